This is an optimization exercise on Yosys and OpenROAD, whose aim is small area and a short achievable clock period, not a production implementation.
Where RTL was checked, it was by simulation tests only, not by an equivalence proof against the original.
Runs are listed by start time; runs that overlapped did not see each other's results, and the first one shown may already differ from the original design.
The series may have gaps, and a smaller design here may also do less where the tests do not look.
Function not checked in runs 3 to 14, 21, 22 and 27: the RTL went through the layout flow alone.
No activity file was given, so power comes from the tool's default toggle rates.

[run.sh]
#!/bin/bash
# synth_recipe.tcl (not shown) runs the flow's synth.tcl, then flattens the netlist and writes it again
# the make line also repeats each setting of config.mk as NAME=value (left out here)
make -C /OpenROAD-flow-scripts/flow DESIGN_CONFIG=/design/flow/config.mk WORK_HOME=/design/flow/orfs CLKGATE_MAP_FILE= SYNTH_SCRIPT=/design/flow/synth_recipe.tcl finish
[config.mk]
export PLATFORM = sky130hd
export DESIGN_NAME = LCD_CTRL
export DESIGN_NICKNAME = LCD_CTRL
export VERILOG_FILES = /design/flow/design.v
export SDC_FILE = /design/flow/constraint.sdc
export NUM_CORES = 4
export LEC_CHECK = 0
export CAP_MARGIN = 20
export CORE_MARGIN = 2
export CORE_UTILIZATION = 40
export SETUP_SLACK_MARGIN = 3.0
export SLEW_MARGIN = 20
[constraint.sdc]
create_clock -name core_clock -period 5.5 [get_ports {clk}]
set_input_delay 1.1000 -clock core_clock [delete_from_list [all_inputs] [get_ports {clk}]]
set_output_delay 1.1000 -clock core_clock [all_outputs]
set_load 0.01 [all_outputs]
[design.v]
module LCD_CTRL(clk,reset,datain,cmd,cmd_valid,dataout,output_valid,busy);
input clk;
input reset;
input [7:0] datain;
input [2:0] cmd;
input cmd_valid;
output  [7:0] dataout;
output  output_valid;
output  busy;
reg [2:0]origin_x, origin_y;
reg	magnification;
reg [7:0]img_buffer[0:7][0:7];
reg [5:0]counter;
reg [1:0] state;
wire [2:0]zoomouty[0:15];
wire [2:0]zoomoutx[0:15];
wire [2:0]zoominy[0:15];
wire [2:0]zoominx[0:15];
wire [2:0]addressy,addressx;
integer i;
assign zoomouty[0]=3'd0;
assign zoomouty[1]=3'd0;
assign zoomouty[2]=3'd0;
assign zoomouty[3]=3'd0;
assign zoomouty[4]=3'd2;
assign zoomouty[5]=3'd2;
assign zoomouty[6]=3'd2;
assign zoomouty[7]=3'd2;
assign zoomouty[8]=3'd4;
assign zoomouty[9]=3'd4;
assign zoomouty[10]=3'd4;
assign zoomouty[11]=3'd4;
assign zoomouty[12]=3'd6;
assign zoomouty[13]=3'd6;
assign zoomouty[14]=3'd6;
assign zoomouty[15]=3'd6;
assign zoomoutx[0]=3'd0;
assign zoomoutx[1]=3'd2;
assign zoomoutx[2]=3'd4;
assign zoomoutx[3]=3'd6;
assign zoomoutx[4]=3'd0;
assign zoomoutx[5]=3'd2;
assign zoomoutx[6]=3'd4;
assign zoomoutx[7]=3'd6;
assign zoomoutx[8]=3'd0;
assign zoomoutx[9]=3'd2;
assign zoomoutx[10]=3'd4;
assign zoomoutx[11]=3'd6;
assign zoomoutx[12]=3'd0;
assign zoomoutx[13]=3'd2;
assign zoomoutx[14]=3'd4;
assign zoomoutx[15]=3'd6;
assign zoominy[0] =origin_y;
assign zoominy[1] =origin_y;
assign zoominy[2] =origin_y;
assign zoominy[3] =origin_y;
assign zoominy[4] =origin_y+3'd1;
assign zoominy[5] =origin_y+3'd1;
assign zoominy[6] =origin_y+3'd1;
assign zoominy[7] =origin_y+3'd1;
assign zoominy[8] =origin_y+3'd2;
assign zoominy[9] =origin_y+3'd2;
assign zoominy[10]=origin_y+3'd2;
assign zoominy[11]=origin_y+3'd2;
assign zoominy[12]=origin_y+3'd3;
assign zoominy[13]=origin_y+3'd3;
assign zoominy[14]=origin_y+3'd3;
assign zoominy[15]=origin_y+3'd3;
assign zoominx[0] =origin_x;
assign zoominx[1] =origin_x+3'd1;
assign zoominx[2] =origin_x+3'd2;
assign zoominx[3] =origin_x+3'd3;
assign zoominx[4] =origin_x;
assign zoominx[5] =origin_x+3'd1;
assign zoominx[6] =origin_x+3'd2;
assign zoominx[7] =origin_x+3'd3;
assign zoominx[8] =origin_x;
assign zoominx[9] =origin_x+3'd1;
assign zoominx[10]=origin_x+3'd2;
assign zoominx[11]=origin_x+3'd3;
assign zoominx[12]=origin_x;
assign zoominx[13]=origin_x+3'd1;
assign zoominx[14]=origin_x+3'd2;
assign zoominx[15]=origin_x+3'd3;
always@(posedge clk)begin
if(reset)begin
state<=2'd0;
counter<=6'd0;
end
else begin
		case(state)
		2'd0:  	if(cmd_valid)	begin
									case(cmd)
									3'd1:	state<=2'd1;
									default:state<=2'd3;
									endcase
								end
		2'd1:					 
								if(counter<6'd63)
									counter<=counter+6'd1;
								else begin
									counter<=0;
									state<=2'd3; end 
		2'd3:	begin 
					if(counter<6'd15)begin
						counter<=counter+6'd1;
						end
					else begin
						counter<=0;
						state<=2'd0;end
				end
		endcase			
end end
always@(posedge clk)begin
		case(state)
		2'd0:			if(cmd_valid)begin 
							case(cmd)
							3'd0:;	  
							3'd1:;	 
							3'd2:	begin 
									magnification<=1;
									{origin_y,origin_x}<={3'b010,3'b010};
									end
							3'd3:	begin 
									magnification<=0;
									end
							3'd4:	begin 
										if(origin_x==3'b100)
											origin_x<=origin_x;
										else 
											origin_x<=origin_x+3'd1;
									end
							3'd5:	begin 
										if(origin_x==3'b000)
											origin_x<=origin_x;
										else 
											origin_x<=origin_x-3'd1;
									end
							3'd6:	begin 
										if(origin_y==3'b000)
											origin_y<=origin_y;
										else 
											origin_y<=origin_y-3'd1;
									end
							3'd7:	begin 
										if(origin_y==3'b100)
											origin_y<=origin_y;
										else 
											origin_y<=origin_y+3'd1;
									end
							endcase
						end
		2'd1:			begin 	if(counter<6'd63)		
									img_buffer[counter[5:3]][counter[2:0]]<=datain;
								else begin
									img_buffer[counter[5:3]][counter[2:0]]<=datain;
									origin_x<=0;
									origin_y<=0;
									magnification<=0;
								end			
						end
		2'd3: 		;	
		endcase
end
assign	busy=(state==0)?0:1;
assign	output_valid=(state==2'd3 )? 1 :0;
assign	dataout=img_buffer[addressy][addressx];
assign	addressy=(magnification)? zoominy[counter]: zoomouty[counter];
assign	addressx=(magnification)? zoominx[counter]: zoomoutx[counter];
endmodule
==> summary.txt, run 1 <==
- The core region is 65600 sq um.
- The cell with the largest stage delay on the worst path is sky130_fd_sc_hd__mux4_2.
- Measured along the y axis, the die boundary spans 261 um.
- After synthesis, the share of flip-flops with an asynchronous set or reset is 0.
- The area added between synthesis and finish is 26.5%.
- Sorting the synthesized cells by how often they occur yields 519 x sky130_fd_sc_hd__edfxtp_1, 215 x sky130_fd_sc_hd__o21ai_0, 214 x sky130_fd_sc_hd__o22ai_1, 202 x sky130_fd_sc_hd__nor2_1, 118 x sky130_fd_sc_hd__clkbuf_1.
- Pin placement for this block handled 24 I/O pins.
- The number of cells in the design after placement is 3118.
- Across all setup checks in the final design, the least slack found is 0.309 ns.
- The leftover overflow at the end of global routing is 0.
- The cell area power density is 686 nW/um^2.
- The count of flip-flops with a built-in enable after synthesis is 519.
- The post-synthesis instance area is 26400 sq um.
- At the worst endpoint, the arrival time is 4.09 ns.
- The average instance in the mapped netlist occupies 11.3 sq um.
- The largest net degree at the start of global routing is 94.
- The worst setup path is of the register to output pin kind.
- The final-report hold violation count is 0.
- The number of synthesized register bits is 527.
- The flow ran to the end and the layout has no timing, DRC or antenna violations.
- The congestion estimate from routability-driven global placement came to 0.922.
- The final-report max-slew violation count is 0.
- The worst-case headroom to the max-slew limit is 0.200.
- The share of final-layout standard cells stronger than drive strength 1 is 0.251.
- The final period utilization is 0.944.
- Dividing the detail-routed via count by the number of cells gives 6.87.
- The overall power of the completed layout is 23.0 mW.
- The post-route minimum period is 5.19 ns.
- The detailed router's first-iteration violation count is 3497.
- Measured on the finished design, the core utilization comes to 0.510.
- The sequential element share of the synthesized area is 0.595.
- The net count of the finished layout is 2497.
- The H-tree depth is 2.
- Data on the critical path is required at its endpoint by 4.40 ns.
- The count of distinct cell types in the synthesized netlist is 74.
- The clock root buffer is sky130_fd_sc_hd__clkbuf_16.
- The number of placement rows is 94.
- sky130_fd_sc_hd__edfxtp_1 is the most common cell in the netlist.
- The HPWL after detailed placement is 54.3 mm.
- The final standard cell count with taps included and fillers excluded is 3379.
- Counting the fill cells in the layout gives 5512.
- The initial cell density of the core is 0.403.
- In this design, the largest share of critical-path delay is due to buffers and inverters.
- The count of clock tree sinks is 527.
- The number of max-capacitance violations reported is 0.
- For this run, the detailed router's first-pass iteration total came to 8.
- The number of antenna violations at the first check in global routing was 0.
- The die is 261 um wide.
- Counting stages on the worst path, the most repeated cell is sky130_fd_sc_hd__buf_4.
- The number of vias in the routed layout is 23205.
- For this run, the number of Yosys warnings is 1.
- The most used flip-flop cell after synthesis is sky130_fd_sc_hd__edfxtp_1.
- Sorting the synthesized cells by area gives the leading types as sky130_fd_sc_hd__edfxtp_1 59%, sky130_fd_sc_hd__o22ai_1 5.1%, sky130_fd_sc_hd__o21ai_0 4.1%.
- Synthesis produced a netlist whose cell count is 2344.
- The antenna cell count is 0.
- The sort of element at the end of the critical path is an output pin.
- For this run, design rule violations remaining after detail routing come to 0.
- The clock buffer count from CTS is 56.
- The critical path startpoint category is a register.
- The clock skew is 0.0421 ns.
- The signal on the critical path passes through buf_4 -> ha_4 -> a211oi_4 -> buf_4 -> nor3_4 -> buf_12 -> a21oi_4 -> buf_12 -> nand2_1 -> buf_4 -> mux4_2 -> mux2i_2 -> o31a_1 -> nand4_1 -> buf_2.
- The latest clock arrival within the worst-skew pair is 0.67 ns.
- The number of flip-flops in the largest register is 512.
- The count of nets left with antenna violations once routing finished came out at 0.
- No sink is reached through more buffers than the 3 on the longest clock path.
- The top cell type by total area after synthesis is sky130_fd_sc_hd__edfxtp_1.
- Setup violations remaining at the end of the flow were counted as 0.
- At the placement stage, the worst setup path has a slack of -0.131 ns.
- The number of buffers added on ports is 23.
- The first global-routing pass estimated 147 mm of wire.
- The highest attainable clock frequency is 193 MHz.
- The min-delay analysis places its worst path in the category register to register.
- The wire length per cell is 30.1 um.
- The share of synthesized area in the top cell type comes to 0.589.
- VDD sags by at most 0.386 mV.
- The clock tree from TritonCTS is yes.
- The maximum fanout along the worst path is 7.
- Hold repair after CTS inserted 0 buffers.
- The CTS clock-pin slew for the worst setup and hold paths is 0.06 ns.
- The via count of the first global-routing pass is 22021.
- The total die area is 68200 sq um.
- Summed over all layers, the routed wires come to 102 mm.
- The longest individual stage delay on the worst path is 0.44 ns.
- Summed over all cells, the static leakage comes to 10.7 nW.
- The number of buffers and inverters on the critical path is 6.
- Setup repair after global routing could not meet its margin everywhere.
- For this run, the total global-route usage over all layers was measured as 0.291.
- For the pin with the worst max-slew slack, the measured transition is 1.20 ns.
-- cells by family after synthesis --
group / count (synthesis) / synth area share
buf+inv: 253 / 0.0427
simple gates: 553 / 0.0978
flops: 527 / 0.595
compound gates: 954 / 0.241
mux: 27 / 0.0112
xor+xnor: 16 / 0.00530
fa+ha+maj: 14 / 0.00662
-- stage by stage --
step	instance area (sq um)	hold WS, ns	setup TNS, ns
after global routing	33500	0.611	0
after global placement	28000	0.497	-0.116
after CTS	32600	0.608	0
final	33500	0.569	0
after detailed placement	28000	0.528	-0.150
after floorplan	26600	0.480	0
-- cell usage in the layout (no fill, tap or decap), types with 23 or more instances in the layout --
cell                        Yosys  final
sky130_fd_sc_hd__a21oi_1      113     93
sky130_fd_sc_hd__nor2_4         0     50
sky130_fd_sc_hd__edfxtp_1     519    519
sky130_fd_sc_hd__or3_1         69     64
sky130_fd_sc_hd__o221ai_1      70     66
sky130_fd_sc_hd__clkbuf_16      0     61
sky130_fd_sc_hd__nor2_1       202    141
sky130_fd_sc_hd__buf_12         0     40
sky130_fd_sc_hd__nand2_1      104     91
sky130_fd_sc_hd__mux2i_1       25     23
sky130_fd_sc_hd__o22ai_1      214    195
sky130_fd_sc_hd__buf_6          3     32
sky130_fd_sc_hd__o211ai_1      67     67
sky130_fd_sc_hd__a211oi_2       1     29
sky130_fd_sc_hd__nor3_1        59     55
sky130_fd_sc_hd__nand3_1       61     55
sky130_fd_sc_hd__o22a_1        74     74
sky130_fd_sc_hd__o21ai_0      215    193
sky130_fd_sc_hd__buf_4         13    163
sky130_fd_sc_hd__a211oi_1      76     42
-- tightest hold or removal path, delay by kind of cell, from the launching register on --
family,cells,cell delay [ns]
buffers and inverters,1,0.09
AOI/OAI and AO/OA,1,0.08
DFF,1,0.35
-- layer usage --
metal  wire length, um  track usage
met3             12500       0.0531
met4              6380        0.159
met1             37400        0.391
met5                 0            0
met2             45300        0.448
-- report_power, final --
group / total [mW] / switching, mW / internal [mW] / leakage (nW)
clock network: 3.95 / 1.70 / 2.26 / 0.913
registers: 4.58 / 0.0822 / 4.50 / 4.74
logic: 14.4 / 8.50 / 5.93 / 5.04
total: 23.0 / 10.3 / 12.7 / 10.7
-- what timing repair did --
item	CTS	global route
gates cloned	21	5
pin swaps	85	58
gates resized for setup	355	82
setup endpoints to repair	482	329
hold endpoints to repair	0	0
buffers inserted	98	33
-- path summary, 6_finish.rpt --
path,startpoint,cells after the start,slack (ns),end
worst min register to register,state[1]$_SDFFE_PP0P_,2,0.57,state[1]$_SDFFE_PP0P_
worst min-delay path,state[1]$_SDFFE_PP0P_,2,0.57,state[1]$_SDFFE_PP0P_
worst max-delay path,counter[1]$_SDFFE_PP0P_,15,0.31,dataout[6]
worst max register to register,counter[0]$_SDFFE_PP0P_,5,2.85,img_buffer[21][1]$_DFFE_PP_
-- area by class of cell --
cell class                 instances  area [sq um]  area share
multi-input combinational       1566         11100       0.332
clock inverter                    41           462      0.0138
tap                              864          1080      0.0323
timing repair buffer             292          3520       0.105
inverter                          26           113     0.00337
clock buffer                      63          1430      0.0427
sequential                       527         15800       0.471
==> run 2, diff against run 1 <==
==> design.v (replaced) <==
module LCD_CTRL(clk,reset,datain,cmd,cmd_valid,dataout,output_valid,busy);
input clk;
input reset;
input [7:0] datain;
input [2:0] cmd;
input cmd_valid;
output [7:0] dataout;
output output_valid;
output busy;
reg [7:0] ring [0:63];
reg [5:0] phase;
reg       busy_r, ov_r;       
reg [3:0] cnt;                
reg [5:0] ra_reg;             
reg [2:0] ox, oy;
reg       mag;
reg [7:0] out_r;
integer i;
wire idle   = ~busy_r;
wire accept = idle & cmd_valid;
wire is_load = busy_r & ~ov_r;
wire [2:0] ox_r = (ox == 3'd4) ? ox : ox + 3'd1;
wire [2:0] ox_l = (ox == 3'd0) ? ox : ox - 3'd1;
wire [2:0] oy_u = (oy == 3'd0) ? oy : oy - 3'd1;
wire [2:0] oy_d = (oy == 3'd4) ? oy : oy + 3'd1;
wire [5:0] p_o  = phase - {oy, ox};
wire [5:0] p_r  = phase - {oy, ox_r};
wire [5:0] p_l  = phase - {oy, ox_l};
wire [5:0] p_u  = phase - {oy_u, ox};
wire [5:0] p_d  = phase - {oy_d, ox};
wire [5:0] p_zi = phase - 6'd18;
reg [5:0] ra0;
reg       mag_n;
always @* begin
  mag_n = mag;
  case (cmd)
    3'd2: mag_n = 1'b1;
    3'd1, 3'd3: mag_n = 1'b0;
    default: ;
  endcase
  case (cmd)
    3'd0: ra0 = mag ? p_o : phase;
    3'd2: ra0 = p_zi;
    3'd4: ra0 = mag ? p_r : phase;
    3'd5: ra0 = mag ? p_l : phase;
    3'd6: ra0 = mag ? p_u : phase;
    3'd7: ra0 = mag ? p_d : phase;
    default: ra0 = phase;
  endcase
end
wire [5:0] ra = ov_r ? ra_reg : is_load ? phase : ra0;
wire [7:0] rd = ring[ra];
wire       row_next = (cnt[1:0] == 2'd2);
wire [5:0] step     = mag ? (row_next ? 6'd60 : 6'd0) : (row_next ? 6'd55 : 6'd63);
always @(posedge clk) begin
  for (i = 63; i > 0; i = i - 1) ring[i] <= ring[i-1];
  ring[0] <= is_load ? datain : ring[63];
  out_r <= rd;
  phase <= (accept & (cmd == 3'd1)) ? 6'd63 : phase + 6'd1;
end
always @(posedge clk) begin
  if (reset) begin
    busy_r <= 1'b0;
    ov_r   <= 1'b0;
  end else if (idle) begin
    if (cmd_valid) begin
      busy_r <= 1'b1;
      ov_r   <= (cmd != 3'd1);
    end
  end else if (is_load) begin
    if (phase == 6'd62) ov_r <= 1'b1;
  end else if (cnt == 4'd15) begin
    busy_r <= 1'b0;
    ov_r   <= 1'b0;
  end
end
always @(posedge clk) begin
  if (ov_r) begin
    cnt    <= cnt + 4'd1;
    ra_reg <= ra_reg + step;
  end else begin
    cnt    <= 4'd0;
    ra_reg <= ra + (mag_n & ~is_load ? 6'd0 : 6'd63);
  end
end
always @(posedge clk) begin
  if (accept) begin
    mag <= mag_n;
    case (cmd)
      3'd1: begin ox <= 3'd0; oy <= 3'd0; end
      3'd2: begin ox <= 3'd2; oy <= 3'd2; end
      3'd4: ox <= ox_r;
      3'd5: ox <= ox_l;
      3'd6: oy <= oy_u;
      3'd7: oy <= oy_d;
      default: ;
    endcase
  end
end
assign dataout      = out_r;
assign busy         = busy_r;
assign output_valid = ov_r;
endmodule
==> run 2 against run 1 <==
Compared with the run above: non-clock buffer count fell by 31; cell count is 26% lower; total power shrank 40%; worst setup slack gained 0.81 ns; sequential share of layout area fell by 1.4 points; via count decreased by 35%; clock skew shrank 0.016 ns.
==> summary.txt, run 2 <==
- The worst flop-to-flop path startpoint is ox[1]$_DFFE_PP_.
- The final layout contains routed wiring with a total length of 66.0 mm.
- The wire-length estimate of the detail-placed layout is 42.2 mm.
- After floorplanning, the core was divided into 77 placement rows.
- The post-synthesis instance area is 18100 sq um.
- The clock skew is 0.0263 ns.
- The initial cell density of the core is 0.408.
- The via count of the first global-routing pass came to 14536.
- TritonCTS built the clock tree.
- After clock tree synthesis, the clock-pin slew on the worst setup and hold paths is 0.07 ns.
- After detailed routing, the number of vias per cell comes to 6.03.
- The clock share of power is 0.277.
- Across all register-to-register paths, the minimum setup slack is 1.12 ns.
- The number of antenna violations at the first check in global routing is 2.
- The share of synthesized area in the top cell type comes to 0.595.
- The endpoint of the worst register-to-register path is out_r[3]$_DFF_P_.
- For this design, the sink count on the clock tree is 545.
- The run finished with no timing, DRC or antenna violations.
- The most used flip-flop cell after synthesis is sky130_fd_sc_hd__dfxtp_1.
- The clock reaches the later pin of the worst-skew pair after 0.61 ns.
- The final-report hold violation count is 0.
- STA classifies the critical path endpoint as a register.
- The critical path class is register to register.
- CTS built an H-tree with a depth of 2.
- The arrival time reported for the critical path endpoint is 4.85 ns.
- The share of total power dissipated in sequential elements is 0.324.
- In the finished design, the share of the clock period the worst path needs comes to 0.796.
- The path type of the worst min-delay path is register to register.
- The library cell used most frequently in the layout, excluding fill and tap cells, is sky130_fd_sc_hd__dfxtp_1.
- Of all cell types, the one taking the most synthesized area is sky130_fd_sc_hd__dfxtp_1.
- The synthesized design contains 7 enable-type register cells.
- Summing all non-filler instances in the final layout gives an area of 24100 sq um.
- The first global-routing pass estimated 93.6 mm of wire.
- STA classifies the critical path startpoint as a register.
- The worst slack at placement is 0.100 ns.
- The worst path setup slack after routing is 1.12 ns.
- The required time of the critical path is 5.97 ns.
- Summing over every cut layer, the via total after detailed routing is 15082.
- The floorplan step defined a die boundary enclosing 47000 sq um.
- The cell depth of the worst min-delay path is 0.
- The vertical extent of the die is 217 um.
- Once layout is complete, the utilization of the core stands at 0.542.
- The number of synthesized register bits is 545.
- The filler cell count is 3717.
- The summed negative setup slack over all endpoints is 0 ns.
- Routability-driven placement finished with a final weighted congestion of 0.953.
- A synthesized cell averages 11.0 sq um.
- The most frequently used cell type in the post-synthesis netlist is sky130_fd_sc_hd__dfxtp_1.
- After global routing the overflow that remains totals 0.
- The clock buffer count from CTS is 51.
- The cell area power density is 569 nW/um^2.
- The maximum resistive drop on vdd is 0.274 mV.
- The number of flip-flops in the largest register is 512.
- In this run the tool buffered the top-level ports with 23 buffer cells.
- The detailed-router iteration count before antenna repair is 6.
- The number of max-capacitance violations reported is 0.
- The total global-route track usage is 0.268.
- In the layout the commonest cells are 534 x sky130_fd_sc_hd__dfxtp_1, 162 x sky130_fd_sc_hd__buf_4, 127 x sky130_fd_sc_hd__nand2_1.
- The final-report max-slew violation count is 0.
- The floorplan core area is 44400 sq um.
- Compared with the post-synthesis result, the final layout area differs by 32.9%.
- The final standard cell count with taps included and fillers excluded is 2502.
- The slew at the pin with the worst max-slew slack is 0.915 ns.
- For this run, the number of Yosys warnings is 2.
- From left edge to right edge, the die measures 217 um.
- The cell area reported after detailed placement is 19700 sq um.
- The launch point of the critical path is ox[1]$_DFFE_PP_.
- The netlist uses 87 different library cells.
- For this design the total switching power over the nets is 4.95 mW.
- The post-route minimum period is 4.38 ns.
- The number of setup violations in the final report is 0.
- Setup repair after global routing could not meet its margin everywhere.
- The largest net degree at the start of global routing is 44.
- For this design the static power due to leakage is 9.43 nW.
- The maximum count of clock buffers along a single path is 3.
- Of the total power, the share spent switching nets is 0.362.
- The post-detailed-route count of antenna-violating nets is 0.
- By area the synthesized netlist is led by sky130_fd_sc_hd__dfxtp_1 60%, sky130_fd_sc_hd__nand2_1 2.8%, sky130_fd_sc_hd__ha_1 2.6%.
- At the end of the flow, the number of nets in the layout was 1925.
- The critical path capture point is out_r[3]$_DFF_P_.
- The number of cells on the worst reg-to-reg path is 18.
- The internal power of the cells totals 8.74 mW.
- The residual DRC count is 0.
- The gate count of the mapped netlist is 1647.
- The highest attainable clock frequency is 228 MHz.
- After the first detailed-routing iteration, the DRC count stood at 1906.
- The wire length per cell is 26.4 um.
- The sequential element share of the synthesized area is 0.607.
- The commonest cells after synthesis are 538 x sky130_fd_sc_hd__dfxtp_1, 135 x sky130_fd_sc_hd__nand2_1, 80 x sky130_fd_sc_hd__nand3_1, 72 x sky130_fd_sc_hd__a21oi_1, 58 x sky130_fd_sc_hd__nor2_1.
- The fraction of registers with async set/reset is 0.
- The clock root buffer is sky130_fd_sc_hd__clkbuf_16.
- In the final layout, the share of cells above drive strength 1 is 0.275.
- The post-cts hold buffer count is 0.
- The worst pin sits at a relative slew slack of 0.390.
- The count of pins on the block boundary is 24.
- Of the total power, combinational logic draws 0.398.
- Along the worst path, the maximum fanout reaches 7.
- The number of cells in the design after placement is 2266.
-- run 2: cell types whose count changed after synthesis, moves of 67 or more --
cell	previous run	this run
sky130_fd_sc_hd__dfxtp_1	8	538
sky130_fd_sc_hd__o21ai_0	215	36
sky130_fd_sc_hd__o221ai_1	70	2
sky130_fd_sc_hd__edfxtp_1	519	7
sky130_fd_sc_hd__nor2_1	202	58
sky130_fd_sc_hd__o22a_1	74	2
sky130_fd_sc_hd__or3_1	69	2
sky130_fd_sc_hd__o22ai_1	214	15
-- run 2: per-layer routing --
layer	wire [um]	share of wire	track usage
met4	3190	0.048	0.124
met5	12	0.00018	0
met1	27800	0.42	0.366
met2	28000	0.42	0.401
met3	7100	0.11	0.0655
-- run 2: worst min-delay path by stage --
stage                        startpoint                  end  slack [ns]
floorplan            ring[3][0]$_DFF_P_   ring[4][0]$_DFF_P_        0.32
global placement     ring[3][0]$_DFF_P_   ring[4][0]$_DFF_P_        0.33
detailed placement  ring[23][5]$_DFF_P_  ring[24][5]$_DFF_P_        0.34
CTS                 ring[43][2]$_DFF_P_  ring[44][2]$_DFF_P_        0.34
global route        ring[43][2]$_DFF_P_  ring[44][2]$_DFF_P_        0.34
finish              ring[61][4]$_DFF_P_  ring[62][4]$_DFF_P_        0.34
-- run 2: stage by stage --
step | hold slack (ns) | power (mW)
after detailed placement | 0.336 | 8.27
after global placement | 0.329 | 8.24
after CTS | 0.341 | 13.1
after global routing | 0.341 | 14.1
after floorplan | 0.323 | 6.71
final | 0.335 | 13.7
-- run 2: critical path, stage by stage, from the launching register on --
cell and delay, ns:
sky130_fd_sc_hd__edfxtp_1 0.43, sky130_fd_sc_hd__inv_2 0.13, sky130_fd_sc_hd__ha_4 0.19, sky130_fd_sc_hd__nand2_4 0.09, sky130_fd_sc_hd__mux2i_4 0.20, sky130_fd_sc_hd__ha_1 0.27, sky130_fd_sc_hd__nand2b_1 0.07, sky130_fd_sc_hd__a21oi_2 0.24
sky130_fd_sc_hd__mux2_4 0.34, sky130_fd_sc_hd__o31a_1 0.34, sky130_fd_sc_hd__a211oi_4 0.30, sky130_fd_sc_hd__bufinv_8 0.27, sky130_fd_sc_hd__buf_6 0.12, sky130_fd_sc_hd__nand3_4 0.18, sky130_fd_sc_hd__o2bb2ai_4 0.07, sky130_fd_sc_hd__a221oi_2 0.17
sky130_fd_sc_hd__nand4_1 0.21, sky130_fd_sc_hd__a222oi_1 0.41, sky130_fd_sc_hd__a41oi_1 0.18
-- run 2: layout make-up --
type                    count  area [sq um]  area share
repair buffers            261          2680       0.111
repair inverters            1          6.26    0.000260
clock inverters            22           314      0.0131
clock buffers              72          1530      0.0635
multi-input cells         976          7650       0.318
inverters                  32           151     0.00629
diodes                      1          2.50    0.000104
flip-flops and latches    545         11000       0.457
well taps                 592           741      0.0308
-- run 2: power by group through the flow --
stage | logic (mW) | clock network, mW | registers, mW
2_1_floorplan | 2.30 | 0 | 4.42
3_3_place_gp | 3.73 | 0 | 4.51
3_5_place_dp | 3.76 | 0 | 4.51
4_1_cts | 4.83 | 3.81 | 4.43
5_1_grt | 5.61 | 3.99 | 4.46
6_report | 5.45 | 3.80 | 4.44
-- run 2: what timing repair did --
| action | 4_1_cts | 5_1_grt |
|---|---|---|
| gates cloned | 11 | 3 |
| setup endpoints to repair | 24 | 14 |
| pin swaps | 62 | 68 |
| buffers inserted | 79 | 48 |
| resized for setup | 210 | 82 |
-- run 2: kinds of logic (layout without fill, tap and decap cells) --
family          after synthesis  count (layout)  synth area share
compound gates              443             443             0.184
xor+xnor                     31              31            0.0150
fa+ha+maj                    43              43            0.0318
buf+inv                     127             388            0.0289
flops                       545             545             0.607
mux                          25              25            0.0142
other cells                   0               1                 0
simple gates                433             434             0.119
==> run 3, diff against run 2 <==
==> design.v (replaced) <==
module LCD_CTRL(clk,reset,datain,cmd,cmd_valid,dataout,output_valid,busy);
input clk;
input reset;
input [7:0] datain;
input [2:0] cmd;
input cmd_valid;
output [7:0] dataout;
output output_valid;
output busy;
reg [7:0] ring [0:63];
reg [5:0] phase;              
reg [5:0] base;               
reg       busy_r, ov_r;       
reg [3:0] cnt;                
reg [5:0] ra_reg;             
reg [2:0] ox, oy;
reg       mag;
reg [7:0] out_r;
integer i;
wire is_load = busy_r & ~ov_r;
wire accept  = ~busy_r & cmd_valid;
wire ox0 = (ox == 3'd0), ox4 = (ox == 3'd4);
wire oy0 = (oy == 3'd0), oy4 = (oy == 3'd4);
reg [5:0] bn;
always @* begin
  case (cmd)
    3'd1: bn = 6'd62;
    3'd2: bn = phase - 6'd18;
    3'd4: bn = ox4 ? base : base - 6'd1;
    3'd5: bn = ox0 ? base : base + 6'd1;
    3'd6: bn = oy0 ? base : base + 6'd8;
    3'd7: bn = oy4 ? base : base - 6'd8;
    default: bn = base;
  endcase
end
wire out_view = (cmd == 3'd1) | (cmd == 3'd3) | (~mag & (cmd != 3'd2));
wire [5:0] ra = busy_r ? ra_reg : out_view ? phase : bn;
wire [7:0]  lo = 8'd1 << ra[2:0];
wire [7:0]  hi = 8'd1 << ra[5:3];
wire [63:0] sel;
wire [7:0]  rd;
genvar g, b;
generate
  for (g = 0; g < 64; g = g + 1) begin : s
    assign sel[g] = lo[g%8] & hi[g/8];
  end
  for (b = 0; b < 8; b = b + 1) begin : rbit
    wire [20:0] t;
    wire        t21;
    wire [5:0]  u;
    wire        v0, v1;
    for (g = 0; g < 21; g = g + 1) begin : a3
      lcd_aoi222 ua (.a(sel[3*g]), .b(ring[3*g][b]), .c(sel[3*g+1]), .d(ring[3*g+1][b]),
                     .e(sel[3*g+2]), .f(ring[3*g+2][b]), .y(t[g]));
    end
    lcd_nand2 ub (.a(sel[63]), .b(ring[63][b]), .y(t21));
    lcd_nand4 n0 (.a(t[0]),  .b(t[1]),  .c(t[2]),  .d(t[3]),  .y(u[0]));
    lcd_nand4 n1 (.a(t[4]),  .b(t[5]),  .c(t[6]),  .d(t[7]),  .y(u[1]));
    lcd_nand4 n2 (.a(t[8]),  .b(t[9]),  .c(t[10]), .d(t[11]), .y(u[2]));
    lcd_nand4 n3 (.a(t[12]), .b(t[13]), .c(t[14]), .d(t[15]), .y(u[3]));
    lcd_nand4 n4 (.a(t[16]), .b(t[17]), .c(t[18]), .d(t[19]), .y(u[4]));
    lcd_nand2 n5 (.a(t[20]), .b(t21), .y(u[5]));
    lcd_nor3  m0 (.a(u[0]), .b(u[1]), .c(u[2]), .y(v0));
    lcd_nor3  m1 (.a(u[3]), .b(u[4]), .c(u[5]), .y(v1));
    lcd_nand2 m2 (.a(v0), .b(v1), .y(rd[b]));
  end
endgenerate
wire       row_next = (cnt[1:0] == 2'd2);
wire       mag_n    = (cmd == 3'd2) | (mag & ~out_view);
reg  [5:0] step;
always @* begin
  if (ov_r)         step = mag ? (row_next ? 6'd60 : 6'd0) : (row_next ? 6'd55 : 6'd63);
  else if (busy_r)  step = (ra_reg == 6'd62) ? 6'd63 : 6'd1;
  else if (cmd == 3'd1) step = 6'd1;
  else              step = mag_n ? 6'd0 : 6'd63;
end
always @(posedge clk) begin
  for (i = 63; i > 0; i = i - 1) ring[i] <= ring[i-1];
  ring[0] <= is_load ? datain : ring[63];
  out_r  <= rd;
  ra_reg <= ((accept & (cmd == 3'd1)) ? 6'd62 : ra) + step;
  phase  <= (accept & (cmd == 3'd1)) ? 6'd63 : phase + 6'd1;
  base   <= (accept ? bn : base) + 6'd1;
  cnt    <= ov_r ? cnt + 4'd1 : 4'd0;
end
always @(posedge clk) begin
  if (reset) begin
    busy_r <= 1'b0;
    ov_r   <= 1'b0;
  end else if (~busy_r) begin
    if (cmd_valid) begin
      busy_r <= 1'b1;
      ov_r   <= (cmd != 3'd1);
    end
  end else if (is_load) begin
    if (ra_reg == 6'd62) ov_r <= 1'b1;
  end else if (cnt == 4'd15) begin
    busy_r <= 1'b0;
    ov_r   <= 1'b0;
  end
end
always @(posedge clk) begin
  if (accept) begin
    mag <= mag_n;
    case (cmd)
      3'd1: begin ox <= 3'd0; oy <= 3'd0; end
      3'd2: begin ox <= 3'd2; oy <= 3'd2; end
      3'd4: if (!ox4) ox <= ox + 3'd1;
      3'd5: if (!ox0) ox <= ox - 3'd1;
      3'd6: if (!oy0) oy <= oy - 3'd1;
      3'd7: if (!oy4) oy <= oy + 3'd1;
      default: ;
    endcase
  end
end
assign dataout      = out_r;
assign busy         = busy_r;
assign output_valid = ov_r;
endmodule
module lcd_aoi222(input a, b, c, d, e, f, output y);
  assign y = ~((a & b) | (c & d) | (e & f));
endmodule
module lcd_nand4(input a, b, c, d, output y);
  assign y = ~(a & b & c & d);
endmodule
module lcd_nand2(input a, b, output y);
  assign y = ~(a & b);
endmodule
module lcd_nor3(input a, b, c, output y);
  assign y = ~(a | b | c);
endmodule
--- a/config.mk
+++ b/config.mk
@@ -10,3 +10,4 @@
 export CORE_UTILIZATION = 40
 export SETUP_SLACK_MARGIN = 3.0
 export SLEW_MARGIN = 20
+export SYNTH_HIERARCHICAL = 1
==> run 3 against run 2 <==
Compared with the run above: non-clock buffer count decreased by 130; synthesized cell count decreased by 28%; worst hold slack improved by 0.0033 ns; total power fell by 27%; maximum frequency is 16% higher; critical endpoint is now out_r[4]$_DFF_P_; highest routed layer is now met4.
==> summary.txt, run 3 <==
- The run finished with no timing, DRC or antenna violations.
- The count of clock tree sinks is 551.
- The count of distinct cell types in the synthesized netlist is 71.
- VDD sags by at most 0.278 mV.
- In this run the cell area of the synthesized design comes to 15800 sq um.
- The maximum count of clock buffers along a single path is 3.
- The post-route minimum period is 3.79 ns.
- The share of final-layout standard cells stronger than drive strength 1 is 0.263.
- The critical path goes through buf_8 -> buf_12 -> buf_12 -> xor2_2 -> o21ai_2 -> o32ai_2 -> o211ai_1 -> buf_4 -> buf_4 -> o32a_4 -> nand3_4 -> buf_4 -> nor2_2 -> a222oi_1 -> nand4_1 -> nor3_2 -> nand2_1.
- TritonCTS built the clock tree.
- By count the netlist is led by 544 x sky130_fd_sc_hd__dfxtp_1, 168 x sky130_fd_sc_hd__a222oi_1, 79 x sky130_fd_sc_hd__nor2_1, 50 x sky130_fd_sc_hd__nand2_1, 45 x sky130_fd_sc_hd__nand4_1.
- The number of synthesized register bits is 551.
- The final-report hold violation count is 0.
- The final period utilization is 0.689.
- The via density per instance is 5.72.
- The top cell types in the final layout, fill and taps aside, are 537 x sky130_fd_sc_hd__dfxtp_1, 168 x sky130_fd_sc_hd__a222oi_1, 80 x sky130_fd_sc_hd__buf_4.
- Detailed placement finished with a half-perimeter wire length of 26.1 mm.
- After synthesis, the cell types taking the most area are sky130_fd_sc_hd__dfxtp_1 69%, sky130_fd_sc_hd__a222oi_1 11%, sky130_fd_sc_hd__nor2_1 1.9%.
- The total buffers and inverters traversed by the critical path is 6.
- The die span in x is 203 um.
- The routed design has 40.6 mm of wire.
- The number of vias in the routed layout is 10941.
- The via count of the first global-routing pass is 10889.
- For this run, the total global-route usage over all layers was measured as 0.194.
- The maximum fanout along the worst path is 8.
- The initial cell density of the core is 0.406.
- The sequential element share of the synthesized area is 0.704.
- The tool flagged a number of max-cap violations equal to 0.
- The antenna cell count is 0.
- The final-report max-slew violation count is 0.
- The post-detailed-route count of antenna-violating nets is 0.
- The required time of the critical path is 5.95 ns.
- The most common cell after layout, fill and taps aside is sky130_fd_sc_hd__dfxtp_1.
- The fraction of registers with async set/reset is 0.
- The vertical extent of the die is 203 um.
- The initialized floorplan defines 72 standard-cell rows.
- At the pin with the least slew margin, the transition time is 0.670 ns.
- Entering global routing, the biggest net connects 16 pins.
- Hold is met by 0.338 ns.
- Setup violations remaining at the end of the flow were counted as 0.
- The final non-filler cell area is 20300 sq um.
- The count of flip-flops with a built-in enable after synthesis is 7.
- After the last flow step, the layout net total stands at 1390.
- After global routing the overflow that remains totals 0.
- The sort of element at the end of the critical path is a register.
- The path type of the worst min-delay path is register to register.
- The clock reaches the later pin of the worst-skew pair after 0.57 ns.
- The gate count of the mapped netlist is 1194.
- The H-tree depth is 2.
- The cell area reported after detailed placement is 16800 sq um.
- The count of buffers added on input and output ports is 23.
- The cell area power density is 492 nW/um^2.
- Averaged over all synthesized cells, the footprint is 13.2 sq um.
- For this run, the leading register cell type out of synthesis is sky130_fd_sc_hd__dfxtp_1.
- The tree is rooted in a sky130_fd_sc_hd__clkbuf_16.
- The highest attainable clock frequency is 264 MHz.
- The floorplan core area is 38800 sq um.
- During synthesis, Yosys emitted a total of 9 warnings.
- The worst-case headroom to the max-slew limit is 0.552.
- The most frequently used cell type in the post-synthesis netlist is sky130_fd_sc_hd__dfxtp_1.
- The clock skew is 0.0217 ns.
- The area added between synthesis and finish is 28.6%.
- The longest individual stage delay on the worst path is 0.52 ns.
- The dominant delay contributor by cell family on the critical path is compound AO/OA/AOI/OAI gates.
- The post-cts hold buffer count is 0.
- Routability-driven placement finished with a final weighted congestion of 0.870.
- After detailed routing, the number of remaining DRC violations is 0.
- The portion of synthesized cell area occupied by the leading cell type is 0.691.
- The total die area is 41000 sq um.
- STA puts the critical path data arrival time at 4.24 ns.
- The cell with the largest stage delay on the worst path is sky130_fd_sc_hd__a222oi_1.
- The number of antenna violations at the first check in global routing is 1.
- The critical path startpoint category is a primary input.
- Setup repair after global routing could not meet its margin everywhere.
- The clock buffer count from CTS is 51.
- The cell seen most often among critical-path stages is sky130_fd_sc_hd__buf_4.
- 24 I/O pins were placed.
- Clock-pin slew was measured on the worst setup and hold paths at 0.06 ns.
- Summed over all cells, the static leakage comes to 7.76 nW.
- The register with the most flip-flops in the layout has 512 of them.
- The critical path class is primary input to register.
- The first TritonRoute pass finished after 6 iterations.
- After detailed routing, the average wire length per cell comes to 21.2 um.
- The biggest area contributor in the post-synthesis netlist is sky130_fd_sc_hd__dfxtp_1.
- Setup total negative slack on the finished layout was measured at 0 ns.
- The first global-routing pass estimated 63.0 mm of wire.
- The first routing iteration left 1427 violations.
==> run 3: cell types whose count changed after synthesis, sizes merged, moves of 30 or more <==
cell    delta
a221oi    -35
clkbuf    -42
nand3     -57
nand2     -85
a22o      -36
a21oi     -48
a222oi   +153
a22oi     -54
buf       -30
==> run 3: power by group <==
group	internal (mW)	total, mW	switching, mW
Combinational	0.822	1.87	1.05
Clock	2.14	3.61	1.48
Sequential	4.28	4.49	0.212
Total	7.23	9.97	2.74
==> run 3: what timing repair did <==
item,in CTS,in global routing
gates resized for setup,224,30
endpoints found under the setup margin,35,16
endpoints found under the hold margin,0,0
pin swaps,117,61
cloned,4,0
setup buffers,57,26
==> run 3: stage by stage <==
stage | setup slack [ns] | cells | util | power [mW]
after floorplan | 1.78 | 1194 | - | 5.25
after global placement | 0.266 | 1734 | 0.433 | 5.70
after detailed placement | 0.231 | 1734 | 0.433 | 5.70
after CTS | 1.82 | 1888 | 0.513 | 9.83
after global routing | 1.60 | 1914 | 0.522 | 10.4
final | 1.71 | 1914 | 0.522 | 9.97
==> run 3: cell type report <==
cell class / count / area [sq um]
Clock buffer: 73 / 1500
Tap cell: 518 / 648
Fill cell: 3203 / 18500
Sequential cell: 551 / 11100
Timing Repair Buffer: 131 / 1280
Multi-Input combinational cell: 601 / 5390
Inverter: 20 / 82.6
Clock inverter: 20 / 254
==> run 3: final timing paths <==
kind                          to  slack (ns)                 from  cells past startpoint
max             out_r[4]$_DFF_P_        1.71               cmd[1]                     17
min          ring[62][1]$_DFF_P_        0.34  ring[61][1]$_DFF_P_                      0
max reg2reg     out_r[4]$_DFF_P_        1.76      base[1]$_DFF_P_                     15
min reg2reg  ring[62][1]$_DFF_P_        0.34  ring[61][1]$_DFF_P_                      0
==> run 3: cell families (layout without fill, tap and decap cells) <==
group | Yosys count | count (layout) | synth area share
multiplexers | 12 | 12 | 0.00833
flip-flops | 551 | 551 | 0.704
XOR/XNOR | 21 | 21 | 0.0121
buffers and inverters | 43 | 244 | 0.0125
AND/OR/NAND/NOR | 283 | 283 | 0.0956
adder cells (fa/ha/maj) | 20 | 20 | 0.0173
AO/OA/AOI/OAI | 264 | 265 | 0.150
==> run 3: worst reg2reg max path: cells and delay by family (launching register included) <==
family | cells | cell delay [ns]
buf+inv | 4 | 0.58
compound gates | 6 | 1.92
flops | 1 | 0.36
simple gates | 5 | 0.76
==> run 3: per-layer routing <==
| layer | track usage | vias to the layer above | routed length, um |
|---|---|---|---|
| met5 | 0 | - | 0 |
| met4 | 0.0576 | 0 | 920 |
| met3 | 0.0324 | 69 | 2750 |
| met2 | 0.314 | 418 | 18800 |
| met1 | 0.268 | 5441 | 18100 |
| li1 | - | 5013 | - |
==> run 3: per-module statistics from Yosys (local to each module, per instance) <==
module / area [sq um] / flip-flops and latches / cells inside
lcd_nand2: 3.75 / 0 / 1
lcd_nor3: 10.0 / 0 / 1
lcd_nand4: 6.26 / 0 / 1
lcd_aoi222: 10.0 / 0 / 1
LCD_CTRL: 13600 / 551 / 946
==> run 4, diff against run 3 <==
--- a/config.mk
+++ b/config.mk
@@ -8,6 +8,6 @@
 export CAP_MARGIN = 20
 export CORE_MARGIN = 2
 export CORE_UTILIZATION = 40
-export SETUP_SLACK_MARGIN = 3.0
+export SETUP_SLACK_MARGIN = 0
 export SLEW_MARGIN = 20
 export SYNTH_HIERARCHICAL = 1
==> run 4 against run 3 <==
Compared with the run above: global-route usage is 1.2 points lower; worst setup slack worse by 0.99 ns; sequential power hardly changed; via count is 5.5% lower; synthesized area stayed put; critical path depth is 2 lower; combinational power is 39% lower; non-clock buffer count is 66 lower; sequential cell count stayed put; largest cell class unchanged; highest routed layer unchanged.
==> summary.txt, run 4 <==
- The clock reaches the later pin of the worst-skew pair after 0.56 ns.
- The via count of the first global-routing pass was 10307.
- By area the synthesized netlist is led by sky130_fd_sc_hd__dfxtp_1 69%, sky130_fd_sc_hd__a222oi_1 11%, sky130_fd_sc_hd__nor2_1 1.9%.
- The maximum fanout along the worst path is 15.
- For this run, the share of the core covered by cells in the final layout is 0.478.
- In the synthesized netlist the dominant register cell turns out to be sky130_fd_sc_hd__dfxtp_1.
- From synthesis to final layout, the design area changed by 17.6%.
- The share of final-layout standard cells stronger than drive strength 1 is 0.124.
- After clock tree synthesis, the repair step resized 0 gates.
- The largest net degree at the start of global routing is 35.
- In this run, placement finished with an instance count of 1754.
- The highest attainable clock frequency is 209 MHz.
- The total die area is 41000 sq um.
- The required time of the critical path is 6.01 ns.
- The maximum count of clock buffers along a single path is 3.
- The number of antenna violations at the first check in global routing was 0.
- The number of buffers inserted to repair setup after CTS is 0.
- The commonest cells after synthesis are 544 x sky130_fd_sc_hd__dfxtp_1, 168 x sky130_fd_sc_hd__a222oi_1, 79 x sky130_fd_sc_hd__nor2_1, 50 x sky130_fd_sc_hd__nand2_1, 45 x sky130_fd_sc_hd__nand4_1.
- Counting I/O delays and the setup requirement, the final critical path takes 4.78 ns.
- The clock skew is 0.0138 ns.
- For the final routed database, the setup TNS stands at 0 ns.
- The die span in x is 203 um.
- The critical path startpoint category is a primary input.
- The gate count of the mapped netlist is 1194.
- The top cell type by total area after synthesis is sky130_fd_sc_hd__dfxtp_1.
- The final period utilization is 0.869.
- In this run the number of H-tree levels came out at 2.
- In this run the cell area of the synthesized design comes to 15800 sq um.
- The post-detailed-route count of antenna-violating nets is 0.
- After global routing the overflow that remains totals 0.
- In this run, synthesis produced a sequential element count of 551.
- The root buffer cell chosen for the clock tree is sky130_fd_sc_hd__clkbuf_16.
- The cell area power density is 493 nW/um^2.
- The final standard cell count with taps included and fillers excluded is 1844.
- Of the synthesized area, sequential elements account for 0.704.
- The clock buffer count from CTS is 50.
- The final weighted congestion of routability-driven global placement is 0.859.
- The final-report max-slew violation count was 0.
- For this run, the number of Yosys warnings is 9.
- The initial cell density of the core is 0.406.
- In the routed design, unresolved DRC markers number 0.
- The floorplan core area is 38800 sq um.
- The flow ran to the end and the layout has no timing, DRC or antenna violations.
- For this design, the sink count on the clock tree is 551.
- The arrival time reported for the critical path endpoint is 5.29 ns.
- At the pin with the least slew margin, the transition time is 1.22 ns.
- By startpoint and endpoint, the worst setup path is classified as primary input to register.
- The portion of synthesized cell area occupied by the leading cell type is 0.691.
- After detailed routing, the average wire length per cell comes to 20.5 um.
- After the first detailed-routing iteration, the DRC count stood at 1377.
- The maximum resistive drop on vdd is 0.310 mV.
- The half-perimeter wire length after placement is 25.9 mm.
- The placed instances occupy a cell area of 16900 sq um.
- The number of vias in the routed layout is 10334.
- The first detailed-routing pass ran for 6 iterations.
- The fraction of registers with async set/reset is 0.
- Setup repair after global routing left no endpoint under its margin.
- The die is 203 um tall.
- For this run, the total global-route usage over all layers was measured as 0.182.
- Using the TritonRoute via totals, the vias-per-cell ratio works out to 5.60.
- The path type of the worst min-delay path is register to register.
- The register with the most flip-flops in the layout has 512 of them.
- Leaving out fill and tap cells, the most frequent cells in the layout are 544 x sky130_fd_sc_hd__dfxtp_1, 168 x sky130_fd_sc_hd__a222oi_1, 79 x sky130_fd_sc_hd__nor2_1.
- The CTS clock-pin slew for the worst setup and hold paths is 0.06 ns.
- The final-report hold violation count came to 0.
- The count of flip-flops with a built-in enable after synthesis is 7.
- The wire length of the first global-routing pass is 59.0 mm.
- The routed wire length is 37.7 mm.
- The leakage power of the design is 7.09 nW.
- The worst setup path is captured at a register.
- The most common cell after layout, fill and taps aside is sky130_fd_sc_hd__dfxtp_1.
- The antenna cell count is 0.
- The worst pin sits at a relative slew slack of 0.180.
- The count of distinct cell types in the synthesized netlist is 71.
- By instance count, the leading cell after synthesis is sky130_fd_sc_hd__dfxtp_1.
- The finished cells cover 18500 sq um.
- Setup violations remaining at the end of the flow were counted as 0.
- Input and output buffers added on the ports amount to 23.
- The count of pins on the block boundary is 24.
- Across the run, the number of max-cap violations was 0.
- The average size of a mapped cell is 13.2 sq um.
- The net count of the finished layout is 1322.
- TritonCTS built the clock tree.
- The post-cts hold buffer count is 0.
- Row generation in the floorplan step produced 72 rows.
==> run 4: cell count changes in the layout (fill, tap and decap cells not counted), moves of 11 or more <==
| cell | before | now |
|---|---|---|
| sky130_fd_sc_hd__buf_4 | 80 | 41 |
| sky130_fd_sc_hd__buf_6 | 15 | 0 |
| sky130_fd_sc_hd__clkdlybuf4s50_1 | 10 | 23 |
| sky130_fd_sc_hd__nand3_1 | 12 | 23 |
| sky130_fd_sc_hd__nor2_1 | 30 | 79 |
| sky130_fd_sc_hd__nor2_2 | 27 | 0 |
| sky130_fd_sc_hd__nor2_4 | 22 | 0 |
| sky130_fd_sc_hd__nor3_4 | 11 | 0 |
==> run 4: final cells by class <==
| type | count | area (sq um) |
|---|---|---|
| fill | 3425 | 20300 |
| sequential | 551 | 11100 |
| multi-input combinational | 600 | 4480 |
| clock buffer | 71 | 1470 |
| tap | 518 | 648 |
| timing repair buffer | 65 | 558 |
| clock inverter | 19 | 210 |
| inverter | 20 | 75.1 |
==> run 4: kinds of logic after synthesis <==
kind of cell	synth area share
muxes	0.00833
AOI/OAI and AO/OA	0.150
xor gates and xnor gates	0.0121
adders and majority gates	0.0173
DFF	0.704
buffers and inverters	0.0125
and+or+nand+nor	0.0956
==> run 4: routing by layer <==
| layer | vias to the layer above | global-route usage | share of wire |
|---|---|---|---|
| met5 | - | 0 | 0 |
| met4 | 0 | 0.0571 | 0.023 |
| met3 | 65 | 0.0321 | 0.067 |
| met2 | 377 | 0.289 | 0.45 |
| met1 | 5032 | 0.253 | 0.46 |
| li1 | 4860 | - | - |
==> run 4: final timing paths <==
check / start / end / slack, ns / cells after the start
max reg2reg: base[4]$_DFF_P_ / out_r[1]$_DFF_P_ / 1.26 / 14
max: cmd[2] / out_r[3]$_DFF_P_ / 0.72 / 15
min reg2reg: ring[31][1]$_DFF_P_ / ring[32][1]$_DFF_P_ / 0.34 / 0
min: ring[31][1]$_DFF_P_ / ring[32][1]$_DFF_P_ / 0.34 / 0
==> run 4: power breakdown <==
part           internal [mW]  leakage, nW  switching [mW]
Combinational          0.474         1.74           0.680
Sequential              4.27         4.52           0.228
Clock                   2.05        0.837            1.44
Total                   6.79         7.09            2.35
==> run 4: through the flow <==
step / power (mW) / hold slack, ns / worst slack [ns]
global route: 9.53 / 0.350 / 0.471
global placement: 5.70 / 0.332 / 0.144
floorplan: 5.22 / 0.330 / 1.49
detailed placement: 5.71 / 0.335 / 0.0905
finish: 9.15 / 0.342 / 0.718
CTS: 9.20 / 0.345 / 0.643
==> run 4: per-module statistics from Yosys (local to each module, per instance) <==
module / cell area [sq um] / cells inside
lcd_nand4: 6.26 / 1
lcd_nor3: 10.0 / 1
lcd_nand2: 3.75 / 1
lcd_aoi222: 10.0 / 1
LCD_CTRL: 13600 / 946
==> run 4: critical path: stages <==
cell	delay, ns
sky130_fd_sc_hd__clkdlybuf4s50_1	0.63
sky130_fd_sc_hd__buf_4	0.30
sky130_fd_sc_hd__or3b_2	0.49
sky130_fd_sc_hd__o31ai_1	0.11
sky130_fd_sc_hd__o21bai_1	0.26
sky130_fd_sc_hd__o21ai_0	0.20
sky130_fd_sc_hd__a211oi_1	0.37
sky130_fd_sc_hd__buf_4	0.19
sky130_fd_sc_hd__nand3_1	0.11
sky130_fd_sc_hd__buf_4	0.19
sky130_fd_sc_hd__nor2_1	0.67
sky130_fd_sc_hd__a222oi_1	0.27
sky130_fd_sc_hd__nand4_1	0.22
sky130_fd_sc_hd__nor3_2	0.10
sky130_fd_sc_hd__nand2_1	0.08
==> run 5, diff against run 4 <==
--- a/design.v
+++ b/design.v
@@ -16,27 +16,14 @@
 reg [2:0] ox, oy;
 reg       mag;
 reg [7:0] out_r;
+reg [7:0] c00, c22, c_o, c_r, c_d, c_u;
 integer i;
 wire is_load = busy_r & ~ov_r;
 wire accept  = ~busy_r & cmd_valid;
 wire ox0 = (ox == 3'd0), ox4 = (ox == 3'd4);
 wire oy0 = (oy == 3'd0), oy4 = (oy == 3'd4);
-reg [5:0] bn;
-always @* begin
-  case (cmd)
-    3'd1: bn = 6'd62;
-    3'd2: bn = phase - 6'd18;
-    3'd4: bn = ox4 ? base : base - 6'd1;
-    3'd5: bn = ox0 ? base : base + 6'd1;
-    3'd6: bn = oy0 ? base : base + 6'd8;
-    3'd7: bn = oy4 ? base : base - 6'd8;
-    default: bn = base;
-  endcase
-end
-wire out_view = (cmd == 3'd1) | (cmd == 3'd3) | (~mag & (cmd != 3'd2));
-wire [5:0] ra = busy_r ? ra_reg : out_view ? phase : bn;
-wire [7:0]  lo = 8'd1 << ra[2:0];
-wire [7:0]  hi = 8'd1 << ra[5:3];
+wire [7:0]  lo = 8'd1 << ra_reg[2:0];
+wire [7:0]  hi = 8'd1 << ra_reg[5:3];
 wire [63:0] sel;
 wire [7:0]  rd;
 genvar g, b;
@@ -65,23 +52,68 @@
     lcd_nand2 m2 (.a(v0), .b(v1), .y(rd[b]));
   end
 endgenerate
+reg [5:0] bn;
+always @* begin
+  case (cmd)
+    3'd1: bn = 6'd62;
+    3'd2: bn = phase - 6'd18;
+    3'd4: bn = ox4 ? base : base - 6'd1;
+    3'd5: bn = ox0 ? base : base + 6'd1;
+    3'd6: bn = oy0 ? base : base + 6'd8;
+    3'd7: bn = oy4 ? base : base - 6'd8;
+    default: bn = base;
+  endcase
+end
+wire mag_n = (cmd == 3'd2) | (mag & (cmd != 3'd1) & (cmd != 3'd3));
+reg [7:0] first;
+always @* begin
+  case (cmd)
+    3'd2: first = c22;
+    3'd0: first = mag ? c_o : c00;
+    3'd4: first = mag ? (ox4 ? c_o : c_r) : c00;
+    3'd5: first = mag ? (ox0 ? c_o : rd) : c00;
+    3'd6: first = mag ? (oy0 ? c_o : c_u) : c00;
+    3'd7: first = mag ? (oy4 ? c_o : c_d) : c00;
+    default: first = c00;
+  endcase
+end
 wire       row_next = (cnt[1:0] == 2'd2);
-wire       mag_n    = (cmd == 3'd2) | (mag & ~out_view);
-reg  [5:0] step;
+wire [5:0] step     = mag ? (row_next ? 6'd60 : 6'd0) : (row_next ? 6'd55 : 6'd63);
+reg [5:0] ra_n;
 always @* begin
-  if (ov_r)         step = mag ? (row_next ? 6'd60 : 6'd0) : (row_next ? 6'd55 : 6'd63);
-  else if (busy_r)  step = (ra_reg == 6'd62) ? 6'd63 : 6'd1;
-  else if (cmd == 3'd1) step = 6'd1;
-  else              step = mag_n ? 6'd0 : 6'd63;
+  if (~busy_r) begin
+    if (~cmd_valid)        ra_n = base + 6'd2;           
+    else if (cmd == 3'd1)  ra_n = 6'd63;
+    else if (mag_n)        ra_n = bn;                    
+    else                   ra_n = phase - 6'd1;          
+  end else if (~ov_r) begin
+    ra_n = (ra_reg == 6'd62) ? 6'd61 : ra_reg + 6'd1;
+  end else if (cnt == 4'd14) begin
+    ra_n = base + 6'd9;                                  
+  end else if (cnt == 4'd15) begin
+    ra_n = base + 6'd2;                                  
+  end else begin
+    ra_n = ra_reg + step;
+  end
 end
 always @(posedge clk) begin
   for (i = 63; i > 0; i = i - 1) ring[i] <= ring[i-1];
   ring[0] <= is_load ? datain : ring[63];
-  out_r  <= rd;
-  ra_reg <= ((accept & (cmd == 3'd1)) ? 6'd62 : ra) + step;
+  out_r  <= busy_r ? rd : first;
+  ra_reg <= ra_n;
   phase  <= (accept & (cmd == 3'd1)) ? 6'd63 : phase + 6'd1;
   base   <= (accept ? bn : base) + 6'd1;
   cnt    <= ov_r ? cnt + 4'd1 : 4'd0;
+end
+always @(posedge clk) begin
+  if (is_load & (ra_reg == 6'd63)) c00 <= datain;
+  if (is_load & (ra_reg == 6'd17)) c22 <= datain;
+  if (ov_r & (cnt == 4'd0)) begin
+    c_o <= out_r;
+    c_r <= rd;
+  end
+  if (ov_r & (cnt == 4'd3))  c_d <= rd;
+  if (ov_r & (cnt == 4'd15)) c_u <= rd;
 end
 always @(posedge clk) begin
   if (reset) begin
--- a/config.mk
+++ b/config.mk
@@ -8,6 +8,6 @@
 export CAP_MARGIN = 20
 export CORE_MARGIN = 2
 export CORE_UTILIZATION = 40
-export SETUP_SLACK_MARGIN = 0
+export SETUP_SLACK_MARGIN = 3.4
 export SLEW_MARGIN = 20
 export SYNTH_HIERARCHICAL = 1
==> run 5 against run 4 <==
Compared with the run above: clock skew grew 0.017 ns; via count is 21% higher; worst setup slack better by 1.7 ns; design area grew 25%; global-route usage up 1.9 points; combinational power rose by 96%; routed wire length rose by 27%; synthesized cell count grew 20%; critical path depth shrank 2; critical endpoint is now out_r[7]$_DFF_P_; largest cell class unchanged; largest power group unchanged.
==> summary.txt, run 5 <==
- The run finished with no timing, DRC or antenna violations.
- The wire length per cell is 21.7 um.
- Data on the critical path is required at its endpoint by 6.01 ns.
- The final-report max-slew violation count is 0.
- Yosys printed 9 warnings.
- The number of synthesized register bits is 599.
- Prior to clock tree synthesis, the placed netlist has a worst setup slack of 1.35 ns.
- The half-perimeter wire length after placement is 31.6 mm.
- The via count of the first global-routing pass is 12804.
- The initial cell density of the core is 0.406.
- The worst hold path passes through 0 cells.
- The analysis attributes to cell leakage a power of 8.59 nW.
- The routed wire length is 48.0 mm.
- The most common cell after layout, fill and taps aside is sky130_fd_sc_hd__dfxtp_1.
- Once layout is complete, the utilization of the core stands at 0.510.
- After synthesis, the mean cell area works out to 12.9 sq um.
- Of all nets on the critical path, the largest fanout is 8.
- The via density per instance is 5.66.
- The number of flip-flops in the largest register is 512.
- The routing usage on met3 is 0.0431.
- TritonCTS built the clock tree.
- The post-route minimum period is 3.07 ns.
- For this run, the total global-route usage over all layers was measured as 0.201.
- In the synthesized netlist, the cells that appear most often are 544 x sky130_fd_sc_hd__dfxtp_1, 170 x sky130_fd_sc_hd__a222oi_1, 115 x sky130_fd_sc_hd__nor2_1, 69 x sky130_fd_sc_hd__nand2_1, 55 x sky130_fd_sc_hd__edfxtp_1.
- The sequential element share of the synthesized area is 0.681.
- The summed negative setup slack over all endpoints is 0 ns.
- The signal on the critical path passes through inv_2 -> ha_4 -> nand2_8 -> buf_12 -> nor2_2 -> a222oi_1 -> nand4_1 -> nor3_4 -> nand2_2 -> a32o_1 -> a2111oi_4 -> o22ai_1 -> a22o_1.
- The total die area is 47800 sq um.
- The residual DRC count is 0.
- On the final layout, the worst clock skew is 0.0305 ns.
- The longest individual stage delay on the worst path is 0.41 ns.
- The post-synthesis instance area is 18400 sq um.
- The die span in x is 219 um.
- The share of synthesized area in the top cell type comes to 0.591.
- The clock root buffer is sky130_fd_sc_hd__clkbuf_16.
- The layer flagged by global routing as most heavily used is met2.
- The number of antenna diodes in the final layout is 0.
- In this run the remaining antenna-violating nets after routing total 0.
- The cell count after synthesis came out at 1430.
- For the worst flop-to-flop path, the logic depth is 13.
- The worst setup path is launched from a register.
- Setup violations remaining at the end of the flow were counted as 0.
- The source of the worst hold timing path is ring[61][5]$_DFF_P_.
- The launch point of the critical path is ra_reg[0]$_DFF_P_.
- The largest net degree at the start of global routing is 30.
- The number of vias in the routed layout is 12522.
- The net count of the finished layout is 1608.
- The storage element area is 12600 sq um.
- The area growth from synthesis to layout is 25.5%.
- The filler cell count is 3841.
- The maximum count of clock buffers along a single path is 3.
- For this run, global-route usage on met2 was measured as 0.323.
- The slowest stage of the critical path is the sky130_fd_sc_hd__dfxtp_4 cell.
- The sort of element at the end of the critical path is a register.
- The number of antenna violations at the first check in global routing came to 0.
- Based on the critical path, the design can be clocked at up to 326 MHz.
- The worst pin sits at a relative slew slack of 0.481.
- The count of pins on the block boundary is 24.
- The clock reaches the later pin of the worst-skew pair after 0.62 ns.
- The final weighted congestion of routability-driven global placement is 0.892.
- The leftover overflow at the end of global routing is 0.
- In the layout the commonest cells are 522 x sky130_fd_sc_hd__dfxtp_1, 170 x sky130_fd_sc_hd__a222oi_1, 64 x sky130_fd_sc_hd__nor2_1.
- The synthesized design contains 55 enable-type register cells.
- The global routing usage on met1 is 0.264.
- On the final layout, the worst hold slack is 0.324 ns.
- The wire length of the first global-routing pass is 74.4 mm.
- The final-report hold violation count is 0.
- The count of distinct cell types in the synthesized netlist is 87.
- The number of placement rows is 78.
- The number of buffers added on ports is 23.
- By area the synthesized netlist is led by sky130_fd_sc_hd__dfxtp_1 59%, sky130_fd_sc_hd__a222oi_1 9.2%, sky130_fd_sc_hd__edfxtp_1 9.0%.
- Hold repair after CTS inserted 0 buffers.
- The count of clock tree sinks is 599.
- The maximum resistive drop on vdd is 0.314 mV.
- Of all cell types, the one taking the most synthesized area is sky130_fd_sc_hd__dfxtp_1.
- The slew at the pin with the worst max-slew slack is 0.776 ns.
- The critical path class is register to register.
- The arrival time reported for the critical path endpoint is 3.58 ns.
- After layout, the worst setup slack is 2.43 ns.
- The final period utilization is 0.558.
- Counting flops with an async set or reset pin after synthesis yields a share of 0.
- The finished cells cover 23100 sq um.
- The most frequently used cell type in the post-synthesis netlist is sky130_fd_sc_hd__dfxtp_1.
- The cell area power density is 487 nW/um^2.
- In this run, CTS created clock tree buffers numbering 57.
- The vertical extent of the die is 219 um.
- The CTS clock-pin slew for the worst setup and hold paths is 0.06 ns.
- Once placement finished, the instance area stood at 19500 sq um.
- The detailed router's first-iteration violation count is 1410.
- The worst register-to-register path begins at ra_reg[0]$_DFF_P_.
- Summing all multi-input logic gate instances after layout gives 6520 sq um.
- Across the run, the number of max-cap violations was 0.
- The H-tree depth is 2.
- Setup repair after global routing could not meet its margin everywhere.
- The detailed-router iteration count before antenna repair is 9.
- In the final layout, the share of cells above drive strength 1 is 0.265.
- The floorplan core area is 45400 sq um.
- In the synthesized netlist the dominant register cell turns out to be sky130_fd_sc_hd__dfxtp_1.
- The worst hold path belongs to the class register to register.
-- run 5: cells by family (layout without fill, tap and decap cells) --
logic type / count (synthesis) / in the layout / share of synthesized area
DFF: 599 / 599 / 0.681
buffers and inverters: 77 / 258 / 0.0181
AOI/OAI and AO/OA: 336 / 336 / 0.156
adders and majority gates: 32 / 32 / 0.0229
muxes: 17 / 17 / 0.00991
and+or+nand+nor: 332 / 332 / 0.0942
xor gates and xnor gates: 37 / 37 / 0.0180
-- run 5: critical path, delay by kind of cell (launching register included) --
family,cells,cell delay [ns]
AOI/OAI and AO/OA,5,1.19
adders and majority gates,1,0.21
buffers and inverters,2,0.20
DFF,1,0.41
and+or+nand+nor,5,0.94
-- run 5: worst paths after layout --
path / end / slack (ns)
setup / recovery: out_r[7]$_DFF_P_ / 2.43
hold / removal: ring[62][5]$_DFF_P_ / 0.32
setup reg to reg: out_r[7]$_DFF_P_ / 2.43
hold reg to reg: ring[62][5]$_DFF_P_ / 0.32
-- run 5: stage by stage --
step | instances | power [mW]
final | 2211 | 11.3
after global routing | 2211 | 11.7
after CTS | 2193 | 11.1
after detailed placement | 2019 | 6.63
after global placement | 2019 | 6.63
after floorplan | 1430 | 6.08
-- run 5: cell type report --
| class | instances | share of cell area |
|---|---|---|
| clock inverter | 26 | 0.0103 |
| tap | 600 | 0.0324 |
| timing repair buffer | 114 | 0.0492 |
| multi-input combinational | 754 | 0.282 |
| inverter | 36 | 0.00784 |
| clock buffer | 82 | 0.0736 |
| sequential | 599 | 0.545 |
-- run 5: layer usage --
metal	routed length (um)	vias up
met3	3080	108
met1	21000	6159
met4	1540	0
met2	22400	425
met5	0	-
li1	-	5830
-- run 5: per-module statistics from Yosys, one instance, submodules excluded --
module	area [sq um]	flops+latches	cells	copies in the design
lcd_nor3	10.0	0	1	16
lcd_nand4	6.26	0	1	40
LCD_CTRL	16200	599	1182	1
lcd_aoi222	10.0	0	1	168
lcd_nand2	3.75	0	1	24
-- run 5: where the power goes --
group / switching (mW) / internal (mW)
Sequential: 0.309 / 4.73
Combinational: 1.29 / 0.951
Clock: 1.67 / 2.30
-- run 5: what timing repair did --
action | 4_1_cts | 5_1_grt
gates cloned | 1 | 0
pin swaps | 108 | 85
endpoints found under the setup margin | 99 | 69
setup buffers | 65 | 18
resized for setup | 252 | 56
==> run 6, diff against run 5 <==
--- a/config.mk
+++ b/config.mk
@@ -8,6 +8,6 @@
 export CAP_MARGIN = 20
 export CORE_MARGIN = 2
 export CORE_UTILIZATION = 40
-export SETUP_SLACK_MARGIN = 3.4
+export SETUP_SLACK_MARGIN = 3.0
 export SLEW_MARGIN = 20
 export SYNTH_HIERARCHICAL = 1
==> run 6 against run 5 <==
Compared with the run above: worst setup slack got worse by 0.034 ns; synthesized area unchanged; worst hold slack better by 0.014 ns; cell count shrank 1.1%; sequential share of layout area is 1.3 points higher; critical path depth fell by 1; non-clock buffer count fell by 19; largest power group unchanged; highest routed layer unchanged; clock-buffer cell count decreased by 4; total power is 2.3% lower; utilization fell by 1.3 points; critical path type unchanged; combinational power fell by 8%.
==> summary.txt, run 6 <==
- The library cells used most frequently in the layout, excluding fill and tap cells, are 532 x sky130_fd_sc_hd__dfxtp_1, 170 x sky130_fd_sc_hd__a222oi_1, 67 x sky130_fd_sc_hd__nor2_1.
- The summed negative setup slack over all endpoints is 0 ns.
- The CTS clock-pin slew for the worst setup and hold paths is 0.07 ns.
- The most used flip-flop cell after synthesis is sky130_fd_sc_hd__dfxtp_1.
- After synthesis, the cell types taking the most area are sky130_fd_sc_hd__dfxtp_1 59%, sky130_fd_sc_hd__a222oi_1 9.2%, sky130_fd_sc_hd__edfxtp_1 9.0%.
- The critical path class is register to register.
- Setup repair after global routing could not meet its margin everywhere.
- The floorplan has 78 rows.
- The region available for standard cell placement spans 45400 sq um.
- Buffers placed on the I/O ports in this run total 23.
- The most frequently used cell type in the post-synthesis netlist is sky130_fd_sc_hd__dfxtp_1.
- 0 antenna diodes ended up in the layout.
- Including well taps, the total number of placed cells is 2021.
- Between clock sinks in the finished design, the worst skew comes to 0.0311 ns.
- Of all flip-flops after synthesis, the portion carrying an async set or reset was 0.
- The post-route minimum period is 3.10 ns.
- The maximum fanout along the worst path is 8.
- The leakage power of the design is 8.44 nW.
- The half-perimeter wire length after placement is 31.9 mm.
- The path class of the tightest hold or removal check is register to register.
- The clock buffer count from CTS is 55.
- Data on the critical path arrives at its endpoint at 3.59 ns.
- The post-synthesis instance area is 18400 sq um.
- The post-detailed-route count of antenna-violating nets is 0.
- The number of synthesized register bits is 599.
- The clock tree from TritonCTS is yes.
- The count of distinct cell types in the synthesized netlist is 87.
- Entering global routing, the biggest net connects 18 pins.
- The final route contains 12537 vias.
- The count of clock tree sinks is 599.
- After the first detailed-routing iteration, the DRC count stood at 1543.
- Setup violations remaining at the end of the flow were counted as 0.
- The run finished with no timing, DRC or antenna violations.
- The number of antenna violations at the first check in global routing was 0.
- Measured against its own limit, the worst slew margin works out to 0.409.
- After synthesis, the mean cell area works out to 12.9 sq um.
- The wire length per cell is 21.9 um.
- Max-cap violations in this run came to 0.
- The clock reaches the later pin of the worst-skew pair after 0.62 ns.
- For the worst setup path, the data required time is 5.99 ns.
- The routed wire length is 47.8 mm.
- The sort of element at the end of the critical path is a register.
- The worst hold path passes through 0 cells.
- Derived from the worst setup path, the maximum achievable clock frequency is 322 MHz.
- The final-report max-slew violation count is 0.
- Ranked by instance count, the synthesized netlist is headed by 544 x sky130_fd_sc_hd__dfxtp_1, 170 x sky130_fd_sc_hd__a222oi_1, 115 x sky130_fd_sc_hd__nor2_1, 69 x sky130_fd_sc_hd__nand2_1, 55 x sky130_fd_sc_hd__edfxtp_1.
- The via count of the first global-routing pass is 12701.
- In the final layout, the share of cells above drive strength 1 is 0.216.
- The startpoint identified for the worst hold timing path is ring[4][5]$_DFF_P_.
- The clock root buffer is sky130_fd_sc_hd__clkbuf_16.
- The wire length of the first global-routing pass is 73.9 mm.
- The most critical setup path has its startpoint at ra_reg[1]$_DFF_P_.
- The via density per instance is 5.74.
- The floorplan step defined a die boundary enclosing 47800 sq um.
- The endpoint identified for the worst register-to-register timing path is out_r[6]$_DFF_P_.
- The maximum resistive drop on vdd is 0.310 mV.
- At the pin with the least slew margin, the transition time is 0.884 ns.
- The portion of synthesized cell area occupied by the leading cell type is 0.591.
- The worst flop-to-flop path startpoint is ra_reg[1]$_DFF_P_.
- The cell area power density is 488 nW/um^2.
- The area added between synthesis and finish is 22.3%.
- The first detailed-routing pass ran for 7 iterations.
- For this configuration, the core starts out at a cell density of 0.406.
- Across all register-to-register paths, the minimum setup slack is 2.40 ns.
- The final weighted congestion of routability-driven global placement is 0.895.
- The maximum count of clock buffers along a single path is 3.
- STA classifies the critical path startpoint as a register.
- From bottom edge to top edge, the die measures 219 um.
- Counting every instance in the synthesized netlist gives 1430.
- Dividing the final minimum period by the clock period gives 0.564.
- In this run, synthesis inferred 55 flip-flops with an integrated enable.
- The final standard cell utilization of the core is 0.497.
- The final layout contains 1587 nets.
- The count of pins on the block boundary is 24.
- Across every metal layer, demand over resource in global routing totals 0.200.
- For this run, the register share of the synthesized area comes to 0.681.
- The most common cell after layout, fill and taps aside is sky130_fd_sc_hd__dfxtp_1.
- The H-tree depth is 2.
- The largest total area in the synthesized netlist belongs to sky130_fd_sc_hd__dfxtp_1.
- In the routed design, unresolved DRC markers number 0.
- The leftover overflow at the end of global routing is 0.
- The register with the most flip-flops in the layout has 512 of them.
- The final-report hold violation count is 0.
- The post-cts hold buffer count is 0.
- Measured in cells, the most critical reg-to-reg path has a length of 12.
- After filler insertion, the fill cell instance count of the layout stands at 3939.
- For hold timing, the worst endpoint is ring[5][5]$_DFF_P_.
- The finished layout holds 2186 standard cells, fillers aside.
- The die span in x is 219 um.
- The overall power of the completed layout is 11.0 mW.
- The Yosys step of the flow raised 9 warnings.
## run 6: timing repair
item,CTS,global route
pin swaps,101,39
gates resized for setup,171,37
endpoints found under the setup margin,72,41
setup buffers,48,14
gates cloned,1,0
## run 6: per-module statistics from Yosys, one instance, submodules excluded
module,cells,flip-flops and latches,times used,area [sq um]
lcd_nor3,1,0,16,10.0
lcd_nand2,1,0,24,3.75
lcd_nand4,1,0,40,6.26
LCD_CTRL,1182,599,1,16200
lcd_aoi222,1,0,168,10.0
## run 6: through the flow
step / hold slack [ns] / area [sq um] / setup WS [ns]
floorplan: 0.330 / 18600 / 2.96
global placement: 0.332 / 19400 / 1.40
detailed placement: 0.335 / 19400 / 1.39
CTS: 0.334 / 22300 / 2.45
global route: 0.342 / 22500 / 2.32
finish: 0.337 / 22500 / 2.40
## run 6: power by group
group / total (mW) / switching [mW] / internal, mW
sequential: 5.03 / 0.313 / 4.72
clock: 3.89 / 1.66 / 2.23
combinational: 2.08 / 1.22 / 0.863
## run 6: layer usage
metal / GRT usage / share of wire / vias up
li1: - / - / 5798
met1: 0.264 / 0.44 / 6174
met2: 0.323 / 0.47 / 469
met3: 0.0351 / 0.061 / 96
met4: 0.0822 / 0.032 / 0
met5: 0 / 0 / -
## run 6: worst max-delay path, cell delays in order, from the launching register on
cell and delay, ns:
sky130_fd_sc_hd__dfxtp_4 0.38, sky130_fd_sc_hd__buf_4 0.14, sky130_fd_sc_hd__ha_4 0.20, sky130_fd_sc_hd__nand2_8 0.11
sky130_fd_sc_hd__nor2_2 0.10, sky130_fd_sc_hd__a222oi_1 0.47, sky130_fd_sc_hd__nand4_1 0.32, sky130_fd_sc_hd__nor3_2 0.31
sky130_fd_sc_hd__nand2_2 0.11, sky130_fd_sc_hd__a221o_1 0.32, sky130_fd_sc_hd__a221o_1 0.28, sky130_fd_sc_hd__a21oi_2 0.12
sky130_fd_sc_hd__o31ai_1 0.08
## run 6: worst max-delay path by stage
stage / end / cells past startpoint
final: out_r[6]$_DFF_P_ / 12
after global routing: out_r[6]$_DFF_P_ / 13
after CTS: out_r[6]$_DFF_P_ / 12
after detailed placement: base[5]$_DFF_P_ / 8
after global placement: base[5]$_DFF_P_ / 8
after floorplan: out_r[6]$_DFF_P_ / 11
## run 6: cells by family after synthesis
group | synth area share
flops | 0.681
compound gates | 0.156
simple gates | 0.0942
buf+inv | 0.0181
xor+xnor | 0.0180
fa+ha+maj | 0.0229
mux | 0.00991
## run 6: area by class of cell
class | instances | area (sq um) | area share
clock buffer | 78 | 1590 | 0.0706
timing repair buffer | 95 | 946 | 0.0420
multi-input combinational | 754 | 6200 | 0.275
tap | 600 | 751 | 0.0333
sequential | 599 | 12600 | 0.558
clock inverter | 24 | 309 | 0.0137
inverter | 36 | 168 | 0.00744
==> run 7, diff against run 6 <==
--- a/design.v
+++ b/design.v
@@ -12,7 +12,7 @@
 reg [5:0] base;               
 reg       busy_r, ov_r;       
 reg [3:0] cnt;                
-reg [5:0] ra_reg;             
+reg [7:0] lo_r, hi_r;         
 reg [2:0] ox, oy;
 reg       mag;
 reg [7:0] out_r;
@@ -22,14 +22,16 @@
 wire accept  = ~busy_r & cmd_valid;
 wire ox0 = (ox == 3'd0), ox4 = (ox == 3'd4);
 wire oy0 = (oy == 3'd0), oy4 = (oy == 3'd4);
-wire [7:0]  lo = 8'd1 << ra_reg[2:0];
-wire [7:0]  hi = 8'd1 << ra_reg[5:3];
+wire [5:0] ra_reg = {|hi_r[7:4] , |{hi_r[7:6], hi_r[3:2]}, |{hi_r[7], hi_r[5], hi_r[3], hi_r[1]},
+                     |lo_r[7:4] , |{lo_r[7:6], lo_r[3:2]}, |{lo_r[7], lo_r[5], lo_r[3], lo_r[1]}};
+wire use_rd = busy_r | (mag & ~ox0 & (cmd == 3'd5));
 wire [63:0] sel;
-wire [7:0]  rd;
+wire [7:0]  rd, out_d, first_n;
+wire        nuse_rd = ~use_rd;
 genvar g, b;
 generate
   for (g = 0; g < 64; g = g + 1) begin : s
-    assign sel[g] = lo[g%8] & hi[g/8];
+    assign sel[g] = lo_r[g%8] & hi_r[g/8];
   end
   for (b = 0; b < 8; b = b + 1) begin : rbit
     wire [20:0] t;
@@ -50,6 +52,7 @@
     lcd_nor3  m0 (.a(u[0]), .b(u[1]), .c(u[2]), .y(v0));
     lcd_nor3  m1 (.a(u[3]), .b(u[4]), .c(u[5]), .y(v1));
     lcd_nand2 m2 (.a(v0), .b(v1), .y(rd[b]));
+    lcd_a32oi m3 (.a1(v0), .a2(v1), .a3(use_rd), .b1(nuse_rd), .b2(first_n[b]), .y(out_d[b]));
   end
 endgenerate
 reg [5:0] bn;
@@ -64,6 +67,18 @@
     default: bn = base;
   endcase
 end
+reg [5:0] bnp;
+always @* begin
+  case (cmd)
+    3'd1: bnp = 6'd63;
+    3'd2: bnp = phase - 6'd17;
+    3'd4: bnp = ox4 ? base + 6'd1 : base;
+    3'd5: bnp = ox0 ? base + 6'd1 : base + 6'd2;
+    3'd6: bnp = oy0 ? base + 6'd1 : base + 6'd9;
+    3'd7: bnp = oy4 ? base + 6'd1 : base - 6'd7;
+    default: bnp = base + 6'd1;
+  endcase
+end
 wire mag_n = (cmd == 3'd2) | (mag & (cmd != 3'd1) & (cmd != 3'd3));
 reg [7:0] first;
 always @* begin
@@ -71,12 +86,13 @@
     3'd2: first = c22;
     3'd0: first = mag ? c_o : c00;
     3'd4: first = mag ? (ox4 ? c_o : c_r) : c00;
-    3'd5: first = mag ? (ox0 ? c_o : rd) : c00;
+    3'd5: first = mag ? c_o : c00;
     3'd6: first = mag ? (oy0 ? c_o : c_u) : c00;
     3'd7: first = mag ? (oy4 ? c_o : c_d) : c00;
     default: first = c00;
   endcase
 end
+assign first_n = ~first;
 wire       row_next = (cnt[1:0] == 2'd2);
 wire [5:0] step     = mag ? (row_next ? 6'd60 : 6'd0) : (row_next ? 6'd55 : 6'd63);
 reg [5:0] ra_n;
@@ -99,10 +115,11 @@
 always @(posedge clk) begin
   for (i = 63; i > 0; i = i - 1) ring[i] <= ring[i-1];
   ring[0] <= is_load ? datain : ring[63];
-  out_r  <= busy_r ? rd : first;
-  ra_reg <= ra_n;
+  out_r  <= out_d;
+  lo_r   <= 8'd1 << ra_n[2:0];
+  hi_r   <= 8'd1 << ra_n[5:3];
   phase  <= (accept & (cmd == 3'd1)) ? 6'd63 : phase + 6'd1;
-  base   <= (accept ? bn : base) + 6'd1;
+  base   <= accept ? bnp : base + 6'd1;
   cnt    <= ov_r ? cnt + 4'd1 : 4'd0;
 end
 always @(posedge clk) begin
@@ -161,3 +178,6 @@
 module lcd_nor3(input a, b, c, output y);
   assign y = ~(a | b | c);
 endmodule
+module lcd_a32oi(input a1, a2, a3, b1, b2, output y);
+  assign y = ~((a1 & a2 & a3) | (b1 & b2));
+endmodule
--- a/config.mk
+++ b/config.mk
@@ -8,6 +8,6 @@
 export CAP_MARGIN = 20
 export CORE_MARGIN = 2
 export CORE_UTILIZATION = 40
-export SETUP_SLACK_MARGIN = 3.0
+export SETUP_SLACK_MARGIN = 3.3
 export SLEW_MARGIN = 20
 export SYNTH_HIERARCHICAL = 1
==> run 7 against run 6 <==
Compared with the run above: register-to-register slack improved by 0.64 ns; worst hold slack got worse by 0.0043 ns; largest cell class unchanged; maximum frequency rose by 26%; synthesized area rose by 2.0%; still clean on timing, DRC and antenna; design area rose by 2.4%.
==> summary.txt, run 7 <==
- The run finished with no timing, DRC or antenna violations.
- The routing usage on met3 is 0.0381.
- Counting every sink on the clock net gives 609.
- The number of vias in the routed layout is 12907.
- The synthesized design contains 61 enable-type register cells.
- Yosys attributes the largest share of cell area to sky130_fd_sc_hd__dfxtp_1 58%, sky130_fd_sc_hd__edfxtp_1 9.7%, sky130_fd_sc_hd__a222oi_1 9.3%.
- At the end of routability-driven placement, the weighted congestion stood at 0.905.
- The fraction of registers with async set/reset is 0.
- Measured against its own limit, the worst slew margin works out to 0.608.
- The via count of the first global-routing pass is 12866.
- The count of buffers added on input and output ports is 23.
- The most used flip-flop cell after synthesis is sky130_fd_sc_hd__dfxtp_1.
- Across every metal layer, demand over resource in global routing totals 0.199.
- Clock skew on the completed layout was measured at 0.0292 ns.
- The met2 capacity usage during global routing is 0.314.
- Dividing the detail-routed via count by the number of cells gives 5.81.
- The number of synthesized register bits is 609.
- The final-report hold violation count came to 0.
- After clock tree synthesis, the flow added hold-fix buffers numbering 0.
- The most congested layer reported by global routing is met2.
- The largest net degree at the start of global routing is 18.
- The sort of element at the end of the critical path is a register.
- The post-synthesis instance area is 18800 sq um.
- The floorplan step defined a die boundary enclosing 48800 sq um.
- In this run the horizontal extent of the chip is 221 um.
- Clock tree synthesis selected as its root buffer the cell sky130_fd_sc_hd__clkbuf_16.
- The number of cells in the design after placement is 2038.
- The global routing usage on met1 is 0.275.
- For this design the static power due to leakage is 8.82 nW.
- The count of pins on the block boundary is 24.
- The vertical extent of the die is 221 um.
- The floorplan core area is 46500 sq um.
- The share of final-layout standard cells stronger than drive strength 1 is 0.237.
- The share of synthesized area in the top cell type comes to 0.583.
- Summed over all instances, the cell type with the most area after synthesis is sky130_fd_sc_hd__dfxtp_1.
- The share of the Yosys chip area taken by registers is 0.681.
- Overall power consumption after layout is estimated at 11.5 mW.
- Clock-pin slew was measured on the worst setup and hold paths at 0.06 ns.
- The clock tree from TritonCTS is yes.
- After detailed routing, the number of remaining DRC violations is 0.
- The number of antenna violations at the first check in global routing is 0.
- The initial utilization of the core area, before any placement, comes to 0.405.
- The routed wire length is 49.7 mm.
- For the final routed database, the setup TNS stands at 0 ns.
- The cell area reported after detailed placement is 19900 sq um.
- The H-tree depth is 2.
- The gate count of the mapped netlist is 1443.
- Yosys printed 9 warnings.
- The worst path needs 2.46 ns of the cycle, external delays included.
- The average size of a mapped cell is 13.0 sq um.
- The number of placement rows is 79.
- By count the netlist is led by 548 x sky130_fd_sc_hd__dfxtp_1, 175 x sky130_fd_sc_hd__a222oi_1, 95 x sky130_fd_sc_hd__nand2_1, 71 x sky130_fd_sc_hd__and2_1, 61 x sky130_fd_sc_hd__edfxtp_1.
- The detailed router's first-iteration violation count is 1799.
- The layout has 4057 filler cells.
- The register with the most flip-flops in the layout has 512 of them.
- The HPWL after detailed placement is 32.9 mm.
- Of the available clock period, the critical path in the final layout requires 0.448.
- The count of nets left with antenna violations once routing finished came out at 0.
- The highest attainable clock frequency is 406 MHz.
- By instance count, the leading cell after synthesis is sky130_fd_sc_hd__dfxtp_1.
- At the pin with the least slew margin, the transition time is 0.589 ns.
- Counting distinct cell types in the post-synthesis netlist gives 74.
- After the last flow step, the layout net total stands at 1617.
- The path type of the worst min-delay path is register to register.
- The detailed-router iteration count before antenna repair is 5.
- The maximum fanout along the worst path is 4.
- The finished cells cover 23100 sq um.
- The final-report max-slew violation count is 0.
- Excluding fillers, the count of instances in the completed layout stands at 2220.
- The most common cell after layout, fill and taps aside is sky130_fd_sc_hd__dfxtp_1.
- The leftover overflow at the end of global routing is 0.
- The worst setup path is of the register to register kind.
- The first global-routing pass estimated 76.0 mm of wire.
- The latest clock arrival within the worst-skew pair is 0.61 ns.
- The cell area power density is 498 nW/um^2.
- The required time of the critical path is 6.00 ns.
- The tool flagged a number of max-cap violations equal to 0.
- The clock buffer count from CTS is 57.
- The area added between synthesis and finish is 22.8%.
- Data arrives at the worst endpoint at 2.97 ns.
- In the layout the commonest cells are 521 x sky130_fd_sc_hd__dfxtp_1, 175 x sky130_fd_sc_hd__a222oi_1, 86 x sky130_fd_sc_hd__nand2_1.
- Setup repair after global routing could not meet its margin everywhere.
- The maximum resistive drop on vdd is 0.316 mV.
- Setup violations remaining at the end of the flow were counted as 0.
- The clock passes through at most 3 buffers.
- In the final routed layout, each cell accounts on average for 22.4 um.
- STA classifies the critical path startpoint as a register.
- The worst register-to-register path has a setup slack of 3.04 ns.
==> run 7: cell types whose count changed in the layout (fill, tap and decap cells not counted), sizes merged, moves of 8 or more <==
cell	before	now
buf	73	104
and2	5	71
a21oi	45	30
a32oi	1	9
a211oi	5	14
nor2	116	36
dlygate4sd2	9	0
nor3	34	26
nand2	70	95
==> run 7: final timing paths <==
kind	startpoint	to	cells past startpoint
max reg2reg	mag$_DFFE_PP_	lo_r[4]$_SDFF_PN0_	9
min	ring[2][3]$_DFF_P_	ring[3][3]$_DFF_P_	0
min reg2reg	ring[2][3]$_DFF_P_	ring[3][3]$_DFF_P_	0
max	mag$_DFFE_PP_	lo_r[4]$_SDFF_PN0_	9
==> run 7: kinds of logic after synthesis <==
family / synth area share
DFF: 0.681
AOI/OAI and AO/OA: 0.159
and+or+nand+nor: 0.105
buffers and inverters: 0.0164
xor gates and xnor gates: 0.0149
adders and majority gates: 0.0198
muxes: 0.00393
==> run 7: critical path, stage by stage, from the launching register on <==
cell                         delay (ns)
sky130_fd_sc_hd__edfxtp_1          0.49
sky130_fd_sc_hd__clkinvlp_4        0.18
sky130_fd_sc_hd__ha_4              0.18
sky130_fd_sc_hd__inv_2             0.06
sky130_fd_sc_hd__fa_2              0.42
sky130_fd_sc_hd__mux2_4            0.29
sky130_fd_sc_hd__a21oi_4           0.17
sky130_fd_sc_hd__a221oi_4          0.10
sky130_fd_sc_hd__a211o_1           0.31
sky130_fd_sc_hd__and3_1            0.16
==> run 7: power by group <==
part / leakage (nW) / switching [mW] / internal, mW
Sequential: 5.08 / 0.353 / 4.85
Clock: 0.882 / 1.61 / 2.15
Combinational: 2.85 / 1.46 / 1.06
==> run 7: per-module statistics from Yosys, one instance, submodules excluded <==
module	cells	area (sq um)	times used	flops+latches
LCD_CTRL	1187	16600	1	609
lcd_a32oi	1	8.76	8	0
lcd_aoi222	1	10.0	168	0
lcd_nand2	1	3.75	24	0
lcd_nand4	1	6.26	40	0
lcd_nor3	1	10.0	16	0
==> run 7: cell type report <==
cell class	instances	area (sq um)	share of cell area
sequential	609	12900	0.557
multi-input combinational	758	6450	0.279
clock buffer	79	1630	0.0706
timing repair buffer	116	1090	0.0471
tap	607	759	0.0329
clock inverter	17	156	0.00677
inverter	33	131	0.00569
antenna	1	2.50	0.000108
==> run 7: stage by stage <==
stage	hold slack, ns	setup WS [ns]	utilization
floorplan	0.330	2.85	-
global placement	0.332	1.46	0.428
detailed placement	0.335	1.40	0.428
CTS	0.337	3.07	0.492
global route	0.349	2.97	0.497
finish	0.333	3.04	0.497
==> run 7: per-layer routing <==
layer	wire [um]	vias to the layer above
li1	-	5921
met1	22300	6393
met2	22600	499
met3	3530	94
met4	1370	0
met5	0	-
==> run 7: timing repair <==
| action | 4_1_cts | 5_1_grt |
|---|---|---|
| buffers inserted | 73 | 8 |
| pin swaps | 81 | 73 |
| resized for setup | 228 | 68 |
| endpoints found under the setup margin | 104 | 65 |
| hold endpoints to repair | 0 | 0 |
| cloned | 4 | 0 |
==> run 8, diff against run 7 <==
--- a/config.mk
+++ b/config.mk
@@ -8,6 +8,6 @@
 export CAP_MARGIN = 20
 export CORE_MARGIN = 2
 export CORE_UTILIZATION = 40
-export SETUP_SLACK_MARGIN = 3.3
+export SETUP_SLACK_MARGIN = 3.0
 export SLEW_MARGIN = 20
 export SYNTH_HIERARCHICAL = 1
==> run 8 against run 7 <==
Compared with the run above: maximum frequency is 3.5% lower; worst setup slack worse by 0.089 ns; global-route usage is 0.36 points lower; non-clock buffer count is 21 lower; largest cell class unchanged.
==> summary.txt, run 8 <==
- The floorplan core area is 46500 sq um.
- The initial cell density of the core is 0.405.
- In this run the worst path has a maximum fanout of 13.
- The worst setup path is captured at a register.
- The count of clock tree sinks is 609.
- The antenna cell count is 0.
- The number of cells in the design after placement is 2039.
- The final non-filler cell area is 22900 sq um.
- The cell area power density is 519 nW/um^2.
- The total number of cells along the worst setup path is 9.
- The completed layout was analyzed and its total power is 11.9 mW.
- The count of pins on the block boundary is 24.
- The most used flip-flop cell after synthesis is sky130_fd_sc_hd__dfxtp_1.
- The maximum count of clock buffers along a single path is 3.
- The latest clock arrival within the worst-skew pair is 0.63 ns.
- The largest net degree at the start of global routing is 18.
- The library cell used most frequently in the layout, excluding fill and tap cells, is sky130_fd_sc_hd__dfxtp_1.
- The number of placement rows is 79.
- Leaving out fill and tap cells, the most frequent cells in the layout are 532 x sky130_fd_sc_hd__dfxtp_1, 175 x sky130_fd_sc_hd__a222oi_1, 91 x sky130_fd_sc_hd__nand2_1.
- The number of max-capacitance violations reported is 0.
- The clock skew is 0.0397 ns.
- The cell area reported after detailed placement is 19700 sq um.
- The flow ran to the end and the layout has no timing, DRC or antenna violations.
- The post-detailed-route count of antenna-violating nets is 0.
- The internal portion of the total power is 8.43 mW.
- The highest attainable clock frequency is 392 MHz.
- The most frequently used cell type in the post-synthesis netlist is sky130_fd_sc_hd__dfxtp_1.
- The total die area is 48800 sq um.
- The worst setup path is launched from a primary input.
- By area the synthesized netlist is led by sky130_fd_sc_hd__dfxtp_1 58%, sky130_fd_sc_hd__edfxtp_1 9.7%, sky130_fd_sc_hd__a222oi_1 9.3%.
- The share of final-layout standard cells stronger than drive strength 1 is 0.186.
- The final period utilization is 0.464.
- The maximum resistive drop on vdd is 0.374 mV.
- The signal on the critical path passes through clkdlybuf4s15_2 -> buf_12 -> or3b_4 -> nor4b_4 -> o31a_1 -> o22a_1 -> o211ai_1 -> buf_4 -> nor4_2.
- For this block, the initial DRC count from the detailed router was 1776.
- The final-report hold violation count is 0.
- The H-tree was split into 2 levels.
- For this block, the routed nets add up to 49.6 mm of wire.
- On the worst path, the slowest cell contributes a delay of 0.42 ns.
- Data on the critical path arrives at its endpoint at 3.08 ns.
- The cell family contributing the most delay on the critical path is simple AND/OR/NAND/NOR gates.
- The fraction of registers with async set/reset is 0.
- The first detailed-routing pass ran for 9 iterations.
- The clock share of power is 0.360.
- In this run the static leakage power is 8.71 nW.
- For this run, design rule violations remaining after detail routing come to 0.
- Setup repair after global routing could not meet its margin everywhere.
- The final weighted congestion of routability-driven global placement is 0.898.
- The startpoint identified for the worst hold timing path is ring[41][1]$_DFF_P_.
- sky130_fd_sc_hd__dfxtp_1 takes more of the synthesized area than any other cell.
- In this run the clock root is driven by a sky130_fd_sc_hd__clkbuf_16.
- The critical path class is primary input to register.
- The total global-route track usage is 0.195.
- The path depth of the worst reg2reg path is 5.
- The wire length per cell is 22.4 um.
- The summed negative setup slack over all endpoints is 0 ns.
- The worst flop-to-flop path startpoint is lo_r[0]$_SDFF_PP0_.
- For the worst setup path, the data required time is 6.03 ns.
- Once detailed placement completed, the half-perimeter wirelength came to 33.0 mm.
- The post-route minimum period is 2.55 ns.
- The post-synthesis instance area is 18800 sq um.
- The share of total power dissipated in sequential elements is 0.437.
- In the synthesized netlist, the number of instances is 1443.
- The sequential element share of the synthesized area is 0.681.
- After clock tree synthesis, the clock-pin slew on the worst setup and hold paths is 0.06 ns.
- The first global-routing pass estimated 74.9 mm of wire.
- The number of antenna violations at the first check in global routing was 0.
- The commonest cells after synthesis are 548 x sky130_fd_sc_hd__dfxtp_1, 175 x sky130_fd_sc_hd__a222oi_1, 95 x sky130_fd_sc_hd__nand2_1, 71 x sky130_fd_sc_hd__and2_1, 61 x sky130_fd_sc_hd__edfxtp_1.
- The launch point of the critical path is cmd[0].
- The final-report max-slew violation count is 0.
- The routed layout has 12831 vias.
- The via count of the first global-routing pass is 12574.
- The final worst hold slack is 0.334 ns.
- Global routing finished with a remaining overflow of 0.
- After the flow finishes, the layout carries non-filler instances totaling 2212.
- The cell with the largest stage delay on the worst path is sky130_fd_sc_hd__or3b_4.
- During synthesis, Yosys emitted a total of 9 warnings.
- At the pin with the least slew margin, the transition time is 0.654 ns.
- The clock tree from TritonCTS is yes.
- Counting distinct cell types in the post-synthesis netlist gives 74.
- Of the total power, the share spent switching nets is 0.291.
- The vertical extent of the die is 221 um.
- The worst hold path passes through 0 cells.
- Setup violations remaining at the end of the flow were counted as 0.
- The register with the most flip-flops in the layout has 512 of them.
- The clock buffer count from CTS is 58.
- The count of flip-flops with a built-in enable after synthesis is 61.
- The tightest min-delay check is of the register to register type.
- The total buffers and inverters traversed by the critical path is 3.
- Synthesis inferred 609 register bits.
- The via density per instance is 5.80.
- The net switching power is 3.45 mW.
- The final layout contains 1598 nets.
- The die span in x is 221 um.
- Relative to the synthesized area, the layout overhead comes to 21.7%.
- The share of synthesized area in the top cell type comes to 0.583.
- The share of total power dissipated in combinational logic is 0.202.
- The worst-case headroom to the max-slew limit is 0.563.
- In this run the mean area of a mapped cell was 13.0 sq um.
- The number of buffers added on ports is 23.
## run 8: cell counts after synthesis
Identical to the previous run, type by type.
## run 8: metal layers
metal,global-route usage,vias up,routed length (um)
met5,0,-,0
met4,0.0598,0,1040
met3,0.0315,75,3100
met2,0.304,438,22500
met1,0.279,6434,23000
li1,-,5884,-
## run 8: cell families (layout without fill, tap and decap cells)
| logic type | Yosys count | count (layout) | synth area share |
|---|---|---|---|
| AOI/OAI and AO/OA | 346 | 347 | 0.159 |
| adders and majority gates | 28 | 28 | 0.0198 |
| muxes | 7 | 7 | 0.00393 |
| and+or+nand+nor | 345 | 345 | 0.105 |
| DFF | 609 | 609 | 0.681 |
| xor gates and xnor gates | 32 | 32 | 0.0149 |
| buffers and inverters | 76 | 237 | 0.0164 |
## run 8: final timing paths
kind | slack, ns | end
min reg2reg | 0.33 | ring[42][1]$_DFF_P_
max | 2.95 | hi_r[3]$_SDFF_PP0_
max reg2reg | 3.00 | c_d[1]$_DFFE_PP_
min | 0.33 | ring[42][1]$_DFF_P_
## run 8: Yosys stat by module, one instance, submodules excluded
| module | cells | flops+latches | times used | cell area (sq um) |
|---|---|---|---|---|
| lcd_nor3 | 1 | 0 | 16 | 10.0 |
| LCD_CTRL | 1187 | 609 | 1 | 16600 |
| lcd_aoi222 | 1 | 0 | 168 | 10.0 |
| lcd_a32oi | 1 | 0 | 8 | 8.76 |
| lcd_nand4 | 1 | 0 | 40 | 6.26 |
| lcd_nand2 | 1 | 0 | 24 | 3.75 |
## run 8: area by class of cell
type / instances / area, sq um
clock inverters: 29 / 442
fillers: 4034 / 23600
inverters: 33 / 135
flip-flops and latches: 609 / 12800
multi-input cells: 759 / 6140
well taps: 607 / 759
repair buffers: 95 / 912
clock buffers: 80 / 1660
## run 8: what timing repair did
| action | 4_1_cts | 5_1_grt |
|---|---|---|
| hold buffers | 0 | 0 |
| pin swaps | 14 | 34 |
| endpoints found under the setup margin | 76 | 32 |
| gates resized for setup | 94 | 54 |
| buffers inserted | 29 | 29 |
| cloned | 3 | 3 |
## run 8: power by group through the flow
stage	clock network [mW]	logic (mW)	registers [mW]
CTS	4.35	2.05	5.21
finish	4.28	2.40	5.19
detailed placement	0	1.77	5.34
global placement	0	1.76	5.34
floorplan	0	1.31	5.08
global route	4.54	2.56	5.23
## run 8: per-stage QoR
stage / setup slack (ns) / utilization
2_1_floorplan: 2.86 / -
3_3_place_gp: 1.60 / 0.425
3_5_place_dp: 1.53 / 0.425
4_1_cts: 3.00 / 0.481
5_1_grt: 2.90 / 0.493
6_report: 2.95 / 0.493
==> run 9, diff against run 8 <==
--- a/design.v
+++ b/design.v
@@ -12,7 +12,8 @@
 reg [5:0] base;               
 reg       busy_r, ov_r;       
 reg [3:0] cnt;                
-reg [7:0] lo_r, hi_r;         
+reg [7:0] lo_n, hi_n;         
+wire [7:0] lo_r = ~lo_n, hi_r = ~hi_n;
 reg [2:0] ox, oy;
 reg       mag;
 reg [7:0] out_r;
@@ -22,8 +23,6 @@
 wire accept  = ~busy_r & cmd_valid;
 wire ox0 = (ox == 3'd0), ox4 = (ox == 3'd4);
 wire oy0 = (oy == 3'd0), oy4 = (oy == 3'd4);
-wire [5:0] ra_reg = {|hi_r[7:4] , |{hi_r[7:6], hi_r[3:2]}, |{hi_r[7], hi_r[5], hi_r[3], hi_r[1]},
-                     |lo_r[7:4] , |{lo_r[7:6], lo_r[3:2]}, |{lo_r[7], lo_r[5], lo_r[3], lo_r[1]}};
 wire use_rd = busy_r | (mag & ~ox0 & (cmd == 3'd5));
 wire [63:0] sel;
 wire [7:0]  rd, out_d, first_n;
@@ -31,7 +30,7 @@
 genvar g, b;
 generate
   for (g = 0; g < 64; g = g + 1) begin : s
-    assign sel[g] = lo_r[g%8] & hi_r[g/8];
+    assign sel[g] = ~(lo_n[g%8] | hi_n[g/8]);
   end
   for (b = 0; b < 8; b = b + 1) begin : rbit
     wire [20:0] t;
@@ -55,10 +54,40 @@
     lcd_a32oi m3 (.a1(v0), .a2(v1), .a3(use_rd), .b1(nuse_rd), .b2(first_n[b]), .y(out_d[b]));
   end
 endgenerate
+function [15:0] oh;
+  input [5:0] v;
+  oh = {8'd1 << v[5:3], 8'd1 << v[2:0]};
+endfunction
+function [7:0] rotl;
+  input [7:0] v;
+  input [2:0] k;
+  rotl = (v << k) | (v >> (4'd8 - k));
+endfunction
+function [15:0] oh_add;
+  input [15:0] v;
+  input [5:0]  k;
+  reg          c;
+  begin
+    c = |(v[7:0] & ~(8'hff >> k[2:0]));
+    oh_add = {c ? rotl(v[15:8], k[5:3] + 3'd1) : rotl(v[15:8], k[5:3]),
+              rotl(v[7:0], k[2:0])};
+  end
+endfunction
+wire mag_n = (cmd == 3'd2) | (mag & (cmd != 3'd1) & (cmd != 3'd3));
+wire [15:0] rr = {hi_r, lo_r};
+wire        row_next = (cnt[1:0] == 2'd2);
+wire        at62     = lo_r[6] & hi_r[7];
+reg  [15:0] busy_n;
+always @* begin
+  if (~ov_r)              busy_n = at62 ? oh(6'd61) : oh_add(rr, 6'd1);
+  else if (cnt == 4'd14)  busy_n = oh(base + 6'd9);    
+  else if (cnt == 4'd15)  busy_n = oh(base + 6'd2);    
+  else if (mag)           busy_n = row_next ? oh_add(rr, 6'd60) : rr;
+  else                    busy_n = row_next ? oh_add(rr, 6'd55) : oh_add(rr, 6'd63);
+end
 reg [5:0] bn;
 always @* begin
   case (cmd)
-    3'd1: bn = 6'd62;
     3'd2: bn = phase - 6'd18;
     3'd4: bn = ox4 ? base : base - 6'd1;
     3'd5: bn = ox0 ? base : base + 6'd1;
@@ -67,6 +96,14 @@
     default: bn = base;
   endcase
 end
+reg [5:0] idle_n;
+always @* begin
+  if (~cmd_valid)        idle_n = base + 6'd2;
+  else if (cmd == 3'd1)  idle_n = 6'd63;
+  else if (mag_n)        idle_n = bn;
+  else                   idle_n = phase - 6'd1;
+end
+wire [15:0] ra_n = busy_r ? busy_n : oh(idle_n);
 reg [5:0] bnp;
 always @* begin
   case (cmd)
@@ -79,7 +116,6 @@
     default: bnp = base + 6'd1;
   endcase
 end
-wire mag_n = (cmd == 3'd2) | (mag & (cmd != 3'd1) & (cmd != 3'd3));
 reg [7:0] first;
 always @* begin
   case (cmd)
@@ -93,38 +129,18 @@
   endcase
 end
 assign first_n = ~first;
-wire       row_next = (cnt[1:0] == 2'd2);
-wire [5:0] step     = mag ? (row_next ? 6'd60 : 6'd0) : (row_next ? 6'd55 : 6'd63);
-reg [5:0] ra_n;
-always @* begin
-  if (~busy_r) begin
-    if (~cmd_valid)        ra_n = base + 6'd2;           
-    else if (cmd == 3'd1)  ra_n = 6'd63;
-    else if (mag_n)        ra_n = bn;                    
-    else                   ra_n = phase - 6'd1;          
-  end else if (~ov_r) begin
-    ra_n = (ra_reg == 6'd62) ? 6'd61 : ra_reg + 6'd1;
-  end else if (cnt == 4'd14) begin
-    ra_n = base + 6'd9;                                  
-  end else if (cnt == 4'd15) begin
-    ra_n = base + 6'd2;                                  
-  end else begin
-    ra_n = ra_reg + step;
-  end
-end
 always @(posedge clk) begin
   for (i = 63; i > 0; i = i - 1) ring[i] <= ring[i-1];
   ring[0] <= is_load ? datain : ring[63];
   out_r  <= out_d;
-  lo_r   <= 8'd1 << ra_n[2:0];
-  hi_r   <= 8'd1 << ra_n[5:3];
+  {hi_n, lo_n} <= ~ra_n;
   phase  <= (accept & (cmd == 3'd1)) ? 6'd63 : phase + 6'd1;
   base   <= accept ? bnp : base + 6'd1;
   cnt    <= ov_r ? cnt + 4'd1 : 4'd0;
 end
 always @(posedge clk) begin
-  if (is_load & (ra_reg == 6'd63)) c00 <= datain;
-  if (is_load & (ra_reg == 6'd17)) c22 <= datain;
+  if (is_load & lo_r[7] & hi_r[7]) c00 <= datain;
+  if (is_load & lo_r[1] & hi_r[2]) c22 <= datain;
   if (ov_r & (cnt == 4'd0)) begin
     c_o <= out_r;
     c_r <= rd;
@@ -142,7 +158,7 @@
       ov_r   <= (cmd != 3'd1);
     end
   end else if (is_load) begin
-    if (ra_reg == 6'd62) ov_r <= 1'b1;
+    if (at62) ov_r <= 1'b1;
   end else if (cnt == 4'd15) begin
     busy_r <= 1'b0;
     ov_r   <= 1'b0;
--- a/config.mk
+++ b/config.mk
@@ -8,6 +8,8 @@
 export CAP_MARGIN = 20
 export CORE_MARGIN = 2
 export CORE_UTILIZATION = 40
-export SETUP_SLACK_MARGIN = 3.0
+export CTS_CLUSTER_DIAMETER = 100
+export CTS_CLUSTER_SIZE = 30
+export SETUP_SLACK_MARGIN = 3.3
 export SLEW_MARGIN = 20
 export SYNTH_HIERARCHICAL = 1
==> run 9 against run 8 <==
Compared with the run above: clock skew fell by 0.024 ns; cell count rose by 3.8%; synthesized cell count rose by 4.4%; total power fell by 11%; worst hold slack improved by 0.0098 ns; non-clock buffer count rose by 116; still clean on timing, DRC and antenna; routed wire length rose by 7.5%; clock-buffer cell count fell by 49.
==> summary.txt, run 9 <==
- Synthesis produced 1507 cells.
- Setup repair after global routing could not meet its margin everywhere.
- The critical path startpoint category is a register.
- The number of placement rows is 79.
- Yosys instantiated no cell more often than sky130_fd_sc_hd__dfxtp_1.
- The most numerous cell type found on the critical path is sky130_fd_sc_hd__buf_12.
- The congestion estimate from routability-driven global placement came to 0.915.
- After legalization and detailed placement, the total HPWL measured 34.6 mm.
- The clock buffer count from CTS is 24.
- The longest individual stage delay on the worst path is 0.60 ns.
- Sorting the synthesized cells by area gives the leading types as sky130_fd_sc_hd__dfxtp_1 56%, sky130_fd_sc_hd__edfxtp_1 12%, sky130_fd_sc_hd__a222oi_1 9.5%.
- The clock tree from TritonCTS is yes.
- The floorplan core area is 46800 sq um.
- The via density per instance is 5.92.
- The final-report max-slew violation count is 0.
- The total global-route track usage is 0.206.
- The number of setup violations in the final report is 0.
- The number of antenna violations at the first check in global routing is 0.
- The antenna cell count is 0.
- Setup slack on the critical path of the routed design comes to 3.11 ns.
- The final-report hold violation count is 0.
- The post-route minimum period is 2.39 ns.
- Timing would allow up to 419 MHz.
- The leakage power of the design is 8.82 nW.
- The worst setup path is captured at a register.
- The number of cells in the design after placement is 2087.
- The sequential element share of the synthesized area is 0.681.
- In the final layout, the share of cells above drive strength 1 is 0.257.
- Counting flops with a built-in enable in the synthesized netlist gives 77.
- The worst-case IR drop observed on VDD is 0.276 mV.
- The count of distinct cell types in the synthesized netlist is 74.
- Dividing the detail-routed wire length by the instance count gives 23.2 um.
- For the worst setup path, the data required time is 5.84 ns.
- The clock passes through at most 3 buffers.
- The register-to-register setup slack is 3.11 ns.
- CTS placed an instance of sky130_fd_sc_hd__clkbuf_16 at the clock tree root.
- At the worst endpoint, the arrival time is 2.73 ns.
- The first TritonRoute pass finished after 8 iterations.
- The H-tree depth is 1.
- The via count of the first global-routing pass is 13268.
- In the finished design, the share of the clock period the worst path needs comes to 0.434.
- The critical path capture point is c_u[6]$_DFFE_PP_.
- Entering global routing, the biggest net connects 32 pins.
- The latest clock arrival within the worst-skew pair is 0.59 ns.
- For this configuration, the core starts out at a cell density of 0.407.
- The total of warnings raised by yosys is 9.
- The residual DRC count is 0.
- After synthesis, the mean cell area works out to 12.6 sq um.
- Dividing total power by cell area gives a power density of 453 nW/um^2.
- The leftover overflow at the end of global routing is 0.
- Of all nets on the critical path, the largest fanout is 8.
- The detailed router's first-iteration violation count is 1936.
- The routed wire length is 53.3 mm.
- The wire length of the first global-routing pass is 79.1 mm.
- The total number of cells along the worst setup path is 8.
- The commonest cells after synthesis are 532 x sky130_fd_sc_hd__dfxtp_1, 180 x sky130_fd_sc_hd__a222oi_1, 110 x sky130_fd_sc_hd__nor2_1, 108 x sky130_fd_sc_hd__nand2_1, 77 x sky130_fd_sc_hd__edfxtp_1.
- The count of clock tree sinks is 609.
- The total die area is 49300 sq um.
- By startpoint and endpoint, the worst setup path is classified as register to register.
- The number of vias in the routed layout is 13607.
- The run finished with no timing, DRC or antenna violations.
- In the layout the commonest cells are 521 x sky130_fd_sc_hd__dfxtp_1, 180 x sky130_fd_sc_hd__a222oi_1, 141 x sky130_fd_sc_hd__buf_4.
- OpenSTA, run right after detailed placement, puts the worst setup slack at 1.32 ns.
- The largest individual stage delay along the critical path comes from the cell sky130_fd_sc_hd__edfxtp_1.
- The net count of the finished layout is 1719.
- Compared with the post-synthesis result, the final layout area differs by 22.9%.
- For this run, the number of standard cells in the final layout without fillers is 2297.
- Setup total negative slack on the finished layout was measured at 0 ns.
- The most used flip-flop cell after synthesis is sky130_fd_sc_hd__dfxtp_1.
- The number of synthesized register bits is 609.
- The count of pins on the block boundary is 24.
- The worst pin sits at a relative slew slack of 0.457.
- The library cell used most frequently in the layout, excluding fill and tap cells, is sky130_fd_sc_hd__dfxtp_1.
- For the worst flop-to-flop path, the logic depth is 8.
- In the synthesized netlist the async set-or-reset flop fraction comes to 0.
- The tightest min-delay check is of the register to register type.
- The post-detailed-route count of antenna-violating nets is 0.
- The overall power of the completed layout is 10.6 mW.
- Across the run, the number of max-cap violations was 0.
- The endpoint of the worst register-to-register path is c_u[6]$_DFFE_PP_.
- The post-synthesis instance area is 19000 sq um.
- In this run the horizontal extent of the chip is 222 um.
- For the pin with the worst max-slew slack, the measured transition is 0.811 ns.
- The critical path goes through buf_12 -> buf_12 -> nor2_4 -> buf_4 -> a222oi_1 -> nand4_1 -> nor3_4 -> nand2_2.
- The die is 222 um tall.
- The cell family contributing the most delay on the critical path is simple AND/OR/NAND/NOR gates.
- After clock tree synthesis, the clock-pin slew on the worst setup and hold paths is 0.12 ns.
- The portion of synthesized cell area occupied by the leading cell type is 0.560.
- The top cell type by total area after synthesis is sky130_fd_sc_hd__dfxtp_1.
- The number of buffers added on ports is 23.
- The register with the most flip-flops in the layout has 512 of them.
- The total buffers and inverters traversed by the critical path is 3.
- The clock skew is 0.0158 ns.
[run 9: changes by cell type after synthesis, moves of 14 or more]
cell,change
sky130_fd_sc_hd__and2_1,-62
sky130_fd_sc_hd__nor2_1,+74
sky130_fd_sc_hd__edfxtp_1,+16
sky130_fd_sc_hd__dfxtp_1,-16
sky130_fd_sc_hd__mux2i_1,+14
sky130_fd_sc_hd__a21oi_1,+17
[run 9: area by class of cell]
type                            instances  area, sq um
Clock buffer                           31          647
Clock inverter                          3         36.3
Fill cell                            3950        23400
Inverter                               30          128
Multi-Input combinational cell        806         6720
Sequential cell                       609        13000
Tap cell                              607          759
Timing Repair Buffer                  211         2090
[run 9: per-module statistics from Yosys, one instance, submodules excluded]
| module | cells | cell area (sq um) | copies in the design |
|---|---|---|---|
| LCD_CTRL | 1251 | 16800 | 1 |
| lcd_aoi222 | 1 | 10.0 | 168 |
| lcd_nor3 | 1 | 10.0 | 16 |
| lcd_a32oi | 1 | 8.76 | 8 |
| lcd_nand4 | 1 | 6.26 | 40 |
| lcd_nand2 | 1 | 3.75 | 24 |
[run 9: cell families (layout without fill, tap and decap cells)]
family	after synthesis	after routing	share of synthesized area
flip-flops	609	609	0.681
adder cells (fa/ha/maj)	23	23	0.0159
AO/OA/AOI/OAI	364	364	0.163
AND/OR/NAND/NOR	365	366	0.0944
multiplexers	21	21	0.0112
buffers and inverters	93	275	0.0195
XOR/XNOR	32	32	0.0147
[run 9: power breakdown]
part	total (mW)	switching [mW]	internal, mW	leakage, nW
combinational	3.25	1.89	1.36	3.40
clock	2.16	1.31	0.847	0.334
sequential	5.18	0.277	4.90	5.09
total	10.6	3.48	7.11	8.82
[run 9: timing repair]
item,CTS,global route
endpoints found under the setup margin,118,65
gates cloned,5,3
pin swaps,119,102
resized for setup,253,88
hold buffers,0,0
hold endpoints to repair,0,0
setup buffers,124,44
[run 9: worst reg2reg max path, stage by stage (launching register included)]
cell and delay (ns):
sky130_fd_sc_hd__edfxtp_1 0.60, sky130_fd_sc_hd__buf_12 0.20, sky130_fd_sc_hd__buf_12 0.12, sky130_fd_sc_hd__nor2_4 0.07, sky130_fd_sc_hd__buf_4 0.14, sky130_fd_sc_hd__a222oi_1 0.33, sky130_fd_sc_hd__nand4_1 0.22, sky130_fd_sc_hd__nor3_4 0.34
sky130_fd_sc_hd__nand2_2 0.12
[run 9: per-stage QoR]
| step | area, sq um | util | hold slack, ns |
|---|---|---|---|
| floorplan | 19200 | - | 0.330 |
| global placement | 20000 | 0.427 | 0.331 |
| detailed placement | 20000 | 0.427 | 0.335 |
| CTS | 22600 | 0.483 | 0.347 |
| global route | 23400 | 0.500 | 0.356 |
| finish | 23400 | 0.500 | 0.344 |
[run 9: metal layers]
metal	global-route usage	share of wire	vias to the layer above
met5	0	0	-
met4	0.0721	0.037	0
met3	0.0419	0.072	108
met2	0.328	0.45	566
met1	0.280	0.44	6762
li1	-	-	6171
[run 9: worst min-delay path by stage]
stage                         from                  end  slack, ns  cells past startpoint
5_1_grt        ring[25][5]$_DFF_P_  ring[26][5]$_DFF_P_       0.36                      0
6_report       ring[41][7]$_DFF_P_  ring[42][7]$_DFF_P_       0.34                      0
2_1_floorplan   ring[9][0]$_DFF_P_  ring[10][0]$_DFF_P_       0.33                      0
4_1_cts        ring[41][7]$_DFF_P_  ring[42][7]$_DFF_P_       0.35                      0
3_3_place_gp   ring[49][1]$_DFF_P_  ring[50][1]$_DFF_P_       0.33                      0
3_5_place_dp   ring[49][4]$_DFF_P_  ring[50][4]$_DFF_P_       0.34                      0
==> run 10, diff against run 9 <==
--- a/config.mk
+++ b/config.mk
@@ -8,8 +8,6 @@
 export CAP_MARGIN = 20
 export CORE_MARGIN = 2
 export CORE_UTILIZATION = 40
-export CTS_CLUSTER_DIAMETER = 100
-export CTS_CLUSTER_SIZE = 30
 export SETUP_SLACK_MARGIN = 3.3
 export SLEW_MARGIN = 20
 export SYNTH_HIERARCHICAL = 1
==> run 10 against run 9 <==
Compared with the run above: combinational power fell by 2%; total power rose by 16%; sequential share of layout area fell by 2.6 points; sequential power barely moved; routed wire length rose by 3.4%; first-iteration DRC count rose by 5.1%; critical path type unchanged; largest cell class unchanged; highest routed layer unchanged.
==> summary.txt, run 10 <==
- Input and output buffers added on the ports amount to 23.
- The die is 222 um wide.
- For this block, the via count after detailed routing is 13944.
- The area of combinational cells with multiple inputs is 6660 sq um.
- The critical path startpoint category is a register.
- The final period utilization is 0.454.
- The required time of the critical path is 5.85 ns.
- The final-report hold violation count is 0.
- The core region is 46800 sq um.
- The most common cell after layout, fill and taps aside is sky130_fd_sc_hd__dfxtp_1.
- Dividing the synthesized area by the synthesized cell count gives 12.6 sq um.
- For this configuration, the core starts out at a cell density of 0.407.
- The portion of synthesized cell area occupied by the leading cell type is 0.560.
- Along the worst hold path, the cell count comes to 0.
- Entering global routing, the biggest net connects 24 pins.
- Between clock sinks in the finished design, the worst skew comes to 0.0149 ns.
- TritonCTS built the clock tree.
- The detailed-router iteration count before antenna repair is 7.
- The worst pin sits at a relative slew slack of 0.249.
- Max-cap violations in this run came to 0.
- Detailed routing placed a total of 25.0 mm of wire on met2.
- The arrival time reported for the critical path endpoint is 2.85 ns.
- The number of antenna violations at the first check in global routing is 0.
- For flop-to-flop paths, the worst setup slack is 3.00 ns.
- Measured in cells, the most critical reg-to-reg path has a length of 9.
- Synthesis produced a netlist whose cell count is 1507.
- Summed over all layers, the routed wires come to 55.1 mm.
- The cell area power density is 500 nW/um^2.
- The min-delay analysis places its worst path in the category register to register.
- Compared with the post-synthesis result, the final layout area differs by 28.8%.
- The leftover overflow at the end of global routing is 0.
- TritonCTS created 57 clock buffers.
- The detailed router's first-iteration violation count is 2034.
- The net count of the finished layout is 1750.
- In this run the worst path has a maximum fanout of 5.
- The cell area reported after detailed placement is 20000 sq um.
- The most used flip-flop cell after synthesis is sky130_fd_sc_hd__dfxtp_1.
- The die covers 49300 sq um.
- The count of distinct cell types in the synthesized netlist is 74.
- The summed negative setup slack over all endpoints is 0 ns.
- The total of warnings raised by yosys is 9.
- Sorting the synthesized cells by area gives the leading types as sky130_fd_sc_hd__dfxtp_1 56%, sky130_fd_sc_hd__edfxtp_1 12%, sky130_fd_sc_hd__a222oi_1 9.5%.
- The CTS clock-pin slew for the worst setup and hold paths is 0.07 ns.
- Of all flip-flops after synthesis, the portion carrying an async set or reset was 0.
- The share of the Yosys chip area taken by registers is 0.681.
- The highest attainable clock frequency is 401 MHz.
- The count of nets left with antenna violations once routing finished came out at 0.
- Row generation in the floorplan step produced 79 rows.
- The via density per instance is 5.90.
- The number of synthesized register bits is 609.
- The wire length on met1 is 23.3 mm.
- The root buffer cell chosen for the clock tree is sky130_fd_sc_hd__clkbuf_16.
- Yosys mapped a number of flops with a built-in enable equal to 77.
- The worst flop-to-flop path startpoint is ox[1]$_DFFE_PP_.
- Setup repair after global routing could not meet its margin everywhere.
- The final weighted congestion of routability-driven global placement is 0.915.
- The share of final-layout standard cells stronger than drive strength 1 is 0.276.
- The latest clock arrival within the worst-skew pair is 0.62 ns.
- The number of flip-flops in the largest register is 512.
- The flow ran to the end and the layout has no timing, DRC or antenna violations.
- Summed over all cells, the static leakage comes to 9.40 nW.
- The length of routed met3 wiring is 4.58 mm.
- The count of pins on the block boundary is 24.
- The startpoint identified for the worst hold timing path is ring[10][2]$_DFF_P_.
- The vertical extent of the die is 222 um.
- The routed design could run at a clock period as short as 2.50 ns.
- For hold timing, the worst endpoint is ring[11][2]$_DFF_P_.
- For this run, the share of the core covered by cells in the final layout is 0.524.
- For this run, design rule violations remaining after detail routing come to 0.
- The mapped netlist covers 19000 sq um.
- The H-tree depth is 2.
- The number of antenna diodes in the final layout is 0.
- Once layout is done, the placed cells without fillers occupy 24500 sq um.
- The biggest area contributor in the post-synthesis netlist is sky130_fd_sc_hd__dfxtp_1.
- The number of setup violations in the final report is 0.
- The via count of the first global-routing pass is 13788.
- The slew at the pin with the worst max-slew slack is 1.12 ns.
- In the layout the commonest cells are 521 x sky130_fd_sc_hd__dfxtp_1, 180 x sky130_fd_sc_hd__a222oi_1, 140 x sky130_fd_sc_hd__buf_4.
- The maximum resistive drop on vdd is 0.288 mV.
- The topmost layer with routed signal wires is met4.
- The half-perimeter wire length after placement is 34.6 mm.
- The most frequently used cell type in the post-synthesis netlist is sky130_fd_sc_hd__dfxtp_1.
- The wire length per cell is 23.3 um.
- In the final layout, flip-flops and latches occupy 13000 sq um.
- The sort of element at the end of the critical path is a register.
- The wire length of the first global-routing pass is 81.2 mm.
- Ranked by instance count, the synthesized netlist is headed by 532 x sky130_fd_sc_hd__dfxtp_1, 180 x sky130_fd_sc_hd__a222oi_1, 110 x sky130_fd_sc_hd__nor2_1, 108 x sky130_fd_sc_hd__nand2_1, 77 x sky130_fd_sc_hd__edfxtp_1.
- The final-report max-slew violation count is 0.
- Across every metal layer, demand over resource in global routing totals 0.214.
- The maximum count of clock buffers along a single path is 3.
- The overall power of the completed layout is 12.3 mW.
- After filler insertion, the fill cell instance count of the layout stands at 3861.
- The count of clock tree sinks is 609.
- The worst setup path is of the register to register kind.
run 10: report_power, final:
group	total [mW]	leakage (nW)	switching (mW)	internal (mW)
registers	5.17	5.09	0.270	4.90
logic	3.18	3.37	1.88	1.30
clock network	3.89	0.944	1.68	2.21
total	12.3	9.40	3.84	8.41
run 10: repair_timing:
item	CTS	global route
setup endpoints to repair	118	64
setup buffers	120	43
gates resized for setup	261	71
hold buffers	0	0
pin swaps	130	116
cloned	8	3
run 10: worst max path at each step:
stage	start	end	slack (ns)	depth (start not counted)
after global placement	cmd[1]	register	1.38	9
after detailed placement	cmd[1]	register	1.32	9
after floorplan	cmd[1]	register	2.84	8
final	ox[1]$_DFFE_PP_	register	3.00	9
after global routing	ox[1]$_DFFE_PP_	register	2.97	9
after CTS	busy_r$_SDFF_PP0_	busy	3.19	2
run 10: logic make-up after synthesis:
logic type | share of synthesized area
flip-flops | 0.681
AND/OR/NAND/NOR | 0.0944
AO/OA/AOI/OAI | 0.163
buffers and inverters | 0.0195
XOR/XNOR | 0.0147
adder cells (fa/ha/maj) | 0.0159
multiplexers | 0.0112
run 10: metal layers:
metal	global-route usage	up-vias
met5	0	-
met3	0.0481	147
met1	0.280	6849
met2	0.334	673
met4	0.102	0
li1	-	6275
run 10: layout make-up:
type	instances	area share
sequential	609	0.530
timing repair buffer	208	0.0845
multi-input combinational	806	0.272
clock inverter	24	0.00802
tap	607	0.0310
clock buffer	79	0.0691
timing repair inverter	1	0.000306
inverter	30	0.00516
run 10: through the flow:
stage / instances / setup WS [ns] / hold WS (ns)
6_report: 2364 / 3.00 / 0.346
5_1_grt: 2364 / 2.97 / 0.339
4_1_cts: 2318 / 3.19 / 0.342
3_5_place_dp: 2087 / 1.32 / 0.335
3_3_place_gp: 2086 / 1.38 / 0.331
2_1_floorplan: 1507 / 2.84 / 0.330
run 10: per-module statistics from Yosys (local to each module, per instance):
| module | times used | cells inside | area, sq um | flops+latches |
|---|---|---|---|---|
| LCD_CTRL | 1 | 1251 | 16800 | 609 |
| lcd_a32oi | 8 | 1 | 8.76 | 0 |
| lcd_aoi222 | 168 | 1 | 10.0 | 0 |
| lcd_nand2 | 24 | 1 | 3.75 | 0 |
| lcd_nand4 | 40 | 1 | 6.26 | 0 |
| lcd_nor3 | 16 | 1 | 10.0 | 0 |
run 10: worst max-delay path, stage by stage (launching register included):
cell and delay (ns):
sky130_fd_sc_hd__edfxtp_1 0.47, sky130_fd_sc_hd__buf_4 0.18, sky130_fd_sc_hd__or3b_4 0.44, sky130_fd_sc_hd__o21ai_2 0.19
sky130_fd_sc_hd__and3_1 0.21, sky130_fd_sc_hd__o31a_1 0.22, sky130_fd_sc_hd__nand2b_1 0.16, sky130_fd_sc_hd__buf_4 0.18
sky130_fd_sc_hd__nor2_4 0.09, sky130_fd_sc_hd__a22oi_1 0.09
==> run 11, diff against run 10 <==
--- a/design.v
+++ b/design.v
@@ -13,20 +13,36 @@
 reg       busy_r, ov_r;       
 reg [3:0] cnt;                
 reg [7:0] lo_n, hi_n;         
-wire [7:0] lo_r = ~lo_n, hi_r = ~hi_n;
 reg [2:0] ox, oy;
 reg       mag;
 reg [7:0] out_r;
-reg [7:0] c00, c22, c_o, c_r, c_d, c_u;
+reg [7:0] c00, c22, c_o, c_r, c_d;
 integer i;
+wire [7:0] lo_r = ~lo_n;
+wire [7:0] hi_r = ~hi_n;
 wire is_load = busy_r & ~ov_r;
 wire accept  = ~busy_r & cmd_valid;
 wire ox0 = (ox == 3'd0), ox4 = (ox == 3'd4);
 wire oy0 = (oy == 3'd0), oy4 = (oy == 3'd4);
-wire use_rd = busy_r | (mag & ~ox0 & (cmd == 3'd5));
+wire mag_n = (cmd == 3'd2) | (mag & (cmd != 3'd1) & (cmd != 3'd3));
+reg [7:0] first;
+always @* begin
+  if (~cmd_valid) first = out_r;
+  else case (cmd)
+    3'd2: first = c22;
+    3'd0: first = mag ? c_o : c00;
+    3'd4: first = mag ? (ox4 ? c_o : c_r) : c00;
+    3'd5: first = mag ? c_o : c00;
+    3'd6: first = mag ? (oy0 ? c_o : out_r) : c00;
+    3'd7: first = mag ? (oy4 ? c_o : c_d) : c00;
+    default: first = c00;
+  endcase
+end
+wire [7:0] first_n = ~first;
+wire use_rd  = busy_r | (cmd_valid & mag & ~ox0 & (cmd == 3'd5));
+wire nuse_rd = ~use_rd;
 wire [63:0] sel;
-wire [7:0]  rd, out_d, first_n;
-wire        nuse_rd = ~use_rd;
+wire [7:0]  rd, out_d;
 genvar g, b;
 generate
   for (g = 0; g < 64; g = g + 1) begin : s
@@ -73,7 +89,6 @@
               rotl(v[7:0], k[2:0])};
   end
 endfunction
-wire mag_n = (cmd == 3'd2) | (mag & (cmd != 3'd1) & (cmd != 3'd3));
 wire [15:0] rr = {hi_r, lo_r};
 wire        row_next = (cnt[1:0] == 2'd2);
 wire        at62     = lo_r[6] & hi_r[7];
@@ -85,25 +100,23 @@
   else if (mag)           busy_n = row_next ? oh_add(rr, 6'd60) : rr;
   else                    busy_n = row_next ? oh_add(rr, 6'd55) : oh_add(rr, 6'd63);
 end
-reg [5:0] bn;
-always @* begin
-  case (cmd)
-    3'd2: bn = phase - 6'd18;
-    3'd4: bn = ox4 ? base : base - 6'd1;
-    3'd5: bn = ox0 ? base : base + 6'd1;
-    3'd6: bn = oy0 ? base : base + 6'd8;
-    3'd7: bn = oy4 ? base : base - 6'd8;
-    default: bn = base;
+reg [5:0] idle_n;
+always @* begin
+  if (~cmd_valid) idle_n = base + 6'd2;             
+  else case (cmd)
+    3'd0: idle_n = mag ? base : phase - 6'd1;
+    3'd1: idle_n = 6'd63;
+    3'd2: idle_n = phase - 6'd18;
+    3'd4: idle_n = ~mag ? phase - 6'd1 : ox4 ? base : base - 6'd1;
+    3'd5: idle_n = ~mag ? phase - 6'd1 : ox0 ? base : base + 6'd1;
+    3'd6: idle_n = ~mag ? phase - 6'd1 : oy0 ? base : base + 6'd8;
+    3'd7: idle_n = ~mag ? phase - 6'd1 : oy4 ? base : base - 6'd8;
+    default: idle_n = phase - 6'd1;
   endcase
 end
-reg [5:0] idle_n;
-always @* begin
-  if (~cmd_valid)        idle_n = base + 6'd2;
-  else if (cmd == 3'd1)  idle_n = 6'd63;
-  else if (mag_n)        idle_n = bn;
-  else                   idle_n = phase - 6'd1;
-end
-wire [15:0] ra_n = busy_r ? busy_n : oh(idle_n);
+wire [15:0] idle_oh = oh(idle_n);
+wire [15:0] ra_n;
+lcd_mux2 #(.W(16)) mra (.s(busy_r), .a(busy_n), .b(idle_oh), .y(ra_n));
 reg [5:0] bnp;
 always @* begin
   case (cmd)
@@ -116,37 +129,22 @@
     default: bnp = base + 6'd1;
   endcase
 end
-reg [7:0] first;
-always @* begin
-  case (cmd)
-    3'd2: first = c22;
-    3'd0: first = mag ? c_o : c00;
-    3'd4: first = mag ? (ox4 ? c_o : c_r) : c00;
-    3'd5: first = mag ? c_o : c00;
-    3'd6: first = mag ? (oy0 ? c_o : c_u) : c00;
-    3'd7: first = mag ? (oy4 ? c_o : c_d) : c00;
-    default: first = c00;
-  endcase
-end
-assign first_n = ~first;
 always @(posedge clk) begin
   for (i = 63; i > 0; i = i - 1) ring[i] <= ring[i-1];
   ring[0] <= is_load ? datain : ring[63];
-  out_r  <= out_d;
-  {hi_n, lo_n} <= ~ra_n;
-  phase  <= (accept & (cmd == 3'd1)) ? 6'd63 : phase + 6'd1;
-  base   <= accept ? bnp : base + 6'd1;
-  cnt    <= ov_r ? cnt + 4'd1 : 4'd0;
+  out_r <= out_d;
+  lo_n  <= ~ra_n[7:0];
+  hi_n  <= ~ra_n[15:8];
+  phase <= accept & (cmd == 3'd1) ? 6'd63 : phase + 6'd1;
+  base  <= accept ? bnp : base + 6'd1;
+  cnt   <= ov_r ? cnt + 4'd1 : 4'd0;
 end
 always @(posedge clk) begin
   if (is_load & lo_r[7] & hi_r[7]) c00 <= datain;
   if (is_load & lo_r[1] & hi_r[2]) c22 <= datain;
-  if (ov_r & (cnt == 4'd0)) begin
-    c_o <= out_r;
-    c_r <= rd;
-  end
-  if (ov_r & (cnt == 4'd3))  c_d <= rd;
-  if (ov_r & (cnt == 4'd15)) c_u <= rd;
+  if (ov_r & (cnt == 4'd0)) c_o <= out_r;
+  if (ov_r & (cnt == 4'd1)) c_r <= out_r;
+  if (ov_r & (cnt == 4'd4)) c_d <= out_r;
 end
 always @(posedge clk) begin
   if (reset) begin
@@ -197,3 +195,6 @@
 module lcd_a32oi(input a1, a2, a3, b1, b2, output y);
   assign y = ~((a1 & a2 & a3) | (b1 & b2));
 endmodule
+module lcd_mux2 #(parameter W = 1) (input s, input [W-1:0] a, b, output [W-1:0] y);
+  assign y = s ? a : b;
+endmodule
--- a/config.mk
+++ b/config.mk
@@ -8,6 +8,8 @@
 export CAP_MARGIN = 20
 export CORE_MARGIN = 2
 export CORE_UTILIZATION = 40
-export SETUP_SLACK_MARGIN = 3.3
+export CTS_CLUSTER_DIAMETER = 100
+export CTS_CLUSTER_SIZE = 25
+export SETUP_SLACK_MARGIN = 3.6
 export SLEW_MARGIN = 20
 export SYNTH_HIERARCHICAL = 1
==> run 11 against run 10 <==
Compared with the run above: sequential share of layout area grew 0.81 points; still clean on timing, DRC and antenna; largest power group unchanged; critical path type is now primary input to register; clock-buffer cell count fell by 45; cell count shrank 0.80%; synthesized area increased by 1.7%; combinational power is 11% lower; via count grew 0.62%; clock skew rose by 0.027 ns.
==> summary.txt, run 11 <==
- Internal power comes to 6.97 mW.
- Yosys printed 9 warnings.
- After synthesis, the netlist uses 80 different library cells.
- The floorplan core area is 47700 sq um.
- TritonCTS built the clock tree.
- The critical path class is primary input to register.
- The final-report hold violation count came to 0.
- The antenna cell count is 0.
- For this run, the leading register cell type out of synthesis is sky130_fd_sc_hd__dfxtp_1.
- STA classifies the critical path endpoint as a register.
- Global routing finished with a remaining overflow of 0.
- The CTS clock-pin slew for the worst setup and hold paths is 0.09 ns.
- In the synthesized netlist, the cells that appear most often are 548 x sky130_fd_sc_hd__dfxtp_1, 169 x sky130_fd_sc_hd__a222oi_1, 117 x sky130_fd_sc_hd__nor2_1, 97 x sky130_fd_sc_hd__nand2_1, 53 x sky130_fd_sc_hd__edfxtp_1.
- The count of pins on the block boundary is 24.
- The net switching power is 3.37 mW.
- In this run, the number of DRC markers left after iteration 0 of detailed routing was 1886.
- In the routed layout, each cell is associated on average with a via count of 5.98.
- The area growth from synthesis to layout is 21.4%.
- The final standard cell count with taps included and fillers excluded is 2345.
- Across every metal layer, demand over resource in global routing totals 0.211.
- For this design the static power due to leakage is 8.68 nW.
- The H-tree depth is 1.
- The clock buffer count from CTS is 28.
- The initial cell density of the core is 0.405.
- The number of cells in the design after placement is 2179.
- The logic gate share of total power is 0.273.
- After layout, the worst setup slack is 3.07 ns.
- The latest clock arrival within the worst-skew pair is 0.63 ns.
- The portion of synthesized cell area occupied by the leading cell type is 0.567.
- For the finished layout, the period the worst path requires is 2.43 ns.
- The via count of the first global-routing pass came to 13681.
- The count of clock tree sinks is 601.
- The number of flip-flops in the largest register is 512.
- The final weighted congestion of routability-driven global placement is 0.935.
- By instance count, the leading cell after synthesis is sky130_fd_sc_hd__dfxtp_1.
- The average size of a mapped cell is 12.1 sq um.
- The number of vias in the routed layout is 14031.
- The tightest min-delay check is of the register to register type.
- The top cell type by total area after synthesis is sky130_fd_sc_hd__dfxtp_1.
- VDD sags by at most 0.261 mV.
- The half-perimeter wire length after placement is 35.6 mm.
- The clock share of power is 0.221.
- The count of flip-flops with a built-in enable after synthesis is 53.
- The final-report max-slew violation count is 0.
- The worst slack at placement is 1.21 ns.
- Across the run, the number of max-cap violations was 0.
- At the worst endpoint, the arrival time is 2.94 ns.
- The first detailed-routing pass took 6 iterations.
- In this run the tool buffered the top-level ports with 23 buffer cells.
- The fraction of registers with async set/reset is 0.
- The cell area power density is 440 nW/um^2.
- In this run, synthesis produced a sequential element count of 601.
- After floorplanning, the core was divided into 80 placement rows.
- The routed wire length is 54.4 mm.
- The post-detailed-route count of antenna-violating nets is 0.
- The maximum count of clock buffers along a single path is 3.
- The sequential element share of the synthesized area is 0.649.
- STA puts the critical path data required time at 6.00 ns.
- The number of antenna violations at the first check in global routing was 2.
- The final standard cell utilization of the core is 0.492.
- The wire length of the first global-routing pass is 82.2 mm.
- Setup total negative slack on the finished layout was measured at 0 ns.
- Setup repair after global routing could not meet its margin everywhere.
- The highest attainable clock frequency is 411 MHz.
- For the pin with the worst max-slew slack, the measured transition is 1.04 ns.
- Entering global routing, the biggest net connects 27 pins.
- The clock skew is 0.0417 ns.
- The library cells used most frequently in the layout, excluding fill and tap cells, are 518 x sky130_fd_sc_hd__dfxtp_1, 169 x sky130_fd_sc_hd__a222oi_1, 105 x sky130_fd_sc_hd__nor2_1.
- Of the total power, the share spent switching nets is 0.326.
- Hold is met by 0.328 ns.
- The post-synthesis instance area is 19400 sq um.
- In this run the horizontal extent of the chip is 224 um.
- The total die area is 50200 sq um.
- In this run the tightest slew margin relative to its limit is 0.301.
- The final layout contains 1762 nets.
- Synthesis handed over a netlist of 1593 instances.
- Measured along the y axis, the die boundary spans 224 um.
- Of the total power, registers draw 0.506.
- The maximum fanout along the worst path is 8.
- The run finished with no timing, DRC or antenna violations.
- In the post-synthesis netlist, the biggest area contributors are sky130_fd_sc_hd__dfxtp_1 57%, sky130_fd_sc_hd__a222oi_1 8.7%, sky130_fd_sc_hd__edfxtp_1 8.2%.
- The most common cell after layout, fill and taps aside is sky130_fd_sc_hd__dfxtp_1.
- The number of setup violations in the final report is 0.
- In the final routed layout, each cell accounts on average for 23.2 um.
- The post-cts hold buffer count is 0.
- In the finished design, the share of the clock period the worst path needs comes to 0.443.
- STA classifies the critical path startpoint as a primary input.
- In the final layout, the share of cells above drive strength 1 is 0.247.
- The residual DRC count is 0.
- The clock root buffer is sky130_fd_sc_hd__clkbuf_16.
==> run 11: cell count changes in the layout (fill, tap and decap cells not counted), moves of 15 or more <==
cell	change
sky130_fd_sc_hd__edfxtp_1	-24
sky130_fd_sc_hd__nor3_2	+22
sky130_fd_sc_hd__nor2_2	-24
sky130_fd_sc_hd__nor2_1	+41
sky130_fd_sc_hd__clkbuf_16	-35
sky130_fd_sc_hd__o21ai_0	+28
sky130_fd_sc_hd__buf_4	-36
sky130_fd_sc_hd__dfxtp_4	+15
==> run 11: what timing repair did <==
item / 4_1_cts / 5_1_grt
gates cloned: 6 / 0
pin swaps: 64 / 38
resized for setup: 324 / 64
endpoints found under the setup margin: 67 / 50
setup buffers: 96 / 27
endpoints found under the hold margin: 0 / 0
==> run 11: cell type report <==
cell class	instances	area, sq um
inverters	49	219
flip-flops and latches	601	12600
well taps	615	769
repair buffers	165	1710
clock inverters	3	62.6
multi-input cells	878	7370
clock buffers	34	723
fillers	4138	24200
==> run 11: path summary, 6_finish.rpt <==
kind / from / slack [ns] / end / cells after the start
setup reg to reg: base[1]$_DFFE_PP_ / 3.11 / hi_n[1]$_DFF_P_ / 10
hold reg to reg: ring[46][1]$_DFF_P_ / 0.33 / ring[47][1]$_DFF_P_ / 0
setup / recovery: cmd[1] / 3.07 / lo_n[3]$_DFF_P_ / 12
hold / removal: ring[46][1]$_DFF_P_ / 0.33 / ring[47][1]$_DFF_P_ / 0
==> run 11: modules after synthesis, one instance, submodules excluded, excerpt <==
module / cell area, sq um / flops+latches
lcd_a32oi: 8.76 / 0
lcd_nor3: 10.0 / 0
lcd_nand4: 6.26 / 0
lcd_aoi222: 10.0 / 0
lcd_nand2: 3.75 / 0
LCD_CTRL: 16900 / 601
==> run 11: power by group through the flow <==
| stage | Sequential [mW] | Combinational, mW | Clock, mW |
|---|---|---|---|
| 6_report | 5.23 | 2.82 | 2.28 |
| 2_1_floorplan | 4.97 | 1.47 | 0 |
| 3_3_place_gp | 5.31 | 1.82 | 0 |
| 3_5_place_dp | 5.31 | 1.83 | 0 |
| 4_1_cts | 5.22 | 2.48 | 2.35 |
| 5_1_grt | 5.28 | 2.99 | 2.50 |
==> run 11: kinds of logic after synthesis <==
logic type,count (synthesis),share of synthesized area
DFF,601,0.649
buffers and inverters,114,0.0262
xor gates and xnor gates,33,0.0149
adders and majority gates,25,0.0169
and+or+nand+nor,374,0.0959
AOI/OAI and AO/OA,394,0.167
muxes,52,0.0303
==> run 11: worst max-delay path: stages <==
cell                       delay, ns
sky130_fd_sc_hd__buf_12         0.11
sky130_fd_sc_hd__buf_4          0.13
sky130_fd_sc_hd__buf_6          0.10
sky130_fd_sc_hd__buf_6          0.10
sky130_fd_sc_hd__or3_4          0.41
sky130_fd_sc_hd__a21oi_4        0.16
sky130_fd_sc_hd__nor2_1         0.05
sky130_fd_sc_hd__o211ai_1       0.13
sky130_fd_sc_hd__o221a_2        0.31
sky130_fd_sc_hd__and3_1         0.16
sky130_fd_sc_hd__mux2_2         0.14
sky130_fd_sc_hd__inv_1          0.03
==> run 11: layer usage <==
metal / GRT usage / share of wire / up-vias
met3: 0.0245 / 0.053 / 134
met5: 0 / 0.00024 / -
met2: 0.340 / 0.46 / 506
met4: 0.0738 / 0.041 / 2
met1: 0.295 / 0.45 / 7023
li1: - / - / 6366
==> run 11: per-stage QoR <==
step / instance area [sq um] / power [mW]
3_3_place_gp: 20200 / 7.13
5_1_grt: 23500 / 10.8
2_1_floorplan: 19500 / 6.44
4_1_cts: 23000 / 10.0
6_report: 23500 / 10.3
3_5_place_dp: 20300 / 7.14
==> run 12, diff against run 11 <==
--- a/config.mk
+++ b/config.mk
@@ -10,6 +10,6 @@
 export CORE_UTILIZATION = 40
 export CTS_CLUSTER_DIAMETER = 100
 export CTS_CLUSTER_SIZE = 25
-export SETUP_SLACK_MARGIN = 3.6
+export SETUP_SLACK_MARGIN = 3.3
 export SLEW_MARGIN = 20
 export SYNTH_HIERARCHICAL = 1
==> run 12 against run 11 <==
Compared with the run above: still clean on timing, DRC and antenna; sequential power about the same; critical endpoint is now hi_n[2]$_DFF_P_; maximum frequency increased by 0.70%; total power decreased by 1.2%.
==> summary.txt, run 12 <==
- In this run the worst path has a maximum fanout of 4.
- The number of max-capacitance violations reported is 0.
- The register-to-register setup slack is 3.08 ns.
- Of the total synthesized cell area, the portion taken by XOR and XNOR cells is 0.0149.
- Counting distinct cell types in the post-synthesis netlist gives 80.
- The top cell type by total area after synthesis is sky130_fd_sc_hd__dfxtp_1.
- Clock-pin slew was measured on the worst setup and hold paths at 0.11 ns.
- The final-report max-slew violation count is 0.
- The total of warnings raised by yosys is 9.
- The number of placement rows is 80.
- The antenna cell count is 0.
- The count of pins on the block boundary is 24.
- Among all flip-flop cells after synthesis, the most frequent one is sky130_fd_sc_hd__dfxtp_1.
- The wire length per cell is 23.1 um.
- The first detailed-routing pass ran for 10 iterations.
- Traced cell by cell, the critical path runs through buf_6 -> inv_4 -> ha_4 -> nand2b_4 -> a211oi_4 -> mux2i_2 -> a41oi_4 -> o21a_4 -> nor3_2 -> mux2_4 -> inv_2.
- The final weighted congestion of routability-driven global placement is 0.941.
- The required time of the critical path is 6.03 ns.
- The most common cell after layout, fill and taps aside is sky130_fd_sc_hd__dfxtp_1.
- The wire length on met1 is 23.1 mm.
- The wire length of the first global-routing pass is 79.6 mm.
- The largest net degree at the start of global routing is 27.
- The floorplan core area is 47700 sq um.
- The final standard cell count with taps included and fillers excluded is 2326.
- STA classifies the critical path startpoint as a register.
- The sort of element at the end of the critical path is a register.
- The number of flip-flops in the largest register is 512.
- The highest attainable clock frequency is 414 MHz.
- The worst-case headroom to the max-slew limit is 0.284.
- The clock skew is 0.0187 ns.
- TritonCTS created 28 clock buffers.
- Across the VDD grid, the largest voltage drop is 0.296 mV.
- The post-cts hold buffer count is 0.
- The initial cell density of the core is 0.405.
- Relative to the synthesized area, the layout overhead comes to 18.7%.
- The filler cell count is 4186.
- The worst flop-to-flop path startpoint is base[1]$_DFFE_PP_.
- In this run the number of H-tree levels came out at 1.
- The slew at the pin with the worst max-slew slack is 1.07 ns.
- The latest clock arrival within the worst-skew pair is 0.61 ns.
- CTS placed an instance of sky130_fd_sc_hd__clkbuf_16 at the clock tree root.
- The synthesized-area fraction occupied by ao, oa, aoi and oai cells was 0.167.
- The worst setup path is of the register to register kind.
- Detailed placement finished with a half-perimeter wire length of 35.9 mm.
- The total die area is 50200 sq um.
- The storage element area is 12600 sq um.
- The summed negative setup slack over all endpoints is 0 ns.
- The via count of the first global-routing pass is 13281.
- Buffers placed on the I/O ports in this run total 23.
- The share of synthesized area in the top cell type comes to 0.567.
- The most frequently used cell type in the post-synthesis netlist is sky130_fd_sc_hd__dfxtp_1.
- After detailed routing, the number of remaining DRC violations is 0.
- The number of vias in the routed layout is 13934.
- Setup violations remaining at the end of the flow were counted as 0.
- Setup repair after global routing could not meet its margin everywhere.
- The leftover overflow at the end of global routing is 0.
- The end point of the most critical hold path is ring[32][7]$_DFF_P_.
- The fraction of registers with async set/reset is 0.
- Before CTS, the worst setup slack after placement is 1.19 ns.
- The count of clock tree sinks is 601.
- The gate count of the mapped netlist is 1593.
- In the layout the commonest cells are 519 x sky130_fd_sc_hd__dfxtp_1, 169 x sky130_fd_sc_hd__a222oi_1, 107 x sky130_fd_sc_hd__nor2_1.
- The worst path setup slack after routing is 3.08 ns.
- In the finished design, the share of the clock period the worst path needs comes to 0.440.
- The clock tree from TritonCTS is yes.
- The number of synthesized register bits is 601.
- By count the netlist is led by 548 x sky130_fd_sc_hd__dfxtp_1, 169 x sky130_fd_sc_hd__a222oi_1, 117 x sky130_fd_sc_hd__nor2_1, 97 x sky130_fd_sc_hd__nand2_1, 53 x sky130_fd_sc_hd__edfxtp_1.
- The final-report hold violation count came to 0.
- The endpoint of the worst register-to-register path is hi_n[2]$_DFF_P_.
- The path depth of the worst reg2reg path is 11.
- The detailed router's first-iteration violation count is 2054.
- In the final design database the tool counted 1744 nets.
- Counting along the longest clock path gives a buffer depth of 3.
- The count of nets left with antenna violations once routing finished came out at 0.
- The synthesized design contains 53 enable-type register cells.
- The fraction of synthesized area in multiplexers is 0.0303.
- In this run the worst hold path is classified as register to register.
- STA puts the critical path data arrival time at 2.95 ns.
- The die is 224 um wide.
- The routed wire length is 53.7 mm.
- The die is 224 um tall.
- The post-route minimum period is 2.42 ns.
- In this design, the stage delay of the slowest critical-path cell is 0.48 ns.
- The cell depth of the worst min-delay path is 0.
- The average instance in the mapped netlist occupies 12.1 sq um.
- The simple-gate share of the synthesized area is 0.0959.
- The area of combinational cells with multiple inputs is 7090 sq um.
- The post-synthesis instance area is 19400 sq um.
- The total global-route track usage is 0.204.
- The share of final-layout standard cells stronger than drive strength 1 is 0.217.
- Of the total synthesized cell area, the portion taken by full adders, half adders and majority gates is 0.0169.
- Summed over all cells, the static leakage comes to 8.50 nW.
- The source of the worst hold timing path is ring[31][7]$_DFF_P_.
- The cell with the largest stage delay on the worst path is sky130_fd_sc_hd__edfxtp_1.
- The overall power of the completed layout is 10.2 mW.
- The routed design uses 24.9 mm of met2 wire.
- The flow ran to the end and the layout has no timing, DRC or antenna violations.
- Counting tap cells, the placed design contains a total of 2178 instances.
- For this design the ratio of total power to cell area is 445 nW/um^2.
- The detailed router used layers up to and including met5.
- The number of antenna violations at the first check in global routing is 2.
- The share of the Yosys chip area taken by registers is 0.649.
- The routed design uses 3.31 mm of met3 wire.
- Yosys attributes the largest share of cell area to sky130_fd_sc_hd__dfxtp_1 57%, sky130_fd_sc_hd__a222oi_1 8.7%, sky130_fd_sc_hd__edfxtp_1 8.2%.
- The via density per instance is 5.99.
- The main combinational cell family by area after synthesis is compound AO/OA/AOI/OAI gates.
-- run 12: changes by cell type in the layout (fill, tap and decap cells not counted), moves of 4 or more --
cell / previous run / this run
sky130_fd_sc_hd__nor3_1: 4 / 9
sky130_fd_sc_hd__bufbuf_16: 6 / 2
sky130_fd_sc_hd__nor3_2: 29 / 23
sky130_fd_sc_hd__o21ai_1: 9 / 5
sky130_fd_sc_hd__a21oi_1: 31 / 39
sky130_fd_sc_hd__buf_6: 31 / 18
sky130_fd_sc_hd__buf_4: 104 / 100
sky130_fd_sc_hd__clkbuf_16: 28 / 32
sky130_fd_sc_hd__o21ai_0: 41 / 47
sky130_fd_sc_hd__a21oi_2: 12 / 5
-- run 12: critical path, delay by kind of cell (launching register included) --
kind | cells | cell delay [ns]
simple gates | 2 | 0.22
compound gates | 3 | 0.76
buf+inv | 3 | 0.23
mux | 2 | 0.48
flops | 1 | 0.48
fa+ha+maj | 1 | 0.14
-- run 12: metal layers --
| metal | vias up | global-route usage |
|---|---|---|
| met3 | 143 | 0.0235 |
| met4 | 4 | 0.0809 |
| met5 | - | 0 |
| li1 | 6340 | - |
| met1 | 6901 | 0.277 |
| met2 | 546 | 0.334 |
-- run 12: cell type report --
type                       instances  share of cell area
multi-input combinational        878               0.309
timing repair buffer             147              0.0628
clock inverter                     3             0.00240
sequential                       601               0.551
inverter                          49             0.00959
tap                              615              0.0335
clock buffer                      33              0.0323
-- run 12: cell families after synthesis --
group,count (synthesis)
flip-flops,601
AO/OA/AOI/OAI,394
AND/OR/NAND/NOR,374
buffers and inverters,114
multiplexers,52
XOR/XNOR,33
adder cells (fa/ha/maj),25
-- run 12: worst max path at each step --
stage	from	to	slack [ns]	cells after the start
CTS	base[1]$_DFFE_PP_	hi_n[3]$_DFF_P_	3.13	11
detailed placement	cmd[0]	hi_n[1]$_DFF_P_	1.19	9
global placement	cmd[0]	hi_n[1]$_DFF_P_	1.24	9
global route	phase[1]$_SDFF_PP1_	hi_n[5]$_DFF_P_	3.03	11
finish	base[1]$_DFFE_PP_	hi_n[2]$_DFF_P_	3.08	11
floorplan	cmd[2]	hi_n[1]$_DFF_P_	2.67	10
-- run 12: Yosys stat by module, one instance, submodules excluded, a selection --
module      cells  flops+latches  cell area [sq um]  times used
lcd_aoi222      1              0               10.0         168
lcd_a32oi       1              0               8.76           8
lcd_nor3        1              0               10.0          16
lcd_nand2       1              0               3.75          16
LCD_CTRL     1327            601              16900           1
lcd_nand4       1              0               6.26          40
-- run 12: what timing repair did --
| item | in CTS | in global routing |
|---|---|---|
| gates cloned | 2 | 3 |
| endpoints found under the setup margin | 76 | 38 |
| resized for setup | 246 | 67 |
| pin swaps | 46 | 35 |
| setup buffers | 63 | 44 |
-- run 12: power by group --
group          switching, mW  internal (mW)  total (mW)
sequential             0.477           4.76        5.24
clock                   1.33          0.969        2.30
combinational           1.49           1.20        2.69
total                   3.30           6.92        10.2
-- run 12: stage by stage --
stage | hold slack (ns) | cell area (sq um) | util
after floorplan | 0.330 | 19500 | -
after global placement | 0.332 | 20200 | 0.423
after detailed placement | 0.335 | 20200 | 0.423
after CTS | 0.337 | 22200 | 0.466
after global routing | 0.336 | 23000 | 0.481
final | 0.337 | 23000 | 0.481
==> run 13, diff against run 12 <==
--- a/design.v
+++ b/design.v
@@ -9,9 +9,9 @@
 output busy;
 reg [7:0] ring [0:63];
 reg [5:0] phase;              
-reg [5:0] base;               
 reg       busy_r, ov_r;       
 reg [3:0] cnt;                
+reg [5:0] ra;                 
 reg [7:0] lo_n, hi_n;         
 reg [2:0] ox, oy;
 reg       mag;
@@ -70,78 +70,49 @@
     lcd_a32oi m3 (.a1(v0), .a2(v1), .a3(use_rd), .b1(nuse_rd), .b2(first_n[b]), .y(out_d[b]));
   end
 endgenerate
-function [15:0] oh;
-  input [5:0] v;
-  oh = {8'd1 << v[5:3], 8'd1 << v[2:0]};
-endfunction
-function [7:0] rotl;
-  input [7:0] v;
-  input [2:0] k;
-  rotl = (v << k) | (v >> (4'd8 - k));
-endfunction
-function [15:0] oh_add;
-  input [15:0] v;
-  input [5:0]  k;
-  reg          c;
-  begin
-    c = |(v[7:0] & ~(8'hff >> k[2:0]));
-    oh_add = {c ? rotl(v[15:8], k[5:3] + 3'd1) : rotl(v[15:8], k[5:3]),
-              rotl(v[7:0], k[2:0])};
+wire       row_next = (cnt[1:0] == 2'd2);
+wire       at62     = (ra == 6'd62);
+reg        from_ph;               
+reg  [5:0] off;
+always @* begin
+  from_ph = 1'b0;
+  if (busy_r) begin
+    if (~ov_r)              off = at62 ? 6'd63 : 6'd1;
+    else if (cnt == 4'd14)  off = 6'd36;         
+    else if (cnt == 4'd15)  off = 6'd58;         
+    else if (mag)           off = row_next ? 6'd60 : 6'd0;
+    else                    off = row_next ? 6'd55 : 6'd63;
+  end else if (~cmd_valid) begin
+    off = 6'd1;                                  
+  end else begin
+    case (cmd)
+      3'd1: begin from_ph = 1'b1; off = 6'd63; end    
+      3'd2: begin from_ph = 1'b1; off = 6'd46; end    
+      3'd3: begin from_ph = 1'b1; off = 6'd63; end    
+      3'd4: off = ox4 ? 6'd63 : 6'd62;
+      3'd5: off = ox0 ? 6'd63 : 6'd0;
+      3'd6: off = oy0 ? 6'd63 : 6'd7;
+      3'd7: off = oy4 ? 6'd63 : 6'd55;
+      default: off = 6'd63;
+    endcase
+    if (~mag) begin from_ph = 1'b1; if (cmd != 3'd2) off = 6'd63; end
   end
-endfunction
-wire [15:0] rr = {hi_r, lo_r};
-wire        row_next = (cnt[1:0] == 2'd2);
-wire        at62     = lo_r[6] & hi_r[7];
-reg  [15:0] busy_n;
-always @* begin
-  if (~ov_r)              busy_n = at62 ? oh(6'd61) : oh_add(rr, 6'd1);
-  else if (cnt == 4'd14)  busy_n = oh(base + 6'd9);    
-  else if (cnt == 4'd15)  busy_n = oh(base + 6'd2);    
-  else if (mag)           busy_n = row_next ? oh_add(rr, 6'd60) : rr;
-  else                    busy_n = row_next ? oh_add(rr, 6'd55) : oh_add(rr, 6'd63);
 end
-reg [5:0] idle_n;
-always @* begin
-  if (~cmd_valid) idle_n = base + 6'd2;             
-  else case (cmd)
-    3'd0: idle_n = mag ? base : phase - 6'd1;
-    3'd1: idle_n = 6'd63;
-    3'd2: idle_n = phase - 6'd18;
-    3'd4: idle_n = ~mag ? phase - 6'd1 : ox4 ? base : base - 6'd1;
-    3'd5: idle_n = ~mag ? phase - 6'd1 : ox0 ? base : base + 6'd1;
-    3'd6: idle_n = ~mag ? phase - 6'd1 : oy0 ? base : base + 6'd8;
-    3'd7: idle_n = ~mag ? phase - 6'd1 : oy4 ? base : base - 6'd8;
-    default: idle_n = phase - 6'd1;
-  endcase
-end
-wire [15:0] idle_oh = oh(idle_n);
-wire [15:0] ra_n;
-lcd_mux2 #(.W(16)) mra (.s(busy_r), .a(busy_n), .b(idle_oh), .y(ra_n));
-reg [5:0] bnp;
-always @* begin
-  case (cmd)
-    3'd1: bnp = 6'd63;
-    3'd2: bnp = phase - 6'd17;
-    3'd4: bnp = ox4 ? base + 6'd1 : base;
-    3'd5: bnp = ox0 ? base + 6'd1 : base + 6'd2;
-    3'd6: bnp = oy0 ? base + 6'd1 : base + 6'd9;
-    3'd7: bnp = oy4 ? base + 6'd1 : base - 6'd7;
-    default: bnp = base + 6'd1;
-  endcase
-end
+wire [5:0] ra_src = from_ph ? ((cmd == 3'd1) ? 6'd0 : phase) : ra;
+wire [5:0] ra_n   = ra_src + off;
 always @(posedge clk) begin
   for (i = 63; i > 0; i = i - 1) ring[i] <= ring[i-1];
   ring[0] <= is_load ? datain : ring[63];
   out_r <= out_d;
-  lo_n  <= ~ra_n[7:0];
-  hi_n  <= ~ra_n[15:8];
+  ra    <= ra_n;
+  lo_n  <= ~(8'd1 << ra_n[2:0]);
+  hi_n  <= ~(8'd1 << ra_n[5:3]);
   phase <= accept & (cmd == 3'd1) ? 6'd63 : phase + 6'd1;
-  base  <= accept ? bnp : base + 6'd1;
   cnt   <= ov_r ? cnt + 4'd1 : 4'd0;
 end
 always @(posedge clk) begin
-  if (is_load & lo_r[7] & hi_r[7]) c00 <= datain;
-  if (is_load & lo_r[1] & hi_r[2]) c22 <= datain;
+  if (is_load & (ra == 6'd63)) c00 <= datain;
+  if (is_load & (ra == 6'd17)) c22 <= datain;
   if (ov_r & (cnt == 4'd0)) c_o <= out_r;
   if (ov_r & (cnt == 4'd1)) c_r <= out_r;
   if (ov_r & (cnt == 4'd4)) c_d <= out_r;
==> run 13 against run 12 <==
Compared with the run above: worst setup slack got worse by 0.41 ns; design area fell by 13%; critical path depth rose by 7; register-to-register slack got worse by 0.36 ns; critical path type is now primary input to register.
==> summary.txt, run 13 <==
- The flow ran to the end and the layout has no timing, DRC or antenna violations.
- The sequential element share of the synthesized area is 0.721.
- The number of buffers added on ports is 23.
- The maximum fanout along the worst path is 5.
- Leaving out fill and tap cells, the most frequent cells in the layout are 530 x sky130_fd_sc_hd__dfxtp_1, 168 x sky130_fd_sc_hd__a222oi_1, 100 x sky130_fd_sc_hd__nor2_1.
- After synthesis, the mean cell area works out to 13.4 sq um.
- The most frequently used cell type in the post-synthesis netlist is sky130_fd_sc_hd__dfxtp_1.
- The post-detailed-route count of antenna-violating nets is 0.
- In the finished design, the share of the clock period the worst path needs comes to 0.515.
- The fraction of synthesized area in multiplexers is 0.0219.
- The cell area reported after detailed placement is 18200 sq um.
- The share of synthesized cell area in full adder, half adder and majority cells is 0.0110.
- For this run, global-route usage on met2 was measured as 0.317.
- The number of antenna violations at the first check in global routing is 0.
- The worst-case headroom to the max-slew limit is 0.378.
- The number of clock buffers added by TritonCTS is 28.
- The register with the most flip-flops in the layout has 512 of them.
- The final weighted congestion of routability-driven global placement is 0.851.
- The count of pins on the block boundary is 24.
- The floorplan core area is 43000 sq um.
- The share of synthesized area in the top cell type comes to 0.639.
- Buffers inserted to repair hold after CTS numbered 0.
- The final non-filler cell area is 20100 sq um.
- The arrival time reported for the critical path endpoint is 3.33 ns.
- The clock skew is 0.0358 ns.
- The slew at the pin with the worst max-slew slack is 0.931 ns.
- After filler insertion, the fill cell instance count of the layout stands at 3855.
- The synthesized-area fraction occupied by ao, oa, aoi and oai cells is 0.137.
- The xor and xnor fraction of the mapped netlist area is 0.00844.
- The highest attainable clock frequency is 353 MHz.
- Entering global routing, the biggest net connects 42 pins.
- The summed negative setup slack over all endpoints is 0 ns.
- By area, the combinational part of the netlist is dominated by compound AO/OA/AOI/OAI gates.
- Of the cells placed in the final design, the portion with a size suffix greater than 1 is 0.175.
- The library cell used most frequently in the layout, excluding fill and tap cells, is sky130_fd_sc_hd__dfxtp_1.
- The cell sitting at the root of the clock tree is a sky130_fd_sc_hd__clkbuf_16.
- In this run the power density over the cells is 413 nW/um^2.
- The via count of the first global-routing pass is 11207.
- No sink is reached through more buffers than the 3 on the longest clock path.
- The antenna cell count is 0.
- The count of clock tree sinks is 601.
- The sort of element at the end of the critical path is a register.
- In the post-synthesis netlist, the biggest area contributors are sky130_fd_sc_hd__dfxtp_1 64%, sky130_fd_sc_hd__a222oi_1 9.7%, sky130_fd_sc_hd__edfxtp_1 8.1%.
- The final-report hold violation count is 0.
- Dividing the detail-routed wire length by the instance count gives 22.0 um.
- The detailed router placed 11247 vias in this run.
- The simple-gate share of the synthesized area is 0.0850.
- TritonCTS built the clock tree.
- In the routed layout, each cell is associated on average with a via count of 5.72.
- After synthesis, the share of flip-flops with an asynchronous set or reset is 0.
- After the first detailed-routing iteration, the DRC count stood at 1443.
- Along the worst hold path, the cell count comes to 0.
- After detailed routing, the number of remaining DRC violations is 0.
- Global routing finished with a remaining overflow of 0.
- The path depth of the worst reg2reg path is 14.
- Among all flip-flop cells after synthesis, the most frequent one is sky130_fd_sc_hd__dfxtp_1.
- The worst setup path is launched from a primary input.
- The pre-antenna-repair detailed-routing pass consisted of 6 iterations.
- The cell area that synthesis handed to floorplanning was 17300 sq um.
- The tightest min-delay check is of the register to register type.
- Clock latency on the worst-skew pair, taken at its later pin, is 0.60 ns.
- The initial cell density of the core is 0.404.
- Setup violations remaining at the end of the flow were counted as 0.
- From bottom edge to top edge, the die measures 212 um.
- Setup repair after global routing could not meet its margin everywhere.
- The routed wire length is 43.3 mm.
- The die span in x is 212 um.
- The area added between synthesis and finish is 15.8%.
- The top cell type by total area after synthesis is sky130_fd_sc_hd__dfxtp_1.
- Clock-pin slew was measured on the worst setup and hold paths at 0.10 ns.
- The global routing stage identified its most utilized layer as met2.
- The half-perimeter wire length after placement is 28.3 mm.
- The floorplan has 76 rows.
- The number of max-capacitance violations reported is 0.
- The total die area is 45100 sq um.
- The net count of the finished layout is 1404.
- The required time of the critical path is 6.00 ns.
- The gate count of the mapped netlist is 1296.
- In the global route stage, overall resource usage came out at 0.191.
- IR analysis of the VDD net gives a maximum drop of 0.243 mV.
- Summed over all cells, the static leakage comes to 7.38 nW.
- For this run, global-route usage on met1 was measured as 0.261.
- The number of synthesized register bits is 601.
- The final-report max-slew violation count was 0.
- The H-tree depth is 1.
- The count of distinct cell types in the synthesized netlist is 58.
- For met3 alone, demand over resource in global routing was 0.0256.
- After layout, the minimum clock period comes to 2.83 ns.
- The first global-routing pass estimated 66.3 mm of wire.
- Yosys mapped a number of flops with a built-in enable equal to 47.
- The total of warnings raised by yosys is 9.
- Sorting the synthesized cells by how often they occur yields 554 x sky130_fd_sc_hd__dfxtp_1, 168 x sky130_fd_sc_hd__a222oi_1, 107 x sky130_fd_sc_hd__nor2_1, 60 x sky130_fd_sc_hd__nand2_1, 47 x sky130_fd_sc_hd__edfxtp_1.
- The critical path class is primary input to register.
run 13: metrics by stage:
step | hold slack, ns | total power [mW] | instances | util | setup WS [ns]
3_5_place_dp | 0.335 | 5.79 | 1869 | 0.424 | 0.940
3_3_place_gp | 0.332 | 5.76 | 1869 | 0.424 | 1.07
6_report | 0.321 | 8.30 | 1966 | 0.467 | 2.67
4_1_cts | 0.321 | 8.23 | 1951 | 0.460 | 2.76
5_1_grt | 0.346 | 8.63 | 1966 | 0.467 | 2.52
2_1_floorplan | 0.330 | 5.47 | 1296 | - | 2.16
run 13: path summary, 6_finish.rpt:
check | start | end | slack, ns
worst min-delay path | ring[26][0]$_DFF_P_ | ring[27][0]$_DFF_P_ | 0.32
worst max-delay path | cmd[1] | hi_n[0]$_DFF_P_ | 2.67
worst max register to register | ox[2]$_DFFE_PP_ | hi_n[2]$_DFF_P_ | 2.72
worst min register to register | ring[26][0]$_DFF_P_ | ring[27][0]$_DFF_P_ | 0.32
run 13: report_power, final:
part | switching, mW | total [mW] | internal [mW]
Combinational | 0.568 | 1.06 | 0.488
Sequential | 0.260 | 4.95 | 4.69
Clock | 1.28 | 2.29 | 1.00
Total | 2.11 | 8.30 | 6.19
run 13: Yosys stat by module (local to each module, per instance):
module	cell area [sq um]	flops+latches	copies in the design
LCD_CTRL	15100	601	1
lcd_aoi222	10.0	0	168
lcd_nor3	10.0	0	16
lcd_a32oi	8.76	0	8
lcd_nand4	6.26	0	40
lcd_nand2	3.75	0	16
run 13: timing repair:
action / CTS / global route
gates cloned: 4 / 0
buffers inserted: 43 / 15
pin swaps: 29 / 31
setup endpoints to repair: 73 / 43
gates resized for setup: 167 / 38
run 13: worst max-delay path, stage by stage:
cell and delay [ns]:
sky130_fd_sc_hd__buf_12 0.11, sky130_fd_sc_hd__buf_12 0.13, sky130_fd_sc_hd__nor3b_4 0.18, sky130_fd_sc_hd__a21oi_2 0.05, sky130_fd_sc_hd__o22ai_1 0.10, sky130_fd_sc_hd__nand2_1 0.13, sky130_fd_sc_hd__o22ai_2 0.17, sky130_fd_sc_hd__a21oi_2 0.05
sky130_fd_sc_hd__ha_2 0.20, sky130_fd_sc_hd__inv_2 0.05, sky130_fd_sc_hd__fa_2 0.20, sky130_fd_sc_hd__inv_2 0.03, sky130_fd_sc_hd__a21o_1 0.18, sky130_fd_sc_hd__a21oi_2 0.18, sky130_fd_sc_hd__xnor2_2 0.13, sky130_fd_sc_hd__buf_4 0.16
sky130_fd_sc_hd__nor2_2 0.11, sky130_fd_sc_hd__nand2b_1 0.06
run 13: kinds of logic after synthesis:
kind of cell               Yosys count
and+or+nand+nor                    295
DFF                                601
AOI/OAI and AO/OA                  270
adders and majority gates           14
buffers and inverters               65
muxes                               36
xor gates and xnor gates            15
run 13: layout make-up:
type / instances / area [sq um] / share of cell area
sequential: 601 / 12600 / 0.625
clock buffer: 31 / 733 / 0.0365
timing repair buffer: 91 / 932 / 0.0464
multi-input combinational: 631 / 4970 / 0.248
inverter: 23 / 93.8 / 0.00467
clock inverter: 4 / 57.6 / 0.00287
tap: 585 / 732 / 0.0365
run 13: layer usage:
| metal | part of all wire | vias to the layer above |
|---|---|---|
| li1 | - | 5153 |
| met4 | 0.027 | 0 |
| met1 | 0.45 | 5686 |
| met3 | 0.050 | 71 |
| met5 | 0 | - |
| met2 | 0.47 | 337 |
==> run 14, diff against run 13 <==
--- a/config.mk
+++ b/config.mk
@@ -10,6 +10,6 @@
 export CORE_UTILIZATION = 40
 export CTS_CLUSTER_DIAMETER = 100
 export CTS_CLUSTER_SIZE = 25
-export SETUP_SLACK_MARGIN = 3.3
+export SETUP_SLACK_MARGIN = 3.6
 export SLEW_MARGIN = 20
 export SYNTH_HIERARCHICAL = 1
==> run 14 against run 13 <==
Compared with the run above: still clean on timing, DRC and antenna; first-iteration DRC count increased by 6.6%; synthesized cell count unchanged; total power up 0.29%; synthesized area stayed put; critical path depth down 5; clock power hardly changed; clock-buffer cell count up 1.
==> summary.txt, run 14 <==
- The antenna cell count is 0.
- The gate count of the mapped netlist is 1296.
- The path class of the tightest hold or removal check is register to register.
- The final route contains 11152 vias.
- By count the netlist is led by 554 x sky130_fd_sc_hd__dfxtp_1, 168 x sky130_fd_sc_hd__a222oi_1, 107 x sky130_fd_sc_hd__nor2_1, 60 x sky130_fd_sc_hd__nand2_1, 47 x sky130_fd_sc_hd__edfxtp_1.
- At the end of routability-driven placement, the weighted congestion stood at 0.839.
- Among all flip-flop cells after synthesis, the most frequent one is sky130_fd_sc_hd__dfxtp_1.
- The total buffers and inverters traversed by the critical path is 3.
- The via count of the first global-routing pass is 10951.
- The number of max-capacitance violations reported is 0.
- The number of placement rows is 76.
- The share of final-layout standard cells stronger than drive strength 1 is 0.206.
- The post-synthesis instance area is 17300 sq um.
- Of the total power, combinational logic draws 0.130.
- The cell seen most often among critical-path stages is sky130_fd_sc_hd__buf_8.
- The worst pin sits at a relative slew slack of 0.444.
- 24 I/O pins were placed.
- The clock arrives with 0.0286 ns of skew.
- The storage element area is 12600 sq um.
- Leaving out fill and tap cells, the most frequent cell in the layout is sky130_fd_sc_hd__dfxtp_1.
- Clock-pin slew was measured on the worst setup and hold paths at 0.10 ns.
- The via density per instance is 5.66.
- In this run the deepest clock path goes through 3 buffers.
- Summed over all instances, the cell type with the most area after synthesis is sky130_fd_sc_hd__dfxtp_1.
- Setup repair after global routing could not meet its margin everywhere.
- The number of flip-flops in the largest register is 512.
- The clock buffer count from CTS is 28.
- The top cell types in the final layout, fill and taps aside, are 523 x sky130_fd_sc_hd__dfxtp_1, 168 x sky130_fd_sc_hd__a222oi_1, 79 x sky130_fd_sc_hd__nor2_1.
- The share of the Yosys chip area taken by registers is 0.721.
- The residual DRC count is 0.
- The final non-filler cell area is 20300 sq um.
- The H-tree depth is 1.
- From synthesis to final layout, the design area changed by 17.0%.
- By area the synthesized netlist is led by sky130_fd_sc_hd__dfxtp_1 64%, sky130_fd_sc_hd__a222oi_1 9.7%, sky130_fd_sc_hd__edfxtp_1 8.1%.
- Dividing the final minimum period by the clock period gives 0.514.
- The count of distinct cell types in the synthesized netlist is 58.
- The slew at the pin with the worst max-slew slack is 0.831 ns.
- The count of clock tree sinks is 601.
- The longest individual stage delay on the worst path is 0.32 ns.
- The cell area power density is 410 nW/um^2.
- The share of total power consumed by net switching is 0.260.
- The critical path startpoint category is a primary input.
- The area of combinational cells with multiple inputs is 5120 sq um.
- The die is 212 um tall.
- The cell area reported after detailed placement is 18300 sq um.
- The dominant delay contributor by cell family on the critical path is compound AO/OA/AOI/OAI gates.
- The clock share of power is 0.272.
- The post-cts hold buffer count is 0.
- The die covers 45100 sq um.
- The flow ran to the end and the layout has no timing, DRC or antenna violations.
- After global routing the overflow that remains totals 0.
- In this run the power spent charging and discharging nets is 2.16 mW.
- The wire length of the first global-routing pass is 64.1 mm.
- The detailed-router iteration count before antenna repair is 7.
- Setup violations remaining at the end of the flow were counted as 0.
- The required time of the critical path is 5.98 ns.
- The worst setup path is captured at a register.
- The leakage power of the design is 7.41 nW.
- For this run, the total global-route usage over all layers was measured as 0.185.
- The detail route stage leaves a number of antenna-violating nets equal to 0.
- The floorplan core area is 43000 sq um.
- The arrival time reported for the critical path endpoint is 3.31 ns.
- The final worst hold slack is 0.334 ns.
- The number of antenna violations at the first check in global routing is 0.
- TritonCTS built the clock tree.
- Derived from the worst setup path, the maximum achievable clock frequency is 353 MHz.
- Each instance of the synthesized netlist takes up on average 13.4 sq um.
- The total of warnings raised by yosys is 9.
- The portion of synthesized cell area occupied by the leading cell type is 0.639.
- The final-report max-slew violation count is 0.
- In the final routed layout, each cell accounts on average for 21.8 um.
- Across the VDD grid, the largest voltage drop is 0.267 mV.
- Wires add up to 42.9 mm.
- The final-report hold violation count is 0.
- The detailed router's first-iteration violation count is 1538.
- The maximum fanout along the worst path is 5.
- The fraction of registers with async set/reset is 0.
- Clock latency on the worst-skew pair, taken at its later pin, is 0.60 ns.
- The most frequently used cell type in the post-synthesis netlist is sky130_fd_sc_hd__dfxtp_1.
- Traced cell by cell, the critical path runs through buf_8 -> buf_8 -> o21bai_1 -> a21oi_4 -> buf_4 -> nand3_1 -> o21ai_0 -> ha_1 -> nor2b_2 -> o21ai_2 -> o2bb2ai_2 -> xnor3_2 -> nand3b_1.
- The largest net degree at the start of global routing is 42.
- The slowest stage of the critical path belongs to the cell sky130_fd_sc_hd__xnor3_2.
- The fraction of power consumed by sequential logic is 0.597.
- The die span in x is 212 um.
- For this configuration, the core starts out at a cell density of 0.404.
- The final layout contains 1409 nets.
- Port buffering added 23 buffers.
- The critical path class is primary input to register.
- The number of synthesized register bits is 601.
- The summed negative setup slack over all endpoints is 0 ns.
- The count of flip-flops with a built-in enable after synthesis is 47.
- After filler insertion, the fill cell instance count of the layout stands at 3798.
- The internal power is 6.16 mW.
- The clock root buffer is sky130_fd_sc_hd__clkbuf_16.
- The post-route minimum period is 2.83 ns.
- Detailed placement ended at an HPWL of 27.9 mm.
run 14: cell counts after synthesis:
Identical to the previous run, type by type.
run 14: routing by layer:
layer  track usage  share of wire  up-vias
met5             0              0        -
met4        0.0535          0.028        0
met3        0.0253          0.047       76
met2         0.303           0.47      334
met1         0.256           0.46     5581
li1              -              -     5161
run 14: logic make-up (layout without fill, tap and decap cells):
logic type / after synthesis / after routing / synth area share
adders and majority gates: 14 / 14 / 0.0110
DFF: 601 / 601 / 0.721
buffers and inverters: 65 / 153 / 0.0157
xor gates and xnor gates: 15 / 16 / 0.00844
muxes: 36 / 36 / 0.0219
and+or+nand+nor: 295 / 295 / 0.0850
AOI/OAI and AO/OA: 270 / 270 / 0.137
run 14: cell type report:
type	count	area share
Tap cell	585	0.0360
Sequential cell	601	0.620
Inverter	23	0.00487
Timing Repair Buffer	96	0.0487
Clock buffer	32	0.0363
Multi-Input combinational cell	631	0.252
Clock inverter	2	0.00136
run 14: power by group through the flow:
| stage | combinational (mW) | clock (mW) | sequential, mW |
|---|---|---|---|
| floorplan | 0.589 | 0 | 4.89 |
| global placement | 0.728 | 0 | 5.04 |
| detailed placement | 0.741 | 0 | 5.04 |
| CTS | 0.915 | 2.31 | 4.96 |
| global route | 1.17 | 2.47 | 5.00 |
| finish | 1.08 | 2.27 | 4.97 |
run 14: final timing paths:
path / depth (start not counted) / slack, ns / start / endpoint
min reg2reg: 0 / 0.33 / ring[10][1]$_DFF_P_ / ring[11][1]$_DFF_P_
max reg2reg: 12 / 2.69 / ra[1]$_DFF_P_ / hi_n[3]$_DFF_P_
max: 13 / 2.67 / cmd[2] / hi_n[3]$_DFF_P_
min: 0 / 0.33 / ring[10][1]$_DFF_P_ / ring[11][1]$_DFF_P_
run 14: Yosys stat by module (local to each module, per instance):
module,cells,times used
lcd_a32oi,1,8
lcd_nand2,1,16
lcd_aoi222,1,168
lcd_nand4,1,40
LCD_CTRL,1048,1
lcd_nor3,1,16
run 14: worst register-to-register path: stages, from the launching register on:
cell,delay (ns)
sky130_fd_sc_hd__dfxtp_2,0.35
sky130_fd_sc_hd__nand4_1,0.12
sky130_fd_sc_hd__or3_4,0.37
sky130_fd_sc_hd__a21boi_2,0.18
sky130_fd_sc_hd__a21oi_2,0.10
sky130_fd_sc_hd__a211oi_2,0.27
sky130_fd_sc_hd__ha_1,0.29
sky130_fd_sc_hd__a21oi_2,0.15
sky130_fd_sc_hd__nor2b_2,0.07
sky130_fd_sc_hd__o21ai_2,0.14
sky130_fd_sc_hd__o2bb2ai_2,0.15
sky130_fd_sc_hd__xnor3_2,0.33
sky130_fd_sc_hd__nand3b_1,0.18
run 14: through the flow:
step | worst slack, ns | power (mW) | util | std cells
after floorplan | 2.16 | 5.48 | - | 1296
after global placement | 1.03 | 5.76 | 0.425 | 1868
after detailed placement | 0.950 | 5.78 | 0.425 | 1868
after CTS | 2.74 | 8.19 | 0.462 | 1946
after global routing | 2.56 | 8.65 | 0.472 | 1970
final | 2.67 | 8.32 | 0.472 | 1970
run 14: timing repair:
| item | in CTS | in global routing |
|---|---|---|
| pin swaps | 45 | 52 |
| buffers inserted | 40 | 23 |
| endpoints found under the setup margin | 99 | 55 |
| resized for setup | 203 | 73 |
| gates cloned | 4 | 1 |
==> run 15, diff against run 14 <==
--- a/design.v
+++ b/design.v
@@ -11,7 +11,6 @@
 reg [5:0] phase;              
 reg       busy_r, ov_r;       
 reg [3:0] cnt;                
-reg [5:0] ra;                 
 reg [7:0] lo_n, hi_n;         
 reg [2:0] ox, oy;
 reg       mag;
@@ -70,49 +69,78 @@
     lcd_a32oi m3 (.a1(v0), .a2(v1), .a3(use_rd), .b1(nuse_rd), .b2(first_n[b]), .y(out_d[b]));
   end
 endgenerate
-wire       row_next = (cnt[1:0] == 2'd2);
-wire       at62     = (ra == 6'd62);
-reg        from_ph;               
-reg  [5:0] off;
-always @* begin
-  from_ph = 1'b0;
-  if (busy_r) begin
-    if (~ov_r)              off = at62 ? 6'd63 : 6'd1;
-    else if (cnt == 4'd14)  off = 6'd36;         
-    else if (cnt == 4'd15)  off = 6'd58;         
-    else if (mag)           off = row_next ? 6'd60 : 6'd0;
-    else                    off = row_next ? 6'd55 : 6'd63;
-  end else if (~cmd_valid) begin
-    off = 6'd1;                                  
-  end else begin
-    case (cmd)
-      3'd1: begin from_ph = 1'b1; off = 6'd63; end    
-      3'd2: begin from_ph = 1'b1; off = 6'd46; end    
-      3'd3: begin from_ph = 1'b1; off = 6'd63; end    
-      3'd4: off = ox4 ? 6'd63 : 6'd62;
-      3'd5: off = ox0 ? 6'd63 : 6'd0;
-      3'd6: off = oy0 ? 6'd63 : 6'd7;
-      3'd7: off = oy4 ? 6'd63 : 6'd55;
-      default: off = 6'd63;
-    endcase
-    if (~mag) begin from_ph = 1'b1; if (cmd != 3'd2) off = 6'd63; end
-  end
-end
-wire [5:0] ra_src = from_ph ? ((cmd == 3'd1) ? 6'd0 : phase) : ra;
-wire [5:0] ra_n   = ra_src + off;
+function [7:0] rotl;
+  input [7:0] v;
+  input [2:0] k;
+  rotl = (v << k) | (v >> (4'd8 - k));
+endfunction
+wire row_next = (cnt[1:0] == 2'd2);
+wire at62     = lo_r[6] & hi_r[7];
+wire cnt14    = (cnt == 4'd14);
+wire cnt15    = (cnt == 4'd15);
+wire out_mid  = ov_r & ~cnt14 & ~cnt15;
+wire c_p1  = (is_load & ~at62) | (~busy_r & ~cmd_valid);        
+wire c_u   = ov_r & cnt14;                                      
+wire c_l   = ov_r & cnt15;                                      
+wire c_zi0 = out_mid & mag & ~row_next;                         
+wire c_zi4 = out_mid & mag & row_next;                          
+wire c_zo9 = out_mid & ~mag & row_next;                         
+wire c_m1b = (is_load & at62) | (out_mid & ~mag & ~row_next);   
+wire a_ld  = accept & (cmd == 3'd1);                            
+wire a_zi  = accept & (cmd == 3'd2);                            
+wire a_zo  = accept & ((cmd == 3'd3) | (~mag & (cmd != 3'd1) & (cmd != 3'd2)));  
+wire a_in  = accept & mag;
+wire a_m1  = a_in & ((cmd == 3'd0) | ((cmd == 3'd4) & ox4) | ((cmd == 3'd5) & ox0) |
+                     ((cmd == 3'd6) & oy0) | ((cmd == 3'd7) & oy4));   
+wire a_m2  = a_in & (cmd == 3'd4) & ~ox4;                       
+wire a_0   = a_in & (cmd == 3'd5) & ~ox0;                       
+wire a_p7  = a_in & (cmd == 3'd6) & ~oy0;                       
+wire a_m9  = a_in & (cmd == 3'd7) & ~oy4;                       
+wire l0    = lo_r[0];
+wire l_ge1 = ~lo_r[0];
+wire l_ge2 = ~(lo_r[0] | lo_r[1]);
+wire l_ge4 = |lo_r[7:4];
+wire l_ge6 = lo_r[6] | lo_r[7];
+wire l7    = lo_r[7];
+wire m1  = c_m1b | a_m1;
+wire m9  = c_zo9 | a_m9;
+wire r0 = c_zi0 | a_0;
+wire r1 = c_p1;
+wire r7 = m1 | m9 | a_p7;
+wire r4 = c_u | c_zi4;
+wire r2 = c_l;
+wire r6 = a_m2;
+wire h1 = (c_p1 & l7) | (a_p7 & l_ge1);
+wire h0 = (c_p1 & ~l7) | (m1 & ~l0) | r0 | (c_l & l_ge6) | (c_zi4 & l_ge4) |
+          (a_m2 & l_ge2) | (a_p7 & ~l_ge1);
+wire h7 = (m1 & l0) | (c_l & ~l_ge6) | (c_zi4 & ~l_ge4) | (a_m2 & ~l_ge2) | (m9 & l_ge1);
+wire h6 = m9 & ~l_ge1;
+wire h4 = c_u & ~l_ge4;
+wire h5 = c_u & l_ge4;
+wire [7:0] pl  = 8'd1 << phase[2:0];
+wire [7:0] ph  = 8'd1 << phase[5:3];
+wire [7:0] ph_zo = (phase[2:0] == 3'd0) ? rotl(ph, 3'd7) : ph;
+wire [7:0] ph_zi = (phase[2:0] >= 3'd2) ? rotl(ph, 3'd6) : rotl(ph, 3'd5);
+wire [7:0] lo_nx = ({8{r0}} & lo_r) | ({8{r1}} & rotl(lo_r, 3'd1)) | ({8{r7}} & rotl(lo_r, 3'd7)) |
+                   ({8{r4}} & rotl(lo_r, 3'd4)) | ({8{r2}} & rotl(lo_r, 3'd2)) |
+                   ({8{r6}} & rotl(lo_r, 3'd6)) | ({8{a_zo}} & rotl(pl, 3'd7)) |
+                   ({8{a_zi}} & rotl(pl, 3'd6)) | ({8{a_ld}} & 8'h80);
+wire [7:0] hi_nx = ({8{h0}} & hi_r) | ({8{h1}} & rotl(hi_r, 3'd1)) | ({8{h7}} & rotl(hi_r, 3'd7)) |
+                   ({8{h6}} & rotl(hi_r, 3'd6)) | ({8{h4}} & rotl(hi_r, 3'd4)) |
+                   ({8{h5}} & rotl(hi_r, 3'd5)) | ({8{a_zo}} & ph_zo) | ({8{a_zi}} & ph_zi) |
+                   ({8{a_ld}} & 8'h80);
 always @(posedge clk) begin
   for (i = 63; i > 0; i = i - 1) ring[i] <= ring[i-1];
   ring[0] <= is_load ? datain : ring[63];
   out_r <= out_d;
-  ra    <= ra_n;
-  lo_n  <= ~(8'd1 << ra_n[2:0]);
-  hi_n  <= ~(8'd1 << ra_n[5:3]);
+  lo_n  <= ~lo_nx;
+  hi_n  <= ~hi_nx;
   phase <= accept & (cmd == 3'd1) ? 6'd63 : phase + 6'd1;
   cnt   <= ov_r ? cnt + 4'd1 : 4'd0;
 end
 always @(posedge clk) begin
-  if (is_load & (ra == 6'd63)) c00 <= datain;
-  if (is_load & (ra == 6'd17)) c22 <= datain;
+  if (is_load & lo_r[7] & hi_r[7]) c00 <= datain;
+  if (is_load & lo_r[1] & hi_r[2]) c22 <= datain;
   if (ov_r & (cnt == 4'd0)) c_o <= out_r;
   if (ov_r & (cnt == 4'd1)) c_r <= out_r;
   if (ov_r & (cnt == 4'd4)) c_d <= out_r;
==> run 15 against run 14 <==
Compared with the run above: still clean; clock-buffer cell count down 1; via count up 10%; worst hold slack worse by 0.022 ns; register-to-register slack better by 0.65 ns; critical endpoint is now hi_n[1]$_DFF_P_; highest routed layer unchanged.
==> summary.txt, run 15 <==
- The run finished with no timing, DRC or antenna violations.
- The final layout contains routed wiring with a total length of 47.0 mm.
- Across all layers, the routed design uses 12279 vias.
- The most common cell after layout, fill and taps aside is sky130_fd_sc_hd__dfxtp_1.
- Port buffering added 23 buffers.
- The die covers 46600 sq um.
- Across every metal layer, demand over resource in global routing totals 0.195.
- The clock buffer count from CTS is 28.
- Summed over all failing endpoints, the final setup total negative slack is 0 ns.
- At the pin with the least slew margin, the transition time is 0.800 ns.
- The arrival time reported for the critical path endpoint is 2.73 ns.
- The commonest cells after synthesis are 548 x sky130_fd_sc_hd__dfxtp_1, 168 x sky130_fd_sc_hd__a222oi_1, 108 x sky130_fd_sc_hd__nor2_1, 75 x sky130_fd_sc_hd__nand2_1, 47 x sky130_fd_sc_hd__edfxtp_1.
- The overall power of the completed layout is 9.00 mW.
- The wire length of the first global-routing pass is 71.4 mm.
- The maximum fanout along the worst path is 19.
- The cell area that synthesis handed to floorplanning was 18000 sq um.
- The sort of element at the end of the critical path is a register.
- The filler cell count is 3877.
- After clock tree synthesis, the clock-pin slew on the worst setup and hold paths is 0.10 ns.
- The number of synthesized register bits is 595.
- Synthesis instantiated 81 different standard cells from the library.
- After synthesis, the cell types taking the most area are sky130_fd_sc_hd__dfxtp_1 61%, sky130_fd_sc_hd__a222oi_1 9.4%, sky130_fd_sc_hd__edfxtp_1 7.9%.
- The total of warnings raised by yosys is 9.
- The area added between synthesis and finish is 18.4%.
- The H-tree depth is 1.
- The net count of the finished layout is 1517.
- By startpoint and endpoint, the worst setup path is classified as primary input to register.
- In this run, the number of DRC markers left after iteration 0 of detailed routing was 1660.
- The leftover overflow at the end of global routing is 0.
- The number of flip-flops in the largest register is 512.
- After synthesis, the mean cell area works out to 12.9 sq um.
- The final-report max-slew violation count is 0.
- The fraction of registers with async set/reset is 0.
- The most used flip-flop cell after synthesis is sky130_fd_sc_hd__dfxtp_1.
- The worst setup path is launched from a primary input.
- The clock root buffer is sky130_fd_sc_hd__clkbuf_16.
- The most common cell in the synthesized netlist is sky130_fd_sc_hd__dfxtp_1.
- The number of setup violations in the final report is 0.
- Of the available clock period, the critical path in the final layout requires 0.403.
- The vertical extent of the die is 216 um.
- Once detailed placement completed, the half-perimeter wirelength came to 30.9 mm.
- Of the post-synthesis cell area, the dominant cell type holds 0.611.
- The top cell type by total area after synthesis is sky130_fd_sc_hd__dfxtp_1.
- Hold repair after CTS inserted 0 buffers.
- The final non-filler cell area is 21300 sq um.
- The post-detailed-route count of antenna-violating nets is 0.
- The worst hold path belongs to the class register to register.
- The count of pins on the block boundary is 24.
- The leakage power of the design is 7.73 nW.
- Summing all placed instances gives a cell area of 18900 sq um.
- For the finished layout, the period the worst path requires is 2.22 ns.
- The floorplan core area is 44200 sq um.
- The initial utilization of the core area, before any placement, comes to 0.406.
- Dividing the detail-routed via count by the number of cells gives 5.88.
- The cell area power density is 424 nW/um^2.
- Across the run, the number of max-cap violations was 0.
- In the final layout, the share of cells above drive strength 1 is 0.211.
- The required time of the critical path is 6.01 ns.
- The via count of the first global-routing pass is 11799.
- Measured against its own limit, the worst slew margin works out to 0.464.
- The number of antenna diodes in the final layout is 0.
- Setup repair after global routing could not meet its margin everywhere.
- The number of antenna violations at the first check in global routing is 0.
- The final-report hold violation count came to 0.
- In the synthesized netlist, the number of instances is 1392.
- The highest attainable clock frequency is 451 MHz.
- The latest clock arrival within the worst-skew pair is 0.61 ns.
- The top cell types in the final layout, fill and taps aside, are 521 x sky130_fd_sc_hd__dfxtp_1, 168 x sky130_fd_sc_hd__a222oi_1, 72 x sky130_fd_sc_hd__buf_4.
- The wire length per cell is 22.5 um.
- The share of the Yosys chip area taken by registers is 0.689.
- Row generation in the floorplan step produced 77 rows.
- The final weighted congestion of routability-driven global placement is 0.907.
- The count of clock tree sinks is 595.
- The die is 216 um wide.
- Counting flops with a built-in enable in the synthesized netlist gives 47.
- VDD sags by at most 0.252 mV.
- The clock arrives with 0.0483 ns of skew.
- Before antenna repair, the detailed router went through 7 iterations.
- No sink is reached through more buffers than the 3 on the longest clock path.
- After detailed routing, the number of remaining DRC violations is 0.
- Entering global routing, the biggest net connects 36 pins.
- The clock tree from TritonCTS is yes.
## run 15: worst paths after layout
path	startpoint	end	slack, ns	depth (start not counted)
max reg2reg	oy[2]$_DFFE_PP_	hi_n[1]$_DFF_P_	3.34	6
min reg2reg	ring[38][6]$_DFF_P_	ring[39][6]$_DFF_P_	0.31	0
max	cmd_valid	hi_n[1]$_DFF_P_	3.28	8
min	ring[38][6]$_DFF_P_	ring[39][6]$_DFF_P_	0.31	0
## run 15: worst max-delay path, cell delays in order
cell,delay (ns)
sky130_fd_sc_hd__buf_6,0.18
sky130_fd_sc_hd__nand2b_4,0.11
sky130_fd_sc_hd__inv_4,0.08
sky130_fd_sc_hd__and2_4,0.25
sky130_fd_sc_hd__nand3_4,0.16
sky130_fd_sc_hd__o211a_1,0.24
sky130_fd_sc_hd__o221a_2,0.34
sky130_fd_sc_hd__o221a_1,0.25
## run 15: cell families after synthesis
logic type,share of synthesized area
AO/OA/AOI/OAI,0.167
multiplexers,0.0148
adder cells (fa/ha/maj),0.00920
flip-flops,0.689
AND/OR/NAND/NOR,0.0955
buffers and inverters,0.0190
XOR/XNOR,0.00481
## run 15: final cells by class
| class | count | area (sq um) | share of cell area |
|---|---|---|---|
| multi-input combinational | 721 | 5860 | 0.276 |
| clock inverter | 4 | 63.8 | 0.00300 |
| sequential | 595 | 12500 | 0.587 |
| clock buffer | 31 | 733 | 0.0345 |
| inverter | 23 | 92.6 | 0.00436 |
| timing repair buffer | 122 | 1290 | 0.0608 |
| tap | 592 | 741 | 0.0348 |
## run 15: metal layers
| layer | vias to the layer above | global-route usage | routed length [um] | part of all wire |
|---|---|---|---|---|
| met5 | - | 0 | 0 | 0 |
| met4 | 0 | 0.0561 | 1400 | 0.030 |
| met3 | 69 | 0.0303 | 2900 | 0.062 |
| met2 | 438 | 0.304 | 21100 | 0.45 |
| met1 | 6135 | 0.282 | 21700 | 0.46 |
| li1 | 5637 | - | - | - |
## run 15: repair_timing
item                       4_1_cts  5_1_grt
buffers inserted                59       26
pin swaps                       73       50
setup endpoints to repair       72       50
gates cloned                     2        1
resized for setup              233       43
## run 15: where the power goes
part | leakage [nW] | internal, mW | switching [mW]
logic | 2.41 | 0.692 | 0.982
registers | 4.93 | 4.69 | 0.329
clock network | 0.390 | 1.01 | 1.31
total | 7.73 | 6.38 | 2.62
## run 15: per-module statistics from Yosys (local to each module, per instance)
module,flip-flops and latches,cells
LCD_CTRL,595,1144
lcd_aoi222,0,1
lcd_nor3,0,1
lcd_a32oi,0,1
lcd_nand4,0,1
lcd_nand2,0,1
## run 15: metrics by stage
| stage | hold slack, ns | utilization | cells | worst slack [ns] |
|---|---|---|---|---|
| floorplan | 0.330 | - | 1392 | 2.83 |
| global placement | 0.330 | 0.428 | 1965 | 1.55 |
| detailed placement | 0.335 | 0.428 | 1965 | 1.50 |
| CTS | 0.315 | 0.471 | 2061 | 3.25 |
| global route | 0.325 | 0.481 | 2088 | 3.25 |
| finish | 0.312 | 0.481 | 2088 | 3.28 |
==> run 16, diff against run 15 <==
--- a/config.mk
+++ b/config.mk
@@ -10,6 +10,6 @@
 export CORE_UTILIZATION = 40
 export CTS_CLUSTER_DIAMETER = 100
 export CTS_CLUSTER_SIZE = 25
-export SETUP_SLACK_MARGIN = 3.6
+export SETUP_SLACK_MARGIN = 3.3
 export SLEW_MARGIN = 20
 export SYNTH_HIERARCHICAL = 1
==> run 16 against run 15 <==
Compared with the run above: register-to-register slack about the same; worst hold slack improved by 0.023 ns; critical path depth shrank 7; sequential power rose by 1%; die area is the same; maximum frequency grew 1.1%; design area shrank 4.1%; first-iteration DRC count grew 2.5%; sequential cell count stayed put; synthesized cell count stayed put; clock-buffer cell count rose by 1; worst setup slack better by 0.024 ns.
==> summary.txt, run 16 <==
- The gate count of the mapped netlist is 1392.
- The antenna cell count is 0.
- The critical path startpoint category is a register.
- For this design, the sink count on the clock tree is 595.
- By area the synthesized netlist is led by sky130_fd_sc_hd__dfxtp_1 61%, sky130_fd_sc_hd__a222oi_1 9.4%, sky130_fd_sc_hd__edfxtp_1 7.9%.
- After detailed routing, the average wire length per cell comes to 21.7 um.
- By area, the combinational part of the netlist is dominated by compound AO/OA/AOI/OAI gates.
- The number of antenna violations at the first check in global routing came to 0.
- The detailed router placed 12047 vias in this run.
- The summed negative setup slack over all endpoints is 0 ns.
- The worst-case headroom to the max-slew limit is 0.459.
- The maximum count of clock buffers along a single path is 3.
- The fraction of registers with async set/reset is 0.
- At the end of routability-driven placement, the weighted congestion stood at 0.932.
- The leftover overflow at the end of global routing is 0.
- The number of synthesized register bits is 595.
- Measured in cells, the most critical reg-to-reg path has a length of 5.
- The maximum fanout along the worst path is 2.
- The post-route minimum period is 2.19 ns.
- The highest attainable clock frequency is 456 MHz.
- The register-to-register setup slack is 3.33 ns.
- The share of final-layout standard cells stronger than drive strength 1 is 0.150.
- After floorplanning, the core was sized to cover 44200 sq um.
- The final standard cell count with taps included and fillers excluded is 2051.
- The half-perimeter wire length after placement is 30.8 mm.
- The path type of the worst min-delay path is register to register.
- In this run the number of cells on the critical path is 1.
- Among cell families on the critical path, the largest total delay comes from flip-flops.
- The top cell type by total area after synthesis is sky130_fd_sc_hd__dfxtp_1.
- Setup repair after global routing could not meet its margin everywhere.
- The cell area power density is 420 nW/um^2.
- The synthesized-area fraction occupied by ao, oa, aoi and oai cells came to 0.167.
- The first global-routing pass estimated 68.8 mm of wire.
- The clock buffer count from CTS is 28.
- Of the total synthesized cell area, the portion taken by full adders, half adders and majority gates is 0.00920.
- The register with the most flip-flops in the layout has 512 of them.
- By startpoint and endpoint, the worst setup path is classified as register to output pin.
- The slew at the pin with the worst max-slew slack is 0.809 ns.
- The largest net degree at the start of global routing is 27.
- The final-report max-slew violation count is 0.
- The required time of the critical path is 4.40 ns.
- Each instance of the synthesized netlist takes up on average 12.9 sq um.
- Of the available clock period, the critical path in the final layout requires 0.399.
- Data arrives at the worst endpoint at 1.09 ns.
- The post-synthesis instance area is 18000 sq um.
- The sort of element at the end of the critical path is an output pin.
- The floorplan has 77 rows.
- In this design, the stage delay of the slowest critical-path cell is 0.37 ns.
- Measured along the y axis, the die boundary spans 216 um.
- The final layout contains 1480 nets.
- The number of max-capacitance violations reported is 0.
- The cell depth of the worst min-delay path is 0.
- After detailed routing, the number of vias per cell comes to 5.87.
- VDD sags by at most 0.250 mV.
- After the first detailed-routing iteration, the DRC count stood at 1701.
- Setup violations remaining at the end of the flow were counted as 0.
- Yosys printed 9 warnings.
- The total buffers and inverters traversed by the critical path is 1.
- For this run, the leading register cell type out of synthesis is sky130_fd_sc_hd__dfxtp_1.
- Yosys instantiated no cell more often than sky130_fd_sc_hd__dfxtp_1.
- The residual DRC count is 0.
- The synthesized design contains 47 enable-type register cells.
- The H-tree depth is 1.
- Compared with the post-synthesis result, the final layout area differs by 13.5%.
- The CTS clock-pin slew for the worst setup and hold paths is 0.10 ns.
- In this run the remaining antenna-violating nets after routing total 0.
- The latest clock arrival within the worst-skew pair is 0.61 ns.
- Traced cell by cell, the critical path runs through buf_6.
- After detailed routing, the total wire length is 44.6 mm.
- The sequential element share of the synthesized area is 0.689.
- For this design, the slowest cell found on the critical path is sky130_fd_sc_hd__dfxtp_4.
- The die span in x is 216 um.
- The initial utilization of the core area, before any placement, comes to 0.406.
- The portion of synthesized cell area occupied by the leading cell type is 0.611.
- The endpoint of the worst register-to-register path is out_r[0]$_DFF_P_.
- The worst hold path terminates at ring[39][6]$_DFF_P_.
- The source of the worst hold timing path is ring[38][6]$_DFF_P_.
- Buffers inserted to repair hold after CTS numbered 0.
- The final-report hold violation count is 0.
- The worst register-to-register path begins at lo_n[6]$_DFF_P_.
- The most common cell after layout, fill and taps aside is sky130_fd_sc_hd__dfxtp_1.
- Pin placement for this block handled 24 I/O pins.
- Buffers placed on the I/O ports in this run total 23.
- Once placement completed, the tool counted placed cells totaling 1968.
- After synthesis, the most frequently instantiated cells are 548 x sky130_fd_sc_hd__dfxtp_1, 168 x sky130_fd_sc_hd__a222oi_1, 108 x sky130_fd_sc_hd__nor2_1, 75 x sky130_fd_sc_hd__nand2_1, 47 x sky130_fd_sc_hd__edfxtp_1.
- TritonCTS built the clock tree.
- The via count of the first global-routing pass is 11690.
- The clock root buffer is sky130_fd_sc_hd__clkbuf_16.
- The run finished with no timing, DRC or antenna violations.
- The total die area is 46600 sq um.
- Of the total synthesized cell area, the portion taken by XOR and XNOR cells is 0.00481.
- The simple-gate share of the synthesized area is 0.0955.
- In the layout the commonest cells are 523 x sky130_fd_sc_hd__dfxtp_1, 168 x sky130_fd_sc_hd__a222oi_1, 100 x sky130_fd_sc_hd__nor2_1.
- For the final database, setup skew stands at 0.0290 ns.
- The count of distinct cell types in the synthesized netlist is 81.
- The detailed-router iteration count before antenna repair is 7.
- The leakage power of the design is 7.38 nW.
- Measured against the total synthesized area, the mux share comes to 0.0148.
- The overall power of the completed layout is 8.55 mW.
- In the global route stage, overall resource usage came out at 0.187.
[run 16: cell count changes in the layout (fill, tap and decap cells not counted), moves of 5 or more]
cell | previous run | this run
sky130_fd_sc_hd__buf_4 | 72 | 54
sky130_fd_sc_hd__nor2_2 | 38 | 8
sky130_fd_sc_hd__dfxtp_4 | 24 | 17
sky130_fd_sc_hd__buf_6 | 23 | 17
sky130_fd_sc_hd__buf_12 | 10 | 0
sky130_fd_sc_hd__nor2_1 | 66 | 100
sky130_fd_sc_hd__dfxtp_2 | 3 | 8
[run 16: per-layer routing]
| layer | share of wire | GRT usage | up-vias | routed length, um |
|---|---|---|---|---|
| li1 | - | - | 5566 | - |
| met1 | 0.47 | 0.271 | 6037 | 20900 |
| met2 | 0.44 | 0.284 | 370 | 19800 |
| met3 | 0.055 | 0.0254 | 74 | 2460 |
| met4 | 0.033 | 0.0703 | 0 | 1460 |
| met5 | 0 | 0 | - | 0 |
[run 16: stage by stage]
| step | hold slack [ns] | utilization | instance area, sq um | setup slack (ns) |
|---|---|---|---|---|
| 2_1_floorplan | 0.330 | - | 18200 | 2.83 |
| 6_report | 0.336 | 0.461 | 20400 | 3.31 |
| 3_5_place_dp | 0.335 | 0.427 | 18900 | 1.61 |
| 4_1_cts | 0.339 | 0.455 | 20100 | 3.28 |
| 5_1_grt | 0.343 | 0.461 | 20400 | 3.27 |
| 3_3_place_gp | 0.332 | 0.427 | 18900 | 1.66 |
[run 16: repair_timing]
item | in CTS | in global routing
cloned | 0 | 1
endpoints found under the setup margin | 52 | 32
pin swaps | 14 | 26
resized for setup | 136 | 35
buffers inserted | 34 | 13
[run 16: layout make-up]
cell class              instances  area (sq um)
multi-input cells             721          5540
clock buffers                  32           737
inverters                      23          88.8
well taps                     592           741
clock inverters                 3          36.3
flip-flops and latches        595         12500
fillers                      3977         23800
repair buffers                 85           787
[run 16: worst max-delay path by stage]
stage / endpoint / slack, ns / startpoint
final: dataout[1] / 3.31 / out_r[1]$_DFF_P_
after global placement: hi_n[1]$_DFF_P_ / 1.66 / cmd[2]
after global routing: dataout[2] / 3.27 / out_r[2]$_DFF_P_
after CTS: dataout[1] / 3.28 / out_r[1]$_DFF_P_
after detailed placement: hi_n[4]$_DFF_P_ / 1.61 / cmd[2]
after floorplan: hi_n[0]$_DFF_P_ / 2.83 / cmd_valid
[run 16: logic make-up (layout without fill, tap and decap cells)]
family	after synthesis	after routing
AOI/OAI and AO/OA	344	344
xor gates and xnor gates	9	9
buffers and inverters	76	143
and+or+nand+nor	330	330
DFF	595	595
adders and majority gates	12	12
muxes	26	26
[run 16: report_power, final]
part           internal (mW)  switching, mW  total [mW]
Sequential              4.68          0.392        5.07
Clock                  0.961           1.29        2.26
Combinational          0.470          0.757        1.23
[run 16: modules after synthesis (local to each module, per instance)]
module	copies in the design	cells inside
lcd_a32oi	8	1
lcd_nor3	16	1
LCD_CTRL	1	1144
lcd_nand2	16	1
lcd_nand4	40	1
lcd_aoi222	168	1
==> run 17, diff against run 16 <==
--- a/config.mk
+++ b/config.mk
@@ -7,7 +7,7 @@
 export LEC_CHECK = 0
 export CAP_MARGIN = 20
 export CORE_MARGIN = 2
-export CORE_UTILIZATION = 40
+export CORE_UTILIZATION = 60
 export CTS_CLUSTER_DIAMETER = 100
 export CTS_CLUSTER_SIZE = 25
 export SETUP_SLACK_MARGIN = 3.3
==> run 17 against run 16 <==
Compared with the run above: worst hold slack improved by 0.0050 ns; sequential cell count unchanged; first-iteration DRC count increased by 2.5%; largest cell class unchanged; via count increased by 0.17%; sequential share of layout area increased by 0.88 points; synthesized area unchanged; global-route usage increased by 8.8 points; non-clock buffer count decreased by 6; design area decreased by 1.3%; clock power decreased by 4%; still clean.
==> summary.txt, run 17 <==
- The via density per instance is 6.56.
- For this run, the share of the core covered by cells in the final layout is 0.681.
- In the layout the commonest cells are 521 x sky130_fd_sc_hd__dfxtp_1, 168 x sky130_fd_sc_hd__a222oi_1, 96 x sky130_fd_sc_hd__nor2_1.
- Clock tree synthesis found a total of 595 sinks.
- The highest attainable clock frequency is 452 MHz.
- Ranked by total cell area, the synthesized netlist is headed by sky130_fd_sc_hd__dfxtp_1 61%, sky130_fd_sc_hd__a222oi_1 9.4%, sky130_fd_sc_hd__edfxtp_1 7.9%.
- The endpoint of the worst register-to-register path is out_r[1]$_DFF_P_.
- Relative to the synthesized area, the layout overhead comes to 12.1%.
- The logic gate share of total power is 0.158.
- The clock root buffer is sky130_fd_sc_hd__clkbuf_16.
- Setup total negative slack on the finished layout was measured at 0 ns.
- Along the worst path, the maximum fanout reaches 20.
- For this design the top-level I/O count stands at 24.
- Summed over all nets, the switching power comes to 2.46 mW.
- TritonCTS built the clock tree.
- The required time of the critical path is 5.98 ns.
- The design draws 8.58 mW.
- Synthesis inferred 595 register bits.
- For hold timing, the worst endpoint is ring[11][0]$_DFF_P_.
- Max-cap violations in this run came to 0.
- The most used flip-flop cell after synthesis is sky130_fd_sc_hd__dfxtp_1.
- For this design the ratio of total power to cell area is 426 nW/um^2.
- The synthesized netlist occupies a cell area of 18000 sq um.
- The number of flip-flops in the largest register is 512.
- The die covers 31300 sq um.
- The detailed-router iteration count before antenna repair is 9.
- Summed over all layers, the routed wires come to 44.0 mm.
- The worst-case IR drop observed on VDD is 0.348 mV.
- The total of warnings raised by yosys is 9.
- The share of total power dissipated in the clock network is 0.252.
- The final-report hold violation count is 0.
- In the final design database the tool counted 1473 nets.
- Of all cell types, the one taking the most synthesized area is sky130_fd_sc_hd__dfxtp_1.
- The count of flip-flops with a built-in enable after synthesis is 47.
- The maximum count of clock buffers along a single path is 3.
- The post-detailed-route count of antenna-violating nets is 0.
- The path type of the worst min-delay path is register to register.
- The latest clock arrival within the worst-skew pair is 0.60 ns.
- In this run the critical register-to-register path is launched from lo_n[0]$_DFF_P_.
- The run finished with no timing, DRC or antenna violations.
- At the end of routability-driven placement, the weighted congestion stood at 0.885.
- The final-report max-slew violation count is 0.
- Including well taps, the total number of placed cells is 1764.
- The number of antenna violations at the first check in global routing is 0.
- The most common cell after layout, fill and taps aside is sky130_fd_sc_hd__dfxtp_1.
- Of the total power, registers draw 0.590.
- Detailed placement finished with a half-perimeter wire length of 29.5 mm.
- After synthesis, the mean cell area works out to 12.9 sq um.
- The internal power is 6.11 mW.
- The number of setup violations in the final report is 0.
- The share of total power consumed by net switching is 0.287.
- The setup check on the worst reg-to-reg path leaves a slack of 3.30 ns.
- The largest net degree at the start of global routing is 36.
- The region available for standard cell placement spans 29600 sq um.
- The number of vias in the routed layout is 12068.
- The most frequently used cell type in the post-synthesis netlist is sky130_fd_sc_hd__dfxtp_1.
- The critical path class is primary input to register.
- Sorting the synthesized cells by how often they occur yields 548 x sky130_fd_sc_hd__dfxtp_1, 168 x sky130_fd_sc_hd__a222oi_1, 108 x sky130_fd_sc_hd__nor2_1, 75 x sky130_fd_sc_hd__nand2_1, 47 x sky130_fd_sc_hd__edfxtp_1.
- The portion of synthesized cell area occupied by the leading cell type is 0.611.
- The critical path startpoint category is a primary input.
- The clock skew is 0.0219 ns.
- The residual DRC count is 0.
- The slew at the pin with the worst max-slew slack is 0.900 ns.
- The leftover overflow at the end of global routing is 0.
- The final non-filler cell area is 20100 sq um.
- In the finished design, the share of the clock period the worst path needs comes to 0.402.
- The gate count of the mapped netlist is 1392.
- The tightest hold path in the finished design has a slack of 0.341 ns.
- In the final layout, the share of cells above drive strength 1 is 0.152.
- The sort of element at the end of the critical path is a register.
- The path depth of the worst reg2reg path is 6.
- The die span in x is 177 um.
- The detailed router's first-iteration violation count is 1743.
- The source of the worst hold timing path is ring[10][0]$_DFF_P_.
- The number of buffers added on ports is 23.
- The worst path setup slack after routing is 3.29 ns.
- The worst-case headroom to the max-slew limit is 0.397.
- The repair_antennas step left the layout with diodes totalling 0.
- The count of distinct cell types in the synthesized netlist is 81.
- Setup repair after global routing could not meet its margin everywhere.
- The sequential element share of the synthesized area is 0.689.
- Measured along the y axis, the die boundary spans 177 um.
- The wire length per cell is 23.9 um.
- The worst hold path was traced through 0 stages.
- The clock buffer count from CTS is 27.
- Timing analysis after detailed placement gives a worst setup slack of 1.51 ns.
- The number of placement rows is 63.
- The wire length of the first global-routing pass is 66.1 mm.
- The CTS clock-pin slew for the worst setup and hold paths is 0.10 ns.
- The initial cell density of the core is 0.608.
- CTS built an H-tree with a depth of 1.
- The cell area reported after detailed placement is 18600 sq um.
- At the worst endpoint, the arrival time is 2.69 ns.
- For this run, the total global-route usage over all layers was measured as 0.275.
- The via count of the first global-routing pass is 11275.
- Once layout is complete, the cells apart from fillers number 1840.
- Counting I/O delays and the setup requirement, the final critical path takes 2.21 ns.
- Counting flops with an async set or reset pin after synthesis yields a share of 0.
- The leakage power of the design is 7.32 nW.
==> run 17: power groups by stage <==
stage | Sequential, mW | Combinational [mW] | Clock, mW
2_1_floorplan | 4.89 | 0.813 | 0
5_1_grt | 5.10 | 1.43 | 2.35
6_report | 5.06 | 1.35 | 2.16
3_3_place_gp | 5.14 | 1.07 | 0
3_5_place_dp | 5.15 | 1.07 | 0
4_1_cts | 5.06 | 1.16 | 2.20
==> run 17: worst max-delay path: stages <==
cell and delay (ns):
sky130_fd_sc_hd__buf_12 0.14, sky130_fd_sc_hd__xnor2_2 0.16, sky130_fd_sc_hd__or4b_4 0.50, sky130_fd_sc_hd__o31ai_4 0.11, sky130_fd_sc_hd__o21ai_1 0.10, sky130_fd_sc_hd__and3_1 0.29, sky130_fd_sc_hd__o221a_2 0.28
==> run 17: final cells by class <==
type                       instances  area [sq um]
timing repair buffer              79           764
fill                            2157          9440
inverter                          23          92.6
clock buffer                      30           687
clock inverter                     2          26.3
multi-input combinational        721          5590
tap                              390           488
sequential                       595         12500
==> run 17: metal layers <==
metal / vias to the layer above / track usage / share of wire
met1: 5951 / 0.405 / 0.45
met2: 517 / 0.419 / 0.45
met4: 0 / 0.0754 / 0.027
li1: 5525 / - / -
met5: - / 0 / 0
met3: 75 / 0.0470 / 0.076
==> run 17: repair_timing <==
action / CTS / global route
pin swaps: 14 / 26
resized for setup: 145 / 51
hold buffers: 0 / 0
endpoints found under the hold margin: 0 / 0
buffers inserted: 15 / 29
setup endpoints to repair: 53 / 29
==> run 17: cells by family after synthesis <==
logic type	after synthesis	share of synthesized area
flip-flops	595	0.689
AO/OA/AOI/OAI	344	0.167
AND/OR/NAND/NOR	330	0.0955
buffers and inverters	76	0.0190
multiplexers	26	0.0148
adder cells (fa/ha/maj)	12	0.00920
XOR/XNOR	9	0.00481
==> run 17: worst max path at each step <==
| stage | start | end | slack (ns) | depth (start not counted) |
|---|---|---|---|---|
| floorplan | cmd_valid | hi_n[0]$_DFF_P_ | 2.83 | 10 |
| global placement | cmd[0] | hi_n[6]$_DFF_P_ | 1.57 | 7 |
| detailed placement | cmd[0] | hi_n[2]$_DFF_P_ | 1.51 | 7 |
| CTS | lo_n[0]$_DFF_P_ | out_r[1]$_DFF_P_ | 3.30 | 6 |
| global route | cmd[2] | lo_n[4]$_DFF_P_ | 3.25 | 7 |
| finish | cmd[0] | lo_n[3]$_DFF_P_ | 3.29 | 7 |
==> run 17: modules after synthesis, one instance, submodules excluded <==
module	cell area [sq um]	cells	times used	flip-flops and latches
LCD_CTRL	15700	1144	1	595
lcd_aoi222	10.0	1	168	0
lcd_a32oi	8.76	1	8	0
lcd_nand4	6.26	1	40	0
lcd_nand2	3.75	1	16	0
lcd_nor3	10.0	1	16	0
==> run 18, diff against run 17 <==
--- a/config.mk
+++ b/config.mk
@@ -7,9 +7,9 @@
 export LEC_CHECK = 0
 export CAP_MARGIN = 20
 export CORE_MARGIN = 2
-export CORE_UTILIZATION = 60
-export CTS_CLUSTER_DIAMETER = 100
-export CTS_CLUSTER_SIZE = 25
+export CORE_UTILIZATION = 40
+export CTS_CLUSTER_DIAMETER = 60
+export CTS_CLUSTER_SIZE = 40
 export SETUP_SLACK_MARGIN = 3.3
 export SLEW_MARGIN = 20
 export SYNTH_HIERARCHICAL = 1
==> run 18 against run 17 <==
Compared with the run above: still clean on timing, DRC and antenna; non-clock buffer count rose by 12; routed wire length rose by 2.0%; sequential cell count did not move; worst hold slack got worse by 0.0076 ns; sequential power barely moved; maximum frequency rose by 0.65%; clock power rose by 27%; worst setup slack improved by 0.014 ns; register-to-register slack improved by 0.05 ns; largest power group unchanged; highest routed layer unchanged.
==> summary.txt, run 18 <==
- The flow ran to the end and the layout has no timing, DRC or antenna violations.
- The wire length of the first global-routing pass is 68.8 mm.
- The count of flip-flops with a built-in enable after synthesis is 47.
- The final-report hold violation count is 0.
- The most used flip-flop cell after synthesis is sky130_fd_sc_hd__dfxtp_1.
- The number of buffers and inverters on the critical path is 3.
- In this run the worst hold path is classified as register to register.
- The H-tree depth is 1.
- The net count of the finished layout is 1488.
- The cell depth of the worst min-delay path is 0.
- The final-report max-slew violation count is 0.
- Walking the worst path, the cells encountered are buf_16 -> xnor2_4 -> or4b_4 -> o31ai_4 -> buf_4 -> a311oi_4 -> buf_6 -> o221a_1.
- The highest attainable clock frequency is 455 MHz.
- The cell count after synthesis came out at 1392.
- The post-synthesis instance area is 18000 sq um.
- The final period utilization is 0.400.
- The maximum count of clock buffers along a single path is 3.
- The fraction of registers with async set/reset is 0.
- The number of antenna violations at the first check in global routing is 0.
- The worst path needs 2.20 ns of the cycle, external delays included.
- The maximum fanout along the worst path is 10.
- For this block, the via count after detailed routing is 12134.
- The longest individual stage delay on the worst path is 0.50 ns.
- The die span in x is 216 um.
- The count of buffers added on input and output ports is 23.
- The netlist uses 81 different library cells.
- Overall power consumption after layout is estimated at 9.08 mW.
- Data on the critical path arrives at its endpoint at 2.69 ns.
- After detailed routing, the average wire length per cell comes to 21.6 um.
- Global routing finished with a remaining overflow of 0.
- Before antenna repair, the detailed router went through 8 iterations.
- The total global-route track usage is 0.187.
- The required time of the critical path is 5.99 ns.
- The top cell type by total area after synthesis is sky130_fd_sc_hd__dfxtp_1.
- Summed over all cells, the static leakage comes to 7.59 nW.
- For the final routed database, the setup TNS stands at 0 ns.
- The most common cell after layout, fill and taps aside is sky130_fd_sc_hd__dfxtp_1.
- The slowest stage of the critical path is the sky130_fd_sc_hd__or4b_4 cell.
- The share of final-layout standard cells stronger than drive strength 1 is 0.170.
- The average size of a mapped cell is 12.9 sq um.
- The critical path is of the primary input to register type.
- Routability-driven placement finished with a final weighted congestion of 0.932.
- In this run the number of cells on the critical path is 8.
- In the layout the commonest cells are 523 x sky130_fd_sc_hd__dfxtp_1, 168 x sky130_fd_sc_hd__a222oi_1, 100 x sky130_fd_sc_hd__nor2_1.
- The most common cell in the synthesized netlist is sky130_fd_sc_hd__dfxtp_1.
- The worst-case headroom to the max-slew limit is 0.460.
- The antenna cell count is 0.
- VDD sags by at most 0.257 mV.
- The area added between synthesis and finish is 16.2%.
- The number of synthesized register bits is 595.
- Wires add up to 44.9 mm.
- The sequential element share of the synthesized area is 0.689.
- The path depth of the worst reg2reg path is 5.
- The register with the most flip-flops in the layout has 512 of them.
- The portion of synthesized cell area occupied by the leading cell type is 0.611.
- The final worst hold slack is 0.333 ns.
- The cell sitting at the root of the clock tree is a sky130_fd_sc_hd__clkbuf_16.
- The dominant delay contributor by cell family on the critical path is simple AND/OR/NAND/NOR gates.
- The cell area power density is 435 nW/um^2.
- Ranked by total cell area, the synthesized netlist is headed by sky130_fd_sc_hd__dfxtp_1 61%, sky130_fd_sc_hd__a222oi_1 9.4%, sky130_fd_sc_hd__edfxtp_1 7.9%.
- The die covers 46600 sq um.
- The number of placement rows is 77.
- Setup violations remaining at the end of the flow were counted as 0.
- The Yosys step of the flow raised 9 warnings.
- The largest net degree at the start of global routing is 35.
- The floorplan core area is 44200 sq um.
- The initial cell density of the core is 0.406.
- Setup repair after global routing could not meet its margin everywhere.
- The slew at the pin with the worst max-slew slack is 0.808 ns.
- The clock skew is 0.0230 ns.
- The via count of the first global-routing pass is 11698.
- The count of pins on the block boundary is 24.
- In the routed layout, each cell is associated on average with a via count of 5.84.
- The count of clock tree sinks is 595.
- Across the run, the number of max-cap violations was 0.
- In the routed design, unresolved DRC markers number 0.
- After the first detailed-routing iteration, the DRC count stood at 1669.
- Counting the buffers created by CTS gives 30.
- The sort of element at the end of the critical path is a register.
- The post-detailed-route count of antenna-violating nets is 0.
- The vertical extent of the die is 216 um.
- The worst setup path is launched from a primary input.
- TritonCTS built the clock tree.
- The wire-length estimate of the detail-placed layout is 30.8 mm.
- The latest clock arrival within the worst-skew pair is 0.61 ns.
- The CTS clock-pin slew for the worst setup and hold paths is 0.10 ns.
- After synthesis, the most frequently instantiated cells are 548 x sky130_fd_sc_hd__dfxtp_1, 168 x sky130_fd_sc_hd__a222oi_1, 108 x sky130_fd_sc_hd__nor2_1, 75 x sky130_fd_sc_hd__nand2_1, 47 x sky130_fd_sc_hd__edfxtp_1.
## run 18: cell counts after synthesis
Identical to the previous run, type by type.
## run 18: final timing paths
check	from	to	slack [ns]
max	cmd[0]	hi_n[5]$_DFF_P_	3.30
min	ring[34][6]$_DFF_P_	ring[35][6]$_DFF_P_	0.33
max reg2reg	hi_n[1]$_DFF_P_	out_r[1]$_DFF_P_	3.35
min reg2reg	ring[34][6]$_DFF_P_	ring[35][6]$_DFF_P_	0.33
## run 18: layer usage
| metal | GRT usage | wire length (um) | up-vias |
|---|---|---|---|
| met1 | 0.268 | 21000 | 6028 |
| li1 | - | - | 5595 |
| met3 | 0.0293 | 2650 | 92 |
| met4 | 0.0701 | 1720 | 0 |
| met5 | 0 | 0 | - |
| met2 | 0.284 | 19600 | 419 |
## run 18: power breakdown
group          internal (mW)  leakage (nW)  switching [mW]
clock network           1.21         0.542            1.53
registers               4.68          4.93           0.393
logic                  0.495          2.12           0.777
## run 18: logic make-up after synthesis
| family | count (synthesis) | share of synthesized area |
|---|---|---|
| DFF | 595 | 0.689 |
| AOI/OAI and AO/OA | 344 | 0.167 |
| and+or+nand+nor | 330 | 0.0955 |
| buffers and inverters | 76 | 0.0190 |
| muxes | 26 | 0.0148 |
| adders and majority gates | 12 | 0.00920 |
| xor gates and xnor gates | 9 | 0.00481 |
## run 18: what timing repair did
action | 4_1_cts | 5_1_grt
buffers inserted | 34 | 19
gates cloned | 0 | 1
endpoints found under the setup margin | 52 | 32
hold endpoints to repair | 0 | 0
hold buffers | 0 | 0
pin swaps | 12 | 33
gates resized for setup | 138 | 44
## run 18: metrics by stage
step | utilization | instances | cell area, sq um | worst slack, ns
floorplan | - | 1392 | 18200 | 2.83
finish | 0.472 | 2077 | 20900 | 3.30
detailed placement | 0.427 | 1968 | 18900 | 1.61
global route | 0.472 | 2077 | 20900 | 3.28
global placement | 0.427 | 1968 | 18900 | 1.66
CTS | 0.464 | 2057 | 20500 | 3.28
## run 18: cell type report
cell class                 instances  area (sq um)
inverter                          23          88.8
timing repair buffer              91           856
clock inverter                    21           327
fill                            3934         23400
clock buffer                      34           807
sequential                       595         12500
tap                              592           741
multi-input combinational        721          5590
## run 18: modules after synthesis (local to each module, per instance)
| module | flops+latches | cells inside | copies in the design | area [sq um] |
|---|---|---|---|---|
| LCD_CTRL | 595 | 1144 | 1 | 15700 |
| lcd_a32oi | 0 | 1 | 8 | 8.76 |
| lcd_aoi222 | 0 | 1 | 168 | 10.0 |
| lcd_nand2 | 0 | 1 | 16 | 3.75 |
| lcd_nand4 | 0 | 1 | 40 | 6.26 |
| lcd_nor3 | 0 | 1 | 16 | 10.0 |
==> run 19, diff against run 18 <==
--- a/config.mk
+++ b/config.mk
@@ -8,8 +8,9 @@
 export CAP_MARGIN = 20
 export CORE_MARGIN = 2
 export CORE_UTILIZATION = 40
+export CTS_BUF_LIST = sky130_fd_sc_hd__clkbuf_8
 export CTS_CLUSTER_DIAMETER = 60
-export CTS_CLUSTER_SIZE = 40
+export CTS_CLUSTER_SIZE = 14
 export SETUP_SLACK_MARGIN = 3.3
 export SLEW_MARGIN = 20
 export SYNTH_HIERARCHICAL = 1
==> run 19 against run 18 <==
Compared with the run above: critical endpoint is now dataout[6]; die area unchanged; clock skew up 0.018 ns; global-route usage up 0.37 points; worst hold slack better by 0.0023 ns; clock power down 18%; register-to-register slack worse by 0.02 ns; critical path type is now register to output pin; largest cell class unchanged; maximum frequency down 2.0%.
==> summary.txt, run 19 <==
- The run finished with no timing, DRC or antenna violations.
- Power comes to 8.54 mW.
- The final-report max-slew violation count came to 0.
- The register with the most flip-flops in the layout has 512 of them.
- The logic gate share of total power is 0.142.
- The share of total power consumed by net switching is 0.292.
- Synthesis inferred 595 register bits.
- The number of clock buffers added by TritonCTS is 50.
- TritonCTS built the clock tree.
- The internal portion of the total power is 6.05 mW.
- The highest attainable clock frequency is 446 MHz.
- The most frequently used cell type in the post-synthesis netlist is sky130_fd_sc_hd__dfxtp_1.
- The sort of element at the end of the critical path is an output pin.
- The area added between synthesis and finish is 13.3%.
- The gate count of the mapped netlist is 1392.
- The worst-case headroom to the max-slew limit is 0.448.
- After detailed routing, the average wire length per cell comes to 21.6 um.
- Across the VDD grid, the largest voltage drop is 0.176 mV.
- In the routed design, unresolved DRC markers number 0.
- The share of final-layout standard cells stronger than drive strength 1 is 0.163.
- The worst hold path belongs to the class register to register.
- The count of clock tree sinks is 595.
- The H-tree generated during clock tree synthesis spans 2 levels.
- The most used flip-flop cell after synthesis is sky130_fd_sc_hd__dfxtp_1.
- Ranked by instance count, the synthesized netlist is headed by 548 x sky130_fd_sc_hd__dfxtp_1, 168 x sky130_fd_sc_hd__a222oi_1, 108 x sky130_fd_sc_hd__nor2_1, 75 x sky130_fd_sc_hd__nand2_1, 47 x sky130_fd_sc_hd__edfxtp_1.
- STA classifies the critical path startpoint as a register.
- After synthesis, the largest family of logic cells by area is compound AO/OA/AOI/OAI gates.
- Setup violations remaining at the end of the flow were counted as 0.
- Across the run, the number of max-cap violations was 0.
- The worst path needs 2.24 ns of the cycle, external delays included.
- Setup repair after global routing could not meet its margin everywhere.
- The analysis attributes to cell leakage a power of 7.40 nW.
- The via density per instance is 5.86.
- The library cell used most frequently in the layout, excluding fill and tap cells, is sky130_fd_sc_hd__dfxtp_1.
- The kind of cell with the highest combined delay along the critical path is flip-flops.
- The floorplan core area is 44200 sq um.
- sky130_fd_sc_hd__dfxtp_1 takes more of the synthesized area than any other cell.
- The tree is rooted in a sky130_fd_sc_hd__clkbuf_8.
- The initial cell density of the core is 0.406.
- Dividing the synthesized area by the synthesized cell count gives 12.9 sq um.
- After clock tree synthesis, the clock-pin slew on the worst setup and hold paths is 0.09 ns.
- The register-to-register setup slack is 3.33 ns.
- Along the worst path, the maximum fanout reaches 2.
- After floorplanning, the core was divided into 77 placement rows.
- The fraction of synthesized area in multiplexers is 0.0148.
- The detailed-router iteration count before antenna repair is 7.
- The final period utilization is 0.408.
- The cell with the largest stage delay on the worst path is sky130_fd_sc_hd__dfxtp_4.
- After synthesis, the share of flip-flops with an asynchronous set or reset is 0.
- Of the total synthesized cell area, the portion taken by full adders, half adders and majority gates is 0.00920.
- The synthesized design contains 47 enable-type register cells.
- The portion of synthesized cell area occupied by the leading cell type is 0.611.
- Of the total power, the clock network draws 0.264.
- The number of different library cells used by synthesis comes to 81.
- The post-cts hold buffer count is 0.
- The summed negative setup slack over all endpoints is 0 ns.
- In the global route stage, overall resource usage came out at 0.191.
- In the final design database the tool counted 1499 nets.
- The latest clock arrival within the worst-skew pair is 0.65 ns.
- At the end of the flow the core is filled with cells to 0.460.
- During placement, the flow inserted port buffers numbering 23.
- The final route contains 12173 vias.
- Wires add up to 44.9 mm.
- Yosys attributes the largest share of cell area to sky130_fd_sc_hd__dfxtp_1 61%, sky130_fd_sc_hd__a222oi_1 9.4%, sky130_fd_sc_hd__edfxtp_1 7.9%.
- The top cell types in the final layout, fill and taps aside, are 523 x sky130_fd_sc_hd__dfxtp_1, 168 x sky130_fd_sc_hd__a222oi_1, 100 x sky130_fd_sc_hd__nor2_1.
- The worst setup path is of the register to output pin kind.
- The simple-gate share of the synthesized area is 0.0955.
- The total overflow left after global routing is 0.
- The slew at the pin with the worst max-slew slack is 0.825 ns.
- The post-synthesis instance area is 18000 sq um.
- The largest net degree at the start of global routing is 25.
- During synthesis, Yosys emitted a total of 9 warnings.
- The largest single stage delay on the critical path is 0.37 ns.
- The wire length of the first global-routing pass is 69.5 mm.
- Timing analysis after detailed placement gives a worst setup slack of 1.61 ns.
- In this run the power spent charging and discharging nets is 2.49 mW.
- The required time of the critical path is 4.40 ns.
- The synthesized-area fraction occupied by ao, oa, aoi and oai cells is 0.167.
- Walking the worst path, the cells encountered are buf_6.
- The vertical extent of the die is 216 um.
- The die covers 46600 sq um.
- The wire-length estimate of the detail-placed layout is 30.8 mm.
- The detailed router's first-iteration violation count is 1654.
- The total buffers and inverters traversed by the critical path is 1.
- 24 I/O pins were placed.
- The final weighted congestion of routability-driven global placement is 0.932.
- After layout, the worst setup slack is 3.26 ns.
- In this run the power density over the cells is 420 nW/um^2.
- The maximum count of clock buffers along a single path is 3.
- The antenna cell count is 0.
- The via count of the first global-routing pass was 11898.
- The detail route stage leaves a number of antenna-violating nets equal to 0.
- Of the total synthesized cell area, the portion taken by XOR and XNOR cells is 0.00481.
- The final-report hold violation count is 0.
- For the worst setup path, the data arrival time is 1.14 ns.
- On the final layout, the worst clock skew is 0.0412 ns.
- In this run the horizontal extent of the chip is 216 um.
- The sequential element share of the synthesized area is 0.689.
- The number of antenna violations at the first check in global routing was 0.
- The fraction of power consumed by sequential logic is 0.594.
run 19: layer usage:
layer | wire [um] | vias to the layer above | track usage
met5 | 0 | - | 0
met4 | 1580 | 0 | 0.0802
met3 | 2850 | 93 | 0.0324
met2 | 19700 | 405 | 0.288
met1 | 20800 | 6079 | 0.269
li1 | - | 5596 | -
run 19: logic make-up (layout without fill, tap and decap cells):
group / after synthesis / after routing
flip-flops: 595 / 595
AND/OR/NAND/NOR: 330 / 330
AO/OA/AOI/OAI: 344 / 344
buffers and inverters: 76 / 170
multiplexers: 26 / 26
XOR/XNOR: 9 / 9
adder cells (fa/ha/maj): 12 / 12
run 19: layout make-up:
cell class / instances / area [sq um]
Multi-Input combinational cell: 721 / 5530
Clock inverter: 10 / 58.8
Fill cell: 3989 / 23900
Sequential cell: 595 / 12500
Clock buffer: 55 / 757
Tap cell: 592 / 741
Inverter: 23 / 88.8
Timing Repair Buffer: 82 / 716
run 19: path summary, 6_finish.rpt:
| kind | cells after the start | from | endpoint |
|---|---|---|---|
| hold / removal | 0 | ring[35][7]$_DFF_P_ | ring[36][7]$_DFF_P_ |
| setup reg to reg | 5 | lo_n[6]$_DFF_P_ | out_r[4]$_DFF_P_ |
| setup / recovery | 1 | out_r[6]$_DFF_P_ | dataout[6] |
| hold reg to reg | 0 | ring[35][7]$_DFF_P_ | ring[36][7]$_DFF_P_ |
run 19: what timing repair did:
item                       in CTS  in global routing
gates resized for setup       131                 29
setup endpoints to repair      52                 34
pin swaps                      15                 28
buffers inserted               33                 12
run 19: per-stage QoR:
step | cell area, sq um | instances | hold slack (ns)
final | 20300 | 2078 | 0.335
after global routing | 20300 | 2078 | 0.336
after CTS | 20100 | 2066 | 0.313
after detailed placement | 18900 | 1968 | 0.335
after global placement | 18900 | 1968 | 0.332
after floorplan | 18200 | 1392 | 0.330
run 19: Yosys stat by module, one instance, submodules excluded:
| module | times used | flops+latches |
|---|---|---|
| LCD_CTRL | 1 | 595 |
| lcd_a32oi | 8 | 0 |
| lcd_aoi222 | 168 | 0 |
| lcd_nand2 | 16 | 0 |
| lcd_nand4 | 40 | 0 |
| lcd_nor3 | 16 | 0 |
run 19: power by group through the flow:
stage                     clock (mW)  combinational, mW  sequential (mW)
after floorplan                    0              0.813             4.89
after global placement             0               1.05             5.15
after detailed placement           0               1.05             5.15
after CTS                       2.33               1.16             5.05
after global routing            2.49               1.31             5.11
final                           2.25               1.21             5.07
==> run 20, diff against run 19 <==
--- a/config.mk
+++ b/config.mk
@@ -8,9 +8,8 @@
 export CAP_MARGIN = 20
 export CORE_MARGIN = 2
 export CORE_UTILIZATION = 40
-export CTS_BUF_LIST = sky130_fd_sc_hd__clkbuf_8
-export CTS_CLUSTER_DIAMETER = 60
-export CTS_CLUSTER_SIZE = 14
-export SETUP_SLACK_MARGIN = 3.3
+export CTS_CLUSTER_DIAMETER = 100
+export CTS_CLUSTER_SIZE = 25
+export SETUP_SLACK_MARGIN = 3.4
 export SLEW_MARGIN = 20
 export SYNTH_HIERARCHICAL = 1
==> run 20 against run 19 <==
Compared with the run above: worst hold slack barely moved; via count fell by 0.44%; synthesized area did not move; maximum frequency rose by 2.3%; synthesized cell count did not move; clock power barely moved; still clean on timing, DRC and antenna; design area rose by 2.5%; die area did not move; worst setup slack improved by 0.051 ns.
==> summary.txt, run 20 <==
- The most frequently used cell type in the post-synthesis netlist is sky130_fd_sc_hd__dfxtp_1.
- The CTS clock-pin slew for the worst setup and hold paths is 0.10 ns.
- The cell area power density is 423 nW/um^2.
- The net count of the finished layout is 1496.
- The final weighted congestion of routability-driven global placement is 0.928.
- CTS built an H-tree with a depth of 1.
- The arrival time reported for the critical path endpoint is 1.09 ns.
- The maximum resistive drop on vdd is 0.270 mV.
- The routed wire length is 46.3 mm.
- At the later pin of the worst-skew pair, clock insertion delay measures 0.61 ns.
- Traced cell by cell, the critical path runs through buf_6.
- The longest individual stage delay on the worst path is 0.37 ns.
- Setup violations remaining at the end of the flow were counted as 0.
- Before antenna repair, the detailed router went through 6 iterations.
- The number of synthesized register bits is 595.
- The number of vias in the routed layout is 12120.
- Dividing the synthesized area by the synthesized cell count gives 12.9 sq um.
- The portion of synthesized cell area occupied by the leading cell type is 0.611.
- Of the available clock period, the critical path in the final layout requires 0.399.
- The floorplan has 77 rows.
- The cell area reported after detailed placement is 18900 sq um.
- The clock buffer count from CTS is 28.
- The via count of the first global-routing pass is 11681.
- The count of pins on the block boundary is 24.
- The worst-case headroom to the max-slew limit is 0.493.
- Once layout is done, the placed cells without fillers occupy 20900 sq um.
- The initial utilization of the core area, before any placement, comes to 0.406.
- The detailed router's first-iteration violation count is 1716.
- For this run, the total global-route usage over all layers was measured as 0.190.
- The top cell type by total area after synthesis is sky130_fd_sc_hd__dfxtp_1.
- Global routing finished with a remaining overflow of 0.
- The die covers 46600 sq um.
- In the post-synthesis netlist, the biggest area contributors are sky130_fd_sc_hd__dfxtp_1 61%, sky130_fd_sc_hd__a222oi_1 9.4%, sky130_fd_sc_hd__edfxtp_1 7.9%.
- Across the run, the number of max-cap violations was 0.
- In the synthesized netlist, the number of instances is 1392.
- The tree is rooted in a sky130_fd_sc_hd__clkbuf_16.
- The count of clock tree sinks is 595.
- Sorting the synthesized cells by how often they occur yields 548 x sky130_fd_sc_hd__dfxtp_1, 168 x sky130_fd_sc_hd__a222oi_1, 108 x sky130_fd_sc_hd__nor2_1, 75 x sky130_fd_sc_hd__nand2_1, 47 x sky130_fd_sc_hd__edfxtp_1.
- The maximum fanout along the worst path is 2.
- The top cell types in the final layout, fill and taps aside, are 520 x sky130_fd_sc_hd__dfxtp_1, 168 x sky130_fd_sc_hd__a222oi_1, 90 x sky130_fd_sc_hd__nor2_1.
- The clock skew is 0.0252 ns.
- The final-report max-slew violation count is 0.
- The residual DRC count is 0.
- For this design, the slowest cell found on the critical path is sky130_fd_sc_hd__dfxtp_4.
- In the final timing run, aggregate negative setup slack is 0 ns.
- The run finished with no timing, DRC or antenna violations.
- Entering global routing, the biggest net connects 39 pins.
- TritonCTS built the clock tree.
- The longest clock path from root to sink contains 3 buffers.
- Relative to the synthesized area, the layout overhead comes to 16.1%.
- The half-perimeter wire length after placement is 31.3 mm.
- The worst setup path is launched from a register.
- The count of flip-flops with a built-in enable after synthesis is 47.
- Setup repair after global routing could not meet its margin everywhere.
- The most used flip-flop cell after synthesis is sky130_fd_sc_hd__dfxtp_1.
- At the placement stage, the worst setup path has a slack of 1.47 ns.
- The required time of the critical path is 4.40 ns.
- The count of nets left with antenna violations once routing finished came out at 0.
- The leakage power of the design is 7.57 nW.
- The floorplan step set the die height to 216 um.
- The count of distinct cell types in the synthesized netlist is 81.
- The number of antenna violations at the first check in global routing is 1.
- In the synthesized netlist the async set-or-reset flop fraction comes to 0.
- The antenna cell count is 0.
- The post-route minimum period is 2.19 ns.
- The final-report hold violation count is 0.
- The wire length per cell is 22.4 um.
- The die span in x is 216 um.
- Of the synthesized area, sequential elements account for 0.689.
- Port buffering added 23 buffers.
- For this run, the top clock speed supported by timing is 456 MHz.
- The kind of cell with the highest combined delay along the critical path is flip-flops.
- The total of warnings raised by yosys is 9.
- The library cell used most frequently in the layout, excluding fill and tap cells, is sky130_fd_sc_hd__dfxtp_1.
- Using the TritonRoute via totals, the vias-per-cell ratio works out to 5.86.
- The first global-routing pass estimated 70.0 mm of wire.
- The share of final-layout standard cells stronger than drive strength 1 is 0.178.
- The worst path setup slack after routing is 3.31 ns.
- The setup path with the least slack is of type register to output pin.
- The tightest min-delay check is of the register to register type.
- The total area inside the core boundary comes to 44200 sq um.
- The post-synthesis instance area is 18000 sq um.
- The register with the most flip-flops in the layout has 512 of them.
- Counting both buffers and inverters, the worst setup path holds a total of 1.
- STA classifies the critical path endpoint as an output pin.
- The layout has 3878 filler cells.
- The slew at the pin with the worst max-slew slack is 0.757 ns.
- For this design, the CTS-stage hold fixing added 0 buffers.
## run 20: cell counts after synthesis
Identical to the previous run, type by type.
## run 20: cells by family after synthesis
family | synth area share
buffers and inverters | 0.0190
adder cells (fa/ha/maj) | 0.00920
flip-flops | 0.689
AO/OA/AOI/OAI | 0.167
XOR/XNOR | 0.00481
AND/OR/NAND/NOR | 0.0955
multiplexers | 0.0148
## run 20: layout make-up
class / count / area (sq um) / area share
clock buffer: 33 / 719 / 0.0345
clock inverter: 4 / 72.6 / 0.00348
inverter: 23 / 88.8 / 0.00426
multi-input combinational: 721 / 5710 / 0.274
sequential: 595 / 12500 / 0.598
tap: 592 / 741 / 0.0355
timing repair buffer: 101 / 1040 / 0.0501
## run 20: modules after synthesis (local to each module, per instance)
module / cells inside / area, sq um
LCD_CTRL: 1144 / 15700
lcd_aoi222: 1 / 10.0
lcd_nor3: 1 / 10.0
lcd_a32oi: 1 / 8.76
lcd_nand4: 1 / 6.26
lcd_nand2: 1 / 3.75
## run 20: path summary, 6_finish.rpt
check	startpoint	to	slack (ns)	cells past startpoint
min	ring[31][6]$_DFF_P_	ring[32][6]$_DFF_P_	0.34	0
min reg2reg	ring[31][6]$_DFF_P_	ring[32][6]$_DFF_P_	0.34	0
max reg2reg	hi_n[7]$_DFF_P_	out_r[3]$_DFF_P_	3.38	5
max	out_r[5]$_DFF_P_	dataout[5]	3.31	1
## run 20: worst register-to-register path, delay by kind of cell (launching register included)
family             cells  cell delay, ns
DFF                    1            0.48
AOI/OAI and AO/OA      2            0.70
and+or+nand+nor        3            0.80
## run 20: per-layer routing
metal	vias up	wire, um	GRT usage
li1	5578	-	-
met1	6032	21600	0.279
met2	441	20500	0.296
met3	69	2880	0.0244
met4	0	1330	0.0503
met5	-	0	0
## run 20: power breakdown
part | internal (mW) | switching [mW]
clock | 0.966 | 1.31
combinational | 0.617 | 0.861
sequential | 4.69 | 0.380
total | 6.27 | 2.55
## run 20: what timing repair did
action                                  CTS  global route
cloned                                    0             4
pin swaps                                26            70
endpoints found under the setup margin   54            34
gates resized for setup                 160            66
buffers inserted                         37            24
## run 20: stage by stage
step	power [mW]	cells	util	hold slack (ns)
floorplan	5.71	1392	-	0.330
global placement	6.22	1967	0.428	0.332
detailed placement	6.22	1967	0.428	0.335
CTS	8.63	2041	0.460	0.333
global route	9.16	2069	0.472	0.334
finish	8.82	2069	0.472	0.335
==> run 21, diff against run 20 <==
--- a/design.v
+++ b/design.v
@@ -17,6 +17,7 @@
 reg [7:0] out_r;
 reg [7:0] c00, c22, c_o, c_r, c_d;
 integer i;
+genvar g, b;
 wire [7:0] lo_r = ~lo_n;
 wire [7:0] hi_r = ~hi_n;
 wire is_load = busy_r & ~ov_r;
@@ -24,25 +25,27 @@
 wire ox0 = (ox == 3'd0), ox4 = (ox == 3'd4);
 wire oy0 = (oy == 3'd0), oy4 = (oy == 3'd4);
 wire mag_n = (cmd == 3'd2) | (mag & (cmd != 3'd1) & (cmd != 3'd3));
-reg [7:0] first;
-always @* begin
-  if (~cmd_valid) first = out_r;
-  else case (cmd)
-    3'd2: first = c22;
-    3'd0: first = mag ? c_o : c00;
-    3'd4: first = mag ? (ox4 ? c_o : c_r) : c00;
-    3'd5: first = mag ? c_o : c00;
-    3'd6: first = mag ? (oy0 ? c_o : out_r) : c00;
-    3'd7: first = mag ? (oy4 ? c_o : c_d) : c00;
-    default: first = c00;
-  endcase
-end
-wire [7:0] first_n = ~first;
+wire cmd0 = (cmd == 3'd0), cmd1 = (cmd == 3'd1), cmd2 = (cmd == 3'd2), cmd3 = (cmd == 3'd3);
+wire cmd4 = (cmd == 3'd4), cmd5 = (cmd == 3'd5), cmd6 = (cmd == 3'd6), cmd7 = (cmd == 3'd7);
+wire f_22 = cmd_valid & cmd2;
+wire f_00 = cmd_valid & (cmd1 | cmd3 | (~mag & ~cmd2));
+wire f_o  = cmd_valid & mag & (cmd0 | cmd5 | (cmd4 & ox4) | (cmd6 & oy0) | (cmd7 & oy4));
+wire f_r  = cmd_valid & mag & cmd4 & ~ox4;
+wire f_u  = ~cmd_valid | (mag & cmd6 & ~oy0);
+wire f_d  = cmd_valid & mag & cmd7 & ~oy4;
+wire [7:0] first_n;
+generate
+  for (b = 0; b < 8; b = b + 1) begin : fbit
+    wire p, q;
+    lcd_aoi222 fa (.a(f_22), .b(c22[b]), .c(f_00), .d(c00[b]), .e(f_o), .f(c_o[b]), .y(p));
+    lcd_aoi222 fb (.a(f_r), .b(c_r[b]), .c(f_u), .d(out_r[b]), .e(f_d), .f(c_d[b]), .y(q));
+    lcd_and2 fc (.a(p), .b(q), .y(first_n[b]));
+  end
+endgenerate
 wire use_rd  = busy_r | (cmd_valid & mag & ~ox0 & (cmd == 3'd5));
 wire nuse_rd = ~use_rd;
 wire [63:0] sel;
 wire [7:0]  rd, out_d;
-genvar g, b;
 generate
   for (g = 0; g < 64; g = g + 1) begin : s
     assign sel[g] = ~(lo_n[g%8] | hi_n[g/8]);
@@ -121,20 +124,27 @@
 wire [7:0] ph  = 8'd1 << phase[5:3];
 wire [7:0] ph_zo = (phase[2:0] == 3'd0) ? rotl(ph, 3'd7) : ph;
 wire [7:0] ph_zi = (phase[2:0] >= 3'd2) ? rotl(ph, 3'd6) : rotl(ph, 3'd5);
-wire [7:0] lo_nx = ({8{r0}} & lo_r) | ({8{r1}} & rotl(lo_r, 3'd1)) | ({8{r7}} & rotl(lo_r, 3'd7)) |
-                   ({8{r4}} & rotl(lo_r, 3'd4)) | ({8{r2}} & rotl(lo_r, 3'd2)) |
-                   ({8{r6}} & rotl(lo_r, 3'd6)) | ({8{a_zo}} & rotl(pl, 3'd7)) |
-                   ({8{a_zi}} & rotl(pl, 3'd6)) | ({8{a_ld}} & 8'h80);
-wire [7:0] hi_nx = ({8{h0}} & hi_r) | ({8{h1}} & rotl(hi_r, 3'd1)) | ({8{h7}} & rotl(hi_r, 3'd7)) |
-                   ({8{h6}} & rotl(hi_r, 3'd6)) | ({8{h4}} & rotl(hi_r, 3'd4)) |
-                   ({8{h5}} & rotl(hi_r, 3'd5)) | ({8{a_zo}} & ph_zo) | ({8{a_zi}} & ph_zi) |
-                   ({8{a_ld}} & 8'h80);
+wire [7:0] lo_nn, hi_nn;
+wire [7:0] pl_zo = rotl(pl, 3'd7), pl_zi = rotl(pl, 3'd6);
+generate
+  for (b = 0; b < 8; b = b + 1) begin : nbit
+    wire p, q, t, u, v, w;
+    lcd_aoi222 la (.a(r0), .b(lo_r[b]), .c(r1), .d(lo_r[(b+7)%8]), .e(r7), .f(lo_r[(b+1)%8]), .y(p));
+    lcd_aoi222 lb (.a(r4), .b(lo_r[(b+4)%8]), .c(r2), .d(lo_r[(b+6)%8]), .e(r6), .f(lo_r[(b+2)%8]), .y(q));
+    lcd_aoi222 lc (.a(a_zo), .b(pl_zo[b]), .c(a_zi), .d(pl_zi[b]), .e(a_ld), .f(b == 7 ? 1'b1 : 1'b0), .y(t));
+    lcd_and3   ld (.a(p), .b(q), .c(t), .y(lo_nn[b]));
+    lcd_aoi222 ha (.a(h0), .b(hi_r[b]), .c(h1), .d(hi_r[(b+7)%8]), .e(h7), .f(hi_r[(b+1)%8]), .y(u));
+    lcd_aoi222 hb (.a(h6), .b(hi_r[(b+2)%8]), .c(h4), .d(hi_r[(b+4)%8]), .e(h5), .f(hi_r[(b+3)%8]), .y(v));
+    lcd_aoi222 hc (.a(a_zo), .b(ph_zo[b]), .c(a_zi), .d(ph_zi[b]), .e(a_ld), .f(b == 7 ? 1'b1 : 1'b0), .y(w));
+    lcd_and3   hd (.a(u), .b(v), .c(w), .y(hi_nn[b]));
+  end
+endgenerate
 always @(posedge clk) begin
   for (i = 63; i > 0; i = i - 1) ring[i] <= ring[i-1];
   ring[0] <= is_load ? datain : ring[63];
   out_r <= out_d;
-  lo_n  <= ~lo_nx;
-  hi_n  <= ~hi_nx;
+  lo_n  <= lo_nn;
+  hi_n  <= hi_nn;
   phase <= accept & (cmd == 3'd1) ? 6'd63 : phase + 6'd1;
   cnt   <= ov_r ? cnt + 4'd1 : 4'd0;
 end
@@ -191,6 +201,12 @@
 module lcd_nor3(input a, b, c, output y);
   assign y = ~(a | b | c);
 endmodule
+module lcd_and2(input a, b, output y);
+  assign y = a & b;
+endmodule
+module lcd_and3(input a, b, c, output y);
+  assign y = a & b & c;
+endmodule
 module lcd_a32oi(input a1, a2, a3, b1, b2, output y);
   assign y = ~((a1 & a2 & a3) | (b1 & b2));
 endmodule
--- a/config.mk
+++ b/config.mk
@@ -10,6 +10,6 @@
 export CORE_UTILIZATION = 40
 export CTS_CLUSTER_DIAMETER = 100
 export CTS_CLUSTER_SIZE = 25
-export SETUP_SLACK_MARGIN = 3.4
+export SETUP_SLACK_MARGIN = 3.2
 export SLEW_MARGIN = 20
 export SYNTH_HIERARCHICAL = 1
==> run 21 against run 20 <==
Compared with the run above: still clean; synthesized cell count shrank 9.9%; maximum frequency shrank 8.3%; first-iteration DRC count grew 18%; routed wire length shrank 8.4%; critical path type is now primary input to register.
==> summary.txt, run 21 <==
- The worst-case headroom to the max-slew limit is 0.339.
- The count of pins on the block boundary is 24.
- The highest attainable clock frequency is 418 MHz.
- The worst path setup slack after routing is 3.11 ns.
- By startpoint and endpoint, the worst setup path is classified as primary input to register.
- Of the cells placed in the final design, the portion with a size suffix greater than 1 is 0.127.
- The most frequently used cell type in the post-synthesis netlist is sky130_fd_sc_hd__dfxtp_1.
- The worst flop-to-flop path startpoint is ox[0]$_DFFE_PP_.
- The launch point of the critical path is cmd_valid.
- For this run, the register share of the synthesized area comes to 0.724.
- For this run, design rule violations remaining after detail routing come to 0.
- The maximum resistive drop on vdd is 0.217 mV.
- The largest net degree at the start of global routing is 27.
- The endpoint of the worst register-to-register path is hi_n[6]$_DFF_P_.
- The path with the worst hold slack has its endpoint at ring[8][6]$_DFF_P_.
- Among all flip-flop cells after synthesis, the most frequent one is sky130_fd_sc_hd__dfxtp_1.
- The clock root buffer is sky130_fd_sc_hd__clkbuf_16.
- The clock skew is 0.0137 ns.
- The number of max-capacitance violations reported is 0.
- The arrival time reported for the critical path endpoint is 2.94 ns.
- The summed negative setup slack over all endpoints is 0 ns.
- The library cells used most frequently in the layout, excluding fill and tap cells, are 523 x sky130_fd_sc_hd__dfxtp_1, 232 x sky130_fd_sc_hd__a222oi_1, 90 x sky130_fd_sc_hd__nor2_1.
- The first global-routing pass estimated 64.8 mm of wire.
- Synthesis handed over a netlist of 1254 instances.
- In this run, distinct cell masters in the synthesized netlist total 52.
- The final layout contains 1355 nets.
- For this run, asynchronously set or reset flops after synthesis account for 0.
- The register with the most flip-flops in the layout has 512 of them.
- The antenna cell count is 0.
- The latest clock arrival within the worst-skew pair is 0.60 ns.
- The worst slack at placement is 1.77 ns.
- The detailed-router iteration count before antenna repair is 11.
- The CTS clock-pin slew for the worst setup and hold paths is 0.10 ns.
- The source of the worst hold timing path is ring[7][6]$_DFF_P_.
- Of the available clock period, the critical path in the final layout requires 0.435.
- TritonCTS built the clock tree.
- Port buffering added 23 buffers.
- The cell area power density is 444 nW/um^2.
- After detailed routing, the number of vias per cell comes to 5.92.
- The number of synthesized register bits is 595.
- The flow ran to the end and the layout has no timing, DRC or antenna violations.
- Setup repair after global routing could not meet its margin everywhere.
- Setup violations remaining at the end of the flow were counted as 0.
- The routed wire length is 42.4 mm.
- Detailed placement finished with a half-perimeter wire length of 29.4 mm.
- The design draws 8.50 mW.
- For this block, the initial DRC count from the detailed router was 2033.
- The total global-route track usage is 0.189.
- The number of cells in the design after placement is 1805.
- Relative to the synthesized area, the layout overhead comes to 12.1%.
- Leaving out filler cells and counting taps, the final layout contains 1872.
- The final-report max-slew violation count is 0.
- The via count of the first global-routing pass is 10861.
- The wire length per cell is 22.7 um.
- In this run, CTS created clock tree buffers numbering 27.
- Ranked by total cell area, the synthesized netlist is headed by sky130_fd_sc_hd__dfxtp_1 64%, sky130_fd_sc_hd__a222oi_1 14%, sky130_fd_sc_hd__edfxtp_1 8.3%.
- The worst register-to-register path has a setup slack of 3.15 ns.
- The post-route minimum period is 2.39 ns.
- Summed over all layers, the global routing overflow is 0.
- The path depth of the worst reg2reg path is 6.
- A synthesized cell averages 13.6 sq um.
- The die covers 44400 sq um.
- The number of placement rows is 75.
- Yosys printed 9 warnings.
- Along the worst path, the maximum fanout reaches 8.
- The number of antenna violations at the first check in global routing was 1.
- Data on the critical path is required at its endpoint by 6.05 ns.
- The most common cell after layout, fill and taps aside is sky130_fd_sc_hd__dfxtp_1.
- The number of vias in the routed layout is 11086.
- The final-report hold violation count was 0.
- The synthesized design contains 47 enable-type register cells.
- The portion of synthesized cell area occupied by the leading cell type is 0.642.
- The die is 211 um tall.
- The count of clock tree sinks is 595.
- The H-tree depth is 1.
- The largest total area in the synthesized netlist belongs to sky130_fd_sc_hd__dfxtp_1.
- The final worst hold slack is 0.347 ns.
- The core region is 42000 sq um.
- The commonest cells after synthesis are 548 x sky130_fd_sc_hd__dfxtp_1, 232 x sky130_fd_sc_hd__a222oi_1, 95 x sky130_fd_sc_hd__nor2_1, 63 x sky130_fd_sc_hd__nand2_1, 47 x sky130_fd_sc_hd__edfxtp_1.
- The slew at the pin with the worst max-slew slack is 0.989 ns.
- The count of nets left with antenna violations once routing finished came out at 0.
- The initial utilization of the core area, before any placement, comes to 0.407.
- The final weighted congestion of routability-driven global placement is 0.875.
- The worst setup path is launched from a primary input.
- The leakage power of the design is 7.08 nW.
- The sort of element at the end of the critical path is a register.
- The post-cts hold buffer count is 0.
- In this run the deepest clock path goes through 3 buffers.
- The post-synthesis instance area is 17100 sq um.
- Counting instances, the worst hold path has a depth of 0.
- The die is 211 um wide.
- The min-delay analysis places its worst path in the category register to register.
==> run 21: cell types whose count changed in the layout (fill, tap and decap cells not counted), moves of 12 or more <==
cell,previous run,this run
sky130_fd_sc_hd__a222oi_1,168,232
sky130_fd_sc_hd__buf_6,23,1
sky130_fd_sc_hd__nor2_2,18,4
sky130_fd_sc_hd__and3_1,2,19
sky130_fd_sc_hd__o21ai_0,28,6
sky130_fd_sc_hd__conb_1,0,16
sky130_fd_sc_hd__nand2_1,72,60
sky130_fd_sc_hd__mux2i_1,22,0
sky130_fd_sc_hd__o22ai_1,25,4
sky130_fd_sc_hd__a21oi_1,33,7
sky130_fd_sc_hd__buf_4,52,40
==> run 21: logic make-up (layout without fill, tap and decap cells) <==
logic type               Yosys count  count (layout)  share of synthesized area
flip-flops                       595             595                      0.724
multiplexers                       1               1                   0.000658
other                              2              16                   0.000439
adder cells (fa/ha/maj)           12              12                    0.00966
XOR/XNOR                           9               9                    0.00461
buffers and inverters             60             125                     0.0158
AO/OA/AOI/OAI                    273             273                      0.153
AND/OR/NAND/NOR                  302             302                     0.0921
==> run 21: layout make-up <==
cell class              instances  area, sq um
well taps                     539          674
multi-input cells             613         4730
inverters                      32          130
flip-flops and latches        595        12400
repair buffers                 60          467
clock buffers                  30          687
fillers                      3768        22900
clock inverters                 3         28.8
==> run 21: worst max-delay path, stage by stage <==
cell and delay, ns:
sky130_fd_sc_hd__buf_12 0.11, sky130_fd_sc_hd__or2b_4 0.22, sky130_fd_sc_hd__clkinvlp_4 0.14, sky130_fd_sc_hd__a21oi_4 0.20, sky130_fd_sc_hd__nor2_4 0.05, sky130_fd_sc_hd__or4_4 0.55, sky130_fd_sc_hd__a222oi_1 0.35, sky130_fd_sc_hd__and3_1 0.20
==> run 21: power by group <==
part,switching (mW),internal [mW]
Clock,1.26,0.897
Sequential,0.435,4.69
Combinational,0.794,0.422
Total,2.49,6.01
==> run 21: worst max-delay path by stage <==
stage | slack (ns) | to | cells past startpoint
6_report | 3.11 | hi_n[6]$_DFF_P_ | 8
5_1_grt | 3.01 | hi_n[7]$_DFF_P_ | 8
4_1_cts | 3.15 | hi_n[3]$_DFF_P_ | 8
3_5_place_dp | 1.77 | out_r[5]$_DFF_P_ | 7
3_3_place_gp | 1.81 | out_r[1]$_DFF_P_ | 7
2_1_floorplan | 2.81 | hi_n[0]$_DFF_P_ | 6
==> run 21: timing repair <==
action,in CTS,in global routing
endpoints found under the setup margin,38,25
cloned,0,0
gates resized for setup,131,14
hold endpoints to repair,0,0
pin swaps,7,11
buffers inserted,28,6
==> run 21: layer usage <==
metal  up-vias  part of all wire  track usage
met5         -           0.00042            0
met4         2             0.030       0.0610
met3        78             0.058       0.0219
met2       413              0.47        0.321
met1      5480              0.44        0.252
li1       5113                 -            -
==> run 21: modules after synthesis (local to each module, per instance) <==
module,cells,copies in the design
lcd_a32oi,1,8
lcd_and3,1,16
lcd_nand4,1,40
LCD_CTRL,918,1
lcd_nor3,1,16
lcd_and2,1,8
lcd_nand2,1,16
lcd_aoi222,1,232
==> run 21: through the flow <==
step / util / cell area [sq um]
6_report: 0.456 / 19200
4_1_cts: 0.453 / 19100
3_5_place_dp: 0.428 / 18000
2_1_floorplan: - / 17200
3_3_place_gp: 0.428 / 18000
5_1_grt: 0.456 / 19200
==> run 22, diff against run 21 <==
--- a/config.mk
+++ b/config.mk
@@ -10,6 +10,6 @@
 export CORE_UTILIZATION = 40
 export CTS_CLUSTER_DIAMETER = 100
 export CTS_CLUSTER_SIZE = 25
-export SETUP_SLACK_MARGIN = 3.2
+export SETUP_SLACK_MARGIN = 3.3
 export SLEW_MARGIN = 20
 export SYNTH_HIERARCHICAL = 1
==> run 22 against run 21 <==
Compared with the run above: largest power group unchanged; via count fell by 0.96%; still clean on timing, DRC and antenna; worst setup slack got worse by 0.054 ns; largest cell class unchanged; clock skew rose by 0.035 ns.
==> summary.txt, run 22 <==
- In the routed layout, each cell is associated on average with a via count of 5.86.
- The number of vias in the routed layout is 10980.
- The clock root buffer is sky130_fd_sc_hd__clkbuf_16.
- The internal power is 6.09 mW.
- Of the total power, combinational logic draws 0.139.
- The total buffers and inverters traversed by the critical path is 2.
- The number of setup violations in the final report is 0.
- The endpoint of the worst register-to-register path is hi_n[4]$_DFF_P_.
- The half-perimeter wire length after placement is 28.1 mm.
- The number of synthesized register bits is 595.
- The total global-route track usage is 0.181.
- The startpoint identified for the worst hold timing path is ring[25][6]$_DFF_P_.
- The clock passes through at most 3 buffers.
- The topmost layer with routed signal wires is met4.
- The clock buffer count from CTS is 28.
- The fraction of registers with async set/reset is 0.
- The via count of the first global-routing pass is 10590.
- The storage element area is 12500 sq um.
- The critical path starts at cmd[1].
- The share of total power dissipated in sequential elements is 0.597.
- The worst hold path passes through 0 cells.
- The worst flop-to-flop path startpoint is cnt[0]$_SDFF_PN0_.
- The path type of the worst min-delay path is register to register.
- Dividing the final minimum period by the clock period gives 0.445.
- The largest net degree at the start of global routing is 27.
- The post-route minimum period is 2.45 ns.
- The gate count of the mapped netlist is 1254.
- Max-cap violations in this run came to 0.
- The average instance in the mapped netlist occupies 13.6 sq um.
- The signal on the critical path passes through buf_4 -> nand3b_1 -> inv_2 -> nand2_1 -> a31oi_1 -> or4_4 -> a222oi_1 -> and3_1.
- Counting instances in the post-synthesis netlist gives the leading cell types as 548 x sky130_fd_sc_hd__dfxtp_1, 232 x sky130_fd_sc_hd__a222oi_1, 95 x sky130_fd_sc_hd__nor2_1, 63 x sky130_fd_sc_hd__nand2_1, 47 x sky130_fd_sc_hd__edfxtp_1.
- Clock skew on the completed layout was measured at 0.0485 ns.
- The tree built by TritonCTS fans out to 595 sinks.
- The sequential element share of the synthesized area is 0.724.
- The leftover overflow at the end of global routing is 0.
- The final-report max-slew violation count is 0.
- The layout has 3758 filler cells.
- After synthesis, the netlist uses 52 different library cells.
- The cell area power density is 443 nW/um^2.
- STA classifies the critical path startpoint as a primary input.
- The final worst hold slack is 0.308 ns.
- For this design, the slowest cell found on the critical path is sky130_fd_sc_hd__or4_4.
- Among all cell types in the netlist, the one instantiated most often is sky130_fd_sc_hd__dfxtp_1.
- The first global-routing pass estimated 62.3 mm of wire.
- The required time of the critical path is 6.02 ns.
- Leaving out fill and tap cells, the most frequent cell in the layout is sky130_fd_sc_hd__dfxtp_1.
- The antenna cell count is 0.
- In the final routed layout, each cell accounts on average for 21.8 um.
- The path depth of the worst reg2reg path is 8.
- The share of total power consumed by net switching is 0.288.
- The clock tree from TritonCTS is yes.
- From synthesis to final layout, the design area changed by 13.0%.
- The maximum fanout along the worst path is 13.
- The end point of the most critical hold path is ring[26][6]$_DFF_P_.
- The slew at the pin with the worst max-slew slack is 0.639 ns.
- The top cell types in the final layout, fill and taps aside, are 524 x sky130_fd_sc_hd__dfxtp_1, 232 x sky130_fd_sc_hd__a222oi_1, 88 x sky130_fd_sc_hd__nor2_1.
- Wires add up to 40.9 mm.
- The longest individual stage delay on the worst path is 0.60 ns.
- The CTS clock-pin slew for the worst setup and hold paths is 0.09 ns.
- After the last flow step, the layout net total stands at 1355.
- The arrival time reported for the critical path endpoint is 2.97 ns.
- Routability-driven placement finished with a final weighted congestion of 0.810.
- The cell family contributing the most delay on the critical path is simple AND/OR/NAND/NOR gates.
- STA classifies the critical path endpoint as a register.
- Setup repair after global routing could not meet its margin everywhere.
- The most used flip-flop cell after synthesis is sky130_fd_sc_hd__dfxtp_1.
- The flow ran to the end and the layout has no timing, DRC or antenna violations.
- The critical path class is primary input to register.
- The register-to-register setup slack is 3.07 ns.
- The post-synthesis instance area is 17100 sq um.
- The detailed router's first-iteration violation count is 1925.
- From left edge to right edge, the die measures 211 um.
- The top cell type by total area after synthesis is sky130_fd_sc_hd__dfxtp_1.
- After floorplanning, the core was divided into 75 placement rows.
- The met2 layer wire length in the routed design is 18.9 mm.
- Timing would allow up to 409 MHz.
- The total of warnings raised by yosys is 9.
- The count of nets left with antenna violations once routing finished came out at 0.
- The share of synthesized area in the top cell type comes to 0.642.
- The number of antenna violations at the first check in global routing is 0.
- The detailed router put a total of 18.4 mm of wire on met1.
- The die is 211 um tall.
- The length of routed met3 wiring is 2.02 mm.
- The number of buffers added on ports is 23.
- The share of total power dissipated in the clock network is 0.263.
- Summed over all nets, the switching power comes to 2.47 mW.
- The summed negative setup slack over all endpoints is 0 ns.
- The initial cell density of the core is 0.407.
- In this run the static leakage power is 7.12 nW.
- The final-report hold violation count came to 0.
- In the final layout, the share of cells above drive strength 1 is 0.129.
- The worst pin sits at a relative slew slack of 0.572.
- The detailed-router iteration count before antenna repair is 10.
- IR analysis of the VDD net gives a maximum drop of 0.214 mV.
- The total die area is 44400 sq um.
- Yosys attributes the largest share of cell area to sky130_fd_sc_hd__dfxtp_1 64%, sky130_fd_sc_hd__a222oi_1 14%, sky130_fd_sc_hd__edfxtp_1 8.3%.
- The area of combinational cells with multiple inputs is 4720 sq um.
- The latest clock arrival within the worst-skew pair is 0.62 ns.
- The floorplan core area is 42000 sq um.
- The H-tree depth is 1.
- The number of flip-flops in the largest register is 512.
- The count of pins on the block boundary is 24.
- In this run, synthesis inferred 47 flip-flops with an integrated enable.
- Buffers inserted to repair hold after CTS numbered 0.
- For this run, design rule violations remaining after detail routing come to 0.
run 22: cell counts after synthesis:
Identical to the previous run, type by type.
run 22: power groups by stage:
stage                     registers [mW]  clock network, mW  logic, mW
after floorplan                     4.88                  0      0.837
after global placement              5.19                  0       1.06
after detailed placement            5.20                  0       1.07
after CTS                           5.11               2.32       1.17
after global routing                5.15               2.49       1.30
final                               5.11               2.25       1.19
run 22: cell families after synthesis:
family,share of synthesized area
other,0.000439
xor gates and xnor gates,0.00461
AOI/OAI and AO/OA,0.153
buffers and inverters,0.0158
and+or+nand+nor,0.0921
DFF,0.724
adders and majority gates,0.00966
muxes,0.000658
run 22: how the worst max path moves through the flow:
| stage | end | cells past startpoint |
|---|---|---|
| after floorplan | hi_n[0]$_DFF_P_ | 6 |
| after global placement | out_r[1]$_DFF_P_ | 7 |
| after detailed placement | out_r[6]$_DFF_P_ | 7 |
| after CTS | hi_n[3]$_DFF_P_ | 8 |
| after global routing | hi_n[6]$_DFF_P_ | 8 |
| final | hi_n[4]$_DFF_P_ | 8 |
run 22: what timing repair did:
| item | in CTS | in global routing |
|---|---|---|
| setup endpoints to repair | 45 | 34 |
| setup buffers | 23 | 7 |
| resized for setup | 143 | 21 |
| pin swaps | 12 | 13 |
run 22: per-stage QoR:
step	total power, mW	setup WS (ns)	cell area [sq um]	instances	utilization
after floorplan	5.71	2.81	17200	1268	-
after global placement	6.25	1.74	18000	1808	0.428
after detailed placement	6.27	1.67	18000	1808	0.428
after CTS	8.59	3.11	19200	1868	0.456
after global routing	8.95	2.98	19300	1875	0.460
final	8.56	3.05	19300	1875	0.460
run 22: per-layer routing:
metal / vias to the layer above / global-route usage
met2: 343 / 0.294
met5: - / 0
met4: 0 / 0.0668
met3: 72 / 0.0235
li1: 5119 / -
met1: 5446 / 0.248
run 22: layout make-up:
| type | instances | share of cell area |
|---|---|---|
| flip-flops and latches | 595 | 0.645 |
| clock inverters | 3 | 0.00343 |
| clock buffers | 34 | 0.0374 |
| well taps | 539 | 0.0349 |
| inverters | 32 | 0.00673 |
| repair buffers | 59 | 0.0284 |
| multi-input cells | 613 | 0.244 |
run 22: Yosys stat by module, one instance, submodules excluded:
module      flip-flops and latches  cells inside  copies in the design  area [sq um]
lcd_a32oi                        0             1                     8          8.76
lcd_and3                         0             1                    16          6.26
lcd_nand4                        0             1                    40          6.26
lcd_aoi222                       0             1                   232          10.0
lcd_nor3                         0             1                    16          10.0
LCD_CTRL                       595           918                     1         14100
lcd_and2                         0             1                     8          6.26
lcd_nand2                        0             1                    16          3.75
==> run 23, diff against run 22 <==
--- a/design.v
+++ b/design.v
@@ -124,27 +124,20 @@
 wire [7:0] ph  = 8'd1 << phase[5:3];
 wire [7:0] ph_zo = (phase[2:0] == 3'd0) ? rotl(ph, 3'd7) : ph;
 wire [7:0] ph_zi = (phase[2:0] >= 3'd2) ? rotl(ph, 3'd6) : rotl(ph, 3'd5);
-wire [7:0] lo_nn, hi_nn;
-wire [7:0] pl_zo = rotl(pl, 3'd7), pl_zi = rotl(pl, 3'd6);
-generate
-  for (b = 0; b < 8; b = b + 1) begin : nbit
-    wire p, q, t, u, v, w;
-    lcd_aoi222 la (.a(r0), .b(lo_r[b]), .c(r1), .d(lo_r[(b+7)%8]), .e(r7), .f(lo_r[(b+1)%8]), .y(p));
-    lcd_aoi222 lb (.a(r4), .b(lo_r[(b+4)%8]), .c(r2), .d(lo_r[(b+6)%8]), .e(r6), .f(lo_r[(b+2)%8]), .y(q));
-    lcd_aoi222 lc (.a(a_zo), .b(pl_zo[b]), .c(a_zi), .d(pl_zi[b]), .e(a_ld), .f(b == 7 ? 1'b1 : 1'b0), .y(t));
-    lcd_and3   ld (.a(p), .b(q), .c(t), .y(lo_nn[b]));
-    lcd_aoi222 ha (.a(h0), .b(hi_r[b]), .c(h1), .d(hi_r[(b+7)%8]), .e(h7), .f(hi_r[(b+1)%8]), .y(u));
-    lcd_aoi222 hb (.a(h6), .b(hi_r[(b+2)%8]), .c(h4), .d(hi_r[(b+4)%8]), .e(h5), .f(hi_r[(b+3)%8]), .y(v));
-    lcd_aoi222 hc (.a(a_zo), .b(ph_zo[b]), .c(a_zi), .d(ph_zi[b]), .e(a_ld), .f(b == 7 ? 1'b1 : 1'b0), .y(w));
-    lcd_and3   hd (.a(u), .b(v), .c(w), .y(hi_nn[b]));
-  end
-endgenerate
+wire [7:0] lo_nx = ({8{r0}} & lo_r) | ({8{r1}} & rotl(lo_r, 3'd1)) | ({8{r7}} & rotl(lo_r, 3'd7)) |
+                   ({8{r4}} & rotl(lo_r, 3'd4)) | ({8{r2}} & rotl(lo_r, 3'd2)) |
+                   ({8{r6}} & rotl(lo_r, 3'd6)) | ({8{a_zo}} & rotl(pl, 3'd7)) |
+                   ({8{a_zi}} & rotl(pl, 3'd6)) | ({8{a_ld}} & 8'h80);
+wire [7:0] hi_nx = ({8{h0}} & hi_r) | ({8{h1}} & rotl(hi_r, 3'd1)) | ({8{h7}} & rotl(hi_r, 3'd7)) |
+                   ({8{h6}} & rotl(hi_r, 3'd6)) | ({8{h4}} & rotl(hi_r, 3'd4)) |
+                   ({8{h5}} & rotl(hi_r, 3'd5)) | ({8{a_zo}} & ph_zo) | ({8{a_zi}} & ph_zi) |
+                   ({8{a_ld}} & 8'h80);
 always @(posedge clk) begin
   for (i = 63; i > 0; i = i - 1) ring[i] <= ring[i-1];
   ring[0] <= is_load ? datain : ring[63];
   out_r <= out_d;
-  lo_n  <= lo_nn;
-  hi_n  <= hi_nn;
+  lo_n  <= ~lo_nx;
+  hi_n  <= ~hi_nx;
   phase <= accept & (cmd == 3'd1) ? 6'd63 : phase + 6'd1;
   cnt   <= ov_r ? cnt + 4'd1 : 4'd0;
 end
==> run 23 against run 22 <==
Compared with the run above: still clean; sequential cell count is the same; utilization shrank 0.43 points; total power grew 0.77%; sequential power is essentially flat.
==> summary.txt, run 23 <==
- The final-report max-slew violation count was 0.
- The worst-case headroom to the max-slew limit is 0.459.
- The first global-routing pass estimated 65.0 mm of wire.
- The tree is rooted in a sky130_fd_sc_hd__clkbuf_16.
- The number of flip-flops in the largest register is 512.
- The residual DRC count is 0.
- The latest clock arrival within the worst-skew pair is 0.60 ns.
- The most common cell after layout, fill and taps aside is sky130_fd_sc_hd__dfxtp_1.
- The floorplan step defined a die boundary enclosing 45100 sq um.
- Setup repair after global routing could not meet its margin everywhere.
- The sort of element at the end of the critical path is a register.
- The number of antenna violations at the first check in global routing is 0.
- The clock skew is 0.0317 ns.
- The final non-filler cell area is 19600 sq um.
- For the final routed database, the setup TNS stands at 0 ns.
- Entering global routing, the biggest net connects 27 pins.
- The number of vias in the routed layout is 11108.
- During placement, the flow inserted port buffers numbering 23.
- The fraction of registers with async set/reset is 0.
- The count of pins on the block boundary is 24.
- The detailed router's first-iteration violation count is 1823.
- After legalization and detailed placement, the total HPWL measured 28.5 mm.
- The cell area power density is 441 nW/um^2.
- The maximum resistive drop on vdd is 0.273 mV.
- In the final routed layout, each cell accounts on average for 21.6 um.
- The longest clock path from root to sink contains 3 buffers.
- The top cell type by total area after synthesis is sky130_fd_sc_hd__dfxtp_1.
- The final weighted congestion of routability-driven global placement is 0.842.
- The final period utilization is 0.403.
- The filler cell count is 3882.
- Counting both buffers and inverters, the worst setup path holds a total of 1.
- Dividing the detail-routed via count by the number of cells gives 5.77.
- Of the total synthesized cell area, the portion taken by full adders, half adders and majority gates is 0.00950.
- After the last flow step, the layout net total stands at 1361.
- Yosys mapped the design onto 69 distinct sky130hd cell types.
- In this run the worst path has a maximum fanout of 20.
- The portion of synthesized cell area occupied by the leading cell type is 0.631.
- The sequential element share of the synthesized area is 0.712.
- Among all cell types in the netlist, the one instantiated most often is sky130_fd_sc_hd__dfxtp_1.
- The total of warnings raised by yosys is 9.
- CTS built an H-tree with a depth of 1.
- The repair_antennas step left the layout with diodes totalling 0.
- In the post-synthesis netlist, the biggest area contributors are sky130_fd_sc_hd__dfxtp_1 63%, sky130_fd_sc_hd__a222oi_1 11%, sky130_fd_sc_hd__edfxtp_1 8.1%.
- In the synthesized netlist the dominant register cell turns out to be sky130_fd_sc_hd__dfxtp_1.
- The worst path needs 2.22 ns of the cycle, external delays included.
- The path type of the worst min-delay path is register to register.
- The dominant delay contributor by cell family on the critical path is simple AND/OR/NAND/NOR gates.
- Walking the worst path, the cells encountered are buf_6 -> nor2_1 -> a222oi_1 -> nand4_1 -> nor3_2 -> a32oi_1.
- The die is 212 um tall.
- The arrival time reported for the critical path endpoint is 2.68 ns.
- The portion of synthesized area spent on multiplexers is 0.00698.
- The clock tree from TritonCTS is yes.
- The gate count of the mapped netlist is 1288.
- The final-report hold violation count is 0.
- The flow ran to the end and the layout has no timing, DRC or antenna violations.
- In this run the horizontal extent of the chip is 212 um.
- The initial cell density of the core is 0.404.
- On the worst path, the slowest cell contributes a delay of 0.56 ns.
- The count of nets left with antenna violations once routing finished came out at 0.
- Counting every sink on the clock net gives 595.
- The cell area reported after detailed placement is 18300 sq um.
- The share of final-layout standard cells stronger than drive strength 1 is 0.141.
- Of the total synthesized cell area, the portion taken by XOR and XNOR cells is 0.00504.
- In the layout the commonest cells are 525 x sky130_fd_sc_hd__dfxtp_1, 184 x sky130_fd_sc_hd__a222oi_1, 95 x sky130_fd_sc_hd__nor2_1.
- The region available for standard cell placement spans 43000 sq um.
- The required time of the critical path is 5.96 ns.
- At the pin with the least slew margin, the transition time is 0.808 ns.
- In this run, synthesis produced a sequential element count of 595.
- The total global-route track usage is 0.185.
- The leakage power of the design is 7.06 nW.
- For this run the aggregate overflow at the end of global routing stands at 0.
- The overall power of the completed layout is 8.62 mW.
- The floorplan has 76 rows.
- The simple-gate share of the synthesized area is 0.0990.
- The average size of a mapped cell is 13.5 sq um.
- The area added between synthesis and finish is 12.6%.
- The synthesized-area fraction occupied by ao, oa, aoi and oai cells is 0.152.
- The highest attainable clock frequency is 451 MHz.
- Sorting the synthesized cells by how often they occur yields 548 x sky130_fd_sc_hd__dfxtp_1, 184 x sky130_fd_sc_hd__a222oi_1, 98 x sky130_fd_sc_hd__nor2_1, 54 x sky130_fd_sc_hd__nand2_1, 47 x sky130_fd_sc_hd__edfxtp_1.
- The post-cts hold buffer count is 0.
- The number of max-capacitance violations reported is 0.
- After clock tree synthesis, the clock-pin slew on the worst setup and hold paths is 0.10 ns.
- The final layout contains routed wiring with a total length of 41.7 mm.
- Among all stages on the critical path, the largest delay is contributed by sky130_fd_sc_hd__a222oi_1.
- TritonCTS created 28 clock buffers.
- The main combinational cell family by area after synthesis is compound AO/OA/AOI/OAI gates.
- STA classifies the critical path startpoint as a register.
- The synthesized design contains 47 enable-type register cells.
- The via count of the first global-routing pass is 11156.
- The number of setup violations in the final report is 0.
- The cell area that synthesis handed to floorplanning was 17400 sq um.
- The detailed-router iteration count before antenna repair is 9.
- The critical path is of the register to register type.
## run 23: worst register-to-register path: stages (launching register included)
cell	delay (ns)
sky130_fd_sc_hd__dfxtp_1	0.33
sky130_fd_sc_hd__buf_6	0.26
sky130_fd_sc_hd__nor2_1	0.23
sky130_fd_sc_hd__a222oi_1	0.56
sky130_fd_sc_hd__nand4_1	0.27
sky130_fd_sc_hd__nor3_2	0.32
sky130_fd_sc_hd__a32oi_1	0.13
## run 23: what timing repair did
action                                 in CTS  in global routing
pin swaps                                  19                 14
endpoints found under the hold margin       0                  0
resized for setup                         117                 25
setup endpoints to repair                  55                 32
buffers inserted                           26                  2
## run 23: logic make-up after synthesis
logic type	after synthesis
AO/OA/AOI/OAI	283
flip-flops	595
adder cells (fa/ha/maj)	12
AND/OR/NAND/NOR	317
XOR/XNOR	10
buffers and inverters	60
multiplexers	11
## run 23: modules after synthesis (local to each module, per instance), a selection
| module | cell area [sq um] | cells inside | flip-flops and latches |
|---|---|---|---|
| lcd_nand2 | 3.75 | 1 | 0 |
| lcd_a32oi | 8.76 | 1 | 0 |
| lcd_and2 | 6.26 | 1 | 0 |
| lcd_aoi222 | 10.0 | 1 | 0 |
| lcd_nand4 | 6.26 | 1 | 0 |
| LCD_CTRL | 15000 | 1016 | 595 |
## run 23: per-stage QoR
| step | worst slack, ns | hold slack, ns | util | cells |
|---|---|---|---|---|
| 2_1_floorplan | 3.03 | 0.330 | - | 1288 |
| 3_3_place_gp | 1.74 | 0.333 | 0.426 | 1862 |
| 3_5_place_dp | 1.74 | 0.335 | 0.426 | 1862 |
| 4_1_cts | 3.28 | 0.322 | 0.452 | 1924 |
| 5_1_grt | 3.18 | 0.334 | 0.455 | 1926 |
| 6_report | 3.28 | 0.332 | 0.455 | 1926 |
## run 23: per-layer routing
layer | vias to the layer above | share of wire | track usage
met2 | 368 | 0.47 | 0.298
li1 | 5159 | - | -
met5 | - | 0 | 0
met1 | 5528 | 0.46 | 0.261
met3 | 53 | 0.057 | 0.0253
met4 | 0 | 0.022 | 0.0468
## run 23: worst paths after layout
check / startpoint / end / slack, ns / cells past startpoint
max: lo_n[7]$_DFF_P_ / out_r[3]$_DFF_P_ / 3.28 / 6
min: ring[43][1]$_DFF_P_ / ring[44][1]$_DFF_P_ / 0.33 / 0
max reg2reg: lo_n[7]$_DFF_P_ / out_r[3]$_DFF_P_ / 3.28 / 6
min reg2reg: ring[43][1]$_DFF_P_ / ring[44][1]$_DFF_P_ / 0.33 / 0
## run 23: area by class of cell
type / instances / area, sq um / share of cell area
Tap cell: 585 / 732 / 0.0374
Clock buffer: 33 / 741 / 0.0378
Multi-Input combinational cell: 633 / 5000 / 0.256
Inverter: 17 / 68.8 / 0.00352
Sequential cell: 595 / 12400 / 0.636
Timing Repair Buffer: 60 / 522 / 0.0267
Clock inverter: 3 / 62.6 / 0.00320
## run 23: where the power goes
group | leakage (nW) | internal (mW) | total (mW) | switching [mW]
sequential | 4.92 | 4.69 | 5.10 | 0.412
combinational | 1.74 | 0.457 | 1.25 | 0.792
clock | 0.388 | 0.973 | 2.28 | 1.30
total | 7.06 | 6.12 | 8.62 | 2.51
==> run 24, diff against run 23 <==
--- a/config.mk
+++ b/config.mk
@@ -13,3 +13,4 @@
 export SETUP_SLACK_MARGIN = 3.3
 export SLEW_MARGIN = 20
 export SYNTH_HIERARCHICAL = 1
+export TNS_END_PERCENT = 5
==> run 24 against run 23 <==
Compared with the run above: still clean; total power is 0.29% lower; die area stayed put; sequential share of layout area is 0.40 points higher; clock skew is 0.015 ns lower; largest cell class unchanged; highest routed layer unchanged.
==> summary.txt, run 24 <==
- The run finished with no timing, DRC or antenna violations.
- Setup repair after global routing could not meet its margin everywhere.
- The final-report hold violation count is 0.
- The library cells used most frequently in the layout, excluding fill and tap cells, are 521 x sky130_fd_sc_hd__dfxtp_1, 184 x sky130_fd_sc_hd__a222oi_1, 95 x sky130_fd_sc_hd__nor2_1.
- The tree is rooted in a sky130_fd_sc_hd__clkbuf_16.
- The die covers 45100 sq um.
- The worst hold path begins at ring[34][3]$_DFF_P_.
- The number of buffers added on ports is 23.
- In the routed design, unresolved DRC markers number 0.
- The average size of a mapped cell is 13.5 sq um.
- Routability-driven placement finished with a final weighted congestion of 0.885.
- STA classifies the critical path startpoint as a register.
- The startpoint identified for the worst register-to-register timing path is lo_n[7]$_DFF_P_.
- The clock share of power is 0.264.
- The floorplan core area is 43000 sq um.
- Adding up every negative setup slack in the final design gives 0 ns.
- The count of nets left with antenna violations once routing finished came out at 0.
- Measured in cells, the most critical reg-to-reg path has a length of 6.
- For this block, the routed nets add up to 43.3 mm of wire.
- The most common cell after layout, fill and taps aside is sky130_fd_sc_hd__dfxtp_1.
- Yosys instantiated no cell more often than sky130_fd_sc_hd__dfxtp_1.
- Clock latency on the worst-skew pair, taken at its later pin, is 0.60 ns.
- After the first detailed-routing iteration, the DRC count stood at 1645.
- The post-route minimum period is 2.23 ns.
- The worst register-to-register path ends at out_r[5]$_DFF_P_.
- The portion of synthesized cell area occupied by the leading cell type is 0.631.
- Of the cells placed in the final design, the portion with a size suffix greater than 1 is 0.141.
- The share of the Yosys chip area taken by registers is 0.712.
- The total of warnings raised by yosys is 9.
- The number of antenna violations at the first check in global routing is 0.
- 24 I/O pins were placed.
- The H-tree depth is 1.
- After clock tree synthesis, the clock-pin slew on the worst setup and hold paths is 0.11 ns.
- In this run the static leakage power is 7.02 nW.
- By area the synthesized netlist is led by sky130_fd_sc_hd__dfxtp_1 63%, sky130_fd_sc_hd__a222oi_1 11%, sky130_fd_sc_hd__edfxtp_1 8.1%.
- The leftover overflow at the end of global routing is 0.
- The cell area power density is 441 nW/um^2.
- The count of distinct cell types in the synthesized netlist is 69.
- The final period utilization is 0.406.
- The floorplan has 76 rows.
- The detailed-router iteration count before antenna repair is 8.
- The post-cts hold buffer count is 0.
- The internal power is 6.08 mW.
- The highest attainable clock frequency is 448 MHz.
- The first global-routing pass estimated 66.1 mm of wire.
- By count the netlist is led by 548 x sky130_fd_sc_hd__dfxtp_1, 184 x sky130_fd_sc_hd__a222oi_1, 98 x sky130_fd_sc_hd__nor2_1, 54 x sky130_fd_sc_hd__nand2_1, 47 x sky130_fd_sc_hd__edfxtp_1.
- The cell with the largest stage delay on the worst path is sky130_fd_sc_hd__dfxtp_4.
- The initial cell density of the core is 0.404.
- Entering global routing, the biggest net connects 27 pins.
- Summed over all nets, the switching power comes to 2.51 mW.
- The end point of the most critical hold path is ring[35][3]$_DFF_P_.
- Synthesis inferred 595 register bits.
- Together, buffers and inverters on the worst path number 1.
- After the last flow step, the layout net total stands at 1359.
- The die is 212 um tall.
- The tool flagged a number of max-cap violations equal to 0.
- Of the total power, the share spent switching nets is 0.292.
- Counting every instance in the synthesized netlist gives 1288.
- The clock skew is 0.0164 ns.
- The area added between synthesis and finish is 12.1%.
- TritonCTS created 28 clock buffers.
- CTS saw 595 sinks.
- The synthesized design contains 47 enable-type register cells.
- The critical path class is register to register.
- Counting along the longest clock path gives a buffer depth of 3.
- In this design, the largest share of critical-path delay is due to simple AND/OR/NAND/NOR gates.
- The worst setup path is captured at a register.
- In the final routed layout, each cell accounts on average for 22.5 um.
- The via density per instance is 5.84.
- The register with the most flip-flops in the layout has 512 of them.
- The critical path goes through buf_6 -> nor2_1 -> a222oi_1 -> nand4_1 -> nor3_4 -> a32oi_1.
- Of all nets on the critical path, the largest fanout is 11.
- Headroom to the max-slew limit came out at 0.388.
- Setup violations remaining at the end of the flow were counted as 0.
- Data arrives at the worst endpoint at 2.70 ns.
- The most used flip-flop cell after synthesis is sky130_fd_sc_hd__dfxtp_1.
- For this run, asynchronously set or reset flops after synthesis account for 0.
- In this run the worst hold path is classified as register to register.
- The total global-route track usage is 0.189.
- The number of vias in the routed layout is 11233.
- The cell depth of the worst min-delay path is 0.
- Across all register-to-register paths, the minimum setup slack is 3.27 ns.
- The die is 212 um wide.
- Summed over all instances, the cell type with the most area after synthesis is sky130_fd_sc_hd__dfxtp_1.
- Hold timing on the final database bottoms out at a slack of 0.336 ns.
- The half-perimeter wire length after placement is 29.4 mm.
- The logic gate share of total power is 0.134.
- The via count of the first global-routing pass is 11045.
- The cell area that synthesis handed to floorplanning was 17400 sq um.
- The required time of the critical path is 5.97 ns.
- TritonCTS built the clock tree.
- VDD sags by at most 0.249 mV.
- The final-report max-slew violation count is 0.
- Of the total power, registers draw 0.603.
- In this design, the stage delay of the slowest critical-path cell is 0.45 ns.
- The slew at the pin with the worst max-slew slack is 0.913 ns.
[run 24: cell types whose count changed in the layout (fill, tap and decap cells not counted), sizes merged]
cell,before,now
buf,49,46
diode,0,1
[run 24: cells by family after synthesis]
kind of cell,Yosys count,share of synthesized area
AOI/OAI and AO/OA,283,0.152
buffers and inverters,60,0.0153
xor gates and xnor gates,10,0.00504
DFF,595,0.712
muxes,11,0.00698
adders and majority gates,12,0.00950
and+or+nand+nor,317,0.0990
[run 24: timing repair]
| item | CTS | global route |
|---|---|---|
| pin swaps | 12 | 13 |
| buffers inserted | 25 | 5 |
| gates resized for setup | 129 | 31 |
| endpoints found under the setup margin | 57 | 35 |
[run 24: worst max path at each step]
stage                     from                to  slack (ns)  cells after the start
2_1_floorplan           cmd[1]   hi_n[1]$_DFF_P_        2.99                      7
3_5_place_dp         cmd_valid   hi_n[4]$_DFF_P_        1.70                      8
5_1_grt        ox[1]$_DFFE_PP_  out_r[0]$_DFF_P_        3.22                      8
4_1_cts        lo_n[5]$_DFF_P_  out_r[7]$_DFF_P_        3.22                      5
3_3_place_gp         cmd_valid   hi_n[4]$_DFF_P_        1.78                      8
6_report       lo_n[7]$_DFF_P_  out_r[5]$_DFF_P_        3.27                      6
[run 24: power groups by stage]
| stage | Clock, mW | Sequential [mW] | Combinational, mW |
|---|---|---|---|
| global placement | 0 | 5.22 | 0.996 |
| CTS | 2.32 | 5.15 | 1.09 |
| global route | 2.46 | 5.22 | 1.24 |
| floorplan | 0 | 4.89 | 0.854 |
| finish | 2.27 | 5.18 | 1.15 |
| detailed placement | 0 | 5.23 | 1.00 |
[run 24: per-stage QoR]
| stage | utilization | power, mW | area (sq um) | instances | worst slack [ns] |
|---|---|---|---|---|---|
| after floorplan | - | 5.74 | 17400 | 1288 | 2.99 |
| after CTS | 0.450 | 8.57 | 19400 | 1918 | 3.22 |
| after global routing | 0.454 | 8.93 | 19500 | 1923 | 3.22 |
| final | 0.454 | 8.60 | 19500 | 1924 | 3.27 |
| after detailed placement | 0.424 | 6.23 | 18200 | 1858 | 1.70 |
| after global placement | 0.424 | 6.22 | 18200 | 1858 | 1.78 |
[run 24: final cells by class]
class                      count  area [sq um]
clock inverter                 3          71.3
inverter                      17          63.8
antenna                        1          2.50
tap                          585           732
sequential                   595         12500
fill                        3906         23500
multi-input combinational    633          4980
timing repair buffer          58           454
clock buffer                  32           716
[run 24: routing by layer]
| layer | vias to the layer above | GRT usage | share of wire |
|---|---|---|---|
| met4 | 0 | 0.0593 | 0.031 |
| met1 | 5621 | 0.266 | 0.45 |
| met5 | - | 0 | 0 |
| li1 | 5144 | - | - |
| met3 | 58 | 0.0318 | 0.071 |
| met2 | 410 | 0.298 | 0.45 |
[run 24: Yosys stat by module, one instance, submodules excluded]
module | flip-flops and latches | cells | area, sq um
lcd_nor3 | 0 | 1 | 10.0
lcd_a32oi | 0 | 1 | 8.76
lcd_nand4 | 0 | 1 | 6.26
lcd_aoi222 | 0 | 1 | 10.0
lcd_and2 | 0 | 1 | 6.26
LCD_CTRL | 595 | 1016 | 15000
lcd_nand2 | 0 | 1 | 3.75
==> run 25, diff against run 24 <==
--- a/config.mk
+++ b/config.mk
@@ -7,10 +7,10 @@
 export LEC_CHECK = 0
 export CAP_MARGIN = 20
 export CORE_MARGIN = 2
-export CORE_UTILIZATION = 40
+export CORE_UTILIZATION = 50
 export CTS_CLUSTER_DIAMETER = 100
 export CTS_CLUSTER_SIZE = 25
+export PLACE_DENSITY = 0.65
 export SETUP_SLACK_MARGIN = 3.3
 export SLEW_MARGIN = 20
 export SYNTH_HIERARCHICAL = 1
-export TNS_END_PERCENT = 5
==> run 25 against run 24 <==
Compared with the run above: still clean; utilization increased by 11 points; die area decreased by 20%; maximum frequency decreased by 0.45%; global-route usage increased by 3.6 points; synthesized area unchanged; worst hold slack got worse by 0.0018 ns; register-to-register slack about the same; synthesized cell count unchanged; clock-buffer cell count unchanged; worst setup slack got worse by 0.010 ns; cell count decreased by 6.2%; critical path type unchanged; highest routed layer is now met5.
==> summary.txt, run 25 <==
- The arrival time reported for the critical path endpoint is 2.74 ns.
- Measured along the y axis, the die boundary spans 190 um.
- The post-synthesis instance area is 17400 sq um.
- The fraction of power consumed by sequential logic is 0.600.
- The internal power is 6.10 mW.
- The clock share of power is 0.259.
- Leaving out fill and tap cells, the most frequent cells in the layout are 522 x sky130_fd_sc_hd__dfxtp_1, 184 x sky130_fd_sc_hd__a222oi_1, 90 x sky130_fd_sc_hd__nor2_1.
- The via count of the first global-routing pass came to 10870.
- The sort of element at the end of the critical path is a register.
- The first routing iteration left 1759 violations.
- The detailed-router iteration count before antenna repair is 9.
- The worst hold path belongs to the class register to register.
- For this run, the register share of the synthesized area comes to 0.712.
- For this design the total switching power over the nets is 2.50 mW.
- The total global-route track usage is 0.225.
- At the end of routability-driven placement, the weighted congestion stood at 0.848.
- The wire length per cell is 23.2 um.
- After legalization and detailed placement, the total HPWL measured 27.9 mm.
- The residual DRC count is 0.
- For this design the top-level I/O count stands at 24.
- Among all stages on the critical path, the largest delay is contributed by sky130_fd_sc_hd__or3b_4.
- The tree built by TritonCTS fans out to 595 sinks.
- The share of synthesized area in the top cell type comes to 0.631.
- The fraction of registers with async set/reset is 0.
- The maximum resistive drop on vdd is 0.262 mV.
- The share of total power consumed by net switching is 0.290.
- The share of final-layout standard cells stronger than drive strength 1 is 0.160.
- The critical path is of the register to register type.
- The most used flip-flop cell after synthesis is sky130_fd_sc_hd__dfxtp_1.
- The initial utilization of the core area, before any placement, comes to 0.506.
- The longest individual stage delay on the worst path is 0.42 ns.
- The clock root buffer is sky130_fd_sc_hd__clkbuf_16.
- The number of max-capacitance violations reported is 0.
- Setup violations remaining at the end of the flow were counted as 0.
- In this run the number of H-tree levels came out at 1.
- Walking the worst path, the cells encountered are or3b_4 -> nor3b_4 -> or3_4 -> a21oi_4 -> a222oi_1 -> and2_1 -> a32oi_1.
- The summed negative setup slack over all endpoints is 0 ns.
- Counting flops and latches in the post-synthesis netlist gives 595.
- The final-report hold violation count came to 0.
- The number of buffers added on ports is 23.
- In this run the standard cell core region covers 34400 sq um.
- The gate count of the mapped netlist is 1288.
- The highest attainable clock frequency is 446 MHz.
- STA puts the critical path data required time at 6.00 ns.
- Counting I/O delays and the setup requirement, the final critical path takes 2.24 ns.
- The final period utilization is 0.408.
- By area the synthesized netlist is led by sky130_fd_sc_hd__dfxtp_1 63%, sky130_fd_sc_hd__a222oi_1 11%, sky130_fd_sc_hd__edfxtp_1 8.1%.
- The post-detailed-route count of antenna-violating nets is 0.
- Detailed routing inserted a total of 11317 vias.
- The count of distinct cell types in the synthesized netlist is 69.
- After global routing the overflow that remains totals 0.
- The run finished with no timing, DRC or antenna violations.
- The maximum count of clock buffers along a single path is 3.
- The count of flip-flops with a built-in enable after synthesis is 47.
- The final-report max-slew violation count is 0.
- The number of cells in the design after placement is 1731.
- The critical path startpoint category is a register.
- The largest net degree at the start of global routing is 27.
- The routed design has 41.8 mm of wire.
- Sorting the synthesized cells by how often they occur yields 548 x sky130_fd_sc_hd__dfxtp_1, 184 x sky130_fd_sc_hd__a222oi_1, 98 x sky130_fd_sc_hd__nor2_1, 54 x sky130_fd_sc_hd__nand2_1, 47 x sky130_fd_sc_hd__edfxtp_1.
- TritonCTS built the clock tree.
- The die span in x is 190 um.
- The cell area power density is 441 nW/um^2.
- The logic gate share of total power is 0.141.
- The most common cell after layout, fill and taps aside is sky130_fd_sc_hd__dfxtp_1.
- The area added between synthesis and finish is 12.3%.
- The wire length of the first global-routing pass is 63.0 mm.
- The clock skew is 0.0193 ns.
- The slew at the pin with the worst max-slew slack is 0.801 ns.
- The leakage power of the design is 7.08 nW.
- The filler cells instantiated in the layout total 2817.
- The most frequently used cell type in the post-synthesis netlist is sky130_fd_sc_hd__dfxtp_1.
- In this run the mean area of a mapped cell was 13.5 sq um.
- The biggest area contributor in the post-synthesis netlist is sky130_fd_sc_hd__dfxtp_1.
- The total die area is 36300 sq um.
- The net count of the finished layout is 1368.
- Setup repair after global routing could not meet its margin everywhere.
- The number of antenna violations at the first check in global routing is 2.
- Once placement finished, the instance area stood at 18100 sq um.
- Clock latency on the worst-skew pair, taken at its later pin, is 0.58 ns.
- After clock tree synthesis, the clock-pin slew on the worst setup and hold paths is 0.10 ns.
- The overall power of the completed layout is 8.60 mW.
- The total of warnings raised by yosys is 9.
- The maximum fanout along the worst path is 8.
- The number of flip-flops in the largest register is 512.
- The final non-filler cell area is 19500 sq um.
- The initialized floorplan defines 68 standard-cell rows.
- Buffers inserted during clock tree synthesis total 28.
- Leaving out filler cells and counting taps, the final layout contains 1804.
- The worst-case headroom to the max-slew limit is 0.464.
- The via density per instance is 6.27.
[run 25: cell counts after synthesis]
Identical to the previous run, type by type.
[run 25: timing repair]
item,in CTS,in global routing
endpoints found under the setup margin,51,29
gates resized for setup,127,46
buffers inserted,25,11
hold buffers,0,0
pin swaps,16,27
[run 25: worst paths after layout]
path | startpoint | endpoint | slack (ns) | depth (start not counted)
setup reg to reg | ox[1]$_DFFE_PP_ | out_r[7]$_DFF_P_ | 3.26 | 7
hold reg to reg | ring[25][1]$_DFF_P_ | ring[26][1]$_DFF_P_ | 0.33 | 0
hold / removal | ring[25][1]$_DFF_P_ | ring[26][1]$_DFF_P_ | 0.33 | 0
setup / recovery | ox[1]$_DFFE_PP_ | out_r[7]$_DFF_P_ | 3.26 | 7
[run 25: power by group through the flow]
stage	Combinational (mW)	Clock [mW]	Sequential, mW
5_1_grt	1.29	2.42	5.20
2_1_floorplan	0.868	0	4.89
4_1_cts	1.12	2.28	5.14
6_report	1.21	2.23	5.16
3_5_place_dp	1.02	0	5.22
3_3_place_gp	1.01	0	5.21
[run 25: per-stage QoR]
step	hold slack [ns]	worst slack [ns]	utilization
global placement	0.331	1.82	0.528
finish	0.334	3.26	0.568
floorplan	0.330	3.03	-
global route	0.336	3.21	0.568
CTS	0.336	3.28	0.560
detailed placement	0.335	1.77	0.528
[run 25: layout make-up]
cell class,instances,area [sq um],share of cell area
multi-input cells,633,5060,0.259
repair buffers,67,582,0.0298
clock buffers,32,716,0.0367
well taps,455,569,0.0292
inverters,17,76.3,0.00391
flip-flops and latches,595,12500,0.638
clock inverters,4,51.3,0.00263
diodes,1,2.50,0.000128
[run 25: worst max-delay path: cells and delay by family (launching register included)]
kind / cells / cell delay (ns)
AND/OR/NAND/NOR: 4 / 1.15
flip-flops: 1 / 0.41
AO/OA/AOI/OAI: 3 / 0.60
[run 25: per-module statistics from Yosys, one instance, submodules excluded]
module | copies in the design | cell area (sq um)
lcd_nand4 | 40 | 6.26
lcd_nor3 | 16 | 10.0
lcd_a32oi | 8 | 8.76
lcd_aoi222 | 184 | 10.0
LCD_CTRL | 1 | 15000
lcd_and2 | 8 | 6.26
lcd_nand2 | 16 | 3.75
[run 25: layer usage]
layer  vias to the layer above  GRT usage  wire length (um)
met3                        66     0.0346              2930
met2                       439      0.359             19300
met5                         -          0                22
met4                         4     0.0561               922
li1                       5182          -                 -
met1                      5626      0.322             18700
[run 25: kinds of logic after synthesis]
kind of cell,synth area share
AO/OA/AOI/OAI,0.152
XOR/XNOR,0.00504
adder cells (fa/ha/maj),0.00950
buffers and inverters,0.0153
flip-flops,0.712
multiplexers,0.00698
AND/OR/NAND/NOR,0.0990
==> run 26, diff against run 25 <==
--- a/config.mk
+++ b/config.mk
@@ -7,10 +7,10 @@
 export LEC_CHECK = 0
 export CAP_MARGIN = 20
 export CORE_MARGIN = 2
-export CORE_UTILIZATION = 50
+export CORE_UTILIZATION = 40
 export CTS_CLUSTER_DIAMETER = 100
 export CTS_CLUSTER_SIZE = 25
-export PLACE_DENSITY = 0.65
+export PLACE_DENSITY = 0.75
 export SETUP_SLACK_MARGIN = 3.3
 export SLEW_MARGIN = 20
 export SYNTH_HIERARCHICAL = 1
==> run 26 against run 25 <==
Compared with the run above: still clean; critical endpoint is now out_r[6]$_DFF_P_; cell count is 6.4% higher; routed wire length down 2.6%; total power is 0.67% lower; critical path depth is the same; largest power group unchanged; register-to-register slack about the same.
==> summary.txt, run 26 <==
- The maximum count of clock buffers along a single path is 3.
- Subtracting the final worst setup slack from the clock period gives 2.23 ns.
- Leaving out fill and tap cells, the most frequent cell in the layout is sky130_fd_sc_hd__dfxtp_1.
- The worst register-to-register path has a setup slack of 3.27 ns.
- For this run, the total global-route usage over all layers was measured as 0.176.
- The slew at the pin with the worst max-slew slack is 0.827 ns.
- The net count of the finished layout is 1354.
- The maximum fanout along the worst path is 8.
- sky130_fd_sc_hd__dfxtp_1 is the most common cell in the netlist.
- The floorplan core area is 43000 sq um.
- Setup repair after global routing could not meet its margin everywhere.
- The register with the most flip-flops in the layout has 512 of them.
- Compared with the post-synthesis result, the final layout area differs by 12.3%.
- The most used flip-flop cell after synthesis is sky130_fd_sc_hd__dfxtp_1.
- The required time of the critical path is 6.00 ns.
- The sort of element at the end of the critical path is a register.
- After legalization and detailed placement, the total HPWL measured 27.1 mm.
- The average size of a mapped cell is 13.5 sq um.
- Dividing the detail-routed via count by the number of cells gives 5.91.
- The overall power of the completed layout is 8.54 mW.
- For the worst flop-to-flop path, the logic depth is 7.
- The vertical extent of the die is 212 um.
- In this run the power density over the cells is 438 nW/um^2.
- The antenna cell count is 0.
- The total buffers and inverters traversed by the critical path is 0.
- TritonCTS built the clock tree.
- The path type of the worst min-delay path is register to register.
- Yosys printed 9 warnings.
- The longest individual stage delay on the worst path is 0.42 ns.
- For this run, the register share of the synthesized area comes to 0.712.
- Data on the critical path arrives at its endpoint at 2.74 ns.
- The congestion estimate from routability-driven global placement came to 0.893.
- The source of the worst hold timing path is ring[25][4]$_DFF_P_.
- In this run, the number of DRC markers left after iteration 0 of detailed routing was 1815.
- The number of antenna violations at the first check in global routing is 0.
- The dominant delay contributor by cell family on the critical path is simple AND/OR/NAND/NOR gates.
- Counting distinct cell types in the post-synthesis netlist gives 69.
- The portion of synthesized cell area occupied by the leading cell type is 0.631.
- The final-report hold violation count is 0.
- The highest attainable clock frequency is 448 MHz.
- The largest net degree at the start of global routing is 27.
- The maximum resistive drop on vdd is 0.245 mV.
- The run finished with no timing, DRC or antenna violations.
- Between clock sinks in the finished design, the worst skew comes to 0.0313 ns.
- The number of vias in the routed layout is 11343.
- The tree built by TritonCTS fans out to 595 sinks.
- In this run the number of H-tree levels came out at 1.
- The final-report max-slew violation count is 0.
- The top cell type by total area after synthesis is sky130_fd_sc_hd__dfxtp_1.
- The share of final-layout standard cells stronger than drive strength 1 is 0.141.
- In the routed design, unresolved DRC markers number 0.
- The critical path startpoint category is a register.
- The initial cell density of the core is 0.404.
- Synthesis inferred 595 register bits.
- In the final routed layout, each cell accounts on average for 21.2 um.
- Measured against its own limit, the worst slew margin works out to 0.447.
- The number of buffers added on ports is 23.
- The worst hold path passes through 0 cells.
- After clock tree synthesis, the clock-pin slew on the worst setup and hold paths is 0.10 ns.
- In this run the critical register-to-register path is launched from ox[1]$_DFFE_PP_.
- The final period utilization is 0.406.
- Global routing finished with a remaining overflow of 0.
- After technology mapping, the gate count stands at 1288.
- The die is 212 um wide.
- The fraction of registers with async set/reset is 0.
- In the post-synthesis netlist, the biggest area contributors are sky130_fd_sc_hd__dfxtp_1 63%, sky130_fd_sc_hd__a222oi_1 11%, sky130_fd_sc_hd__edfxtp_1 8.1%.
- In this run the core area contains 76 standard-cell rows.
- The routed wire length is 40.7 mm.
- The filler cell count is 3787.
- The worst hold path terminates at ring[26][4]$_DFF_P_.
- Once detail routing completed, the nets flagged for antenna violations numbered 0.
- The total die area is 45100 sq um.
- The synthesized netlist occupies a cell area of 17400 sq um.
- The clock buffer count from CTS is 28.
- The endpoint of the worst register-to-register path is out_r[6]$_DFF_P_.
- The number of setup violations in the final report is 0.
- Adding up every negative setup slack in the final design gives 0 ns.
- The count of flip-flops with a built-in enable after synthesis is 47.
- The library cells used most frequently in the layout, excluding fill and tap cells, are 524 x sky130_fd_sc_hd__dfxtp_1, 184 x sky130_fd_sc_hd__a222oi_1, 95 x sky130_fd_sc_hd__nor2_1.
- 24 I/O pins were placed.
- The via count of the first global-routing pass is 11217.
- The detailed-router iteration count before antenna repair is 8.
- For the worst-skew pair, the clock arrives at the later sink with an insertion delay of 0.61 ns.
- The leakage power of the design is 7.02 nW.
- The critical path class is register to register.
- Hold repair after CTS inserted 0 buffers.
- Sorting the synthesized cells by how often they occur yields 548 x sky130_fd_sc_hd__dfxtp_1, 184 x sky130_fd_sc_hd__a222oi_1, 98 x sky130_fd_sc_hd__nor2_1, 54 x sky130_fd_sc_hd__nand2_1, 47 x sky130_fd_sc_hd__edfxtp_1.
- The tool flagged a number of max-cap violations equal to 0.
- The cell with the largest stage delay on the worst path is sky130_fd_sc_hd__or3b_4.
- The signal on the critical path passes through or3b_4 -> nor3b_4 -> or3_4 -> a21oi_4 -> a222oi_1 -> and2_1 -> a32oi_1.
- The wire length of the first global-routing pass is 63.1 mm.
- The clock root buffer is sky130_fd_sc_hd__clkbuf_16.
[run 26: cell counts after synthesis]
Identical to the previous run, type by type.
[run 26: worst max path at each step]
| stage | slack (ns) | end | start | depth (start not counted) |
|---|---|---|---|---|
| CTS | 3.24 | hi_n[3]$_DFF_P_ | ox[0]$_DFFE_PP_ | 7 |
| global route | 3.20 | out_r[0]$_DFF_P_ | ox[1]$_DFFE_PP_ | 7 |
| detailed placement | 1.72 | hi_n[4]$_DFF_P_ | cmd[0] | 7 |
| global placement | 1.81 | hi_n[0]$_DFF_P_ | cmd[0] | 7 |
| finish | 3.27 | out_r[6]$_DFF_P_ | ox[1]$_DFFE_PP_ | 7 |
| floorplan | 3.03 | hi_n[1]$_DFF_P_ | cmd[1] | 7 |
[run 26: kinds of logic (layout without fill, tap and decap cells)]
| family | Yosys count | in the layout | synth area share |
|---|---|---|---|
| fa+ha+maj | 12 | 12 | 0.00950 |
| mux | 11 | 11 | 0.00698 |
| flops | 595 | 595 | 0.712 |
| xor+xnor | 10 | 10 | 0.00504 |
| simple gates | 317 | 317 | 0.0990 |
| buf+inv | 60 | 107 | 0.0153 |
| compound gates | 283 | 283 | 0.152 |
[run 26: worst reg2reg max path, cell delays in order (launching register included)]
cell                       delay (ns)
sky130_fd_sc_hd__edfxtp_1        0.41
sky130_fd_sc_hd__or3b_4          0.42
sky130_fd_sc_hd__nor3b_4         0.17
sky130_fd_sc_hd__or3_4           0.38
sky130_fd_sc_hd__a21oi_4         0.29
sky130_fd_sc_hd__a222oi_1        0.15
sky130_fd_sc_hd__and2_1          0.17
sky130_fd_sc_hd__a32oi_1         0.15
[run 26: per-layer routing]
layer	global-route usage	share of wire
met5	0	0
met2	0.285	0.46
met1	0.238	0.43
met4	0.0649	0.035
met3	0.0287	0.071
[run 26: modules after synthesis, one instance, submodules excluded]
module / times used / flops+latches / cells inside / area (sq um)
lcd_and2: 8 / 0 / 1 / 6.26
lcd_nor3: 16 / 0 / 1 / 10.0
lcd_nand4: 40 / 0 / 1 / 6.26
lcd_a32oi: 8 / 0 / 1 / 8.76
lcd_aoi222: 184 / 0 / 1 / 10.0
lcd_nand2: 16 / 0 / 1 / 3.75
LCD_CTRL: 1 / 595 / 1016 / 15000
[run 26: cell type report]
type,count,area [sq um],area share
Clock inverter,3,68.8,0.00353
Tap cell,585,732,0.0375
Timing Repair Buffer,53,469,0.0240
Multi-Input combinational cell,633,5010,0.257
Clock buffer,34,723,0.0370
Inverter,17,68.8,0.00353
Sequential cell,595,12400,0.638
[run 26: timing repair]
item | 4_1_cts | 5_1_grt
gates cloned | 0 | 0
endpoints found under the setup margin | 56 | 33
pin swaps | 15 | 17
setup buffers | 21 | 2
gates resized for setup | 114 | 34
[run 26: where the power goes]
group	switching (mW)	total (mW)	internal [mW]
clock network	1.30	2.25	0.948
registers	0.460	5.15	4.69
logic	0.723	1.15	0.428
total	2.48	8.54	6.06
[run 26: stage by stage]
step	area, sq um	setup slack [ns]	utilization	std cells	hold WS (ns)
after CTS	19400	3.24	0.450	1918	0.329
after detailed placement	18300	1.72	0.426	1860	0.335
after floorplan	17500	3.03	-	1288	0.330
after global placement	18300	1.81	0.426	1860	0.332
after global routing	19500	3.20	0.454	1920	0.334
final	19500	3.27	0.454	1920	0.327
==> run 27, diff against run 26 <==
--- a/design.v
+++ b/design.v
@@ -12,14 +12,15 @@
 reg       busy_r, ov_r;       
 reg [3:0] cnt;                
 reg [7:0] lo_n, hi_n;         
+reg [7:0] lo_q, hi_q;         
 reg [2:0] ox, oy;
 reg       mag;
 reg [7:0] out_r;
 reg [7:0] c00, c22, c_o, c_r, c_d;
 integer i;
 genvar g, b;
-wire [7:0] lo_r = ~lo_n;
-wire [7:0] hi_r = ~hi_n;
+wire [7:0] lo_r = lo_q;
+wire [7:0] hi_r = hi_q;
 wire is_load = busy_r & ~ov_r;
 wire accept  = ~busy_r & cmd_valid;
 wire ox0 = (ox == 3'd0), ox4 = (ox == 3'd4);
@@ -138,6 +139,8 @@
   out_r <= out_d;
   lo_n  <= ~lo_nx;
   hi_n  <= ~hi_nx;
+  lo_q  <= lo_nx;
+  hi_q  <= hi_nx;
   phase <= accept & (cmd == 3'd1) ? 6'd63 : phase + 6'd1;
   cnt   <= ov_r ? cnt + 4'd1 : 4'd0;
 end
--- a/config.mk
+++ b/config.mk
@@ -10,7 +10,6 @@
 export CORE_UTILIZATION = 40
 export CTS_CLUSTER_DIAMETER = 100
 export CTS_CLUSTER_SIZE = 25
-export PLACE_DENSITY = 0.75
 export SETUP_SLACK_MARGIN = 3.3
 export SLEW_MARGIN = 20
 export SYNTH_HIERARCHICAL = 1
==> run 27 against run 26 <==
Compared with the run above: register-to-register slack worse by 0.08 ns; die area up 3.5%; combinational power up about 10%; sequential power up 5.0%; via count up 5.0%; synthesized cell count up 6.2%; maximum frequency down 3.4%; utilization up 1.1 points; clock power up 5%; routed wire length up 6.3%; non-clock buffer count up 34; critical path type unchanged; critical endpoint is now hi_q[7]$_DFF_P_; largest cell class unchanged; highest routed layer unchanged.
==> summary.txt, run 27 <==
- The worst-case headroom to the max-slew limit is 0.409.
- The final weighted congestion of routability-driven global placement is 0.860.
- The via density per instance is 5.88.
- The final-report max-slew violation count is 0.
- The final-report hold violation count was 0.
- The most frequently used cell type in the post-synthesis netlist is sky130_fd_sc_hd__dfxtp_1.
- The gate count of the mapped netlist is 1368.
- On the worst path, the slowest cell contributes a delay of 0.38 ns.
- The smallest clock period supported by the final layout is computed as 2.31 ns.
- The half-perimeter wire length after placement is 28.7 mm.
- The cell with the largest stage delay on the worst path is sky130_fd_sc_hd__dfxtp_4.
- The number of clock buffers added by TritonCTS is 29.
- The die covers 46700 sq um.
- The worst setup path is launched from a register.
- Of the synthesized area, sequential elements account for 0.705.
- The setup path with the least slack is of type register to register.
- The area added between synthesis and finish is 14.4%.
- The via count of the first global-routing pass is 11530.
- The leftover overflow at the end of global routing is 0.
- By area the synthesized netlist is led by sky130_fd_sc_hd__dfxtp_1 63%, sky130_fd_sc_hd__a222oi_1 11%, sky130_fd_sc_hd__edfxtp_1 7.8%.
- Clock latency on the worst-skew pair, taken at its later pin, is 0.60 ns.
- The number of buffers added on ports is 23.
- The cell area power density is 439 nW/um^2.
- The largest net degree at the start of global routing is 27.
- The CTS clock-pin slew for the worst setup and hold paths is 0.10 ns.
- The maximum resistive drop on vdd is 0.339 mV.
- The number of placement rows is 77.
- The net count of the finished layout is 1453.
- Walking the worst path, the cells encountered are buf_6 -> buf_6 -> buf_4 -> buf_4 -> o22ai_2 -> a21o_1 -> a2111oi_2 -> nand2_1 -> a2111o_1.
- Setup repair after global routing could not meet its margin everywhere.
- The path type of the worst min-delay path is register to register.
- For this design the top-level I/O count stands at 24.
- The leakage power of the design is 7.58 nW.
- After synthesis the netlist holds a flip-flop and latch count of 611.
- The required time of the critical path is 5.98 ns.
- The arrival time reported for the critical path endpoint is 2.79 ns.
- The library cell used most frequently in the layout, excluding fill and tap cells, is sky130_fd_sc_hd__dfxtp_1.
- For this run, the total global-route usage over all layers was measured as 0.179.
- The number of vias in the routed layout is 11911.
- Of all nets on the critical path, the largest fanout is 11.
- In the layout the commonest cells are 531 x sky130_fd_sc_hd__dfxtp_1, 190 x sky130_fd_sc_hd__a222oi_1, 87 x sky130_fd_sc_hd__nand2_1.
- The maximum count of clock buffers along a single path is 3.
- The post-synthesis instance area is 18000 sq um.
- The number of antenna violations at the first check in global routing is 0.
- In this run the horizontal extent of the chip is 216 um.
- The count of clock tree sinks is 611.
- For this configuration, the core starts out at a cell density of 0.406.
- The wire length of the first global-routing pass is 66.3 mm.
- The most used flip-flop cell after synthesis is sky130_fd_sc_hd__dfxtp_1.
- The clock root buffer is sky130_fd_sc_hd__clkbuf_16.
- The detailed router's first-iteration violation count is 1723.
- The repair_antennas step left the layout with diodes totalling 0.
- The final worst hold slack is 0.346 ns.
- Dividing the final minimum period by the clock period gives 0.420.
- The worst slack at placement is 1.42 ns.
- In this run the most critical hold path is launched from ring[21][7]$_DFF_P_.
- The top cell type by total area after synthesis is sky130_fd_sc_hd__dfxtp_1.
- Wires add up to 43.3 mm.
- In the synthesized netlist, the cells that appear most often are 564 x sky130_fd_sc_hd__dfxtp_1, 190 x sky130_fd_sc_hd__a222oi_1, 89 x sky130_fd_sc_hd__nand2_1, 85 x sky130_fd_sc_hd__nor2_1, 48 x sky130_fd_sc_hd__nand4_1.
- The portion of synthesized cell area occupied by the leading cell type is 0.627.
- The floorplan core area is 44300 sq um.
- The slew at the pin with the worst max-slew slack is 0.884 ns.
- The worst flop-to-flop path startpoint is busy_r$_SDFF_PP0_.
- The average size of a mapped cell is 13.2 sq um.
- The highest attainable clock frequency is 432 MHz.
- The vertical extent of the die is 216 um.
- In the post-route analysis, the smallest setup slack over all paths is 3.19 ns.
- The total of warnings raised by yosys is 9.
- In the synthesized netlist the async set-or-reset flop fraction comes to 0.
- The netlist uses 71 different library cells.
- Of the cells placed in the final design, the portion with a size suffix greater than 1 is 0.159.
- The H-tree depth is 1.
- The post-detailed-route count of antenna-violating nets is 0.
- The register with the most flip-flops in the layout has 512 of them.
- The post-cts hold buffer count is 0.
- Between clock sinks in the finished design, the worst skew comes to 0.0221 ns.
- The number of max-capacitance violations reported is 0.
- The count of flip-flops with a built-in enable after synthesis is 47.
- The residual DRC count is 0.
- Tracing the worst setup path back leads to its startpoint at busy_r$_SDFF_PP0_.
- The run finished with no timing, DRC or antenna violations.
- TritonCTS built the clock tree.
- STA classifies the critical path endpoint as a register.
- After detailed routing, the average wire length per cell comes to 21.4 um.
- The summed negative setup slack over all endpoints is 0 ns.
- Setup violations remaining at the end of the flow were counted as 0.
- The first detailed-routing pass ran for 7 iterations.
==> run 27: cell types whose count changed in the layout (fill, tap and decap cells not counted), moves of 10 or more <==
cell	previous run	this run
sky130_fd_sc_hd__nor2_1	95	83
sky130_fd_sc_hd__a21oi_1	7	19
sky130_fd_sc_hd__a221oi_2	0	10
sky130_fd_sc_hd__nand2_1	50	87
sky130_fd_sc_hd__o22ai_1	21	4
sky130_fd_sc_hd__buf_4	28	54
sky130_fd_sc_hd__a221o_1	0	11
==> run 27: per-module statistics from Yosys, one instance, submodules excluded <==
module / copies in the design / area (sq um) / flip-flops and latches
lcd_and2: 8 / 6.26 / 0
lcd_nor3: 16 / 10.0 / 0
lcd_nand4: 40 / 6.26 / 0
lcd_nand2: 16 / 3.75 / 0
LCD_CTRL: 1 / 15600 / 611
lcd_a32oi: 8 / 8.76 / 0
lcd_aoi222: 184 / 10.0 / 0
==> run 27: path summary, 6_finish.rpt <==
check / end / slack, ns / depth (start not counted)
min reg2reg: ring[22][7]$_DFF_P_ / 0.35 / 0
max: hi_q[7]$_DFF_P_ / 3.19 / 9
max reg2reg: hi_q[7]$_DFF_P_ / 3.19 / 9
min: ring[22][7]$_DFF_P_ / 0.35 / 0
==> run 27: metrics by stage <==
stage / util / total power, mW / std cells / cell area [sq um]
final: 0.465 / 9.05 / 2024 / 20600
after global routing: 0.465 / 9.39 / 2024 / 20600
after CTS: 0.460 / 9.00 / 2011 / 20400
after detailed placement: 0.425 / 6.41 / 1924 / 18800
after global placement: 0.425 / 6.40 / 1924 / 18800
after floorplan: - / 5.97 / 1368 / 18200
==> run 27: kinds of logic after synthesis <==
group / count (synthesis) / share of synthesized area
compound gates: 317 / 0.162
xor+xnor: 11 / 0.00535
fa+ha+maj: 12 / 0.00917
buf+inv: 73 / 0.0164
flops: 611 / 0.705
mux: 2 / 0.00111
simple gates: 342 / 0.100
==> run 27: layer usage <==
metal	track usage	share of wire	vias to the layer above
met5	0	0	-
met4	0.0598	0.035	0
met3	0.0248	0.063	79
met2	0.287	0.46	451
met1	0.249	0.45	5885
li1	-	-	5496
==> run 27: final cells by class <==
type / instances / area [sq um]
clock inverter: 4 / 90.1
inverter: 12 / 45.0
timing repair buffer: 87 / 785
sequential: 611 / 12800
tap: 592 / 741
multi-input combinational: 686 / 5430
fill: 3983 / 23700
clock buffer: 32 / 737
==> run 27: critical path, delay by kind of cell, from the launching register on <==
kind                   cells  cell delay, ns
AOI/OAI and AO/OA          4            1.19
buffers and inverters      4            0.41
and+or+nand+nor            1            0.20
DFF                        1            0.38
==> run 27: report_power, final <==
group / total [mW] / leakage [nW] / internal (mW) / switching, mW
Combinational: 1.27 / 2.11 / 0.562 / 0.711
Clock: 2.37 / 0.404 / 1.03 / 1.34
Sequential: 5.41 / 5.06 / 4.84 / 0.565
==> run 27: repair_timing <==
action / in CTS / in global routing
gates cloned: 2 / 0
resized for setup: 170 / 29
pin swaps: 23 / 31
buffers inserted: 49 / 13
endpoints found under the setup margin: 81 / 49
==> run 28, diff against run 27 <==
--- a/design.v
+++ b/design.v
@@ -12,15 +12,14 @@
 reg       busy_r, ov_r;       
 reg [3:0] cnt;                
 reg [7:0] lo_n, hi_n;         
-reg [7:0] lo_q, hi_q;         
 reg [2:0] ox, oy;
 reg       mag;
 reg [7:0] out_r;
 reg [7:0] c00, c22, c_o, c_r, c_d;
 integer i;
 genvar g, b;
-wire [7:0] lo_r = lo_q;
-wire [7:0] hi_r = hi_q;
+wire [7:0] lo_r = ~lo_n;
+wire [7:0] hi_r = ~hi_n;
 wire is_load = busy_r & ~ov_r;
 wire accept  = ~busy_r & cmd_valid;
 wire ox0 = (ox == 3'd0), ox4 = (ox == 3'd4);
@@ -139,8 +138,6 @@
   out_r <= out_d;
   lo_n  <= ~lo_nx;
   hi_n  <= ~hi_nx;
-  lo_q  <= lo_nx;
-  hi_q  <= hi_nx;
   phase <= accept & (cmd == 3'd1) ? 6'd63 : phase + 6'd1;
   cnt   <= ov_r ? cnt + 4'd1 : 4'd0;
 end
--- a/config.mk
+++ b/config.mk
@@ -10,6 +10,6 @@
 export CORE_UTILIZATION = 40
 export CTS_CLUSTER_DIAMETER = 100
 export CTS_CLUSTER_SIZE = 25
-export SETUP_SLACK_MARGIN = 3.3
+export SETUP_SLACK_MARGIN = 3.2
 export SLEW_MARGIN = 20
 export SYNTH_HIERARCHICAL = 1
==> run 28 against run 27 <==
Compared with the run above: still clean; via count decreased by 6.5%; synthesized area decreased by 3.5%; maximum frequency increased by 1.6%; total power decreased by 5.3%; clock-buffer cell count increased by 2; routed wire length decreased by 2.9%; critical path depth decreased by 1; clock power decreased by 3%; sequential share of layout area increased by 2.1 points; non-clock buffer count decreased by 36; critical endpoint is now lo_n[2]$_DFF_P_.
==> summary.txt, run 28 <==
- The run finished with no timing, DRC or antenna violations.
- The cell area reported after detailed placement is 18300 sq um.
- The post-detailed-route count of antenna-violating nets is 0.
- The latest clock arrival within the worst-skew pair is 0.59 ns.
- The final worst hold slack is 0.336 ns.
- The wire length on met1 is 19.1 mm.
- TritonCTS built the clock tree.
- In this run the cell area of the synthesized design comes to 17400 sq um.
- The number of antenna violations at the first check in global routing came to 0.
- The average size of a mapped cell is 13.5 sq um.
- The clock buffer count from CTS is 28.
- The finished cells cover 19400 sq um.
- STA classifies the critical path endpoint as a register.
- The wire length per cell is 21.9 um.
- The congestion estimate from routability-driven global placement came to 0.817.
- Summed over all nets, the switching power comes to 2.48 mW.
- Wire segments on met3 add up to 2.63 mm in the final route.
- The maximum resistive drop on vdd is 0.258 mV.
- Setup repair after global routing could not meet its margin everywhere.
- The area growth from synthesis to layout is 11.7%.
- For the worst setup path, the data arrival time is 2.77 ns.
- The number of antenna diodes in the final layout is 0.
- Synthesis instantiated 69 different standard cells from the library.
- For the pin with the worst max-slew slack, the measured transition is 0.886 ns.
- The most used flip-flop cell after synthesis is sky130_fd_sc_hd__dfxtp_1.
- The largest single stage delay on the critical path is 0.33 ns.
- The post-cts hold buffer count is 0.
- Clock tree synthesis found a total of 595 sinks.
- The analysis attributes to cell leakage a power of 6.99 nW.
- The post-route minimum period is 2.28 ns.
- The total of warnings raised by yosys is 9.
- In the layout the commonest cells are 523 x sky130_fd_sc_hd__dfxtp_1, 184 x sky130_fd_sc_hd__a222oi_1, 95 x sky130_fd_sc_hd__nor2_1.
- After detailed routing, the number of remaining DRC violations is 0.
- Timing would allow up to 439 MHz.
- The critical path class is primary input to register.
- At the end of the flow the core is filled with cells to 0.452.
- The number of vias in the routed layout is 11139.
- The biggest area contributor in the post-synthesis netlist is sky130_fd_sc_hd__dfxtp_1.
- Traced cell by cell, the critical path runs through clkbuf_4 -> xnor2_4 -> nand4_1 -> o21ai_2 -> buf_4 -> nor4_4 -> buf_4 -> o221a_2.
- The net count of the finished layout is 1352.
- The clock root buffer is sky130_fd_sc_hd__clkbuf_16.
- Before antenna repair, the detailed router went through 8 iterations.
- The initial utilization of the core area, before any placement, comes to 0.404.
- The routed wire length is 42.0 mm.
- The number of synthesized register bits is 595.
- Entering global routing, the biggest net connects 27 pins.
- Input and output buffers added on the ports amount to 23.
- In this run the horizontal extent of the chip is 212 um.
- Row generation in the floorplan step produced 76 rows.
- The summed negative setup slack over all endpoints is 0 ns.
- CTS built an H-tree with a depth of 1.
- The gate count of the mapped netlist is 1288.
- The most common cell after layout, fill and taps aside is sky130_fd_sc_hd__dfxtp_1.
- The final-report max-slew violation count came to 0.
- The worst pin sits at a relative slew slack of 0.407.
- In the final layout, the share of cells above drive strength 1 is 0.138.
- The floorplan core area is 43000 sq um.
- The number of setup violations in the final report is 0.
- The maximum count of clock buffers along a single path is 3.
- The total die area is 45100 sq um.
- The worst flop-to-flop path startpoint is hi_n[3]$_DFF_P_.
- Of the total power, the share spent switching nets is 0.289.
- Global routing finished with a remaining overflow of 0.
- Counting cells, the worst reg-to-reg path comes to 5.
- Of all flip-flops after synthesis, the portion carrying an async set or reset was 0.
- The fraction of power consumed by sequential logic is 0.605.
- The count of pins on the block boundary is 24.
- The vertical extent of the die is 212 um.
- The half-perimeter wire length after placement is 28.3 mm.
- The cell seen most often among critical-path stages is sky130_fd_sc_hd__buf_4.
- The share of total power dissipated in the clock network is 0.267.
- The required time of the critical path is 6.00 ns.
- The total global-route track usage is 0.184.
- For the final database, setup skew stands at 0.0272 ns.
- The via count of the first global-routing pass is 10958.
- The worst setup path is launched from a primary input.
- The wire length of the first global-routing pass is 64.2 mm.
- The maximum fanout along the worst path is 13.
- The number of flip-flops in the largest register is 512.
- The internal power is 6.09 mW.
- The portion of synthesized cell area occupied by the leading cell type is 0.631.
- The number of max-capacitance violations reported is 0.
- The slowest stage of the critical path belongs to the cell sky130_fd_sc_hd__nand4_1.
- By area the synthesized netlist is led by sky130_fd_sc_hd__dfxtp_1 63%, sky130_fd_sc_hd__a222oi_1 11%, sky130_fd_sc_hd__edfxtp_1 8.1%.
- The final-report hold violation count came to 0.
- The topmost layer with routed signal wires is met4.
- sky130_fd_sc_hd__dfxtp_1 is the most common cell in the netlist.
- The logic gate share of total power is 0.128.
- Excluding fillers, the count of instances in the completed layout stands at 1918.
- The critical path ends at lo_n[2]$_DFF_P_.
- The register-to-register setup slack is 3.24 ns.
- The routed design uses 19.0 mm of met2 wire.
- Counting flops with a built-in enable in the synthesized netlist gives 47.
- The cell area power density is 441 nW/um^2.
- The launch point of the critical path is cmd[0].
- The tightest min-delay check is of the register to register type.
- The number of cells in the design after placement is 1857.
- The endpoint of the worst register-to-register path is out_r[3]$_DFF_P_.
- The via density per instance is 5.81.
- By count the netlist is led by 548 x sky130_fd_sc_hd__dfxtp_1, 184 x sky130_fd_sc_hd__a222oi_1, 98 x sky130_fd_sc_hd__nor2_1, 54 x sky130_fd_sc_hd__nand2_1, 47 x sky130_fd_sc_hd__edfxtp_1.
- The CTS clock-pin slew for the worst setup and hold paths is 0.10 ns.
- The first routing iteration left 1681 violations.
- The sequential element share of the synthesized area is 0.712.
- The final period utilization is 0.414.
==> run 28: cell types whose count changed in the layout (fill, tap and decap cells not counted), moves of 12 or more <==
cell,change
sky130_fd_sc_hd__buf_2,+12
sky130_fd_sc_hd__buf_6,-19
sky130_fd_sc_hd__nand2_1,-36
sky130_fd_sc_hd__nor2_1,+12
sky130_fd_sc_hd__o22ai_1,+18
sky130_fd_sc_hd__buf_4,-28
==> run 28: kinds of logic after synthesis <==
| logic type | Yosys count | synth area share |
|---|---|---|
| compound gates | 283 | 0.152 |
| xor+xnor | 10 | 0.00504 |
| fa+ha+maj | 12 | 0.00950 |
| buf+inv | 60 | 0.0153 |
| flops | 595 | 0.712 |
| mux | 11 | 0.00698 |
| simple gates | 317 | 0.0990 |
==> run 28: what timing repair did <==
action / 4_1_cts / 5_1_grt
setup endpoints to repair: 46 / 25
buffers inserted: 20 / 4
pin swaps: 14 / 11
resized for setup: 111 / 18
gates cloned: 0 / 0
==> run 28: final cells by class <==
cell class                 instances  area, sq um
clock inverter                     3         56.3
inverter                          17         68.8
fill                            3893        23600
clock buffer                      34          744
multi-input combinational        633         4970
timing repair buffer              51          392
sequential                       595        12500
tap                              585          732
==> run 28: worst max-delay path: cells and delay by family <==
family	cells	cell delay, ns
AOI/OAI and AO/OA	2	0.54
xor gates and xnor gates	1	0.15
buffers and inverters	3	0.60
and+or+nand+nor	2	0.37
==> run 28: modules after synthesis (local to each module, per instance) <==
module      cells  times used  flip-flops and latches
LCD_CTRL     1016           1                     595
lcd_a32oi       1           8                       0
lcd_and2        1           8                       0
lcd_aoi222      1         184                       0
lcd_nand2       1          16                       0
lcd_nand4       1          40                       0
lcd_nor3        1          16                       0
==> run 28: layer usage <==
metal,vias up,GRT usage
met5,-,0
met4,0,0.0615
met3,70,0.0236
met2,415,0.292
met1,5497,0.259
li1,5157,-
==> run 28: worst min path at each step <==
stage	to	cells past startpoint	start	slack, ns
final	ring[30][3]$_DFF_P_	0	ring[29][3]$_DFF_P_	0.34
after global routing	ring[28][5]$_DFF_P_	0	ring[27][5]$_DFF_P_	0.34
after CTS	ring[30][3]$_DFF_P_	0	ring[29][3]$_DFF_P_	0.33
after detailed placement	ring[2][3]$_DFF_P_	0	ring[1][3]$_DFF_P_	0.33
after global placement	ring[38][1]$_DFF_P_	0	ring[37][1]$_DFF_P_	0.33
after floorplan	ring[10][0]$_DFF_P_	0	ring[9][0]$_DFF_P_	0.33
==> run 28: metrics by stage <==
stage	power, mW	setup slack, ns
after floorplan	5.75	3.03
after global placement	6.22	1.75
after detailed placement	6.24	1.72
after CTS	8.57	3.20
after global routing	8.90	3.12
final	8.57	3.22
==> run 28: power groups by stage <==
stage	Combinational [mW]	Sequential (mW)	Clock [mW]
3_3_place_gp	0.988	5.24	0
3_5_place_dp	1.00	5.24	0
4_1_cts	1.07	5.16	2.34
6_report	1.10	5.19	2.29
2_1_floorplan	0.867	4.89	0
5_1_grt	1.19	5.22	2.49
==> run 29, diff against run 28 <==
--- a/config.mk
+++ b/config.mk
@@ -8,8 +8,9 @@
 export CAP_MARGIN = 20
 export CORE_MARGIN = 2
 export CORE_UTILIZATION = 40
-export CTS_CLUSTER_DIAMETER = 100
-export CTS_CLUSTER_SIZE = 25
-export SETUP_SLACK_MARGIN = 3.2
+export CTS_BUF_LIST = sky130_fd_sc_hd__clkbuf_8 sky130_fd_sc_hd__clkbuf_16
+export CTS_CLUSTER_DIAMETER = 80
+export CTS_CLUSTER_SIZE = 20
+export SETUP_SLACK_MARGIN = 3.3
 export SLEW_MARGIN = 20
 export SYNTH_HIERARCHICAL = 1
==> run 29 against run 28 <==
Compared with the run above: synthesized area is the same; critical path depth fell by 2; sequential power shrank 2%; critical path type is now register to register; largest cell class unchanged.
==> summary.txt, run 29 <==
- The flow ran to the end and the layout has no timing, DRC or antenna violations.
- The area of combinational cells with multiple inputs is 5040 sq um.
- The routed wire length is 42.1 mm.
- The number of flip-flops in the largest register is 512.
- For this design the total switching power over the nets is 2.59 mW.
- The fraction of registers with async set/reset is 0.
- The clock passes through at most 3 buffers.
- The final-report max-slew violation count was 0.
- The final standard cell utilization of the core is 0.461.
- Buffers inserted to repair hold after CTS numbered 0.
- Entering global routing, the biggest net connects 22 pins.
- The final period utilization is 0.406.
- Of all nets on the critical path, the largest fanout is 20.
- Setup repair after global routing could not meet its margin everywhere.
- Summed over all layers, the global routing overflow is 0.
- The count of clock tree sinks is 595.
- Of the total power, combinational logic draws 0.139.
- Across every metal layer, demand over resource in global routing totals 0.187.
- After filler insertion, the fill cell instance count of the layout stands at 3867.
- The via count of the first global-routing pass is 11234.
- The slew at the pin with the worst max-slew slack is 0.843 ns.
- The sort of element at the end of the critical path is a register.
- Synthesis produced a netlist whose cell count is 1288.
- The floorplan step set the die width to 212 um.
- In this run, the number of DRC markers left after iteration 0 of detailed routing was 1698.
- The storage element area is 12500 sq um.
- The portion of synthesized cell area occupied by the leading cell type is 0.631.
- By area the synthesized netlist is led by sky130_fd_sc_hd__dfxtp_1 63%, sky130_fd_sc_hd__a222oi_1 11%, sky130_fd_sc_hd__edfxtp_1 8.1%.
- The die covers 45100 sq um.
- The net count of the finished layout is 1368.
- The root buffer cell chosen for the clock tree is sky130_fd_sc_hd__clkbuf_16.
- The average size of a mapped cell is 13.5 sq um.
- The area growth from synthesis to layout is 14.0%.
- In the layout the commonest cells are 524 x sky130_fd_sc_hd__dfxtp_1, 184 x sky130_fd_sc_hd__a222oi_1, 94 x sky130_fd_sc_hd__nor2_1.
- The endpoint identified for the worst register-to-register timing path is out_r[6]$_DFF_P_.
- The fraction of power consumed by sequential logic is 0.566.
- Yosys instantiated no cell more often than sky130_fd_sc_hd__dfxtp_1.
- The share of total power dissipated in the clock network is 0.295.
- The library cell used most frequently in the layout, excluding fill and tap cells, is sky130_fd_sc_hd__dfxtp_1.
- The internal power is 6.42 mW.
- The number of antenna violations at the first check in global routing came to 0.
- The post-synthesis instance area is 17400 sq um.
- The post-route minimum period is 2.23 ns.
- The register-to-register setup slack is 3.27 ns.
- The most used flip-flop cell after synthesis is sky130_fd_sc_hd__dfxtp_1.
- CTS built an H-tree with a depth of 2.
- The first global-routing pass estimated 65.4 mm of wire.
- The detailed-router iteration count before antenna repair is 9.
- The post-detailed-route count of antenna-violating nets is 0.
- The highest attainable clock frequency is 448 MHz.
- The residual DRC count is 0.
- Summed over all failing endpoints, the final setup total negative slack is 0 ns.
- The tool flagged a number of max-cap violations equal to 0.
- The maximum resistive drop on vdd is 0.280 mV.
- The critical path class is register to register.
- The worst-case headroom to the max-slew limit is 0.436.
- The number of vias in the routed layout is 11144.
- The path depth of the worst reg2reg path is 6.
- After synthesis the netlist holds a flip-flop and latch count of 595.
- Detailed placement finished with a half-perimeter wire length of 28.5 mm.
- The share of final-layout standard cells stronger than drive strength 1 is 0.154.
- The launch point of the critical path is lo_n[7]$_DFF_P_.
- Of the total power, the share spent switching nets is 0.287.
- The number of buffers added on ports is 23.
- Setup violations remaining at the end of the flow were counted as 0.
- The cell area power density is 454 nW/um^2.
- The sequential element share of the synthesized area is 0.712.
- For this design the static power due to leakage is 7.20 nW.
- The critical path capture point is out_r[6]$_DFF_P_.
- At the later pin of the worst-skew pair, clock insertion delay measures 0.55 ns.
- Data arrives at the worst endpoint at 2.65 ns.
- In this run the count of I/O pins placed on the die edge is 24.
- Clock tree synthesis inserted a total of 36 buffers.
- Yosys mapped a number of flops with a built-in enable equal to 47.
- The total of warnings raised by yosys is 9.
- Row generation in the floorplan step produced 76 rows.
- The count of distinct cell types in the synthesized netlist is 69.
- In the synthesized netlist, the cells that appear most often are 548 x sky130_fd_sc_hd__dfxtp_1, 184 x sky130_fd_sc_hd__a222oi_1, 98 x sky130_fd_sc_hd__nor2_1, 54 x sky130_fd_sc_hd__nand2_1, 47 x sky130_fd_sc_hd__edfxtp_1.
- The vertical extent of the die is 212 um.
- The worst setup path is launched from a register.
- The worst flop-to-flop path startpoint is lo_n[7]$_DFF_P_.
- The path type of the worst min-delay path is register to register.
- The required time of the critical path is 5.91 ns.
- The top cell type by total area after synthesis is sky130_fd_sc_hd__dfxtp_1.
- The CTS clock-pin slew for the worst setup and hold paths is 0.08 ns.
- After floorplanning, the core was sized to cover 43000 sq um.
- The initial cell density of the core is 0.404.
- The final-report hold violation count is 0.
- The clock arrives with 0.0175 ns of skew.
- The via density per instance is 5.75.
- 0 antenna diodes ended up in the layout.
- TritonCTS built the clock tree.
- The final weighted congestion of routability-driven global placement is 0.842.
- The wire length per cell is 21.7 um.
-- run 29: cell type report --
class	instances	share of cell area
inverters	17	0.00347
well taps	585	0.0369
flip-flops and latches	595	0.628
clock buffers	37	0.0467
repair buffers	59	0.0248
clock inverters	11	0.00581
multi-input cells	633	0.254
-- run 29: cells by family after synthesis --
family | synth area share
AO/OA/AOI/OAI | 0.152
XOR/XNOR | 0.00504
adder cells (fa/ha/maj) | 0.00950
buffers and inverters | 0.0153
flip-flops | 0.712
multiplexers | 0.00698
AND/OR/NAND/NOR | 0.0990
-- run 29: worst min-delay path by stage --
stage	start	to	cells past startpoint
detailed placement	ring[13][4]$_DFF_P_	ring[14][4]$_DFF_P_	0
global placement	ring[37][1]$_DFF_P_	ring[38][1]$_DFF_P_	0
floorplan	ring[9][0]$_DFF_P_	ring[10][0]$_DFF_P_	0
global route	ring[47][0]$_DFF_P_	ring[48][0]$_DFF_P_	0
finish	ring[37][2]$_DFF_P_	ring[38][2]$_DFF_P_	0
CTS	ring[37][2]$_DFF_P_	ring[38][2]$_DFF_P_	0
-- run 29: power by group through the flow --
| stage | logic (mW) | clock network, mW | registers, mW |
|---|---|---|---|
| after floorplan | 0.868 | 0 | 4.89 |
| after global placement | 1.11 | 0 | 5.17 |
| after detailed placement | 1.11 | 0 | 5.16 |
| after CTS | 1.19 | 2.73 | 5.08 |
| after global routing | 1.35 | 2.89 | 5.14 |
| final | 1.26 | 2.65 | 5.10 |
-- run 29: worst max-delay path, stage by stage, from the launching register on --
cell,delay [ns]
sky130_fd_sc_hd__dfxtp_1,0.33
sky130_fd_sc_hd__buf_6,0.27
sky130_fd_sc_hd__nor2_1,0.21
sky130_fd_sc_hd__a222oi_1,0.58
sky130_fd_sc_hd__nand4_1,0.23
sky130_fd_sc_hd__nor3_2,0.33
sky130_fd_sc_hd__a32oi_1,0.14
-- run 29: per-stage QoR --
stage               hold WS [ns]  worst slack, ns  area (sq um)  power, mW  instances
floorplan                  0.330             3.03         17500       5.75       1288
global placement           0.333             1.74         18300       6.27       1862
detailed placement         0.335             1.74         18300       6.27       1862
CTS                        0.336             3.29         19700       9.00       1929
global route               0.345             3.22         19800       9.38       1937
finish                     0.337             3.27         19800       9.01       1937
-- run 29: per-layer routing --
metal,global-route usage,part of all wire
met4,0.0555,0.026
met5,0,0
met1,0.262,0.46
met3,0.0312,0.059
met2,0.297,0.46
-- run 29: Yosys stat by module (local to each module, per instance) --
module	flops+latches	area (sq um)
LCD_CTRL	595	15000
lcd_aoi222	0	10.0
lcd_nor3	0	10.0
lcd_a32oi	0	8.76
lcd_and2	0	6.26
lcd_nand4	0	6.26
lcd_nand2	0	3.75
-- run 29: timing repair --
| item | in CTS | in global routing |
|---|---|---|
| endpoints found under the setup margin | 59 | 23 |
| pin swaps | 19 | 23 |
| buffers inserted | 19 | 8 |
| hold endpoints to repair | 0 | 0 |
| gates resized for setup | 121 | 28 |

what the ideal ports hide:
How much do the figures lean on ideal ports? The routed layouts below were timed once more, with nothing changed but the port constraints.
Step 1 (the two cells are an assumption about what drives the block):
set clk [get_ports {clk}]
set_driving_cell -lib_cell sky130_fd_sc_hd__clkbuf_16 $clk
set_driving_cell -lib_cell sky130_fd_sc_hd__buf_2 [delete_from_list [all_inputs] $clk]
Step 2, shift: input delay + t, output delay - t, t = (earliest + latest rising clock arrival at the registers) / 2. This alone moves slack from input paths to output paths.
Slacks: ideal / step 1 / step 2; pairs: ideal / step 1.
| run | t, ns | slack for setup (ns) | slew at the worst register clock pin (ns) | cell pins on the clock port's net |
|---|---|---|---|---|
| run 1 | 0.698 | 0.309 / 0.255 / 0.953 | 0.07 / 0.07 | 1 |
| run 2 | 0.660 | 1.122 / 1.122 / 0.585 | 0.07 / 0.07 | 1 |
| run 3 | 0.613 | 1.712 / 1.725 / 1.113 | 0.07 / 0.07 | 1 |
| run 4 | 0.607 | 0.718 / 0.745 / 0.139 | 0.07 / 0.07 | 1 |
| run 5 | 0.659 | 2.433 / 2.433 / 2.433 | 0.07 / 0.07 | 1 |
| run 6 | 0.655 | 2.399 / 2.399 / 2.399 | 0.07 / 0.07 | 1 |
| run 7 | 0.649 | 3.037 / 3.037 / 2.451 | 0.07 / 0.07 | 1 |
| run 8 | 0.660 | 2.948 / 2.974 / 2.314 | 0.07 / 0.07 | 1 |
| run 9 | 0.635 | 3.111 / 3.095 / 2.460 | 0.12 / 0.12 | 1 |
| run 10 | 0.657 | 3.003 / 3.003 / 2.369 | 0.07 / 0.07 | 1 |
| run 11 | 0.668 | 3.065 / 3.077 / 2.409 | 0.11 / 0.11 | 1 |
| run 12 | 0.661 | 3.082 / 3.082 / 2.426 | 0.11 / 0.11 | 1 |
| run 13 | 0.633 | 2.667 / 2.672 / 2.039 | 0.10 / 0.10 | 1 |
| run 14 | 0.633 | 2.671 / 2.684 / 2.051 | 0.10 / 0.10 | 1 |
| run 15 | 0.641 | 3.283 / 3.241 / 2.619 | 0.10 / 0.10 | 1 |
| run 16 | 0.645 | 3.307 / 3.250 / 2.630 | 0.10 / 0.10 | 1 |
| run 17 | 0.641 | 3.287 / 3.258 / 2.645 | 0.10 / 0.10 | 1 |
| run 18 | 0.657 | 3.301 / 3.253 / 2.611 | 0.11 / 0.11 | 1 |
| run 19 | 0.683 | 3.256 / 3.205 / 2.633 | 0.09 / 0.09 | 1 |
| run 20 | 0.641 | 3.308 / 3.257 / 2.651 | 0.11 / 0.11 | 1 |
| run 21 | 0.645 | 3.108 / 3.107 / 2.462 | 0.10 / 0.10 | 1 |
| run 22 | 0.651 | 3.054 / 3.067 / 2.435 | 0.10 / 0.10 | 1 |
| run 23 | 0.637 | 3.282 / 3.277 / 2.716 | 0.10 / 0.10 | 1 |
| run 24 | 0.647 | 3.266 / 3.220 / 2.650 | 0.11 / 0.11 | 1 |
| run 25 | 0.621 | 3.256 / 3.256 / 2.705 | 0.10 / 0.10 | 1 |
| run 26 | 0.645 | 3.267 / 3.267 / 2.682 | 0.10 / 0.10 | 1 |
| run 27 | 0.647 | 3.188 / 3.145 / 2.561 | 0.10 / 0.10 | 1 |
| run 28 | 0.629 | 3.224 / 3.239 / 2.620 | 0.10 / 0.10 | 1 |
| run 29 | 0.599 | 3.268 / 3.268 / 2.755 | 0.08 / 0.08 | 1 |
After both steps every run listed still meets setup and hold. The setup slack of run 18, which loses most, moves by -0.048 ns with the drivers and by -0.690 ns with both steps.
